This is an optimization exercise on Yosys and OpenROAD, whose aim is small area, not a production implementation. RTL that was checked went through simulation tests only; none was proved equivalent to the original. Runs are listed by start time; runs that overlapped did not see each other's results, and the first one shown may already differ from the original design. The series may have gaps, and a smaller design here may also do less where the tests do not look. For runs 4 to 6, only the layout was checked, not whether the RTL still works.

==> flow/design.v <==
module ascii_font_8x8 (input [7:0] i_ASCII,        
                       output [63:0] o_PIXEL  
                       );
reg [63:0] s_PIXEL;
always @*
begin
case(i_ASCII)
    8'h00: s_PIXEL   = {8'h00, 8'h00, 8'h00, 8'h00, 8'h00, 8'h00, 8'h00, 8'h00};    
    8'h01: s_PIXEL   = {8'h00, 8'h00, 8'h00, 8'h00, 8'h00, 8'h00, 8'h00, 8'h00};    
    8'h02: s_PIXEL   = {8'h00, 8'h00, 8'h00, 8'h00, 8'h00, 8'h00, 8'h00, 8'h00};    
    8'h03: s_PIXEL   = {8'h00, 8'h00, 8'h00, 8'h00, 8'h00, 8'h00, 8'h00, 8'h00};    
    8'h04: s_PIXEL   = {8'h00, 8'h00, 8'h00, 8'h00, 8'h00, 8'h00, 8'h00, 8'h00};    
    8'h05: s_PIXEL   = {8'h00, 8'h00, 8'h00, 8'h00, 8'h00, 8'h00, 8'h00, 8'h00};    
    8'h06: s_PIXEL   = {8'h00, 8'h00, 8'h00, 8'h00, 8'h00, 8'h00, 8'h00, 8'h00};    
    8'h07: s_PIXEL   = {8'h00, 8'h00, 8'h00, 8'h00, 8'h00, 8'h00, 8'h00, 8'h00};    
    8'h08: s_PIXEL   = {8'h00, 8'h00, 8'h00, 8'h00, 8'h00, 8'h00, 8'h00, 8'h00};    
    8'h09: s_PIXEL   = {8'h00, 8'h00, 8'h00, 8'h00, 8'h00, 8'h00, 8'h00, 8'h00};    
    8'h0A: s_PIXEL   = {8'h00, 8'h00, 8'h00, 8'h00, 8'h00, 8'h00, 8'h00, 8'h00};    
    8'h0B: s_PIXEL   = {8'h00, 8'h00, 8'h00, 8'h00, 8'h00, 8'h00, 8'h00, 8'h00};    
    8'h0C: s_PIXEL   = {8'h00, 8'h00, 8'h00, 8'h00, 8'h00, 8'h00, 8'h00, 8'h00};    
    8'h0D: s_PIXEL   = {8'h00, 8'h00, 8'h00, 8'h00, 8'h00, 8'h00, 8'h00, 8'h00};    
    8'h0E: s_PIXEL   = {8'h00, 8'h00, 8'h00, 8'h00, 8'h00, 8'h00, 8'h00, 8'h00};    
    8'h0F: s_PIXEL   = {8'h00, 8'h00, 8'h00, 8'h00, 8'h00, 8'h00, 8'h00, 8'h00};    
    8'h10: s_PIXEL   = {8'h00, 8'h00, 8'h00, 8'h00, 8'h00, 8'h00, 8'h00, 8'h00};    
    8'h11: s_PIXEL   = {8'h00, 8'h00, 8'h00, 8'h00, 8'h00, 8'h00, 8'h00, 8'h00};    
    8'h12: s_PIXEL   = {8'h00, 8'h00, 8'h00, 8'h00, 8'h00, 8'h00, 8'h00, 8'h00};    
    8'h13: s_PIXEL   = {8'h00, 8'h00, 8'h00, 8'h00, 8'h00, 8'h00, 8'h00, 8'h00};    
    8'h14: s_PIXEL   = {8'h00, 8'h00, 8'h00, 8'h00, 8'h00, 8'h00, 8'h00, 8'h00};    
    8'h15: s_PIXEL   = {8'h00, 8'h00, 8'h00, 8'h00, 8'h00, 8'h00, 8'h00, 8'h00};    
    8'h16: s_PIXEL   = {8'h00, 8'h00, 8'h00, 8'h00, 8'h00, 8'h00, 8'h00, 8'h00};    
    8'h17: s_PIXEL   = {8'h00, 8'h00, 8'h00, 8'h00, 8'h00, 8'h00, 8'h00, 8'h00};    
    8'h18: s_PIXEL   = {8'h00, 8'h00, 8'h00, 8'h00, 8'h00, 8'h00, 8'h00, 8'h00};    
    8'h19: s_PIXEL   = {8'h00, 8'h00, 8'h00, 8'h00, 8'h00, 8'h00, 8'h00, 8'h00};    
    8'h1A: s_PIXEL   = {8'h00, 8'h00, 8'h00, 8'h00, 8'h00, 8'h00, 8'h00, 8'h00};    
    8'h1B: s_PIXEL   = {8'h00, 8'h00, 8'h00, 8'h00, 8'h00, 8'h00, 8'h00, 8'h00};    
    8'h1C: s_PIXEL   = {8'h00, 8'h00, 8'h00, 8'h00, 8'h00, 8'h00, 8'h00, 8'h00};    
    8'h1D: s_PIXEL   = {8'h00, 8'h00, 8'h00, 8'h00, 8'h00, 8'h00, 8'h00, 8'h00};    
    8'h1E: s_PIXEL   = {8'h00, 8'h00, 8'h00, 8'h00, 8'h00, 8'h00, 8'h00, 8'h00};    
    8'h1F: s_PIXEL   = {8'h00, 8'h00, 8'h00, 8'h00, 8'h00, 8'h00, 8'h00, 8'h00};    
    8'h20: s_PIXEL   = {8'h00, 8'h00, 8'h00, 8'h00, 8'h00, 8'h00, 8'h00, 8'h00};    
    8'h21: s_PIXEL   = {8'h18, 8'h3C, 8'h3C, 8'h18, 8'h18, 8'h00, 8'h18, 8'h00};    
    8'h22: s_PIXEL   = {8'h36, 8'h36, 8'h00, 8'h00, 8'h00, 8'h00, 8'h00, 8'h00};    
    8'h23: s_PIXEL   = {8'h36, 8'h36, 8'h7F, 8'h36, 8'h7F, 8'h36, 8'h36, 8'h00};    
    8'h24: s_PIXEL   = {8'h0C, 8'h3E, 8'h03, 8'h1E, 8'h30, 8'h1F, 8'h0C, 8'h00};    
    8'h25: s_PIXEL   = {8'h00, 8'h63, 8'h33, 8'h18, 8'h0C, 8'h66, 8'h63, 8'h00};    
    8'h26: s_PIXEL   = {8'h1C, 8'h36, 8'h1C, 8'h6E, 8'h3B, 8'h33, 8'h6E, 8'h00};    
    8'h27: s_PIXEL   = {8'h06, 8'h06, 8'h03, 8'h00, 8'h00, 8'h00, 8'h00, 8'h00};    
    8'h28: s_PIXEL   = {8'h18, 8'h0C, 8'h06, 8'h06, 8'h06, 8'h0C, 8'h18, 8'h00};    
    8'h29: s_PIXEL   = {8'h06, 8'h0C, 8'h18, 8'h18, 8'h18, 8'h0C, 8'h06, 8'h00};    
    8'h2A: s_PIXEL   = {8'h00, 8'h66, 8'h3C, 8'hFF, 8'h3C, 8'h66, 8'h00, 8'h00};    
    8'h2B: s_PIXEL   = {8'h00, 8'h0C, 8'h0C, 8'h3F, 8'h0C, 8'h0C, 8'h00, 8'h00};    
    8'h2C: s_PIXEL   = {8'h00, 8'h00, 8'h00, 8'h00, 8'h00, 8'h0C, 8'h0C, 8'h06};    
    8'h2D: s_PIXEL   = {8'h00, 8'h00, 8'h00, 8'h3F, 8'h00, 8'h00, 8'h00, 8'h00};    
    8'h2E: s_PIXEL   = {8'h00, 8'h00, 8'h00, 8'h00, 8'h00, 8'h0C, 8'h0C, 8'h00};    
    8'h2F: s_PIXEL   = {8'h60, 8'h30, 8'h18, 8'h0C, 8'h06, 8'h03, 8'h01, 8'h00};    
    8'h30: s_PIXEL   = {8'h3E, 8'h63, 8'h73, 8'h7B, 8'h6F, 8'h67, 8'h3E, 8'h00};    
    8'h31: s_PIXEL   = {8'h0C, 8'h0E, 8'h0C, 8'h0C, 8'h0C, 8'h0C, 8'h3F, 8'h00};    
    8'h32: s_PIXEL   = {8'h1E, 8'h33, 8'h30, 8'h1C, 8'h06, 8'h33, 8'h3F, 8'h00};    
    8'h33: s_PIXEL   = {8'h1E, 8'h33, 8'h30, 8'h1C, 8'h30, 8'h33, 8'h1E, 8'h00};    
    8'h34: s_PIXEL   = {8'h38, 8'h3C, 8'h36, 8'h33, 8'h7F, 8'h30, 8'h78, 8'h00};    
    8'h35: s_PIXEL   = {8'h3F, 8'h03, 8'h1F, 8'h30, 8'h30, 8'h33, 8'h1E, 8'h00};    
    8'h36: s_PIXEL   = {8'h1C, 8'h06, 8'h03, 8'h1F, 8'h33, 8'h33, 8'h1E, 8'h00};    
    8'h37: s_PIXEL   = {8'h3F, 8'h33, 8'h30, 8'h18, 8'h0C, 8'h0C, 8'h0C, 8'h00};    
    8'h38: s_PIXEL   = {8'h1E, 8'h33, 8'h33, 8'h1E, 8'h33, 8'h33, 8'h1E, 8'h00};    
    8'h39: s_PIXEL   = {8'h1E, 8'h33, 8'h33, 8'h3E, 8'h30, 8'h18, 8'h0E, 8'h00};    
    8'h3A: s_PIXEL   = {8'h00, 8'h0C, 8'h0C, 8'h00, 8'h00, 8'h0C, 8'h0C, 8'h00};    
    8'h3B: s_PIXEL   = {8'h00, 8'h0C, 8'h0C, 8'h00, 8'h00, 8'h0C, 8'h0C, 8'h06};    
    8'h3C: s_PIXEL   = {8'h18, 8'h0C, 8'h06, 8'h03, 8'h06, 8'h0C, 8'h18, 8'h00};    
    8'h3D: s_PIXEL   = {8'h00, 8'h00, 8'h3F, 8'h00, 8'h00, 8'h3F, 8'h00, 8'h00};    
    8'h3E: s_PIXEL   = {8'h06, 8'h0C, 8'h18, 8'h30, 8'h18, 8'h0C, 8'h06, 8'h00};    
    8'h3F: s_PIXEL   = {8'h1E, 8'h33, 8'h30, 8'h18, 8'h0C, 8'h00, 8'h0C, 8'h00};    
    8'h40: s_PIXEL   = {8'h3E, 8'h63, 8'h7B, 8'h7B, 8'h7B, 8'h03, 8'h1E, 8'h00};    
    8'h41: s_PIXEL   = {8'h0C, 8'h1E, 8'h33, 8'h33, 8'h3F, 8'h33, 8'h33, 8'h00};    
    8'h42: s_PIXEL   = {8'h3F, 8'h66, 8'h66, 8'h3E, 8'h66, 8'h66, 8'h3F, 8'h00};    
    8'h43: s_PIXEL   = {8'h3C, 8'h66, 8'h03, 8'h03, 8'h03, 8'h66, 8'h3C, 8'h00};    
    8'h44: s_PIXEL   = {8'h1F, 8'h36, 8'h66, 8'h66, 8'h66, 8'h36, 8'h1F, 8'h00};    
    8'h45: s_PIXEL   = {8'h7F, 8'h46, 8'h16, 8'h1E, 8'h16, 8'h46, 8'h7F, 8'h00};    
    8'h46: s_PIXEL   = {8'h7F, 8'h46, 8'h16, 8'h1E, 8'h16, 8'h06, 8'h0F, 8'h00};    
    8'h47: s_PIXEL   = {8'h3C, 8'h66, 8'h03, 8'h03, 8'h73, 8'h66, 8'h7C, 8'h00};    
    8'h48: s_PIXEL   = {8'h33, 8'h33, 8'h33, 8'h3F, 8'h33, 8'h33, 8'h33, 8'h00};    
    8'h49: s_PIXEL   = {8'h1E, 8'h0C, 8'h0C, 8'h0C, 8'h0C, 8'h0C, 8'h1E, 8'h00};    
    8'h4A: s_PIXEL   = {8'h78, 8'h30, 8'h30, 8'h30, 8'h33, 8'h33, 8'h1E, 8'h00};    
    8'h4B: s_PIXEL   = {8'h67, 8'h66, 8'h36, 8'h1E, 8'h36, 8'h66, 8'h67, 8'h00};    
    8'h4C: s_PIXEL   = {8'h0F, 8'h06, 8'h06, 8'h06, 8'h46, 8'h66, 8'h7F, 8'h00};    
    8'h4D: s_PIXEL   = {8'h63, 8'h77, 8'h7F, 8'h7F, 8'h6B, 8'h63, 8'h63, 8'h00};    
    8'h4E: s_PIXEL   = {8'h63, 8'h67, 8'h6F, 8'h7B, 8'h73, 8'h63, 8'h63, 8'h00};    
    8'h4F: s_PIXEL   = {8'h1C, 8'h36, 8'h63, 8'h63, 8'h63, 8'h36, 8'h1C, 8'h00};    
    8'h50: s_PIXEL   = {8'h3F, 8'h66, 8'h66, 8'h3E, 8'h06, 8'h06, 8'h0F, 8'h00};    
    8'h51: s_PIXEL   = {8'h1E, 8'h33, 8'h33, 8'h33, 8'h3B, 8'h1E, 8'h38, 8'h00};    
    8'h52: s_PIXEL   = {8'h3F, 8'h66, 8'h66, 8'h3E, 8'h36, 8'h66, 8'h67, 8'h00};    
    8'h53: s_PIXEL   = {8'h1E, 8'h33, 8'h07, 8'h0E, 8'h38, 8'h33, 8'h1E, 8'h00};    
    8'h54: s_PIXEL   = {8'h3F, 8'h2D, 8'h0C, 8'h0C, 8'h0C, 8'h0C, 8'h1E, 8'h00};    
    8'h55: s_PIXEL   = {8'h33, 8'h33, 8'h33, 8'h33, 8'h33, 8'h33, 8'h3F, 8'h00};    
    8'h56: s_PIXEL   = {8'h33, 8'h33, 8'h33, 8'h33, 8'h33, 8'h1E, 8'h0C, 8'h00};    
    8'h57: s_PIXEL   = {8'h63, 8'h63, 8'h63, 8'h6B, 8'h7F, 8'h77, 8'h63, 8'h00};    
    8'h58: s_PIXEL   = {8'h63, 8'h63, 8'h36, 8'h1C, 8'h1C, 8'h36, 8'h63, 8'h00};    
    8'h59: s_PIXEL   = {8'h33, 8'h33, 8'h33, 8'h1E, 8'h0C, 8'h0C, 8'h1E, 8'h00};    
    8'h5A: s_PIXEL   = {8'h7F, 8'h63, 8'h31, 8'h18, 8'h4C, 8'h66, 8'h7F, 8'h00};    
    8'h5B: s_PIXEL   = {8'h1E, 8'h06, 8'h06, 8'h06, 8'h06, 8'h06, 8'h1E, 8'h00};    
    8'h5C: s_PIXEL   = {8'h03, 8'h06, 8'h0C, 8'h18, 8'h30, 8'h60, 8'h40, 8'h00};    
    8'h5D: s_PIXEL   = {8'h1E, 8'h18, 8'h18, 8'h18, 8'h18, 8'h18, 8'h1E, 8'h00};    
    8'h5E: s_PIXEL   = {8'h08, 8'h1C, 8'h36, 8'h63, 8'h00, 8'h00, 8'h00, 8'h00};    
    8'h5F: s_PIXEL   = {8'h00, 8'h00, 8'h00, 8'h00, 8'h00, 8'h00, 8'h00, 8'hFF};    
    8'h60: s_PIXEL   = {8'h0C, 8'h0C, 8'h18, 8'h00, 8'h00, 8'h00, 8'h00, 8'h00};    
    8'h61: s_PIXEL   = {8'h00, 8'h00, 8'h1E, 8'h30, 8'h3E, 8'h33, 8'h6E, 8'h00};    
    8'h62: s_PIXEL   = {8'h07, 8'h06, 8'h06, 8'h3E, 8'h66, 8'h66, 8'h3B, 8'h00};    
    8'h63: s_PIXEL   = {8'h00, 8'h00, 8'h1E, 8'h33, 8'h03, 8'h33, 8'h1E, 8'h00};    
    8'h64: s_PIXEL   = {8'h38, 8'h30, 8'h30, 8'h3e, 8'h33, 8'h33, 8'h6E, 8'h00};    
    8'h65: s_PIXEL   = {8'h00, 8'h00, 8'h1E, 8'h33, 8'h3f, 8'h03, 8'h1E, 8'h00};    
    8'h66: s_PIXEL   = {8'h1C, 8'h36, 8'h06, 8'h0f, 8'h06, 8'h06, 8'h0F, 8'h00};    
    8'h67: s_PIXEL   = {8'h00, 8'h00, 8'h6E, 8'h33, 8'h33, 8'h3E, 8'h30, 8'h1F};    
    8'h68: s_PIXEL   = {8'h07, 8'h06, 8'h36, 8'h6E, 8'h66, 8'h66, 8'h67, 8'h00};    
    8'h69: s_PIXEL   = {8'h0C, 8'h00, 8'h0E, 8'h0C, 8'h0C, 8'h0C, 8'h1E, 8'h00};    
    8'h6A: s_PIXEL   = {8'h30, 8'h00, 8'h30, 8'h30, 8'h30, 8'h33, 8'h33, 8'h1E};    
    8'h6B: s_PIXEL   = {8'h07, 8'h06, 8'h66, 8'h36, 8'h1E, 8'h36, 8'h67, 8'h00};    
    8'h6C: s_PIXEL   = {8'h0E, 8'h0C, 8'h0C, 8'h0C, 8'h0C, 8'h0C, 8'h1E, 8'h00};    
    8'h6D: s_PIXEL   = {8'h00, 8'h00, 8'h33, 8'h7F, 8'h7F, 8'h6B, 8'h63, 8'h00};    
    8'h6E: s_PIXEL   = {8'h00, 8'h00, 8'h1F, 8'h33, 8'h33, 8'h33, 8'h33, 8'h00};    
    8'h6F: s_PIXEL   = {8'h00, 8'h00, 8'h1E, 8'h33, 8'h33, 8'h33, 8'h1E, 8'h00};    
    8'h70: s_PIXEL   = {8'h00, 8'h00, 8'h3B, 8'h66, 8'h66, 8'h3E, 8'h06, 8'h0F};    
    8'h71: s_PIXEL   = {8'h00, 8'h00, 8'h6E, 8'h33, 8'h33, 8'h3E, 8'h30, 8'h78};    
    8'h72: s_PIXEL   = {8'h00, 8'h00, 8'h3B, 8'h6E, 8'h66, 8'h06, 8'h0F, 8'h00};    
    8'h73: s_PIXEL   = {8'h00, 8'h00, 8'h3E, 8'h03, 8'h1E, 8'h30, 8'h1F, 8'h00};    
    8'h74: s_PIXEL   = {8'h08, 8'h0C, 8'h3E, 8'h0C, 8'h0C, 8'h2C, 8'h18, 8'h00};    
    8'h75: s_PIXEL   = {8'h00, 8'h00, 8'h33, 8'h33, 8'h33, 8'h33, 8'h6E, 8'h00};    
    8'h76: s_PIXEL   = {8'h00, 8'h00, 8'h33, 8'h33, 8'h33, 8'h1E, 8'h0C, 8'h00};    
    8'h77: s_PIXEL   = {8'h00, 8'h00, 8'h63, 8'h6B, 8'h7F, 8'h7F, 8'h36, 8'h00};    
    8'h78: s_PIXEL   = {8'h00, 8'h00, 8'h63, 8'h36, 8'h1C, 8'h36, 8'h63, 8'h00};    
    8'h79: s_PIXEL   = {8'h00, 8'h00, 8'h33, 8'h33, 8'h33, 8'h3E, 8'h30, 8'h1F};    
    8'h7A: s_PIXEL   = {8'h00, 8'h00, 8'h3F, 8'h19, 8'h0C, 8'h26, 8'h3F, 8'h00};    
    8'h7B: s_PIXEL   = {8'h38, 8'h0C, 8'h0C, 8'h07, 8'h0C, 8'h0C, 8'h38, 8'h00};    
    8'h7C: s_PIXEL   = {8'h18, 8'h18, 8'h18, 8'h00, 8'h18, 8'h18, 8'h18, 8'h00};    
    8'h7D: s_PIXEL   = {8'h07, 8'h0C, 8'h0C, 8'h38, 8'h0C, 8'h0C, 8'h07, 8'h00};    
    8'h7E: s_PIXEL   = {8'h6E, 8'h3B, 8'h00, 8'h00, 8'h00, 8'h00, 8'h00, 8'h00};    
    8'h7F: s_PIXEL   = {8'h00, 8'h00, 8'h00, 8'h00, 8'h00, 8'h00, 8'h00, 8'h00};     
    default: s_PIXEL = {8'h00, 8'h00, 8'h00, 8'h00, 8'h00, 8'h00, 8'h00, 8'h00};  
endcase
end
assign o_PIXEL[7:0] = {s_PIXEL[0], s_PIXEL[1], s_PIXEL[2], s_PIXEL[3], s_PIXEL[4], s_PIXEL[5], s_PIXEL[6], s_PIXEL[7]};
assign o_PIXEL[15:8] = {s_PIXEL[8], s_PIXEL[9], s_PIXEL[10], s_PIXEL[11], s_PIXEL[12], s_PIXEL[13], s_PIXEL[14], s_PIXEL[15]};
assign o_PIXEL[23:16] = {s_PIXEL[16], s_PIXEL[17], s_PIXEL[18], s_PIXEL[19], s_PIXEL[20], s_PIXEL[21], s_PIXEL[22], s_PIXEL[23]};
assign o_PIXEL[31:24] = {s_PIXEL[24], s_PIXEL[25], s_PIXEL[26], s_PIXEL[27], s_PIXEL[28], s_PIXEL[29], s_PIXEL[30], s_PIXEL[31]};
assign o_PIXEL[39:32] = {s_PIXEL[32], s_PIXEL[33], s_PIXEL[34], s_PIXEL[35], s_PIXEL[36], s_PIXEL[37], s_PIXEL[38], s_PIXEL[39]};
assign o_PIXEL[47:40] = {s_PIXEL[40], s_PIXEL[41], s_PIXEL[42], s_PIXEL[43], s_PIXEL[44], s_PIXEL[45], s_PIXEL[46], s_PIXEL[47]};
assign o_PIXEL[55:48] = {s_PIXEL[48], s_PIXEL[49], s_PIXEL[50], s_PIXEL[51], s_PIXEL[52], s_PIXEL[53], s_PIXEL[54], s_PIXEL[55]};
assign o_PIXEL[63:56] = {s_PIXEL[56], s_PIXEL[57], s_PIXEL[58], s_PIXEL[59], s_PIXEL[60], s_PIXEL[61], s_PIXEL[62], s_PIXEL[63]};
endmodule
module clock_divider(
    input i_CLK,
    input i_RST,
    input i_EN,
    output reg o_CLK_DIV,
    output o_RISE,
    output o_FALL
    );
    parameter DVSR = 100;  
    reg [31:0] s_ms_reg;
    wire [31:0] s_ms_next;
    wire s_toggle;
    always @(posedge i_CLK, posedge i_RST)
        if(i_RST)
        begin
            s_ms_reg <= 0;
            o_CLK_DIV <= 1'b0;
        end
        else if (i_EN && DVSR != 0)
        begin
            s_ms_reg <= s_ms_next;
            if(s_ms_reg == (DVSR-1)/2)
                o_CLK_DIV <= ~o_CLK_DIV;
        end
    assign s_ms_next = (i_RST || ((s_ms_reg == (DVSR-1)/2) && i_EN)) ? 0 :
                       (i_EN) ?   s_ms_reg + 1 :
                                  s_ms_reg;
    assign s_toggle = i_EN && (DVSR != 0) && (s_ms_reg == (DVSR-1)/2);
    assign o_RISE   = s_toggle && !o_CLK_DIV;
    assign o_FALL   = s_toggle && o_CLK_DIV;
endmodule
module Nbit_MOSI_SPI (input i_CLK,
                      input i_FALL,
                      input i_RST,
                      input [8-1: 0] i_DATA,
                      input i_START,                
                      input i_DC,                   
                      output reg o_MOSI,            
                      output reg o_CS,
                      output reg o_DC,              
                      output reg o_MOSI_FINAL_TX);  
    parameter WIDTH = 8;  
    localparam idle = 1'b0,
    transmit = 1'b1;
    reg      s_state_reg;   
    reg [WIDTH-1:0] s_data_reg;    
    reg [4:0] s_bit_reg;  
    reg s_MOSI_LSB;  
    always @(posedge i_CLK)
        if (i_FALL && !i_RST)
        begin
            if (s_state_reg == idle)
            begin
                if (i_START)
                    s_MOSI_LSB <= i_DATA[0];
            end
            else if (s_bit_reg >= WIDTH - 1 && i_START == 1'b1)
                s_MOSI_LSB <= i_DATA[0];
        end
    always @(posedge i_CLK, posedge i_RST)
        if (i_RST)
        begin
            s_state_reg     <= idle;
            s_data_reg      <= 0;
            o_MOSI          <= 1'b0;
            o_CS            <= 1'b1;
            o_DC            <= 1'b0;
            o_MOSI_FINAL_TX <= 1'b0;
            s_bit_reg       <= 0;
        end
    else if (i_FALL)
    begin
    case(s_state_reg)
        idle:
        begin
            o_MOSI_FINAL_TX <= 1'b0;
            if (i_START)
            begin
                s_state_reg <= transmit;
                o_MOSI <= i_DATA[WIDTH-1];
                o_CS   <= 1'b0;
                o_DC   <= i_DC;
                s_bit_reg  <= 1;  
                s_data_reg <= i_DATA << 1;
            end
            else
                o_CS <= 1'b1;
        end
        transmit:
        begin
            if (s_bit_reg == 0)  
            begin
                o_DC <= i_DC;  
                o_MOSI_FINAL_TX <= 1'b0;
            end
            else if (s_bit_reg == WIDTH - 2)  
            begin
                o_MOSI_FINAL_TX <= 1'b1;  
            end
            if (s_bit_reg >= WIDTH - 1)  
            begin
                o_MOSI          <= s_MOSI_LSB;
                o_MOSI_FINAL_TX <= 1'b0;
                if (i_START == 1'b1)  
                begin
                    s_bit_reg  <= 0;
                    s_data_reg <= i_DATA;
                end
                else  
                    s_state_reg <= idle;
            end
            else  
            begin
                o_MOSI          <= s_data_reg[WIDTH-1];
                s_data_reg      <= s_data_reg << 1;  
                s_bit_reg       <= s_bit_reg + 1;
            end
        end
    endcase
    end
endmodule
module Nbit_MOSI_SPI_Buffer (input i_CLK,
                             input i_RISE,
                             input i_RST,
                             input [(8*8)-1:0]i_DATA,  
                             input [8-1:0] i_DC,                
                             input i_START,                     
                             input [4:0] i_N_transmit,          
                             input i_MOSI_FINAL_BIT,  
                             output reg [8-1:0] o_DATA,     
                             output reg o_START,                
                             output reg o_DC,                   
                             output reg o_MOSI_FINAL_BYTE);       
    parameter WIDTH = 8;  
    parameter N     = 8;  
    localparam idle = 1'b0,
    transmit = 1'b1;
    reg s_state_reg;   
    reg [(WIDTH*N)-1:0] s_data_reg;    
    reg [4:0] s_N_transmit_reg;  
    reg [4:0] s_byte_reg;  
    reg [N-1:0] s_DC_reg; 
    always @(posedge i_CLK)
        if (i_RISE && !i_RST)
        begin
            if (s_state_reg == idle)
            begin
                if (i_START == 1'b1 && i_N_transmit > 0)
                begin
                    s_DC_reg         <= i_DC;
                    s_N_transmit_reg <= i_N_transmit;
                end
            end
            else if (i_MOSI_FINAL_BIT == 1'b1 && s_byte_reg >= s_N_transmit_reg &&
                     i_START == 1'b1 && (i_N_transmit > 0))
            begin
                s_DC_reg         <= i_DC;
                s_N_transmit_reg <= i_N_transmit;
            end
        end
    always @(posedge i_CLK, posedge i_RST)
        if (i_RST)
        begin
            s_state_reg     <= idle;
            s_data_reg      <= 0;
            s_byte_reg      <= 0;  
            o_DATA          <= 0;
            o_START         <= 1'b0;
            o_DC            <= 1'b0;
            o_MOSI_FINAL_BYTE <= 1'b0;
        end
    else if (i_RISE)
    begin
    case(s_state_reg)
        idle:
        begin
            if(i_START == 1'b1)
            begin
                if (i_N_transmit == 1)
                    o_MOSI_FINAL_BYTE <= 1'b1;
                else
                    o_MOSI_FINAL_BYTE <= 1'b0;
                if (i_N_transmit > 0)
                begin
                    s_state_reg <= transmit;
                    s_data_reg <= i_DATA >> 8;  
                    o_START <= 1'b1;  
                    o_DC    <= i_DC[0];  
                    o_DATA  <= i_DATA[WIDTH-1:0];  
                    s_byte_reg <= 1;  
                end
            end
            else
                o_MOSI_FINAL_BYTE <= 1'b0;
        end
        transmit:
        begin
            if (i_MOSI_FINAL_BIT == 1'b1)  
            begin
                if (s_byte_reg == 0)  
                begin
                    o_MOSI_FINAL_BYTE <= 1'b0;
                end
                else if (s_byte_reg == s_N_transmit_reg - 1)  
                begin
                    o_MOSI_FINAL_BYTE <= 1'b1;
                end
                if(s_byte_reg >= s_N_transmit_reg)  
                begin
                    if (i_START == 1'b1 && (i_N_transmit > 0))  
                    begin
                        s_state_reg <= idle;
                        o_START <= 1'b1;  
                        o_DC    <= i_DC[0];  
                        o_DATA  <= i_DATA[WIDTH-1:0];  
                        s_byte_reg <= 1;  
                    end
                    else  
                    begin
                        s_state_reg <= idle;
                        o_START <= 1'b0;  
                    end
                end
                else  
                begin
                    o_DATA          <= s_data_reg[WIDTH-1:0];  
                    o_DC            <= s_DC_reg[s_byte_reg];
                    s_byte_reg      <= s_byte_reg + 1;  
                end
                s_data_reg <= s_data_reg >> 8;  
            end
        end
    endcase
    end
endmodule
module Nbit_MOSI_SPI_Buffer_Combined (input i_CLK,
                                    input i_RISE,
                                    input i_FALL,
                                    input i_RST,
                                    input [(8*8)-1:0]i_DATA,  
                                    input [8-1:0] i_DC,                
                                    input i_START,                     
                                    input [4:0] i_N_transmit,                
                                    output o_MOSI_FINAL_BYTE,
                                    output o_MOSI,
                                    output o_CS,
                                    output o_DC,
                                    output o_MOSI_FINAL_BIT
                                    );       
    parameter WIDTH = 8;  
    parameter N     = 8;  
    wire [WIDTH-1:0] s_BYTE;
    wire s_start_mosi;
    wire s_DC_mosi;
    Nbit_MOSI_SPI_Buffer #(.WIDTH(WIDTH), .N(N)) g_Nbit_MOSI_SPI_Buffer
    (.i_CLK(i_CLK),
    .i_RISE(i_RISE),
    .i_RST(i_RST),
    .i_DATA(i_DATA),
    .i_DC(i_DC),
    .i_START(i_START),
    .i_N_transmit(i_N_transmit),
    .i_MOSI_FINAL_BIT(o_MOSI_FINAL_BIT),
    .o_DATA(s_BYTE),  
    .o_START(s_start_mosi),  
    .o_DC(s_DC_mosi),
    .o_MOSI_FINAL_BYTE(o_MOSI_FINAL_BYTE)
    );
    Nbit_MOSI_SPI #(.WIDTH(WIDTH)) g_Nbit_MOSI_SPI
    (.i_CLK(i_CLK),
    .i_FALL(i_FALL),
    .i_RST(i_RST),
    .i_DATA(s_BYTE),
    .i_START(s_start_mosi),
    .i_DC(s_DC_mosi),
    .o_MOSI(o_MOSI),
    .o_CS(o_CS),
    .o_DC(o_DC),
    .o_MOSI_FINAL_TX(o_MOSI_FINAL_BIT)
    );
endmodule
module OLED_interface (input i_CLK,
                       input i_RST,
                       input [1:0] i_MODE,
                       input i_START,
                       input [8-1:0] i_TEXT_COLOR,
                       input [8-1:0] i_BACKGROUND_COLOR,
                       input [12 * 8 * 8 - 1:0] i_ASCII,  
                       output reg o_READY,                                       
                       output o_CS,
                       output o_MOSI,
                       output o_SCK,
                       output o_DC,
                       output reg o_RES,                                         
                       output reg o_VCCEN,                                       
                       output reg o_PMODEN,
                       output o_MOSI_FINAL_BIT,
                       output o_MOSI_FINAL_BYTE);
    parameter WIDTH        = 8;  
    parameter N            = 8;  
    parameter SCLK_DIVIDER = 4;  
    parameter WAIT_3_US   = 20;  
    parameter WAIT_100_MS = 1000;  
    parameter [31:0] NUM_COL = 96;  
    parameter [31:0] NUM_ROW = 64;  
    parameter [7:0] ASCII_COL_SIZE = 8;  
    parameter [7:0] ASCII_ROW_SIZE = 8;  
    parameter [7:0] NUM_ASCII_COL  = NUM_COL / ASCII_COL_SIZE;  
    parameter [7:0] NUM_ASCII_ROW  = NUM_ROW / ASCII_ROW_SIZE;  
    parameter N_COLOR_BITS = WIDTH;
    localparam idle = 4'b0000,
    turnon_1 = 4'b0001,
    turnon_2 = 4'b0010,
    turnon_3 = 4'b0011,
    turnon_4 = 4'b0100,
    fill_screen_1 = 4'b0101,
    pixel_display_1 = 4'b0110,  
    pixel_display_2 = 4'b0111;  
    localparam turnon = 2'b00,
    fill_screen = 2'b01,
    pixel_display = 2'b10;
    reg [3:0] s_state_reg;   
    reg [31:0] s_count_reg;  
    reg s_buffer_start_reg;
    reg s_init_reg;  
    reg [N_COLOR_BITS - 1:0] s_TEXT_COLOR_reg;
    reg [N_COLOR_BITS - 1:0] s_BACKGROUND_COLOR_reg;
    reg [7:0] s_PIXEL_COUNT_reg;  
    reg [7:0] s_ASCII_col_reg;
    reg [7:0] s_ASCII_row_reg;
    wire [7:0] s_ASCII_first_col, s_ASCII_last_col;
    wire [7:0] s_ASCII_first_row, s_ASCII_last_row;
    reg [NUM_ASCII_COL * NUM_ASCII_ROW * 8 - 1:0] s_ASCII;  
    wire [7:0] s_ASCII_current;  
    wire [ASCII_COL_SIZE*ASCII_ROW_SIZE - 1:0] s_ASCII_PIXEL;  
    wire s_SCK;
    wire s_SCK_RISE;  
    wire s_SCK_FALL;  
    reg [(WIDTH*N)-1:0] s_DATA;  
    reg [N-1:0] s_DC;
    reg [4:0] s_N_transmit;
    wire s_MOSI_FINAL_BYTE;
    wire s_MOSI_FINAL_BIT;
    Nbit_MOSI_SPI_Buffer_Combined #(.WIDTH(WIDTH), .N(N)) g_Nbit_MOSI_SPI_Buffer_Combined
    (.i_CLK(i_CLK),
    .i_RISE(s_SCK_RISE),
    .i_FALL(s_SCK_FALL),
    .i_RST(i_RST),
    .i_DATA(s_DATA),
    .i_DC(s_DC),
    .i_START(s_buffer_start_reg),
    .i_N_transmit(s_N_transmit),
    .o_MOSI_FINAL_BYTE(s_MOSI_FINAL_BYTE),
    .o_MOSI(o_MOSI),
    .o_CS(o_CS),
    .o_DC(o_DC),
    .o_MOSI_FINAL_BIT(s_MOSI_FINAL_BIT)
    );
    clock_divider #(.DVSR(SCLK_DIVIDER)) SCLK_clock_divider
    (
    .i_CLK(i_CLK),
    .i_RST(i_RST),
    .i_EN(1'b1),  
    .o_CLK_DIV(s_SCK),
    .o_RISE(s_SCK_RISE),
    .o_FALL(s_SCK_FALL)
    );
    ascii_font_8x8 font(
    .i_ASCII(s_ASCII_current),  
    .o_PIXEL(s_ASCII_PIXEL)  
    );
    assign s_ASCII_first_col = s_ASCII_col_reg * 8;
    assign s_ASCII_last_col  = s_ASCII_col_reg*8 + 7;
    assign s_ASCII_first_row = s_ASCII_row_reg*8;
    assign s_ASCII_last_row  = s_ASCII_row_reg*8 + 7;
    assign s_ASCII_current = s_ASCII[NUM_ASCII_COL * NUM_ASCII_ROW * 8 - 1 : NUM_ASCII_COL * NUM_ASCII_ROW * 8 - 8];
    always @(posedge i_CLK, posedge i_RST)
        if (i_RST)
        begin
            s_state_reg            <= idle;
            s_buffer_start_reg     <= 1'b0;
            s_count_reg            <= 0;
            s_DATA                 <= 0;
            s_DC                   <= 0;
            s_N_transmit           <= 0;
            s_init_reg             <= 1'b0;
            s_PIXEL_COUNT_reg      <= 0;
            s_ASCII_col_reg        <= 0;
            s_ASCII_row_reg        <= 0;
            s_ASCII                <= 0;
            s_TEXT_COLOR_reg       <= 0;
            s_BACKGROUND_COLOR_reg <= 0;
            o_RES                  <= 1'b1;
            o_VCCEN                <= 1'b0;
            o_PMODEN               <= 1'b0;
            o_READY                <= 1'b0;
        end
    else if (s_SCK_RISE)
    begin
    case(s_state_reg)
        idle:
        begin
            s_buffer_start_reg <= 1'b0;
            s_count_reg        <= 0;
            s_DATA             <= 0;
            s_DC               <= 0;
            s_N_transmit       <= 0;
            o_RES              <= 1'b1;
            if (s_init_reg == 1'b0)
            begin
                s_state_reg <= turnon_1;
                o_READY     <= 1'b0;
            end
            else if (i_START == 1'b1)  
            begin
                o_READY <= 1'b0;  
                case(i_MODE)
                    turnon:
                    begin
                        s_state_reg <= turnon_1;
                    end
                    fill_screen:
                    begin
                        s_state_reg            <= fill_screen_1;
                        s_BACKGROUND_COLOR_reg <= i_BACKGROUND_COLOR;
                    end
                    pixel_display:
                    begin
                        s_state_reg            <= pixel_display_1;
                        s_TEXT_COLOR_reg       <= i_TEXT_COLOR;
                        s_BACKGROUND_COLOR_reg <= i_BACKGROUND_COLOR;
                        s_PIXEL_COUNT_reg      <= 0;
                        s_ASCII_col_reg        <= 0;
                        s_ASCII_row_reg        <= 0;
                        s_ASCII                <= i_ASCII;
                    end
                endcase
            end
            else
                o_READY <= 1'b1;
        end
        turnon_1:  
        begin
            o_RES <= 1'b0;
            if (s_count_reg >= WAIT_3_US - 1)  
            begin
                s_state_reg <= turnon_2;
                s_count_reg <= 0;  
            end
            else  
                s_count_reg <= s_count_reg + 1;
        end
        turnon_2:  
        begin
            o_RES    <= 1'b1;
            o_VCCEN  <= 1'b1;
            o_PMODEN <= 1'b1;
            if (s_count_reg >= WAIT_3_US - 1)  
            begin
                s_state_reg <= turnon_3;
                s_count_reg <= 0;  
            end
            else  
                s_count_reg <= s_count_reg + 1;
        end
        turnon_3:  
        begin
            s_DATA[(WIDTH-1)+WIDTH*2:0] <= {8'h20, 8'hA0, 8'hAF};  
            s_DC[2:0]                   <= 3'b000;  
            s_N_transmit                <= 3;  
            s_buffer_start_reg          <= 1'b1;
            s_state_reg <= turnon_4;
        end
        turnon_4:  
        begin
            s_buffer_start_reg <= 1'b0;  
            if (s_count_reg >= WAIT_100_MS - 1)  
            begin
                s_state_reg <= idle;
                s_count_reg <= 0;  
                s_init_reg  <= 1'b1;  
            end
            else  
                s_count_reg <= s_count_reg + 1;
        end
        fill_screen_1:
        begin
            s_DATA[WIDTH-1:0]  <= s_BACKGROUND_COLOR_reg;  
            s_DC[0]            <= 1'b1;  
            s_N_transmit       <= 1;  
            s_buffer_start_reg <= 1'b1;
            s_state_reg <= idle;
        end
        pixel_display_1:  
        begin
            s_DATA[(WIDTH-1)+WIDTH*5:0] <= {s_ASCII_last_row, s_ASCII_first_row, 8'h75, s_ASCII_last_col, s_ASCII_first_col, 8'h15};  
            s_DC[5:0]                   <= 6'b000000;  
            s_N_transmit                <= 6;  
            s_buffer_start_reg          <= 1'b1;
            s_state_reg       <= pixel_display_2;
            s_PIXEL_COUNT_reg <= 0;  
        end
        pixel_display_2:  
        begin
            if (s_MOSI_FINAL_BYTE == 1'b1 && s_MOSI_FINAL_BIT == 1'b1)  
            begin
                if (s_PIXEL_COUNT_reg >= ASCII_COL_SIZE * ASCII_ROW_SIZE)  
                begin
                    if ((s_ASCII_row_reg >= NUM_ASCII_ROW - 1) && (s_ASCII_col_reg >= NUM_ASCII_COL - 1))  
                    begin
                        s_state_reg <= idle;
                    end
                    else if (s_ASCII_col_reg >= NUM_ASCII_COL - 1)  
                    begin
                        s_ASCII_col_reg <= 0;
                        s_ASCII_row_reg <= s_ASCII_row_reg + 1;
                        s_state_reg     <= pixel_display_1;  
                    end
                    else  
                    begin
                        s_ASCII_col_reg <= s_ASCII_col_reg + 1;
                        s_state_reg     <= pixel_display_1;  
                    end
                    s_ASCII <= s_ASCII << 8;  
                    s_buffer_start_reg <= 1'b0;
                end
                else
                begin
                    if (s_ASCII_PIXEL[ASCII_COL_SIZE * ASCII_ROW_SIZE - 1 - s_PIXEL_COUNT_reg] == 1'b0)   
                        s_DATA[WIDTH-1:0] <= s_BACKGROUND_COLOR_reg;  
                    else   
                        s_DATA[WIDTH-1:0] <= s_TEXT_COLOR_reg;  
                    s_DC[0]      <= 1'b1;  
                    s_N_transmit <= 1;  
                    s_PIXEL_COUNT_reg <= s_PIXEL_COUNT_reg + 1;
                    s_buffer_start_reg <= 1'b1;
                end
            end
            else
                s_buffer_start_reg <= 1'b0;
        end
    endcase
    end
    assign o_SCK             = s_SCK;
    assign o_MOSI_FINAL_BIT  = s_MOSI_FINAL_BIT;
    assign o_MOSI_FINAL_BYTE = s_MOSI_FINAL_BYTE;
endmodule
==> flow/run.sh <==
#!/bin/bash
# synth_recipe.tcl (not shown) runs the flow's synth.tcl, then flattens the netlist and writes it again
# the make line also repeats each setting of config.mk as NAME=value (left out here)
make -C /OpenROAD-flow-scripts/flow DESIGN_CONFIG=/design/flow/config.mk WORK_HOME=/design/flow/orfs CLKGATE_MAP_FILE= SYNTH_SCRIPT=/design/flow/synth_recipe.tcl finish
==> flow/config.mk <==
export PLATFORM = sky130hd
export DESIGN_NAME = OLED_interface
export DESIGN_NICKNAME = OLED_interface
export VERILOG_FILES = /design/flow/design.v
export SDC_FILE = /design/flow/constraint.sdc
export NUM_CORES = 4
export LEC_CHECK = 0
export CAP_MARGIN = 20
export CORE_MARGIN = 2
export CORE_UTILIZATION = 40
export SLEW_MARGIN = 20
export SYNTH_MEMORY_MAX_BITS = 20000
==> flow/constraint.sdc <==
create_clock -name core_clock -period 10.0 [get_ports {i_CLK}]
set_input_delay 2.0000 -clock core_clock [delete_from_list [all_inputs] [get_ports {i_CLK}]]
set_output_delay 2.0000 -clock core_clock [all_outputs]
set_load 0.01 [all_outputs]
==> summary.md, run 1 <==
| Metric | Value |
|---|---|
| Post-CTS Setup Bufs | `0` |
| DIE HEIGHT | `362 um` |
| Synth area leader | `dfrtp_1` |
| Least-Margin Pin Slew | `1.18 ns` |
| Post-DP HPWL | `139000 um` |
| Max FFs per register | `768` |
| Vias | `43300` |
| Global-route wire length before repair | `286000 um` |
| Clock Path Buffers | `3` |
| Worst hold-check path type | `reg2reg` |
| Routed WL per cell | `25.2 um` |
| Max Clock Skew | `0.0435 ns` |
| Clock latency (worst-skew pair) | `0.75 ns` |
| CTS root buffer | `clkbuf_16` |
| Synth Flop Type | `dfrtp_1` |
| I/O Buffers | `798` |
| Initial Util | `0.403` |
| I/O pin cnt | `799` |
| Net Count, Synth | `6242` |
| Mapped cell area | `51300 um2` |
| Worst setup EP type | `flip-flop` |
| Dpl ws | `4.46 ns` |
| GP Congestion | `1.02` |
| Hold-fix buffers at CTS | `0` |
| Netlist cell types | `96` |
| Rows | `131` |
| Die width | `362 um` |
| Req. time, crit path | `10.59 ns` |
| Initial antenna violation count | `79` |
| Drt total wl | `195000 um` |
| Maxcap violations | `0` |
| EDFF count, synth | `5` |
| Grt total ovfl | `0` |
| GRT Total Usage | `0.292` |
| 1st-iter DRT viols | `4133` |
| FFs w/ async S/R, synth | `0.995` |
| Unrepaired setup endpoints after global routing | `no` |
| Largest net degree at the start of global routing | `277` |
| Worst setup margin | `4.45 ns` |
| Vias per Instance | `5.58` |
| Final setup violation count | `0` |
| Post-layout minimum cycle time | `5.55 ns` |
| CTS tree | `built` |
| Vias in the first global route | `42500` |
| CP startpoint kind | `flip-flop` |
| Drc violations | `0` |
| Fin crit share | `0.555` |
| Critical Path AT | `6.14 ns` |
| Register area share after synthesis | `0.478` |
| Core area | `127000 um2` |
| Seq cells post-synth | `979` |
| CTS Sinks | `979` |
| TritonCTS Buffers | `108` |
| Final hold slack | `0.466 ns` |
| Total die area | `131000 um2` |
| FMAX | `180 MHz` |
| Mapped Avg Cell Area | `9.48 um2` |
| CP Max Fanout | `64` |
| Post-synth top cells | `972 x dfrtp_1, 948 x nand2_1, 935 x o21ai_0` |
| Fin. Hold Viols | `0` |
| Fin nets | `6800` |
| Top post-synthesis cells by area | `dfrtp_1 47%, mux2i_1 15%, o21ai_0 9.1%` |
| Share of the synthesized area in the top cell type | `0.474` |
| Number of max-slew violations in the final report | `0` |
| Slew headroom | `0.210` |
| Post-CTS sizing | `0` |
| Area growth, synth to finish | `24.9%` |
| Layout cells sized above 1 | `0.0563` |
| H-tree Lvls | `3` |
| Outcome | `complete, no violations` |
| Syn Inst Count | `5414` |
| Antenna viol nets, final | `0` |
| TritonRoute pass-1 iters | `8` |
| Clock-pin slew on the worst setup and hold paths | `0.06 ns` |
| Critical path class | `reg2reg` |
| Count leader, synth | `dfrtp_1` |
| Yosys warnings | `5` |
[worst max-delay path, cell delays in order (launching register included)]
cell,delay (ns)
dfrtp_4,0.56
buf_4,0.65
buf_4,0.62
nand2b_1,0.55
nand3_1,0.18
a211oi_1,0.77
nor4_1,0.16
o221ai_1,0.27
o2111ai_1,0.40
a31oi_2,0.47
a211oi_4,0.18
mux2_4,0.34
a22o_1,0.18
[cells in the final DEF, fill, tap and decap left out, drive strengths merged, types with 21 or more instances in the layout]
cell / n
o21ai: 939
o211ai: 23
nand2b: 57
a21oi: 145
a22o: 21
nand2: 948
buf: 90
nor2: 190
a311oi: 22
nor2b: 57
and2: 21
dfrtp: 972
ha: 39
nand4: 26
clkdlybuf4s50: 798
xor2: 25
nor4: 30
mux2i: 784
clkbuf: 159
clkinv: 33
nand3: 86
o22ai: 23
a22oi: 24
a31oi: 54
a211oi: 33
and3: 31
o31ai: 24
diode: 37
inv: 42
nor3: 38
[kinds of logic (layout without fill, tap and decap cells)]
group           count (synthesis)  after routing  share of synthesized area
compound gates               1495           1495                      0.171
xor+xnor                       37             37                    0.00632
fa+ha+maj                      40             40                    0.00971
buf+inv                       483           1130                     0.0400
flops                         979            979                      0.478
mux                           811            811                      0.161
other cells                     0             37                          0
simple gates                 1569           1569                      0.135
[cell type report]
cell class	instances	area (um2)
fillers	11900	63300
multi-input cells	3952	24800
flip-flops and latches	979	24500
repair buffers	888	8840
clock buffers	159	3170
well taps	1662	2080
clock inverters	40	440
inverters	43	165
diodes	37	92.6
[through the flow]
stage | setup TNS [ns] | std cells | utilization | instance area (um2)
2_1_floorplan | -5264.50 | 5414 | - | 51300
3_3_place_gp | 0 | 7523 | 0.474 | 60400
3_5_place_dp | 0 | 7523 | 0.474 | 60400
4_1_cts | 0 | 7722 | 0.502 | 64000
5_1_grt | 0 | 7751 | 0.503 | 64100
6_report | 0 | 7760 | 0.503 | 64100
[worst paths after layout]
check | cells past startpoint | end | startpoint | slack [ns]
worst max-delay path | 12 | flip-flop | s_ASCII[762]$_DFFE_PP0P_ | 4.45
worst min-delay path | 2 | s_ASCII[7]$_DFFE_PP0P_ | s_ASCII[7]$_DFFE_PP0P_ | 0.47
worst max register to register | 12 | flip-flop | s_ASCII[762]$_DFFE_PP0P_ | 4.45
worst min register to register | 2 | s_ASCII[7]$_DFFE_PP0P_ | s_ASCII[7]$_DFFE_PP0P_ | 0.47
max in group asynchronous | 4 | s_ASCII[470]$_DFFE_PP0P_ | i_RST | 6.14
min in group asynchronous | 2 | async pin | i_RST | 2.06
[routing by layer]
layer / wire length (um) / up-vias / track usage
met5: 489 / - / 0
met4: 7600 / 72 / 0.117
met3: 15700 / 449 / 0.0800
met2: 89600 / 1521 / 0.455
met1: 81900 / 20800 / 0.384
li1: - / 20500 / -
Power of run 1 is not shown: the default activity estimate is doubtful for this run.
==> inputs of run 2 (changes only) <==
==> flow/design.v (replaced) <==
module ascii_font_8x8 (input [6:0] i_CODE,
                       input [2:0] i_ROW,
                       output reg [7:0] o_ROW);
always @*
    case ({i_CODE, i_ROW})
    10'h108: o_ROW = 8'h18;
    10'h109: o_ROW = 8'h3c;
    10'h10a: o_ROW = 8'h3c;
    10'h10b: o_ROW = 8'h18;
    10'h10c: o_ROW = 8'h18;
    10'h10e: o_ROW = 8'h18;
    10'h110: o_ROW = 8'h36;
    10'h111: o_ROW = 8'h36;
    10'h118: o_ROW = 8'h36;
    10'h119: o_ROW = 8'h36;
    10'h11a: o_ROW = 8'h7f;
    10'h11b: o_ROW = 8'h36;
    10'h11c: o_ROW = 8'h7f;
    10'h11d: o_ROW = 8'h36;
    10'h11e: o_ROW = 8'h36;
    10'h120: o_ROW = 8'h0c;
    10'h121: o_ROW = 8'h3e;
    10'h122: o_ROW = 8'h03;
    10'h123: o_ROW = 8'h1e;
    10'h124: o_ROW = 8'h30;
    10'h125: o_ROW = 8'h1f;
    10'h126: o_ROW = 8'h0c;
    10'h129: o_ROW = 8'h63;
    10'h12a: o_ROW = 8'h33;
    10'h12b: o_ROW = 8'h18;
    10'h12c: o_ROW = 8'h0c;
    10'h12d: o_ROW = 8'h66;
    10'h12e: o_ROW = 8'h63;
    10'h130: o_ROW = 8'h1c;
    10'h131: o_ROW = 8'h36;
    10'h132: o_ROW = 8'h1c;
    10'h133: o_ROW = 8'h6e;
    10'h134: o_ROW = 8'h3b;
    10'h135: o_ROW = 8'h33;
    10'h136: o_ROW = 8'h6e;
    10'h138: o_ROW = 8'h06;
    10'h139: o_ROW = 8'h06;
    10'h13a: o_ROW = 8'h03;
    10'h140: o_ROW = 8'h18;
    10'h141: o_ROW = 8'h0c;
    10'h142: o_ROW = 8'h06;
    10'h143: o_ROW = 8'h06;
    10'h144: o_ROW = 8'h06;
    10'h145: o_ROW = 8'h0c;
    10'h146: o_ROW = 8'h18;
    10'h148: o_ROW = 8'h06;
    10'h149: o_ROW = 8'h0c;
    10'h14a: o_ROW = 8'h18;
    10'h14b: o_ROW = 8'h18;
    10'h14c: o_ROW = 8'h18;
    10'h14d: o_ROW = 8'h0c;
    10'h14e: o_ROW = 8'h06;
    10'h151: o_ROW = 8'h66;
    10'h152: o_ROW = 8'h3c;
    10'h153: o_ROW = 8'hff;
    10'h154: o_ROW = 8'h3c;
    10'h155: o_ROW = 8'h66;
    10'h159: o_ROW = 8'h0c;
    10'h15a: o_ROW = 8'h0c;
    10'h15b: o_ROW = 8'h3f;
    10'h15c: o_ROW = 8'h0c;
    10'h15d: o_ROW = 8'h0c;
    10'h165: o_ROW = 8'h0c;
    10'h166: o_ROW = 8'h0c;
    10'h167: o_ROW = 8'h06;
    10'h16b: o_ROW = 8'h3f;
    10'h175: o_ROW = 8'h0c;
    10'h176: o_ROW = 8'h0c;
    10'h178: o_ROW = 8'h60;
    10'h179: o_ROW = 8'h30;
    10'h17a: o_ROW = 8'h18;
    10'h17b: o_ROW = 8'h0c;
    10'h17c: o_ROW = 8'h06;
    10'h17d: o_ROW = 8'h03;
    10'h17e: o_ROW = 8'h01;
    10'h180: o_ROW = 8'h3e;
    10'h181: o_ROW = 8'h63;
    10'h182: o_ROW = 8'h73;
    10'h183: o_ROW = 8'h7b;
    10'h184: o_ROW = 8'h6f;
    10'h185: o_ROW = 8'h67;
    10'h186: o_ROW = 8'h3e;
    10'h188: o_ROW = 8'h0c;
    10'h189: o_ROW = 8'h0e;
    10'h18a: o_ROW = 8'h0c;
    10'h18b: o_ROW = 8'h0c;
    10'h18c: o_ROW = 8'h0c;
    10'h18d: o_ROW = 8'h0c;
    10'h18e: o_ROW = 8'h3f;
    10'h190: o_ROW = 8'h1e;
    10'h191: o_ROW = 8'h33;
    10'h192: o_ROW = 8'h30;
    10'h193: o_ROW = 8'h1c;
    10'h194: o_ROW = 8'h06;
    10'h195: o_ROW = 8'h33;
    10'h196: o_ROW = 8'h3f;
    10'h198: o_ROW = 8'h1e;
    10'h199: o_ROW = 8'h33;
    10'h19a: o_ROW = 8'h30;
    10'h19b: o_ROW = 8'h1c;
    10'h19c: o_ROW = 8'h30;
    10'h19d: o_ROW = 8'h33;
    10'h19e: o_ROW = 8'h1e;
    10'h1a0: o_ROW = 8'h38;
    10'h1a1: o_ROW = 8'h3c;
    10'h1a2: o_ROW = 8'h36;
    10'h1a3: o_ROW = 8'h33;
    10'h1a4: o_ROW = 8'h7f;
    10'h1a5: o_ROW = 8'h30;
    10'h1a6: o_ROW = 8'h78;
    10'h1a8: o_ROW = 8'h3f;
    10'h1a9: o_ROW = 8'h03;
    10'h1aa: o_ROW = 8'h1f;
    10'h1ab: o_ROW = 8'h30;
    10'h1ac: o_ROW = 8'h30;
    10'h1ad: o_ROW = 8'h33;
    10'h1ae: o_ROW = 8'h1e;
    10'h1b0: o_ROW = 8'h1c;
    10'h1b1: o_ROW = 8'h06;
    10'h1b2: o_ROW = 8'h03;
    10'h1b3: o_ROW = 8'h1f;
    10'h1b4: o_ROW = 8'h33;
    10'h1b5: o_ROW = 8'h33;
    10'h1b6: o_ROW = 8'h1e;
    10'h1b8: o_ROW = 8'h3f;
    10'h1b9: o_ROW = 8'h33;
    10'h1ba: o_ROW = 8'h30;
    10'h1bb: o_ROW = 8'h18;
    10'h1bc: o_ROW = 8'h0c;
    10'h1bd: o_ROW = 8'h0c;
    10'h1be: o_ROW = 8'h0c;
    10'h1c0: o_ROW = 8'h1e;
    10'h1c1: o_ROW = 8'h33;
    10'h1c2: o_ROW = 8'h33;
    10'h1c3: o_ROW = 8'h1e;
    10'h1c4: o_ROW = 8'h33;
    10'h1c5: o_ROW = 8'h33;
    10'h1c6: o_ROW = 8'h1e;
    10'h1c8: o_ROW = 8'h1e;
    10'h1c9: o_ROW = 8'h33;
    10'h1ca: o_ROW = 8'h33;
    10'h1cb: o_ROW = 8'h3e;
    10'h1cc: o_ROW = 8'h30;
    10'h1cd: o_ROW = 8'h18;
    10'h1ce: o_ROW = 8'h0e;
    10'h1d1: o_ROW = 8'h0c;
    10'h1d2: o_ROW = 8'h0c;
    10'h1d5: o_ROW = 8'h0c;
    10'h1d6: o_ROW = 8'h0c;
    10'h1d9: o_ROW = 8'h0c;
    10'h1da: o_ROW = 8'h0c;
    10'h1dd: o_ROW = 8'h0c;
    10'h1de: o_ROW = 8'h0c;
    10'h1df: o_ROW = 8'h06;
    10'h1e0: o_ROW = 8'h18;
    10'h1e1: o_ROW = 8'h0c;
    10'h1e2: o_ROW = 8'h06;
    10'h1e3: o_ROW = 8'h03;
    10'h1e4: o_ROW = 8'h06;
    10'h1e5: o_ROW = 8'h0c;
    10'h1e6: o_ROW = 8'h18;
    10'h1ea: o_ROW = 8'h3f;
    10'h1ed: o_ROW = 8'h3f;
    10'h1f0: o_ROW = 8'h06;
    10'h1f1: o_ROW = 8'h0c;
    10'h1f2: o_ROW = 8'h18;
    10'h1f3: o_ROW = 8'h30;
    10'h1f4: o_ROW = 8'h18;
    10'h1f5: o_ROW = 8'h0c;
    10'h1f6: o_ROW = 8'h06;
    10'h1f8: o_ROW = 8'h1e;
    10'h1f9: o_ROW = 8'h33;
    10'h1fa: o_ROW = 8'h30;
    10'h1fb: o_ROW = 8'h18;
    10'h1fc: o_ROW = 8'h0c;
    10'h1fe: o_ROW = 8'h0c;
    10'h200: o_ROW = 8'h3e;
    10'h201: o_ROW = 8'h63;
    10'h202: o_ROW = 8'h7b;
    10'h203: o_ROW = 8'h7b;
    10'h204: o_ROW = 8'h7b;
    10'h205: o_ROW = 8'h03;
    10'h206: o_ROW = 8'h1e;
    10'h208: o_ROW = 8'h0c;
    10'h209: o_ROW = 8'h1e;
    10'h20a: o_ROW = 8'h33;
    10'h20b: o_ROW = 8'h33;
    10'h20c: o_ROW = 8'h3f;
    10'h20d: o_ROW = 8'h33;
    10'h20e: o_ROW = 8'h33;
    10'h210: o_ROW = 8'h3f;
    10'h211: o_ROW = 8'h66;
    10'h212: o_ROW = 8'h66;
    10'h213: o_ROW = 8'h3e;
    10'h214: o_ROW = 8'h66;
    10'h215: o_ROW = 8'h66;
    10'h216: o_ROW = 8'h3f;
    10'h218: o_ROW = 8'h3c;
    10'h219: o_ROW = 8'h66;
    10'h21a: o_ROW = 8'h03;
    10'h21b: o_ROW = 8'h03;
    10'h21c: o_ROW = 8'h03;
    10'h21d: o_ROW = 8'h66;
    10'h21e: o_ROW = 8'h3c;
    10'h220: o_ROW = 8'h1f;
    10'h221: o_ROW = 8'h36;
    10'h222: o_ROW = 8'h66;
    10'h223: o_ROW = 8'h66;
    10'h224: o_ROW = 8'h66;
    10'h225: o_ROW = 8'h36;
    10'h226: o_ROW = 8'h1f;
    10'h228: o_ROW = 8'h7f;
    10'h229: o_ROW = 8'h46;
    10'h22a: o_ROW = 8'h16;
    10'h22b: o_ROW = 8'h1e;
    10'h22c: o_ROW = 8'h16;
    10'h22d: o_ROW = 8'h46;
    10'h22e: o_ROW = 8'h7f;
    10'h230: o_ROW = 8'h7f;
    10'h231: o_ROW = 8'h46;
    10'h232: o_ROW = 8'h16;
    10'h233: o_ROW = 8'h1e;
    10'h234: o_ROW = 8'h16;
    10'h235: o_ROW = 8'h06;
    10'h236: o_ROW = 8'h0f;
    10'h238: o_ROW = 8'h3c;
    10'h239: o_ROW = 8'h66;
    10'h23a: o_ROW = 8'h03;
    10'h23b: o_ROW = 8'h03;
    10'h23c: o_ROW = 8'h73;
    10'h23d: o_ROW = 8'h66;
    10'h23e: o_ROW = 8'h7c;
    10'h240: o_ROW = 8'h33;
    10'h241: o_ROW = 8'h33;
    10'h242: o_ROW = 8'h33;
    10'h243: o_ROW = 8'h3f;
    10'h244: o_ROW = 8'h33;
    10'h245: o_ROW = 8'h33;
    10'h246: o_ROW = 8'h33;
    10'h248: o_ROW = 8'h1e;
    10'h249: o_ROW = 8'h0c;
    10'h24a: o_ROW = 8'h0c;
    10'h24b: o_ROW = 8'h0c;
    10'h24c: o_ROW = 8'h0c;
    10'h24d: o_ROW = 8'h0c;
    10'h24e: o_ROW = 8'h1e;
    10'h250: o_ROW = 8'h78;
    10'h251: o_ROW = 8'h30;
    10'h252: o_ROW = 8'h30;
    10'h253: o_ROW = 8'h30;
    10'h254: o_ROW = 8'h33;
    10'h255: o_ROW = 8'h33;
    10'h256: o_ROW = 8'h1e;
    10'h258: o_ROW = 8'h67;
    10'h259: o_ROW = 8'h66;
    10'h25a: o_ROW = 8'h36;
    10'h25b: o_ROW = 8'h1e;
    10'h25c: o_ROW = 8'h36;
    10'h25d: o_ROW = 8'h66;
    10'h25e: o_ROW = 8'h67;
    10'h260: o_ROW = 8'h0f;
    10'h261: o_ROW = 8'h06;
    10'h262: o_ROW = 8'h06;
    10'h263: o_ROW = 8'h06;
    10'h264: o_ROW = 8'h46;
    10'h265: o_ROW = 8'h66;
    10'h266: o_ROW = 8'h7f;
    10'h268: o_ROW = 8'h63;
    10'h269: o_ROW = 8'h77;
    10'h26a: o_ROW = 8'h7f;
    10'h26b: o_ROW = 8'h7f;
    10'h26c: o_ROW = 8'h6b;
    10'h26d: o_ROW = 8'h63;
    10'h26e: o_ROW = 8'h63;
    10'h270: o_ROW = 8'h63;
    10'h271: o_ROW = 8'h67;
    10'h272: o_ROW = 8'h6f;
    10'h273: o_ROW = 8'h7b;
    10'h274: o_ROW = 8'h73;
    10'h275: o_ROW = 8'h63;
    10'h276: o_ROW = 8'h63;
    10'h278: o_ROW = 8'h1c;
    10'h279: o_ROW = 8'h36;
    10'h27a: o_ROW = 8'h63;
    10'h27b: o_ROW = 8'h63;
    10'h27c: o_ROW = 8'h63;
    10'h27d: o_ROW = 8'h36;
    10'h27e: o_ROW = 8'h1c;
    10'h280: o_ROW = 8'h3f;
    10'h281: o_ROW = 8'h66;
    10'h282: o_ROW = 8'h66;
    10'h283: o_ROW = 8'h3e;
    10'h284: o_ROW = 8'h06;
    10'h285: o_ROW = 8'h06;
    10'h286: o_ROW = 8'h0f;
    10'h288: o_ROW = 8'h1e;
    10'h289: o_ROW = 8'h33;
    10'h28a: o_ROW = 8'h33;
    10'h28b: o_ROW = 8'h33;
    10'h28c: o_ROW = 8'h3b;
    10'h28d: o_ROW = 8'h1e;
    10'h28e: o_ROW = 8'h38;
    10'h290: o_ROW = 8'h3f;
    10'h291: o_ROW = 8'h66;
    10'h292: o_ROW = 8'h66;
    10'h293: o_ROW = 8'h3e;
    10'h294: o_ROW = 8'h36;
    10'h295: o_ROW = 8'h66;
    10'h296: o_ROW = 8'h67;
    10'h298: o_ROW = 8'h1e;
    10'h299: o_ROW = 8'h33;
    10'h29a: o_ROW = 8'h07;
    10'h29b: o_ROW = 8'h0e;
    10'h29c: o_ROW = 8'h38;
    10'h29d: o_ROW = 8'h33;
    10'h29e: o_ROW = 8'h1e;
    10'h2a0: o_ROW = 8'h3f;
    10'h2a1: o_ROW = 8'h2d;
    10'h2a2: o_ROW = 8'h0c;
    10'h2a3: o_ROW = 8'h0c;
    10'h2a4: o_ROW = 8'h0c;
    10'h2a5: o_ROW = 8'h0c;
    10'h2a6: o_ROW = 8'h1e;
    10'h2a8: o_ROW = 8'h33;
    10'h2a9: o_ROW = 8'h33;
    10'h2aa: o_ROW = 8'h33;
    10'h2ab: o_ROW = 8'h33;
    10'h2ac: o_ROW = 8'h33;
    10'h2ad: o_ROW = 8'h33;
    10'h2ae: o_ROW = 8'h3f;
    10'h2b0: o_ROW = 8'h33;
    10'h2b1: o_ROW = 8'h33;
    10'h2b2: o_ROW = 8'h33;
    10'h2b3: o_ROW = 8'h33;
    10'h2b4: o_ROW = 8'h33;
    10'h2b5: o_ROW = 8'h1e;
    10'h2b6: o_ROW = 8'h0c;
    10'h2b8: o_ROW = 8'h63;
    10'h2b9: o_ROW = 8'h63;
    10'h2ba: o_ROW = 8'h63;
    10'h2bb: o_ROW = 8'h6b;
    10'h2bc: o_ROW = 8'h7f;
    10'h2bd: o_ROW = 8'h77;
    10'h2be: o_ROW = 8'h63;
    10'h2c0: o_ROW = 8'h63;
    10'h2c1: o_ROW = 8'h63;
    10'h2c2: o_ROW = 8'h36;
    10'h2c3: o_ROW = 8'h1c;
    10'h2c4: o_ROW = 8'h1c;
    10'h2c5: o_ROW = 8'h36;
    10'h2c6: o_ROW = 8'h63;
    10'h2c8: o_ROW = 8'h33;
    10'h2c9: o_ROW = 8'h33;
    10'h2ca: o_ROW = 8'h33;
    10'h2cb: o_ROW = 8'h1e;
    10'h2cc: o_ROW = 8'h0c;
    10'h2cd: o_ROW = 8'h0c;
    10'h2ce: o_ROW = 8'h1e;
    10'h2d0: o_ROW = 8'h7f;
    10'h2d1: o_ROW = 8'h63;
    10'h2d2: o_ROW = 8'h31;
    10'h2d3: o_ROW = 8'h18;
    10'h2d4: o_ROW = 8'h4c;
    10'h2d5: o_ROW = 8'h66;
    10'h2d6: o_ROW = 8'h7f;
    10'h2d8: o_ROW = 8'h1e;
    10'h2d9: o_ROW = 8'h06;
    10'h2da: o_ROW = 8'h06;
    10'h2db: o_ROW = 8'h06;
    10'h2dc: o_ROW = 8'h06;
    10'h2dd: o_ROW = 8'h06;
    10'h2de: o_ROW = 8'h1e;
    10'h2e0: o_ROW = 8'h03;
    10'h2e1: o_ROW = 8'h06;
    10'h2e2: o_ROW = 8'h0c;
    10'h2e3: o_ROW = 8'h18;
    10'h2e4: o_ROW = 8'h30;
    10'h2e5: o_ROW = 8'h60;
    10'h2e6: o_ROW = 8'h40;
    10'h2e8: o_ROW = 8'h1e;
    10'h2e9: o_ROW = 8'h18;
    10'h2ea: o_ROW = 8'h18;
    10'h2eb: o_ROW = 8'h18;
    10'h2ec: o_ROW = 8'h18;
    10'h2ed: o_ROW = 8'h18;
    10'h2ee: o_ROW = 8'h1e;
    10'h2f0: o_ROW = 8'h08;
    10'h2f1: o_ROW = 8'h1c;
    10'h2f2: o_ROW = 8'h36;
    10'h2f3: o_ROW = 8'h63;
    10'h2ff: o_ROW = 8'hff;
    10'h300: o_ROW = 8'h0c;
    10'h301: o_ROW = 8'h0c;
    10'h302: o_ROW = 8'h18;
    10'h30a: o_ROW = 8'h1e;
    10'h30b: o_ROW = 8'h30;
    10'h30c: o_ROW = 8'h3e;
    10'h30d: o_ROW = 8'h33;
    10'h30e: o_ROW = 8'h6e;
    10'h310: o_ROW = 8'h07;
    10'h311: o_ROW = 8'h06;
    10'h312: o_ROW = 8'h06;
    10'h313: o_ROW = 8'h3e;
    10'h314: o_ROW = 8'h66;
    10'h315: o_ROW = 8'h66;
    10'h316: o_ROW = 8'h3b;
    10'h31a: o_ROW = 8'h1e;
    10'h31b: o_ROW = 8'h33;
    10'h31c: o_ROW = 8'h03;
    10'h31d: o_ROW = 8'h33;
    10'h31e: o_ROW = 8'h1e;
    10'h320: o_ROW = 8'h38;
    10'h321: o_ROW = 8'h30;
    10'h322: o_ROW = 8'h30;
    10'h323: o_ROW = 8'h3e;
    10'h324: o_ROW = 8'h33;
    10'h325: o_ROW = 8'h33;
    10'h326: o_ROW = 8'h6e;
    10'h32a: o_ROW = 8'h1e;
    10'h32b: o_ROW = 8'h33;
    10'h32c: o_ROW = 8'h3f;
    10'h32d: o_ROW = 8'h03;
    10'h32e: o_ROW = 8'h1e;
    10'h330: o_ROW = 8'h1c;
    10'h331: o_ROW = 8'h36;
    10'h332: o_ROW = 8'h06;
    10'h333: o_ROW = 8'h0f;
    10'h334: o_ROW = 8'h06;
    10'h335: o_ROW = 8'h06;
    10'h336: o_ROW = 8'h0f;
    10'h33a: o_ROW = 8'h6e;
    10'h33b: o_ROW = 8'h33;
    10'h33c: o_ROW = 8'h33;
    10'h33d: o_ROW = 8'h3e;
    10'h33e: o_ROW = 8'h30;
    10'h33f: o_ROW = 8'h1f;
    10'h340: o_ROW = 8'h07;
    10'h341: o_ROW = 8'h06;
    10'h342: o_ROW = 8'h36;
    10'h343: o_ROW = 8'h6e;
    10'h344: o_ROW = 8'h66;
    10'h345: o_ROW = 8'h66;
    10'h346: o_ROW = 8'h67;
    10'h348: o_ROW = 8'h0c;
    10'h34a: o_ROW = 8'h0e;
    10'h34b: o_ROW = 8'h0c;
    10'h34c: o_ROW = 8'h0c;
    10'h34d: o_ROW = 8'h0c;
    10'h34e: o_ROW = 8'h1e;
    10'h350: o_ROW = 8'h30;
    10'h352: o_ROW = 8'h30;
    10'h353: o_ROW = 8'h30;
    10'h354: o_ROW = 8'h30;
    10'h355: o_ROW = 8'h33;
    10'h356: o_ROW = 8'h33;
    10'h357: o_ROW = 8'h1e;
    10'h358: o_ROW = 8'h07;
    10'h359: o_ROW = 8'h06;
    10'h35a: o_ROW = 8'h66;
    10'h35b: o_ROW = 8'h36;
    10'h35c: o_ROW = 8'h1e;
    10'h35d: o_ROW = 8'h36;
    10'h35e: o_ROW = 8'h67;
    10'h360: o_ROW = 8'h0e;
    10'h361: o_ROW = 8'h0c;
    10'h362: o_ROW = 8'h0c;
    10'h363: o_ROW = 8'h0c;
    10'h364: o_ROW = 8'h0c;
    10'h365: o_ROW = 8'h0c;
    10'h366: o_ROW = 8'h1e;
    10'h36a: o_ROW = 8'h33;
    10'h36b: o_ROW = 8'h7f;
    10'h36c: o_ROW = 8'h7f;
    10'h36d: o_ROW = 8'h6b;
    10'h36e: o_ROW = 8'h63;
    10'h372: o_ROW = 8'h1f;
    10'h373: o_ROW = 8'h33;
    10'h374: o_ROW = 8'h33;
    10'h375: o_ROW = 8'h33;
    10'h376: o_ROW = 8'h33;
    10'h37a: o_ROW = 8'h1e;
    10'h37b: o_ROW = 8'h33;
    10'h37c: o_ROW = 8'h33;
    10'h37d: o_ROW = 8'h33;
    10'h37e: o_ROW = 8'h1e;
    10'h382: o_ROW = 8'h3b;
    10'h383: o_ROW = 8'h66;
    10'h384: o_ROW = 8'h66;
    10'h385: o_ROW = 8'h3e;
    10'h386: o_ROW = 8'h06;
    10'h387: o_ROW = 8'h0f;
    10'h38a: o_ROW = 8'h6e;
    10'h38b: o_ROW = 8'h33;
    10'h38c: o_ROW = 8'h33;
    10'h38d: o_ROW = 8'h3e;
    10'h38e: o_ROW = 8'h30;
    10'h38f: o_ROW = 8'h78;
    10'h392: o_ROW = 8'h3b;
    10'h393: o_ROW = 8'h6e;
    10'h394: o_ROW = 8'h66;
    10'h395: o_ROW = 8'h06;
    10'h396: o_ROW = 8'h0f;
    10'h39a: o_ROW = 8'h3e;
    10'h39b: o_ROW = 8'h03;
    10'h39c: o_ROW = 8'h1e;
    10'h39d: o_ROW = 8'h30;
    10'h39e: o_ROW = 8'h1f;
    10'h3a0: o_ROW = 8'h08;
    10'h3a1: o_ROW = 8'h0c;
    10'h3a2: o_ROW = 8'h3e;
    10'h3a3: o_ROW = 8'h0c;
    10'h3a4: o_ROW = 8'h0c;
    10'h3a5: o_ROW = 8'h2c;
    10'h3a6: o_ROW = 8'h18;
    10'h3aa: o_ROW = 8'h33;
    10'h3ab: o_ROW = 8'h33;
    10'h3ac: o_ROW = 8'h33;
    10'h3ad: o_ROW = 8'h33;
    10'h3ae: o_ROW = 8'h6e;
    10'h3b2: o_ROW = 8'h33;
    10'h3b3: o_ROW = 8'h33;
    10'h3b4: o_ROW = 8'h33;
    10'h3b5: o_ROW = 8'h1e;
    10'h3b6: o_ROW = 8'h0c;
    10'h3ba: o_ROW = 8'h63;
    10'h3bb: o_ROW = 8'h6b;
    10'h3bc: o_ROW = 8'h7f;
    10'h3bd: o_ROW = 8'h7f;
    10'h3be: o_ROW = 8'h36;
    10'h3c2: o_ROW = 8'h63;
    10'h3c3: o_ROW = 8'h36;
    10'h3c4: o_ROW = 8'h1c;
    10'h3c5: o_ROW = 8'h36;
    10'h3c6: o_ROW = 8'h63;
    10'h3ca: o_ROW = 8'h33;
    10'h3cb: o_ROW = 8'h33;
    10'h3cc: o_ROW = 8'h33;
    10'h3cd: o_ROW = 8'h3e;
    10'h3ce: o_ROW = 8'h30;
    10'h3cf: o_ROW = 8'h1f;
    10'h3d2: o_ROW = 8'h3f;
    10'h3d3: o_ROW = 8'h19;
    10'h3d4: o_ROW = 8'h0c;
    10'h3d5: o_ROW = 8'h26;
    10'h3d6: o_ROW = 8'h3f;
    10'h3d8: o_ROW = 8'h38;
    10'h3d9: o_ROW = 8'h0c;
    10'h3da: o_ROW = 8'h0c;
    10'h3db: o_ROW = 8'h07;
    10'h3dc: o_ROW = 8'h0c;
    10'h3dd: o_ROW = 8'h0c;
    10'h3de: o_ROW = 8'h38;
    10'h3e0: o_ROW = 8'h18;
    10'h3e1: o_ROW = 8'h18;
    10'h3e2: o_ROW = 8'h18;
    10'h3e4: o_ROW = 8'h18;
    10'h3e5: o_ROW = 8'h18;
    10'h3e6: o_ROW = 8'h18;
    10'h3e8: o_ROW = 8'h07;
    10'h3e9: o_ROW = 8'h0c;
    10'h3ea: o_ROW = 8'h0c;
    10'h3eb: o_ROW = 8'h38;
    10'h3ec: o_ROW = 8'h0c;
    10'h3ed: o_ROW = 8'h0c;
    10'h3ee: o_ROW = 8'h07;
    10'h3f0: o_ROW = 8'h6e;
    10'h3f1: o_ROW = 8'h3b;
    default: o_ROW = 8'h00;
    endcase
endmodule
module OLED_interface (input i_CLK,
                       input i_RST,
                       input [1:0] i_MODE,
                       input i_START,
                       input [7:0] i_TEXT_COLOR,
                       input [7:0] i_BACKGROUND_COLOR,
                       input [767:0] i_ASCII,
                       output reg o_READY,
                       output o_CS,
                       output o_MOSI,
                       output o_SCK,
                       output o_DC,
                       output reg o_RES,
                       output reg o_VCCEN,
                       output reg o_PMODEN,
                       output o_MOSI_FINAL_BIT,
                       output o_MOSI_FINAL_BYTE);
    localparam [2:0] idle            = 3'd0,
                     turnon_1        = 3'd1,
                     turnon_2        = 3'd2,
                     turnon_3        = 3'd3,
                     turnon_4        = 3'd4,
                     fill_screen_1   = 3'd5,
                     pixel_display_1 = 3'd6,
                     pixel_display_2 = 3'd7;
    localparam [1:0] k_turnon = 2'd0,  
                     k_header = 2'd1,  
                     k_bg     = 2'd2,  
                     k_text   = 2'd3;  
    reg s_ms, s_SCK;
    always @(posedge i_CLK, posedge i_RST)
        if (i_RST) begin
            s_ms  <= 1'b0;
            s_SCK <= 1'b0;
        end else begin
            s_ms <= ~s_ms;
            if (s_ms)
                s_SCK <= ~s_SCK;
        end
    wire s_rise = s_ms & ~s_SCK;
    wire s_fall = s_ms & s_SCK;
    assign o_SCK = s_SCK;
    reg [2:0] s_state;
    reg       s_bstart;      
    reg       s_init;
    reg [9:0] s_count;
    reg [7:0] s_text, s_bg;
    reg [6:0] s_pix;         
    reg [3:0] s_col;         
    reg [2:0] s_row;         
    reg [1:0] s_kind;        
    wire s_fbyte, s_fbit;
    wire s_go   = (s_state == idle) & s_init & i_START;
    wire s_load = s_rise & s_go & (i_MODE == 2'b10);
    reg  [671:0] s_ring;
    wire [671:0] s_ring_in;
    genvar j;
    generate
        for (j = 0; j < 96; j = j + 1) begin : g_ring
            wire [7:0] c = i_ASCII[8*(95-j) +: 8];
            assign s_ring_in[7*j +: 7] = {c[6] & ~c[7], c[5] & ~c[7], c[4:0]};
        end
    endgenerate
    wire [671:0] s_ring_rot = {s_ring[6:0], s_ring[671:7]};
    always @(posedge i_CLK)
        s_ring <= ~(s_load ? s_ring_in : s_ring_rot);
    reg [3:0] s_pcol;
    reg [2:0] s_prow;
    always @(posedge i_CLK)
        if (s_load) begin
            s_pcol <= 4'd0;
            s_prow <= 3'd0;
        end else if (s_pcol == 4'd11) begin
            s_pcol <= 4'd0;
            s_prow <= s_prow + 3'd1;
        end else
            s_pcol <= s_pcol + 4'd1;
    reg [6:0] s_char;        
    always @(posedge i_CLK)
        if (s_pcol == s_col && s_prow == s_row)
            s_char <= s_pcol[0] ? s_ring[6:0] : ~s_ring[6:0];
    wire [7:0] s_font_row;
    ascii_font_8x8 font (.i_CODE(s_char), .i_ROW(s_pix[5:3]), .o_ROW(s_font_row));
    wire s_pixel = s_font_row[s_pix[2:0]];
    always @(posedge i_CLK, posedge i_RST)
        if (i_RST) begin
            s_state  <= idle;
            s_bstart <= 1'b0;
            s_init   <= 1'b0;
            o_RES    <= 1'b1;
            o_VCCEN  <= 1'b0;
            o_PMODEN <= 1'b0;
            o_READY  <= 1'b0;
        end else if (s_rise) begin
            case (s_state)
                idle: begin
                    s_bstart <= 1'b0;
                    o_RES    <= 1'b1;
                    if (!s_init) begin
                        s_state <= turnon_1;
                        o_READY <= 1'b0;
                    end else if (i_START) begin
                        o_READY <= 1'b0;
                        case (i_MODE)
                            2'b00: s_state <= turnon_1;
                            2'b01: s_state <= fill_screen_1;
                            2'b10: s_state <= pixel_display_1;
                            default: ;
                        endcase
                    end else
                        o_READY <= 1'b1;
                end
                turnon_1: begin
                    o_RES <= 1'b0;
                    if (s_count >= 10'd19)
                        s_state <= turnon_2;
                end
                turnon_2: begin
                    o_RES    <= 1'b1;
                    o_VCCEN  <= 1'b1;
                    o_PMODEN <= 1'b1;
                    if (s_count >= 10'd19)
                        s_state <= turnon_3;
                end
                turnon_3: begin
                    s_bstart <= 1'b1;
                    s_state  <= turnon_4;
                end
                turnon_4: begin
                    s_bstart <= 1'b0;
                    if (s_count >= 10'd999) begin
                        s_state <= idle;
                        s_init  <= 1'b1;
                    end
                end
                fill_screen_1: begin
                    s_bstart <= 1'b1;
                    s_state  <= idle;
                end
                pixel_display_1: begin
                    s_bstart <= 1'b1;
                    s_state  <= pixel_display_2;
                end
                pixel_display_2: begin
                    if (s_fbyte && s_fbit) begin
                        if (s_pix[6]) begin
                            if (s_row == 3'd7 && s_col == 4'd11)
                                s_state <= idle;
                            else
                                s_state <= pixel_display_1;
                            s_bstart <= 1'b0;
                        end else
                            s_bstart <= 1'b1;
                    end else
                        s_bstart <= 1'b0;
                end
            endcase
        end
    always @(posedge i_CLK)
        if (s_rise)
            case (s_state)
                idle: begin
                    s_count <= 10'd0;
                    if (s_init && i_START) begin
                        if (i_MODE == 2'b01)
                            s_bg <= i_BACKGROUND_COLOR;
                        if (i_MODE == 2'b10) begin
                            s_text <= i_TEXT_COLOR;
                            s_bg   <= i_BACKGROUND_COLOR;
                            s_col  <= 4'd0;
                            s_row  <= 3'd0;
                        end
                    end
                end
                turnon_1, turnon_2, turnon_4:
                    s_count <= (s_count >= (s_state == turnon_4 ? 10'd999 : 10'd19)) ? 10'd0 : s_count + 10'd1;
                turnon_3:
                    s_kind <= k_turnon;
                fill_screen_1:
                    s_kind <= k_bg;
                pixel_display_1: begin
                    s_kind <= k_header;
                    s_pix  <= 7'd0;
                end
                pixel_display_2:
                    if (s_fbyte && s_fbit) begin
                        if (s_pix[6]) begin
                            if (s_col == 4'd11) begin
                                s_col <= 4'd0;
                                s_row <= s_row + 3'd1;
                            end else
                                s_col <= s_col + 4'd1;
                        end else begin
                            s_kind <= s_pixel ? k_text : k_bg;
                            s_pix  <= s_pix + 7'd1;
                        end
                    end
                default: ;
            endcase
    reg       b_state;       
    reg       b_start;       
    reg       b_dc;
    reg       b_fbyte;
    reg [7:0] b_data;
    reg [2:0] b_byte;
    reg [1:0] b_kind;
    wire [7:0] s_byte0 = (s_kind == k_turnon) ? 8'hAF :
                         (s_kind == k_header) ? 8'h15 :
                         (s_kind == k_bg)     ? s_bg  : s_text;
    reg [7:0] b_next;
    always @*
        if (b_kind == k_turnon)
            b_next = (b_byte == 3'd1) ? 8'hA0 : 8'h20;
        else
            case (b_byte)
                3'd1:    b_next = {1'b0, s_col, 3'b000};
                3'd2:    b_next = {1'b0, s_col, 3'b111};
                3'd3:    b_next = 8'h75;
                3'd4:    b_next = {2'b00, s_row, 3'b000};
                default: b_next = {2'b00, s_row, 3'b111};
            endcase
    wire b_done = b_kind[1] | (b_kind == k_turnon ? (b_byte == 3'd3) : (b_byte == 3'd6));
    wire b_penu = ~b_kind[1] & (b_kind == k_turnon ? (b_byte == 3'd2) : (b_byte == 3'd5));
    always @(posedge i_CLK, posedge i_RST)
        if (i_RST) begin
            b_state <= 1'b0;
            b_start <= 1'b0;
            b_dc    <= 1'b0;
            b_fbyte <= 1'b0;
        end else if (s_rise) begin
            if (!b_state) begin
                if (s_bstart) begin
                    b_fbyte <= s_kind[1];
                    b_state <= 1'b1;
                    b_start <= 1'b1;
                    b_dc    <= s_kind[1];
                end else
                    b_fbyte <= 1'b0;
            end else if (s_fbit) begin
                if (b_penu)
                    b_fbyte <= 1'b1;
                if (b_done) begin
                    b_state <= 1'b0;
                    if (s_bstart) begin
                        b_start <= 1'b1;
                        b_dc    <= s_kind[1];
                    end else
                        b_start <= 1'b0;
                end else
                    b_dc <= 1'b0;
            end
        end
    always @(posedge i_CLK)
        if (s_rise) begin
            if (!b_state) begin
                if (s_bstart) begin
                    b_data <= s_byte0;
                    b_byte <= 3'd1;
                    b_kind <= s_kind;
                end
            end else if (s_fbit) begin
                if (b_done) begin
                    if (s_bstart) begin
                        b_data <= s_byte0;
                        b_byte <= 3'd1;
                    end
                end else begin
                    b_data <= b_next;
                    b_byte <= b_byte + 3'd1;
                end
            end
        end
    reg       m_state;
    reg       m_mosi, m_cs, m_dc, m_fbit;
    reg [7:0] m_data;
    reg [2:0] m_bit;
    always @(posedge i_CLK, posedge i_RST)
        if (i_RST) begin
            m_state <= 1'b0;
            m_mosi  <= 1'b0;
            m_cs    <= 1'b1;
            m_dc    <= 1'b0;
            m_fbit  <= 1'b0;
        end else if (s_fall) begin
            if (!m_state) begin
                m_fbit <= 1'b0;
                if (b_start) begin
                    m_state <= 1'b1;
                    m_mosi  <= b_data[7];
                    m_cs    <= 1'b0;
                    m_dc    <= b_dc;
                end else
                    m_cs <= 1'b1;
            end else begin
                m_mosi <= m_data[7];
                if (m_bit == 3'd0) begin
                    m_dc   <= b_dc;
                    m_fbit <= 1'b0;
                end else if (m_bit == 3'd6)
                    m_fbit <= 1'b1;
                else if (m_bit == 3'd7) begin
                    m_fbit <= 1'b0;
                    if (!b_start)
                        m_state <= 1'b0;
                end
            end
        end
    always @(posedge i_CLK)
        if (s_fall) begin
            if (!m_state) begin
                if (b_start) begin
                    m_bit  <= 3'd1;
                    m_data <= {b_data[6:0], 1'b0};
                end
            end else if (m_bit == 3'd7) begin
                if (b_start) begin
                    m_bit  <= 3'd0;
                    m_data <= b_data;
                end
            end else begin
                m_bit  <= m_bit + 3'd1;
                m_data <= {m_data[6:0], 1'b0};
            end
        end
    assign o_MOSI            = m_mosi;
    assign o_CS              = m_cs;
    assign o_DC              = m_dc;
    assign o_MOSI_FINAL_BIT  = m_fbit;
    assign o_MOSI_FINAL_BYTE = b_fbyte;
    assign s_fbit            = m_fbit;
    assign s_fbyte           = b_fbyte;
endmodule
--- a/flow/config.mk
+++ b/flow/config.mk
@@ -5,8 +5,9 @@
 export SDC_FILE = /design/flow/constraint.sdc
 export NUM_CORES = 4
 export LEC_CHECK = 0
+export ABC_AREA = 1
 export CAP_MARGIN = 20
 export CORE_MARGIN = 2
-export CORE_UTILIZATION = 40
+export CORE_UTILIZATION = 80
 export SLEW_MARGIN = 20
 export SYNTH_MEMORY_MAX_BITS = 20000
==> summary.md, run 2 <==
| Metric | Value |
|---|---|
| Post-synth top cells | `679 x dfxtp_1, 565 x nand2_1, 480 x mux2i_1` |
| Netlist cell types | `49` |
| Failed at | `3_2_place_iop` |
| Syn Inst Count | `3454` |
| Err | `[ERROR PPL-0024] Number of IO pins (799) exceeds maximum number of available positions (726). Increase the die perimeter from 807.16um to 1086.64um.` |
| Largest family of logic cells by synthesized area | `multiplexers` |
| Synth Area in Adders | `0.0164` |
| Net Count, Synth | `4284` |
| Xor/xnor share of the synthesized area | `0.00672` |
| Share of the synthesized area in the top cell type | `0.434` |
| Rows | `72` |
| DIE HEIGHT | `202 um` |
| Seq cells post-synth | `771` |
| Register area share after synthesis | `0.520` |
| Mux share of post-synthesis cell area | `0.154` |
| Count leader, synth | `dfxtp_1` |
| Mapped Avg Cell Area | `9.06 um2` |
| Initial Util | `0.810` |
| Yosys warnings | `2` |
| EDFF count, synth | `73` |
| Synth area leader | `dfxtp_1` |
| Compound-Gate Fraction of Synth Area | `0.100` |
| Mapped cell area | `31300 um2` |
| Synth Flop Type | `dfxtp_1` |
| Top post-synthesis cells by area | `dfxtp_1 43%, mux2i_1 15%, edfxtp_1 7.0%` |
| FFs w/ async S/R, synth | `0.0246` |
| Outcome | `did not finish` |
| Synthesized-area fraction occupied by and/or/nand/nor cells | `0.137` |
| Die width | `202 um` |
## run 2: changes by cell type after synthesis, sizes merged, moves of 68 or more
cell / before / now
nand2: 948 / 567
clkbuf: 333 / 71
dfxtp: 0 / 679
dfrtp: 972 / 17
o21ai: 939 / 451
inv: 40 / 334
edfxtp: 5 / 73
mux2i: 784 / 480
nand3: 86 / 240
## run 2: cell families after synthesis
family	count (synthesis)
adder cells (fa/ha/maj)	41
buffers and inverters	507
flip-flops	771
XOR/XNOR	24
AO/OA/AOI/OAI	602
multiplexers	481
AND/OR/NAND/NOR	1028
==> inputs of run 3 (changes only) <==
--- a/flow/config.mk
+++ b/flow/config.mk
@@ -7,7 +7,7 @@
 export LEC_CHECK = 0
 export ABC_AREA = 1
 export CAP_MARGIN = 20
-export CORE_MARGIN = 2
-export CORE_UTILIZATION = 80
+export CORE_AREA = 2 2 278 278
+export DIE_AREA = 0 0 280 280
 export SLEW_MARGIN = 20
 export SYNTH_MEMORY_MAX_BITS = 20000
==> summary.md, run 3 <==
| Metric | Value |
|---|---|
| Least-Margin Pin Slew | `1.20 ns` |
| Initial antenna violation count | `31` |
| CTS tree | `built` |
| H-tree Lvls | `3` |
| Netlist cell types | `49` |
| Fin. Hold Viols | `0` |
| Die width | `280 um` |
| Critical Path AT | `5.67 ns` |
| Yosys warnings | `2` |
| Fin nets | `5022` |
| Drc violations | `0` |
| Unrepaired setup endpoints after global routing | `no` |
| CP top delay family | `buffers and inverters` |
| Slew headroom | `0.202` |
| EDFF count, synth | `73` |
| R2r setup slk | `5.11 ns` |
| Hold-fix buffers at CTS | `0` |
| I/O Buffers | `798` |
| R2r worst-path depth | `18` |
| Clock latency (worst-skew pair) | `0.65 ns` |
| Crit path top cell by count | `buf_4` |
| Final setup violation count | `0` |
| Rows | `101` |
| GRT Total Usage | `0.295` |
| Post-layout minimum cycle time | `5.12 ns` |
| Mapped Avg Cell Area | `9.06 um2` |
| Post-synth top cells | `679 x dfxtp_1, 565 x nand2_1, 480 x mux2i_1` |
| Grt total ovfl | `0` |
| TNS Setup | `0 ns` |
| CP Max Fanout | `130` |
| Max Clock Skew | `0.0245 ns` |
| CTS Sinks | `771` |
| Synth area leader | `dfxtp_1` |
| WHS Endpoint | `s_ring[386]$_DFF_P_` |
| CP Cell Sequence | `clkdlybuf4s50_1, inv_1, ha_1, nand4_1, buf_4, buf_12, buf_4, mux2i_1` |
| Layout cells sized above 1 | `0.0425` |
| Syn Inst Count | `3454` |
| Post-DP HPWL | `90700 um` |
| FFs w/ async S/R, synth | `0.0246` |
| Critical Path Max Stage Delay | `0.91 ns` |
| DIE HEIGHT | `280 um` |
| Antenna viol nets, final | `0` |
| Worst hold-check path type | `reg2reg` |
| Register area share after synthesis | `0.520` |
| Critical path buffers and inverters | `5` |
| Worst Hold Depth | `1` |
| Synth Flop Type | `dfxtp_1` |
| Req. time, crit path | `10.55 ns` |
| Maxcap violations | `0` |
| Share of the synthesized area in the top cell type | `0.434` |
| Count leader, synth | `dfxtp_1` |
| Reg with most FFs | `s_ring` |
| Top post-synthesis cells by area | `dfxtp_1 43%, mux2i_1 15%, edfxtp_1 7.0%` |
| Total die area | `78400 um2` |
| Seq cells post-synth | `771` |
| Routed WL per cell | `22.7 um` |
| Post-CTS Setup Bufs | `0` |
| Dpl ws | `4.33 ns` |
| GP Congestion | `1.04` |
| Max FFs per register | `672` |
| Post-CTS sizing | `0` |
| Mapped cell area | `31300 um2` |
| 1st-iter DRT viols | `2748` |
| Outcome | `complete, no violations` |
| Clock-pin slew on the worst setup and hold paths | `0.06 ns` |
| Worst setup margin | `4.88 ns` |
| Number of max-slew violations in the final report | `0` |
| Most frequent cells in the layout | `798 x clkdlybuf4s50_1, 679 x dfxtp_1, 565 x nand2_1, 480 x mux2i_1, 436 x o21ai_0` |
| Net Count, Synth | `4284` |
| Worst setup EP type | `flip-flop` |
| Vias | `27200` |
| Critical path class | `in2reg` |
| FMAX | `195 MHz` |
| Hold Startpoint | `s_ring[393]$_DFF_P_` |
| Fin crit share | `0.512` |
| Vias per Instance | `5.19` |
| Fillers | `6846` |
| RR Startpoint | `s_pix[4]$_SDFFCE_PN0P_` |
| CTS root buffer | `clkbuf_16` |
| Area growth, synth to finish | `36.9%` |
| Initial Util | `0.413` |
| Clock Path Buffers | `3` |
| Final core occ | `0.566` |
| Core area | `75700 um2` |
| Largest net degree at the start of global routing | `319` |
| I/O pin cnt | `799` |
| Drt total wl | `119000 um` |
| Global-route wire length before repair | `172000 um` |
| R2R Path End | `s_kind[0]$_DFFE_PP_` |
| TritonRoute pass-1 iters | `7` |
| CP max stage cell | `buf_4` |
| TritonCTS Buffers | `83` |
| CP startpoint kind | `primary input` |
| Commonest non-fill, non-tap cell in the layout | `clkdlybuf4s50_1` |
| Vias in the first global route | `26300` |
## run 3: cell counts after synthesis
No cell type changed its count.
## run 3: logic make-up (layout without fill, tap and decap cells)
logic type | after synthesis | after routing | share of synthesized area
multiplexers | 481 | 481 | 0.154
flip-flops | 771 | 771 | 0.520
buffers and inverters | 507 | 1308 | 0.0655
AND/OR/NAND/NOR | 1028 | 1028 | 0.137
XOR/XNOR | 24 | 24 | 0.00672
AO/OA/AOI/OAI | 602 | 602 | 0.100
adder cells (fa/ha/maj) | 41 | 41 | 0.0164
other | 0 | 14 | 0
## run 3: worst max path at each step
stage | end | startpoint | cells past startpoint | slack [ns]
floorplan | s_text[0]$_DFFE_PP_ | i_MODE[0] | 7 | 6.57
detailed placement | s_ring[564]$_DFF_P_ | i_MODE[0] | 8 | 4.33
global route | s_ring[430]$_DFF_P_ | i_MODE[0] | 8 | 4.77
global placement | s_ring[164]$_DFF_P_ | i_MODE[0] | 8 | 4.37
CTS | s_ring[427]$_DFF_P_ | i_MODE[0] | 8 | 5.00
finish | s_ring[450]$_DFF_P_ | i_MODE[0] | 8 | 4.88
## run 3: worst reg2reg max path, delay by kind of cell, from the launching register on
family	cells	cell delay, ns
adders and majority gates	1	0.68
buffers and inverters	2	0.91
DFF	1	0.90
and+or+nand+nor	13	2.01
AOI/OAI and AO/OA	2	0.25
## run 3: final cells by class
| type | count | area, um2 | share of cell area |
|---|---|---|---|
| flip-flops and latches | 771 | 16300 | 0.380 |
| multi-input cells | 2176 | 13000 | 0.303 |
| repair buffers | 825 | 8230 | 0.192 |
| clock buffers | 116 | 2450 | 0.0573 |
| inverters | 335 | 1270 | 0.0296 |
| well taps | 978 | 1220 | 0.0286 |
| clock inverters | 32 | 380 | 0.00888 |
| diodes | 14 | 35.0 | 0.000818 |
## run 3: layer usage
| layer | up-vias | share of wire | global-route usage |
|---|---|---|---|
| met3 | 270 | 0.10 | 0.100 |
| met4 | 32 | 0.029 | 0.0856 |
| met5 | - | 0.0017 | 0 |
| met2 | 1257 | 0.46 | 0.473 |
| li1 | 13100 | - | - |
| met1 | 12600 | 0.41 | 0.375 |
## run 3: stage by stage
step / instance area [um2] / cells / hold WS (ns)
after global routing: 42800 / 5239 / 0.408
after floorplan: 31300 / 3454 / 0.391
after detailed placement: 40000 / 5085 / 0.398
after CTS: 42800 / 5233 / 0.394
after global placement: 40000 / 5085 / 0.392
final: 42800 / 5247 / 0.395
Power of run 3 is not shown: the default activity estimate is doubtful for this run.
==> inputs of run 4 (changes only) <==
--- a/flow/design.v
+++ b/flow/design.v
@@ -618,11 +618,13 @@
     reg [2:0] s_state;
     reg       s_bstart;      
     reg       s_init;
-    reg [9:0] s_count;
     reg [7:0] s_text, s_bg;
-    reg [6:0] s_pix;         
-    reg [3:0] s_col;         
-    reg [2:0] s_row;         
+    reg [13:0] s_cnt;
+    wire [9:0] s_count = s_cnt[9:0];
+    wire [6:0] s_pix   = s_cnt[6:0];    
+    wire [3:0] s_col   = s_cnt[10:7];   
+    wire [2:0] s_row   = s_cnt[13:11];  
+    wire [9:0] s_inc   = s_cnt[9:0] + 10'd1;
     reg [1:0] s_kind;        
     wire s_fbyte, s_fbit;
     wire s_go   = (s_state == idle) & s_init & i_START;
@@ -735,39 +737,37 @@
         if (s_rise)
             case (s_state)
                 idle: begin
-                    s_count <= 10'd0;
+                    s_cnt <= 14'd0;
                     if (s_init && i_START) begin
                         if (i_MODE == 2'b01)
                             s_bg <= i_BACKGROUND_COLOR;
                         if (i_MODE == 2'b10) begin
                             s_text <= i_TEXT_COLOR;
                             s_bg   <= i_BACKGROUND_COLOR;
-                            s_col  <= 4'd0;
-                            s_row  <= 3'd0;
                         end
                     end
                 end
                 turnon_1, turnon_2, turnon_4:
-                    s_count <= (s_count >= (s_state == turnon_4 ? 10'd999 : 10'd19)) ? 10'd0 : s_count + 10'd1;
+                    s_cnt[9:0] <= (s_count >= (s_state == turnon_4 ? 10'd999 : 10'd19)) ? 10'd0 : s_inc;
                 turnon_3:
                     s_kind <= k_turnon;
                 fill_screen_1:
                     s_kind <= k_bg;
                 pixel_display_1: begin
-                    s_kind <= k_header;
-                    s_pix  <= 7'd0;
+                    s_kind     <= k_header;
+                    s_cnt[6:0] <= 7'd0;
                 end
                 pixel_display_2:
                     if (s_fbyte && s_fbit) begin
                         if (s_pix[6]) begin
                             if (s_col == 4'd11) begin
-                                s_col <= 4'd0;
-                                s_row <= s_row + 3'd1;
+                                s_cnt[10:7]  <= 4'd0;
+                                s_cnt[13:11] <= s_row + 3'd1;
                             end else
-                                s_col <= s_col + 4'd1;
+                                s_cnt[10:7]  <= s_col + 4'd1;
                         end else begin
-                            s_kind <= s_pixel ? k_text : k_bg;
-                            s_pix  <= s_pix + 7'd1;
+                            s_kind     <= s_pixel ? k_text : k_bg;
+                            s_cnt[6:0] <= s_inc[6:0];
                         end
                     end
                 default: ;
==> flow/flow/run.sh (new file) <==
#!/bin/bash
# Own layout flow: the standard flow (standard.sh, unchanged synthesis,
# floorplan, power grid, tap cells, placement, CTS and routing), with the
# port buffers that global placement inserts made of sky130_fd_sc_hd__buf_1
# instead of the cell buffer_ports picks by itself. Every input and output
# port still gets its own buffer.
set -euo pipefail
export BUFFER_PORTS_ARGS="-buffer_cell sky130_fd_sc_hd__buf_1"
bash standard.sh finish > standard_flow.log 2>&1
==> flow/standard.sh (new file) <==
#!/bin/bash
# synth_recipe.tcl (not shown) runs the flow's synth.tcl, then flattens the netlist and writes it again
# the make line also repeats each setting of config.mk as NAME=value (left out here)
make -C /OpenROAD-flow-scripts/flow DESIGN_CONFIG=/design/flow/config.mk WORK_HOME=/design/flow/orfs CLKGATE_MAP_FILE= SYNTH_SCRIPT=/design/flow/synth_recipe.tcl "${@:-finish}"
removed: flow/run.sh
==> summary.md, run 4 <==
| Metric | Value |
|---|---|
| Final setup violation count | `0` |
| EDFF count, synth | `63` |
| Netlist cell types | `50` |
| Vias in the first global route | `26200` |
| Least-Margin Pin Slew | `1.16 ns` |
| Register area share after synthesis | `0.517` |
| Yosys warnings | `2` |
| Dpl ws | `4.50 ns` |
| Routed WL per cell | `21.7 um` |
| Unrepaired setup endpoints after global routing | `no` |
| TritonCTS Buffers | `81` |
| Fin. Hold Viols | `0` |
| Synth area leader | `dfxtp_1` |
| Synth Flop Type | `dfxtp_1` |
| Max FFs per register | `672` |
| Post-layout minimum cycle time | `4.87 ns` |
| Top post-synthesis cells by area | `dfxtp_1 44%, mux2i_1 16%, o21ai_0 7.1%` |
| Area growth, synth to finish | `20.7%` |
| Vias | `26900` |
| TNS Setup | `0 ns` |
| CP Max Fanout | `126` |
| Critical path class | `in2reg` |
| Grt total ovfl | `0` |
| R2r worst-path depth | `20` |
| Fin crit share | `0.487` |
| Req. time, crit path | `10.58 ns` |
| Worst Hold Depth | `1` |
| Hold-fix buffers at CTS | `0` |
| Post-CTS Setup Bufs | `0` |
| Initial Util | `0.408` |
| Storage element area | `16000 um2` |
| Antenna viol nets, final | `0` |
| Area taken by multi-input logic gates | `12900 um2` |
| GP Congestion | `1.03` |
| Maxcap violations | `0` |
| Die width | `280 um` |
| Worst setup margin | `5.13 ns` |
| I/O pin cnt | `799` |
| Worst setup EP type | `flip-flop` |
| Layout cells sized above 1 | `0.0443` |
| TritonRoute pass-1 iters | `9` |
| Net Count, Synth | `4224` |
| Post-CTS sizing | `0` |
| Post-DP HPWL | `84500 um` |
| Mapped Avg Cell Area | `9.10 um2` |
| Core area | `75700 um2` |
| Number of max-slew violations in the final report | `0` |
| Seq cells post-synth | `761` |
| Worst hold-check path type | `reg2reg` |
| CP startpoint kind | `primary input` |
| CTS root buffer | `clkbuf_16` |
| 1st-iter DRT viols | `2635` |
| Clock Path Buffers | `3` |
| Max Clock Skew | `0.0424 ns` |
| Initial antenna violation count | `10` |
| Rows | `101` |
| Syn Inst Count | `3393` |
| Largest net degree at the start of global routing | `304` |
| Mapped cell area | `30900 um2` |
| Most frequent cells in the layout | `798 x buf_1, 679 x dfxtp_1, 541 x nand2_1, 480 x mux2i_1, 438 x o21ai_0` |
| Outcome | `complete, no violations` |
| GRT Total Usage | `0.277` |
| Reg with most FFs | `s_ring` |
| Clock latency (worst-skew pair) | `0.67 ns` |
| Final non-filler cell total | `5182` |
| Fillers | `7346` |
| I/O Buffers | `798` |
| Count leader, synth | `dfxtp_1` |
| Clock-pin slew on the worst setup and hold paths | `0.06 ns` |
| Critical Path AT | `5.45 ns` |
| CTS Sinks | `761` |
| Drt total wl | `112000 um` |
| Global-route wire length before repair | `162000 um` |
| DIE HEIGHT | `280 um` |
| Fin nets | `4961` |
| Vias per Instance | `5.19` |
| Cells after DPL | `5025` |
| FFs w/ async S/R, synth | `0.0250` |
| H-tree Lvls | `3` |
| CTS tree | `built` |
| Slew headroom | `0.228` |
| Commonest non-fill, non-tap cell in the layout | `buf_1` |
| Share of the synthesized area in the top cell type | `0.440` |
| Drc violations | `0` |
| Post-synth top cells | `679 x dfxtp_1, 541 x nand2_1, 480 x mux2i_1` |
| FMAX | `205 MHz` |
| Total die area | `78400 um2` |
## run 4: path summary, 6_finish.rpt
| path | startpoint | to | slack (ns) |
|---|---|---|---|
| worst max-delay path | i_MODE[0] | s_ring[254]$_DFF_P_ | 5.13 |
| worst min-delay path | s_ring[648]$_DFF_P_ | s_ring[641]$_DFF_P_ | 0.38 |
| worst max register to register | s_cnt[5]$_DFFE_PP_ | s_kind[0]$_DFFE_PP_ | 5.68 |
| worst min register to register | s_ring[648]$_DFF_P_ | s_ring[641]$_DFF_P_ | 0.38 |
| max in group asynchronous | i_RST | o_READY$_DFFE_PP0P_ | 8.02 |
| min in group asynchronous | i_RST | b_state$_DFFE_PP0P_ | 1.47 |
## run 4: metrics by stage
step	hold slack (ns)	cell area [um2]	util
final	0.383	37300	0.493
after detailed placement	0.397	34500	0.456
after CTS	0.390	37300	0.492
after floorplan	0.391	30900	-
after global placement	0.391	34500	0.456
after global routing	0.393	37300	0.493
## run 4: cells by family (layout without fill, tap and decap cells)
family	after synthesis	in the layout	synth area share
AND/OR/NAND/NOR	995	995	0.136
buffers and inverters	498	1301	0.0674
XOR/XNOR	22	22	0.00624
other	0	8	0
AO/OA/AOI/OAI	594	594	0.101
adder cells (fa/ha/maj)	42	42	0.0173
flip-flops	761	761	0.517
multiplexers	481	481	0.156
## run 4: final cells by class
class / count / share of cell area
well taps: 978 / 0.0328
inverters: 325 / 0.0330
diodes: 8 / 0.000537
multi-input cells: 2134 / 0.345
clock buffers: 121 / 0.0638
flip-flops and latches: 761 / 0.428
repair buffers: 827 / 0.0869
clock inverters: 28 / 0.0104
## run 4: worst max-delay path, cell delays in order
cell,delay (ns)
buf_1,0.07
inv_1,0.06
ha_1,0.22
nand4_1,0.15
buf_12,0.66
buf_4,0.80
buf_4,0.95
mux2i_1,0.30
## run 4: layer usage
metal	vias to the layer above	global-route usage	wire (um)
met2	1349	0.431	50100
met4	4	0.107	4330
li1	12900	-	-
met5	-	0	28
met3	278	0.0842	11200
met1	12400	0.359	46500
Power of run 4 is not shown: the default activity estimate is doubtful for this run.
==> inputs of run 5 (changes only) <==
==> flow/design.v (replaced) <==
module ascii_font_8x8 (input [6:0] i_CODE, input [5:0] i_PIX, output o_PIXEL);
reg b;
always @* case ({i_CODE, i_PIX[2:0], i_PIX[5:3]})
  13'd2136: b = 1'b1;
  13'd2144: b = 1'b1;
  13'd2129: b = 1'b1;
  13'd2137: b = 1'b1;
  13'd2145: b = 1'b1;
  13'd2153: b = 1'b1;
  13'd2130: b = 1'b1;
  13'd2138: b = 1'b1;
  13'd2146: b = 1'b1;
  13'd2154: b = 1'b1;
  13'd2139: b = 1'b1;
  13'd2147: b = 1'b1;
  13'd2140: b = 1'b1;
  13'd2148: b = 1'b1;
  13'd2142: b = 1'b1;
  13'd2150: b = 1'b1;
  13'd2184: b = 1'b1;
  13'd2192: b = 1'b1;
  13'd2208: b = 1'b1;
  13'd2216: b = 1'b1;
  13'd2185: b = 1'b1;
  13'd2193: b = 1'b1;
  13'd2209: b = 1'b1;
  13'd2217: b = 1'b1;
  13'd2248: b = 1'b1;
  13'd2256: b = 1'b1;
  13'd2272: b = 1'b1;
  13'd2280: b = 1'b1;
  13'd2249: b = 1'b1;
  13'd2257: b = 1'b1;
  13'd2273: b = 1'b1;
  13'd2281: b = 1'b1;
  13'd2242: b = 1'b1;
  13'd2250: b = 1'b1;
  13'd2258: b = 1'b1;
  13'd2266: b = 1'b1;
  13'd2274: b = 1'b1;
  13'd2282: b = 1'b1;
  13'd2290: b = 1'b1;
  13'd2251: b = 1'b1;
  13'd2259: b = 1'b1;
  13'd2275: b = 1'b1;
  13'd2283: b = 1'b1;
  13'd2244: b = 1'b1;
  13'd2252: b = 1'b1;
  13'd2260: b = 1'b1;
  13'd2268: b = 1'b1;
  13'd2276: b = 1'b1;
  13'd2284: b = 1'b1;
  13'd2292: b = 1'b1;
  13'd2253: b = 1'b1;
  13'd2261: b = 1'b1;
  13'd2277: b = 1'b1;
  13'd2285: b = 1'b1;
  13'd2254: b = 1'b1;
  13'd2262: b = 1'b1;
  13'd2278: b = 1'b1;
  13'd2286: b = 1'b1;
  13'd2320: b = 1'b1;
  13'd2328: b = 1'b1;
  13'd2313: b = 1'b1;
  13'd2321: b = 1'b1;
  13'd2329: b = 1'b1;
  13'd2337: b = 1'b1;
  13'd2345: b = 1'b1;
  13'd2306: b = 1'b1;
  13'd2314: b = 1'b1;
  13'd2315: b = 1'b1;
  13'd2323: b = 1'b1;
  13'd2331: b = 1'b1;
  13'd2339: b = 1'b1;
  13'd2340: b = 1'b1;
  13'd2348: b = 1'b1;
  13'd2309: b = 1'b1;
  13'd2317: b = 1'b1;
  13'd2325: b = 1'b1;
  13'd2333: b = 1'b1;
  13'd2341: b = 1'b1;
  13'd2326: b = 1'b1;
  13'd2334: b = 1'b1;
  13'd2369: b = 1'b1;
  13'd2377: b = 1'b1;
  13'd2409: b = 1'b1;
  13'd2417: b = 1'b1;
  13'd2370: b = 1'b1;
  13'd2378: b = 1'b1;
  13'd2402: b = 1'b1;
  13'd2410: b = 1'b1;
  13'd2395: b = 1'b1;
  13'd2403: b = 1'b1;
  13'd2388: b = 1'b1;
  13'd2396: b = 1'b1;
  13'd2381: b = 1'b1;
  13'd2389: b = 1'b1;
  13'd2413: b = 1'b1;
  13'd2421: b = 1'b1;
  13'd2374: b = 1'b1;
  13'd2382: b = 1'b1;
  13'd2414: b = 1'b1;
  13'd2422: b = 1'b1;
  13'd2448: b = 1'b1;
  13'd2456: b = 1'b1;
  13'd2464: b = 1'b1;
  13'd2441: b = 1'b1;
  13'd2449: b = 1'b1;
  13'd2465: b = 1'b1;
  13'd2473: b = 1'b1;
  13'd2450: b = 1'b1;
  13'd2458: b = 1'b1;
  13'd2466: b = 1'b1;
  13'd2443: b = 1'b1;
  13'd2451: b = 1'b1;
  13'd2459: b = 1'b1;
  13'd2475: b = 1'b1;
  13'd2483: b = 1'b1;
  13'd2436: b = 1'b1;
  13'd2444: b = 1'b1;
  13'd2460: b = 1'b1;
  13'd2468: b = 1'b1;
  13'd2476: b = 1'b1;
  13'd2437: b = 1'b1;
  13'd2445: b = 1'b1;
  13'd2469: b = 1'b1;
  13'd2477: b = 1'b1;
  13'd2446: b = 1'b1;
  13'd2454: b = 1'b1;
  13'd2462: b = 1'b1;
  13'd2478: b = 1'b1;
  13'd2486: b = 1'b1;
  13'd2504: b = 1'b1;
  13'd2512: b = 1'b1;
  13'd2505: b = 1'b1;
  13'd2513: b = 1'b1;
  13'd2498: b = 1'b1;
  13'd2506: b = 1'b1;
  13'd2584: b = 1'b1;
  13'd2592: b = 1'b1;
  13'd2577: b = 1'b1;
  13'd2585: b = 1'b1;
  13'd2570: b = 1'b1;
  13'd2578: b = 1'b1;
  13'd2571: b = 1'b1;
  13'd2579: b = 1'b1;
  13'd2572: b = 1'b1;
  13'd2580: b = 1'b1;
  13'd2581: b = 1'b1;
  13'd2589: b = 1'b1;
  13'd2590: b = 1'b1;
  13'd2598: b = 1'b1;
  13'd2632: b = 1'b1;
  13'd2640: b = 1'b1;
  13'd2641: b = 1'b1;
  13'd2649: b = 1'b1;
  13'd2650: b = 1'b1;
  13'd2658: b = 1'b1;
  13'd2651: b = 1'b1;
  13'd2659: b = 1'b1;
  13'd2652: b = 1'b1;
  13'd2660: b = 1'b1;
  13'd2645: b = 1'b1;
  13'd2653: b = 1'b1;
  13'd2638: b = 1'b1;
  13'd2646: b = 1'b1;
  13'd2697: b = 1'b1;
  13'd2705: b = 1'b1;
  13'd2729: b = 1'b1;
  13'd2737: b = 1'b1;
  13'd2706: b = 1'b1;
  13'd2714: b = 1'b1;
  13'd2722: b = 1'b1;
  13'd2730: b = 1'b1;
  13'd2691: b = 1'b1;
  13'd2699: b = 1'b1;
  13'd2707: b = 1'b1;
  13'd2715: b = 1'b1;
  13'd2723: b = 1'b1;
  13'd2731: b = 1'b1;
  13'd2739: b = 1'b1;
  13'd2747: b = 1'b1;
  13'd2708: b = 1'b1;
  13'd2716: b = 1'b1;
  13'd2724: b = 1'b1;
  13'd2732: b = 1'b1;
  13'd2701: b = 1'b1;
  13'd2709: b = 1'b1;
  13'd2733: b = 1'b1;
  13'd2741: b = 1'b1;
  13'd2769: b = 1'b1;
  13'd2777: b = 1'b1;
  13'd2770: b = 1'b1;
  13'd2778: b = 1'b1;
  13'd2755: b = 1'b1;
  13'd2763: b = 1'b1;
  13'd2771: b = 1'b1;
  13'd2779: b = 1'b1;
  13'd2787: b = 1'b1;
  13'd2795: b = 1'b1;
  13'd2772: b = 1'b1;
  13'd2780: b = 1'b1;
  13'd2773: b = 1'b1;
  13'd2781: b = 1'b1;
  13'd2837: b = 1'b1;
  13'd2845: b = 1'b1;
  13'd2838: b = 1'b1;
  13'd2846: b = 1'b1;
  13'd2831: b = 1'b1;
  13'd2839: b = 1'b1;
  13'd2883: b = 1'b1;
  13'd2891: b = 1'b1;
  13'd2899: b = 1'b1;
  13'd2907: b = 1'b1;
  13'd2915: b = 1'b1;
  13'd2923: b = 1'b1;
  13'd2965: b = 1'b1;
  13'd2973: b = 1'b1;
  13'd2966: b = 1'b1;
  13'd2974: b = 1'b1;
  13'd3048: b = 1'b1;
  13'd3056: b = 1'b1;
  13'd3041: b = 1'b1;
  13'd3049: b = 1'b1;
  13'd3034: b = 1'b1;
  13'd3042: b = 1'b1;
  13'd3027: b = 1'b1;
  13'd3035: b = 1'b1;
  13'd3020: b = 1'b1;
  13'd3028: b = 1'b1;
  13'd3013: b = 1'b1;
  13'd3021: b = 1'b1;
  13'd3014: b = 1'b1;
  13'd3080: b = 1'b1;
  13'd3088: b = 1'b1;
  13'd3096: b = 1'b1;
  13'd3104: b = 1'b1;
  13'd3112: b = 1'b1;
  13'd3073: b = 1'b1;
  13'd3081: b = 1'b1;
  13'd3113: b = 1'b1;
  13'd3121: b = 1'b1;
  13'd3074: b = 1'b1;
  13'd3082: b = 1'b1;
  13'd3106: b = 1'b1;
  13'd3114: b = 1'b1;
  13'd3122: b = 1'b1;
  13'd3075: b = 1'b1;
  13'd3083: b = 1'b1;
  13'd3099: b = 1'b1;
  13'd3107: b = 1'b1;
  13'd3115: b = 1'b1;
  13'd3123: b = 1'b1;
  13'd3076: b = 1'b1;
  13'd3084: b = 1'b1;
  13'd3092: b = 1'b1;
  13'd3100: b = 1'b1;
  13'd3116: b = 1'b1;
  13'd3124: b = 1'b1;
  13'd3077: b = 1'b1;
  13'd3085: b = 1'b1;
  13'd3093: b = 1'b1;
  13'd3117: b = 1'b1;
  13'd3125: b = 1'b1;
  13'd3086: b = 1'b1;
  13'd3094: b = 1'b1;
  13'd3102: b = 1'b1;
  13'd3110: b = 1'b1;
  13'd3118: b = 1'b1;
  13'd3152: b = 1'b1;
  13'd3160: b = 1'b1;
  13'd3145: b = 1'b1;
  13'd3153: b = 1'b1;
  13'd3161: b = 1'b1;
  13'd3154: b = 1'b1;
  13'd3162: b = 1'b1;
  13'd3155: b = 1'b1;
  13'd3163: b = 1'b1;
  13'd3156: b = 1'b1;
  13'd3164: b = 1'b1;
  13'd3157: b = 1'b1;
  13'd3165: b = 1'b1;
  13'd3142: b = 1'b1;
  13'd3150: b = 1'b1;
  13'd3158: b = 1'b1;
  13'd3166: b = 1'b1;
  13'd3174: b = 1'b1;
  13'd3182: b = 1'b1;
  13'd3208: b = 1'b1;
  13'd3216: b = 1'b1;
  13'd3224: b = 1'b1;
  13'd3232: b = 1'b1;
  13'd3201: b = 1'b1;
  13'd3209: b = 1'b1;
  13'd3233: b = 1'b1;
  13'd3241: b = 1'b1;
  13'd3234: b = 1'b1;
  13'd3242: b = 1'b1;
  13'd3219: b = 1'b1;
  13'd3227: b = 1'b1;
  13'd3235: b = 1'b1;
  13'd3212: b = 1'b1;
  13'd3220: b = 1'b1;
  13'd3205: b = 1'b1;
  13'd3213: b = 1'b1;
  13'd3237: b = 1'b1;
  13'd3245: b = 1'b1;
  13'd3206: b = 1'b1;
  13'd3214: b = 1'b1;
  13'd3222: b = 1'b1;
  13'd3230: b = 1'b1;
  13'd3238: b = 1'b1;
  13'd3246: b = 1'b1;
  13'd3272: b = 1'b1;
  13'd3280: b = 1'b1;
  13'd3288: b = 1'b1;
  13'd3296: b = 1'b1;
  13'd3265: b = 1'b1;
  13'd3273: b = 1'b1;
  13'd3297: b = 1'b1;
  13'd3305: b = 1'b1;
  13'd3298: b = 1'b1;
  13'd3306: b = 1'b1;
  13'd3283: b = 1'b1;
  13'd3291: b = 1'b1;
  13'd3299: b = 1'b1;
  13'd3300: b = 1'b1;
  13'd3308: b = 1'b1;
  13'd3269: b = 1'b1;
  13'd3277: b = 1'b1;
  13'd3301: b = 1'b1;
  13'd3309: b = 1'b1;
  13'd3278: b = 1'b1;
  13'd3286: b = 1'b1;
  13'd3294: b = 1'b1;
  13'd3302: b = 1'b1;
  13'd3352: b = 1'b1;
  13'd3360: b = 1'b1;
  13'd3368: b = 1'b1;
  13'd3345: b = 1'b1;
  13'd3353: b = 1'b1;
  13'd3361: b = 1'b1;
  13'd3369: b = 1'b1;
  13'd3338: b = 1'b1;
  13'd3346: b = 1'b1;
  13'd3362: b = 1'b1;
  13'd3370: b = 1'b1;
  13'd3331: b = 1'b1;
  13'd3339: b = 1'b1;
  13'd3363: b = 1'b1;
  13'd3371: b = 1'b1;
  13'd3332: b = 1'b1;
  13'd3340: b = 1'b1;
  13'd3348: b = 1'b1;
  13'd3356: b = 1'b1;
  13'd3364: b = 1'b1;
  13'd3372: b = 1'b1;
  13'd3380: b = 1'b1;
  13'd3365: b = 1'b1;
  13'd3373: b = 1'b1;
  13'd3358: b = 1'b1;
  13'd3366: b = 1'b1;
  13'd3374: b = 1'b1;
  13'd3382: b = 1'b1;
  13'd3392: b = 1'b1;
  13'd3400: b = 1'b1;
  13'd3408: b = 1'b1;
  13'd3416: b = 1'b1;
  13'd3424: b = 1'b1;
  13'd3432: b = 1'b1;
  13'd3393: b = 1'b1;
  13'd3401: b = 1'b1;
  13'd3394: b = 1'b1;
  13'd3402: b = 1'b1;
  13'd3410: b = 1'b1;
  13'd3418: b = 1'b1;
  13'd3426: b = 1'b1;
  13'd3427: b = 1'b1;
  13'd3435: b = 1'b1;
  13'd3428: b = 1'b1;
  13'd3436: b = 1'b1;
  13'd3397: b = 1'b1;
  13'd3405: b = 1'b1;
  13'd3429: b = 1'b1;
  13'd3437: b = 1'b1;
  13'd3406: b = 1'b1;
  13'd3414: b = 1'b1;
  13'd3422: b = 1'b1;
  13'd3430: b = 1'b1;
  13'd3472: b = 1'b1;
  13'd3480: b = 1'b1;
  13'd3488: b = 1'b1;
  13'd3465: b = 1'b1;
  13'd3473: b = 1'b1;
  13'd3458: b = 1'b1;
  13'd3466: b = 1'b1;
  13'd3459: b = 1'b1;
  13'd3467: b = 1'b1;
  13'd3475: b = 1'b1;
  13'd3483: b = 1'b1;
  13'd3491: b = 1'b1;
  13'd3460: b = 1'b1;
  13'd3468: b = 1'b1;
  13'd3492: b = 1'b1;
  13'd3500: b = 1'b1;
  13'd3461: b = 1'b1;
  13'd3469: b = 1'b1;
  13'd3493: b = 1'b1;
  13'd3501: b = 1'b1;
  13'd3470: b = 1'b1;
  13'd3478: b = 1'b1;
  13'd3486: b = 1'b1;
  13'd3494: b = 1'b1;
  13'd3520: b = 1'b1;
  13'd3528: b = 1'b1;
  13'd3536: b = 1'b1;
  13'd3544: b = 1'b1;
  13'd3552: b = 1'b1;
  13'd3560: b = 1'b1;
  13'd3521: b = 1'b1;
  13'd3529: b = 1'b1;
  13'd3553: b = 1'b1;
  13'd3561: b = 1'b1;
  13'd3554: b = 1'b1;
  13'd3562: b = 1'b1;
  13'd3547: b = 1'b1;
  13'd3555: b = 1'b1;
  13'd3540: b = 1'b1;
  13'd3548: b = 1'b1;
  13'd3541: b = 1'b1;
  13'd3549: b = 1'b1;
  13'd3542: b = 1'b1;
  13'd3550: b = 1'b1;
  13'd3592: b = 1'b1;
  13'd3600: b = 1'b1;
  13'd3608: b = 1'b1;
  13'd3616: b = 1'b1;
  13'd3585: b = 1'b1;
  13'd3593: b = 1'b1;
  13'd3617: b = 1'b1;
  13'd3625: b = 1'b1;
  13'd3586: b = 1'b1;
  13'd3594: b = 1'b1;
  13'd3618: b = 1'b1;
  13'd3626: b = 1'b1;
  13'd3595: b = 1'b1;
  13'd3603: b = 1'b1;
  13'd3611: b = 1'b1;
  13'd3619: b = 1'b1;
  13'd3588: b = 1'b1;
  13'd3596: b = 1'b1;
  13'd3620: b = 1'b1;
  13'd3628: b = 1'b1;
  13'd3589: b = 1'b1;
  13'd3597: b = 1'b1;
  13'd3621: b = 1'b1;
  13'd3629: b = 1'b1;
  13'd3598: b = 1'b1;
  13'd3606: b = 1'b1;
  13'd3614: b = 1'b1;
  13'd3622: b = 1'b1;
  13'd3656: b = 1'b1;
  13'd3664: b = 1'b1;
  13'd3672: b = 1'b1;
  13'd3680: b = 1'b1;
  13'd3649: b = 1'b1;
  13'd3657: b = 1'b1;
  13'd3681: b = 1'b1;
  13'd3689: b = 1'b1;
  13'd3650: b = 1'b1;
  13'd3658: b = 1'b1;
  13'd3682: b = 1'b1;
  13'd3690: b = 1'b1;
  13'd3659: b = 1'b1;
  13'd3667: b = 1'b1;
  13'd3675: b = 1'b1;
  13'd3683: b = 1'b1;
  13'd3691: b = 1'b1;
  13'd3684: b = 1'b1;
  13'd3692: b = 1'b1;
  13'd3677: b = 1'b1;
  13'd3685: b = 1'b1;
  13'd3662: b = 1'b1;
  13'd3670: b = 1'b1;
  13'd3678: b = 1'b1;
  13'd3729: b = 1'b1;
  13'd3737: b = 1'b1;
  13'd3730: b = 1'b1;
  13'd3738: b = 1'b1;
  13'd3733: b = 1'b1;
  13'd3741: b = 1'b1;
  13'd3734: b = 1'b1;
  13'd3742: b = 1'b1;
  13'd3793: b = 1'b1;
  13'd3801: b = 1'b1;
  13'd3794: b = 1'b1;
  13'd3802: b = 1'b1;
  13'd3797: b = 1'b1;
  13'd3805: b = 1'b1;
  13'd3798: b = 1'b1;
  13'd3806: b = 1'b1;
  13'd3791: b = 1'b1;
  13'd3799: b = 1'b1;
  13'd3864: b = 1'b1;
  13'd3872: b = 1'b1;
  13'd3857: b = 1'b1;
  13'd3865: b = 1'b1;
  13'd3850: b = 1'b1;
  13'd3858: b = 1'b1;
  13'd3843: b = 1'b1;
  13'd3851: b = 1'b1;
  13'd3852: b = 1'b1;
  13'd3860: b = 1'b1;
  13'd3861: b = 1'b1;
  13'd3869: b = 1'b1;
  13'd3870: b = 1'b1;
  13'd3878: b = 1'b1;
  13'd3906: b = 1'b1;
  13'd3914: b = 1'b1;
  13'd3922: b = 1'b1;
  13'd3930: b = 1'b1;
  13'd3938: b = 1'b1;
  13'd3946: b = 1'b1;
  13'd3909: b = 1'b1;
  13'd3917: b = 1'b1;
  13'd3925: b = 1'b1;
  13'd3933: b = 1'b1;
  13'd3941: b = 1'b1;
  13'd3949: b = 1'b1;
  13'd3976: b = 1'b1;
  13'd3984: b = 1'b1;
  13'd3985: b = 1'b1;
  13'd3993: b = 1'b1;
  13'd3994: b = 1'b1;
  13'd4002: b = 1'b1;
  13'd4003: b = 1'b1;
  13'd4011: b = 1'b1;
  13'd3996: b = 1'b1;
  13'd4004: b = 1'b1;
  13'd3989: b = 1'b1;
  13'd3997: b = 1'b1;
  13'd3982: b = 1'b1;
  13'd3990: b = 1'b1;
  13'd4040: b = 1'b1;
  13'd4048: b = 1'b1;
  13'd4056: b = 1'b1;
  13'd4064: b = 1'b1;
  13'd4033: b = 1'b1;
  13'd4041: b = 1'b1;
  13'd4065: b = 1'b1;
  13'd4073: b = 1'b1;
  13'd4066: b = 1'b1;
  13'd4074: b = 1'b1;
  13'd4059: b = 1'b1;
  13'd4067: b = 1'b1;
  13'd4052: b = 1'b1;
  13'd4060: b = 1'b1;
  13'd4054: b = 1'b1;
  13'd4062: b = 1'b1;
  13'd4104: b = 1'b1;
  13'd4112: b = 1'b1;
  13'd4120: b = 1'b1;
  13'd4128: b = 1'b1;
  13'd4136: b = 1'b1;
  13'd4097: b = 1'b1;
  13'd4105: b = 1'b1;
  13'd4137: b = 1'b1;
  13'd4145: b = 1'b1;
  13'd4098: b = 1'b1;
  13'd4106: b = 1'b1;
  13'd4122: b = 1'b1;
  13'd4130: b = 1'b1;
  13'd4138: b = 1'b1;
  13'd4146: b = 1'b1;
  13'd4099: b = 1'b1;
  13'd4107: b = 1'b1;
  13'd4123: b = 1'b1;
  13'd4131: b = 1'b1;
  13'd4139: b = 1'b1;
  13'd4147: b = 1'b1;
  13'd4100: b = 1'b1;
  13'd4108: b = 1'b1;
  13'd4124: b = 1'b1;
  13'd4132: b = 1'b1;
  13'd4140: b = 1'b1;
  13'd4148: b = 1'b1;
  13'd4101: b = 1'b1;
  13'd4109: b = 1'b1;
  13'd4110: b = 1'b1;
  13'd4118: b = 1'b1;
  13'd4126: b = 1'b1;
  13'd4134: b = 1'b1;
  13'd4176: b = 1'b1;
  13'd4184: b = 1'b1;
  13'd4169: b = 1'b1;
  13'd4177: b = 1'b1;
  13'd4185: b = 1'b1;
  13'd4193: b = 1'b1;
  13'd4162: b = 1'b1;
  13'd4170: b = 1'b1;
  13'd4194: b = 1'b1;
  13'd4202: b = 1'b1;
  13'd4163: b = 1'b1;
  13'd4171: b = 1'b1;
  13'd4195: b = 1'b1;
  13'd4203: b = 1'b1;
  13'd4164: b = 1'b1;
  13'd4172: b = 1'b1;
  13'd4180: b = 1'b1;
  13'd4188: b = 1'b1;
  13'd4196: b = 1'b1;
  13'd4204: b = 1'b1;
  13'd4165: b = 1'b1;
  13'd4173: b = 1'b1;
  13'd4197: b = 1'b1;
  13'd4205: b = 1'b1;
  13'd4166: b = 1'b1;
  13'd4174: b = 1'b1;
  13'd4198: b = 1'b1;
  13'd4206: b = 1'b1;
  13'd4224: b = 1'b1;
  13'd4232: b = 1'b1;
  13'd4240: b = 1'b1;
  13'd4248: b = 1'b1;
  13'd4256: b = 1'b1;
  13'd4264: b = 1'b1;
  13'd4233: b = 1'b1;
  13'd4241: b = 1'b1;
  13'd4265: b = 1'b1;
  13'd4273: b = 1'b1;
  13'd4234: b = 1'b1;
  13'd4242: b = 1'b1;
  13'd4266: b = 1'b1;
  13'd4274: b = 1'b1;
  13'd4235: b = 1'b1;
  13'd4243: b = 1'b1;
  13'd4251: b = 1'b1;
  13'd4259: b = 1'b1;
  13'd4267: b = 1'b1;
  13'd4236: b = 1'b1;
  13'd4244: b = 1'b1;
  13'd4268: b = 1'b1;
  13'd4276: b = 1'b1;
  13'd4237: b = 1'b1;
  13'd4245: b = 1'b1;
  13'd4269: b = 1'b1;
  13'd4277: b = 1'b1;
  13'd4230: b = 1'b1;
  13'd4238: b = 1'b1;
  13'd4246: b = 1'b1;
  13'd4254: b = 1'b1;
  13'd4262: b = 1'b1;
  13'd4270: b = 1'b1;
  13'd4304: b = 1'b1;
  13'd4312: b = 1'b1;
  13'd4320: b = 1'b1;
  13'd4328: b = 1'b1;
  13'd4297: b = 1'b1;
  13'd4305: b = 1'b1;
  13'd4329: b = 1'b1;
  13'd4337: b = 1'b1;
  13'd4290: b = 1'b1;
  13'd4298: b = 1'b1;
  13'd4291: b = 1'b1;
  13'd4299: b = 1'b1;
  13'd4292: b = 1'b1;
  13'd4300: b = 1'b1;
  13'd4301: b = 1'b1;
  13'd4309: b = 1'b1;
  13'd4333: b = 1'b1;
  13'd4341: b = 1'b1;
  13'd4310: b = 1'b1;
  13'd4318: b = 1'b1;
  13'd4326: b = 1'b1;
  13'd4334: b = 1'b1;
  13'd4352: b = 1'b1;
  13'd4360: b = 1'b1;
  13'd4368: b = 1'b1;
  13'd4376: b = 1'b1;
  13'd4384: b = 1'b1;
  13'd4361: b = 1'b1;
  13'd4369: b = 1'b1;
  13'd4385: b = 1'b1;
  13'd4393: b = 1'b1;
  13'd4362: b = 1'b1;
  13'd4370: b = 1'b1;
  13'd4394: b = 1'b1;
  13'd4402: b = 1'b1;
  13'd4363: b = 1'b1;
  13'd4371: b = 1'b1;
  13'd4395: b = 1'b1;
  13'd4403: b = 1'b1;
  13'd4364: b = 1'b1;
  13'd4372: b = 1'b1;
  13'd4396: b = 1'b1;
  13'd4404: b = 1'b1;
  13'd4365: b = 1'b1;
  13'd4373: b = 1'b1;
  13'd4389: b = 1'b1;
  13'd4397: b = 1'b1;
  13'd4358: b = 1'b1;
  13'd4366: b = 1'b1;
  13'd4374: b = 1'b1;
  13'd4382: b = 1'b1;
  13'd4390: b = 1'b1;
  13'd4416: b = 1'b1;
  13'd4424: b = 1'b1;
  13'd4432: b = 1'b1;
  13'd4440: b = 1'b1;
  13'd4448: b = 1'b1;
  13'd4456: b = 1'b1;
  13'd4464: b = 1'b1;
  13'd4425: b = 1'b1;
  13'd4433: b = 1'b1;
  13'd4465: b = 1'b1;
  13'd4426: b = 1'b1;
  13'd4434: b = 1'b1;
  13'd4450: b = 1'b1;
  13'd4427: b = 1'b1;
  13'd4435: b = 1'b1;
  13'd4443: b = 1'b1;
  13'd4451: b = 1'b1;
  13'd4428: b = 1'b1;
  13'd4436: b = 1'b1;
  13'd4452: b = 1'b1;
  13'd4429: b = 1'b1;
  13'd4437: b = 1'b1;
  13'd4469: b = 1'b1;
  13'd4422: b = 1'b1;
  13'd4430: b = 1'b1;
  13'd4438: b = 1'b1;
  13'd4446: b = 1'b1;
  13'd4454: b = 1'b1;
  13'd4462: b = 1'b1;
  13'd4470: b = 1'b1;
  13'd4480: b = 1'b1;
  13'd4488: b = 1'b1;
  13'd4496: b = 1'b1;
  13'd4504: b = 1'b1;
  13'd4512: b = 1'b1;
  13'd4520: b = 1'b1;
  13'd4528: b = 1'b1;
  13'd4489: b = 1'b1;
  13'd4497: b = 1'b1;
  13'd4529: b = 1'b1;
  13'd4490: b = 1'b1;
  13'd4498: b = 1'b1;
  13'd4514: b = 1'b1;
  13'd4491: b = 1'b1;
  13'd4499: b = 1'b1;
  13'd4507: b = 1'b1;
  13'd4515: b = 1'b1;
  13'd4492: b = 1'b1;
  13'd4500: b = 1'b1;
  13'd4516: b = 1'b1;
  13'd4493: b = 1'b1;
  13'd4501: b = 1'b1;
  13'd4486: b = 1'b1;
  13'd4494: b = 1'b1;
  13'd4502: b = 1'b1;
  13'd4510: b = 1'b1;
  13'd4560: b = 1'b1;
  13'd4568: b = 1'b1;
  13'd4576: b = 1'b1;
  13'd4584: b = 1'b1;
  13'd4553: b = 1'b1;
  13'd4561: b = 1'b1;
  13'd4585: b = 1'b1;
  13'd4593: b = 1'b1;
  13'd4546: b = 1'b1;
  13'd4554: b = 1'b1;
  13'd4547: b = 1'b1;
  13'd4555: b = 1'b1;
  13'd4548: b = 1'b1;
  13'd4556: b = 1'b1;
  13'd4580: b = 1'b1;
  13'd4588: b = 1'b1;
  13'd4596: b = 1'b1;
  13'd4557: b = 1'b1;
  13'd4565: b = 1'b1;
  13'd4589: b = 1'b1;
  13'd4597: b = 1'b1;
  13'd4566: b = 1'b1;
  13'd4574: b = 1'b1;
  13'd4582: b = 1'b1;
  13'd4590: b = 1'b1;
  13'd4598: b = 1'b1;
  13'd4608: b = 1'b1;
  13'd4616: b = 1'b1;
  13'd4640: b = 1'b1;
  13'd4648: b = 1'b1;
  13'd4609: b = 1'b1;
  13'd4617: b = 1'b1;
  13'd4641: b = 1'b1;
  13'd4649: b = 1'b1;
  13'd4610: b = 1'b1;
  13'd4618: b = 1'b1;
  13'd4642: b = 1'b1;
  13'd4650: b = 1'b1;
  13'd4611: b = 1'b1;
  13'd4619: b = 1'b1;
  13'd4627: b = 1'b1;
  13'd4635: b = 1'b1;
  13'd4643: b = 1'b1;
  13'd4651: b = 1'b1;
  13'd4612: b = 1'b1;
  13'd4620: b = 1'b1;
  13'd4644: b = 1'b1;
  13'd4652: b = 1'b1;
  13'd4613: b = 1'b1;
  13'd4621: b = 1'b1;
  13'd4645: b = 1'b1;
  13'd4653: b = 1'b1;
  13'd4614: b = 1'b1;
  13'd4622: b = 1'b1;
  13'd4646: b = 1'b1;
  13'd4654: b = 1'b1;
  13'd4680: b = 1'b1;
  13'd4688: b = 1'b1;
  13'd4696: b = 1'b1;
  13'd4704: b = 1'b1;
  13'd4689: b = 1'b1;
  13'd4697: b = 1'b1;
  13'd4690: b = 1'b1;
  13'd4698: b = 1'b1;
  13'd4691: b = 1'b1;
  13'd4699: b = 1'b1;
  13'd4692: b = 1'b1;
  13'd4700: b = 1'b1;
  13'd4693: b = 1'b1;
  13'd4701: b = 1'b1;
  13'd4686: b = 1'b1;
  13'd4694: b = 1'b1;
  13'd4702: b = 1'b1;
  13'd4710: b = 1'b1;
  13'd4760: b = 1'b1;
  13'd4768: b = 1'b1;
  13'd4776: b = 1'b1;
  13'd4784: b = 1'b1;
  13'd4769: b = 1'b1;
  13'd4777: b = 1'b1;
  13'd4770: b = 1'b1;
  13'd4778: b = 1'b1;
  13'd4771: b = 1'b1;
  13'd4779: b = 1'b1;
  13'd4740: b = 1'b1;
  13'd4748: b = 1'b1;
  13'd4772: b = 1'b1;
  13'd4780: b = 1'b1;
  13'd4741: b = 1'b1;
  13'd4749: b = 1'b1;
  13'd4773: b = 1'b1;
  13'd4781: b = 1'b1;
  13'd4750: b = 1'b1;
  13'd4758: b = 1'b1;
  13'd4766: b = 1'b1;
  13'd4774: b = 1'b1;
  13'd4800: b = 1'b1;
  13'd4808: b = 1'b1;
  13'd4816: b = 1'b1;
  13'd4840: b = 1'b1;
  13'd4848: b = 1'b1;
  13'd4809: b = 1'b1;
  13'd4817: b = 1'b1;
  13'd4841: b = 1'b1;
  13'd4849: b = 1'b1;
  13'd4810: b = 1'b1;
  13'd4818: b = 1'b1;
  13'd4834: b = 1'b1;
  13'd4842: b = 1'b1;
  13'd4811: b = 1'b1;
  13'd4819: b = 1'b1;
  13'd4827: b = 1'b1;
  13'd4835: b = 1'b1;
  13'd4812: b = 1'b1;
  13'd4820: b = 1'b1;
  13'd4836: b = 1'b1;
  13'd4844: b = 1'b1;
  13'd4813: b = 1'b1;
  13'd4821: b = 1'b1;
  13'd4845: b = 1'b1;
  13'd4853: b = 1'b1;
  13'd4806: b = 1'b1;
  13'd4814: b = 1'b1;
  13'd4822: b = 1'b1;
  13'd4846: b = 1'b1;
  13'd4854: b = 1'b1;
  13'd4864: b = 1'b1;
  13'd4872: b = 1'b1;
  13'd4880: b = 1'b1;
  13'd4888: b = 1'b1;
  13'd4873: b = 1'b1;
  13'd4881: b = 1'b1;
  13'd4874: b = 1'b1;
  13'd4882: b = 1'b1;
  13'd4875: b = 1'b1;
  13'd4883: b = 1'b1;
  13'd4876: b = 1'b1;
  13'd4884: b = 1'b1;
  13'd4916: b = 1'b1;
  13'd4877: b = 1'b1;
  13'd4885: b = 1'b1;
  13'd4909: b = 1'b1;
  13'd4917: b = 1'b1;
  13'd4870: b = 1'b1;
  13'd4878: b = 1'b1;
  13'd4886: b = 1'b1;
  13'd4894: b = 1'b1;
  13'd4902: b = 1'b1;
  13'd4910: b = 1'b1;
  13'd4918: b = 1'b1;
  13'd4928: b = 1'b1;
  13'd4936: b = 1'b1;
  13'd4968: b = 1'b1;
  13'd4976: b = 1'b1;
  13'd4929: b = 1'b1;
  13'd4937: b = 1'b1;
  13'd4945: b = 1'b1;
  13'd4961: b = 1'b1;
  13'd4969: b = 1'b1;
  13'd4977: b = 1'b1;
  13'd4930: b = 1'b1;
  13'd4938: b = 1'b1;
  13'd4946: b = 1'b1;
  13'd4954: b = 1'b1;
  13'd4962: b = 1'b1;
  13'd4970: b = 1'b1;
  13'd4978: b = 1'b1;
  13'd4931: b = 1'b1;
  13'd4939: b = 1'b1;
  13'd4947: b = 1'b1;
  13'd4955: b = 1'b1;
  13'd4963: b = 1'b1;
  13'd4971: b = 1'b1;
  13'd4979: b = 1'b1;
  13'd4932: b = 1'b1;
  13'd4940: b = 1'b1;
  13'd4956: b = 1'b1;
  13'd4972: b = 1'b1;
  13'd4980: b = 1'b1;
  13'd4933: b = 1'b1;
  13'd4941: b = 1'b1;
  13'd4973: b = 1'b1;
  13'd4981: b = 1'b1;
  13'd4934: b = 1'b1;
  13'd4942: b = 1'b1;
  13'd4974: b = 1'b1;
  13'd4982: b = 1'b1;
  13'd4992: b = 1'b1;
  13'd5000: b = 1'b1;
  13'd5032: b = 1'b1;
  13'd5040: b = 1'b1;
  13'd4993: b = 1'b1;
  13'd5001: b = 1'b1;
  13'd5009: b = 1'b1;
  13'd5033: b = 1'b1;
  13'd5041: b = 1'b1;
  13'd4994: b = 1'b1;
  13'd5002: b = 1'b1;
  13'd5010: b = 1'b1;
  13'd5018: b = 1'b1;
  13'd5034: b = 1'b1;
  13'd5042: b = 1'b1;
  13'd4995: b = 1'b1;
  13'd5003: b = 1'b1;
  13'd5019: b = 1'b1;
  13'd5027: b = 1'b1;
  13'd5035: b = 1'b1;
  13'd5043: b = 1'b1;
  13'd4996: b = 1'b1;
  13'd5004: b = 1'b1;
  13'd5028: b = 1'b1;
  13'd5036: b = 1'b1;
  13'd5044: b = 1'b1;
  13'd4997: b = 1'b1;
  13'd5005: b = 1'b1;
  13'd5037: b = 1'b1;
  13'd5045: b = 1'b1;
  13'd4998: b = 1'b1;
  13'd5006: b = 1'b1;
  13'd5038: b = 1'b1;
  13'd5046: b = 1'b1;
  13'd5072: b = 1'b1;
  13'd5080: b = 1'b1;
  13'd5088: b = 1'b1;
  13'd5065: b = 1'b1;
  13'd5073: b = 1'b1;
  13'd5089: b = 1'b1;
  13'd5097: b = 1'b1;
  13'd5058: b = 1'b1;
  13'd5066: b = 1'b1;
  13'd5098: b = 1'b1;
  13'd5106: b = 1'b1;
  13'd5059: b = 1'b1;
  13'd5067: b = 1'b1;
  13'd5099: b = 1'b1;
  13'd5107: b = 1'b1;
  13'd5060: b = 1'b1;
  13'd5068: b = 1'b1;
  13'd5100: b = 1'b1;
  13'd5108: b = 1'b1;
  13'd5069: b = 1'b1;
  13'd5077: b = 1'b1;
  13'd5093: b = 1'b1;
  13'd5101: b = 1'b1;
  13'd5078: b = 1'b1;
  13'd5086: b = 1'b1;
  13'd5094: b = 1'b1;
  13'd5120: b = 1'b1;
  13'd5128: b = 1'b1;
  13'd5136: b = 1'b1;
  13'd5144: b = 1'b1;
  13'd5152: b = 1'b1;
  13'd5160: b = 1'b1;
  13'd5129: b = 1'b1;
  13'd5137: b = 1'b1;
  13'd5161: b = 1'b1;
  13'd5169: b = 1'b1;
  13'd5130: b = 1'b1;
  13'd5138: b = 1'b1;
  13'd5162: b = 1'b1;
  13'd5170: b = 1'b1;
  13'd5131: b = 1'b1;
  13'd5139: b = 1'b1;
  13'd5147: b = 1'b1;
  13'd5155: b = 1'b1;
  13'd5163: b = 1'b1;
  13'd5132: b = 1'b1;
  13'd5140: b = 1'b1;
  13'd5133: b = 1'b1;
  13'd5141: b = 1'b1;
  13'd5126: b = 1'b1;
  13'd5134: b = 1'b1;
  13'd5142: b = 1'b1;
  13'd5150: b = 1'b1;
  13'd5192: b = 1'b1;
  13'd5200: b = 1'b1;
  13'd5208: b = 1'b1;
  13'd5216: b = 1'b1;
  13'd5185: b = 1'b1;
  13'd5193: b = 1'b1;
  13'd5217: b = 1'b1;
  13'd5225: b = 1'b1;
  13'd5186: b = 1'b1;
  13'd5194: b = 1'b1;
  13'd5218: b = 1'b1;
  13'd5226: b = 1'b1;
  13'd5187: b = 1'b1;
  13'd5195: b = 1'b1;
  13'd5219: b = 1'b1;
  13'd5227: b = 1'b1;
  13'd5188: b = 1'b1;
  13'd5196: b = 1'b1;
  13'd5212: b = 1'b1;
  13'd5220: b = 1'b1;
  13'd5228: b = 1'b1;
  13'd5197: b = 1'b1;
  13'd5205: b = 1'b1;
  13'd5213: b = 1'b1;
  13'd5221: b = 1'b1;
  13'd5214: b = 1'b1;
  13'd5222: b = 1'b1;
  13'd5230: b = 1'b1;
  13'd5248: b = 1'b1;
  13'd5256: b = 1'b1;
  13'd5264: b = 1'b1;
  13'd5272: b = 1'b1;
  13'd5280: b = 1'b1;
  13'd5288: b = 1'b1;
  13'd5257: b = 1'b1;
  13'd5265: b = 1'b1;
  13'd5289: b = 1'b1;
  13'd5297: b = 1'b1;
  13'd5258: b = 1'b1;
  13'd5266: b = 1'b1;
  13'd5290: b = 1'b1;
  13'd5298: b = 1'b1;
  13'd5259: b = 1'b1;
  13'd5267: b = 1'b1;
  13'd5275: b = 1'b1;
  13'd5283: b = 1'b1;
  13'd5291: b = 1'b1;
  13'd5260: b = 1'b1;
  13'd5268: b = 1'b1;
  13'd5284: b = 1'b1;
  13'd5292: b = 1'b1;
  13'd5261: b = 1'b1;
  13'd5269: b = 1'b1;
  13'd5293: b = 1'b1;
  13'd5301: b = 1'b1;
  13'd5254: b = 1'b1;
  13'd5262: b = 1'b1;
  13'd5270: b = 1'b1;
  13'd5294: b = 1'b1;
  13'd5302: b = 1'b1;
  13'd5320: b = 1'b1;
  13'd5328: b = 1'b1;
  13'd5336: b = 1'b1;
  13'd5344: b = 1'b1;
  13'd5313: b = 1'b1;
  13'd5321: b = 1'b1;
  13'd5345: b = 1'b1;
  13'd5353: b = 1'b1;
  13'd5314: b = 1'b1;
  13'd5322: b = 1'b1;
  13'd5330: b = 1'b1;
  13'd5323: b = 1'b1;
  13'd5331: b = 1'b1;
  13'd5339: b = 1'b1;
  13'd5340: b = 1'b1;
  13'd5348: b = 1'b1;
  13'd5356: b = 1'b1;
  13'd5317: b = 1'b1;
  13'd5325: b = 1'b1;
  13'd5349: b = 1'b1;
  13'd5357: b = 1'b1;
  13'd5326: b = 1'b1;
  13'd5334: b = 1'b1;
  13'd5342: b = 1'b1;
  13'd5350: b = 1'b1;
  13'd5376: b = 1'b1;
  13'd5384: b = 1'b1;
  13'd5392: b = 1'b1;
  13'd5400: b = 1'b1;
  13'd5408: b = 1'b1;
  13'd5416: b = 1'b1;
  13'd5377: b = 1'b1;
  13'd5393: b = 1'b1;
  13'd5401: b = 1'b1;
  13'd5417: b = 1'b1;
  13'd5394: b = 1'b1;
  13'd5402: b = 1'b1;
  13'd5395: b = 1'b1;
  13'd5403: b = 1'b1;
  13'd5396: b = 1'b1;
  13'd5404: b = 1'b1;
  13'd5397: b = 1'b1;
  13'd5405: b = 1'b1;
  13'd5390: b = 1'b1;
  13'd5398: b = 1'b1;
  13'd5406: b = 1'b1;
  13'd5414: b = 1'b1;
  13'd5440: b = 1'b1;
  13'd5448: b = 1'b1;
  13'd5472: b = 1'b1;
  13'd5480: b = 1'b1;
  13'd5441: b = 1'b1;
  13'd5449: b = 1'b1;
  13'd5473: b = 1'b1;
  13'd5481: b = 1'b1;
  13'd5442: b = 1'b1;
  13'd5450: b = 1'b1;
  13'd5474: b = 1'b1;
  13'd5482: b = 1'b1;
  13'd5443: b = 1'b1;
  13'd5451: b = 1'b1;
  13'd5475: b = 1'b1;
  13'd5483: b = 1'b1;
  13'd5444: b = 1'b1;
  13'd5452: b = 1'b1;
  13'd5476: b = 1'b1;
  13'd5484: b = 1'b1;
  13'd5445: b = 1'b1;
  13'd5453: b = 1'b1;
  13'd5477: b = 1'b1;
  13'd5485: b = 1'b1;
  13'd5446: b = 1'b1;
  13'd5454: b = 1'b1;
  13'd5462: b = 1'b1;
  13'd5470: b = 1'b1;
  13'd5478: b = 1'b1;
  13'd5486: b = 1'b1;
  13'd5504: b = 1'b1;
  13'd5512: b = 1'b1;
  13'd5536: b = 1'b1;
  13'd5544: b = 1'b1;
  13'd5505: b = 1'b1;
  13'd5513: b = 1'b1;
  13'd5537: b = 1'b1;
  13'd5545: b = 1'b1;
  13'd5506: b = 1'b1;
  13'd5514: b = 1'b1;
  13'd5538: b = 1'b1;
  13'd5546: b = 1'b1;
  13'd5507: b = 1'b1;
  13'd5515: b = 1'b1;
  13'd5539: b = 1'b1;
  13'd5547: b = 1'b1;
  13'd5508: b = 1'b1;
  13'd5516: b = 1'b1;
  13'd5540: b = 1'b1;
  13'd5548: b = 1'b1;
  13'd5517: b = 1'b1;
  13'd5525: b = 1'b1;
  13'd5533: b = 1'b1;
  13'd5541: b = 1'b1;
  13'd5526: b = 1'b1;
  13'd5534: b = 1'b1;
  13'd5568: b = 1'b1;
  13'd5576: b = 1'b1;
  13'd5608: b = 1'b1;
  13'd5616: b = 1'b1;
  13'd5569: b = 1'b1;
  13'd5577: b = 1'b1;
  13'd5609: b = 1'b1;
  13'd5617: b = 1'b1;
  13'd5570: b = 1'b1;
  13'd5578: b = 1'b1;
  13'd5610: b = 1'b1;
  13'd5618: b = 1'b1;
  13'd5571: b = 1'b1;
  13'd5579: b = 1'b1;
  13'd5595: b = 1'b1;
  13'd5611: b = 1'b1;
  13'd5619: b = 1'b1;
  13'd5572: b = 1'b1;
  13'd5580: b = 1'b1;
  13'd5588: b = 1'b1;
  13'd5596: b = 1'b1;
  13'd5604: b = 1'b1;
  13'd5612: b = 1'b1;
  13'd5620: b = 1'b1;
  13'd5573: b = 1'b1;
  13'd5581: b = 1'b1;
  13'd5589: b = 1'b1;
  13'd5605: b = 1'b1;
  13'd5613: b = 1'b1;
  13'd5621: b = 1'b1;
  13'd5574: b = 1'b1;
  13'd5582: b = 1'b1;
  13'd5614: b = 1'b1;
  13'd5622: b = 1'b1;
  13'd5632: b = 1'b1;
  13'd5640: b = 1'b1;
  13'd5672: b = 1'b1;
  13'd5680: b = 1'b1;
  13'd5633: b = 1'b1;
  13'd5641: b = 1'b1;
  13'd5673: b = 1'b1;
  13'd5681: b = 1'b1;
  13'd5642: b = 1'b1;
  13'd5650: b = 1'b1;
  13'd5666: b = 1'b1;
  13'd5674: b = 1'b1;
  13'd5651: b = 1'b1;
  13'd5659: b = 1'b1;
  13'd5667: b = 1'b1;
  13'd5652: b = 1'b1;
  13'd5660: b = 1'b1;
  13'd5668: b = 1'b1;
  13'd5645: b = 1'b1;
  13'd5653: b = 1'b1;
  13'd5669: b = 1'b1;
  13'd5677: b = 1'b1;
  13'd5638: b = 1'b1;
  13'd5646: b = 1'b1;
  13'd5678: b = 1'b1;
  13'd5686: b = 1'b1;
  13'd5696: b = 1'b1;
  13'd5704: b = 1'b1;
  13'd5728: b = 1'b1;
  13'd5736: b = 1'b1;
  13'd5697: b = 1'b1;
  13'd5705: b = 1'b1;
  13'd5729: b = 1'b1;
  13'd5737: b = 1'b1;
  13'd5698: b = 1'b1;
  13'd5706: b = 1'b1;
  13'd5730: b = 1'b1;
  13'd5738: b = 1'b1;
  13'd5707: b = 1'b1;
  13'd5715: b = 1'b1;
  13'd5723: b = 1'b1;
  13'd5731: b = 1'b1;
  13'd5716: b = 1'b1;
  13'd5724: b = 1'b1;
  13'd5717: b = 1'b1;
  13'd5725: b = 1'b1;
  13'd5710: b = 1'b1;
  13'd5718: b = 1'b1;
  13'd5726: b = 1'b1;
  13'd5734: b = 1'b1;
  13'd5760: b = 1'b1;
  13'd5768: b = 1'b1;
  13'd5776: b = 1'b1;
  13'd5784: b = 1'b1;
  13'd5792: b = 1'b1;
  13'd5800: b = 1'b1;
  13'd5808: b = 1'b1;
  13'd5761: b = 1'b1;
  13'd5769: b = 1'b1;
  13'd5801: b = 1'b1;
  13'd5809: b = 1'b1;
  13'd5762: b = 1'b1;
  13'd5794: b = 1'b1;
  13'd5802: b = 1'b1;
  13'd5787: b = 1'b1;
  13'd5795: b = 1'b1;
  13'd5780: b = 1'b1;
  13'd5788: b = 1'b1;
  13'd5812: b = 1'b1;
  13'd5773: b = 1'b1;
  13'd5781: b = 1'b1;
  13'd5805: b = 1'b1;
  13'd5813: b = 1'b1;
  13'd5766: b = 1'b1;
  13'd5774: b = 1'b1;
  13'd5782: b = 1'b1;
  13'd5790: b = 1'b1;
  13'd5798: b = 1'b1;
  13'd5806: b = 1'b1;
  13'd5814: b = 1'b1;
  13'd5832: b = 1'b1;
  13'd5840: b = 1'b1;
  13'd5848: b = 1'b1;
  13'd5856: b = 1'b1;
  13'd5833: b = 1'b1;
  13'd5841: b = 1'b1;
  13'd5834: b = 1'b1;
  13'd5842: b = 1'b1;
  13'd5835: b = 1'b1;
  13'd5843: b = 1'b1;
  13'd5836: b = 1'b1;
  13'd5844: b = 1'b1;
  13'd5837: b = 1'b1;
  13'd5845: b = 1'b1;
  13'd5838: b = 1'b1;
  13'd5846: b = 1'b1;
  13'd5854: b = 1'b1;
  13'd5862: b = 1'b1;
  13'd5888: b = 1'b1;
  13'd5896: b = 1'b1;
  13'd5897: b = 1'b1;
  13'd5905: b = 1'b1;
  13'd5906: b = 1'b1;
  13'd5914: b = 1'b1;
  13'd5915: b = 1'b1;
  13'd5923: b = 1'b1;
  13'd5924: b = 1'b1;
  13'd5932: b = 1'b1;
  13'd5933: b = 1'b1;
  13'd5941: b = 1'b1;
  13'd5942: b = 1'b1;
  13'd5960: b = 1'b1;
  13'd5968: b = 1'b1;
  13'd5976: b = 1'b1;
  13'd5984: b = 1'b1;
  13'd5977: b = 1'b1;
  13'd5985: b = 1'b1;
  13'd5978: b = 1'b1;
  13'd5986: b = 1'b1;
  13'd5979: b = 1'b1;
  13'd5987: b = 1'b1;
  13'd5980: b = 1'b1;
  13'd5988: b = 1'b1;
  13'd5981: b = 1'b1;
  13'd5989: b = 1'b1;
  13'd5966: b = 1'b1;
  13'd5974: b = 1'b1;
  13'd5982: b = 1'b1;
  13'd5990: b = 1'b1;
  13'd6040: b = 1'b1;
  13'd6033: b = 1'b1;
  13'd6041: b = 1'b1;
  13'd6049: b = 1'b1;
  13'd6026: b = 1'b1;
  13'd6034: b = 1'b1;
  13'd6050: b = 1'b1;
  13'd6058: b = 1'b1;
  13'd6019: b = 1'b1;
  13'd6027: b = 1'b1;
  13'd6059: b = 1'b1;
  13'd6067: b = 1'b1;
  13'd6087: b = 1'b1;
  13'd6095: b = 1'b1;
  13'd6103: b = 1'b1;
  13'd6111: b = 1'b1;
  13'd6119: b = 1'b1;
  13'd6127: b = 1'b1;
  13'd6135: b = 1'b1;
  13'd6143: b = 1'b1;
  13'd6160: b = 1'b1;
  13'd6168: b = 1'b1;
  13'd6161: b = 1'b1;
  13'd6169: b = 1'b1;
  13'd6170: b = 1'b1;
  13'd6178: b = 1'b1;
  13'd6218: b = 1'b1;
  13'd6226: b = 1'b1;
  13'd6234: b = 1'b1;
  13'd6242: b = 1'b1;
  13'd6243: b = 1'b1;
  13'd6251: b = 1'b1;
  13'd6220: b = 1'b1;
  13'd6228: b = 1'b1;
  13'd6236: b = 1'b1;
  13'd6244: b = 1'b1;
  13'd6252: b = 1'b1;
  13'd6213: b = 1'b1;
  13'd6221: b = 1'b1;
  13'd6245: b = 1'b1;
  13'd6253: b = 1'b1;
  13'd6222: b = 1'b1;
  13'd6230: b = 1'b1;
  13'd6238: b = 1'b1;
  13'd6254: b = 1'b1;
  13'd6262: b = 1'b1;
  13'd6272: b = 1'b1;
  13'd6280: b = 1'b1;
  13'd6288: b = 1'b1;
  13'd6281: b = 1'b1;
  13'd6289: b = 1'b1;
  13'd6282: b = 1'b1;
  13'd6290: b = 1'b1;
  13'd6283: b = 1'b1;
  13'd6291: b = 1'b1;
  13'd6299: b = 1'b1;
  13'd6307: b = 1'b1;
  13'd6315: b = 1'b1;
  13'd6284: b = 1'b1;
  13'd6292: b = 1'b1;
  13'd6316: b = 1'b1;
  13'd6324: b = 1'b1;
  13'd6285: b = 1'b1;
  13'd6293: b = 1'b1;
  13'd6317: b = 1'b1;
  13'd6325: b = 1'b1;
  13'd6278: b = 1'b1;
  13'd6286: b = 1'b1;
  13'd6302: b = 1'b1;
  13'd6310: b = 1'b1;
  13'd6318: b = 1'b1;
  13'd6346: b = 1'b1;
  13'd6354: b = 1'b1;
  13'd6362: b = 1'b1;
  13'd6370: b = 1'b1;
  13'd6339: b = 1'b1;
  13'd6347: b = 1'b1;
  13'd6371: b = 1'b1;
  13'd6379: b = 1'b1;
  13'd6340: b = 1'b1;
  13'd6348: b = 1'b1;
  13'd6341: b = 1'b1;
  13'd6349: b = 1'b1;
  13'd6373: b = 1'b1;
  13'd6381: b = 1'b1;
  13'd6350: b = 1'b1;
  13'd6358: b = 1'b1;
  13'd6366: b = 1'b1;
  13'd6374: b = 1'b1;
  13'd6424: b = 1'b1;
  13'd6432: b = 1'b1;
  13'd6440: b = 1'b1;
  13'd6433: b = 1'b1;
  13'd6441: b = 1'b1;
  13'd6434: b = 1'b1;
  13'd6442: b = 1'b1;
  13'd6411: b = 1'b1;
  13'd6419: b = 1'b1;
  13'd6427: b = 1'b1;
  13'd6435: b = 1'b1;
  13'd6443: b = 1'b1;
  13'd6404: b = 1'b1;
  13'd6412: b = 1'b1;
  13'd6436: b = 1'b1;
  13'd6444: b = 1'b1;
  13'd6405: b = 1'b1;
  13'd6413: b = 1'b1;
  13'd6437: b = 1'b1;
  13'd6445: b = 1'b1;
  13'd6414: b = 1'b1;
  13'd6422: b = 1'b1;
  13'd6430: b = 1'b1;
  13'd6446: b = 1'b1;
  13'd6454: b = 1'b1;
  13'd6474: b = 1'b1;
  13'd6482: b = 1'b1;
  13'd6490: b = 1'b1;
  13'd6498: b = 1'b1;
  13'd6467: b = 1'b1;
  13'd6475: b = 1'b1;
  13'd6499: b = 1'b1;
  13'd6507: b = 1'b1;
  13'd6468: b = 1'b1;
  13'd6476: b = 1'b1;
  13'd6484: b = 1'b1;
  13'd6492: b = 1'b1;
  13'd6500: b = 1'b1;
  13'd6508: b = 1'b1;
  13'd6469: b = 1'b1;
  13'd6477: b = 1'b1;
  13'd6478: b = 1'b1;
  13'd6486: b = 1'b1;
  13'd6494: b = 1'b1;
  13'd6502: b = 1'b1;
  13'd6544: b = 1'b1;
  13'd6552: b = 1'b1;
  13'd6560: b = 1'b1;
  13'd6537: b = 1'b1;
  13'd6545: b = 1'b1;
  13'd6561: b = 1'b1;
  13'd6569: b = 1'b1;
  13'd6538: b = 1'b1;
  13'd6546: b = 1'b1;
  13'd6531: b = 1'b1;
  13'd6539: b = 1'b1;
  13'd6547: b = 1'b1;
  13'd6555: b = 1'b1;
  13'd6540: b = 1'b1;
  13'd6548: b = 1'b1;
  13'd6541: b = 1'b1;
  13'd6549: b = 1'b1;
  13'd6534: b = 1'b1;
  13'd6542: b = 1'b1;
  13'd6550: b = 1'b1;
  13'd6558: b = 1'b1;
  13'd6602: b = 1'b1;
  13'd6610: b = 1'b1;
  13'd6618: b = 1'b1;
  13'd6634: b = 1'b1;
  13'd6642: b = 1'b1;
  13'd6595: b = 1'b1;
  13'd6603: b = 1'b1;
  13'd6627: b = 1'b1;
  13'd6635: b = 1'b1;
  13'd6596: b = 1'b1;
  13'd6604: b = 1'b1;
  13'd6628: b = 1'b1;
  13'd6636: b = 1'b1;
  13'd6605: b = 1'b1;
  13'd6613: b = 1'b1;
  13'd6621: b = 1'b1;
  13'd6629: b = 1'b1;
  13'd6637: b = 1'b1;
  13'd6630: b = 1'b1;
  13'd6638: b = 1'b1;
  13'd6599: b = 1'b1;
  13'd6607: b = 1'b1;
  13'd6615: b = 1'b1;
  13'd6623: b = 1'b1;
  13'd6631: b = 1'b1;
  13'd6656: b = 1'b1;
  13'd6664: b = 1'b1;
  13'd6672: b = 1'b1;
  13'd6665: b = 1'b1;
  13'd6673: b = 1'b1;
  13'd6666: b = 1'b1;
  13'd6674: b = 1'b1;
  13'd6690: b = 1'b1;
  13'd6698: b = 1'b1;
  13'd6667: b = 1'b1;
  13'd6675: b = 1'b1;
  13'd6683: b = 1'b1;
  13'd6699: b = 1'b1;
  13'd6707: b = 1'b1;
  13'd6668: b = 1'b1;
  13'd6676: b = 1'b1;
  13'd6700: b = 1'b1;
  13'd6708: b = 1'b1;
  13'd6669: b = 1'b1;
  13'd6677: b = 1'b1;
  13'd6701: b = 1'b1;
  13'd6709: b = 1'b1;
  13'd6662: b = 1'b1;
  13'd6670: b = 1'b1;
  13'd6678: b = 1'b1;
  13'd6702: b = 1'b1;
  13'd6710: b = 1'b1;
  13'd6736: b = 1'b1;
  13'd6744: b = 1'b1;
  13'd6730: b = 1'b1;
  13'd6738: b = 1'b1;
  13'd6746: b = 1'b1;
  13'd6739: b = 1'b1;
  13'd6747: b = 1'b1;
  13'd6740: b = 1'b1;
  13'd6748: b = 1'b1;
  13'd6741: b = 1'b1;
  13'd6749: b = 1'b1;
  13'd6734: b = 1'b1;
  13'd6742: b = 1'b1;
  13'd6750: b = 1'b1;
  13'd6758: b = 1'b1;
  13'd6816: b = 1'b1;
  13'd6824: b = 1'b1;
  13'd6818: b = 1'b1;
  13'd6826: b = 1'b1;
  13'd6819: b = 1'b1;
  13'd6827: b = 1'b1;
  13'd6820: b = 1'b1;
  13'd6828: b = 1'b1;
  13'd6789: b = 1'b1;
  13'd6797: b = 1'b1;
  13'd6821: b = 1'b1;
  13'd6829: b = 1'b1;
  13'd6790: b = 1'b1;
  13'd6798: b = 1'b1;
  13'd6822: b = 1'b1;
  13'd6830: b = 1'b1;
  13'd6799: b = 1'b1;
  13'd6807: b = 1'b1;
  13'd6815: b = 1'b1;
  13'd6823: b = 1'b1;
  13'd6848: b = 1'b1;
  13'd6856: b = 1'b1;
  13'd6864: b = 1'b1;
  13'd6857: b = 1'b1;
  13'd6865: b = 1'b1;
  13'd6858: b = 1'b1;
  13'd6866: b = 1'b1;
  13'd6890: b = 1'b1;
  13'd6898: b = 1'b1;
  13'd6859: b = 1'b1;
  13'd6867: b = 1'b1;
  13'd6883: b = 1'b1;
  13'd6891: b = 1'b1;
  13'd6860: b = 1'b1;
  13'd6868: b = 1'b1;
  13'd6876: b = 1'b1;
  13'd6884: b = 1'b1;
  13'd6861: b = 1'b1;
  13'd6869: b = 1'b1;
  13'd6885: b = 1'b1;
  13'd6893: b = 1'b1;
  13'd6854: b = 1'b1;
  13'd6862: b = 1'b1;
  13'd6870: b = 1'b1;
  13'd6894: b = 1'b1;
  13'd6902: b = 1'b1;
  13'd6920: b = 1'b1;
  13'd6928: b = 1'b1;
  13'd6936: b = 1'b1;
  13'd6929: b = 1'b1;
  13'd6937: b = 1'b1;
  13'd6930: b = 1'b1;
  13'd6938: b = 1'b1;
  13'd6931: b = 1'b1;
  13'd6939: b = 1'b1;
  13'd6932: b = 1'b1;
  13'd6940: b = 1'b1;
  13'd6933: b = 1'b1;
  13'd6941: b = 1'b1;
  13'd6926: b = 1'b1;
  13'd6934: b = 1'b1;
  13'd6942: b = 1'b1;
  13'd6950: b = 1'b1;
  13'd6978: b = 1'b1;
  13'd6986: b = 1'b1;
  13'd7010: b = 1'b1;
  13'd7018: b = 1'b1;
  13'd6979: b = 1'b1;
  13'd6987: b = 1'b1;
  13'd6995: b = 1'b1;
  13'd7003: b = 1'b1;
  13'd7011: b = 1'b1;
  13'd7019: b = 1'b1;
  13'd7027: b = 1'b1;
  13'd6980: b = 1'b1;
  13'd6988: b = 1'b1;
  13'd6996: b = 1'b1;
  13'd7004: b = 1'b1;
  13'd7012: b = 1'b1;
  13'd7020: b = 1'b1;
  13'd7028: b = 1'b1;
  13'd6981: b = 1'b1;
  13'd6989: b = 1'b1;
  13'd7005: b = 1'b1;
  13'd7021: b = 1'b1;
  13'd7029: b = 1'b1;
  13'd6982: b = 1'b1;
  13'd6990: b = 1'b1;
  13'd7022: b = 1'b1;
  13'd7030: b = 1'b1;
  13'd7042: b = 1'b1;
  13'd7050: b = 1'b1;
  13'd7058: b = 1'b1;
  13'd7066: b = 1'b1;
  13'd7074: b = 1'b1;
  13'd7043: b = 1'b1;
  13'd7051: b = 1'b1;
  13'd7075: b = 1'b1;
  13'd7083: b = 1'b1;
  13'd7044: b = 1'b1;
  13'd7052: b = 1'b1;
  13'd7076: b = 1'b1;
  13'd7084: b = 1'b1;
  13'd7045: b = 1'b1;
  13'd7053: b = 1'b1;
  13'd7077: b = 1'b1;
  13'd7085: b = 1'b1;
  13'd7046: b = 1'b1;
  13'd7054: b = 1'b1;
  13'd7078: b = 1'b1;
  13'd7086: b = 1'b1;
  13'd7114: b = 1'b1;
  13'd7122: b = 1'b1;
  13'd7130: b = 1'b1;
  13'd7138: b = 1'b1;
  13'd7107: b = 1'b1;
  13'd7115: b = 1'b1;
  13'd7139: b = 1'b1;
  13'd7147: b = 1'b1;
  13'd7108: b = 1'b1;
  13'd7116: b = 1'b1;
  13'd7140: b = 1'b1;
  13'd7148: b = 1'b1;
  13'd7109: b = 1'b1;
  13'd7117: b = 1'b1;
  13'd7141: b = 1'b1;
  13'd7149: b = 1'b1;
  13'd7118: b = 1'b1;
  13'd7126: b = 1'b1;
  13'd7134: b = 1'b1;
  13'd7142: b = 1'b1;
  13'd7170: b = 1'b1;
  13'd7178: b = 1'b1;
  13'd7194: b = 1'b1;
  13'd7202: b = 1'b1;
  13'd7210: b = 1'b1;
  13'd7179: b = 1'b1;
  13'd7187: b = 1'b1;
  13'd7211: b = 1'b1;
  13'd7219: b = 1'b1;
  13'd7180: b = 1'b1;
  13'd7188: b = 1'b1;
  13'd7212: b = 1'b1;
  13'd7220: b = 1'b1;
  13'd7181: b = 1'b1;
  13'd7189: b = 1'b1;
  13'd7197: b = 1'b1;
  13'd7205: b = 1'b1;
  13'd7213: b = 1'b1;
  13'd7182: b = 1'b1;
  13'd7190: b = 1'b1;
  13'd7175: b = 1'b1;
  13'd7183: b = 1'b1;
  13'd7191: b = 1'b1;
  13'd7199: b = 1'b1;
  13'd7242: b = 1'b1;
  13'd7250: b = 1'b1;
  13'd7258: b = 1'b1;
  13'd7274: b = 1'b1;
  13'd7282: b = 1'b1;
  13'd7235: b = 1'b1;
  13'd7243: b = 1'b1;
  13'd7267: b = 1'b1;
  13'd7275: b = 1'b1;
  13'd7236: b = 1'b1;
  13'd7244: b = 1'b1;
  13'd7268: b = 1'b1;
  13'd7276: b = 1'b1;
  13'd7245: b = 1'b1;
  13'd7253: b = 1'b1;
  13'd7261: b = 1'b1;
  13'd7269: b = 1'b1;
  13'd7277: b = 1'b1;
  13'd7270: b = 1'b1;
  13'd7278: b = 1'b1;
  13'd7263: b = 1'b1;
  13'd7271: b = 1'b1;
  13'd7279: b = 1'b1;
  13'd7287: b = 1'b1;
  13'd7298: b = 1'b1;
  13'd7306: b = 1'b1;
  13'd7322: b = 1'b1;
  13'd7330: b = 1'b1;
  13'd7338: b = 1'b1;
  13'd7307: b = 1'b1;
  13'd7315: b = 1'b1;
  13'd7323: b = 1'b1;
  13'd7339: b = 1'b1;
  13'd7347: b = 1'b1;
  13'd7308: b = 1'b1;
  13'd7316: b = 1'b1;
  13'd7340: b = 1'b1;
  13'd7348: b = 1'b1;
  13'd7309: b = 1'b1;
  13'd7317: b = 1'b1;
  13'd7302: b = 1'b1;
  13'd7310: b = 1'b1;
  13'd7318: b = 1'b1;
  13'd7326: b = 1'b1;
  13'd7370: b = 1'b1;
  13'd7378: b = 1'b1;
  13'd7386: b = 1'b1;
  13'd7394: b = 1'b1;
  13'd7402: b = 1'b1;
  13'd7363: b = 1'b1;
  13'd7371: b = 1'b1;
  13'd7372: b = 1'b1;
  13'd7380: b = 1'b1;
  13'd7388: b = 1'b1;
  13'd7396: b = 1'b1;
  13'd7397: b = 1'b1;
  13'd7405: b = 1'b1;
  13'd7366: b = 1'b1;
  13'd7374: b = 1'b1;
  13'd7382: b = 1'b1;
  13'd7390: b = 1'b1;
  13'd7398: b = 1'b1;
  13'd7448: b = 1'b1;
  13'd7441: b = 1'b1;
  13'd7449: b = 1'b1;
  13'd7434: b = 1'b1;
  13'd7442: b = 1'b1;
  13'd7450: b = 1'b1;
  13'd7458: b = 1'b1;
  13'd7466: b = 1'b1;
  13'd7443: b = 1'b1;
  13'd7451: b = 1'b1;
  13'd7444: b = 1'b1;
  13'd7452: b = 1'b1;
  13'd7445: b = 1'b1;
  13'd7453: b = 1'b1;
  13'd7469: b = 1'b1;
  13'd7454: b = 1'b1;
  13'd7462: b = 1'b1;
  13'd7490: b = 1'b1;
  13'd7498: b = 1'b1;
  13'd7522: b = 1'b1;
  13'd7530: b = 1'b1;
  13'd7491: b = 1'b1;
  13'd7499: b = 1'b1;
  13'd7523: b = 1'b1;
  13'd7531: b = 1'b1;
  13'd7492: b = 1'b1;
  13'd7500: b = 1'b1;
  13'd7524: b = 1'b1;
  13'd7532: b = 1'b1;
  13'd7493: b = 1'b1;
  13'd7501: b = 1'b1;
  13'd7525: b = 1'b1;
  13'd7533: b = 1'b1;
  13'd7502: b = 1'b1;
  13'd7510: b = 1'b1;
  13'd7518: b = 1'b1;
  13'd7534: b = 1'b1;
  13'd7542: b = 1'b1;
  13'd7554: b = 1'b1;
  13'd7562: b = 1'b1;
  13'd7586: b = 1'b1;
  13'd7594: b = 1'b1;
  13'd7555: b = 1'b1;
  13'd7563: b = 1'b1;
  13'd7587: b = 1'b1;
  13'd7595: b = 1'b1;
  13'd7556: b = 1'b1;
  13'd7564: b = 1'b1;
  13'd7588: b = 1'b1;
  13'd7596: b = 1'b1;
  13'd7565: b = 1'b1;
  13'd7573: b = 1'b1;
  13'd7581: b = 1'b1;
  13'd7589: b = 1'b1;
  13'd7574: b = 1'b1;
  13'd7582: b = 1'b1;
  13'd7618: b = 1'b1;
  13'd7626: b = 1'b1;
  13'd7658: b = 1'b1;
  13'd7666: b = 1'b1;
  13'd7619: b = 1'b1;
  13'd7627: b = 1'b1;
  13'd7643: b = 1'b1;
  13'd7659: b = 1'b1;
  13'd7667: b = 1'b1;
  13'd7620: b = 1'b1;
  13'd7628: b = 1'b1;
  13'd7636: b = 1'b1;
  13'd7644: b = 1'b1;
  13'd7652: b = 1'b1;
  13'd7660: b = 1'b1;
  13'd7668: b = 1'b1;
  13'd7621: b = 1'b1;
  13'd7629: b = 1'b1;
  13'd7637: b = 1'b1;
  13'd7645: b = 1'b1;
  13'd7653: b = 1'b1;
  13'd7661: b = 1'b1;
  13'd7669: b = 1'b1;
  13'd7630: b = 1'b1;
  13'd7638: b = 1'b1;
  13'd7654: b = 1'b1;
  13'd7662: b = 1'b1;
  13'd7682: b = 1'b1;
  13'd7690: b = 1'b1;
  13'd7722: b = 1'b1;
  13'd7730: b = 1'b1;
  13'd7691: b = 1'b1;
  13'd7699: b = 1'b1;
  13'd7715: b = 1'b1;
  13'd7723: b = 1'b1;
  13'd7700: b = 1'b1;
  13'd7708: b = 1'b1;
  13'd7716: b = 1'b1;
  13'd7693: b = 1'b1;
  13'd7701: b = 1'b1;
  13'd7717: b = 1'b1;
  13'd7725: b = 1'b1;
  13'd7686: b = 1'b1;
  13'd7694: b = 1'b1;
  13'd7726: b = 1'b1;
  13'd7734: b = 1'b1;
  13'd7746: b = 1'b1;
  13'd7754: b = 1'b1;
  13'd7778: b = 1'b1;
  13'd7786: b = 1'b1;
  13'd7747: b = 1'b1;
  13'd7755: b = 1'b1;
  13'd7779: b = 1'b1;
  13'd7787: b = 1'b1;
  13'd7748: b = 1'b1;
  13'd7756: b = 1'b1;
  13'd7780: b = 1'b1;
  13'd7788: b = 1'b1;
  13'd7757: b = 1'b1;
  13'd7765: b = 1'b1;
  13'd7773: b = 1'b1;
  13'd7781: b = 1'b1;
  13'd7789: b = 1'b1;
  13'd7782: b = 1'b1;
  13'd7790: b = 1'b1;
  13'd7751: b = 1'b1;
  13'd7759: b = 1'b1;
  13'd7767: b = 1'b1;
  13'd7775: b = 1'b1;
  13'd7783: b = 1'b1;
  13'd7810: b = 1'b1;
  13'd7818: b = 1'b1;
  13'd7826: b = 1'b1;
  13'd7834: b = 1'b1;
  13'd7842: b = 1'b1;
  13'd7850: b = 1'b1;
  13'd7811: b = 1'b1;
  13'd7835: b = 1'b1;
  13'd7843: b = 1'b1;
  13'd7828: b = 1'b1;
  13'd7836: b = 1'b1;
  13'd7821: b = 1'b1;
  13'd7829: b = 1'b1;
  13'd7853: b = 1'b1;
  13'd7814: b = 1'b1;
  13'd7822: b = 1'b1;
  13'd7830: b = 1'b1;
  13'd7838: b = 1'b1;
  13'd7846: b = 1'b1;
  13'd7854: b = 1'b1;
  13'd7896: b = 1'b1;
  13'd7904: b = 1'b1;
  13'd7912: b = 1'b1;
  13'd7889: b = 1'b1;
  13'd7897: b = 1'b1;
  13'd7890: b = 1'b1;
  13'd7898: b = 1'b1;
  13'd7875: b = 1'b1;
  13'd7883: b = 1'b1;
  13'd7891: b = 1'b1;
  13'd7892: b = 1'b1;
  13'd7900: b = 1'b1;
  13'd7893: b = 1'b1;
  13'd7901: b = 1'b1;
  13'd7902: b = 1'b1;
  13'd7910: b = 1'b1;
  13'd7918: b = 1'b1;
  13'd7960: b = 1'b1;
  13'd7968: b = 1'b1;
  13'd7961: b = 1'b1;
  13'd7969: b = 1'b1;
  13'd7962: b = 1'b1;
  13'd7970: b = 1'b1;
  13'd7964: b = 1'b1;
  13'd7972: b = 1'b1;
  13'd7965: b = 1'b1;
  13'd7973: b = 1'b1;
  13'd7966: b = 1'b1;
  13'd7974: b = 1'b1;
  13'd8000: b = 1'b1;
  13'd8008: b = 1'b1;
  13'd8016: b = 1'b1;
  13'd8017: b = 1'b1;
  13'd8025: b = 1'b1;
  13'd8018: b = 1'b1;
  13'd8026: b = 1'b1;
  13'd8027: b = 1'b1;
  13'd8035: b = 1'b1;
  13'd8043: b = 1'b1;
  13'd8020: b = 1'b1;
  13'd8028: b = 1'b1;
  13'd8021: b = 1'b1;
  13'd8029: b = 1'b1;
  13'd8006: b = 1'b1;
  13'd8014: b = 1'b1;
  13'd8022: b = 1'b1;
  13'd8072: b = 1'b1;
  13'd8080: b = 1'b1;
  13'd8088: b = 1'b1;
  13'd8104: b = 1'b1;
  13'd8112: b = 1'b1;
  13'd8065: b = 1'b1;
  13'd8073: b = 1'b1;
  13'd8089: b = 1'b1;
  13'd8097: b = 1'b1;
  13'd8105: b = 1'b1;
  default: b = 1'b0;
endcase
assign o_PIXEL = b;
endmodule
module OLED_interface (input i_CLK,
                       input i_RST,
                       input [1:0] i_MODE,
                       input i_START,
                       input [7:0] i_TEXT_COLOR,
                       input [7:0] i_BACKGROUND_COLOR,
                       input [767:0] i_ASCII,
                       output reg o_READY,
                       output o_CS,
                       output o_MOSI,
                       output o_SCK,
                       output o_DC,
                       output reg o_RES,
                       output reg o_VCCEN,
                       output reg o_PMODEN,
                       output o_MOSI_FINAL_BIT,
                       output o_MOSI_FINAL_BYTE);
    localparam [2:0] idle            = 3'd0,
                     turnon_1        = 3'd1,
                     turnon_2        = 3'd2,
                     turnon_3        = 3'd3,
                     turnon_4        = 3'd4,
                     fill_screen_1   = 3'd5,
                     pixel_display_1 = 3'd6,
                     pixel_display_2 = 3'd7;
    localparam [1:0] k_turnon = 2'd0,  
                     k_header = 2'd1,  
                     k_bg     = 2'd2,  
                     k_text   = 2'd3;  
    reg s_ms, s_SCK;
    always @(posedge i_CLK, posedge i_RST)
        if (i_RST) begin
            s_ms  <= 1'b0;
            s_SCK <= 1'b0;
        end else begin
            s_ms <= ~s_ms;
            if (s_ms)
                s_SCK <= ~s_SCK;
        end
    wire s_rise = s_ms & ~s_SCK;
    wire s_fall = s_ms & s_SCK;
    assign o_SCK = s_SCK;
    reg [2:0] s_state;
    reg       s_bstart;      
    reg       s_init;
    reg [7:0] s_text, s_bg;
    reg [13:0] s_cnt;
    wire [9:0] s_count = s_cnt[9:0];
    wire [6:0] s_pix   = s_cnt[6:0];    
    wire [3:0] s_col   = s_cnt[10:7];   
    wire [2:0] s_row   = s_cnt[13:11];  
    wire [9:0] s_inc   = s_cnt[9:0] + 10'd1;
    reg [1:0] s_kind;        
    wire s_fbyte, s_fbit;
    wire s_go   = (s_state == idle) & s_init & i_START;
    wire s_load = s_rise & s_go & (i_MODE == 2'b10);
    reg  [671:0] s_ring;
    wire [671:0] s_ring_in;
    genvar j;
    generate
        for (j = 0; j < 96; j = j + 1) begin : g_ring
            wire [7:0] c = i_ASCII[8*(95-j) +: 8];
            assign s_ring_in[7*j +: 7] = {c[6] & ~c[7], c[5] & ~c[7], c[4:0]};
        end
    endgenerate
    wire [671:0] s_ring_rot = {s_ring[6:0], s_ring[671:7]};
    always @(posedge i_CLK)
        s_ring <= ~(s_load ? s_ring_in : s_ring_rot);
    reg [3:0] s_pcol;
    reg [2:0] s_prow;
    always @(posedge i_CLK)
        if (s_load) begin
            s_pcol <= 4'd0;
            s_prow <= 3'd0;
        end else if (s_pcol == 4'd11) begin
            s_pcol <= 4'd0;
            s_prow <= s_prow + 3'd1;
        end else
            s_pcol <= s_pcol + 4'd1;
    reg [6:0] s_char;        
    always @(posedge i_CLK)
        if (s_pcol == s_col && s_prow == s_row)
            s_char <= s_pcol[0] ? s_ring[6:0] : ~s_ring[6:0];
    wire s_pixel;
    ascii_font_8x8 font (.i_CODE(s_char), .i_PIX(s_pix[5:0]), .o_PIXEL(s_pixel));
    always @(posedge i_CLK, posedge i_RST)
        if (i_RST) begin
            s_state  <= idle;
            s_bstart <= 1'b0;
            s_init   <= 1'b0;
            o_RES    <= 1'b1;
            o_VCCEN  <= 1'b0;
            o_PMODEN <= 1'b0;
            o_READY  <= 1'b0;
        end else if (s_rise) begin
            case (s_state)
                idle: begin
                    s_bstart <= 1'b0;
                    o_RES    <= 1'b1;
                    if (!s_init) begin
                        s_state <= turnon_1;
                        o_READY <= 1'b0;
                    end else if (i_START) begin
                        o_READY <= 1'b0;
                        case (i_MODE)
                            2'b00: s_state <= turnon_1;
                            2'b01: s_state <= fill_screen_1;
                            2'b10: s_state <= pixel_display_1;
                            default: ;
                        endcase
                    end else
                        o_READY <= 1'b1;
                end
                turnon_1: begin
                    o_RES <= 1'b0;
                    if (s_count >= 10'd19)
                        s_state <= turnon_2;
                end
                turnon_2: begin
                    o_RES    <= 1'b1;
                    o_VCCEN  <= 1'b1;
                    o_PMODEN <= 1'b1;
                    if (s_count >= 10'd19)
                        s_state <= turnon_3;
                end
                turnon_3: begin
                    s_bstart <= 1'b1;
                    s_state  <= turnon_4;
                end
                turnon_4: begin
                    s_bstart <= 1'b0;
                    if (s_count >= 10'd999) begin
                        s_state <= idle;
                        s_init  <= 1'b1;
                    end
                end
                fill_screen_1: begin
                    s_bstart <= 1'b1;
                    s_state  <= idle;
                end
                pixel_display_1: begin
                    s_bstart <= 1'b1;
                    s_state  <= pixel_display_2;
                end
                pixel_display_2: begin
                    if (s_fbyte && s_fbit) begin
                        if (s_pix[6]) begin
                            if (s_row == 3'd7 && s_col == 4'd11)
                                s_state <= idle;
                            else
                                s_state <= pixel_display_1;
                            s_bstart <= 1'b0;
                        end else
                            s_bstart <= 1'b1;
                    end else
                        s_bstart <= 1'b0;
                end
            endcase
        end
    always @(posedge i_CLK)
        if (s_rise)
            case (s_state)
                idle: begin
                    s_cnt <= 14'd0;
                    if (s_init && i_START) begin
                        if (i_MODE == 2'b01)
                            s_bg <= i_BACKGROUND_COLOR;
                        if (i_MODE == 2'b10) begin
                            s_text <= i_TEXT_COLOR;
                            s_bg   <= i_BACKGROUND_COLOR;
                        end
                    end
                end
                turnon_1, turnon_2, turnon_4:
                    s_cnt[9:0] <= (s_count >= (s_state == turnon_4 ? 10'd999 : 10'd19)) ? 10'd0 : s_inc;
                turnon_3:
                    s_kind <= k_turnon;
                fill_screen_1:
                    s_kind <= k_bg;
                pixel_display_1: begin
                    s_kind     <= k_header;
                    s_cnt[6:0] <= 7'd0;
                end
                pixel_display_2:
                    if (s_fbyte && s_fbit) begin
                        if (s_pix[6]) begin
                            if (s_col == 4'd11) begin
                                s_cnt[10:7]  <= 4'd0;
                                s_cnt[13:11] <= s_row + 3'd1;
                            end else
                                s_cnt[10:7]  <= s_col + 4'd1;
                        end else begin
                            s_kind     <= s_pixel ? k_text : k_bg;
                            s_cnt[6:0] <= s_inc[6:0];
                        end
                    end
                default: ;
            endcase
    reg       b_state;       
    reg       b_start;       
    reg       b_dc;
    reg       b_fbyte;
    reg [7:0] b_data;
    reg [2:0] b_byte;
    reg [1:0] b_kind;
    wire [7:0] s_byte0 = (s_kind == k_turnon) ? 8'hAF :
                         (s_kind == k_header) ? 8'h15 :
                         (s_kind == k_bg)     ? s_bg  : s_text;
    reg [7:0] b_next;
    always @*
        if (b_kind == k_turnon)
            b_next = (b_byte == 3'd1) ? 8'hA0 : 8'h20;
        else
            case (b_byte)
                3'd1:    b_next = {1'b0, s_col, 3'b000};
                3'd2:    b_next = {1'b0, s_col, 3'b111};
                3'd3:    b_next = 8'h75;
                3'd4:    b_next = {2'b00, s_row, 3'b000};
                default: b_next = {2'b00, s_row, 3'b111};
            endcase
    wire b_done = b_kind[1] | (b_kind == k_turnon ? (b_byte == 3'd3) : (b_byte == 3'd6));
    wire b_penu = ~b_kind[1] & (b_kind == k_turnon ? (b_byte == 3'd2) : (b_byte == 3'd5));
    always @(posedge i_CLK, posedge i_RST)
        if (i_RST) begin
            b_state <= 1'b0;
            b_start <= 1'b0;
            b_dc    <= 1'b0;
            b_fbyte <= 1'b0;
        end else if (s_rise) begin
            if (!b_state) begin
                if (s_bstart) begin
                    b_fbyte <= s_kind[1];
                    b_state <= 1'b1;
                    b_start <= 1'b1;
                    b_dc    <= s_kind[1];
                end else
                    b_fbyte <= 1'b0;
            end else if (s_fbit) begin
                if (b_penu)
                    b_fbyte <= 1'b1;
                if (b_done) begin
                    b_state <= 1'b0;
                    if (s_bstart) begin
                        b_start <= 1'b1;
                        b_dc    <= s_kind[1];
                    end else
                        b_start <= 1'b0;
                end else
                    b_dc <= 1'b0;
            end
        end
    always @(posedge i_CLK)
        if (s_rise) begin
            if (!b_state) begin
                if (s_bstart) begin
                    b_data <= s_byte0;
                    b_byte <= 3'd1;
                    b_kind <= s_kind;
                end
            end else if (s_fbit) begin
                if (b_done) begin
                    if (s_bstart) begin
                        b_data <= s_byte0;
                        b_byte <= 3'd1;
                    end
                end else begin
                    b_data <= b_next;
                    b_byte <= b_byte + 3'd1;
                end
            end
        end
    reg       m_state;
    reg       m_mosi, m_cs, m_dc, m_fbit;
    reg [7:0] m_data;
    reg [2:0] m_bit;
    always @(posedge i_CLK, posedge i_RST)
        if (i_RST) begin
            m_state <= 1'b0;
            m_mosi  <= 1'b0;
            m_cs    <= 1'b1;
            m_dc    <= 1'b0;
            m_fbit  <= 1'b0;
        end else if (s_fall) begin
            if (!m_state) begin
                m_fbit <= 1'b0;
                if (b_start) begin
                    m_state <= 1'b1;
                    m_mosi  <= b_data[7];
                    m_cs    <= 1'b0;
                    m_dc    <= b_dc;
                end else
                    m_cs <= 1'b1;
            end else begin
                m_mosi <= m_data[7];
                if (m_bit == 3'd0) begin
                    m_dc   <= b_dc;
                    m_fbit <= 1'b0;
                end else if (m_bit == 3'd6)
                    m_fbit <= 1'b1;
                else if (m_bit == 3'd7) begin
                    m_fbit <= 1'b0;
                    if (!b_start)
                        m_state <= 1'b0;
                end
            end
        end
    always @(posedge i_CLK)
        if (s_fall) begin
            if (!m_state) begin
                if (b_start) begin
                    m_bit  <= 3'd1;
                    m_data <= {b_data[6:0], 1'b0};
                end
            end else if (m_bit == 3'd7) begin
                if (b_start) begin
                    m_bit  <= 3'd0;
                    m_data <= b_data;
                end
            end else begin
                m_bit  <= m_bit + 3'd1;
                m_data <= {m_data[6:0], 1'b0};
            end
        end
    assign o_MOSI            = m_mosi;
    assign o_CS              = m_cs;
    assign o_DC              = m_dc;
    assign o_MOSI_FINAL_BIT  = m_fbit;
    assign o_MOSI_FINAL_BYTE = b_fbyte;
    assign s_fbit            = m_fbit;
    assign s_fbyte           = b_fbyte;
endmodule
--- a/flow/config.mk
+++ b/flow/config.mk
@@ -8,6 +8,7 @@
 export ABC_AREA = 1
 export CAP_MARGIN = 20
 export CORE_AREA = 2 2 278 278
+export CTS_BUF_LIST = sky130_fd_sc_hd__clkbuf_4
 export DIE_AREA = 0 0 280 280
 export SLEW_MARGIN = 20
 export SYNTH_MEMORY_MAX_BITS = 20000
==> summary.md, run 5 <==
| Metric | Value |
|---|---|
| Maxcap violations | `0` |
| Post-CTS sizing | `0` |
| Seq cells post-synth | `761` |
| GR peak layer | `met2` |
| Fin nets | `4982` |
| Mux share of post-synthesis cell area | `0.157` |
| GRT Total Usage | `0.275` |
| CTS tree | `built` |
| Post-layout minimum cycle time | `4.85 ns` |
| Most frequent cells in the layout | `798 x buf_1, 679 x dfxtp_1, 487 x nand2_1, 480 x mux2i_1, 460 x o21ai_0` |
| Synth Flop Type | `dfxtp_1` |
| TritonRoute pass-1 iters | `6` |
| Critical path class | `reg2reg` |
| Post-route cell area | `36800 um2` |
| GP Congestion | `1.07` |
| Reg with most FFs | `s_ring` |
| Global-route wire length before repair | `160000 um` |
| I/O Buffers | `798` |
| Met1 Track Usage GR | `0.348` |
| I/O pin cnt | `799` |
| 1st-iter DRT viols | `2173` |
| Largest family of logic cells by synthesized area | `multiplexers` |
| Post-CTS Setup Bufs | `0` |
| Worst hold-check path type | `reg2reg` |
| Total die area | `78400 um2` |
| Mapped cell area | `30700 um2` |
| Syn Inst Count | `3288` |
| Met2 Usage GRT | `0.425` |
| Drt total wl | `112000 um` |
| Rows | `101` |
| Synth Area in Adders | `0.0190` |
| Routed WL per cell | `21.1 um` |
| Die width | `280 um` |
| Req. time, crit path | `10.77 ns` |
| Final setup violation count | `0` |
| Register area share after synthesis | `0.520` |
| CTS Sinks | `761` |
| Net Count, Synth | `4123` |
| DIE HEIGHT | `280 um` |
| Antenna viol nets, final | `0` |
| Drc violations | `0` |
| Yosys warnings | `2` |
| Largest net degree at the start of global routing | `274` |
| Synth area leader | `dfxtp_1` |
| Vias | `26700` |
| Share of the synthesized area in the top cell type | `0.443` |
| M3 GR Usage | `0.101` |
| FFs w/ async S/R, synth | `0.0250` |
| Post-DP HPWL | `83500 um` |
| Clock-pin slew on the worst setup and hold paths | `0.08 ns` |
| Count leader, synth | `dfxtp_1` |
| Max FFs per register | `672` |
| Core area | `75700 um2` |
| Area growth, synth to finish | `19.9%` |
| Mapped Avg Cell Area | `9.33 um2` |
| EDFF count, synth | `63` |
| CTS root buffer | `clkbuf_4` |
| Initial Util | `0.405` |
| Top post-synthesis cells by area | `dfxtp_1 44%, mux2i_1 16%, o21ai_0 7.5%` |
| Unrepaired setup endpoints after global routing | `no` |
| CP startpoint kind | `flip-flop` |
| Clock Path Buffers | `3` |
| Slew headroom | `0.195` |
| FMAX | `206 MHz` |
| Initial antenna violation count | `21` |
| Post-place instance area | `34300 um2` |
| Number of max-slew violations in the final report | `0` |
| Netlist cell types | `56` |
| Layout cells sized above 1 | `0.0854` |
| Compound-Gate Fraction of Synth Area | `0.105` |
| H-tree Lvls | `4` |
| CP Max Fanout | `13` |
| Commonest non-fill, non-tap cell in the layout | `buf_1` |
| Synthesized-area fraction occupied by and/or/nand/nor cells | `0.122` |
| Worst setup EP type | `flip-flop` |
| R2r setup slk | `5.15 ns` |
| Grt total ovfl | `0` |
| Outcome | `complete, no violations` |
| TNS Setup | `0 ns` |
| Post-synth top cells | `679 x dfxtp_1, 487 x nand2_1, 480 x mux2i_1` |
| Fin crit share | `0.485` |
| Xor/xnor share of the synthesized area | `0.00657` |
| Final hold slack | `0.348 ns` |
| Least-Margin Pin Slew | `1.19 ns` |
| Fin. Hold Viols | `0` |
| Critical Path AT | `5.63 ns` |
| Vias per Instance | `5.05` |
| Vias in the first global route | `25900` |
| Max Clock Skew | `0.0916 ns` |
| TritonCTS Buffers | `192` |
| Clock latency (worst-skew pair) | `1.04 ns` |
| Hold-fix buffers at CTS | `0` |
## run 5: cell types whose count changed after synthesis, sizes merged, moves of 3 or more
cell / change
a22oi: +4
ha: +4
o22ai: +4
o21ai: +11
nor2: -14
or2: +3
o211ai: +4
buf: -12
nand2: -46
a211oi: -3
o21bai: -3
nand3: -58
nor3: -4
## run 5: path summary, 6_finish.rpt
path | startpoint | end | depth (start not counted)
min in group asynchronous | i_RST | s_init$_DFFE_PP0P_ | 2
max in group asynchronous | i_RST | m_state$_DFFE_PP0P_ | 2
max reg2reg | s_cnt[3]$_DFFE_PP_ | s_kind[0]$_DFFE_PP_ | 18
min | s_ring[606]$_DFF_P_ | s_ring[599]$_DFF_P_ | 1
max | s_cnt[3]$_DFFE_PP_ | s_kind[0]$_DFFE_PP_ | 18
min reg2reg | s_ring[606]$_DFF_P_ | s_ring[599]$_DFF_P_ | 1
## run 5: worst max-delay path: stages, from the launching register on
cell	delay (ns)
edfxtp_1	0.79
clkinv_1	0.62
ha_1	0.53
nand2_1	0.66
nand2_1	0.53
nand2_1	0.16
nand2_1	0.09
nand2_1	0.20
nor2_1	0.07
nor2_1	0.10
nand2_1	0.14
nand2_1	0.10
nand2_1	0.12
nand3_1	0.10
nand2_1	0.07
nand2_1	0.06
nand3_1	0.06
nand2_1	0.11
nand2_1	0.07
## run 5: area by class of cell
type / instances / area [um2]
Antenna cell: 10 / 25.0
Clock buffer: 277 / 2080
Clock inverter: 65 / 409
Fill cell: 7488 / 38900
Inverter: 324 / 1220
Multi-Input combinational cell: 2043 / 12600
Sequential cell: 761 / 16000
Tap cell: 978 / 1220
Timing Repair Buffer: 825 / 3260
## run 5: cell families (layout without fill, tap and decap cells)
family	count (synthesis)	in the layout
simple gates	881	881
mux	480	480
flops	761	761
other cells	0	10
xor+xnor	23	23
fa+ha+maj	46	46
compound gates	613	613
buf+inv	484	1491
## run 5: through the flow
| step | std cells | utilization | setup WS (ns) |
|---|---|---|---|
| 2_1_floorplan | 3288 | - | 6.59 |
| 3_3_place_gp | 4931 | 0.453 | 4.97 |
| 3_5_place_dp | 4931 | 0.453 | 4.91 |
| 4_1_cts | 5273 | 0.485 | 5.50 |
| 5_1_grt | 5278 | 0.486 | 5.23 |
| 6_report | 5283 | 0.486 | 5.15 |
## run 5: routing by layer
metal	up-vias	wire length (um)
met1	12200	46100
met4	18	3600
met5	-	116
li1	12900	-
met3	244	11800
met2	1296	50000
Power of run 5 is not shown: the default activity estimate is doubtful for this run.
==> inputs of run 6 (changes only) <==
--- a/flow/config.mk
+++ b/flow/config.mk
@@ -8,7 +8,9 @@
 export ABC_AREA = 1
 export CAP_MARGIN = 20
 export CORE_AREA = 2 2 278 278
-export CTS_BUF_LIST = sky130_fd_sc_hd__clkbuf_4
+export CTS_BUF_LIST = sky130_fd_sc_hd__clkbuf_16
+export CTS_CLUSTER_DIAMETER = 60
+export CTS_CLUSTER_SIZE = 30
 export DIE_AREA = 0 0 280 280
 export SLEW_MARGIN = 20
 export SYNTH_MEMORY_MAX_BITS = 20000
==> summary.md, run 6 <==
| Metric | Value |
|---|---|
| Worst hold-check path type | `reg2reg` |
| Initial Util | `0.405` |
| Largest net degree at the start of global routing | `274` |
| EDFF count, synth | `63` |
| TNS Setup | `0 ns` |
| CP Max Fanout | `13` |
| TritonCTS Buffers | `53` |
| CP Cell Sequence | `clkinv_1, ha_1, nand2_1, nand2_1, nand2_1, nand2_1, nand2_1, nor2_1, nor2_1, nand2_1, nand2_1, nand2_1, nand3_1, nand2_1, nand2_1, nand3_1, nand2_1, nand2_1` |
| Crit path top cell by count | `nand2_1` |
| Layout cells sized above 1 | `0.0402` |
| Most frequent cells in the layout | `798 x buf_1, 679 x dfxtp_1, 487 x nand2_1, 480 x mux2i_1, 460 x o21ai_0` |
| Synth area leader | `dfxtp_1` |
| Req. time, crit path | `10.37 ns` |
| Yosys warnings | `2` |
| GRT Total Usage | `0.268` |
| Post-DP HPWL | `83500 um` |
| CTS tree | `built` |
| Count leader, synth | `dfxtp_1` |
| Reg with most FFs | `s_ring` |
| Clock Path Buffers | `3` |
| Commonest non-fill, non-tap cell in the layout | `buf_1` |
| Routed WL per cell | `21.8 um` |
| Fin. Hold Viols | `0` |
| Maxcap violations | `0` |
| FFs w/ async S/R, synth | `0.0250` |
| Max FFs per register | `672` |
| Share of the synthesized area in the top cell type | `0.443` |
| Slew headroom | `0.201` |
| Mapped cell area | `30700 um2` |
| Post-synth top cells | `679 x dfxtp_1, 487 x nand2_1, 480 x mux2i_1` |
| Post-CTS Setup Bufs | `0` |
| Fin crit share | `0.483` |
| Netlist cell types | `56` |
| FMAX | `207 MHz` |
| Drc violations | `0` |
| Unrepaired setup endpoints after global routing | `no` |
| I/O Buffers | `798` |
| GP Congestion | `1.07` |
| Vias in the first global route | `24900` |
| CP top delay family | `simple AND/OR/NAND/NOR gates` |
| Seq cells post-synth | `761` |
| Clock latency (worst-skew pair) | `0.64 ns` |
| Critical path class | `reg2reg` |
| Antenna viol nets, final | `0` |
| Post-layout minimum cycle time | `4.83 ns` |
| Critical path buffers and inverters | `1` |
| Core area | `75700 um2` |
| CTS Sinks | `761` |
| Post-CTS sizing | `0` |
| Fillers | `7472` |
| Rows | `101` |
| Vias | `25900` |
| Total die area | `78400 um2` |
| Number of max-slew violations in the final report | `0` |
| Final setup violation count | `0` |
| Die width | `280 um` |
| Drt total wl | `110000 um` |
| TritonRoute pass-1 iters | `7` |
| Least-Margin Pin Slew | `1.20 ns` |
| Register area share after synthesis | `0.520` |
| CP startpoint kind | `flip-flop` |
| CP max stage cell | `edfxtp_1` |
| I/O pin cnt | `799` |
| Fin nets | `4843` |
| Worst setup EP type | `flip-flop` |
| H-tree Lvls | `2` |
| Top post-synthesis cells by area | `dfxtp_1 44%, mux2i_1 16%, o21ai_0 7.5%` |
| 1st-iter DRT viols | `2290` |
| Vias per Instance | `5.13` |
| Net Count, Synth | `4123` |
| Global-route wire length before repair | `157000 um` |
| Grt total ovfl | `0` |
| Max Clock Skew | `0.0352 ns` |
| DIE HEIGHT | `280 um` |
| CTS root buffer | `clkbuf_16` |
| Area growth, synth to finish | `18.2%` |
| Hold-fix buffers at CTS | `0` |
| Synth Flop Type | `dfxtp_1` |
| Outcome | `complete, no violations` |
| Critical Path Max Stage Delay | `0.79 ns` |
| Syn Inst Count | `3288` |
| Clock-pin slew on the worst setup and hold paths | `0.10 ns` |
| Mapped Avg Cell Area | `9.33 um2` |
| Critical Path AT | `5.20 ns` |
| Initial antenna violation count | `25` |
-- run 6: cell counts after synthesis --
Identical to the previous run, type by type.
-- run 6: final timing paths --
| kind | from | endpoint | slack, ns | depth (start not counted) |
|---|---|---|---|---|
| max in group asynchronous | i_RST | s_state[1]$_DFFE_PP0P_ | 8.06 | 2 |
| min reg2reg | s_ring[333]$_DFF_P_ | s_ring[326]$_DFF_P_ | 0.40 | 1 |
| min | s_ring[333]$_DFF_P_ | s_ring[326]$_DFF_P_ | 0.40 | 1 |
| max | s_cnt[3]$_DFFE_PP_ | s_kind[0]$_DFFE_PP_ | 5.17 | 18 |
| min in group asynchronous | i_RST | s_SCK$_DFFE_PP0P_ | 1.46 | 2 |
| max reg2reg | s_cnt[3]$_DFFE_PP_ | s_kind[0]$_DFFE_PP_ | 5.17 | 18 |
-- run 6: kinds of logic after synthesis --
kind of cell / after synthesis / share of synthesized area
AND/OR/NAND/NOR: 881 / 0.122
adder cells (fa/ha/maj): 46 / 0.0190
multiplexers: 480 / 0.157
XOR/XNOR: 23 / 0.00657
AO/OA/AOI/OAI: 613 / 0.105
flip-flops: 761 / 0.520
buffers and inverters: 484 / 0.0702
-- run 6: layout make-up --
class	instances	area, um2	share of cell area
multi-input combinational	2043	12600	0.347
inverter	324	1220	0.0337
timing repair buffer	825	3260	0.0899
clock inverter	43	598	0.0165
tap	978	1220	0.0338
sequential	761	16000	0.440
antenna	16	40.0	0.00110
clock buffer	54	1350	0.0373
-- run 6: metrics by stage --
stage	std cells	instance area (um2)	worst slack, ns	util	hold WS (ns)
after floorplan	3288	30700	6.59	-	0.387
after global placement	4931	34300	4.97	0.453	0.388
after detailed placement	4931	34300	4.91	0.453	0.392
after CTS	5028	36200	5.48	0.478	0.395
after global routing	5036	36200	5.19	0.479	0.409
final	5044	36300	5.17	0.479	0.398
-- run 6: per-layer routing --
metal / vias up / track usage / part of all wire / wire length (um)
met5: - / 0 / 0.0011 / 124
met2: 1197 / 0.419 / 0.45 / 49000
li1: 12500 / - / - / -
met4: 18 / 0.0956 / 0.036 / 3910
met1: 11900 / 0.347 / 0.42 / 45900
met3: 264 / 0.0856 / 0.10 / 11000
Power of run 6 is not shown: the default activity estimate is doubtful for this run.
==> inputs of run 7 (changes only) <==
==> flow/design.v (replaced) <==
module ascii_font_8x8 (input [6:0] i_CODE, input [5:0] i_PIX, output o_PIXEL);
reg b;
always @* case ({i_CODE[6], i_CODE[5], i_PIX[5], i_PIX[4], i_PIX[3], i_CODE[4], i_CODE[3], i_CODE[2], i_CODE[1], i_CODE[0], i_PIX[2], i_PIX[1], i_PIX[0]})
  13'd2059: b = 1'b1;
  13'd2060: b = 1'b1;
  13'd2314: b = 1'b1;
  13'd2315: b = 1'b1;
  13'd2316: b = 1'b1;
  13'd2317: b = 1'b1;
  13'd2570: b = 1'b1;
  13'd2571: b = 1'b1;
  13'd2572: b = 1'b1;
  13'd2573: b = 1'b1;
  13'd2827: b = 1'b1;
  13'd2828: b = 1'b1;
  13'd3083: b = 1'b1;
  13'd3084: b = 1'b1;
  13'd3595: b = 1'b1;
  13'd3596: b = 1'b1;
  13'd2065: b = 1'b1;
  13'd2066: b = 1'b1;
  13'd2068: b = 1'b1;
  13'd2069: b = 1'b1;
  13'd2321: b = 1'b1;
  13'd2322: b = 1'b1;
  13'd2324: b = 1'b1;
  13'd2325: b = 1'b1;
  13'd2073: b = 1'b1;
  13'd2074: b = 1'b1;
  13'd2076: b = 1'b1;
  13'd2077: b = 1'b1;
  13'd2329: b = 1'b1;
  13'd2330: b = 1'b1;
  13'd2332: b = 1'b1;
  13'd2333: b = 1'b1;
  13'd2584: b = 1'b1;
  13'd2585: b = 1'b1;
  13'd2586: b = 1'b1;
  13'd2587: b = 1'b1;
  13'd2588: b = 1'b1;
  13'd2589: b = 1'b1;
  13'd2590: b = 1'b1;
  13'd2841: b = 1'b1;
  13'd2842: b = 1'b1;
  13'd2844: b = 1'b1;
  13'd2845: b = 1'b1;
  13'd3096: b = 1'b1;
  13'd3097: b = 1'b1;
  13'd3098: b = 1'b1;
  13'd3099: b = 1'b1;
  13'd3100: b = 1'b1;
  13'd3101: b = 1'b1;
  13'd3102: b = 1'b1;
  13'd3353: b = 1'b1;
  13'd3354: b = 1'b1;
  13'd3356: b = 1'b1;
  13'd3357: b = 1'b1;
  13'd3609: b = 1'b1;
  13'd3610: b = 1'b1;
  13'd3612: b = 1'b1;
  13'd3613: b = 1'b1;
  13'd2082: b = 1'b1;
  13'd2083: b = 1'b1;
  13'd2337: b = 1'b1;
  13'd2338: b = 1'b1;
  13'd2339: b = 1'b1;
  13'd2340: b = 1'b1;
  13'd2341: b = 1'b1;
  13'd2592: b = 1'b1;
  13'd2593: b = 1'b1;
  13'd2849: b = 1'b1;
  13'd2850: b = 1'b1;
  13'd2851: b = 1'b1;
  13'd2852: b = 1'b1;
  13'd3108: b = 1'b1;
  13'd3109: b = 1'b1;
  13'd3360: b = 1'b1;
  13'd3361: b = 1'b1;
  13'd3362: b = 1'b1;
  13'd3363: b = 1'b1;
  13'd3364: b = 1'b1;
  13'd3618: b = 1'b1;
  13'd3619: b = 1'b1;
  13'd2344: b = 1'b1;
  13'd2345: b = 1'b1;
  13'd2349: b = 1'b1;
  13'd2350: b = 1'b1;
  13'd2600: b = 1'b1;
  13'd2601: b = 1'b1;
  13'd2604: b = 1'b1;
  13'd2605: b = 1'b1;
  13'd2859: b = 1'b1;
  13'd2860: b = 1'b1;
  13'd3114: b = 1'b1;
  13'd3115: b = 1'b1;
  13'd3369: b = 1'b1;
  13'd3370: b = 1'b1;
  13'd3373: b = 1'b1;
  13'd3374: b = 1'b1;
  13'd3624: b = 1'b1;
  13'd3625: b = 1'b1;
  13'd3629: b = 1'b1;
  13'd3630: b = 1'b1;
  13'd2098: b = 1'b1;
  13'd2099: b = 1'b1;
  13'd2100: b = 1'b1;
  13'd2353: b = 1'b1;
  13'd2354: b = 1'b1;
  13'd2356: b = 1'b1;
  13'd2357: b = 1'b1;
  13'd2610: b = 1'b1;
  13'd2611: b = 1'b1;
  13'd2612: b = 1'b1;
  13'd2865: b = 1'b1;
  13'd2866: b = 1'b1;
  13'd2867: b = 1'b1;
  13'd2869: b = 1'b1;
  13'd2870: b = 1'b1;
  13'd3120: b = 1'b1;
  13'd3121: b = 1'b1;
  13'd3123: b = 1'b1;
  13'd3124: b = 1'b1;
  13'd3125: b = 1'b1;
  13'd3376: b = 1'b1;
  13'd3377: b = 1'b1;
  13'd3380: b = 1'b1;
  13'd3381: b = 1'b1;
  13'd3633: b = 1'b1;
  13'd3634: b = 1'b1;
  13'd3635: b = 1'b1;
  13'd3637: b = 1'b1;
  13'd3638: b = 1'b1;
  13'd2105: b = 1'b1;
  13'd2106: b = 1'b1;
  13'd2361: b = 1'b1;
  13'd2362: b = 1'b1;
  13'd2616: b = 1'b1;
  13'd2617: b = 1'b1;
  13'd2115: b = 1'b1;
  13'd2116: b = 1'b1;
  13'd2370: b = 1'b1;
  13'd2371: b = 1'b1;
  13'd2625: b = 1'b1;
  13'd2626: b = 1'b1;
  13'd2881: b = 1'b1;
  13'd2882: b = 1'b1;
  13'd3137: b = 1'b1;
  13'd3138: b = 1'b1;
  13'd3394: b = 1'b1;
  13'd3395: b = 1'b1;
  13'd3651: b = 1'b1;
  13'd3652: b = 1'b1;
  13'd2121: b = 1'b1;
  13'd2122: b = 1'b1;
  13'd2378: b = 1'b1;
  13'd2379: b = 1'b1;
  13'd2635: b = 1'b1;
  13'd2636: b = 1'b1;
  13'd2891: b = 1'b1;
  13'd2892: b = 1'b1;
  13'd3147: b = 1'b1;
  13'd3148: b = 1'b1;
  13'd3402: b = 1'b1;
  13'd3403: b = 1'b1;
  13'd3657: b = 1'b1;
  13'd3658: b = 1'b1;
  13'd2385: b = 1'b1;
  13'd2386: b = 1'b1;
  13'd2389: b = 1'b1;
  13'd2390: b = 1'b1;
  13'd2642: b = 1'b1;
  13'd2643: b = 1'b1;
  13'd2644: b = 1'b1;
  13'd2645: b = 1'b1;
  13'd2896: b = 1'b1;
  13'd2897: b = 1'b1;
  13'd2898: b = 1'b1;
  13'd2899: b = 1'b1;
  13'd2900: b = 1'b1;
  13'd2901: b = 1'b1;
  13'd2902: b = 1'b1;
  13'd2903: b = 1'b1;
  13'd3154: b = 1'b1;
  13'd3155: b = 1'b1;
  13'd3156: b = 1'b1;
  13'd3157: b = 1'b1;
  13'd3409: b = 1'b1;
  13'd3410: b = 1'b1;
  13'd3413: b = 1'b1;
  13'd3414: b = 1'b1;
  13'd2394: b = 1'b1;
  13'd2395: b = 1'b1;
  13'd2650: b = 1'b1;
  13'd2651: b = 1'b1;
  13'd2904: b = 1'b1;
  13'd2905: b = 1'b1;
  13'd2906: b = 1'b1;
  13'd2907: b = 1'b1;
  13'd2908: b = 1'b1;
  13'd2909: b = 1'b1;
  13'd3162: b = 1'b1;
  13'd3163: b = 1'b1;
  13'd3418: b = 1'b1;
  13'd3419: b = 1'b1;
  13'd3426: b = 1'b1;
  13'd3427: b = 1'b1;
  13'd3682: b = 1'b1;
  13'd3683: b = 1'b1;
  13'd3937: b = 1'b1;
  13'd3938: b = 1'b1;
  13'd2920: b = 1'b1;
  13'd2921: b = 1'b1;
  13'd2922: b = 1'b1;
  13'd2923: b = 1'b1;
  13'd2924: b = 1'b1;
  13'd2925: b = 1'b1;
  13'd3442: b = 1'b1;
  13'd3443: b = 1'b1;
  13'd3698: b = 1'b1;
  13'd3699: b = 1'b1;
  13'd2173: b = 1'b1;
  13'd2174: b = 1'b1;
  13'd2428: b = 1'b1;
  13'd2429: b = 1'b1;
  13'd2683: b = 1'b1;
  13'd2684: b = 1'b1;
  13'd2938: b = 1'b1;
  13'd2939: b = 1'b1;
  13'd3193: b = 1'b1;
  13'd3194: b = 1'b1;
  13'd3448: b = 1'b1;
  13'd3449: b = 1'b1;
  13'd3704: b = 1'b1;
  13'd2177: b = 1'b1;
  13'd2178: b = 1'b1;
  13'd2179: b = 1'b1;
  13'd2180: b = 1'b1;
  13'd2181: b = 1'b1;
  13'd2432: b = 1'b1;
  13'd2433: b = 1'b1;
  13'd2437: b = 1'b1;
  13'd2438: b = 1'b1;
  13'd2688: b = 1'b1;
  13'd2689: b = 1'b1;
  13'd2692: b = 1'b1;
  13'd2693: b = 1'b1;
  13'd2694: b = 1'b1;
  13'd2944: b = 1'b1;
  13'd2945: b = 1'b1;
  13'd2947: b = 1'b1;
  13'd2948: b = 1'b1;
  13'd2949: b = 1'b1;
  13'd2950: b = 1'b1;
  13'd3200: b = 1'b1;
  13'd3201: b = 1'b1;
  13'd3202: b = 1'b1;
  13'd3203: b = 1'b1;
  13'd3205: b = 1'b1;
  13'd3206: b = 1'b1;
  13'd3456: b = 1'b1;
  13'd3457: b = 1'b1;
  13'd3458: b = 1'b1;
  13'd3461: b = 1'b1;
  13'd3462: b = 1'b1;
  13'd3713: b = 1'b1;
  13'd3714: b = 1'b1;
  13'd3715: b = 1'b1;
  13'd3716: b = 1'b1;
  13'd3717: b = 1'b1;
  13'd2186: b = 1'b1;
  13'd2187: b = 1'b1;
  13'd2441: b = 1'b1;
  13'd2442: b = 1'b1;
  13'd2443: b = 1'b1;
  13'd2698: b = 1'b1;
  13'd2699: b = 1'b1;
  13'd2954: b = 1'b1;
  13'd2955: b = 1'b1;
  13'd3210: b = 1'b1;
  13'd3211: b = 1'b1;
  13'd3466: b = 1'b1;
  13'd3467: b = 1'b1;
  13'd3720: b = 1'b1;
  13'd3721: b = 1'b1;
  13'd3722: b = 1'b1;
  13'd3723: b = 1'b1;
  13'd3724: b = 1'b1;
  13'd3725: b = 1'b1;
  13'd2193: b = 1'b1;
  13'd2194: b = 1'b1;
  13'd2195: b = 1'b1;
  13'd2196: b = 1'b1;
  13'd2448: b = 1'b1;
  13'd2449: b = 1'b1;
  13'd2452: b = 1'b1;
  13'd2453: b = 1'b1;
  13'd2708: b = 1'b1;
  13'd2709: b = 1'b1;
  13'd2962: b = 1'b1;
  13'd2963: b = 1'b1;
  13'd2964: b = 1'b1;
  13'd3217: b = 1'b1;
  13'd3218: b = 1'b1;
  13'd3472: b = 1'b1;
  13'd3473: b = 1'b1;
  13'd3476: b = 1'b1;
  13'd3477: b = 1'b1;
  13'd3728: b = 1'b1;
  13'd3729: b = 1'b1;
  13'd3730: b = 1'b1;
  13'd3731: b = 1'b1;
  13'd3732: b = 1'b1;
  13'd3733: b = 1'b1;
  13'd2201: b = 1'b1;
  13'd2202: b = 1'b1;
  13'd2203: b = 1'b1;
  13'd2204: b = 1'b1;
  13'd2456: b = 1'b1;
  13'd2457: b = 1'b1;
  13'd2460: b = 1'b1;
  13'd2461: b = 1'b1;
  13'd2716: b = 1'b1;
  13'd2717: b = 1'b1;
  13'd2970: b = 1'b1;
  13'd2971: b = 1'b1;
  13'd2972: b = 1'b1;
  13'd3228: b = 1'b1;
  13'd3229: b = 1'b1;
  13'd3480: b = 1'b1;
  13'd3481: b = 1'b1;
  13'd3484: b = 1'b1;
  13'd3485: b = 1'b1;
  13'd3737: b = 1'b1;
  13'd3738: b = 1'b1;
  13'd3739: b = 1'b1;
  13'd3740: b = 1'b1;
  13'd2211: b = 1'b1;
  13'd2212: b = 1'b1;
  13'd2213: b = 1'b1;
  13'd2466: b = 1'b1;
  13'd2467: b = 1'b1;
  13'd2468: b = 1'b1;
  13'd2469: b = 1'b1;
  13'd2721: b = 1'b1;
  13'd2722: b = 1'b1;
  13'd2724: b = 1'b1;
  13'd2725: b = 1'b1;
  13'd2976: b = 1'b1;
  13'd2977: b = 1'b1;
  13'd2980: b = 1'b1;
  13'd2981: b = 1'b1;
  13'd3232: b = 1'b1;
  13'd3233: b = 1'b1;
  13'd3234: b = 1'b1;
  13'd3235: b = 1'b1;
  13'd3236: b = 1'b1;
  13'd3237: b = 1'b1;
  13'd3238: b = 1'b1;
  13'd3492: b = 1'b1;
  13'd3493: b = 1'b1;
  13'd3747: b = 1'b1;
  13'd3748: b = 1'b1;
  13'd3749: b = 1'b1;
  13'd3750: b = 1'b1;
  13'd2216: b = 1'b1;
  13'd2217: b = 1'b1;
  13'd2218: b = 1'b1;
  13'd2219: b = 1'b1;
  13'd2220: b = 1'b1;
  13'd2221: b = 1'b1;
  13'd2472: b = 1'b1;
  13'd2473: b = 1'b1;
  13'd2728: b = 1'b1;
  13'd2729: b = 1'b1;
  13'd2730: b = 1'b1;
  13'd2731: b = 1'b1;
  13'd2732: b = 1'b1;
  13'd2988: b = 1'b1;
  13'd2989: b = 1'b1;
  13'd3244: b = 1'b1;
  13'd3245: b = 1'b1;
  13'd3496: b = 1'b1;
  13'd3497: b = 1'b1;
  13'd3500: b = 1'b1;
  13'd3501: b = 1'b1;
  13'd3753: b = 1'b1;
  13'd3754: b = 1'b1;
  13'd3755: b = 1'b1;
  13'd3756: b = 1'b1;
  13'd2226: b = 1'b1;
  13'd2227: b = 1'b1;
  13'd2228: b = 1'b1;
  13'd2481: b = 1'b1;
  13'd2482: b = 1'b1;
  13'd2736: b = 1'b1;
  13'd2737: b = 1'b1;
  13'd2992: b = 1'b1;
  13'd2993: b = 1'b1;
  13'd2994: b = 1'b1;
  13'd2995: b = 1'b1;
  13'd2996: b = 1'b1;
  13'd3248: b = 1'b1;
  13'd3249: b = 1'b1;
  13'd3252: b = 1'b1;
  13'd3253: b = 1'b1;
  13'd3504: b = 1'b1;
  13'd3505: b = 1'b1;
  13'd3508: b = 1'b1;
  13'd3509: b = 1'b1;
  13'd3761: b = 1'b1;
  13'd3762: b = 1'b1;
  13'd3763: b = 1'b1;
  13'd3764: b = 1'b1;
  13'd2232: b = 1'b1;
  13'd2233: b = 1'b1;
  13'd2234: b = 1'b1;
  13'd2235: b = 1'b1;
  13'd2236: b = 1'b1;
  13'd2237: b = 1'b1;
  13'd2488: b = 1'b1;
  13'd2489: b = 1'b1;
  13'd2492: b = 1'b1;
  13'd2493: b = 1'b1;
  13'd2748: b = 1'b1;
  13'd2749: b = 1'b1;
  13'd3003: b = 1'b1;
  13'd3004: b = 1'b1;
  13'd3258: b = 1'b1;
  13'd3259: b = 1'b1;
  13'd3514: b = 1'b1;
  13'd3515: b = 1'b1;
  13'd3770: b = 1'b1;
  13'd3771: b = 1'b1;
  13'd2241: b = 1'b1;
  13'd2242: b = 1'b1;
  13'd2243: b = 1'b1;
  13'd2244: b = 1'b1;
  13'd2496: b = 1'b1;
  13'd2497: b = 1'b1;
  13'd2500: b = 1'b1;
  13'd2501: b = 1'b1;
  13'd2752: b = 1'b1;
  13'd2753: b = 1'b1;
  13'd2756: b = 1'b1;
  13'd2757: b = 1'b1;
  13'd3009: b = 1'b1;
  13'd3010: b = 1'b1;
  13'd3011: b = 1'b1;
  13'd3012: b = 1'b1;
  13'd3264: b = 1'b1;
  13'd3265: b = 1'b1;
  13'd3268: b = 1'b1;
  13'd3269: b = 1'b1;
  13'd3520: b = 1'b1;
  13'd3521: b = 1'b1;
  13'd3524: b = 1'b1;
  13'd3525: b = 1'b1;
  13'd3777: b = 1'b1;
  13'd3778: b = 1'b1;
  13'd3779: b = 1'b1;
  13'd3780: b = 1'b1;
  13'd2249: b = 1'b1;
  13'd2250: b = 1'b1;
  13'd2251: b = 1'b1;
  13'd2252: b = 1'b1;
  13'd2504: b = 1'b1;
  13'd2505: b = 1'b1;
  13'd2508: b = 1'b1;
  13'd2509: b = 1'b1;
  13'd2760: b = 1'b1;
  13'd2761: b = 1'b1;
  13'd2764: b = 1'b1;
  13'd2765: b = 1'b1;
  13'd3017: b = 1'b1;
  13'd3018: b = 1'b1;
  13'd3019: b = 1'b1;
  13'd3020: b = 1'b1;
  13'd3021: b = 1'b1;
  13'd3276: b = 1'b1;
  13'd3277: b = 1'b1;
  13'd3531: b = 1'b1;
  13'd3532: b = 1'b1;
  13'd3785: b = 1'b1;
  13'd3786: b = 1'b1;
  13'd3787: b = 1'b1;
  13'd2514: b = 1'b1;
  13'd2515: b = 1'b1;
  13'd2770: b = 1'b1;
  13'd2771: b = 1'b1;
  13'd3538: b = 1'b1;
  13'd3539: b = 1'b1;
  13'd3794: b = 1'b1;
  13'd3795: b = 1'b1;
  13'd2522: b = 1'b1;
  13'd2523: b = 1'b1;
  13'd2778: b = 1'b1;
  13'd2779: b = 1'b1;
  13'd3546: b = 1'b1;
  13'd3547: b = 1'b1;
  13'd3802: b = 1'b1;
  13'd3803: b = 1'b1;
  13'd4057: b = 1'b1;
  13'd4058: b = 1'b1;
  13'd2275: b = 1'b1;
  13'd2276: b = 1'b1;
  13'd2530: b = 1'b1;
  13'd2531: b = 1'b1;
  13'd2785: b = 1'b1;
  13'd2786: b = 1'b1;
  13'd3040: b = 1'b1;
  13'd3041: b = 1'b1;
  13'd3297: b = 1'b1;
  13'd3298: b = 1'b1;
  13'd3554: b = 1'b1;
  13'd3555: b = 1'b1;
  13'd3811: b = 1'b1;
  13'd3812: b = 1'b1;
  13'd2792: b = 1'b1;
  13'd2793: b = 1'b1;
  13'd2794: b = 1'b1;
  13'd2795: b = 1'b1;
  13'd2796: b = 1'b1;
  13'd2797: b = 1'b1;
  13'd3560: b = 1'b1;
  13'd3561: b = 1'b1;
  13'd3562: b = 1'b1;
  13'd3563: b = 1'b1;
  13'd3564: b = 1'b1;
  13'd3565: b = 1'b1;
  13'd2289: b = 1'b1;
  13'd2290: b = 1'b1;
  13'd2546: b = 1'b1;
  13'd2547: b = 1'b1;
  13'd2803: b = 1'b1;
  13'd2804: b = 1'b1;
  13'd3060: b = 1'b1;
  13'd3061: b = 1'b1;
  13'd3315: b = 1'b1;
  13'd3316: b = 1'b1;
  13'd3570: b = 1'b1;
  13'd3571: b = 1'b1;
  13'd3825: b = 1'b1;
  13'd3826: b = 1'b1;
  13'd2297: b = 1'b1;
  13'd2298: b = 1'b1;
  13'd2299: b = 1'b1;
  13'd2300: b = 1'b1;
  13'd2552: b = 1'b1;
  13'd2553: b = 1'b1;
  13'd2556: b = 1'b1;
  13'd2557: b = 1'b1;
  13'd2812: b = 1'b1;
  13'd2813: b = 1'b1;
  13'd3067: b = 1'b1;
  13'd3068: b = 1'b1;
  13'd3322: b = 1'b1;
  13'd3323: b = 1'b1;
  13'd3834: b = 1'b1;
  13'd3835: b = 1'b1;
  13'd4097: b = 1'b1;
  13'd4098: b = 1'b1;
  13'd4099: b = 1'b1;
  13'd4100: b = 1'b1;
  13'd4101: b = 1'b1;
  13'd4352: b = 1'b1;
  13'd4353: b = 1'b1;
  13'd4357: b = 1'b1;
  13'd4358: b = 1'b1;
  13'd4608: b = 1'b1;
  13'd4609: b = 1'b1;
  13'd4611: b = 1'b1;
  13'd4612: b = 1'b1;
  13'd4613: b = 1'b1;
  13'd4614: b = 1'b1;
  13'd4864: b = 1'b1;
  13'd4865: b = 1'b1;
  13'd4867: b = 1'b1;
  13'd4868: b = 1'b1;
  13'd4869: b = 1'b1;
  13'd4870: b = 1'b1;
  13'd5120: b = 1'b1;
  13'd5121: b = 1'b1;
  13'd5123: b = 1'b1;
  13'd5124: b = 1'b1;
  13'd5125: b = 1'b1;
  13'd5126: b = 1'b1;
  13'd5376: b = 1'b1;
  13'd5377: b = 1'b1;
  13'd5633: b = 1'b1;
  13'd5634: b = 1'b1;
  13'd5635: b = 1'b1;
  13'd5636: b = 1'b1;
  13'd4106: b = 1'b1;
  13'd4107: b = 1'b1;
  13'd4361: b = 1'b1;
  13'd4362: b = 1'b1;
  13'd4363: b = 1'b1;
  13'd4364: b = 1'b1;
  13'd4616: b = 1'b1;
  13'd4617: b = 1'b1;
  13'd4620: b = 1'b1;
  13'd4621: b = 1'b1;
  13'd4872: b = 1'b1;
  13'd4873: b = 1'b1;
  13'd4876: b = 1'b1;
  13'd4877: b = 1'b1;
  13'd5128: b = 1'b1;
  13'd5129: b = 1'b1;
  13'd5130: b = 1'b1;
  13'd5131: b = 1'b1;
  13'd5132: b = 1'b1;
  13'd5133: b = 1'b1;
  13'd5384: b = 1'b1;
  13'd5385: b = 1'b1;
  13'd5388: b = 1'b1;
  13'd5389: b = 1'b1;
  13'd5640: b = 1'b1;
  13'd5641: b = 1'b1;
  13'd5644: b = 1'b1;
  13'd5645: b = 1'b1;
  13'd4112: b = 1'b1;
  13'd4113: b = 1'b1;
  13'd4114: b = 1'b1;
  13'd4115: b = 1'b1;
  13'd4116: b = 1'b1;
  13'd4117: b = 1'b1;
  13'd4369: b = 1'b1;
  13'd4370: b = 1'b1;
  13'd4373: b = 1'b1;
  13'd4374: b = 1'b1;
  13'd4625: b = 1'b1;
  13'd4626: b = 1'b1;
  13'd4629: b = 1'b1;
  13'd4630: b = 1'b1;
  13'd4881: b = 1'b1;
  13'd4882: b = 1'b1;
  13'd4883: b = 1'b1;
  13'd4884: b = 1'b1;
  13'd4885: b = 1'b1;
  13'd5137: b = 1'b1;
  13'd5138: b = 1'b1;
  13'd5141: b = 1'b1;
  13'd5142: b = 1'b1;
  13'd5393: b = 1'b1;
  13'd5394: b = 1'b1;
  13'd5397: b = 1'b1;
  13'd5398: b = 1'b1;
  13'd5648: b = 1'b1;
  13'd5649: b = 1'b1;
  13'd5650: b = 1'b1;
  13'd5651: b = 1'b1;
  13'd5652: b = 1'b1;
  13'd5653: b = 1'b1;
  13'd4122: b = 1'b1;
  13'd4123: b = 1'b1;
  13'd4124: b = 1'b1;
  13'd4125: b = 1'b1;
  13'd4377: b = 1'b1;
  13'd4378: b = 1'b1;
  13'd4381: b = 1'b1;
  13'd4382: b = 1'b1;
  13'd4632: b = 1'b1;
  13'd4633: b = 1'b1;
  13'd4888: b = 1'b1;
  13'd4889: b = 1'b1;
  13'd5144: b = 1'b1;
  13'd5145: b = 1'b1;
  13'd5401: b = 1'b1;
  13'd5402: b = 1'b1;
  13'd5405: b = 1'b1;
  13'd5406: b = 1'b1;
  13'd5658: b = 1'b1;
  13'd5659: b = 1'b1;
  13'd5660: b = 1'b1;
  13'd5661: b = 1'b1;
  13'd4128: b = 1'b1;
  13'd4129: b = 1'b1;
  13'd4130: b = 1'b1;
  13'd4131: b = 1'b1;
  13'd4132: b = 1'b1;
  13'd4385: b = 1'b1;
  13'd4386: b = 1'b1;
  13'd4388: b = 1'b1;
  13'd4389: b = 1'b1;
  13'd4641: b = 1'b1;
  13'd4642: b = 1'b1;
  13'd4645: b = 1'b1;
  13'd4646: b = 1'b1;
  13'd4897: b = 1'b1;
  13'd4898: b = 1'b1;
  13'd4901: b = 1'b1;
  13'd4902: b = 1'b1;
  13'd5153: b = 1'b1;
  13'd5154: b = 1'b1;
  13'd5157: b = 1'b1;
  13'd5158: b = 1'b1;
  13'd5409: b = 1'b1;
  13'd5410: b = 1'b1;
  13'd5412: b = 1'b1;
  13'd5413: b = 1'b1;
  13'd5664: b = 1'b1;
  13'd5665: b = 1'b1;
  13'd5666: b = 1'b1;
  13'd5667: b = 1'b1;
  13'd5668: b = 1'b1;
  13'd4136: b = 1'b1;
  13'd4137: b = 1'b1;
  13'd4138: b = 1'b1;
  13'd4139: b = 1'b1;
  13'd4140: b = 1'b1;
  13'd4141: b = 1'b1;
  13'd4142: b = 1'b1;
  13'd4393: b = 1'b1;
  13'd4394: b = 1'b1;
  13'd4398: b = 1'b1;
  13'd4649: b = 1'b1;
  13'd4650: b = 1'b1;
  13'd4652: b = 1'b1;
  13'd4905: b = 1'b1;
  13'd4906: b = 1'b1;
  13'd4907: b = 1'b1;
  13'd4908: b = 1'b1;
  13'd5161: b = 1'b1;
  13'd5162: b = 1'b1;
  13'd5164: b = 1'b1;
  13'd5417: b = 1'b1;
  13'd5418: b = 1'b1;
  13'd5422: b = 1'b1;
  13'd5672: b = 1'b1;
  13'd5673: b = 1'b1;
  13'd5674: b = 1'b1;
  13'd5675: b = 1'b1;
  13'd5676: b = 1'b1;
  13'd5677: b = 1'b1;
  13'd5678: b = 1'b1;
  13'd4144: b = 1'b1;
  13'd4145: b = 1'b1;
  13'd4146: b = 1'b1;
  13'd4147: b = 1'b1;
  13'd4148: b = 1'b1;
  13'd4149: b = 1'b1;
  13'd4150: b = 1'b1;
  13'd4401: b = 1'b1;
  13'd4402: b = 1'b1;
  13'd4406: b = 1'b1;
  13'd4657: b = 1'b1;
  13'd4658: b = 1'b1;
  13'd4660: b = 1'b1;
  13'd4913: b = 1'b1;
  13'd4914: b = 1'b1;
  13'd4915: b = 1'b1;
  13'd4916: b = 1'b1;
  13'd5169: b = 1'b1;
  13'd5170: b = 1'b1;
  13'd5172: b = 1'b1;
  13'd5425: b = 1'b1;
  13'd5426: b = 1'b1;
  13'd5680: b = 1'b1;
  13'd5681: b = 1'b1;
  13'd5682: b = 1'b1;
  13'd5683: b = 1'b1;
  13'd4154: b = 1'b1;
  13'd4155: b = 1'b1;
  13'd4156: b = 1'b1;
  13'd4157: b = 1'b1;
  13'd4409: b = 1'b1;
  13'd4410: b = 1'b1;
  13'd4413: b = 1'b1;
  13'd4414: b = 1'b1;
  13'd4664: b = 1'b1;
  13'd4665: b = 1'b1;
  13'd4920: b = 1'b1;
  13'd4921: b = 1'b1;
  13'd5176: b = 1'b1;
  13'd5177: b = 1'b1;
  13'd5180: b = 1'b1;
  13'd5181: b = 1'b1;
  13'd5182: b = 1'b1;
  13'd5433: b = 1'b1;
  13'd5434: b = 1'b1;
  13'd5437: b = 1'b1;
  13'd5438: b = 1'b1;
  13'd5690: b = 1'b1;
  13'd5691: b = 1'b1;
  13'd5692: b = 1'b1;
  13'd5693: b = 1'b1;
  13'd5694: b = 1'b1;
  13'd4160: b = 1'b1;
  13'd4161: b = 1'b1;
  13'd4164: b = 1'b1;
  13'd4165: b = 1'b1;
  13'd4416: b = 1'b1;
  13'd4417: b = 1'b1;
  13'd4420: b = 1'b1;
  13'd4421: b = 1'b1;
  13'd4672: b = 1'b1;
  13'd4673: b = 1'b1;
  13'd4676: b = 1'b1;
  13'd4677: b = 1'b1;
  13'd4928: b = 1'b1;
  13'd4929: b = 1'b1;
  13'd4930: b = 1'b1;
  13'd4931: b = 1'b1;
  13'd4932: b = 1'b1;
  13'd4933: b = 1'b1;
  13'd5184: b = 1'b1;
  13'd5185: b = 1'b1;
  13'd5188: b = 1'b1;
  13'd5189: b = 1'b1;
  13'd5440: b = 1'b1;
  13'd5441: b = 1'b1;
  13'd5444: b = 1'b1;
  13'd5445: b = 1'b1;
  13'd5696: b = 1'b1;
  13'd5697: b = 1'b1;
  13'd5700: b = 1'b1;
  13'd5701: b = 1'b1;
  13'd4169: b = 1'b1;
  13'd4170: b = 1'b1;
  13'd4171: b = 1'b1;
  13'd4172: b = 1'b1;
  13'd4426: b = 1'b1;
  13'd4427: b = 1'b1;
  13'd4682: b = 1'b1;
  13'd4683: b = 1'b1;
  13'd4938: b = 1'b1;
  13'd4939: b = 1'b1;
  13'd5194: b = 1'b1;
  13'd5195: b = 1'b1;
  13'd5450: b = 1'b1;
  13'd5451: b = 1'b1;
  13'd5705: b = 1'b1;
  13'd5706: b = 1'b1;
  13'd5707: b = 1'b1;
  13'd5708: b = 1'b1;
  13'd4179: b = 1'b1;
  13'd4180: b = 1'b1;
  13'd4181: b = 1'b1;
  13'd4182: b = 1'b1;
  13'd4436: b = 1'b1;
  13'd4437: b = 1'b1;
  13'd4692: b = 1'b1;
  13'd4693: b = 1'b1;
  13'd4948: b = 1'b1;
  13'd4949: b = 1'b1;
  13'd5200: b = 1'b1;
  13'd5201: b = 1'b1;
  13'd5204: b = 1'b1;
  13'd5205: b = 1'b1;
  13'd5456: b = 1'b1;
  13'd5457: b = 1'b1;
  13'd5460: b = 1'b1;
  13'd5461: b = 1'b1;
  13'd5713: b = 1'b1;
  13'd5714: b = 1'b1;
  13'd5715: b = 1'b1;
  13'd5716: b = 1'b1;
  13'd4184: b = 1'b1;
  13'd4185: b = 1'b1;
  13'd4186: b = 1'b1;
  13'd4189: b = 1'b1;
  13'd4190: b = 1'b1;
  13'd4441: b = 1'b1;
  13'd4442: b = 1'b1;
  13'd4445: b = 1'b1;
  13'd4446: b = 1'b1;
  13'd4697: b = 1'b1;
  13'd4698: b = 1'b1;
  13'd4700: b = 1'b1;
  13'd4701: b = 1'b1;
  13'd4953: b = 1'b1;
  13'd4954: b = 1'b1;
  13'd4955: b = 1'b1;
  13'd4956: b = 1'b1;
  13'd5209: b = 1'b1;
  13'd5210: b = 1'b1;
  13'd5212: b = 1'b1;
  13'd5213: b = 1'b1;
  13'd5465: b = 1'b1;
  13'd5466: b = 1'b1;
  13'd5469: b = 1'b1;
  13'd5470: b = 1'b1;
  13'd5720: b = 1'b1;
  13'd5721: b = 1'b1;
  13'd5722: b = 1'b1;
  13'd5725: b = 1'b1;
  13'd5726: b = 1'b1;
  13'd4192: b = 1'b1;
  13'd4193: b = 1'b1;
  13'd4194: b = 1'b1;
  13'd4195: b = 1'b1;
  13'd4449: b = 1'b1;
  13'd4450: b = 1'b1;
  13'd4705: b = 1'b1;
  13'd4706: b = 1'b1;
  13'd4961: b = 1'b1;
  13'd4962: b = 1'b1;
  13'd5217: b = 1'b1;
  13'd5218: b = 1'b1;
  13'd5222: b = 1'b1;
  13'd5473: b = 1'b1;
  13'd5474: b = 1'b1;
  13'd5477: b = 1'b1;
  13'd5478: b = 1'b1;
  13'd5728: b = 1'b1;
  13'd5729: b = 1'b1;
  13'd5730: b = 1'b1;
  13'd5731: b = 1'b1;
  13'd5732: b = 1'b1;
  13'd5733: b = 1'b1;
  13'd5734: b = 1'b1;
  13'd4200: b = 1'b1;
  13'd4201: b = 1'b1;
  13'd4205: b = 1'b1;
  13'd4206: b = 1'b1;
  13'd4456: b = 1'b1;
  13'd4457: b = 1'b1;
  13'd4458: b = 1'b1;
  13'd4460: b = 1'b1;
  13'd4461: b = 1'b1;
  13'd4462: b = 1'b1;
  13'd4712: b = 1'b1;
  13'd4713: b = 1'b1;
  13'd4714: b = 1'b1;
  13'd4715: b = 1'b1;
  13'd4716: b = 1'b1;
  13'd4717: b = 1'b1;
  13'd4718: b = 1'b1;
  13'd4968: b = 1'b1;
  13'd4969: b = 1'b1;
  13'd4970: b = 1'b1;
  13'd4971: b = 1'b1;
  13'd4972: b = 1'b1;
  13'd4973: b = 1'b1;
  13'd4974: b = 1'b1;
  13'd5224: b = 1'b1;
  13'd5225: b = 1'b1;
  13'd5227: b = 1'b1;
  13'd5229: b = 1'b1;
  13'd5230: b = 1'b1;
  13'd5480: b = 1'b1;
  13'd5481: b = 1'b1;
  13'd5485: b = 1'b1;
  13'd5486: b = 1'b1;
  13'd5736: b = 1'b1;
  13'd5737: b = 1'b1;
  13'd5741: b = 1'b1;
  13'd5742: b = 1'b1;
  13'd4208: b = 1'b1;
  13'd4209: b = 1'b1;
  13'd4213: b = 1'b1;
  13'd4214: b = 1'b1;
  13'd4464: b = 1'b1;
  13'd4465: b = 1'b1;
  13'd4466: b = 1'b1;
  13'd4469: b = 1'b1;
  13'd4470: b = 1'b1;
  13'd4720: b = 1'b1;
  13'd4721: b = 1'b1;
  13'd4722: b = 1'b1;
  13'd4723: b = 1'b1;
  13'd4725: b = 1'b1;
  13'd4726: b = 1'b1;
  13'd4976: b = 1'b1;
  13'd4977: b = 1'b1;
  13'd4979: b = 1'b1;
  13'd4980: b = 1'b1;
  13'd4981: b = 1'b1;
  13'd4982: b = 1'b1;
  13'd5232: b = 1'b1;
  13'd5233: b = 1'b1;
  13'd5236: b = 1'b1;
  13'd5237: b = 1'b1;
  13'd5238: b = 1'b1;
  13'd5488: b = 1'b1;
  13'd5489: b = 1'b1;
  13'd5493: b = 1'b1;
  13'd5494: b = 1'b1;
  13'd5744: b = 1'b1;
  13'd5745: b = 1'b1;
  13'd5749: b = 1'b1;
  13'd5750: b = 1'b1;
  13'd4218: b = 1'b1;
  13'd4219: b = 1'b1;
  13'd4220: b = 1'b1;
  13'd4473: b = 1'b1;
  13'd4474: b = 1'b1;
  13'd4476: b = 1'b1;
  13'd4477: b = 1'b1;
  13'd4728: b = 1'b1;
  13'd4729: b = 1'b1;
  13'd4733: b = 1'b1;
  13'd4734: b = 1'b1;
  13'd4984: b = 1'b1;
  13'd4985: b = 1'b1;
  13'd4989: b = 1'b1;
  13'd4990: b = 1'b1;
  13'd5240: b = 1'b1;
  13'd5241: b = 1'b1;
  13'd5245: b = 1'b1;
  13'd5246: b = 1'b1;
  13'd5497: b = 1'b1;
  13'd5498: b = 1'b1;
  13'd5500: b = 1'b1;
  13'd5501: b = 1'b1;
  13'd5754: b = 1'b1;
  13'd5755: b = 1'b1;
  13'd5756: b = 1'b1;
  13'd4224: b = 1'b1;
  13'd4225: b = 1'b1;
  13'd4226: b = 1'b1;
  13'd4227: b = 1'b1;
  13'd4228: b = 1'b1;
  13'd4229: b = 1'b1;
  13'd4481: b = 1'b1;
  13'd4482: b = 1'b1;
  13'd4485: b = 1'b1;
  13'd4486: b = 1'b1;
  13'd4737: b = 1'b1;
  13'd4738: b = 1'b1;
  13'd4741: b = 1'b1;
  13'd4742: b = 1'b1;
  13'd4993: b = 1'b1;
  13'd4994: b = 1'b1;
  13'd4995: b = 1'b1;
  13'd4996: b = 1'b1;
  13'd4997: b = 1'b1;
  13'd5249: b = 1'b1;
  13'd5250: b = 1'b1;
  13'd5505: b = 1'b1;
  13'd5506: b = 1'b1;
  13'd5760: b = 1'b1;
  13'd5761: b = 1'b1;
  13'd5762: b = 1'b1;
  13'd5763: b = 1'b1;
  13'd4233: b = 1'b1;
  13'd4234: b = 1'b1;
  13'd4235: b = 1'b1;
  13'd4236: b = 1'b1;
  13'd4488: b = 1'b1;
  13'd4489: b = 1'b1;
  13'd4492: b = 1'b1;
  13'd4493: b = 1'b1;
  13'd4744: b = 1'b1;
  13'd4745: b = 1'b1;
  13'd4748: b = 1'b1;
  13'd4749: b = 1'b1;
  13'd5000: b = 1'b1;
  13'd5001: b = 1'b1;
  13'd5004: b = 1'b1;
  13'd5005: b = 1'b1;
  13'd5256: b = 1'b1;
  13'd5257: b = 1'b1;
  13'd5259: b = 1'b1;
  13'd5260: b = 1'b1;
  13'd5261: b = 1'b1;
  13'd5513: b = 1'b1;
  13'd5514: b = 1'b1;
  13'd5515: b = 1'b1;
  13'd5516: b = 1'b1;
  13'd5771: b = 1'b1;
  13'd5772: b = 1'b1;
  13'd5773: b = 1'b1;
  13'd4240: b = 1'b1;
  13'd4241: b = 1'b1;
  13'd4242: b = 1'b1;
  13'd4243: b = 1'b1;
  13'd4244: b = 1'b1;
  13'd4245: b = 1'b1;
  13'd4497: b = 1'b1;
  13'd4498: b = 1'b1;
  13'd4501: b = 1'b1;
  13'd4502: b = 1'b1;
  13'd4753: b = 1'b1;
  13'd4754: b = 1'b1;
  13'd4757: b = 1'b1;
  13'd4758: b = 1'b1;
  13'd5009: b = 1'b1;
  13'd5010: b = 1'b1;
  13'd5011: b = 1'b1;
  13'd5012: b = 1'b1;
  13'd5013: b = 1'b1;
  13'd5265: b = 1'b1;
  13'd5266: b = 1'b1;
  13'd5268: b = 1'b1;
  13'd5269: b = 1'b1;
  13'd5521: b = 1'b1;
  13'd5522: b = 1'b1;
  13'd5525: b = 1'b1;
  13'd5526: b = 1'b1;
  13'd5776: b = 1'b1;
  13'd5777: b = 1'b1;
  13'd5778: b = 1'b1;
  13'd5781: b = 1'b1;
  13'd5782: b = 1'b1;
  13'd4249: b = 1'b1;
  13'd4250: b = 1'b1;
  13'd4251: b = 1'b1;
  13'd4252: b = 1'b1;
  13'd4504: b = 1'b1;
  13'd4505: b = 1'b1;
  13'd4508: b = 1'b1;
  13'd4509: b = 1'b1;
  13'd4760: b = 1'b1;
  13'd4761: b = 1'b1;
  13'd4762: b = 1'b1;
  13'd5017: b = 1'b1;
  13'd5018: b = 1'b1;
  13'd5019: b = 1'b1;
  13'd5275: b = 1'b1;
  13'd5276: b = 1'b1;
  13'd5277: b = 1'b1;
  13'd5528: b = 1'b1;
  13'd5529: b = 1'b1;
  13'd5532: b = 1'b1;
  13'd5533: b = 1'b1;
  13'd5785: b = 1'b1;
  13'd5786: b = 1'b1;
  13'd5787: b = 1'b1;
  13'd5788: b = 1'b1;
  13'd4256: b = 1'b1;
  13'd4257: b = 1'b1;
  13'd4258: b = 1'b1;
  13'd4259: b = 1'b1;
  13'd4260: b = 1'b1;
  13'd4261: b = 1'b1;
  13'd4512: b = 1'b1;
  13'd4514: b = 1'b1;
  13'd4515: b = 1'b1;
  13'd4517: b = 1'b1;
  13'd4770: b = 1'b1;
  13'd4771: b = 1'b1;
  13'd5026: b = 1'b1;
  13'd5027: b = 1'b1;
  13'd5282: b = 1'b1;
  13'd5283: b = 1'b1;
  13'd5538: b = 1'b1;
  13'd5539: b = 1'b1;
  13'd5793: b = 1'b1;
  13'd5794: b = 1'b1;
  13'd5795: b = 1'b1;
  13'd5796: b = 1'b1;
  13'd4264: b = 1'b1;
  13'd4265: b = 1'b1;
  13'd4268: b = 1'b1;
  13'd4269: b = 1'b1;
  13'd4520: b = 1'b1;
  13'd4521: b = 1'b1;
  13'd4524: b = 1'b1;
  13'd4525: b = 1'b1;
  13'd4776: b = 1'b1;
  13'd4777: b = 1'b1;
  13'd4780: b = 1'b1;
  13'd4781: b = 1'b1;
  13'd5032: b = 1'b1;
  13'd5033: b = 1'b1;
  13'd5036: b = 1'b1;
  13'd5037: b = 1'b1;
  13'd5288: b = 1'b1;
  13'd5289: b = 1'b1;
  13'd5292: b = 1'b1;
  13'd5293: b = 1'b1;
  13'd5544: b = 1'b1;
  13'd5545: b = 1'b1;
  13'd5548: b = 1'b1;
  13'd5549: b = 1'b1;
  13'd5800: b = 1'b1;
  13'd5801: b = 1'b1;
  13'd5802: b = 1'b1;
  13'd5803: b = 1'b1;
  13'd5804: b = 1'b1;
  13'd5805: b = 1'b1;
  13'd4272: b = 1'b1;
  13'd4273: b = 1'b1;
  13'd4276: b = 1'b1;
  13'd4277: b = 1'b1;
  13'd4528: b = 1'b1;
  13'd4529: b = 1'b1;
  13'd4532: b = 1'b1;
  13'd4533: b = 1'b1;
  13'd4784: b = 1'b1;
  13'd4785: b = 1'b1;
  13'd4788: b = 1'b1;
  13'd4789: b = 1'b1;
  13'd5040: b = 1'b1;
  13'd5041: b = 1'b1;
  13'd5044: b = 1'b1;
  13'd5045: b = 1'b1;
  13'd5296: b = 1'b1;
  13'd5297: b = 1'b1;
  13'd5300: b = 1'b1;
  13'd5301: b = 1'b1;
  13'd5553: b = 1'b1;
  13'd5554: b = 1'b1;
  13'd5555: b = 1'b1;
  13'd5556: b = 1'b1;
  13'd5810: b = 1'b1;
  13'd5811: b = 1'b1;
  13'd4280: b = 1'b1;
  13'd4281: b = 1'b1;
  13'd4285: b = 1'b1;
  13'd4286: b = 1'b1;
  13'd4536: b = 1'b1;
  13'd4537: b = 1'b1;
  13'd4541: b = 1'b1;
  13'd4542: b = 1'b1;
  13'd4792: b = 1'b1;
  13'd4793: b = 1'b1;
  13'd4797: b = 1'b1;
  13'd4798: b = 1'b1;
  13'd5048: b = 1'b1;
  13'd5049: b = 1'b1;
  13'd5051: b = 1'b1;
  13'd5053: b = 1'b1;
  13'd5054: b = 1'b1;
  13'd5304: b = 1'b1;
  13'd5305: b = 1'b1;
  13'd5306: b = 1'b1;
  13'd5307: b = 1'b1;
  13'd5308: b = 1'b1;
  13'd5309: b = 1'b1;
  13'd5310: b = 1'b1;
  13'd5560: b = 1'b1;
  13'd5561: b = 1'b1;
  13'd5562: b = 1'b1;
  13'd5564: b = 1'b1;
  13'd5565: b = 1'b1;
  13'd5566: b = 1'b1;
  13'd5816: b = 1'b1;
  13'd5817: b = 1'b1;
  13'd5821: b = 1'b1;
  13'd5822: b = 1'b1;
  13'd4288: b = 1'b1;
  13'd4289: b = 1'b1;
  13'd4293: b = 1'b1;
  13'd4294: b = 1'b1;
  13'd4544: b = 1'b1;
  13'd4545: b = 1'b1;
  13'd4549: b = 1'b1;
  13'd4550: b = 1'b1;
  13'd4801: b = 1'b1;
  13'd4802: b = 1'b1;
  13'd4804: b = 1'b1;
  13'd4805: b = 1'b1;
  13'd5058: b = 1'b1;
  13'd5059: b = 1'b1;
  13'd5060: b = 1'b1;
  13'd5314: b = 1'b1;
  13'd5315: b = 1'b1;
  13'd5316: b = 1'b1;
  13'd5569: b = 1'b1;
  13'd5570: b = 1'b1;
  13'd5572: b = 1'b1;
  13'd5573: b = 1'b1;
  13'd5824: b = 1'b1;
  13'd5825: b = 1'b1;
  13'd5829: b = 1'b1;
  13'd5830: b = 1'b1;
  13'd4296: b = 1'b1;
  13'd4297: b = 1'b1;
  13'd4300: b = 1'b1;
  13'd4301: b = 1'b1;
  13'd4552: b = 1'b1;
  13'd4553: b = 1'b1;
  13'd4556: b = 1'b1;
  13'd4557: b = 1'b1;
  13'd4808: b = 1'b1;
  13'd4809: b = 1'b1;
  13'd4812: b = 1'b1;
  13'd4813: b = 1'b1;
  13'd5065: b = 1'b1;
  13'd5066: b = 1'b1;
  13'd5067: b = 1'b1;
  13'd5068: b = 1'b1;
  13'd5322: b = 1'b1;
  13'd5323: b = 1'b1;
  13'd5578: b = 1'b1;
  13'd5579: b = 1'b1;
  13'd5833: b = 1'b1;
  13'd5834: b = 1'b1;
  13'd5835: b = 1'b1;
  13'd5836: b = 1'b1;
  13'd4304: b = 1'b1;
  13'd4305: b = 1'b1;
  13'd4306: b = 1'b1;
  13'd4307: b = 1'b1;
  13'd4308: b = 1'b1;
  13'd4309: b = 1'b1;
  13'd4310: b = 1'b1;
  13'd4560: b = 1'b1;
  13'd4561: b = 1'b1;
  13'd4565: b = 1'b1;
  13'd4566: b = 1'b1;
  13'd4816: b = 1'b1;
  13'd4820: b = 1'b1;
  13'd4821: b = 1'b1;
  13'd5075: b = 1'b1;
  13'd5076: b = 1'b1;
  13'd5330: b = 1'b1;
  13'd5331: b = 1'b1;
  13'd5334: b = 1'b1;
  13'd5585: b = 1'b1;
  13'd5586: b = 1'b1;
  13'd5589: b = 1'b1;
  13'd5590: b = 1'b1;
  13'd5840: b = 1'b1;
  13'd5841: b = 1'b1;
  13'd5842: b = 1'b1;
  13'd5843: b = 1'b1;
  13'd5844: b = 1'b1;
  13'd5845: b = 1'b1;
  13'd5846: b = 1'b1;
  13'd4313: b = 1'b1;
  13'd4314: b = 1'b1;
  13'd4315: b = 1'b1;
  13'd4316: b = 1'b1;
  13'd4569: b = 1'b1;
  13'd4570: b = 1'b1;
  13'd4825: b = 1'b1;
  13'd4826: b = 1'b1;
  13'd5081: b = 1'b1;
  13'd5082: b = 1'b1;
  13'd5337: b = 1'b1;
  13'd5338: b = 1'b1;
  13'd5593: b = 1'b1;
  13'd5594: b = 1'b1;
  13'd5849: b = 1'b1;
  13'd5850: b = 1'b1;
  13'd5851: b = 1'b1;
  13'd5852: b = 1'b1;
  13'd4320: b = 1'b1;
  13'd4321: b = 1'b1;
  13'd4577: b = 1'b1;
  13'd4578: b = 1'b1;
  13'd4834: b = 1'b1;
  13'd4835: b = 1'b1;
  13'd5091: b = 1'b1;
  13'd5092: b = 1'b1;
  13'd5348: b = 1'b1;
  13'd5349: b = 1'b1;
  13'd5605: b = 1'b1;
  13'd5606: b = 1'b1;
  13'd5862: b = 1'b1;
  13'd4329: b = 1'b1;
  13'd4330: b = 1'b1;
  13'd4331: b = 1'b1;
  13'd4332: b = 1'b1;
  13'd4587: b = 1'b1;
  13'd4588: b = 1'b1;
  13'd4843: b = 1'b1;
  13'd4844: b = 1'b1;
  13'd5099: b = 1'b1;
  13'd5100: b = 1'b1;
  13'd5355: b = 1'b1;
  13'd5356: b = 1'b1;
  13'd5611: b = 1'b1;
  13'd5612: b = 1'b1;
  13'd5865: b = 1'b1;
  13'd5866: b = 1'b1;
  13'd5867: b = 1'b1;
  13'd5868: b = 1'b1;
  13'd4339: b = 1'b1;
  13'd4594: b = 1'b1;
  13'd4595: b = 1'b1;
  13'd4596: b = 1'b1;
  13'd4849: b = 1'b1;
  13'd4850: b = 1'b1;
  13'd4852: b = 1'b1;
  13'd4853: b = 1'b1;
  13'd5104: b = 1'b1;
  13'd5105: b = 1'b1;
  13'd5109: b = 1'b1;
  13'd5110: b = 1'b1;
  13'd6136: b = 1'b1;
  13'd6137: b = 1'b1;
  13'd6138: b = 1'b1;
  13'd6139: b = 1'b1;
  13'd6140: b = 1'b1;
  13'd6141: b = 1'b1;
  13'd6142: b = 1'b1;
  13'd6143: b = 1'b1;
  13'd6146: b = 1'b1;
  13'd6147: b = 1'b1;
  13'd6402: b = 1'b1;
  13'd6403: b = 1'b1;
  13'd6659: b = 1'b1;
  13'd6660: b = 1'b1;
  13'd6665: b = 1'b1;
  13'd6666: b = 1'b1;
  13'd6667: b = 1'b1;
  13'd6668: b = 1'b1;
  13'd6924: b = 1'b1;
  13'd6925: b = 1'b1;
  13'd7177: b = 1'b1;
  13'd7178: b = 1'b1;
  13'd7179: b = 1'b1;
  13'd7180: b = 1'b1;
  13'd7181: b = 1'b1;
  13'd7432: b = 1'b1;
  13'd7433: b = 1'b1;
  13'd7436: b = 1'b1;
  13'd7437: b = 1'b1;
  13'd7689: b = 1'b1;
  13'd7690: b = 1'b1;
  13'd7691: b = 1'b1;
  13'd7693: b = 1'b1;
  13'd7694: b = 1'b1;
  13'd6160: b = 1'b1;
  13'd6161: b = 1'b1;
  13'd6162: b = 1'b1;
  13'd6417: b = 1'b1;
  13'd6418: b = 1'b1;
  13'd6673: b = 1'b1;
  13'd6674: b = 1'b1;
  13'd6929: b = 1'b1;
  13'd6930: b = 1'b1;
  13'd6931: b = 1'b1;
  13'd6932: b = 1'b1;
  13'd6933: b = 1'b1;
  13'd7185: b = 1'b1;
  13'd7186: b = 1'b1;
  13'd7189: b = 1'b1;
  13'd7190: b = 1'b1;
  13'd7441: b = 1'b1;
  13'd7442: b = 1'b1;
  13'd7445: b = 1'b1;
  13'd7446: b = 1'b1;
  13'd7696: b = 1'b1;
  13'd7697: b = 1'b1;
  13'd7699: b = 1'b1;
  13'd7700: b = 1'b1;
  13'd7701: b = 1'b1;
  13'd6681: b = 1'b1;
  13'd6682: b = 1'b1;
  13'd6683: b = 1'b1;
  13'd6684: b = 1'b1;
  13'd6936: b = 1'b1;
  13'd6937: b = 1'b1;
  13'd6940: b = 1'b1;
  13'd6941: b = 1'b1;
  13'd7192: b = 1'b1;
  13'd7193: b = 1'b1;
  13'd7448: b = 1'b1;
  13'd7449: b = 1'b1;
  13'd7452: b = 1'b1;
  13'd7453: b = 1'b1;
  13'd7705: b = 1'b1;
  13'd7706: b = 1'b1;
  13'd7707: b = 1'b1;
  13'd7708: b = 1'b1;
  13'd6179: b = 1'b1;
  13'd6180: b = 1'b1;
  13'd6181: b = 1'b1;
  13'd6436: b = 1'b1;
  13'd6437: b = 1'b1;
  13'd6692: b = 1'b1;
  13'd6693: b = 1'b1;
  13'd6945: b = 1'b1;
  13'd6946: b = 1'b1;
  13'd6947: b = 1'b1;
  13'd6948: b = 1'b1;
  13'd6949: b = 1'b1;
  13'd7200: b = 1'b1;
  13'd7201: b = 1'b1;
  13'd7204: b = 1'b1;
  13'd7205: b = 1'b1;
  13'd7456: b = 1'b1;
  13'd7457: b = 1'b1;
  13'd7460: b = 1'b1;
  13'd7461: b = 1'b1;
  13'd7713: b = 1'b1;
  13'd7714: b = 1'b1;
  13'd7715: b = 1'b1;
  13'd7717: b = 1'b1;
  13'd7718: b = 1'b1;
  13'd6697: b = 1'b1;
  13'd6698: b = 1'b1;
  13'd6699: b = 1'b1;
  13'd6700: b = 1'b1;
  13'd6952: b = 1'b1;
  13'd6953: b = 1'b1;
  13'd6956: b = 1'b1;
  13'd6957: b = 1'b1;
  13'd7208: b = 1'b1;
  13'd7209: b = 1'b1;
  13'd7210: b = 1'b1;
  13'd7211: b = 1'b1;
  13'd7212: b = 1'b1;
  13'd7213: b = 1'b1;
  13'd7464: b = 1'b1;
  13'd7465: b = 1'b1;
  13'd7721: b = 1'b1;
  13'd7722: b = 1'b1;
  13'd7723: b = 1'b1;
  13'd7724: b = 1'b1;
  13'd6194: b = 1'b1;
  13'd6195: b = 1'b1;
  13'd6196: b = 1'b1;
  13'd6449: b = 1'b1;
  13'd6450: b = 1'b1;
  13'd6452: b = 1'b1;
  13'd6453: b = 1'b1;
  13'd6705: b = 1'b1;
  13'd6706: b = 1'b1;
  13'd6960: b = 1'b1;
  13'd6961: b = 1'b1;
  13'd6962: b = 1'b1;
  13'd6963: b = 1'b1;
  13'd7217: b = 1'b1;
  13'd7218: b = 1'b1;
  13'd7473: b = 1'b1;
  13'd7474: b = 1'b1;
  13'd7728: b = 1'b1;
  13'd7729: b = 1'b1;
  13'd7730: b = 1'b1;
  13'd7731: b = 1'b1;
  13'd6713: b = 1'b1;
  13'd6714: b = 1'b1;
  13'd6715: b = 1'b1;
  13'd6717: b = 1'b1;
  13'd6718: b = 1'b1;
  13'd6968: b = 1'b1;
  13'd6969: b = 1'b1;
  13'd6972: b = 1'b1;
  13'd6973: b = 1'b1;
  13'd7224: b = 1'b1;
  13'd7225: b = 1'b1;
  13'd7228: b = 1'b1;
  13'd7229: b = 1'b1;
  13'd7481: b = 1'b1;
  13'd7482: b = 1'b1;
  13'd7483: b = 1'b1;
  13'd7484: b = 1'b1;
  13'd7485: b = 1'b1;
  13'd7740: b = 1'b1;
  13'd7741: b = 1'b1;
  13'd7992: b = 1'b1;
  13'd7993: b = 1'b1;
  13'd7994: b = 1'b1;
  13'd7995: b = 1'b1;
  13'd7996: b = 1'b1;
  13'd6208: b = 1'b1;
  13'd6209: b = 1'b1;
  13'd6210: b = 1'b1;
  13'd6465: b = 1'b1;
  13'd6466: b = 1'b1;
  13'd6721: b = 1'b1;
  13'd6722: b = 1'b1;
  13'd6724: b = 1'b1;
  13'd6725: b = 1'b1;
  13'd6977: b = 1'b1;
  13'd6978: b = 1'b1;
  13'd6979: b = 1'b1;
  13'd6981: b = 1'b1;
  13'd6982: b = 1'b1;
  13'd7233: b = 1'b1;
  13'd7234: b = 1'b1;
  13'd7237: b = 1'b1;
  13'd7238: b = 1'b1;
  13'd7489: b = 1'b1;
  13'd7490: b = 1'b1;
  13'd7493: b = 1'b1;
  13'd7494: b = 1'b1;
  13'd7744: b = 1'b1;
  13'd7745: b = 1'b1;
  13'd7746: b = 1'b1;
  13'd7749: b = 1'b1;
  13'd7750: b = 1'b1;
  13'd6218: b = 1'b1;
  13'd6219: b = 1'b1;
  13'd6729: b = 1'b1;
  13'd6730: b = 1'b1;
  13'd6731: b = 1'b1;
  13'd6986: b = 1'b1;
  13'd6987: b = 1'b1;
  13'd7242: b = 1'b1;
  13'd7243: b = 1'b1;
  13'd7498: b = 1'b1;
  13'd7499: b = 1'b1;
  13'd7753: b = 1'b1;
  13'd7754: b = 1'b1;
  13'd7755: b = 1'b1;
  13'd7756: b = 1'b1;
  13'd6228: b = 1'b1;
  13'd6229: b = 1'b1;
  13'd6740: b = 1'b1;
  13'd6741: b = 1'b1;
  13'd6996: b = 1'b1;
  13'd6997: b = 1'b1;
  13'd7252: b = 1'b1;
  13'd7253: b = 1'b1;
  13'd7504: b = 1'b1;
  13'd7505: b = 1'b1;
  13'd7508: b = 1'b1;
  13'd7509: b = 1'b1;
  13'd7760: b = 1'b1;
  13'd7761: b = 1'b1;
  13'd7764: b = 1'b1;
  13'd7765: b = 1'b1;
  13'd8017: b = 1'b1;
  13'd8018: b = 1'b1;
  13'd8019: b = 1'b1;
  13'd8020: b = 1'b1;
  13'd6232: b = 1'b1;
  13'd6233: b = 1'b1;
  13'd6234: b = 1'b1;
  13'd6489: b = 1'b1;
  13'd6490: b = 1'b1;
  13'd6745: b = 1'b1;
  13'd6746: b = 1'b1;
  13'd6749: b = 1'b1;
  13'd6750: b = 1'b1;
  13'd7001: b = 1'b1;
  13'd7002: b = 1'b1;
  13'd7004: b = 1'b1;
  13'd7005: b = 1'b1;
  13'd7257: b = 1'b1;
  13'd7258: b = 1'b1;
  13'd7259: b = 1'b1;
  13'd7260: b = 1'b1;
  13'd7513: b = 1'b1;
  13'd7514: b = 1'b1;
  13'd7516: b = 1'b1;
  13'd7517: b = 1'b1;
  13'd7768: b = 1'b1;
  13'd7769: b = 1'b1;
  13'd7770: b = 1'b1;
  13'd7773: b = 1'b1;
  13'd7774: b = 1'b1;
  13'd6241: b = 1'b1;
  13'd6242: b = 1'b1;
  13'd6243: b = 1'b1;
  13'd6498: b = 1'b1;
  13'd6499: b = 1'b1;
  13'd6754: b = 1'b1;
  13'd6755: b = 1'b1;
  13'd7010: b = 1'b1;
  13'd7011: b = 1'b1;
  13'd7266: b = 1'b1;
  13'd7267: b = 1'b1;
  13'd7522: b = 1'b1;
  13'd7523: b = 1'b1;
  13'd7777: b = 1'b1;
  13'd7778: b = 1'b1;
  13'd7779: b = 1'b1;
  13'd7780: b = 1'b1;
  13'd6760: b = 1'b1;
  13'd6761: b = 1'b1;
  13'd6764: b = 1'b1;
  13'd6765: b = 1'b1;
  13'd7016: b = 1'b1;
  13'd7017: b = 1'b1;
  13'd7018: b = 1'b1;
  13'd7019: b = 1'b1;
  13'd7020: b = 1'b1;
  13'd7021: b = 1'b1;
  13'd7022: b = 1'b1;
  13'd7272: b = 1'b1;
  13'd7273: b = 1'b1;
  13'd7274: b = 1'b1;
  13'd7275: b = 1'b1;
  13'd7276: b = 1'b1;
  13'd7277: b = 1'b1;
  13'd7278: b = 1'b1;
  13'd7528: b = 1'b1;
  13'd7529: b = 1'b1;
  13'd7531: b = 1'b1;
  13'd7533: b = 1'b1;
  13'd7534: b = 1'b1;
  13'd7784: b = 1'b1;
  13'd7785: b = 1'b1;
  13'd7789: b = 1'b1;
  13'd7790: b = 1'b1;
  13'd6768: b = 1'b1;
  13'd6769: b = 1'b1;
  13'd6770: b = 1'b1;
  13'd6771: b = 1'b1;
  13'd6772: b = 1'b1;
  13'd7024: b = 1'b1;
  13'd7025: b = 1'b1;
  13'd7028: b = 1'b1;
  13'd7029: b = 1'b1;
  13'd7280: b = 1'b1;
  13'd7281: b = 1'b1;
  13'd7284: b = 1'b1;
  13'd7285: b = 1'b1;
  13'd7536: b = 1'b1;
  13'd7537: b = 1'b1;
  13'd7540: b = 1'b1;
  13'd7541: b = 1'b1;
  13'd7792: b = 1'b1;
  13'd7793: b = 1'b1;
  13'd7796: b = 1'b1;
  13'd7797: b = 1'b1;
  13'd6777: b = 1'b1;
  13'd6778: b = 1'b1;
  13'd6779: b = 1'b1;
  13'd6780: b = 1'b1;
  13'd7032: b = 1'b1;
  13'd7033: b = 1'b1;
  13'd7036: b = 1'b1;
  13'd7037: b = 1'b1;
  13'd7288: b = 1'b1;
  13'd7289: b = 1'b1;
  13'd7292: b = 1'b1;
  13'd7293: b = 1'b1;
  13'd7544: b = 1'b1;
  13'd7545: b = 1'b1;
  13'd7548: b = 1'b1;
  13'd7549: b = 1'b1;
  13'd7801: b = 1'b1;
  13'd7802: b = 1'b1;
  13'd7803: b = 1'b1;
  13'd7804: b = 1'b1;
  13'd6784: b = 1'b1;
  13'd6785: b = 1'b1;
  13'd6787: b = 1'b1;
  13'd6788: b = 1'b1;
  13'd6789: b = 1'b1;
  13'd7041: b = 1'b1;
  13'd7042: b = 1'b1;
  13'd7045: b = 1'b1;
  13'd7046: b = 1'b1;
  13'd7297: b = 1'b1;
  13'd7298: b = 1'b1;
  13'd7301: b = 1'b1;
  13'd7302: b = 1'b1;
  13'd7553: b = 1'b1;
  13'd7554: b = 1'b1;
  13'd7555: b = 1'b1;
  13'd7556: b = 1'b1;
  13'd7557: b = 1'b1;
  13'd7809: b = 1'b1;
  13'd7810: b = 1'b1;
  13'd8064: b = 1'b1;
  13'd8065: b = 1'b1;
  13'd8066: b = 1'b1;
  13'd8067: b = 1'b1;
  13'd6793: b = 1'b1;
  13'd6794: b = 1'b1;
  13'd6795: b = 1'b1;
  13'd6797: b = 1'b1;
  13'd6798: b = 1'b1;
  13'd7048: b = 1'b1;
  13'd7049: b = 1'b1;
  13'd7052: b = 1'b1;
  13'd7053: b = 1'b1;
  13'd7304: b = 1'b1;
  13'd7305: b = 1'b1;
  13'd7308: b = 1'b1;
  13'd7309: b = 1'b1;
  13'd7561: b = 1'b1;
  13'd7562: b = 1'b1;
  13'd7563: b = 1'b1;
  13'd7564: b = 1'b1;
  13'd7565: b = 1'b1;
  13'd7820: b = 1'b1;
  13'd7821: b = 1'b1;
  13'd8075: b = 1'b1;
  13'd8076: b = 1'b1;
  13'd8077: b = 1'b1;
  13'd8078: b = 1'b1;
  13'd6800: b = 1'b1;
  13'd6801: b = 1'b1;
  13'd6803: b = 1'b1;
  13'd6804: b = 1'b1;
  13'd6805: b = 1'b1;
  13'd7057: b = 1'b1;
  13'd7058: b = 1'b1;
  13'd7059: b = 1'b1;
  13'd7061: b = 1'b1;
  13'd7062: b = 1'b1;
  13'd7313: b = 1'b1;
  13'd7314: b = 1'b1;
  13'd7317: b = 1'b1;
  13'd7318: b = 1'b1;
  13'd7569: b = 1'b1;
  13'd7570: b = 1'b1;
  13'd7824: b = 1'b1;
  13'd7825: b = 1'b1;
  13'd7826: b = 1'b1;
  13'd7827: b = 1'b1;
  13'd6809: b = 1'b1;
  13'd6810: b = 1'b1;
  13'd6811: b = 1'b1;
  13'd6812: b = 1'b1;
  13'd6813: b = 1'b1;
  13'd7064: b = 1'b1;
  13'd7065: b = 1'b1;
  13'd7321: b = 1'b1;
  13'd7322: b = 1'b1;
  13'd7323: b = 1'b1;
  13'd7324: b = 1'b1;
  13'd7580: b = 1'b1;
  13'd7581: b = 1'b1;
  13'd7832: b = 1'b1;
  13'd7833: b = 1'b1;
  13'd7834: b = 1'b1;
  13'd7835: b = 1'b1;
  13'd7836: b = 1'b1;
  13'd6307: b = 1'b1;
  13'd6562: b = 1'b1;
  13'd6563: b = 1'b1;
  13'd6817: b = 1'b1;
  13'd6818: b = 1'b1;
  13'd6819: b = 1'b1;
  13'd6820: b = 1'b1;
  13'd6821: b = 1'b1;
  13'd7074: b = 1'b1;
  13'd7075: b = 1'b1;
  13'd7330: b = 1'b1;
  13'd7331: b = 1'b1;
  13'd7586: b = 1'b1;
  13'd7587: b = 1'b1;
  13'd7589: b = 1'b1;
  13'd7843: b = 1'b1;
  13'd7844: b = 1'b1;
  13'd6824: b = 1'b1;
  13'd6825: b = 1'b1;
  13'd6828: b = 1'b1;
  13'd6829: b = 1'b1;
  13'd7080: b = 1'b1;
  13'd7081: b = 1'b1;
  13'd7084: b = 1'b1;
  13'd7085: b = 1'b1;
  13'd7336: b = 1'b1;
  13'd7337: b = 1'b1;
  13'd7340: b = 1'b1;
  13'd7341: b = 1'b1;
  13'd7592: b = 1'b1;
  13'd7593: b = 1'b1;
  13'd7596: b = 1'b1;
  13'd7597: b = 1'b1;
  13'd7849: b = 1'b1;
  13'd7850: b = 1'b1;
  13'd7851: b = 1'b1;
  13'd7853: b = 1'b1;
  13'd7854: b = 1'b1;
  13'd6832: b = 1'b1;
  13'd6833: b = 1'b1;
  13'd6836: b = 1'b1;
  13'd6837: b = 1'b1;
  13'd7088: b = 1'b1;
  13'd7089: b = 1'b1;
  13'd7092: b = 1'b1;
  13'd7093: b = 1'b1;
  13'd7344: b = 1'b1;
  13'd7345: b = 1'b1;
  13'd7348: b = 1'b1;
  13'd7349: b = 1'b1;
  13'd7601: b = 1'b1;
  13'd7602: b = 1'b1;
  13'd7603: b = 1'b1;
  13'd7604: b = 1'b1;
  13'd7858: b = 1'b1;
  13'd7859: b = 1'b1;
  13'd6840: b = 1'b1;
  13'd6841: b = 1'b1;
  13'd6845: b = 1'b1;
  13'd6846: b = 1'b1;
  13'd7096: b = 1'b1;
  13'd7097: b = 1'b1;
  13'd7099: b = 1'b1;
  13'd7101: b = 1'b1;
  13'd7102: b = 1'b1;
  13'd7352: b = 1'b1;
  13'd7353: b = 1'b1;
  13'd7354: b = 1'b1;
  13'd7355: b = 1'b1;
  13'd7356: b = 1'b1;
  13'd7357: b = 1'b1;
  13'd7358: b = 1'b1;
  13'd7608: b = 1'b1;
  13'd7609: b = 1'b1;
  13'd7610: b = 1'b1;
  13'd7611: b = 1'b1;
  13'd7612: b = 1'b1;
  13'd7613: b = 1'b1;
  13'd7614: b = 1'b1;
  13'd7865: b = 1'b1;
  13'd7866: b = 1'b1;
  13'd7868: b = 1'b1;
  13'd7869: b = 1'b1;
  13'd6848: b = 1'b1;
  13'd6849: b = 1'b1;
  13'd6853: b = 1'b1;
  13'd6854: b = 1'b1;
  13'd7105: b = 1'b1;
  13'd7106: b = 1'b1;
  13'd7108: b = 1'b1;
  13'd7109: b = 1'b1;
  13'd7362: b = 1'b1;
  13'd7363: b = 1'b1;
  13'd7364: b = 1'b1;
  13'd7617: b = 1'b1;
  13'd7618: b = 1'b1;
  13'd7620: b = 1'b1;
  13'd7621: b = 1'b1;
  13'd7872: b = 1'b1;
  13'd7873: b = 1'b1;
  13'd7877: b = 1'b1;
  13'd7878: b = 1'b1;
  13'd6856: b = 1'b1;
  13'd6857: b = 1'b1;
  13'd6860: b = 1'b1;
  13'd6861: b = 1'b1;
  13'd7112: b = 1'b1;
  13'd7113: b = 1'b1;
  13'd7116: b = 1'b1;
  13'd7117: b = 1'b1;
  13'd7368: b = 1'b1;
  13'd7369: b = 1'b1;
  13'd7372: b = 1'b1;
  13'd7373: b = 1'b1;
  13'd7625: b = 1'b1;
  13'd7626: b = 1'b1;
  13'd7627: b = 1'b1;
  13'd7628: b = 1'b1;
  13'd7629: b = 1'b1;
  13'd7884: b = 1'b1;
  13'd7885: b = 1'b1;
  13'd8136: b = 1'b1;
  13'd8137: b = 1'b1;
  13'd8138: b = 1'b1;
  13'd8139: b = 1'b1;
  13'd8140: b = 1'b1;
  13'd6864: b = 1'b1;
  13'd6865: b = 1'b1;
  13'd6866: b = 1'b1;
  13'd6867: b = 1'b1;
  13'd6868: b = 1'b1;
  13'd6869: b = 1'b1;
  13'd7120: b = 1'b1;
  13'd7123: b = 1'b1;
  13'd7124: b = 1'b1;
  13'd7378: b = 1'b1;
  13'd7379: b = 1'b1;
  13'd7633: b = 1'b1;
  13'd7634: b = 1'b1;
  13'd7637: b = 1'b1;
  13'd7888: b = 1'b1;
  13'd7889: b = 1'b1;
  13'd7890: b = 1'b1;
  13'd7891: b = 1'b1;
  13'd7892: b = 1'b1;
  13'd7893: b = 1'b1;
  13'd6363: b = 1'b1;
  13'd6364: b = 1'b1;
  13'd6365: b = 1'b1;
  13'd6618: b = 1'b1;
  13'd6619: b = 1'b1;
  13'd6874: b = 1'b1;
  13'd6875: b = 1'b1;
  13'd7128: b = 1'b1;
  13'd7129: b = 1'b1;
  13'd7130: b = 1'b1;
  13'd7386: b = 1'b1;
  13'd7387: b = 1'b1;
  13'd7642: b = 1'b1;
  13'd7643: b = 1'b1;
  13'd7899: b = 1'b1;
  13'd7900: b = 1'b1;
  13'd7901: b = 1'b1;
  13'd6371: b = 1'b1;
  13'd6372: b = 1'b1;
  13'd6627: b = 1'b1;
  13'd6628: b = 1'b1;
  13'd6883: b = 1'b1;
  13'd6884: b = 1'b1;
  13'd7395: b = 1'b1;
  13'd7396: b = 1'b1;
  13'd7651: b = 1'b1;
  13'd7652: b = 1'b1;
  13'd7907: b = 1'b1;
  13'd7908: b = 1'b1;
  13'd6376: b = 1'b1;
  13'd6377: b = 1'b1;
  13'd6378: b = 1'b1;
  13'd6634: b = 1'b1;
  13'd6635: b = 1'b1;
  13'd6890: b = 1'b1;
  13'd6891: b = 1'b1;
  13'd7147: b = 1'b1;
  13'd7148: b = 1'b1;
  13'd7149: b = 1'b1;
  13'd7402: b = 1'b1;
  13'd7403: b = 1'b1;
  13'd7658: b = 1'b1;
  13'd7659: b = 1'b1;
  13'd7912: b = 1'b1;
  13'd7913: b = 1'b1;
  13'd7914: b = 1'b1;
  13'd6385: b = 1'b1;
  13'd6386: b = 1'b1;
  13'd6387: b = 1'b1;
  13'd6389: b = 1'b1;
  13'd6390: b = 1'b1;
  13'd6640: b = 1'b1;
  13'd6641: b = 1'b1;
  13'd6643: b = 1'b1;
  13'd6644: b = 1'b1;
  13'd6645: b = 1'b1;
  default: b = 1'b0;
endcase
assign o_PIXEL = b;
endmodule
module OLED_interface (input i_CLK,
                       input i_RST,
                       input [1:0] i_MODE,
                       input i_START,
                       input [7:0] i_TEXT_COLOR,
                       input [7:0] i_BACKGROUND_COLOR,
                       input [767:0] i_ASCII,
                       output reg o_READY,
                       output o_CS,
                       output o_MOSI,
                       output o_SCK,
                       output o_DC,
                       output reg o_RES,
                       output reg o_VCCEN,
                       output reg o_PMODEN,
                       output o_MOSI_FINAL_BIT,
                       output o_MOSI_FINAL_BYTE);
    localparam [2:0] idle            = 3'd0,
                     turnon_1        = 3'd1,
                     turnon_2        = 3'd2,
                     turnon_3        = 3'd3,
                     turnon_4        = 3'd4,
                     fill_screen_1   = 3'd5,
                     pixel_display_1 = 3'd6,
                     pixel_display_2 = 3'd7;
    localparam [1:0] k_turnon = 2'd0,  
                     k_header = 2'd1,  
                     k_bg     = 2'd2,  
                     k_text   = 2'd3;  
    reg s_ms, s_SCK;
    always @(posedge i_CLK, posedge i_RST)
        if (i_RST) begin
            s_ms  <= 1'b0;
            s_SCK <= 1'b0;
        end else begin
            s_ms <= ~s_ms;
            if (s_ms)
                s_SCK <= ~s_SCK;
        end
    wire s_rise = s_ms & ~s_SCK;
    wire s_fall = s_ms & s_SCK;
    assign o_SCK = s_SCK;
    reg [2:0] s_state;
    reg       s_bstart;      
    reg       s_init;
    reg [7:0] s_text, s_bg;
    reg [13:0] s_cnt;
    wire [9:0] s_count = s_cnt[9:0];
    wire [6:0] s_pix   = s_cnt[6:0];    
    wire [3:0] s_col   = s_cnt[10:7];   
    wire [2:0] s_row   = s_cnt[13:11];  
    wire [9:0] s_inc   = s_cnt[9:0] + 10'd1;
    reg [1:0] s_kind;        
    wire s_fbyte, s_fbit;
    wire s_go   = (s_state == idle) & s_init & i_START;
    wire s_load = s_rise & s_go & (i_MODE == 2'b10);
    reg  [671:0] s_ring;
    wire [671:0] s_ring_in;
    genvar j;
    generate
        for (j = 0; j < 96; j = j + 1) begin : g_ring
            wire [7:0] c = i_ASCII[8*(95-j) +: 8];
            assign s_ring_in[7*j +: 7] = {c[6] & ~c[7], c[5] & ~c[7], c[4:0]};
        end
    endgenerate
    wire [671:0] s_ring_rot = {s_ring[6:0], s_ring[671:7]};
    always @(posedge i_CLK)
        s_ring <= ~(s_load ? s_ring_in : s_ring_rot);
    reg [1:0] s_pa;
    reg [2:0] s_prow;
    wire [3:0] s_pcol = {s_pa, ~s_SCK, s_ms};
    always @(posedge i_CLK)
        if (s_load) begin
            s_pa   <= 2'd0;
            s_prow <= 3'd0;
        end else if (s_rise) begin
            if (s_pa == 2'd2) begin
                s_pa   <= 2'd0;
                s_prow <= s_prow + 3'd1;
            end else
                s_pa <= s_pa + 2'd1;
        end
    reg [6:0] s_char;        
    always @(posedge i_CLK)
        if (s_pcol == s_col && s_prow == s_row)
            s_char <= s_ms ? s_ring[6:0] : ~s_ring[6:0];
    wire s_pixel;
    ascii_font_8x8 font (.i_CODE(s_char), .i_PIX(s_pix[5:0]), .o_PIXEL(s_pixel));
    always @(posedge i_CLK, posedge i_RST)
        if (i_RST) begin
            s_state  <= idle;
            s_bstart <= 1'b0;
            s_init   <= 1'b0;
            o_RES    <= 1'b1;
            o_VCCEN  <= 1'b0;
            o_PMODEN <= 1'b0;
            o_READY  <= 1'b0;
        end else if (s_rise) begin
            case (s_state)
                idle: begin
                    s_bstart <= 1'b0;
                    o_RES    <= 1'b1;
                    if (!s_init) begin
                        s_state <= turnon_1;
                        o_READY <= 1'b0;
                    end else if (i_START) begin
                        o_READY <= 1'b0;
                        case (i_MODE)
                            2'b00: s_state <= turnon_1;
                            2'b01: s_state <= fill_screen_1;
                            2'b10: s_state <= pixel_display_1;
                            default: ;
                        endcase
                    end else
                        o_READY <= 1'b1;
                end
                turnon_1: begin
                    o_RES <= 1'b0;
                    if (s_count >= 10'd19)
                        s_state <= turnon_2;
                end
                turnon_2: begin
                    o_RES    <= 1'b1;
                    o_VCCEN  <= 1'b1;
                    o_PMODEN <= 1'b1;
                    if (s_count >= 10'd19)
                        s_state <= turnon_3;
                end
                turnon_3: begin
                    s_bstart <= 1'b1;
                    s_state  <= turnon_4;
                end
                turnon_4: begin
                    s_bstart <= 1'b0;
                    if (s_count >= 10'd999) begin
                        s_state <= idle;
                        s_init  <= 1'b1;
                    end
                end
                fill_screen_1: begin
                    s_bstart <= 1'b1;
                    s_state  <= idle;
                end
                pixel_display_1: begin
                    s_bstart <= 1'b1;
                    s_state  <= pixel_display_2;
                end
                pixel_display_2: begin
                    if (s_fbyte && s_fbit) begin
                        if (s_pix[6]) begin
                            if (s_row == 3'd7 && s_col == 4'd11)
                                s_state <= idle;
                            else
                                s_state <= pixel_display_1;
                            s_bstart <= 1'b0;
                        end else
                            s_bstart <= 1'b1;
                    end else
                        s_bstart <= 1'b0;
                end
            endcase
        end
    always @(posedge i_CLK)
        if (s_rise)
            case (s_state)
                idle: begin
                    s_cnt <= 14'd0;
                    if (s_init && i_START) begin
                        if (i_MODE == 2'b01)
                            s_bg <= i_BACKGROUND_COLOR;
                        if (i_MODE == 2'b10) begin
                            s_text <= i_TEXT_COLOR;
                            s_bg   <= i_BACKGROUND_COLOR;
                        end
                    end
                end
                turnon_1, turnon_2, turnon_4:
                    s_cnt[9:0] <= (s_count >= (s_state == turnon_4 ? 10'd999 : 10'd19)) ? 10'd0 : s_inc;
                turnon_3:
                    s_kind <= k_turnon;
                fill_screen_1:
                    s_kind <= k_bg;
                pixel_display_1: begin
                    s_kind     <= k_header;
                    s_cnt[6:0] <= 7'd0;
                end
                pixel_display_2:
                    if (s_fbyte && s_fbit) begin
                        if (s_pix[6]) begin
                            if (s_col == 4'd11) begin
                                s_cnt[10:7]  <= 4'd0;
                                s_cnt[13:11] <= s_row + 3'd1;
                            end else
                                s_cnt[10:7]  <= s_col + 4'd1;
                        end else begin
                            s_kind     <= s_pixel ? k_text : k_bg;
                            s_cnt[6:0] <= s_inc[6:0];
                        end
                    end
                default: ;
            endcase
    reg       b_state;       
    reg       b_start;       
    reg       b_dc;
    reg       b_fbyte;
    reg [7:0] b_data;
    reg [2:0] b_pos;
    wire [7:0] s_byte0 = (s_kind == k_turnon) ? 8'hAF :
                         (s_kind == k_header) ? 8'h15 :
                         (s_kind == k_bg)     ? s_bg  : s_text;
    reg [7:0] b_next;
    always @*
        case (b_pos)
            3'd1:    b_next = {1'b0, s_col, 3'b000};
            3'd2:    b_next = {1'b0, s_col, 3'b111};
            3'd3:    b_next = 8'h75;
            3'd4:    b_next = {2'b00, s_row, 3'b000};
            3'd5:    b_next = {2'b00, s_row, 3'b111};
            3'd6:    b_next = 8'hA0;
            default: b_next = 8'h20;
        endcase
    wire b_done = (b_pos == 3'd0);
    wire b_penu = (b_pos == 3'd5) | (b_pos == 3'd7);
    wire [2:0] b_pos0 = s_kind[1] ? 3'd0 : (s_kind == k_turnon) ? 3'd6 : 3'd1;
    always @(posedge i_CLK, posedge i_RST)
        if (i_RST) begin
            b_state <= 1'b0;
            b_start <= 1'b0;
            b_fbyte <= 1'b0;
        end else if (s_rise) begin
            if (!b_state) begin
                if (s_bstart) begin
                    b_fbyte <= s_kind[1];
                    b_state <= 1'b1;
                    b_start <= 1'b1;
                end else
                    b_fbyte <= 1'b0;
            end else if (s_fbit) begin
                if (b_penu)
                    b_fbyte <= 1'b1;
                if (b_done) begin
                    b_state <= 1'b0;
                    b_start <= s_bstart;
                end
            end
        end
    always @(posedge i_CLK)
        if (s_rise) begin
            if (!b_state) begin
                if (s_bstart) begin
                    b_data <= s_byte0;
                    b_dc   <= s_kind[1];
                    b_pos  <= b_pos0;
                end
            end else if (s_fbit) begin
                if (b_done) begin
                    if (s_bstart) begin
                        b_data <= s_byte0;
                        b_dc   <= s_kind[1];
                    end
                end else begin
                    b_data <= b_next;
                    b_dc   <= 1'b0;
                    b_pos  <= b_penu ? 3'd0 : b_pos + 3'd1;
                end
            end
        end
    reg       m_state;
    reg       m_mosi, m_cs, m_dc, m_fbit;
    reg [7:0] m_data;
    reg [2:0] m_bit;
    always @(posedge i_CLK, posedge i_RST)
        if (i_RST) begin
            m_state <= 1'b0;
            m_mosi  <= 1'b0;
            m_cs    <= 1'b1;
            m_dc    <= 1'b0;
            m_fbit  <= 1'b0;
        end else if (s_fall) begin
            if (!m_state) begin
                m_fbit <= 1'b0;
                if (b_start) begin
                    m_state <= 1'b1;
                    m_mosi  <= b_data[7];
                    m_cs    <= 1'b0;
                    m_dc    <= b_dc;
                end else
                    m_cs <= 1'b1;
            end else begin
                m_mosi <= m_data[7];
                if (m_bit == 3'd0) begin
                    m_dc   <= b_dc;
                    m_fbit <= 1'b0;
                end else if (m_bit == 3'd6)
                    m_fbit <= 1'b1;
                else if (m_bit == 3'd7) begin
                    m_fbit <= 1'b0;
                    if (!b_start)
                        m_state <= 1'b0;
                end
            end
        end
    always @(posedge i_CLK)
        if (s_fall) begin
            if (!m_state) begin
                if (b_start) begin
                    m_bit  <= 3'd1;
                    m_data <= {b_data[6:0], 1'b0};
                end
            end else if (m_bit == 3'd7) begin
                if (b_start) begin
                    m_bit  <= 3'd0;
                    m_data <= b_data;
                end
            end else begin
                m_bit  <= m_bit + 3'd1;
                m_data <= {m_data[6:0], 1'b0};
            end
        end
    assign o_MOSI            = m_mosi;
    assign o_CS              = m_cs;
    assign o_DC              = m_dc;
    assign o_MOSI_FINAL_BIT  = m_fbit;
    assign o_MOSI_FINAL_BYTE = b_fbyte;
    assign s_fbit            = m_fbit;
    assign s_fbyte           = b_fbyte;
endmodule
==> flow/flow/run.sh (replaced) <==
#!/bin/bash
# Own layout flow: the standard flow (standard.sh: unchanged synthesis,
# floorplan, power grid, tap cells, placement, CTS and routing) with two
# changes to how the layout is made:
#  - the port buffers that global placement inserts are sky130_fd_sc_hd__buf_1
#    instead of the cell buffer_ports picks by itself (every input and output
#    port still gets its own buffer);
#  - clock tree synthesis builds the tree from clkbuf_8 cells, with at most 20
#    registers per leaf buffer within 50 um, and adds no dummy loads.
# standard.sh writes each step's full log under orfs/logs; the make output
# goes to standard_flow.log here.
set -euo pipefail
export BUFFER_PORTS_ARGS="-buffer_cell sky130_fd_sc_hd__buf_1"
export CTS_ARGS="-sink_clustering_enable -repair_clock_nets -dont_use_dummy_load -buf_list sky130_fd_sc_hd__clkbuf_8 -sink_clustering_size 20 -sink_clustering_max_diameter 50"
bash standard.sh finish > standard_flow.log 2>&1
--- a/flow/config.mk
+++ b/flow/config.mk
@@ -8,9 +8,6 @@
 export ABC_AREA = 1
 export CAP_MARGIN = 20
 export CORE_AREA = 2 2 278 278
-export CTS_BUF_LIST = sky130_fd_sc_hd__clkbuf_16
-export CTS_CLUSTER_DIAMETER = 60
-export CTS_CLUSTER_SIZE = 30
 export DIE_AREA = 0 0 280 280
 export SLEW_MARGIN = 20
 export SYNTH_MEMORY_MAX_BITS = 20000
==> summary.md, run 7 <==
| Metric | Value |
|---|---|
| Yosys warnings | `2` |
| Critical Path Max Stage Delay | `0.67 ns` |
| Post-CTS Setup Bufs | `0` |
| Number of max-slew violations in the final report | `0` |
| Mapped cell area | `30300 um2` |
| Layout cells sized above 1 | `0.0356` |
| 1st-iter DRT viols | `2220` |
| Net Count, Synth | `4114` |
| Core area | `75700 um2` |
| Commonest non-fill, non-tap cell in the layout | `buf_1` |
| Critical Path AT | `5.11 ns` |
| Share of the synthesized area in the top cell type | `0.447` |
| Unrepaired setup endpoints after global routing | `no` |
| I/O pin cnt | `799` |
| EDFF count, synth | `62` |
| Clock Path Buffers | `3` |
| Least-Margin Pin Slew | `1.23 ns` |
| Worst setup EP type | `flip-flop` |
| Fin crit share | `0.457` |
| Maxcap violations | `0` |
| Initial Util | `0.401` |
| Count leader, synth | `dfxtp_1` |
| CP Cell Sequence | `buf_1, inv_1, ha_1, nand2_1, nor2_4, buf_4, buf_12, mux2i_1` |
| Register area share after synthesis | `0.523` |
| Global-route wire length before repair | `150000 um` |
| Total die area | `78400 um2` |
| Xor/xnor share of the synthesized area | `0.00548` |
| Synth Area in Adders | `0.0176` |
| Clock-pin slew on the worst setup and hold paths | `0.11 ns` |
| TritonCTS Buffers | `75` |
| Initial antenna violation count | `21` |
| Mapped Avg Cell Area | `9.24 um2` |
| Slew headroom | `0.181` |
| CTS Sinks | `757` |
| Vias | `25200` |
| Post-layout minimum cycle time | `4.57 ns` |
| Final setup violation count | `0` |
| Area growth, synth to finish | `14.8%` |
| CTS tree | `built` |
| DIE HEIGHT | `280 um` |
| Fin. Hold Viols | `0` |
| Post-DP HPWL | `80900 um` |
| CP Max Fanout | `142` |
| Fin nets | `4854` |
| Most frequent cells in the layout | `798 x buf_1, 677 x dfxtp_1, 646 x nand2_1, 480 x mux2i_1, 321 x nor2_1` |
| Top post-synthesis cells by area | `dfxtp_1 45%, mux2i_1 16%, nand2_1 8.0%` |
| Max Clock Skew | `0.126 ns` |
| Clock latency (worst-skew pair) | `0.71 ns` |
| Drc violations | `0` |
| Req. time, crit path | `10.55 ns` |
| Grt total ovfl | `0` |
| CP startpoint kind | `primary input` |
| CP max stage cell | `nor2_4` |
| Worst hold-check path type | `reg2reg` |
| Vias in the first global route | `23900` |
| Routed WL per cell | `21.0 um` |
| Drt total wl | `105000 um` |
| TNS Setup | `0 ns` |
| Netlist cell types | `56` |
| Outcome | `complete, no violations` |
| Post-CTS sizing | `0` |
| Die width | `280 um` |
| GP Congestion | `0.989` |
| Seq cells post-synth | `757` |
| Synth area leader | `dfxtp_1` |
| Post-synth top cells | `677 x dfxtp_1, 646 x nand2_1, 480 x mux2i_1` |
| GRT Total Usage | `0.257` |
| Synth Flop Type | `dfxtp_1` |
| Rows | `101` |
| CTS root buffer | `clkbuf_8` |
| Compound-Gate Fraction of Synth Area | `0.0679` |
| Max FFs per register | `672` |
| I/O Buffers | `798` |
| Mux share of post-synthesis cell area | `0.159` |
| Reg with most FFs | `s_ring` |
| TritonRoute pass-1 iters | `21` |
| Hold-fix buffers at CTS | `0` |
| Largest net degree at the start of global routing | `267` |
| Synthesized-area fraction occupied by and/or/nand/nor cells | `0.167` |
| FMAX | `219 MHz` |
| H-tree Lvls | `3` |
| Vias per Instance | `5.03` |
| FFs w/ async S/R, synth | `0.0238` |
| Critical path class | `in2reg` |
| Syn Inst Count | `3283` |
| Largest family of logic cells by synthesized area | `simple AND/OR/NAND/NOR gates` |
| Antenna viol nets, final | `0` |
-- run 7: cell types whose count changed after synthesis, sizes merged, moves of 6 or more --
cell    change
nor2      +195
inv        -95
o21ai     -396
xor2        -8
nand4       +6
a21oi     +185
nand2     +155
nand3      -12
o211ai      -7
-- run 7: kinds of logic (layout without fill, tap and decap cells) --
logic type                 Yosys count  count (layout)
AOI/OAI and AO/OA                  386             386
muxes                              481             481
DFF                                757             757
and+or+nand+nor                   1218            1218
other                                0              12
buffers and inverters              380            1118
xor gates and xnor gates            19              19
adders and majority gates           42              42
-- run 7: per-layer routing --
layer / vias to the layer above / GRT usage / routed length (um)
met2: 1080 / 0.397 / 46500
li1: 12300 / - / -
met4: 12 / 0.0834 / 3370
met1: 11600 / 0.343 / 45400
met5: - / 0 / 88
met3: 217 / 0.0782 / 9810
-- run 7: worst paths after layout --
kind,cells after the start,slack (ns),startpoint,end
max,8,5.43,i_MODE[0],s_ring[248]$_DFF_P_
min,1,0.32,s_ring[201]$_DFF_P_,s_ring[194]$_DFF_P_
max reg2reg,9,5.77,s_ms$_DFF_PP0_,s_ring[248]$_DFF_P_
min reg2reg,1,0.32,s_ring[201]$_DFF_P_,s_ring[194]$_DFF_P_
max in group asynchronous,2,7.95,i_RST,s_state[0]$_DFFE_PP0P_
min in group asynchronous,2,1.47,i_RST,m_mosi$_DFFE_PP0P_
-- run 7: metrics by stage --
step / setup slack, ns / instances / instance area, um2 / utilization / hold slack [ns]
final: 5.43 / 5011 / 34800 / 0.460 / 0.317
after global routing: 5.39 / 5004 / 34800 / 0.460 / 0.338
after CTS: 5.62 / 4998 / 34800 / 0.460 / 0.324
after detailed placement: 4.91 / 4923 / 33800 / 0.446 / 0.388
after global placement: 4.97 / 4923 / 33800 / 0.446 / 0.384
after floorplan: 6.80 / 3283 / 30300 / - / 0.383
-- run 7: worst max-delay path, delay by kind of cell --
| family | cells | cell delay [ns] |
|---|---|---|
| adders and majority gates | 1 | 0.22 |
| muxes | 1 | 0.28 |
| and+or+nand+nor | 2 | 0.78 |
| buffers and inverters | 4 | 1.34 |
-- run 7: layout make-up --
cell class	instances	area, um2
flip-flops and latches	757	15900
repair buffers	816	3180
clock buffers	75	1030
diodes	12	30.0
inverters	227	860
fillers	7614	40900
multi-input cells	2146	12600
well taps	978	1220
Power of run 7 is not shown: the default activity estimate is doubtful for this run.
==> inputs of run 8 (changes only) <==
==> flow/flow/run.sh (replaced) <==
#!/bin/bash
# Own layout flow: the standard flow (standard.sh: unchanged synthesis,
# floorplan, power grid, tap cells, placement, CTS and routing) with two
# changes to how the layout is made:
#  - the port buffers that global placement inserts are sky130_fd_sc_hd__buf_1
#    instead of the cell buffer_ports picks by itself (every input and output
#    port still gets its own buffer);
#  - clock tree synthesis builds the tree from clkbuf_4 cells, with at most 12
#    registers per leaf buffer within 40 um, and adds no dummy loads.
# standard.sh writes each step's full log under orfs/logs; the make output
# goes to standard_flow.log here.
set -euo pipefail
export BUFFER_PORTS_ARGS="-buffer_cell sky130_fd_sc_hd__buf_1"
export CTS_ARGS="-sink_clustering_enable -repair_clock_nets -dont_use_dummy_load -buf_list sky130_fd_sc_hd__clkbuf_4 -sink_clustering_size 12 -sink_clustering_max_diameter 40"
bash standard.sh finish > standard_flow.log 2>&1
==> summary.md, run 8 <==
| Metric | Value |
|---|---|
| Net Count, Synth | `4114` |
| EDFF count, synth | `62` |
| R2R Path End | `s_ring[179]$_DFF_P_` |
| Max Clock Skew | `0.138 ns` |
| Post-CTS Setup Bufs | `0` |
| Unrepaired setup endpoints after global routing | `no` |
| GR peak layer | `met2` |
| Synth area leader | `dfxtp_1` |
| Final setup violation count | `0` |
| Share of the synthesized area in the top cell type | `0.447` |
| Post-CTS sizing | `0` |
| Drc violations | `0` |
| TritonRoute pass-1 iters | `7` |
| Syn Inst Count | `3283` |
| CP max stage cell | `nor2_4` |
| Req. time, crit path | `10.76 ns` |
| Met1 Track Usage GR | `0.343` |
| WHS Endpoint | `s_ring[89]$_DFF_P_` |
| Layout cells sized above 1 | `0.0410` |
| Seq cells post-synth | `757` |
| Clock Path Buffers | `3` |
| Most frequent cells in the layout | `798 x buf_1, 677 x dfxtp_1, 646 x nand2_1, 480 x mux2i_1, 321 x nor2_1` |
| Fillers | `7657` |
| Final core occ | `0.457` |
| Yosys warnings | `2` |
| Mapped Avg Cell Area | `9.24 um2` |
| Register area share after synthesis | `0.523` |
| Post-synth top cells | `677 x dfxtp_1, 646 x nand2_1, 480 x mux2i_1` |
| Initial Util | `0.401` |
| GP Congestion | `0.989` |
| FFs w/ async S/R, synth | `0.0238` |
| Global-route wire length before repair | `150000 um` |
| CP Cell Sequence | `buf_1, inv_1, ha_1, nand2_1, nor2_4, buf_4, buf_12, mux2i_1` |
| TNS Setup | `0 ns` |
| Hold-fix buffers at CTS | `0` |
| Rows | `101` |
| Final non-filler cell total | `5038` |
| Critical path buffers and inverters | `4` |
| CP top delay family | `buffers and inverters` |
| R2r worst-path depth | `9` |
| M3 GR Usage | `0.0812` |
| H-tree Lvls | `3` |
| Worst hold-check path type | `reg2reg` |
| TritonCTS Buffers | `98` |
| Vias | `25400` |
| Total die area | `78400 um2` |
| Outcome | `complete, no violations` |
| Fin. Hold Viols | `0` |
| Mapped cell area | `30300 um2` |
| Worst setup EP type | `flip-flop` |
| Routed WL per cell | `20.9 um` |
| Vias per Instance | `5.05` |
| Count leader, synth | `dfxtp_1` |
| I/O Buffers | `798` |
| Hold Startpoint | `s_ring[96]$_DFF_P_` |
| Clock latency (worst-skew pair) | `0.92 ns` |
| Max FFs per register | `672` |
| Met2 Usage GRT | `0.397` |
| Cells after DPL | `4923` |
| 1st-iter DRT viols | `2058` |
| Post-DP HPWL | `80900 um` |
| Vias in the first global route | `24000` |
| Core area | `75700 um2` |
| Antenna viol nets, final | `0` |
| Least-Margin Pin Slew | `1.11 ns` |
| R2r setup slk | `5.82 ns` |
| Synth Flop Type | `dfxtp_1` |
| Fin crit share | `0.429` |
| CTS root buffer | `clkbuf_4` |
| Critical Path AT | `5.05 ns` |
| Critical path class | `in2reg` |
| Number of max-slew violations in the final report | `0` |
| Slew headroom | `0.257` |
| Die width | `280 um` |
| Drt total wl | `105000 um` |
| Critical Path Max Stage Delay | `0.70 ns` |
| Maxcap violations | `0` |
| Netlist cell types | `56` |
| Initial antenna violation count | `19` |
| FMAX | `233 MHz` |
| Commonest non-fill, non-tap cell in the layout | `buf_1` |
| Reg with most FFs | `s_ring` |
| CTS Sinks | `757` |
| Top post-synthesis cells by area | `dfxtp_1 45%, mux2i_1 16%, nand2_1 8.0%` |
| Area growth, synth to finish | `13.9%` |
| Largest net degree at the start of global routing | `267` |
| CP Max Fanout | `142` |
| DIE HEIGHT | `280 um` |
| Grt total ovfl | `0` |
| GRT Total Usage | `0.258` |
| Worst Hold Depth | `1` |
| RR Startpoint | `s_ms$_DFF_PP0_` |
| CP startpoint kind | `primary input` |
| Post-layout minimum cycle time | `4.29 ns` |
| CTS tree | `built` |
| Fin nets | `4877` |
| Clock-pin slew on the worst setup and hold paths | `0.10 ns` |
| I/O pin cnt | `799` |
## run 8: cell counts after synthesis
No cell type changed its count.
## run 8: stage by stage
stage	setup WS, ns	area [um2]	hold WS [ns]
4_1_cts	5.82	34500	0.269
5_1_grt	5.59	34500	0.308
6_report	5.71	34600	0.258
2_1_floorplan	6.80	30300	0.383
3_3_place_gp	4.97	33800	0.384
3_5_place_dp	4.91	33800	0.388
## run 8: worst reg2reg max path, cell delays in order (launching register included)
cell and delay [ns]:
dfrtp_1 0.68, inv_2 0.13, nor2_4 0.24, inv_2 0.21, nor2_1 0.16, inv_2 0.07, nor2_4 0.71, buf_4 0.64
buf_12 0.62, mux2i_1 0.59
## run 8: layout make-up
class                   instances  area, um2  area share
diodes                         16       40.0     0.00116
clock buffers                  98        736      0.0213
inverters                     227        860      0.0249
multi-input cells            2146      12600       0.366
flip-flops and latches        757      15900       0.459
well taps                     978       1220      0.0354
repair buffers                816       3180      0.0921
## run 8: worst max path at each step
stage | start | to | cells past startpoint
after detailed placement | i_MODE[0] | s_ring[158]$_DFF_P_ | 8
after CTS | s_ms$_DFF_PP0_ | s_ring[247]$_DFF_P_ | 9
after global placement | i_START | s_ring[408]$_DFF_P_ | 8
after floorplan | i_MODE[0] | s_text[0]$_DFFE_PP_ | 6
final | i_MODE[0] | s_ring[179]$_DFF_P_ | 8
after global routing | s_ms$_DFF_PP0_ | s_ring[256]$_DFF_P_ | 9
## run 8: kinds of logic (layout without fill, tap and decap cells)
| family | after synthesis | count (layout) | synth area share |
|---|---|---|---|
| simple gates | 1218 | 1218 | 0.167 |
| flops | 757 | 757 | 0.523 |
| mux | 481 | 481 | 0.159 |
| compound gates | 386 | 386 | 0.0679 |
| buf+inv | 380 | 1141 | 0.0609 |
| fa+ha+maj | 42 | 42 | 0.0176 |
| xor+xnor | 19 | 19 | 0.00548 |
| other cells | 0 | 16 | 0 |
## run 8: metal layers
| metal | part of all wire | routed length (um) |
|---|---|---|
| met5 | 0.00050 | 53 |
| met4 | 0.030 | 3180 |
| met3 | 0.097 | 10200 |
| met2 | 0.45 | 47000 |
| met1 | 0.43 | 45100 |
Power of run 8 is not shown: the default activity estimate is doubtful for this run.
==> inputs of run 9 (changes only) <==
==> flow/flow/run.sh (replaced) <==
#!/bin/bash
# Own layout flow: the standard flow (standard.sh: unchanged synthesis,
# floorplan, power grid, tap cells, placement, CTS and routing) with two
# changes to how the layout is made:
#  - the port buffers that global placement inserts are sky130_fd_sc_hd__buf_1
#    instead of the cell buffer_ports picks by itself (every input and output
#    port still gets its own buffer);
#  - clock tree synthesis builds the tree from clkbuf_4 cells, with at most 10
#    registers per leaf buffer within 35 um, and adds no dummy loads.
# standard.sh writes each step's full log under orfs/logs; the make output
# goes to standard_flow.log here.
set -euo pipefail
export BUFFER_PORTS_ARGS="-buffer_cell sky130_fd_sc_hd__buf_1"
export CTS_ARGS="-sink_clustering_enable -repair_clock_nets -dont_use_dummy_load -buf_list sky130_fd_sc_hd__clkbuf_4 -sink_clustering_size 10 -sink_clustering_max_diameter 35"
bash standard.sh finish > standard_flow.log 2>&1
==> summary.md, run 9 <==
| Metric | Value |
|---|---|
| Final hold slack | `0.272 ns` |
| Fin nets | `4892` |
| Vias in the first global route | `24200` |
| CTS Sinks | `757` |
| Maxcap violations | `0` |
| EDFF count, synth | `62` |
| Top post-synthesis cells by area | `dfxtp_1 45%, mux2i_1 16%, nand2_1 8.0%` |
| Mapped Avg Cell Area | `9.24 um2` |
| Core area | `75700 um2` |
| Number of max-slew violations in the final report | `0` |
| Cells after DPL | `4923` |
| CTS root buffer | `clkbuf_4` |
| Largest net degree at the start of global routing | `267` |
| Total die area | `78400 um2` |
| CTS tree | `built` |
| Count leader, synth | `dfxtp_1` |
| Fin. Hold Viols | `0` |
| Post-synth top cells | `677 x dfxtp_1, 646 x nand2_1, 480 x mux2i_1` |
| Mapped cell area | `30300 um2` |
| Post-DP HPWL | `80900 um` |
| Syn Inst Count | `3283` |
| Post-layout minimum cycle time | `4.30 ns` |
| Synth area leader | `dfxtp_1` |
| Routed WL per cell | `20.9 um` |
| R2R Path End | `s_ring[157]$_DFF_P_` |
| GRT Total Usage | `0.258` |
| Hold-fix buffers at CTS | `0` |
| Global-route wire length before repair | `151000 um` |
| Least-Margin Pin Slew | `1.18 ns` |
| CP startpoint kind | `primary input` |
| Drt total wl | `105000 um` |
| I/O pin cnt | `799` |
| H-tree Lvls | `3` |
| Vias | `25500` |
| FMAX | `233 MHz` |
| GP Congestion | `0.989` |
| Rows | `101` |
| 1st-iter DRT viols | `2038` |
| Register area share after synthesis | `0.523` |
| Die width | `280 um` |
| Reg with most FFs | `s_ring` |
| Outcome | `complete, no violations` |
| TritonRoute pass-1 iters | `6` |
| Post-CTS Setup Bufs | `0` |
| R2r setup slk | `5.79 ns` |
| Seq cells post-synth | `757` |
| Area growth, synth to finish | `14.3%` |
| Drc violations | `0` |
| FFs w/ async S/R, synth | `0.0238` |
| Unrepaired setup endpoints after global routing | `no` |
| Fin crit share | `0.430` |
| Commonest non-fill, non-tap cell in the layout | `buf_1` |
| Netlist cell types | `56` |
| R2r worst-path depth | `9` |
| I/O Buffers | `798` |
| Final setup violation count | `0` |
| Net Count, Synth | `4114` |
| Critical Path AT | `5.08 ns` |
| Grt total ovfl | `0` |
| TNS Setup | `0 ns` |
| Vias per Instance | `5.04` |
| Slew headroom | `0.216` |
| Post-CTS sizing | `0` |
| Clock latency (worst-skew pair) | `0.92 ns` |
| Share of the synthesized area in the top cell type | `0.447` |
| Most frequent cells in the layout | `798 x buf_1, 677 x dfxtp_1, 646 x nand2_1, 480 x mux2i_1, 321 x nor2_1` |
| Max Clock Skew | `0.147 ns` |
| WHS Endpoint | `s_ring[146]$_DFF_P_` |
| Critical path class | `in2reg` |
| Clock Path Buffers | `3` |
| Yosys warnings | `2` |
| CP Max Fanout | `142` |
| Antenna viol nets, final | `0` |
| TritonCTS Buffers | `113` |
| Layout cells sized above 1 | `0.0446` |
| DIE HEIGHT | `280 um` |
| Clock-pin slew on the worst setup and hold paths | `0.09 ns` |
| RR Startpoint | `s_ms$_DFF_PP0_` |
| Final non-filler cell total | `5054` |
| Req. time, crit path | `10.78 ns` |
| Worst setup EP type | `flip-flop` |
| Max FFs per register | `672` |
| Worst Hold Depth | `1` |
| Worst hold-check path type | `reg2reg` |
| Synth Flop Type | `dfxtp_1` |
| Hold Startpoint | `s_ring[153]$_DFF_P_` |
| Initial antenna violation count | `22` |
| Initial Util | `0.401` |
[run 9: worst max path at each step]
stage	to	startpoint
finish	s_ring[157]$_DFF_P_	i_MODE[0]
floorplan	s_text[0]$_DFFE_PP_	i_MODE[0]
detailed placement	s_ring[158]$_DFF_P_	i_MODE[0]
CTS	s_ring[389]$_DFF_P_	s_ms$_DFF_PP0_
global placement	s_ring[408]$_DFF_P_	i_START
global route	s_ring[254]$_DFF_P_	s_ms$_DFF_PP0_
[run 9: final cells by class]
class / instances / area [um2]
fill: 7646 / 41000
sequential: 757 / 15900
multi-input combinational: 2146 / 12600
timing repair buffer: 816 / 3180
tap: 978 / 1220
inverter: 227 / 860
clock buffer: 113 / 848
antenna: 17 / 42.5
[run 9: per-layer routing]
metal  vias to the layer above  track usage  part of all wire
li1                      12400            -                 -
met1                     11700        0.342              0.42
met2                      1105        0.399              0.45
met3                       205       0.0834             0.099
met4                        12       0.0835             0.029
met5                         -            0           0.00083
[run 9: kinds of logic after synthesis]
| family | after synthesis | synth area share |
|---|---|---|
| muxes | 481 | 0.159 |
| AOI/OAI and AO/OA | 386 | 0.0679 |
| and+or+nand+nor | 1218 | 0.167 |
| buffers and inverters | 380 | 0.0609 |
| adders and majority gates | 42 | 0.0176 |
| xor gates and xnor gates | 19 | 0.00548 |
| DFF | 757 | 0.523 |
[run 9: critical path, cell delays in order]
cell and delay, ns:
buf_1 0.07, inv_1 0.09, ha_1 0.22, nand2_1 0.11, nor2_4 0.69, buf_4 0.61
buf_12 0.57, mux2i_1 0.28
[run 9: per-stage QoR]
step	worst slack, ns	util	instance area [um2]
6_report	5.70	0.458	34700
5_1_grt	5.53	0.458	34700
4_1_cts	5.78	0.457	34600
3_5_place_dp	4.91	0.446	33800
3_3_place_gp	4.97	0.446	33800
2_1_floorplan	6.80	-	30300
Power of run 9 is not shown: the default activity estimate is doubtful for this run.
==> inputs of run 10 (changes only) <==
==> flow/flow/run.sh (replaced) <==
#!/bin/bash
# Own layout flow: the standard flow (standard.sh: unchanged synthesis,
# floorplan, power grid, tap cells, placement, CTS and routing) with two
# changes to how the layout is made:
#  - the port buffers that global placement inserts are sky130_fd_sc_hd__buf_1
#    instead of the cell buffer_ports picks by itself (every input and output
#    port still gets its own buffer);
#  - clock tree synthesis builds the tree from clkbuf_8 cells, with at most 20
#    registers per leaf buffer within 50 um, and adds no dummy loads.
# standard.sh writes each step's full log under orfs/logs; the make output
# goes to standard_flow.log here.
set -euo pipefail
export BUFFER_PORTS_ARGS="-buffer_cell sky130_fd_sc_hd__buf_1"
export CTS_ARGS="-sink_clustering_enable -repair_clock_nets -dont_use_dummy_load -buf_list sky130_fd_sc_hd__clkbuf_8 -sink_clustering_size 20 -sink_clustering_max_diameter 50"
bash standard.sh finish > standard_flow.log 2>&1
--- a/flow/config.mk
+++ b/flow/config.mk
@@ -9,5 +9,6 @@
 export CAP_MARGIN = 20
 export CORE_AREA = 2 2 278 278
 export DIE_AREA = 0 0 280 280
+export PLACE_DENSITY = 0.8
 export SLEW_MARGIN = 20
 export SYNTH_MEMORY_MAX_BITS = 20000
==> summary.md, run 10 <==
| Metric | Value |
|---|---|
| Outcome | `complete, no violations` |
| Post-DP HPWL | `80700 um` |
| Worst hold-check path type | `reg2reg` |
| Fin nets | `4853` |
| Unrepaired setup endpoints after global routing | `no` |
| Fin crit share | `0.407` |
| Post-layout minimum cycle time | `4.07 ns` |
| Vias in the first global route | `24900` |
| H-tree Lvls | `3` |
| Worst Hold Depth | `1` |
| GP Congestion | `1.06` |
| Top post-synthesis cells by area | `dfxtp_1 45%, mux2i_1 16%, nand2_1 8.0%` |
| Reg with most FFs | `s_ring` |
| CP Max Fanout | `48` |
| CTS tree | `built` |
| CP top delay family | `simple AND/OR/NAND/NOR gates` |
| Least-Margin Pin Slew | `1.05 ns` |
| Initial antenna violation count | `8` |
| CTS Sinks | `757` |
| Post-CTS Setup Bufs | `0` |
| Routed WL per cell | `21.1 um` |
| Maxcap violations | `0` |
| Max FFs per register | `672` |
| Antenna viol nets, final | `0` |
| Share of the synthesized area in the top cell type | `0.447` |
| CTS root buffer | `clkbuf_8` |
| DIE HEIGHT | `280 um` |
| EDFF count, synth | `62` |
| CP startpoint kind | `flip-flop` |
| Core area | `75700 um2` |
| Global-route wire length before repair | `150000 um` |
| Critical Path Max Stage Delay | `0.53 ns` |
| Largest net degree at the start of global routing | `258` |
| Req. time, crit path | `10.49 ns` |
| 1st-iter DRT viols | `2769` |
| Count leader, synth | `dfxtp_1` |
| FMAX | `246 MHz` |
| Seq cells post-synth | `757` |
| Final setup violation count | `0` |
| Fin. Hold Viols | `0` |
| CP max stage cell | `inv_4` |
| Critical path class | `reg2reg` |
| Mapped Avg Cell Area | `9.24 um2` |
| Post-synth top cells | `677 x dfxtp_1, 646 x nand2_1, 480 x mux2i_1` |
| R2r worst-path depth | `19` |
| Synth area leader | `dfxtp_1` |
| Commonest non-fill, non-tap cell in the layout | `buf_1` |
| I/O Buffers | `798` |
| Critical Path AT | `4.55 ns` |
| Layout cells sized above 1 | `0.0348` |
| Drc violations | `0` |
| Initial Util | `0.401` |
| Netlist cell types | `56` |
| Total die area | `78400 um2` |
| Syn Inst Count | `3283` |
| Crit path top cell by count | `nand2_1` |
| Yosys warnings | `2` |
| Mapped cell area | `30300 um2` |
| Die width | `280 um` |
| Vias | `25800` |
| Net Count, Synth | `4114` |
| Max Clock Skew | `0.101 ns` |
| Synth Flop Type | `dfxtp_1` |
| Number of max-slew violations in the final report | `0` |
| I/O pin cnt | `799` |
| Area growth, synth to finish | `14.6%` |
| Vias per Instance | `5.15` |
| FFs w/ async S/R, synth | `0.0238` |
| Post-CTS sizing | `0` |
| Critical path buffers and inverters | `4` |
| Crit path depth | `19` |
| Slew headroom | `0.297` |
| Drt total wl | `105000 um` |
| CP Cell Sequence | `buf_4, buf_4, inv_4, nand2_1, nand2_1, inv_1, nand2_1, nand2_1, nor2_1, nor2_1, nor2_1, nand3_1, nand3_1, nand2_1, nand2_1, nand3_1, nand3_1, nand2_1, nand2_1` |
| GRT Total Usage | `0.257` |
| TritonRoute pass-1 iters | `9` |
| Worst setup EP type | `flip-flop` |
| Clock-pin slew on the worst setup and hold paths | `0.11 ns` |
| Grt total ovfl | `0` |
| Clock Path Buffers | `3` |
| Most frequent cells in the layout | `798 x buf_1, 677 x dfxtp_1, 646 x nand2_1, 480 x mux2i_1, 321 x nor2_1` |
| Clock latency (worst-skew pair) | `0.71 ns` |
| Hold-fix buffers at CTS | `0` |
| TritonCTS Buffers | `70` |
| Rows | `101` |
| Register area share after synthesis | `0.523` |
| TNS Setup | `0 ns` |
run 10: cell count changes in the layout (fill, tap and decap cells not counted), sizes merged:
cell	before	now
inv	225	224
diode	17	5
buf	816	820
clkinv	2	3
clkbuf	113	70
run 10: per-layer routing:
layer,global-route usage,up-vias,part of all wire
li1,-,12300,-
met4,0.106,2,0.041
met5,0,-,0.00013
met3,0.0814,261,0.11
met1,0.343,11900,0.42
met2,0.382,1360,0.43
run 10: worst paths after layout:
kind / startpoint / to / slack [ns]
max in group asynchronous: i_RST / s_state[0]$_DFFE_PP0P_ / 8.03
min in group asynchronous: i_RST / b_fbyte$_DFFE_PP0P_ / 1.43
min reg2reg: s_ring[472]$_DFF_P_ / s_ring[465]$_DFF_P_ / 0.33
max reg2reg: s_char[0]$_DFFE_PP_ / s_kind[0]$_DFFE_PP_ / 5.93
max: s_char[0]$_DFFE_PP_ / s_kind[0]$_DFFE_PP_ / 5.93
min: s_ring[472]$_DFF_P_ / s_ring[465]$_DFF_P_ / 0.33
run 10: logic make-up (layout without fill, tap and decap cells):
| family | count (synthesis) | after routing | share of synthesized area |
|---|---|---|---|
| compound gates | 386 | 386 | 0.0679 |
| xor+xnor | 19 | 19 | 0.00548 |
| fa+ha+maj | 42 | 42 | 0.0176 |
| buf+inv | 380 | 1117 | 0.0609 |
| flops | 757 | 757 | 0.523 |
| mux | 481 | 481 | 0.159 |
| other cells | 0 | 5 | 0 |
| simple gates | 1218 | 1218 | 0.167 |
run 10: final cells by class:
| class | count | area (um2) |
|---|---|---|
| repair buffers | 820 | 3220 |
| well taps | 978 | 1220 |
| diodes | 5 | 12.5 |
| clock buffers | 70 | 963 |
| fillers | 7252 | 40900 |
| multi-input cells | 2146 | 12600 |
| inverters | 227 | 860 |
| flip-flops and latches | 757 | 15900 |
run 10: stage by stage:
step	setup slack, ns	utilization	area, um2	instances	hold WS, ns
after floorplan	6.80	-	30300	3283	0.383
after global placement	5.52	0.447	33800	4928	0.385
after detailed placement	5.47	0.447	33800	4928	0.388
after CTS	6.14	0.459	34800	4998	0.329
after global routing	5.82	0.460	34800	5002	0.328
final	5.93	0.460	34800	5003	0.325
Power of run 10 is not shown: the default activity estimate is doubtful for this run.
==> inputs of run 11 (changes only) <==
--- a/flow/design.v
+++ b/flow/design.v
@@ -2056,6 +2056,10 @@
     wire [3:0] s_col   = s_cnt[10:7];   
     wire [2:0] s_row   = s_cnt[13:11];  
     wire [9:0] s_inc   = s_cnt[9:0] + 10'd1;
+    wire s_end19  = s_cnt[4] & s_cnt[1] & s_cnt[0];
+    wire s_end999 = &{s_cnt[9:5], s_cnt[2:0]};
+    wire s_lastcol = s_col[3] & s_col[1] & s_col[0];
+    wire s_lastrow = &s_row;
     reg [1:0] s_kind;        
     wire s_fbyte, s_fbit;
     wire s_go   = (s_state == idle) & s_init & i_START;
@@ -2080,7 +2084,7 @@
             s_pa   <= 2'd0;
             s_prow <= 3'd0;
         end else if (s_rise) begin
-            if (s_pa == 2'd2) begin
+            if (s_pa[1]) begin
                 s_pa   <= 2'd0;
                 s_prow <= s_prow + 3'd1;
             end else
@@ -2122,14 +2126,14 @@
                 end
                 turnon_1: begin
                     o_RES <= 1'b0;
-                    if (s_count >= 10'd19)
+                    if (s_end19)
                         s_state <= turnon_2;
                 end
                 turnon_2: begin
                     o_RES    <= 1'b1;
                     o_VCCEN  <= 1'b1;
                     o_PMODEN <= 1'b1;
-                    if (s_count >= 10'd19)
+                    if (s_end19)
                         s_state <= turnon_3;
                 end
                 turnon_3: begin
@@ -2138,7 +2142,7 @@
                 end
                 turnon_4: begin
                     s_bstart <= 1'b0;
-                    if (s_count >= 10'd999) begin
+                    if (s_end999) begin
                         s_state <= idle;
                         s_init  <= 1'b1;
                     end
@@ -2154,7 +2158,7 @@
                 pixel_display_2: begin
                     if (s_fbyte && s_fbit) begin
                         if (s_pix[6]) begin
-                            if (s_row == 3'd7 && s_col == 4'd11)
+                            if (s_lastrow && s_lastcol)
                                 s_state <= idle;
                             else
                                 s_state <= pixel_display_1;
@@ -2181,7 +2185,7 @@
                     end
                 end
                 turnon_1, turnon_2, turnon_4:
-                    s_cnt[9:0] <= (s_count >= (s_state == turnon_4 ? 10'd999 : 10'd19)) ? 10'd0 : s_inc;
+                    s_cnt[9:0] <= (s_state == turnon_4 ? s_end999 : s_end19) ? 10'd0 : s_inc;
                 turnon_3:
                     s_kind <= k_turnon;
                 fill_screen_1:
@@ -2193,7 +2197,7 @@
                 pixel_display_2:
                     if (s_fbyte && s_fbit) begin
                         if (s_pix[6]) begin
-                            if (s_col == 4'd11) begin
+                            if (s_lastcol) begin
                                 s_cnt[10:7]  <= 4'd0;
                                 s_cnt[13:11] <= s_row + 3'd1;
                             end else
@@ -2226,7 +2230,7 @@
             default: b_next = 8'h20;
         endcase
     wire b_done = (b_pos == 3'd0);
-    wire b_penu = (b_pos == 3'd5) | (b_pos == 3'd7);
+    wire b_penu = b_pos[2] & b_pos[0];    
     wire [2:0] b_pos0 = s_kind[1] ? 3'd0 : (s_kind == k_turnon) ? 3'd6 : 3'd1;
     always @(posedge i_CLK, posedge i_RST)
         if (i_RST) begin
==> flow/flow/run.sh (replaced) <==
#!/bin/bash
# Own layout flow: the standard flow (standard.sh: unchanged synthesis,
# floorplan, power grid, tap cells, placement, CTS and routing) with two
# changes to how the layout is made:
#  - the port buffers that global placement inserts are sky130_fd_sc_hd__buf_1
#    instead of the cell buffer_ports picks by itself (every input and output
#    port still gets its own buffer);
#  - clock tree synthesis builds the tree from clkbuf_4 cells, with at most 10
#    registers per leaf buffer within 35 um, and adds no dummy loads.
# standard.sh writes each step's full log under orfs/logs; the make output
# goes to standard_flow.log here.
set -euo pipefail
export BUFFER_PORTS_ARGS="-buffer_cell sky130_fd_sc_hd__buf_1"
export CTS_ARGS="-sink_clustering_enable -repair_clock_nets -dont_use_dummy_load -buf_list sky130_fd_sc_hd__clkbuf_4 -sink_clustering_size 10 -sink_clustering_max_diameter 35"
bash standard.sh finish > standard_flow.log 2>&1
--- a/flow/config.mk
+++ b/flow/config.mk
@@ -9,6 +9,5 @@
 export CAP_MARGIN = 20
 export CORE_AREA = 2 2 278 278
 export DIE_AREA = 0 0 280 280
-export PLACE_DENSITY = 0.8
 export SLEW_MARGIN = 20
 export SYNTH_MEMORY_MAX_BITS = 20000
==> summary.md, run 11 <==
| Metric | Value |
|---|---|
| TNS Setup | `0 ns` |
| EDFF count, synth | `62` |
| Share of the synthesized area in the top cell type | `0.450` |
| Number of max-slew violations in the final report | `0` |
| Area growth, synth to finish | `14.5%` |
| Vias in the first global route | `24300` |
| TritonRoute pass-1 iters | `6` |
| Post-DP HPWL | `83300 um` |
| Most frequent cells in the layout | `798 x buf_1, 677 x dfxtp_1, 648 x nand2_1, 480 x mux2i_1, 326 x nor2_1` |
| Seq cells post-synth | `757` |
| Post-CTS sizing | `0` |
| Vias per Instance | `5.07` |
| Worst hold-check path type | `reg2reg` |
| Critical path class | `in2reg` |
| Fin crit share | `0.481` |
| H-tree Lvls | `3` |
| Vias | `25600` |
| DIE HEIGHT | `280 um` |
| Layout cells sized above 1 | `0.0433` |
| 1st-iter DRT viols | `1987` |
| Largest net degree at the start of global routing | `143` |
| Worst Hold Depth | `1` |
| Syn Inst Count | `3284` |
| CP max stage cell | `buf_4` |
| Fin. Hold Viols | `0` |
| Crit path top cell by count | `buf_12` |
| I/O pin cnt | `799` |
| Clock latency (worst-skew pair) | `0.93 ns` |
| GRT Total Usage | `0.266` |
| Core area | `75700 um2` |
| Top post-synthesis cells by area | `dfxtp_1 45%, mux2i_1 16%, nand2_1 8.1%` |
| Rows | `101` |
| R2r setup slk | `5.23 ns` |
| Post-synth top cells | `677 x dfxtp_1, 648 x nand2_1, 480 x mux2i_1` |
| Worst setup EP type | `flip-flop` |
| R2r worst-path depth | `8` |
| Slew headroom | `0.284` |
| CP Max Fanout | `142` |
| FMAX | `208 MHz` |
| Die width | `280 um` |
| Max Clock Skew | `0.169 ns` |
| Mapped cell area | `30100 um2` |
| CTS root buffer | `clkbuf_4` |
| TritonCTS Buffers | `114` |
| Routed WL per cell | `21.5 um` |
| Least-Margin Pin Slew | `1.07 ns` |
| CP startpoint kind | `primary input` |
| Max FFs per register | `672` |
| Yosys warnings | `2` |
| GP Congestion | `1.03` |
| Global-route wire length before repair | `154000 um` |
| Antenna viol nets, final | `0` |
| Initial antenna violation count | `13` |
| Reg with most FFs | `s_ring` |
| Maxcap violations | `0` |
| RR Startpoint | `s_ms$_DFF_PP0_` |
| R2R Path End | `s_ring[296]$_DFF_P_` |
| Req. time, crit path | `10.68 ns` |
| Netlist cell types | `52` |
| Unrepaired setup endpoints after global routing | `no` |
| Drc violations | `0` |
| Post-CTS Setup Bufs | `0` |
| Mapped Avg Cell Area | `9.17 um2` |
| Fin nets | `4890` |
| Clock Path Buffers | `3` |
| CTS tree | `built` |
| Clock-pin slew on the worst setup and hold paths | `0.10 ns` |
| Critical Path Max Stage Delay | `0.87 ns` |
| Commonest non-fill, non-tap cell in the layout | `buf_1` |
| Total die area | `78400 um2` |
| CTS Sinks | `757` |
| I/O Buffers | `798` |
| WHS Endpoint | `s_ring[195]$_DFF_P_` |
| CP Cell Sequence | `buf_1, inv_1, ha_1, nand2_2, nor2_4, buf_12, buf_4, buf_12, mux2i_1` |
| Initial Util | `0.398` |
| Synth area leader | `dfxtp_1` |
| Final setup violation count | `0` |
| Post-layout minimum cycle time | `4.81 ns` |
| Hold-fix buffers at CTS | `0` |
| FFs w/ async S/R, synth | `0.0238` |
| Critical Path AT | `5.49 ns` |
| Register area share after synthesis | `0.527` |
| Outcome | `complete, no violations` |
| Grt total ovfl | `0` |
| Count leader, synth | `dfxtp_1` |
| Synth Flop Type | `dfxtp_1` |
| Drt total wl | `109000 um` |
| Hold Startpoint | `s_ring[202]$_DFF_P_` |
| Net Count, Synth | `4107` |
run 11: cell types whose count changed in the layout (fill, tap and decap cells not counted), moves of 4 or more:
cell	delta
nand3_1	-6
o21ai_0	+8
xnor2_1	-4
clkbuf_8	-70
clkbuf_4	+114
inv_1	+6
nand2_2	-4
ha_1	-8
nor2_1	+5
nand3_2	-5
a21oi_1	+4
buf_4	+8
o211ai_1	-4
run 11: worst max-delay path, delay by kind of cell:
family | cells | cell delay (ns)
mux | 1 | 0.27
simple gates | 2 | 0.27
fa+ha+maj | 1 | 0.21
buf+inv | 5 | 2.32
run 11: per-layer routing:
layer | GRT usage | vias up | share of wire
met5 | 0 | - | 0.00099
met4 | 0.109 | 12 | 0.040
met3 | 0.0660 | 270 | 0.081
met2 | 0.428 | 1188 | 0.46
met1 | 0.342 | 11700 | 0.42
li1 | - | 12400 | -
run 11: per-stage QoR:
step	util	hold slack [ns]	std cells	cell area [um2]	worst slack, ns
floorplan	-	0.383	3284	30100	6.60
global placement	0.444	0.385	4929	33600	4.45
detailed placement	0.444	0.388	4929	33600	4.38
CTS	0.455	0.312	5043	34500	5.34
global route	0.456	0.284	5049	34500	4.99
finish	0.456	0.287	5050	34500	5.19
run 11: cell type report:
class	instances	area, um2
Fill cell	7635	41200
Sequential cell	757	15900
Multi-Input combinational cell	2134	12400
Timing Repair Buffer	826	3230
Tap cell	978	1220
Inverter	234	886
Clock buffer	114	856
Antenna cell	7	17.5
run 11: worst max-delay path by stage:
| stage | from | end | slack, ns | cells after the start |
|---|---|---|---|---|
| floorplan | i_MODE[0] | s_bg[0]$_DFFE_PP_ | 6.60 | 4 |
| global placement | i_MODE[0] | s_ring[394]$_DFF_P_ | 4.45 | 9 |
| detailed placement | i_MODE[0] | s_ring[116]$_DFF_P_ | 4.38 | 9 |
| CTS | s_ms$_DFF_PP0_ | s_ring[212]$_DFF_P_ | 5.34 | 8 |
| global route | s_ms$_DFF_PP0_ | s_ring[296]$_DFF_P_ | 4.99 | 8 |
| finish | i_MODE[0] | s_ring[296]$_DFF_P_ | 5.19 | 9 |
run 11: kinds of logic (layout without fill, tap and decap cells):
logic type                 after synthesis  in the layout  share of synthesized area
adders and majority gates               34             34                     0.0144
other                                    0              7                          0
and+or+nand+nor                       1205           1205                      0.163
xor gates and xnor gates                17             17                    0.00494
buffers and inverters                  393           1174                     0.0617
DFF                                    757            757                      0.527
muxes                                  480            480                      0.159
AOI/OAI and AO/OA                      398            398                     0.0703
Power of run 11 is not shown: the default activity estimate is doubtful for this run.
==> inputs of run 12 (changes only) <==
==> flow/flow/run.sh (replaced) <==
#!/bin/bash
# Own layout flow: the standard flow (standard.sh: unchanged synthesis,
# floorplan, power grid, tap cells, placement, CTS and routing) with two
# changes to how the layout is made:
#  - the port buffers that global placement inserts are sky130_fd_sc_hd__buf_1
#    instead of the cell buffer_ports picks by itself (every input and output
#    port still gets its own buffer);
#  - clock tree synthesis builds the tree from clkbuf_2 cells, with at most 6
#    registers per leaf buffer within 25 um, and adds no dummy loads.
# standard.sh writes each step's full log under orfs/logs; the make output
# goes to standard_flow.log here.
set -euo pipefail
export BUFFER_PORTS_ARGS="-buffer_cell sky130_fd_sc_hd__buf_1"
export CTS_ARGS="-sink_clustering_enable -repair_clock_nets -dont_use_dummy_load -buf_list sky130_fd_sc_hd__clkbuf_2 -sink_clustering_size 6 -sink_clustering_max_diameter 25"
bash standard.sh finish > standard_flow.log 2>&1
==> summary.md, run 12 <==
| Metric | Value |
|---|---|
| Unrepaired setup endpoints after global routing | `no` |
| Synth Flop Type | `dfxtp_1` |
| TritonCTS Buffers | `191` |
| Critical path class | `reg2reg` |
| Post-CTS sizing | `0` |
| Synth area leader | `dfxtp_1` |
| Maxcap violations | `0` |
| Vias per Instance | `5.03` |
| Slew headroom | `0.279` |
| Clock-pin slew on the worst setup and hold paths | `0.11 ns` |
| Post-DP HPWL | `83300 um` |
| Yosys warnings | `2` |
| FMAX | `206 MHz` |
| CTS Sinks | `757` |
| Register area share after synthesis | `0.527` |
| GRT Total Usage | `0.270` |
| Post-synth top cells | `677 x dfxtp_1, 648 x nand2_1, 480 x mux2i_1` |
| Share of the synthesized area in the top cell type | `0.450` |
| Number of max-slew violations in the final report | `0` |
| Commonest non-fill, non-tap cell in the layout | `buf_1` |
| Least-Margin Pin Slew | `1.08 ns` |
| CP startpoint kind | `flip-flop` |
| Fin nets | `4967` |
| CTS tree | `built` |
| GP Congestion | `1.03` |
| CP Max Fanout | `142` |
| Syn Inst Count | `3284` |
| Initial Util | `0.398` |
| Layout cells sized above 1 | `0.0611` |
| Total die area | `78400 um2` |
| Area taken by multi-input logic gates | `12400 um2` |
| Netlist cell types | `52` |
| Clock latency (worst-skew pair) | `1.42 ns` |
| Max Clock Skew | `0.312 ns` |
| Clock Path Buffers | `3` |
| Reg with most FFs | `s_ring` |
| Seq cells post-synth | `757` |
| CTS root buffer | `clkbuf_2` |
| Antenna viol nets, final | `0` |
| Fin crit share | `0.485` |
| Initial antenna violation count | `11` |
| TNS Setup | `0 ns` |
| Post-layout minimum cycle time | `4.85 ns` |
| FFs w/ async S/R, synth | `0.0238` |
| H-tree Lvls | `4` |
| Hold-fix buffers at CTS | `0` |
| Mapped Avg Cell Area | `9.17 um2` |
| I/O Buffers | `798` |
| Routed WL per cell | `21.3 um` |
| Max FFs per register | `672` |
| Req. time, crit path | `11.03 ns` |
| TritonRoute pass-1 iters | `7` |
| Worst hold-check path type | `reg2reg` |
| Critical Path AT | `5.88 ns` |
| Storage element area | `15900 um2` |
| Grt total ovfl | `0` |
| Most frequent cells in the layout | `798 x buf_1, 677 x dfxtp_1, 648 x nand2_1, 480 x mux2i_1, 326 x nor2_1` |
| EDFF count, synth | `62` |
| Post-CTS Setup Bufs | `0` |
| Area growth, synth to finish | `14.9%` |
| Top post-synthesis cells by area | `dfxtp_1 45%, mux2i_1 16%, nand2_1 8.1%` |
| 1st-iter DRT viols | `1998` |
| Vias | `25800` |
| Vias in the first global route | `24800` |
| Fin. Hold Viols | `0` |
| Global-route wire length before repair | `156000 um` |
| Count leader, synth | `dfxtp_1` |
| Drc violations | `0` |
| Core area | `75700 um2` |
| I/O pin cnt | `799` |
| Net Count, Synth | `4107` |
| Rows | `101` |
| Mapped cell area | `30100 um2` |
| Fillers | `7681` |
| Drt total wl | `109000 um` |
| Largest net degree at the start of global routing | `143` |
| Outcome | `complete, no violations` |
| Final setup violation count | `0` |
| DIE HEIGHT | `280 um` |
| Die width | `280 um` |
| Worst setup EP type | `flip-flop` |
==> run 12: cell counts after synthesis <==
No cell type changed its count.
==> run 12: final timing paths <==
kind                                      from                   to  slack, ns  cells past startpoint
max                             s_ms$_DFF_PP0_  s_ring[290]$_DFF_P_       5.15                      8
min                        s_ring[431]$_DFF_P_  s_ring[424]$_DFF_P_       0.16                      1
max reg2reg                     s_ms$_DFF_PP0_  s_ring[290]$_DFF_P_       5.15                      8
min reg2reg                s_ring[431]$_DFF_P_  s_ring[424]$_DFF_P_       0.16                      1
max in group asynchronous                i_RST  o_READY$_DFFE_PP0P_       8.51                      2
min in group asynchronous                i_RST  m_state$_DFFE_PP0P_       0.83                      2
==> run 12: worst max-delay path, cell delays in order, from the launching register on <==
cell and delay [ns]:
dfrtp_1 0.72, inv_2 0.10, nor2_2 0.47, nand2_1 0.22
nor2_4 0.26, buf_12 0.64, buf_4 0.87, buf_12 0.66
mux2i_1 0.27
==> run 12: metrics by stage <==
step                      worst slack, ns  hold slack (ns)  instance area (um2)  utilization  instances
after floorplan                      6.60            0.383                30100            -       3284
after global placement               4.45            0.385                33600        0.444       4929
after detailed placement             4.38            0.388                33600        0.444       4929
after CTS                            5.27            0.129                34600        0.457       5120
after global routing                 4.94            0.168                34600        0.457       5128
final                                5.15            0.162                34600        0.457       5130
==> run 12: kinds of logic after synthesis <==
group | count (synthesis) | share of synthesized area
multiplexers | 480 | 0.159
AND/OR/NAND/NOR | 1205 | 0.163
flip-flops | 757 | 0.527
adder cells (fa/ha/maj) | 34 | 0.0144
AO/OA/AOI/OAI | 398 | 0.0703
buffers and inverters | 393 | 0.0617
XOR/XNOR | 17 | 0.00494
==> run 12: cell type report <==
class / count / area share
diodes: 10 / 0.000723
clock buffers: 191 / 0.0276
inverters: 234 / 0.0256
flip-flops and latches: 757 / 0.459
repair buffers: 826 / 0.0935
multi-input cells: 2134 / 0.359
well taps: 978 / 0.0354
==> run 12: per-layer routing <==
layer  track usage  vias to the layer above  part of all wire
met5             0                        -           0.00051
li1              -                    12600                 -
met2         0.429                     1201              0.46
met1         0.341                    11800              0.42
met4         0.116                        8             0.038
met3        0.0786                      260             0.086
Power of run 12 is not shown: the default activity estimate is doubtful for this run.
==> inputs of run 13 (changes only) <==
==> flow/flow/run.sh (replaced) <==
#!/bin/bash
# Own layout flow, built on the standard flow (standard.sh):
#  1. the standard synthesis, unchanged (bash standard.sh synth);
#  2. the combinational logic of that netlist is mapped again with ABC's
#     area-oriented mapper (flow/reopt.sh); every register instance is kept
#     as it is (same name, same cell), only the gates between them change;
#  3. the rest of the standard flow (floorplan, power grid, tap cells,
#     placement, CTS, routing) on that netlist, with two changes to how the
#     layout is made:
#     - the port buffers that global placement inserts are
#       sky130_fd_sc_hd__buf_1 (every input and output port still gets its
#       own buffer);
#     - clock tree synthesis builds the tree from clkbuf_4 cells, with at most
#       10 registers per leaf buffer within 35 um, and adds no dummy loads.
# Each tool's full output goes to a log file in this folder (and ORFS's own
# step logs under orfs/logs).
set -euo pipefail
export BUFFER_PORTS_ARGS="-buffer_cell sky130_fd_sc_hd__buf_1"
export CTS_ARGS="-sink_clustering_enable -repair_clock_nets -dont_use_dummy_load -buf_list sky130_fd_sc_hd__clkbuf_4 -sink_clustering_size 10 -sink_clustering_max_diameter 35"
bash standard.sh synth > standard_synth.log 2>&1
bash flow/reopt.sh > reopt.log 2>&1
bash standard.sh finish > standard_flow.log 2>&1
==> flow/flow/reopt.sh (new file) <==
#!/bin/bash
# Maps the combinational logic of the standard synthesis netlist again with
# ABC's area mapper (amap). Registers are kept as black boxes, so their
# instances, names and cells do not change.
set -euo pipefail
PLATFORM=${FLOW_PLATFORM:-sky130hd}
R=orfs/results/$PLATFORM/OLED_interface/base
LIB=$FLOW_HOME/platforms/$PLATFORM/lib/sky130_fd_sc_hd__tt_025C_1v80.lib
YOSYS=$FLOW_HOME/../tools/install/yosys/bin/yosys
[[ -x $YOSYS ]] || YOSYS=yosys
cp $R/1_2_yosys.v $R/1_2_yosys.standard.v
echo "strash; dch -f; amap; topo" > reopt.abc
cat > reopt.ys <<EOY
read_liberty -ignore_miss_func $LIB
blackbox $(cat flow/seq_cells.txt)
read_verilog $R/1_2_yosys.standard.v
hierarchy -top ${FLOW_TOP:-OLED_interface}
flatten
delete t:\$scopeinfo
opt_clean
abc -liberty $LIB -dont_use sky130_fd_sc_hd__probe_p_8 -dont_use sky130_fd_sc_hd__probec_p_8 -dont_use sky130_fd_sc_hd__lpflow_* -dont_use sky130_fd_sc_hd__fill_* -script reopt.abc
opt_clean -purge
rename -hide w:*.*
stat -liberty $LIB
write_verilog -noattr -noexpr reopt_netlist.v
EOY
$YOSYS -s reopt.ys
cp reopt_netlist.v $R/1_2_yosys.v
rm -f $R/1_synth.odb $R/1_synth.sdc
==> flow/flow/seq_cells.txt (new file) <==
sky130_fd_sc_hd__dfbbn_1 sky130_fd_sc_hd__dfbbn_2 sky130_fd_sc_hd__dfbbp_1 sky130_fd_sc_hd__dfrbp_1 sky130_fd_sc_hd__dfrbp_2 sky130_fd_sc_hd__dfrtn_1 sky130_fd_sc_hd__dfrtp_1 sky130_fd_sc_hd__dfrtp_2 sky130_fd_sc_hd__dfrtp_4 sky130_fd_sc_hd__dfsbp_1 sky130_fd_sc_hd__dfsbp_2 sky130_fd_sc_hd__dfstp_1 sky130_fd_sc_hd__dfstp_2 sky130_fd_sc_hd__dfstp_4 sky130_fd_sc_hd__dfxbp_1 sky130_fd_sc_hd__dfxbp_2 sky130_fd_sc_hd__dfxtp_1 sky130_fd_sc_hd__dfxtp_2 sky130_fd_sc_hd__dfxtp_4 sky130_fd_sc_hd__dlclkp_1 sky130_fd_sc_hd__dlclkp_2 sky130_fd_sc_hd__dlclkp_4 sky130_fd_sc_hd__dlrbn_1 sky130_fd_sc_hd__dlrbn_2 sky130_fd_sc_hd__dlrbp_1 sky130_fd_sc_hd__dlrbp_2 sky130_fd_sc_hd__dlrtn_1 sky130_fd_sc_hd__dlrtn_2 sky130_fd_sc_hd__dlrtn_4 sky130_fd_sc_hd__dlrtp_1 sky130_fd_sc_hd__dlrtp_2 sky130_fd_sc_hd__dlrtp_4 sky130_fd_sc_hd__dlxbn_1 sky130_fd_sc_hd__dlxbn_2 sky130_fd_sc_hd__dlxbp_1 sky130_fd_sc_hd__dlxtn_1 sky130_fd_sc_hd__dlxtn_2 sky130_fd_sc_hd__dlxtn_4 sky130_fd_sc_hd__dlxtp_1 sky130_fd_sc_hd__edfxbp_1 sky130_fd_sc_hd__edfxtp_1 sky130_fd_sc_hd__lpflow_inputisolatch_1 sky130_fd_sc_hd__sdfbbn_1 sky130_fd_sc_hd__sdfbbn_2 sky130_fd_sc_hd__sdfbbp_1 sky130_fd_sc_hd__sdfrbp_1 sky130_fd_sc_hd__sdfrbp_2 sky130_fd_sc_hd__sdfrtn_1 sky130_fd_sc_hd__sdfrtp_1 sky130_fd_sc_hd__sdfrtp_2 sky130_fd_sc_hd__sdfrtp_4 sky130_fd_sc_hd__sdfsbp_1 sky130_fd_sc_hd__sdfsbp_2 sky130_fd_sc_hd__sdfstp_1 sky130_fd_sc_hd__sdfstp_2 sky130_fd_sc_hd__sdfstp_4 sky130_fd_sc_hd__sdfxbp_1 sky130_fd_sc_hd__sdfxbp_2 sky130_fd_sc_hd__sdfxtp_1 sky130_fd_sc_hd__sdfxtp_2 sky130_fd_sc_hd__sdfxtp_4 sky130_fd_sc_hd__sdlclkp_1 sky130_fd_sc_hd__sdlclkp_2 sky130_fd_sc_hd__sdlclkp_4 sky130_fd_sc_hd__sedfxbp_1 sky130_fd_sc_hd__sedfxbp_2 sky130_fd_sc_hd__sedfxtp_1 sky130_fd_sc_hd__sedfxtp_2 sky130_fd_sc_hd__sedfxtp_4
==> summary.md, run 13 <==
| Metric | Value |
|---|---|
| Req. time, crit path | `10.70 ns` |
| Worst setup EP type | `flip-flop` |
| Vias | `24800` |
| Global-route wire length before repair | `149000 um` |
| R2r setup slk | `4.69 ns` |
| RR Startpoint | `s_cnt[2]$_DFFE_PP_` |
| GRT Total Usage | `0.253` |
| Initial Util | `0.337` |
| Most frequent cells in the layout | `798 x buf_1, 677 x dfxtp_1, 498 x o22ai_1, 300 x nor2_1, 224 x clkinv_1` |
| Clock latency (worst-skew pair) | `0.91 ns` |
| Critical path class | `reg2reg` |
| Post-layout minimum cycle time | `5.31 ns` |
| Hold-fix buffers at CTS | `0` |
| Critical Path Max Stage Delay | `0.65 ns` |
| TritonRoute pass-1 iters | `6` |
| Unrepaired setup endpoints after global routing | `no` |
| Maxcap violations | `0` |
| Max FFs per register | `672` |
| Post-CTS Setup Bufs | `0` |
| Worst hold-check path type | `reg2reg` |
| CTS root buffer | `clkbuf_4` |
| CTS Sinks | `757` |
| 1st-iter DRT viols | `2660` |
| I/O Buffers | `798` |
| CP Max Fanout | `11` |
| DIE HEIGHT | `280 um` |
| Net Count, Synth | `3249` |
| WHS Endpoint | `s_ring[433]$_DFF_P_` |
| I/O pin cnt | `799` |
| CP Cell Sequence | `clkinv_1, nor2_1, nor2_1, nor2_1, clkinv_1, nand2_1, nor2_1, a2111oi_0, o32ai_1, a31oi_1, o21ai_0, a311oi_1, nor2_1, or3_1, nor2_1, o21bai_1` |
| Reg with most FFs | `s_ring` |
| Least-Margin Pin Slew | `1.32 ns` |
| CP startpoint kind | `flip-flop` |
| Clock Path Buffers | `3` |
| Final setup violation count | `0` |
| Area growth, synth to finish | `21.4%` |
| Initial antenna violation count | `20` |
| Fin nets | `4196` |
| Mapped cell area | `25500 um2` |
| Critical Path AT | `6.01 ns` |
| Syn Inst Count | `2460` |
| R2r worst-path depth | `16` |
| Routed WL per cell | `23.9 um` |
| Final hold slack | `0.256 ns` |
| Total die area | `78400 um2` |
| Largest net degree at the start of global routing | `239` |
| Layout cells sized above 1 | `0.0452` |
| Drt total wl | `105000 um` |
| Vias per Instance | `5.63` |
| Number of max-slew violations in the final report | `0` |
| GP Congestion | `1.09` |
| Post-place instance area | `30000 um2` |
| TritonCTS Buffers | `119` |
| Mapped Avg Cell Area | `10.4 um2` |
| Core area | `75700 um2` |
| Grt total ovfl | `0` |
| Post-DP HPWL | `77400 um` |
| H-tree Lvls | `3` |
| Rows | `101` |
| Die width | `280 um` |
| CTS tree | `built` |
| Outcome | `complete, no violations` |
| Worst Hold Depth | `1` |
| CP max stage cell | `edfxtp_1` |
| Post-route cell area | `31000 um2` |
| Fin crit share | `0.531` |
| Crit path top cell by count | `nor2_1` |
| Antenna viol nets, final | `0` |
| Post-CTS sizing | `0` |
| R2R Path End | `s_kind[0]$_DFFE_PP_` |
| Hold Startpoint | `s_ring[440]$_DFF_P_` |
| FMAX | `188 MHz` |
| Fin. Hold Viols | `0` |
| Yosys warnings | `2` |
| Commonest non-fill, non-tap cell in the layout | `buf_1` |
| Vias in the first global route | `23500` |
| Slew headroom | `0.109` |
| Drc violations | `0` |
| Max Clock Skew | `0.158 ns` |
| Clock-pin slew on the worst setup and hold paths | `0.11 ns` |
run 13: worst max path at each step:
stage / cells past startpoint / startpoint / slack, ns / endpoint
2_1_floorplan: 5 / i_MODE[0] / -14.76 / s_ring[103]$_DFF_P_
3_3_place_gp: 15 / s_char[2]$_DFFE_PP_ / 4.75 / s_kind[0]$_DFFE_PP_
3_5_place_dp: 7 / i_MODE[1] / 4.71 / s_ring[310]$_DFF_P_
4_1_cts: 15 / s_char[2]$_DFFE_PP_ / 4.97 / s_kind[0]$_DFFE_PP_
5_1_grt: 19 / s_char[0]$_DFFE_PP_ / 4.57 / s_kind[0]$_DFFE_PP_
6_report: 16 / s_cnt[2]$_DFFE_PP_ / 4.69 / s_kind[0]$_DFFE_PP_
run 13: layout make-up:
class | instances | area [um2]
multi-input combinational | 1478 | 8850
tap | 978 | 1220
fill | 7779 | 44700
antenna | 16 | 40.0
inverter | 225 | 852
timing repair buffer | 826 | 3260
sequential | 757 | 15900
clock buffer | 119 | 893
run 13: layer usage:
metal  track usage  part of all wire
met1         0.332              0.41
met2         0.391              0.45
met3        0.0699             0.096
met4         0.106             0.040
met5             0           0.00062
run 13: through the flow:
stage | setup WS (ns) | setup TNS, ns | std cells | utilization
final | 4.69 | 0 | 4399 | 0.409
after global routing | 4.57 | 0 | 4391 | 0.409
after CTS | 4.97 | 0 | 4383 | 0.409
after detailed placement | 4.71 | 0 | 4264 | 0.397
after global placement | 4.75 | 0 | 4264 | 0.397
after floorplan | -14.76 | -9915.43 | 2460 | -
run 13: worst max-delay path: cells and delay by family, from the launching register on:
family	cells	cell delay [ns]
AO/OA/AOI/OAI	6	1.87
buffers and inverters	2	0.78
flip-flops	1	0.65
AND/OR/NAND/NOR	8	1.85
Power of run 13 is not shown: the default activity estimate is doubtful for this run.
==> inputs of run 14 (changes only) <==
--- a/flow/flow/run.sh
+++ b/flow/flow/run.sh
@@ -2,8 +2,9 @@
 # Own layout flow, built on the standard flow (standard.sh):
 #  1. the standard synthesis, unchanged (bash standard.sh synth);
 #  2. the combinational logic of that netlist is mapped again with ABC's
-#     area-oriented mapper (flow/reopt.sh); every register instance is kept
-#     as it is (same name, same cell), only the gates between them change;
+#     area-oriented mapper and a local rewrite of the ring's folded bits
+#     (flow/reopt.sh, flow/fold.py); every register instance is kept as it is
+#     (same name, same cell), only the gates between them change;
 #  3. the rest of the standard flow (floorplan, power grid, tap cells,
 #     placement, CTS, routing) on that netlist, with two changes to how the
 #     layout is made:
==> flow/flow/fold.py (new file) <==
#!/usr/bin/env python3
"""Local rewrite of the ring's folded bits in a mapped netlist.

The ring bits 5 and 6 of each character compute D = ~(L & c & ~c7 | X & r),
X being the complement of the load select L. ABC maps each to an a32oi fed by
an inverter on c7 that the two bits share. This rewrite builds, once per
character, m = nor2(X, c7) = L & ~c7 and maps each bit to a22oi(m, c, X, r),
then drops inverters left without loads. The function is unchanged.
usage: fold.py in.v out.v
"""
import re, sys

src = open(sys.argv[1]).read()
cell_re = re.compile(r'^  (sky130_fd_sc_hd__\w+) (\S+)\s+\((.*?)\n  \);\n', re.S | re.M)
pin_re = re.compile(r'\.(\w+)\(([^()]*)\)')

cells = []
for m in cell_re.finditer(src):
    pins = {p: s.strip() for p, s in pin_re.findall(m.group(3))}
    cells.append({'type': m.group(1), 'name': m.group(2), 'pins': pins,
                  'span': m.span(), 'keep': True})
outs = ('X', 'Y', 'Q', 'Q_N', 'COUT', 'SUM')
drv, loads = {}, {}
for i, c in enumerate(cells):
    for p, s in c['pins'].items():
        if p in outs:
            drv[s] = i
        else:
            loads.setdefault(s, []).append(i)

def is_port(net):
    return re.match(r'^i_ASCII\[\d+\]$', net) is not None

def flop_of(net):
    i = drv.get(net)
    return i is not None and 'df' in cells[i]['type'] and 's_ring' in cells[i]['name']

new_cells, new_nets, mnet = [], [], {}
done = 0
for i, c in enumerate(cells):
    if c['type'] != 'sky130_fd_sc_hd__a32oi_1':
        continue
    y = c['pins']['Y']
    ld = loads.get(y, [])
    if len(ld) != 1 or 'df' not in cells[ld[0]]['type'] or 's_ring' not in cells[ld[0]]['name']:
        continue
    a = [c['pins'][p] for p in ('A1', 'A2', 'A3')]
    b = [c['pins'][p] for p in ('B1', 'B2')]
    inv = [n for n in a if n in drv and cells[drv[n]]['type'] in
           ('sky130_fd_sc_hd__clkinv_1', 'sky130_fd_sc_hd__inv_1')
           and is_port(cells[drv[n]]['pins']['A'])]
    prt = [n for n in a if is_port(n)]
    if len(inv) != 1 or len(prt) != 1:
        continue
    lsel = [n for n in a if n not in inv and n not in prt]
    rq = [n for n in b if flop_of(n)]
    xs = [n for n in b if not flop_of(n)]
    if len(lsel) != 1 or len(rq) != 1 or len(xs) != 1:
        continue
    c7 = cells[drv[inv[0]]]['pins']['A']
    key = (xs[0], c7)
    if key not in mnet:
        n = 'fold_m_%d' % len(mnet)
        mnet[key] = n
        new_nets.append(n)
        new_cells.append('  sky130_fd_sc_hd__nor2_1 fold_nor_%d (\n    .A(%s),\n    .B(%s),\n    .Y(%s)\n  );\n'
                         % (len(mnet) - 1, xs[0], c7, n))
    c['keep'] = False
    new_cells.append('  sky130_fd_sc_hd__a22oi_1 %s (\n    .A1(%s),\n    .A2(%s),\n    .B1(%s),\n    .B2(%s),\n    .Y(%s)\n  );\n'
                     % (c['name'], mnet[key], prt[0], xs[0], rq[0], y))
    loads[inv[0]].remove(i)
    done += 1
# inverters left without loads: their output net must now appear only in
# its declaration and on the inverter's own pin
def uses(net, text):
    return len(re.findall(r'(?<![\w\\$])' + re.escape(net) + r'(?![\w\[])', text))
kept_text = ''.join(src[c['span'][0]:c['span'][1]] for c in cells if c['keep']) + ''.join(new_cells)
rest = src[:cells[0]['span'][0]] + src[cells[-1]['span'][1]:] if cells else src
for i, c in enumerate(cells):
    if c['keep'] and c['type'] in ('sky130_fd_sc_hd__clkinv_1', 'sky130_fd_sc_hd__inv_1'):
        o = c['pins']['Y']
        if o.startswith('_') and uses(o, kept_text) == 1 and uses(o, rest) == 1:
            c['keep'] = False

out, pos = [], 0
first = cells[0]['span'][0] if cells else len(src)
for c in cells:
    s, e = c['span']
    out.append(src[pos:s])
    if c['keep']:
        out.append(src[s:e])
    pos = e
out.append(src[pos:])
text = ''.join(out)
decl = ''.join('  wire %s;\n' % n for n in new_nets)
text = text[:first] + decl + text[first:]
k = text.rfind('endmodule')
text = text[:k] + ''.join(new_cells) + text[k:]
open(sys.argv[2], 'w').write(text)
print('fold.py: rewrote %d cells, %d nor2 added, %d cells dropped' %
      (done, len(new_nets), sum(1 for c in cells if not c['keep']) - done))
--- a/flow/flow/reopt.sh
+++ b/flow/flow/reopt.sh
@@ -1,7 +1,8 @@
 #!/bin/bash
 # Maps the combinational logic of the standard synthesis netlist again with
 # ABC's area mapper (amap). Registers are kept as black boxes, so their
-# instances, names and cells do not change.
+# instances, names and cells do not change. flow/fold.py then rewrites the
+# gates of the ring's folded bits 5 and 6 (same function, fewer cells).
 set -euo pipefail
 PLATFORM=${FLOW_PLATFORM:-sky130hd}
 R=orfs/results/$PLATFORM/OLED_interface/base
@@ -25,5 +26,7 @@
 write_verilog -noattr -noexpr reopt_netlist.v
 EOY
 $YOSYS -s reopt.ys
-cp reopt_netlist.v $R/1_2_yosys.v
+# local rewrite of the ring's folded bits (see flow/fold.py)
+python3 flow/fold.py reopt_netlist.v reopt_fold.v || cp reopt_netlist.v reopt_fold.v
+cp reopt_fold.v $R/1_2_yosys.v
 rm -f $R/1_synth.odb $R/1_synth.sdc
==> summary.md, run 14 <==
| Metric | Value |
|---|---|
| Final setup violation count | `0` |
| Mapped Avg Cell Area | `10.3 um2` |
| CP startpoint kind | `flip-flop` |
| CTS root buffer | `clkbuf_4` |
| Grt total ovfl | `0` |
| Vias per Instance | `5.62` |
| Yosys warnings | `2` |
| Critical Path AT | `6.31 ns` |
| Fin crit share | `0.567` |
| Clock latency (worst-skew pair) | `0.96 ns` |
| Most frequent cells in the layout | `798 x buf_1, 677 x dfxtp_1, 498 x o22ai_1, 396 x nor2_1, 201 x a22oi_1` |
| Vias in the first global route | `23500` |
| CTS Sinks | `757` |
| Maxcap violations | `0` |
| Post-layout minimum cycle time | `5.67 ns` |
| 1st-iter DRT viols | `2422` |
| Die width | `280 um` |
| I/O Buffers | `798` |
| CTS tree | `built` |
| TritonRoute pass-1 iters | `6` |
| FMAX | `176 MHz` |
| Req. time, crit path | `10.64 ns` |
| CP Max Fanout | `16` |
| Clock Path Buffers | `3` |
| Routed WL per cell | `24.7 um` |
| Mapped cell area | `25300 um2` |
| Area growth, synth to finish | `21.3%` |
| Antenna viol nets, final | `0` |
| TNS Setup | `0 ns` |
| Max FFs per register | `672` |
| Drt total wl | `109000 um` |
| GRT Total Usage | `0.261` |
| Fillers | `7861` |
| Unrepaired setup endpoints after global routing | `no` |
| Initial antenna violation count | `20` |
| I/O pin cnt | `799` |
| R2r setup slk | `4.33 ns` |
| H-tree Lvls | `3` |
| DIE HEIGHT | `280 um` |
| Hold-fix buffers at CTS | `0` |
| Global-route wire length before repair | `152000 um` |
| Syn Inst Count | `2460` |
| Number of max-slew violations in the final report | `0` |
| Worst hold-check path type | `reg2reg` |
| Rows | `101` |
| Post-CTS Setup Bufs | `0` |
| Core area | `75700 um2` |
| Drc violations | `0` |
| Slew headroom | `0.0802` |
| Reg with most FFs | `s_ring` |
| Total die area | `78400 um2` |
| Outcome | `complete, no violations` |
| Worst setup EP type | `flip-flop` |
| GP Congestion | `1.06` |
| Least-Margin Pin Slew | `1.38 ns` |
| Critical path class | `reg2reg` |
| Commonest non-fill, non-tap cell in the layout | `buf_1` |
| Post-DP HPWL | `81300 um` |
| Layout cells sized above 1 | `0.0435` |
| TritonCTS Buffers | `110` |
| Net Count, Synth | `3249` |
| Clock-pin slew on the worst setup and hold paths | `0.11 ns` |
| Initial Util | `0.334` |
| Post-CTS sizing | `0` |
| Fin nets | `4190` |
| Fin. Hold Viols | `0` |
| Vias | `24600` |
| Max Clock Skew | `0.170 ns` |
| Largest net degree at the start of global routing | `213` |
-- run 14: metrics by stage --
| step | util | cell area (um2) | cells | worst slack [ns] | hold slack (ns) |
|---|---|---|---|---|---|
| 6_report | 0.405 | 30700 | 4388 | 4.33 | 0.280 |
| 4_1_cts | 0.405 | 30600 | 4377 | 4.80 | 0.268 |
| 3_3_place_gp | 0.394 | 29800 | 4267 | 4.51 | 0.396 |
| 5_1_grt | 0.405 | 30700 | 4385 | 4.38 | 0.304 |
| 3_5_place_dp | 0.394 | 29800 | 4267 | 4.57 | 0.399 |
| 2_1_floorplan | - | 25300 | 2460 | -13.32 | 0.394 |
-- run 14: worst max-delay path: stages (launching register included) --
cell	delay [ns]
edfxtp_1	0.33
buf_4	0.27
clkinv_1	0.60
nor2_1	0.83
clkinv_1	0.81
nor2_1	0.74
clkinv_1	0.36
o211ai_1	0.40
nor3_1	0.11
o32a_1	0.34
nor2_1	0.09
a311oi_1	0.05
nor2_1	0.12
or3_1	0.11
nor2_1	0.05
o21bai_1	0.15
-- run 14: final cells by class --
type	count	area, um2	area share
inverter	129	492	0.0160
timing repair buffer	829	3280	0.107
clock buffer	110	826	0.0269
antenna	11	27.5	0.000897
sequential	757	15900	0.517
tap	978	1220	0.0399
multi-input combinational	1574	8960	0.292
-- run 14: final timing paths --
kind,from,to,cells past startpoint
min in group asynchronous,i_RST,m_dc$_DFFE_PP0P_,2
worst min-delay path,s_ring[354]$_DFF_P_,s_ring[347]$_DFF_P_,1
max in group asynchronous,i_RST,s_state[0]$_DFFE_PP0P_,2
worst max register to register,s_char[3]$_DFFE_PP_,s_kind[0]$_DFFE_PP_,15
worst max-delay path,s_char[3]$_DFFE_PP_,s_kind[0]$_DFFE_PP_,15
worst min register to register,s_ring[354]$_DFF_P_,s_ring[347]$_DFF_P_,1
-- run 14: layer usage --
metal / up-vias / track usage / wire [um]
met2: 1280 / 0.391 / 47800
met4: 10 / 0.115 / 4570
met1: 11700 / 0.349 / 45400
met5: - / 0 / 75
met3: 302 / 0.0764 / 10700
li1: 11400 / - / -
Power of run 14 is not shown: the default activity estimate is doubtful for this run.
==> inputs of run 15 (changes only) <==
--- a/flow/config.mk
+++ b/flow/config.mk
@@ -6,8 +6,8 @@
 export NUM_CORES = 4
 export LEC_CHECK = 0
 export ABC_AREA = 1
-export CAP_MARGIN = 20
+export CAP_MARGIN = 0
 export CORE_AREA = 2 2 278 278
 export DIE_AREA = 0 0 280 280
-export SLEW_MARGIN = 20
+export SLEW_MARGIN = 0
 export SYNTH_MEMORY_MAX_BITS = 20000
==> summary.md, run 15 <==
| Metric | Value |
|---|---|
| Outcome | `complete, no violations` |
| Net Count, Synth | `3249` |
| Cells after DPL | `4267` |
| 1st-iter DRT viols | `2422` |
| Vias in the first global route | `23500` |
| Worst hold-check path type | `reg2reg` |
| Fin. Hold Viols | `0` |
| Area taken by multi-input logic gates | `8960 um2` |
| Die width | `280 um` |
| I/O pin cnt | `799` |
| Grt total ovfl | `0` |
| Post-DP HPWL | `81300 um` |
| Most frequent cells in the layout | `798 x buf_1, 677 x dfxtp_1, 499 x o22ai_1, 396 x nor2_1, 201 x a22oi_1` |
| Reg with most FFs | `s_ring` |
| Hold-fix buffers at CTS | `0` |
| Fin nets | `4190` |
| CTS Sinks | `757` |
| Mapped Avg Cell Area | `10.3 um2` |
| Final non-filler cell total | `4388` |
| R2r worst-path depth | `15` |
| Storage element area | `15900 um2` |
| Clock-pin slew on the worst setup and hold paths | `0.11 ns` |
| Critical path class | `reg2reg` |
| R2R Path End | `s_kind[0]$_DFFE_PP_` |
| Drt total wl | `109000 um` |
| Total die area | `78400 um2` |
| CTS tree | `built` |
| Largest net degree at the start of global routing | `213` |
| Post-place instance area | `29800 um2` |
| Commonest non-fill, non-tap cell in the layout | `buf_1` |
| Final setup violation count | `0` |
| Slew headroom | `0.0810` |
| Vias per Instance | `5.61` |
| DIE HEIGHT | `280 um` |
| I/O Buffers | `798` |
| TNS Setup | `0 ns` |
| Post-CTS Setup Bufs | `0` |
| Rows | `101` |
| Unrepaired setup endpoints after global routing | `no` |
| Clock latency (worst-skew pair) | `0.96 ns` |
| Mapped cell area | `25300 um2` |
| Fillers | `7860` |
| CTS root buffer | `clkbuf_4` |
| Final core occ | `0.405` |
| Layout cells sized above 1 | `0.0432` |
| Fin crit share | `0.567` |
| Critical Path AT | `6.31 ns` |
| CP Max Fanout | `16` |
| Global-route wire length before repair | `152000 um` |
| Core area | `75700 um2` |
| R2r setup slk | `4.33 ns` |
| Routed WL per cell | `24.7 um` |
| Initial antenna violation count | `20` |
| GRT Total Usage | `0.261` |
| Hold Startpoint | `s_ring[354]$_DFF_P_` |
| Post-route cell area | `30700 um2` |
| Yosys warnings | `2` |
| Post-layout minimum cycle time | `5.67 ns` |
| CP startpoint kind | `flip-flop` |
| Worst setup EP type | `flip-flop` |
| RR Startpoint | `s_char[3]$_DFFE_PP_` |
| Clock Path Buffers | `3` |
| Initial Util | `0.334` |
| TritonCTS Buffers | `110` |
| Maxcap violations | `0` |
| Max FFs per register | `672` |
| Max Clock Skew | `0.170 ns` |
| Least-Margin Pin Slew | `1.38 ns` |
| TritonRoute pass-1 iters | `5` |
| Number of max-slew violations in the final report | `0` |
| Post-CTS sizing | `0` |
| Req. time, crit path | `10.64 ns` |
| Drc violations | `0` |
| Area growth, synth to finish | `21.3%` |
| GP Congestion | `1.06` |
| Syn Inst Count | `2460` |
| Vias | `24600` |
| FMAX | `176 MHz` |
| H-tree Lvls | `3` |
| WHS Endpoint | `s_ring[347]$_DFF_P_` |
| Antenna viol nets, final | `0` |
| Worst Hold Depth | `1` |
==> run 15: worst max-delay path by stage <==
stage | startpoint | endpoint | slack (ns) | depth (start not counted)
CTS | s_char[3]$_DFFE_PP_ | s_kind[0]$_DFFE_PP_ | 4.80 | 15
floorplan | i_MODE[0] | s_ring[103]$_DFF_P_ | -13.32 | 6
detailed placement | i_MODE[0] | s_ring[353]$_DFF_P_ | 4.57 | 9
global placement | s_char[3]$_DFFE_PP_ | s_kind[0]$_DFFE_PP_ | 4.51 | 15
finish | s_char[3]$_DFFE_PP_ | s_kind[0]$_DFFE_PP_ | 4.33 | 15
global route | s_char[3]$_DFFE_PP_ | s_kind[0]$_DFFE_PP_ | 4.38 | 15
==> run 15: final cells by class <==
class / instances / area share
Tap cell: 978 / 0.0399
Antenna cell: 11 / 0.000897
Sequential cell: 757 / 0.517
Timing Repair Buffer: 829 / 0.107
Multi-Input combinational cell: 1574 / 0.292
Inverter: 129 / 0.0160
Clock buffer: 110 / 0.0269
==> run 15: stage by stage <==
stage | hold slack [ns] | setup WS (ns)
6_report | 0.280 | 4.33
5_1_grt | 0.304 | 4.38
4_1_cts | 0.268 | 4.80
3_5_place_dp | 0.399 | 4.57
3_3_place_gp | 0.396 | 4.51
2_1_floorplan | 0.394 | -13.32
==> run 15: worst max-delay path: stages, from the launching register on <==
cell and delay, ns:
edfxtp_1 0.33, buf_4 0.27, clkinv_1 0.60, nor2_1 0.83
clkinv_1 0.81, nor2_1 0.74, clkinv_1 0.36, o211ai_1 0.40
nor3_1 0.11, o32a_1 0.34, nor2_1 0.09, a311oi_1 0.05
nor2_1 0.12, or3_1 0.11, nor2_1 0.05, o21bai_1 0.15
==> run 15: routing by layer <==
layer / global-route usage / up-vias / share of wire
met2: 0.391 / 1273 / 0.44
li1: - / 11400 / -
met5: 0 / - / 0.00069
met4: 0.115 / 10 / 0.042
met1: 0.349 / 11700 / 0.42
met3: 0.0764 / 304 / 0.099
Power of run 15 is not shown: the default activity estimate is doubtful for this run.
==> inputs of run 16 (changes only) <==
--- a/flow/flow/run.sh
+++ b/flow/flow/run.sh
@@ -1,8 +1,9 @@
 #!/bin/bash
 # Own layout flow, built on the standard flow (standard.sh):
 #  1. the standard synthesis, unchanged (bash standard.sh synth);
-#  2. the combinational logic of that netlist is mapped again with ABC's
-#     area-oriented mapper and a local rewrite of the ring's folded bits
+#  2. the combinational logic of that netlist is optimised again with ABC
+#     (&deepsyn, then the area-oriented mapper amap) and a local rewrite of
+#     the ring's folded bits
 #     (flow/reopt.sh, flow/fold.py); every register instance is kept as it is
 #     (same name, same cell), only the gates between them change;
 #  3. the rest of the standard flow (floorplan, power grid, tap cells,
--- a/flow/flow/reopt.sh
+++ b/flow/flow/reopt.sh
@@ -1,6 +1,6 @@
 #!/bin/bash
-# Maps the combinational logic of the standard synthesis netlist again with
-# ABC's area mapper (amap). Registers are kept as black boxes, so their
+# Optimises the combinational logic of the standard synthesis netlist again
+# with ABC (&deepsyn for 8 minutes, then choices and the area mapper amap). Registers are kept as black boxes, so their
 # instances, names and cells do not change. flow/fold.py then rewrites the
 # gates of the ring's folded bits 5 and 6 (same function, fewer cells).
 set -euo pipefail
@@ -10,7 +10,7 @@
 YOSYS=$FLOW_HOME/../tools/install/yosys/bin/yosys
 [[ -x $YOSYS ]] || YOSYS=yosys
 cp $R/1_2_yosys.v $R/1_2_yosys.standard.v
-echo "strash; dch -f; amap; topo" > reopt.abc
+echo "strash; &get -n; &deepsyn -T 480; &put; dch -f; amap; topo" > reopt.abc
 cat > reopt.ys <<EOY
 read_liberty -ignore_miss_func $LIB
 blackbox $(cat flow/seq_cells.txt)
--- a/flow/config.mk
+++ b/flow/config.mk
@@ -6,8 +6,8 @@
 export NUM_CORES = 4
 export LEC_CHECK = 0
 export ABC_AREA = 1
-export CAP_MARGIN = 0
+export CAP_MARGIN = 20
 export CORE_AREA = 2 2 278 278
 export DIE_AREA = 0 0 280 280
-export SLEW_MARGIN = 0
+export SLEW_MARGIN = 20
 export SYNTH_MEMORY_MAX_BITS = 20000
==> summary.md, run 16 <==
| Metric | Value |
|---|---|
| Grt total ovfl | `0` |
| Core area | `75700 um2` |
| Net Count, Synth | `3198` |
| Max FFs per register | `672` |
| GRT Total Usage | `0.258` |
| Layout cells sized above 1 | `0.0448` |
| TritonRoute pass-1 iters | `6` |
| Clock-pin slew on the worst setup and hold paths | `0.10 ns` |
| Clock Path Buffers | `3` |
| CP Max Fanout | `11` |
| Die width | `280 um` |
| Initial Util | `0.331` |
| CP Cell Sequence | `buf_4, clkinv_1, nor2_1, clkinv_1, nor2_1, o21ai_0, nor4b_1, nor4_1, o21ai_0, a31oi_1, or3_1, nand2b_1, nand2b_1, and3_1` |
| Vias | `23800` |
| I/O Buffers | `798` |
| Req. time, crit path | `10.61 ns` |
| Commonest non-fill, non-tap cell in the layout | `buf_1` |
| 1st-iter DRT viols | `2394` |
| Post-DP HPWL | `80600 um` |
| Least-Margin Pin Slew | `1.10 ns` |
| CP top delay family | `simple AND/OR/NAND/NOR gates` |
| Syn Inst Count | `2409` |
| Area growth, synth to finish | `21.6%` |
| Dpl ws | `4.70 ns` |
| CTS tree | `built` |
| Final setup violation count | `0` |
| Vias in the first global route | `23400` |
| CP startpoint kind | `flip-flop` |
| Met1 Track Usage GR | `0.329` |
| Mapped cell area | `25000 um2` |
| Rows | `101` |
| Max Clock Skew | `0.171 ns` |
| Number of max-slew violations in the final report | `0` |
| Fin nets | `4141` |
| Critical path class | `reg2reg` |
| Fin crit share | `0.562` |
| Critical Path AT | `6.23 ns` |
| Initial antenna violation count | `13` |
| CTS Sinks | `757` |
| Fin. Hold Viols | `0` |
| CTS root buffer | `clkbuf_4` |
| Worst setup margin | `4.38 ns` |
| TNS Setup | `0 ns` |
| Met2 Usage GRT | `0.388` |
| Most frequent cells in the layout | `798 x buf_1, 677 x dfxtp_1, 495 x o22ai_1, 365 x nor2_1, 197 x a22oi_1` |
| I/O pin cnt | `799` |
| GP Congestion | `1.12` |
| Post-CTS Setup Bufs | `0` |
| Maxcap violations | `0` |
| Largest net degree at the start of global routing | `222` |
| Area taken by multi-input logic gates | `8700 um2` |
| Clock latency (worst-skew pair) | `0.94 ns` |
| DIE HEIGHT | `280 um` |
| Critical path buffers and inverters | `3` |
| Post-CTS sizing | `0` |
| Reg with most FFs | `s_ring` |
| Total die area | `78400 um2` |
| Critical Path Max Stage Delay | `0.84 ns` |
| Worst setup EP type | `flip-flop` |
| FMAX | `178 MHz` |
| Mapped Avg Cell Area | `10.4 um2` |
| Unrepaired setup endpoints after global routing | `no` |
| Global-route wire length before repair | `151000 um` |
| Post-layout minimum cycle time | `5.62 ns` |
| Hold-fix buffers at CTS | `0` |
| Routed WL per cell | `24.5 um` |
| Worst hold-check path type | `reg2reg` |
| TritonCTS Buffers | `113` |
| Storage element area | `15900 um2` |
| Yosys warnings | `2` |
| M3 GR Usage | `0.0892` |
| GR peak layer | `met2` |
| Antenna viol nets, final | `0` |
| H-tree Lvls | `3` |
| Drc violations | `0` |
| Drt total wl | `106000 um` |
| CP max stage cell | `clkinv_1` |
| Outcome | `complete, no violations` |
| Slew headroom | `0.265` |
| Vias per Instance | `5.49` |
| Fillers | `7875` |
## run 16: area by class of cell
class                      instances  area share
clock buffer                     113      0.0279
multi-input combinational       1518       0.286
tap                              978      0.0402
timing repair buffer             828       0.107
antenna                           11    0.000904
sequential                       757       0.521
inverter                         134      0.0168
## run 16: worst reg2reg max path: cells and delay by family (launching register included)
| kind | cells | cell delay [ns] |
|---|---|---|
| flip-flops | 1 | 0.36 |
| buffers and inverters | 3 | 1.43 |
| AND/OR/NAND/NOR | 8 | 2.98 |
| AO/OA/AOI/OAI | 3 | 0.55 |
## run 16: per-stage QoR
stage	hold slack, ns	cells	utilization	cell area [um2]
final	0.295	4339	0.402	30500
after global routing	0.320	4336	0.402	30400
after CTS	0.289	4328	0.402	30400
after detailed placement	0.413	4215	0.391	29600
after global placement	0.408	4215	0.391	29600
after floorplan	0.406	2409	-	25100
## run 16: worst paths after layout
path,slack (ns),cells past startpoint,from,endpoint
worst max-delay path,4.38,14,s_char[3]$_DFFE_PP_,s_kind[0]$_DFFE_PP_
worst min-delay path,0.29,1,s_ring[391]$_DFF_P_,s_ring[384]$_DFF_P_
worst max register to register,4.38,14,s_char[3]$_DFFE_PP_,s_kind[0]$_DFFE_PP_
worst min register to register,0.29,1,s_ring[391]$_DFF_P_,s_ring[384]$_DFF_P_
max in group asynchronous,8.48,2,i_RST,o_RES$_DFFE_PP1P_
min in group asynchronous,1.08,2,i_RST,s_SCK$_DFFE_PP0P_
## run 16: metal layers
metal | vias up | wire length, um
met5 | - | 54
met4 | 4 | 4900
met3 | 301 | 11200
met2 | 1212 | 46700
met1 | 11200 | 43300
li1 | 11200 | -
Power of run 16 is not shown: the default activity estimate is doubtful for this run.
==> inputs of run 17 (changes only) <==
==> flow/flow/run.sh (replaced) <==
#!/bin/bash
# Own layout flow, built on the standard flow (standard.sh):
#  1. the standard synthesis, unchanged (bash standard.sh synth);
#  2. the combinational logic of that netlist is mapped again with ABC's
#     area-oriented mapper and a local rewrite of the ring's folded bits
#     (flow/reopt.sh, flow/fold.py); every register instance is kept as it is
#     (same name, same cell), only the gates between them change;
#  3. the rest of the standard flow (floorplan, power grid, tap cells,
#     placement, CTS, routing) on that netlist, with two changes to how the
#     layout is made:
#     - the port buffers that global placement inserts are
#       sky130_fd_sc_hd__buf_1 (every input and output port still gets its
#       own buffer);
#     - clock tree synthesis builds the tree from clkbuf_4 cells, with at most
#       10 registers per leaf buffer within 45 um, and adds no dummy loads.
# Each tool's full output goes to a log file in this folder (and ORFS's own
# step logs under orfs/logs).
set -euo pipefail
export BUFFER_PORTS_ARGS="-buffer_cell sky130_fd_sc_hd__buf_1"
export CTS_ARGS="-sink_clustering_enable -repair_clock_nets -dont_use_dummy_load -buf_list sky130_fd_sc_hd__clkbuf_4 -sink_clustering_size 10 -sink_clustering_max_diameter 45"
bash standard.sh synth > standard_synth.log 2>&1
bash flow/reopt.sh > reopt.log 2>&1
bash standard.sh finish > standard_flow.log 2>&1
--- a/flow/flow/reopt.sh
+++ b/flow/flow/reopt.sh
@@ -1,6 +1,6 @@
 #!/bin/bash
-# Optimises the combinational logic of the standard synthesis netlist again
-# with ABC (&deepsyn for 8 minutes, then choices and the area mapper amap). Registers are kept as black boxes, so their
+# Maps the combinational logic of the standard synthesis netlist again with
+# ABC's area mapper (amap). Registers are kept as black boxes, so their
 # instances, names and cells do not change. flow/fold.py then rewrites the
 # gates of the ring's folded bits 5 and 6 (same function, fewer cells).
 set -euo pipefail
@@ -10,7 +10,7 @@
 YOSYS=$FLOW_HOME/../tools/install/yosys/bin/yosys
 [[ -x $YOSYS ]] || YOSYS=yosys
 cp $R/1_2_yosys.v $R/1_2_yosys.standard.v
-echo "strash; &get -n; &deepsyn -T 480; &put; dch -f; amap; topo" > reopt.abc
+echo "strash; dch -f; amap; topo" > reopt.abc
 cat > reopt.ys <<EOY
 read_liberty -ignore_miss_func $LIB
 blackbox $(cat flow/seq_cells.txt)
==> summary.md, run 17 <==
| Metric | Value |
|---|---|
| Outcome | `complete, no violations` |
| Req. time, crit path | `10.62 ns` |
| Initial Util | `0.334` |
| Least-Margin Pin Slew | `1.21 ns` |
| Critical path class | `reg2reg` |
| CTS tree | `built` |
| Fin. Hold Viols | `0` |
| FMAX | `179 MHz` |
| Crit path top cell by count | `nor2_1` |
| Clock-pin slew on the worst setup and hold paths | `0.10 ns` |
| Maxcap violations | `0` |
| Hold-fix buffers at CTS | `0` |
| Antenna viol nets, final | `0` |
| Net Count, Synth | `3249` |
| Commonest non-fill, non-tap cell in the layout | `buf_1` |
| Routed WL per cell | `24.7 um` |
| CTS root buffer | `clkbuf_4` |
| Die width | `280 um` |
| Most frequent cells in the layout | `798 x buf_1, 677 x dfxtp_1, 498 x o22ai_1, 396 x nor2_1, 201 x a22oi_1` |
| Worst setup EP type | `flip-flop` |
| Number of max-slew violations in the final report | `0` |
| CP Cell Sequence | `buf_4, clkinv_1, nor2_1, clkinv_1, nor2_1, clkinv_1, o211ai_1, nor3_1, o32a_1, nor2_1, a311oi_1, nor2_1, or3_1, nor2_1, o21bai_1` |
| Drc violations | `0` |
| Max FFs per register | `672` |
| Unrepaired setup endpoints after global routing | `no` |
| Worst setup margin | `4.43 ns` |
| CP max stage cell | `nor2_1` |
| Syn Inst Count | `2460` |
| Final setup violation count | `0` |
| CP Max Fanout | `16` |
| Mapped Avg Cell Area | `10.3 um2` |
| Clock latency (worst-skew pair) | `0.94 ns` |
| Critical Path Max Stage Delay | `0.85 ns` |
| Total die area | `78400 um2` |
| 1st-iter DRT viols | `2528` |
| H-tree Lvls | `3` |
| Fillers | `7860` |
| Worst hold-check path type | `reg2reg` |
| Dpl ws | `4.57 ns` |
| Critical path buffers and inverters | `4` |
| CP top delay family | `buffers and inverters` |
| Drt total wl | `108000 um` |
| DIE HEIGHT | `280 um` |
| CP startpoint kind | `flip-flop` |
| Mapped cell area | `25300 um2` |
| Fin nets | `4174` |
| Post-CTS sizing | `0` |
| Core area | `75700 um2` |
| GRT Total Usage | `0.260` |
| Clock Path Buffers | `3` |
| I/O pin cnt | `799` |
| Area growth, synth to finish | `20.8%` |
| Vias per Instance | `5.60` |
| I/O Buffers | `798` |
| Yosys warnings | `2` |
| GP Congestion | `1.06` |
| Vias in the first global route | `23400` |
| Post-layout minimum cycle time | `5.57 ns` |
| CTS Sinks | `757` |
| Rows | `101` |
| Post-DP HPWL | `81300 um` |
| TritonRoute pass-1 iters | `6` |
| Critical Path AT | `6.19 ns` |
| Largest net degree at the start of global routing | `213` |
| Post-CTS Setup Bufs | `0` |
| Reg with most FFs | `s_ring` |
| Global-route wire length before repair | `151000 um` |
| Grt total ovfl | `0` |
| Max Clock Skew | `0.164 ns` |
| Slew headroom | `0.193` |
| Vias | `24500` |
| Initial antenna violation count | `17` |
| Fin crit share | `0.557` |
| TritonCTS Buffers | `94` |
| Layout cells sized above 1 | `0.0390` |
==> run 17: path summary, 6_finish.rpt <==
| kind | from | end | slack [ns] | cells past startpoint |
|---|---|---|---|---|
| setup / recovery | s_char[3]$_DFFE_PP_ | s_kind[0]$_DFFE_PP_ | 4.43 | 15 |
| max in group asynchronous | i_RST | s_init$_DFFE_PP0P_ | 8.42 | 2 |
| setup reg to reg | s_char[3]$_DFFE_PP_ | s_kind[0]$_DFFE_PP_ | 4.43 | 15 |
| hold reg to reg | s_ring[333]$_DFF_P_ | s_ring[326]$_DFF_P_ | 0.29 | 1 |
| min in group asynchronous | i_RST | m_mosi$_DFFE_PP0P_ | 1.14 | 2 |
| hold / removal | s_ring[333]$_DFF_P_ | s_ring[326]$_DFF_P_ | 0.29 | 1 |
==> run 17: metrics by stage <==
stage / cells / area [um2] / hold WS [ns] / TNS, ns / utilization
global placement: 4267 / 29800 / 0.396 / 0 / 0.394
global route: 4367 / 30500 / 0.291 / 0 / 0.404
CTS: 4361 / 30500 / 0.272 / 0 / 0.403
finish: 4370 / 30600 / 0.286 / 0 / 0.404
floorplan: 2460 / 25300 / 0.394 / -8708.80 / -
detailed placement: 4267 / 29800 / 0.399 / 0 / 0.394
==> run 17: area by class of cell <==
| type | count | area (um2) | area share |
|---|---|---|---|
| diodes | 9 | 22.5 | 0.000737 |
| clock buffers | 94 | 706 | 0.0231 |
| inverters | 129 | 492 | 0.0161 |
| multi-input cells | 1574 | 8960 | 0.293 |
| flip-flops and latches | 757 | 15900 | 0.519 |
| well taps | 978 | 1220 | 0.0401 |
| repair buffers | 829 | 3280 | 0.107 |
==> run 17: per-layer routing <==
metal / wire (um) / GRT usage / up-vias
met5: 72 / 0 / -
met4: 4400 / 0.110 / 10
met3: 11100 / 0.0816 / 277
met2: 47600 / 0.391 / 1221
met1: 44900 / 0.345 / 11600
li1: - / - / 11300
Power of run 17 is not shown: the default activity estimate is doubtful for this run.
==> inputs of run 18 (changes only) <==
--- a/flow/flow/run.sh
+++ b/flow/flow/run.sh
@@ -1,8 +1,9 @@
 #!/bin/bash
 # Own layout flow, built on the standard flow (standard.sh):
 #  1. the standard synthesis, unchanged (bash standard.sh synth);
-#  2. the combinational logic of that netlist is mapped again with ABC's
-#     area-oriented mapper and a local rewrite of the ring's folded bits
+#  2. the combinational logic of that netlist is optimised again with ABC
+#     (&deepsyn, then the area-oriented mapper amap) and a local rewrite of
+#     the ring's folded bits
 #     (flow/reopt.sh, flow/fold.py); every register instance is kept as it is
 #     (same name, same cell), only the gates between them change;
 #  3. the rest of the standard flow (floorplan, power grid, tap cells,
--- a/flow/flow/reopt.sh
+++ b/flow/flow/reopt.sh
@@ -1,6 +1,6 @@
 #!/bin/bash
-# Maps the combinational logic of the standard synthesis netlist again with
-# ABC's area mapper (amap). Registers are kept as black boxes, so their
+# Optimises the combinational logic of the standard synthesis netlist again
+# with ABC (&deepsyn for 15 minutes, then choices and the area mapper amap). Registers are kept as black boxes, so their
 # instances, names and cells do not change. flow/fold.py then rewrites the
 # gates of the ring's folded bits 5 and 6 (same function, fewer cells).
 set -euo pipefail
@@ -10,7 +10,7 @@
 YOSYS=$FLOW_HOME/../tools/install/yosys/bin/yosys
 [[ -x $YOSYS ]] || YOSYS=yosys
 cp $R/1_2_yosys.v $R/1_2_yosys.standard.v
-echo "strash; dch -f; amap; topo" > reopt.abc
+echo "strash; &get -n; &deepsyn -T 900; &put; dch -f; amap; topo" > reopt.abc
 cat > reopt.ys <<EOY
 read_liberty -ignore_miss_func $LIB
 blackbox $(cat flow/seq_cells.txt)
==> summary.md, run 18 <==
| Metric | Value |
|---|---|
| Slew headroom | `0.166` |
| Post-layout minimum cycle time | `6.00 ns` |
| Die width | `280 um` |
| Worst setup EP type | `flip-flop` |
| GP Congestion | `1.10` |
| M3 GR Usage | `0.0746` |
| Largest net degree at the start of global routing | `228` |
| Rows | `101` |
| Commonest non-fill, non-tap cell in the layout | `buf_1` |
| CP startpoint kind | `flip-flop` |
| CTS root buffer | `clkbuf_4` |
| GR peak layer | `met2` |
| Global-route wire length before repair | `150000 um` |
| Core area | `75700 um2` |
| Initial antenna violation count | `15` |
| Antenna viol nets, final | `0` |
| Vias in the first global route | `22900` |
| Grt total ovfl | `0` |
| Critical path class | `reg2reg` |
| Met1 Track Usage GR | `0.338` |
| FMAX | `167 MHz` |
| Post-DP HPWL | `81200 um` |
| Routed WL per cell | `24.7 um` |
| Vias per Instance | `5.52` |
| Worst hold-check path type | `reg2reg` |
| Post-place instance area | `29500 um2` |
| CTS tree | `built` |
| Reg with most FFs | `s_ring` |
| Req. time, crit path | `10.56 ns` |
| Max Clock Skew | `0.182 ns` |
| GRT Total Usage | `0.258` |
| Hold-fix buffers at CTS | `0` |
| Clock Path Buffers | `3` |
| Post-route cell area | `30300 um2` |
| Fin crit share | `0.600` |
| Maxcap violations | `0` |
| Mapped Avg Cell Area | `10.4 um2` |
| Worst setup margin | `4.00 ns` |
| Critical Path AT | `6.56 ns` |
| Least-Margin Pin Slew | `1.25 ns` |
| Drc violations | `0` |
| Clock latency (worst-skew pair) | `0.94 ns` |
| Unrepaired setup endpoints after global routing | `no` |
| I/O Buffers | `798` |
| Met2 Usage GRT | `0.393` |
| Layout cells sized above 1 | `0.0424` |
| Fin. Hold Viols | `0` |
| Final setup violation count | `0` |
| Vias | `23800` |
| Post-CTS sizing | `0` |
| Mapped cell area | `25000 um2` |
| TNS Setup | `0 ns` |
| DIE HEIGHT | `280 um` |
| Max FFs per register | `672` |
| H-tree Lvls | `3` |
| Net Count, Synth | `3180` |
| TritonCTS Buffers | `95` |
| Number of max-slew violations in the final report | `0` |
| TritonRoute pass-1 iters | `6` |
| Total die area | `78400 um2` |
| Outcome | `complete, no violations` |
| CTS Sinks | `757` |
| Dpl ws | `4.19 ns` |
| CP Max Fanout | `14` |
| Initial Util | `0.330` |
| Drt total wl | `107000 um` |
| Most frequent cells in the layout | `798 x buf_1, 677 x dfxtp_1, 494 x o22ai_1, 367 x nor2_1, 199 x a22oi_1` |
| Post-CTS Setup Bufs | `0` |
| Syn Inst Count | `2391` |
| Area growth, synth to finish | `21.4%` |
| I/O pin cnt | `799` |
| 1st-iter DRT viols | `2300` |
| Yosys warnings | `2` |
| Fin nets | `4113` |
| Clock-pin slew on the worst setup and hold paths | `0.10 ns` |
run 18: metal layers:
metal	vias to the layer above	part of all wire
li1	11100	-
met1	11200	0.41
met2	1201	0.44
met3	297	0.093
met4	14	0.047
met5	-	0.00079
run 18: path summary, 6_finish.rpt:
kind                                      from                  end  slack [ns]  depth (start not counted)
max reg2reg                s_char[2]$_DFFE_PP_  s_kind[0]$_DFFE_PP_        4.00                         20
min                        s_ring[631]$_DFF_P_  s_ring[624]$_DFF_P_        0.30                          1
min in group asynchronous                i_RST  m_state$_DFFE_PP0P_        1.13                          2
max                        s_char[2]$_DFFE_PP_  s_kind[0]$_DFFE_PP_        4.00                         20
max in group asynchronous                i_RST   s_init$_DFFE_PP0P_        8.41                          2
min reg2reg                s_ring[631]$_DFF_P_  s_ring[624]$_DFF_P_        0.30                          1
run 18: worst max-delay path, cell delays in order, from the launching register on:
cell and delay (ns):
edfxtp_1 0.35, buf_4 0.27, clkinv_1 0.43, nor2_1 0.59
clkinv_1 0.57, nor2_1 0.37, nor2_1 0.11, nor4_1 0.43
o311ai_0 0.33, nand3_1 0.18, nand3_1 0.14, a221oi_1 0.33
nor4_1 0.11, o21a_1 0.21, a2111oi_0 0.33, o221ai_1 0.18
o211a_1 0.15, or4_1 0.41, nor2b_1 0.15, nor2_1 0.08
nor2_1 0.04
run 18: area by class of cell:
type	instances	area, um2
flip-flops and latches	757	15900
clock buffers	95	713
well taps	978	1220
multi-input cells	1497	8610
diodes	13	32.5
fillers	7842	45400
repair buffers	836	3320
inverters	137	522
run 18: metrics by stage:
stage / utilization / cells / hold slack [ns]
finish: 0.400 / 4313 / 0.296
CTS: 0.399 / 4300 / 0.308
global route: 0.400 / 4306 / 0.300
global placement: 0.390 / 4205 / 0.408
detailed placement: 0.390 / 4205 / 0.412
floorplan: - / 2391 / 0.406
Power of run 18 is not shown: the default activity estimate is doubtful for this run.

[afterwards: timing with drivers on the ports]
No port has a modelled driver above. Below, the same layouts with a new extraction and two added sets of constraints. Step 1 (the two cells are an assumption about what drives the block):
set clk [get_ports {i_CLK}]
set_driving_cell -lib_cell sky130_fd_sc_hd__clkbuf_16 $clk
set_driving_cell -lib_cell sky130_fd_sc_hd__buf_2 [delete_from_list [all_inputs] $clk]
Step 2, shift: input delay + t, output delay - t, t = (earliest + latest rising clock arrival at the registers) / 2. This alone moves slack from input paths to output paths. Slacks: no drivers / after step 1 / after step 2; pairs: no drivers / after step 1.
run | shift t [ns] | setup slack, ns | clock arrival spread, ns | worst data-port slew with drivers (ns) | cell pins on the clock port's net
run 1 | 0.800 | 4.448 / 4.448 / 4.432 | 0.044 / 0.044 | 0.24 | 1
run 3 | 0.706 | 4.882 / 4.926 / 4.220 | 0.036 / 0.035 | 0.20 | 1
run 4 | 0.713 | 5.127 / 5.172 / 4.459 | 0.052 / 0.052 | 0.12 | 1
run 5 | 1.062 | 5.146 / 5.146 / 4.832 | 0.105 / 0.104 | 0.19 | 1
run 6 | 0.689 | 5.171 / 5.171 / 4.789 | 0.047 / 0.046 | 0.19 | 1
run 7 | 0.721 | 5.434 / 5.463 / 4.742 | 0.160 / 0.160 | 0.14 | 1
run 8 | 0.931 | 5.713 / 5.730 / 4.799 | 0.162 / 0.162 | 0.13 | 1
run 9 | 0.943 | 5.701 / 5.729 / 4.786 | 0.213 / 0.214 | 0.15 | 1
run 10 | 0.701 | 5.933 / 5.933 / 5.369 | 0.139 / 0.138 | 0.11 | 1
run 11 | 0.916 | 5.189 / 5.227 / 4.314 | 0.194 / 0.194 | 0.15 | 1
run 12 | 1.325 | 5.151 / 5.151 / 4.262 | 0.350 / 0.350 | 0.15 | 1
run 13 | 0.928 | 4.693 / 4.693 / 4.574 | 0.212 / 0.212 | 0.14 | 1
run 14 | 0.931 | 4.328 / 4.328 / 4.328 | 0.191 / 0.191 | 0.18 | 1
run 15 | 0.930 | 4.329 / 4.329 / 4.329 | 0.191 / 0.191 | 0.18 | 1
run 16 | 0.922 | 4.378 / 4.378 / 4.378 | 0.217 / 0.216 | 0.17 | 1
run 17 | 0.907 | 4.427 / 4.427 / 4.427 | 0.189 / 0.188 | 0.17 | 1
run 18 | 0.897 | 4.003 / 4.003 / 4.003 | 0.213 / 0.213 | 0.15 | 1
Clock arrivals are far apart in run 12, so t is only a midpoint there and step 2 fits no single register. For run 9, which loses most, drivers alone change the setup slack by +0.028 ns; drivers and shift together by -0.915 ns.
